From an optimization exercise on the open Yosys and OpenROAD flow, aimed at small area, a short achievable clock period and few clock cycles per item; shortcuts taken in it are not production practice. At most, simulation tests tie the RTL to the original design; equivalence was not proved. The runs stand in the order in which they began. Some may have run side by side, so a run need not build on the results above it, and the first need not be the original design. Not every run is shown, and edits may drop behaviour that the tests do not exercise. Only the layout flow was run in runs 8, 21 and 22; the RTL was not checked for function there. In runs 11 to 23 the design's own scripts or RTL, not TritonCTS, make the clock network. The clock input has no modelled driver; a real chip could not lean on it and would need a root buffer or a full tree.

[run.sh]
#!/bin/bash
# synth_recipe.tcl (not shown) runs the flow's synth.tcl, then flattens the netlist and writes it again
# the make line also repeats each setting of config.mk as NAME=value (left out here)
make -C /OpenROAD-flow-scripts/flow DESIGN_CONFIG=/design/flow/config.mk WORK_HOME=/design/flow/orfs CLKGATE_MAP_FILE= SYNTH_SCRIPT=/design/flow/synth_recipe.tcl finish
[config.mk]
export PLATFORM = sky130hd
export DESIGN_NAME = cordic_sin_cos
export DESIGN_NICKNAME = cordic_sin_cos
export VERILOG_FILES = /design/flow/design.v
export SDC_FILE = /design/flow/constraint.sdc
export NUM_CORES = 4
export LEC_CHECK = 0
export CAP_MARGIN = 20
export CORE_MARGIN = 2
export CORE_UTILIZATION = 30
export SLEW_MARGIN = 20
[constraint.sdc]
create_clock -name core_clock -period 5.5 [get_ports {clk}]
set_input_delay 1.1000 -clock core_clock [delete_from_list [all_inputs] [get_ports {clk}]]
set_output_delay 1.1000 -clock core_clock [all_outputs]
set_load 0.01 [all_outputs]
[design.v]
module cordic_sin_cos(
    input       wire        clk,
    input       wire        rst_n,
    input       wire        clk_vld,
    input       wire        soft_rst,
    input       wire        trig,
    output      reg         vld,
    input       wire  [9:0] a,
    output      reg  signed [12:0]  cosa3_latch,
    output      reg  signed [12:0]  sina3_latch
);
reg                     [3:0]               cnt;
reg                                         vld_pre;
reg                     [8:0]               a2;
reg         signed      [16:0]              tmp1;
reg         signed      [16:0]              tmp2;
reg         signed      [15:0]              ar;
reg                     [13:0]              tt; 
reg         signed      [16:0]              cosa;
reg         signed      [16:0]              sina;
wire        signed      [13:0]              cosa_tmp;
wire        signed      [13:0]              sina_tmp;
wire        signed      [12:0]              cosa2;
wire        signed      [12:0]              sina2;
reg         signed      [12:0]              cosa3;
reg         signed      [12:0]              sina3;
always @ (posedge clk or negedge rst_n)
begin
    if (!rst_n)
        cnt <= 4'd0;
    else if (soft_rst)
        cnt <= 4'd0;
    else if (clk_vld)
        begin
            if (trig)
                cnt <= 4'd1;
            else if ((cnt > 4'd0) & (cnt < 4'd14))
                cnt <= cnt + 4'd1;
            else 
                cnt <= 4'd0;
        end
end
always @ (posedge clk or negedge rst_n)
begin
   if (!rst_n)
        vld_pre <= 1'b0;
    else if (soft_rst)
        vld_pre <= 1'b0;
    else if (clk_vld)
        vld_pre <= (cnt == 4'd14);
end
always @ (posedge clk or negedge rst_n)
begin
    if (!rst_n)
        vld <= 1'b0;
    else if (soft_rst)
        vld <= 1'b0;
    else if (clk_vld)
        vld <= vld_pre;
end
always @ (posedge clk or negedge rst_n)
begin
    if (!rst_n)
    begin
        cosa3_latch <= {1'b0,1'b1,11'd0};
        sina3_latch <= 13'd0;
    end
    else if (soft_rst)
    begin
        cosa3_latch <= {1'b0,1'b1,11'd0};
        sina3_latch <= 13'd0;  
    end
    else if (clk_vld & vld_pre)
    begin
        cosa3_latch <= cosa3;
        sina3_latch <= sina3;
    end
end
always @ (*)
begin
    if (a < 10'd256)
        a2 = a;
    else if ((a >= 10'd256) & (a < 10'd512))
        a2 = 11'd512 - a;
    else if ((a >= 10'd512) & (a < 10'd768))
        a2 = a - 11'd512;
    else
        a2 = 11'd1024 - a;
end
always @ (*)
begin
    case (cnt)
            4'd1 : 
            begin
                tmp1 = sina;
                tmp2 = cosa;
            end
            4'd2 :
            begin
                tmp1 = sina >>> 1;
                tmp2 = cosa >>> 1;
            end
            4'd3 :
            begin
                tmp1 = sina >>> 2;
                tmp2 = cosa >>> 2;
            end
            4'd4 :
            begin
                tmp1 = sina >>> 3;
                tmp2 = cosa >>> 3;
            end
            4'd5 :
            begin
                tmp1 = sina >>> 4;
                tmp2 = cosa >>> 4;
            end
            4'd6 :
            begin
                tmp1 = sina >>> 5;
                tmp2 = cosa >>> 5;
            end
            4'd7 :
            begin
                tmp1 = sina >>> 6;
                tmp2 = cosa >>> 6;
            end
            4'd8 :
            begin
                tmp1 = sina >>> 7;
                tmp2 = cosa >>> 7;
            end
            4'd9 :
            begin
                tmp1 = sina >>> 8;
                tmp2 = cosa >>> 8;
            end
            4'd10 :
            begin
                tmp1 = sina >>> 9;
                tmp2 = cosa >>> 9;
            end
            4'd11 :
            begin
                tmp1 = sina >>> 10;
                tmp2 = cosa >>> 10;
            end
            4'd12 :
            begin
                tmp1 = sina >>> 11;
                tmp2 = cosa >>> 11;
            end
            4'd13 :
            begin
                tmp1 = sina >>> 12;
                tmp2 = cosa >>> 12;
            end
            4'd14 :
            begin
                tmp1 = sina >>> 13;
                tmp2 = cosa >>> 13;
            end
            default :
            begin
                tmp1 = 17'd0;
                tmp2 = 17'd0;
            end
    endcase
end
always @ (posedge clk or negedge rst_n)
begin
    if (!rst_n)
        begin
            cosa <= 17'd19898;
            sina <= 17'd0;
        end
    else if (soft_rst)
        begin
            cosa <= 17'd19898;
            sina <= 17'd0;
        end
    else if (clk_vld)
        begin
            if (cnt == 4'd0)
            begin
                cosa <= 17'd19898;
                sina <= 17'd0;
            end
            else 
            begin
                if (ar >= 0)
                begin
                    cosa <= cosa - tmp1;
                    sina <= sina + tmp2;
                end
                else 
                begin
                    cosa <= cosa + tmp1;
                    sina <= sina - tmp2;
                end
            end
        end
end
always @ (posedge clk or negedge rst_n)
begin
    if (!rst_n)
        ar <= 16'd0;
    else if (soft_rst)
        ar <= 16'd0;
    else if (clk_vld)
        begin
            if (cnt == 4'd0)
                ar <= {1'b0,a2,6'd0};
            else 
            begin
                if (ar >= 0)
                    ar <= ar - signed'({1'b0,tt});
                else 
                    ar <= ar + signed'({1'b0,tt});
            end
        end
end
always @ (*)
begin
    case (cnt)
            4'd0 : tt = 14'd0;
            4'd1 : tt = 14'd8192;
            4'd2 : tt = 14'd4836;
            4'd3 : tt = 14'd2555;
            4'd4 : tt = 14'd1297;
            4'd5 : tt = 14'd651;
            4'd6 : tt = 14'd326;
            4'd7 : tt = 14'd163;
            4'd8 : tt = 14'd81;
            4'd9 : tt = 14'd41;
            4'd10 : tt = 14'd20;
            4'd11 : tt = 14'd10;
            4'd12 : tt = 14'd5;
            4'd13 : tt = 14'd3;
            4'd14 : tt = 14'd1;
            default : tt = 14'd0;
    endcase
end 
assign cosa_tmp = (cosa >>> 3) + signed'(14'd1);
assign sina_tmp = (sina >>> 3) + signed'(14'd1);
assign cosa2 = cosa_tmp >>> 1;
assign sina2 = sina_tmp >>> 1;
always @ (*)
begin
    if (a < 10'd256)
        begin
            cosa3 = cosa2;
            sina3 = sina2;
        end
    else if ((a >= 10'd256) & (a < 10'd512))
        begin
            cosa3 = -cosa2;
            sina3 = sina2;
        end
    else if ((a >= 10'd512) & (a < 10'd768))
        begin
            cosa3 = -cosa2;
            sina3 = -sina2;
        end
    else 
        begin
            cosa3 = cosa2;
            sina3 = -sina2;
        end 
end
endmodule 
==> flow_summary.yaml, run 1 <==
run_status:
  outcome: "no timing/DRC/antenna violations"
cts:
  clk_latency_ps: 360
  numCtsBuffers: 9
  clock-root-buffer: "clkbuf_16"
  path_clk_slew_ps: 70
  cts.sinks: 82
  cts_buffer_depth: 2
  htreeDepth: 3
  cts_tree: "done"
worst_hold_path:
  hold_class: "reg2reg"
  worstHoldStart: "vld"
worst_setup_path:
  cp-start-kind: "flop"
  startpoint: "cnt[1]"
  endpoint_kind: "flop"
  worstReg2RegStart: "cnt[1]"
  crit_type: "reg2reg"
  required_ps: 5740
  cp_max_fo: 21
  critical_path_arrival_ps: 5280
global_routing:
  antenna_found_initial: 0
  grt_pass1_wl_um: 52420
  grt_usage_pct: 19.51
  grt_max_degree: 57
  grt_pass1_vias: 9477
  grt-ovfl-total: 0
logic_synthesis:
  synth.avg_cell_area_um2: 7.779
  synthArstFlopShare_pct: 100.0
  synth.top_cell.area_share_pct: 18.34
  yosysTopAreaCell: "dfrtp_1"
  syn_nets: 1344
  synthCells: 1263
  ys_ff_latch: 82
  synthFlopType: "dfrtp_1"
  ys_warn_count: 1
  ys_seq_area_share_pct: 21.01
  synth_area_leaders: "dfrtp_1 (18%), ha_1 (8.0%), xnor2_1 (6.0%), xor2_1 (5.1%), nand2_1 (5.0%)"
  synth_edf_count: 0
  synthesis.area_um2: 9824
  yosysUniqueCellTypes: 84
sta:
  setup_viol: 0
  fin_crit_sh_pct: 91.62
  slew_violations: 0
  fin_skew_ps: 12.03
  relSlewSlack_pct: 37.71
  min_period_ps: 5039
  fmax_mhz: 198.4
  setup_tns_ps: 0
  worst_pin_slew_ps: 932.1
  hold_viol_final: 0
  rsz0062_at_grt: "no"
detailed_routing:
  firstDrtPassIters: 7
  ant_nets: 0
  dr_total_vias: 9804
  wl_per_cell_um: 19.45
  routed_wl_um: 33340
  drc: 0
  drt_iter0_markers: 760
  via_per_inst: 5.720
finish:
  final_common_cell: "nand2_1"
  area_delta_synth_final_pct: 12.71
  layout.cells.non_filler: 1714
  mostFrequentLayoutCells: "nand2_1 (132), a21oi_1 (84), nor2_1 (83), o21ai_0 (83), dfrtp_1 (69)"
  nFillCells: 3450
  utilization_pct: 34.21
  fin_nets: 1348
  diodes: 0
  regArea_um2: 2068
  multiInputGateArea_um2: 7161
  drive_above_1_share_pct: 9.984
floorplanning:
  ios: 42
  dieArea_um2: 34210
  coreArea_um2: 32370
  die_x_um: 185.0
  fp-row-count: 66
  initial_utilization_pct: 30.35
  fp.dieH_um: 185.0
placement:
  numPortBuffers: 41
  gp_congestion: 0.9566
  dp_cells: 1697
  dp_hpwl_um: 24100
job:
  drv_cap: 0
kinds of logic (layout without fill, tap and decap cells):
kind of cell	count (synthesis)	count (layout)	share of synthesized area (%)
flip-flops	82	82	21.01
adder cells (fa/ha/maj)	66	66	8.635
AND/OR/NAND/NOR	405	405	20.33
XOR/XNOR	125	125	11.30
multiplexers	33	33	3.477
AO/OA/AOI/OAI	412	412	28.58
buffers and inverters	140	149	6.673
routing by layer:
metal	vias up	GRT usage [%]	share of wire, %
met3	81	3.755	7.3
met4	0	8.222	4.1
met1	4667	25.20	44
li1	4644	-	-
met5	-	0	0
met2	412	31.75	45
state kept, by name, indices dropped and copies added (netlist names):
name         cells
ar              16
cnt              4
cosa            17
sina3_latch     13
vld_pre          1
sina            17
cosa3_latch     13
vld              1
area by class of cell:
cell class / count / area share, %
well taps: 442 / 4.994
flip-flops and latches: 82 / 18.68
inverters: 36 / 1.220
clock buffers: 10 / 2.068
repair buffers: 97 / 7.706
multi-input cells: 1041 / 64.67
clock inverters: 6 / 0.6667
Yosys cell counts, types with 6 or more instances:
library cell and number:
o21a_1 8, a211oi_1 11, o21ai_1 6, a21oi_1 85
buf_4 9, a31oi_1 17, buf_2 11, nand2_1 132
dfrtp_1 72, a21o_1 6, or2_2 8, clkbuf_1 72
o21ai_0 84, a222oi_1 9, buf_6 11, ha_1 63
a22o_1 32, or3_1 18, a221oi_1 7, a21boi_0 6
nor2_1 85, and2_1 7, nand3b_1 9, a32o_1 9
nand2b_1 19, mux2_2 8, nor2b_1 20, o31ai_1 13
xnor2_1 67, mux2i_1 24, and3_1 15, nor3_1 18
o211ai_1 10, o22ai_1 18, inv_1 33, a22oi_1 39
dfstp_2 10, nand3_1 41, xor2_1 57
worst paths after layout:
| check | endpoint | slack (ps) | depth (start not counted) |
|---|---|---|---|
| worst max-delay path | cosa[15] | 460 | 21 |
| worst min-delay path | vld | 490 | 1 |
| worst max register to register | cosa[15] | 460 | 21 |
| worst min register to register | vld | 490 | 1 |
| max in group asynchronous | cnt[3] | 3770 | 2 |
| min in group asynchronous | sina[13] | 770 | 1 |
what timing repair did:
| action | CTS | global route |
|---|---|---|
| gates resized for setup | 0 | 8 |
| setup endpoints to repair | 0 | 6 |
| hold endpoints to repair | 0 | 0 |
| setup buffers | 0 | 1 |
| hold buffers | 0 | 0 |
through the flow:
stage	area (um2)	worst slack [ps]	hold WS, ps
6_report	11070	460.9	487.8
3_3_place_gp	10720	393.3	470.0
2_1_floorplan	9824	343.2	455.1
4_1_cts	11030	283.8	494.2
5_1_grt	11070	59.87	509.2
3_5_place_dp	10730	317.6	478.2
worst max-delay path, cell delays in order, from the launching register on:
cell and delay [ps]:
dfrtp_2 480, inv_1 180, ha_2 340, buf_4 230, buf_4 290, a22oi_1 100, nand3_1 110, a21oi_1 80
a21oi_1 350, inv_1 80, ha_1 280, mux2i_1 210, ha_1 270, nor2b_1 120, o21ai_0 190, a21boi_0 200
nor4_2 290, o2111ai_1 240, nand3_1 130, a41oi_1 150, or3_1 330, a32o_1 240
Testbench counts, summed over its fixed seeds: cycles 51,200, items 3,200.
Power of run 1 is not shown: the default activity estimate is doubtful for this run.
==> inputs of run 2 (changes only) <==
==> design.v (replaced) <==
module cordic_sin_cos(
    input       wire        clk,
    input       wire        rst_n,
    input       wire        clk_vld,
    input       wire        soft_rst,
    input       wire        trig,
    output      reg         vld,
    input       wire  [9:0] a,
    output      reg  signed [12:0]  cosa3_latch,
    output      reg  signed [12:0]  sina3_latch
);
reg [9:0] a_r;
always @(posedge clk or negedge rst_n)
begin
    if (!rst_n) begin
        a_r <= 10'd0;
        vld <= 1'b0;
    end else if (soft_rst) begin
        a_r <= 10'd0;
        vld <= 1'b0;
    end else if (clk_vld) begin
        vld <= trig;
        if (trig) a_r <= a;
    end
end
wire [8:0] idx = a_r[8] ? (9'd256 - {1'b0,a_r[7:0]}) : {1'b0,a_r[7:0]};
reg [11:0] c2, s2;
always @(*) begin
    case (idx)
        9'd0: begin c2 = 12'd2048; s2 = 12'd0; end
        9'd1: begin c2 = 12'd2048; s2 = 12'd13; end
        9'd2: begin c2 = 12'd2048; s2 = 12'd25; end
        9'd3: begin c2 = 12'd2048; s2 = 12'd38; end
        9'd4: begin c2 = 12'd2047; s2 = 12'd50; end
        9'd5: begin c2 = 12'd2047; s2 = 12'd63; end
        9'd6: begin c2 = 12'd2047; s2 = 12'd76; end
        9'd7: begin c2 = 12'd2046; s2 = 12'd88; end
        9'd8: begin c2 = 12'd2046; s2 = 12'd101; end
        9'd9: begin c2 = 12'd2045; s2 = 12'd113; end
        9'd10: begin c2 = 12'd2044; s2 = 12'd125; end
        9'd11: begin c2 = 12'd2043; s2 = 12'd139; end
        9'd12: begin c2 = 12'd2043; s2 = 12'd151; end
        9'd13: begin c2 = 12'd2041; s2 = 12'd163; end
        9'd14: begin c2 = 12'd2040; s2 = 12'd176; end
        9'd15: begin c2 = 12'd2039; s2 = 12'd189; end
        9'd16: begin c2 = 12'd2038; s2 = 12'd201; end
        9'd17: begin c2 = 12'd2037; s2 = 12'd213; end
        9'd18: begin c2 = 12'd2035; s2 = 12'd226; end
        9'd19: begin c2 = 12'd2034; s2 = 12'd238; end
        9'd20: begin c2 = 12'd2033; s2 = 12'd251; end
        9'd21: begin c2 = 12'd2031; s2 = 12'd264; end
        9'd22: begin c2 = 12'd2029; s2 = 12'd276; end
        9'd23: begin c2 = 12'd2028; s2 = 12'd288; end
        9'd24: begin c2 = 12'd2026; s2 = 12'd300; end
        9'd25: begin c2 = 12'd2024; s2 = 12'd313; end
        9'd26: begin c2 = 12'd2022; s2 = 12'd325; end
        9'd27: begin c2 = 12'd2020; s2 = 12'd338; end
        9'd28: begin c2 = 12'd2018; s2 = 12'd350; end
        9'd29: begin c2 = 12'd2016; s2 = 12'd363; end
        9'd30: begin c2 = 12'd2014; s2 = 12'd375; end
        9'd31: begin c2 = 12'd2011; s2 = 12'd387; end
        9'd32: begin c2 = 12'd2009; s2 = 12'd400; end
        9'd33: begin c2 = 12'd2006; s2 = 12'd412; end
        9'd34: begin c2 = 12'd2004; s2 = 12'd424; end
        9'd35: begin c2 = 12'd2001; s2 = 12'd437; end
        9'd36: begin c2 = 12'd1998; s2 = 12'd449; end
        9'd37: begin c2 = 12'd1995; s2 = 12'd461; end
        9'd38: begin c2 = 12'd1992; s2 = 12'd473; end
        9'd39: begin c2 = 12'd1990; s2 = 12'd486; end
        9'd40: begin c2 = 12'd1987; s2 = 12'd497; end
        9'd41: begin c2 = 12'd1984; s2 = 12'd510; end
        9'd42: begin c2 = 12'd1980; s2 = 12'd522; end
        9'd43: begin c2 = 12'd1977; s2 = 12'd534; end
        9'd44: begin c2 = 12'd1974; s2 = 12'd546; end
        9'd45: begin c2 = 12'd1970; s2 = 12'd558; end
        9'd46: begin c2 = 12'd1967; s2 = 12'd571; end
        9'd47: begin c2 = 12'd1963; s2 = 12'd582; end
        9'd48: begin c2 = 12'd1960; s2 = 12'd595; end
        9'd49: begin c2 = 12'd1956; s2 = 12'd607; end
        9'd50: begin c2 = 12'd1952; s2 = 12'd619; end
        9'd51: begin c2 = 12'd1949; s2 = 12'd630; end
        9'd52: begin c2 = 12'd1945; s2 = 12'd642; end
        9'd53: begin c2 = 12'd1941; s2 = 12'd654; end
        9'd54: begin c2 = 12'd1936; s2 = 12'd667; end
        9'd55: begin c2 = 12'd1932; s2 = 12'd678; end
        9'd56: begin c2 = 12'd1928; s2 = 12'd690; end
        9'd57: begin c2 = 12'd1924; s2 = 12'd702; end
        9'd58: begin c2 = 12'd1920; s2 = 12'd714; end
        9'd59: begin c2 = 12'd1915; s2 = 12'd725; end
        9'd60: begin c2 = 12'd1910; s2 = 12'd738; end
        9'd61: begin c2 = 12'd1906; s2 = 12'd749; end
        9'd62: begin c2 = 12'd1901; s2 = 12'd760; end
        9'd63: begin c2 = 12'd1897; s2 = 12'd772; end
        9'd64: begin c2 = 12'd1892; s2 = 12'd784; end
        9'd65: begin c2 = 12'd1887; s2 = 12'd795; end
        9'd66: begin c2 = 12'd1882; s2 = 12'd807; end
        9'd67: begin c2 = 12'd1878; s2 = 12'd818; end
        9'd68: begin c2 = 12'd1872; s2 = 12'd830; end
        9'd69: begin c2 = 12'd1867; s2 = 12'd841; end
        9'd70: begin c2 = 12'd1862; s2 = 12'd853; end
        9'd71: begin c2 = 12'd1857; s2 = 12'd864; end
        9'd72: begin c2 = 12'd1852; s2 = 12'd875; end
        9'd73: begin c2 = 12'd1846; s2 = 12'd887; end
        9'd74: begin c2 = 12'd1840; s2 = 12'd899; end
        9'd75: begin c2 = 12'd1835; s2 = 12'd910; end
        9'd76: begin c2 = 12'd1829; s2 = 12'd921; end
        9'd77: begin c2 = 12'd1823; s2 = 12'd932; end
        9'd78: begin c2 = 12'd1818; s2 = 12'd944; end
        9'd79: begin c2 = 12'd1812; s2 = 12'd954; end
        9'd80: begin c2 = 12'd1806; s2 = 12'd966; end
        9'd81: begin c2 = 12'd1800; s2 = 12'd977; end
        9'd82: begin c2 = 12'd1794; s2 = 12'd987; end
        9'd83: begin c2 = 12'd1788; s2 = 12'd999; end
        9'd84: begin c2 = 12'd1782; s2 = 12'd1009; end
        9'd85: begin c2 = 12'd1776; s2 = 12'd1021; end
        9'd86: begin c2 = 12'd1769; s2 = 12'd1031; end
        9'd87: begin c2 = 12'd1763; s2 = 12'd1042; end
        9'd88: begin c2 = 12'd1757; s2 = 12'd1053; end
        9'd89: begin c2 = 12'd1750; s2 = 12'd1064; end
        9'd90: begin c2 = 12'd1743; s2 = 12'd1074; end
        9'd91: begin c2 = 12'd1737; s2 = 12'd1085; end
        9'd92: begin c2 = 12'd1730; s2 = 12'd1096; end
        9'd93: begin c2 = 12'd1723; s2 = 12'd1106; end
        9'd94: begin c2 = 12'd1716; s2 = 12'd1117; end
        9'd95: begin c2 = 12'd1709; s2 = 12'd1128; end
        9'd96: begin c2 = 12'd1703; s2 = 12'd1138; end
        9'd97: begin c2 = 12'd1696; s2 = 12'd1148; end
        9'd98: begin c2 = 12'd1688; s2 = 12'd1159; end
        9'd99: begin c2 = 12'd1681; s2 = 12'd1169; end
        9'd100: begin c2 = 12'd1674; s2 = 12'd1179; end
        9'd101: begin c2 = 12'd1667; s2 = 12'd1190; end
        9'd102: begin c2 = 12'd1660; s2 = 12'd1200; end
        9'd103: begin c2 = 12'd1652; s2 = 12'd1210; end
        9'd104: begin c2 = 12'd1645; s2 = 12'd1220; end
        9'd105: begin c2 = 12'd1637; s2 = 12'd1230; end
        9'd106: begin c2 = 12'd1630; s2 = 12'd1240; end
        9'd107: begin c2 = 12'd1622; s2 = 12'd1250; end
        9'd108: begin c2 = 12'd1615; s2 = 12'd1260; end
        9'd109: begin c2 = 12'd1607; s2 = 12'd1270; end
        9'd110: begin c2 = 12'd1599; s2 = 12'd1280; end
        9'd111: begin c2 = 12'd1591; s2 = 12'd1290; end
        9'd112: begin c2 = 12'd1583; s2 = 12'd1299; end
        9'd113: begin c2 = 12'd1575; s2 = 12'd1309; end
        9'd114: begin c2 = 12'd1567; s2 = 12'd1319; end
        9'd115: begin c2 = 12'd1559; s2 = 12'd1328; end
        9'd116: begin c2 = 12'd1551; s2 = 12'd1338; end
        9'd117: begin c2 = 12'd1543; s2 = 12'd1347; end
        9'd118: begin c2 = 12'd1534; s2 = 12'd1357; end
        9'd119: begin c2 = 12'd1526; s2 = 12'd1366; end
        9'd120: begin c2 = 12'd1518; s2 = 12'd1375; end
        9'd121: begin c2 = 12'd1509; s2 = 12'd1385; end
        9'd122: begin c2 = 12'd1500; s2 = 12'd1394; end
        9'd123: begin c2 = 12'd1492; s2 = 12'd1403; end
        9'd124: begin c2 = 12'd1483; s2 = 12'd1412; end
        9'd125: begin c2 = 12'd1475; s2 = 12'd1421; end
        9'd126: begin c2 = 12'd1465; s2 = 12'd1431; end
        9'd127: begin c2 = 12'd1457; s2 = 12'd1439; end
        9'd128: begin c2 = 12'd1448; s2 = 12'd1448; end
        9'd129: begin c2 = 12'd1439; s2 = 12'd1457; end
        9'd130: begin c2 = 12'd1430; s2 = 12'd1466; end
        9'd131: begin c2 = 12'd1421; s2 = 12'd1475; end
        9'd132: begin c2 = 12'd1412; s2 = 12'd1483; end
        9'd133: begin c2 = 12'd1403; s2 = 12'd1492; end
        9'd134: begin c2 = 12'd1394; s2 = 12'd1501; end
        9'd135: begin c2 = 12'd1385; s2 = 12'd1509; end
        9'd136: begin c2 = 12'd1375; s2 = 12'd1518; end
        9'd137: begin c2 = 12'd1366; s2 = 12'd1526; end
        9'd138: begin c2 = 12'd1356; s2 = 12'd1535; end
        9'd139: begin c2 = 12'd1347; s2 = 12'd1543; end
        9'd140: begin c2 = 12'd1338; s2 = 12'd1551; end
        9'd141: begin c2 = 12'd1328; s2 = 12'd1559; end
        9'd142: begin c2 = 12'd1319; s2 = 12'd1567; end
        9'd143: begin c2 = 12'd1309; s2 = 12'd1575; end
        9'd144: begin c2 = 12'd1299; s2 = 12'd1583; end
        9'd145: begin c2 = 12'd1289; s2 = 12'd1591; end
        9'd146: begin c2 = 12'd1280; s2 = 12'd1599; end
        9'd147: begin c2 = 12'd1269; s2 = 12'd1607; end
        9'd148: begin c2 = 12'd1260; s2 = 12'd1615; end
        9'd149: begin c2 = 12'd1250; s2 = 12'd1622; end
        9'd150: begin c2 = 12'd1240; s2 = 12'd1630; end
        9'd151: begin c2 = 12'd1230; s2 = 12'd1638; end
        9'd152: begin c2 = 12'd1220; s2 = 12'd1645; end
        9'd153: begin c2 = 12'd1210; s2 = 12'd1652; end
        9'd154: begin c2 = 12'd1200; s2 = 12'd1660; end
        9'd155: begin c2 = 12'd1189; s2 = 12'd1667; end
        9'd156: begin c2 = 12'd1179; s2 = 12'd1674; end
        9'd157: begin c2 = 12'd1169; s2 = 12'd1682; end
        9'd158: begin c2 = 12'd1158; s2 = 12'd1689; end
        9'd159: begin c2 = 12'd1148; s2 = 12'd1696; end
        9'd160: begin c2 = 12'd1138; s2 = 12'd1703; end
        9'd161: begin c2 = 12'd1127; s2 = 12'd1710; end
        9'd162: begin c2 = 12'd1116; s2 = 12'd1717; end
        9'd163: begin c2 = 12'd1106; s2 = 12'd1723; end
        9'd164: begin c2 = 12'd1096; s2 = 12'd1730; end
        9'd165: begin c2 = 12'd1085; s2 = 12'd1737; end
        9'd166: begin c2 = 12'd1074; s2 = 12'd1743; end
        9'd167: begin c2 = 12'd1063; s2 = 12'd1750; end
        9'd168: begin c2 = 12'd1052; s2 = 12'd1757; end
        9'd169: begin c2 = 12'd1042; s2 = 12'd1763; end
        9'd170: begin c2 = 12'd1031; s2 = 12'd1769; end
        9'd171: begin c2 = 12'd1020; s2 = 12'd1776; end
        9'd172: begin c2 = 12'd1009; s2 = 12'd1782; end
        9'd173: begin c2 = 12'd999; s2 = 12'd1788; end
        9'd174: begin c2 = 12'd987; s2 = 12'd1794; end
        9'd175: begin c2 = 12'd977; s2 = 12'd1800; end
        9'd176: begin c2 = 12'd965; s2 = 12'd1806; end
        9'd177: begin c2 = 12'd954; s2 = 12'd1812; end
        9'd178: begin c2 = 12'd943; s2 = 12'd1818; end
        9'd179: begin c2 = 12'd932; s2 = 12'd1824; end
        9'd180: begin c2 = 12'd921; s2 = 12'd1829; end
        9'd181: begin c2 = 12'd910; s2 = 12'd1835; end
        9'd182: begin c2 = 12'd898; s2 = 12'd1841; end
        9'd183: begin c2 = 12'd887; s2 = 12'd1846; end
        9'd184: begin c2 = 12'd875; s2 = 12'd1852; end
        9'd185: begin c2 = 12'd864; s2 = 12'd1857; end
        9'd186: begin c2 = 12'd853; s2 = 12'd1862; end
        9'd187: begin c2 = 12'd841; s2 = 12'd1867; end
        9'd188: begin c2 = 12'd830; s2 = 12'd1872; end
        9'd189: begin c2 = 12'd818; s2 = 12'd1878; end
        9'd190: begin c2 = 12'd807; s2 = 12'd1882; end
        9'd191: begin c2 = 12'd795; s2 = 12'd1887; end
        9'd192: begin c2 = 12'd783; s2 = 12'd1892; end
        9'd193: begin c2 = 12'd772; s2 = 12'd1897; end
        9'd194: begin c2 = 12'd760; s2 = 12'd1901; end
        9'd195: begin c2 = 12'd749; s2 = 12'd1906; end
        9'd196: begin c2 = 12'd737; s2 = 12'd1911; end
        9'd197: begin c2 = 12'd725; s2 = 12'd1915; end
        9'd198: begin c2 = 12'd714; s2 = 12'd1920; end
        9'd199: begin c2 = 12'd701; s2 = 12'd1924; end
        9'd200: begin c2 = 12'd690; s2 = 12'd1928; end
        9'd201: begin c2 = 12'd678; s2 = 12'd1932; end
        9'd202: begin c2 = 12'd666; s2 = 12'd1937; end
        9'd203: begin c2 = 12'd654; s2 = 12'd1941; end
        9'd204: begin c2 = 12'd642; s2 = 12'd1945; end
        9'd205: begin c2 = 12'd630; s2 = 12'd1949; end
        9'd206: begin c2 = 12'd618; s2 = 12'd1952; end
        9'd207: begin c2 = 12'd606; s2 = 12'd1956; end
        9'd208: begin c2 = 12'd594; s2 = 12'd1960; end
        9'd209: begin c2 = 12'd582; s2 = 12'd1963; end
        9'd210: begin c2 = 12'd570; s2 = 12'd1967; end
        9'd211: begin c2 = 12'd558; s2 = 12'd1970; end
        9'd212: begin c2 = 12'd546; s2 = 12'd1974; end
        9'd213: begin c2 = 12'd534; s2 = 12'd1977; end
        9'd214: begin c2 = 12'd522; s2 = 12'd1980; end
        9'd215: begin c2 = 12'd510; s2 = 12'd1984; end
        9'd216: begin c2 = 12'd497; s2 = 12'd1987; end
        9'd217: begin c2 = 12'd485; s2 = 12'd1990; end
        9'd218: begin c2 = 12'd473; s2 = 12'd1992; end
        9'd219: begin c2 = 12'd461; s2 = 12'd1995; end
        9'd220: begin c2 = 12'd449; s2 = 12'd1998; end
        9'd221: begin c2 = 12'd436; s2 = 12'd2001; end
        9'd222: begin c2 = 12'd424; s2 = 12'd2004; end
        9'd223: begin c2 = 12'd412; s2 = 12'd2006; end
        9'd224: begin c2 = 12'd399; s2 = 12'd2009; end
        9'd225: begin c2 = 12'd387; s2 = 12'd2011; end
        9'd226: begin c2 = 12'd375; s2 = 12'd2014; end
        9'd227: begin c2 = 12'd363; s2 = 12'd2016; end
        9'd228: begin c2 = 12'd350; s2 = 12'd2018; end
        9'd229: begin c2 = 12'd338; s2 = 12'd2020; end
        9'd230: begin c2 = 12'd325; s2 = 12'd2022; end
        9'd231: begin c2 = 12'd313; s2 = 12'd2024; end
        9'd232: begin c2 = 12'd300; s2 = 12'd2026; end
        9'd233: begin c2 = 12'd288; s2 = 12'd2028; end
        9'd234: begin c2 = 12'd276; s2 = 12'd2029; end
        9'd235: begin c2 = 12'd263; s2 = 12'd2031; end
        9'd236: begin c2 = 12'd251; s2 = 12'd2033; end
        9'd237: begin c2 = 12'd238; s2 = 12'd2034; end
        9'd238: begin c2 = 12'd225; s2 = 12'd2036; end
        9'd239: begin c2 = 12'd213; s2 = 12'd2037; end
        9'd240: begin c2 = 12'd201; s2 = 12'd2038; end
        9'd241: begin c2 = 12'd188; s2 = 12'd2039; end
        9'd242: begin c2 = 12'd175; s2 = 12'd2040; end
        9'd243: begin c2 = 12'd163; s2 = 12'd2041; end
        9'd244: begin c2 = 12'd151; s2 = 12'd2043; end
        9'd245: begin c2 = 12'd138; s2 = 12'd2043; end
        9'd246: begin c2 = 12'd125; s2 = 12'd2044; end
        9'd247: begin c2 = 12'd113; s2 = 12'd2045; end
        9'd248: begin c2 = 12'd100; s2 = 12'd2046; end
        9'd249: begin c2 = 12'd88; s2 = 12'd2046; end
        9'd250: begin c2 = 12'd76; s2 = 12'd2047; end
        9'd251: begin c2 = 12'd63; s2 = 12'd2047; end
        9'd252: begin c2 = 12'd50; s2 = 12'd2047; end
        9'd253: begin c2 = 12'd38; s2 = 12'd2048; end
        9'd254: begin c2 = 12'd25; s2 = 12'd2048; end
        9'd255: begin c2 = 12'd13; s2 = 12'd2048; end
        9'd256: begin c2 = 12'd0; s2 = 12'd2048; end
        default: begin c2 = 12'd0; s2 = 12'd0; end
    endcase
    cosa3_latch = (a_r[9] ^ a_r[8]) ? -{1'b0,c2} : {1'b0,c2};
    sina3_latch = a_r[9] ? -{1'b0,s2} : {1'b0,s2};
end
endmodule
==> flow_summary.yaml, run 2 <==
logic_synthesis:
  ys_warn_count: 1
run_status:
  stop_stage: "synthesis (1_2_yosys)"
  outcome: "stopped before the end"
  tool.error: "ERROR: TCL interpreter returned an error: Source files actually used in the design:"
Testbench counts for the RTL of run 2, summed over its fixed seeds: cycles 3,200, items 3,200.
==> inputs of run 3 (changes only) <==
--- a/config.mk
+++ b/config.mk
@@ -5,7 +5,9 @@
 export SDC_FILE = /design/flow/constraint.sdc
 export NUM_CORES = 4
 export LEC_CHECK = 0
+export ABC_AREA = 1
 export CAP_MARGIN = 20
 export CORE_MARGIN = 2
 export CORE_UTILIZATION = 30
 export SLEW_MARGIN = 20
+export SYNTH_MEMORY_MAX_BITS = 65536
==> flow_summary.yaml, run 3 <==
detailed_routing:
  ant_nets: 0
  via_per_inst: 5.958
  routed_wl_um: 35400
  dr_total_vias: 9044
  drt_iter0_markers: 1540
  drc: 0
  firstDrtPassIters: 6
  wl_per_cell_um: 23.32
logic_synthesis:
  synth.avg_cell_area_um2: 4.947
  yosysUniqueCellTypes: 39
  synth_area_leaders: "nand2_1 (34%), nand3_1 (16%), inv_1 (4.9%), dfrtp_1 (4.6%), nor2_1 (4.0%)"
  ys_warn_count: 1
  synthCells: 1219
  ys_seq_area_share_pct: 4.564
  ys_ff_latch: 11
  synthesis.area_um2: 6031
  synth_most_common_cell: "nand2_1"
  syn_nets: 1253
  synth_edf_count: 0
  synthArstFlopShare_pct: 100.0
  synthFlopType: "dfrtp_1"
  yosysTopAreaCell: "nand2_1"
  synthTopCellsByCount: "nand2_1 (543), nand3_1 (188), inv_1 (79)"
  synth.top_cell.area_share_pct: 33.80
finish:
  diodes: 0
  top_register: "a_r"
  final_common_cell: "nand2_1"
  nFillCells: 2270
  mostFrequentLayoutCells: "nand2_1 (535), nand3_1 (183), inv_1 (77)"
  largest_register_ffs: 10
  drive_above_1_share_pct: 11.33
  area_delta_synth_final_pct: 15.64
  post-route-cell-area_um2: 6974
  fin_nets: 1288
  reg.largest.list: "a_r: 10 flops, vld: 1 flops"
  layout.cells.non_filler: 1518
worst_setup_path:
  cp.depth: 20
  slowest_delay_ps: 550
  critical_path_arrival_ps: 4200
  crit_type: "reg2out"
  required_ps: 4400
  endpoint_kind: "primary output"
  crit_chain: "buf_4, nand2_1, o21ai_4, ha_2, nand3_2, nand2_2, inv_2, nor2_1, nand2_1, o21ai_0, nand2_1, nand4_1, nand2_1, nand2_1, nand2_1, nor2_2, nand2_1, nand2_1, xor2_1, clkdlybuf4s50_1"
  slowest_stage: "dfrtp_1"
  critical_path.top_delay_family: "simple AND/OR/NAND/NOR gates"
  cp-start-kind: "flop"
  r2r_cells: 2
  cp_num_buf_inv: 3
  cp_common_cell: "nand2_1"
  cp_max_fo: 10
cts:
  cts.sinks: 11
  clk_latency_ps: 240
  post_cts_buffers: 0
  numCtsBuffers: 3
  htreeDepth: 1
  path_clk_slew_ps: 40
  clock-root-buffer: "clkbuf_16"
  ctsHoldBuffers: 0
  cts_tree: "done"
  cts_buffer_depth: 2
  cts_resized: 0
global_routing:
  grt_max_degree: 30
  grt_usage_pct: 32.07
  grt_pass1_wl_um: 52540
  grt_pass1_vias: 8461
  grt-ovfl-total: 0
  antenna_found_initial: 0
sta:
  relSlewSlack_pct: 52.11
  whs_ps: 544.4
  slew_violations: 0
  setup_viol: 0
  hold_viol_final: 0
  fin_crit_sh_pct: 96.32
  fmax_mhz: 188.8
  min_period_ps: 5298
  fin_ws_ps: 202.2
  fin_skew_ps: 0
  worst_pin_slew_ps: 717.6
floorplanning:
  fp-row-count: 51
  dieArea_um2: 21250
  ios: 42
  initial_utilization_pct: 30.78
  fp.dieH_um: 145.8
  coreArea_um2: 19590
  die_x_um: 145.8
placement:
  dp_hpwl_um: 26770
  dp_cells: 1514
  placed_area_um2: 6770
  numPortBuffers: 41
  gp_congestion: 1.050
  place_worst_setup_slack_ps: 323.7
run_status:
  outcome: "no timing/DRC/antenna violations"
job:
  drv_cap: 0
worst_hold_path:
  min_path_cells: 2
  hold_class: "reg2reg"
## run 3: final timing paths
check,startpoint,endpoint,slack [ps]
setup / recovery,a_r[8],sina3_latch[8],200
hold / removal,vld,vld,540
setup reg to reg,a_r[9],a_r[9],4440
hold reg to reg,vld,vld,540
max in group asynchronous,rst_n,a_r[0],3970
min in group asynchronous,rst_n,a_r[9],1190
## run 3: layout make-up
class,count,area [um2],share of cell area [%]
multi-input combinational,1050,5091,73.00
timing repair buffer,96,847.1,12.15
inverter,92,350.3,5.023
tap,265,331.6,4.754
sequential,11,275.3,3.947
clock buffer,4,78.83,1.130
## run 3: worst reg2reg max path, stage by stage (launching register included)
cell and delay (ps):
dfrtp_1 600, inv_1 180, o21ai_0 180
## run 3: metrics by stage
stage / TNS [ps] / utilization (%)
2_1_floorplan: 0 / -
3_3_place_gp: 0 / 34.56
3_5_place_dp: 0 / 34.56
4_1_cts: 0 / 34.96
5_1_grt: -4.982 / 35.60
6_report: 0 / 35.60
## run 3: logic make-up (layout without fill, tap and decap cells)
group	after synthesis	after routing	synth area share (%)
buffers and inverters	158	192	12.95
AO/OA/AOI/OAI	141	141	12.80
adder cells (fa/ha/maj)	19	19	3.942
flip-flops	11	11	4.564
XOR/XNOR	13	13	1.888
AND/OR/NAND/NOR	877	877	63.86
## run 3: routing by layer
metal | vias up | track usage (%) | wire length (um)
li1 | 4035 | - | -
met1 | 4047 | 41.81 | 13920
met2 | 785 | 48.25 | 14590
met3 | 177 | 7.806 | 4635
met4 | 0 | 17.99 | 2255
met5 | - | 0 | 0
Power of run 3 is not shown: the default activity estimate is doubtful for this run.
==> inputs of run 4 (changes only) <==
==> design.v (replaced) <==
module cordic_sin_cos(
    input       wire        clk,
    input       wire        rst_n,
    input       wire        clk_vld,
    input       wire        soft_rst,
    input       wire        trig,
    output      reg         vld,
    input       wire  [9:0] a,
    output      reg  signed [12:0]  cosa3_latch,
    output      reg  signed [12:0]  sina3_latch
);
wire [7:0] u = a[7:0];
wire [8:0] a2 = a[8] ? (9'd256 - {1'b0,u}) : {1'b0,u};
reg  [7:0] lo;
reg        hi, negc, negs;
always @(posedge clk or negedge rst_n)
begin
    if (!rst_n) begin
        lo <= 8'd0; hi <= 1'b0; negc <= 1'b0; negs <= 1'b0;
        vld <= 1'b0;
    end else if (soft_rst) begin
        lo <= 8'd0; hi <= 1'b0; negc <= 1'b0; negs <= 1'b0;
        vld <= 1'b0;
    end else if (clk_vld) begin
        vld <= trig;
        if (trig) begin
            lo <= a2[7:0];
            hi <= a2[8];
            negc <= a[9] ^ a[8];
            negs <= a[9];
        end
    end
end
reg [11:0] c2, s2;
always @(*) begin
    case (lo)
        8'd0: begin c2 = 12'd2048; s2 = 12'd0; end
        8'd1: begin c2 = 12'd2048; s2 = 12'd13; end
        8'd2: begin c2 = 12'd2048; s2 = 12'd25; end
        8'd3: begin c2 = 12'd2048; s2 = 12'd38; end
        8'd4: begin c2 = 12'd2047; s2 = 12'd50; end
        8'd5: begin c2 = 12'd2047; s2 = 12'd63; end
        8'd6: begin c2 = 12'd2047; s2 = 12'd76; end
        8'd7: begin c2 = 12'd2046; s2 = 12'd88; end
        8'd8: begin c2 = 12'd2046; s2 = 12'd101; end
        8'd9: begin c2 = 12'd2045; s2 = 12'd113; end
        8'd10: begin c2 = 12'd2044; s2 = 12'd125; end
        8'd11: begin c2 = 12'd2043; s2 = 12'd139; end
        8'd12: begin c2 = 12'd2043; s2 = 12'd151; end
        8'd13: begin c2 = 12'd2041; s2 = 12'd163; end
        8'd14: begin c2 = 12'd2040; s2 = 12'd176; end
        8'd15: begin c2 = 12'd2039; s2 = 12'd189; end
        8'd16: begin c2 = 12'd2038; s2 = 12'd201; end
        8'd17: begin c2 = 12'd2037; s2 = 12'd213; end
        8'd18: begin c2 = 12'd2035; s2 = 12'd226; end
        8'd19: begin c2 = 12'd2034; s2 = 12'd238; end
        8'd20: begin c2 = 12'd2033; s2 = 12'd251; end
        8'd21: begin c2 = 12'd2031; s2 = 12'd264; end
        8'd22: begin c2 = 12'd2029; s2 = 12'd276; end
        8'd23: begin c2 = 12'd2028; s2 = 12'd288; end
        8'd24: begin c2 = 12'd2026; s2 = 12'd300; end
        8'd25: begin c2 = 12'd2024; s2 = 12'd313; end
        8'd26: begin c2 = 12'd2022; s2 = 12'd325; end
        8'd27: begin c2 = 12'd2020; s2 = 12'd338; end
        8'd28: begin c2 = 12'd2018; s2 = 12'd350; end
        8'd29: begin c2 = 12'd2016; s2 = 12'd363; end
        8'd30: begin c2 = 12'd2014; s2 = 12'd375; end
        8'd31: begin c2 = 12'd2011; s2 = 12'd387; end
        8'd32: begin c2 = 12'd2009; s2 = 12'd400; end
        8'd33: begin c2 = 12'd2006; s2 = 12'd412; end
        8'd34: begin c2 = 12'd2004; s2 = 12'd424; end
        8'd35: begin c2 = 12'd2001; s2 = 12'd437; end
        8'd36: begin c2 = 12'd1998; s2 = 12'd449; end
        8'd37: begin c2 = 12'd1995; s2 = 12'd461; end
        8'd38: begin c2 = 12'd1992; s2 = 12'd473; end
        8'd39: begin c2 = 12'd1990; s2 = 12'd486; end
        8'd40: begin c2 = 12'd1987; s2 = 12'd497; end
        8'd41: begin c2 = 12'd1984; s2 = 12'd510; end
        8'd42: begin c2 = 12'd1980; s2 = 12'd522; end
        8'd43: begin c2 = 12'd1977; s2 = 12'd534; end
        8'd44: begin c2 = 12'd1974; s2 = 12'd546; end
        8'd45: begin c2 = 12'd1970; s2 = 12'd558; end
        8'd46: begin c2 = 12'd1967; s2 = 12'd571; end
        8'd47: begin c2 = 12'd1963; s2 = 12'd582; end
        8'd48: begin c2 = 12'd1960; s2 = 12'd595; end
        8'd49: begin c2 = 12'd1956; s2 = 12'd607; end
        8'd50: begin c2 = 12'd1952; s2 = 12'd619; end
        8'd51: begin c2 = 12'd1949; s2 = 12'd630; end
        8'd52: begin c2 = 12'd1945; s2 = 12'd642; end
        8'd53: begin c2 = 12'd1941; s2 = 12'd654; end
        8'd54: begin c2 = 12'd1936; s2 = 12'd667; end
        8'd55: begin c2 = 12'd1932; s2 = 12'd678; end
        8'd56: begin c2 = 12'd1928; s2 = 12'd690; end
        8'd57: begin c2 = 12'd1924; s2 = 12'd702; end
        8'd58: begin c2 = 12'd1920; s2 = 12'd714; end
        8'd59: begin c2 = 12'd1915; s2 = 12'd725; end
        8'd60: begin c2 = 12'd1910; s2 = 12'd738; end
        8'd61: begin c2 = 12'd1906; s2 = 12'd749; end
        8'd62: begin c2 = 12'd1901; s2 = 12'd760; end
        8'd63: begin c2 = 12'd1897; s2 = 12'd772; end
        8'd64: begin c2 = 12'd1892; s2 = 12'd784; end
        8'd65: begin c2 = 12'd1887; s2 = 12'd795; end
        8'd66: begin c2 = 12'd1882; s2 = 12'd807; end
        8'd67: begin c2 = 12'd1878; s2 = 12'd818; end
        8'd68: begin c2 = 12'd1872; s2 = 12'd830; end
        8'd69: begin c2 = 12'd1867; s2 = 12'd841; end
        8'd70: begin c2 = 12'd1862; s2 = 12'd853; end
        8'd71: begin c2 = 12'd1857; s2 = 12'd864; end
        8'd72: begin c2 = 12'd1852; s2 = 12'd875; end
        8'd73: begin c2 = 12'd1846; s2 = 12'd887; end
        8'd74: begin c2 = 12'd1840; s2 = 12'd899; end
        8'd75: begin c2 = 12'd1835; s2 = 12'd910; end
        8'd76: begin c2 = 12'd1829; s2 = 12'd921; end
        8'd77: begin c2 = 12'd1823; s2 = 12'd932; end
        8'd78: begin c2 = 12'd1818; s2 = 12'd944; end
        8'd79: begin c2 = 12'd1812; s2 = 12'd954; end
        8'd80: begin c2 = 12'd1806; s2 = 12'd966; end
        8'd81: begin c2 = 12'd1800; s2 = 12'd977; end
        8'd82: begin c2 = 12'd1794; s2 = 12'd987; end
        8'd83: begin c2 = 12'd1788; s2 = 12'd999; end
        8'd84: begin c2 = 12'd1782; s2 = 12'd1009; end
        8'd85: begin c2 = 12'd1776; s2 = 12'd1021; end
        8'd86: begin c2 = 12'd1769; s2 = 12'd1031; end
        8'd87: begin c2 = 12'd1763; s2 = 12'd1042; end
        8'd88: begin c2 = 12'd1757; s2 = 12'd1053; end
        8'd89: begin c2 = 12'd1750; s2 = 12'd1064; end
        8'd90: begin c2 = 12'd1743; s2 = 12'd1074; end
        8'd91: begin c2 = 12'd1737; s2 = 12'd1085; end
        8'd92: begin c2 = 12'd1730; s2 = 12'd1096; end
        8'd93: begin c2 = 12'd1723; s2 = 12'd1106; end
        8'd94: begin c2 = 12'd1716; s2 = 12'd1117; end
        8'd95: begin c2 = 12'd1709; s2 = 12'd1128; end
        8'd96: begin c2 = 12'd1703; s2 = 12'd1138; end
        8'd97: begin c2 = 12'd1696; s2 = 12'd1148; end
        8'd98: begin c2 = 12'd1688; s2 = 12'd1159; end
        8'd99: begin c2 = 12'd1681; s2 = 12'd1169; end
        8'd100: begin c2 = 12'd1674; s2 = 12'd1179; end
        8'd101: begin c2 = 12'd1667; s2 = 12'd1190; end
        8'd102: begin c2 = 12'd1660; s2 = 12'd1200; end
        8'd103: begin c2 = 12'd1652; s2 = 12'd1210; end
        8'd104: begin c2 = 12'd1645; s2 = 12'd1220; end
        8'd105: begin c2 = 12'd1637; s2 = 12'd1230; end
        8'd106: begin c2 = 12'd1630; s2 = 12'd1240; end
        8'd107: begin c2 = 12'd1622; s2 = 12'd1250; end
        8'd108: begin c2 = 12'd1615; s2 = 12'd1260; end
        8'd109: begin c2 = 12'd1607; s2 = 12'd1270; end
        8'd110: begin c2 = 12'd1599; s2 = 12'd1280; end
        8'd111: begin c2 = 12'd1591; s2 = 12'd1290; end
        8'd112: begin c2 = 12'd1583; s2 = 12'd1299; end
        8'd113: begin c2 = 12'd1575; s2 = 12'd1309; end
        8'd114: begin c2 = 12'd1567; s2 = 12'd1319; end
        8'd115: begin c2 = 12'd1559; s2 = 12'd1328; end
        8'd116: begin c2 = 12'd1551; s2 = 12'd1338; end
        8'd117: begin c2 = 12'd1543; s2 = 12'd1347; end
        8'd118: begin c2 = 12'd1534; s2 = 12'd1357; end
        8'd119: begin c2 = 12'd1526; s2 = 12'd1366; end
        8'd120: begin c2 = 12'd1518; s2 = 12'd1375; end
        8'd121: begin c2 = 12'd1509; s2 = 12'd1385; end
        8'd122: begin c2 = 12'd1500; s2 = 12'd1394; end
        8'd123: begin c2 = 12'd1492; s2 = 12'd1403; end
        8'd124: begin c2 = 12'd1483; s2 = 12'd1412; end
        8'd125: begin c2 = 12'd1475; s2 = 12'd1421; end
        8'd126: begin c2 = 12'd1465; s2 = 12'd1431; end
        8'd127: begin c2 = 12'd1457; s2 = 12'd1439; end
        8'd128: begin c2 = 12'd1448; s2 = 12'd1448; end
        8'd129: begin c2 = 12'd1439; s2 = 12'd1457; end
        8'd130: begin c2 = 12'd1430; s2 = 12'd1466; end
        8'd131: begin c2 = 12'd1421; s2 = 12'd1475; end
        8'd132: begin c2 = 12'd1412; s2 = 12'd1483; end
        8'd133: begin c2 = 12'd1403; s2 = 12'd1492; end
        8'd134: begin c2 = 12'd1394; s2 = 12'd1501; end
        8'd135: begin c2 = 12'd1385; s2 = 12'd1509; end
        8'd136: begin c2 = 12'd1375; s2 = 12'd1518; end
        8'd137: begin c2 = 12'd1366; s2 = 12'd1526; end
        8'd138: begin c2 = 12'd1356; s2 = 12'd1535; end
        8'd139: begin c2 = 12'd1347; s2 = 12'd1543; end
        8'd140: begin c2 = 12'd1338; s2 = 12'd1551; end
        8'd141: begin c2 = 12'd1328; s2 = 12'd1559; end
        8'd142: begin c2 = 12'd1319; s2 = 12'd1567; end
        8'd143: begin c2 = 12'd1309; s2 = 12'd1575; end
        8'd144: begin c2 = 12'd1299; s2 = 12'd1583; end
        8'd145: begin c2 = 12'd1289; s2 = 12'd1591; end
        8'd146: begin c2 = 12'd1280; s2 = 12'd1599; end
        8'd147: begin c2 = 12'd1269; s2 = 12'd1607; end
        8'd148: begin c2 = 12'd1260; s2 = 12'd1615; end
        8'd149: begin c2 = 12'd1250; s2 = 12'd1622; end
        8'd150: begin c2 = 12'd1240; s2 = 12'd1630; end
        8'd151: begin c2 = 12'd1230; s2 = 12'd1638; end
        8'd152: begin c2 = 12'd1220; s2 = 12'd1645; end
        8'd153: begin c2 = 12'd1210; s2 = 12'd1652; end
        8'd154: begin c2 = 12'd1200; s2 = 12'd1660; end
        8'd155: begin c2 = 12'd1189; s2 = 12'd1667; end
        8'd156: begin c2 = 12'd1179; s2 = 12'd1674; end
        8'd157: begin c2 = 12'd1169; s2 = 12'd1682; end
        8'd158: begin c2 = 12'd1158; s2 = 12'd1689; end
        8'd159: begin c2 = 12'd1148; s2 = 12'd1696; end
        8'd160: begin c2 = 12'd1138; s2 = 12'd1703; end
        8'd161: begin c2 = 12'd1127; s2 = 12'd1710; end
        8'd162: begin c2 = 12'd1116; s2 = 12'd1717; end
        8'd163: begin c2 = 12'd1106; s2 = 12'd1723; end
        8'd164: begin c2 = 12'd1096; s2 = 12'd1730; end
        8'd165: begin c2 = 12'd1085; s2 = 12'd1737; end
        8'd166: begin c2 = 12'd1074; s2 = 12'd1743; end
        8'd167: begin c2 = 12'd1063; s2 = 12'd1750; end
        8'd168: begin c2 = 12'd1052; s2 = 12'd1757; end
        8'd169: begin c2 = 12'd1042; s2 = 12'd1763; end
        8'd170: begin c2 = 12'd1031; s2 = 12'd1769; end
        8'd171: begin c2 = 12'd1020; s2 = 12'd1776; end
        8'd172: begin c2 = 12'd1009; s2 = 12'd1782; end
        8'd173: begin c2 = 12'd999; s2 = 12'd1788; end
        8'd174: begin c2 = 12'd987; s2 = 12'd1794; end
        8'd175: begin c2 = 12'd977; s2 = 12'd1800; end
        8'd176: begin c2 = 12'd965; s2 = 12'd1806; end
        8'd177: begin c2 = 12'd954; s2 = 12'd1812; end
        8'd178: begin c2 = 12'd943; s2 = 12'd1818; end
        8'd179: begin c2 = 12'd932; s2 = 12'd1824; end
        8'd180: begin c2 = 12'd921; s2 = 12'd1829; end
        8'd181: begin c2 = 12'd910; s2 = 12'd1835; end
        8'd182: begin c2 = 12'd898; s2 = 12'd1841; end
        8'd183: begin c2 = 12'd887; s2 = 12'd1846; end
        8'd184: begin c2 = 12'd875; s2 = 12'd1852; end
        8'd185: begin c2 = 12'd864; s2 = 12'd1857; end
        8'd186: begin c2 = 12'd853; s2 = 12'd1862; end
        8'd187: begin c2 = 12'd841; s2 = 12'd1867; end
        8'd188: begin c2 = 12'd830; s2 = 12'd1872; end
        8'd189: begin c2 = 12'd818; s2 = 12'd1878; end
        8'd190: begin c2 = 12'd807; s2 = 12'd1882; end
        8'd191: begin c2 = 12'd795; s2 = 12'd1887; end
        8'd192: begin c2 = 12'd783; s2 = 12'd1892; end
        8'd193: begin c2 = 12'd772; s2 = 12'd1897; end
        8'd194: begin c2 = 12'd760; s2 = 12'd1901; end
        8'd195: begin c2 = 12'd749; s2 = 12'd1906; end
        8'd196: begin c2 = 12'd737; s2 = 12'd1911; end
        8'd197: begin c2 = 12'd725; s2 = 12'd1915; end
        8'd198: begin c2 = 12'd714; s2 = 12'd1920; end
        8'd199: begin c2 = 12'd701; s2 = 12'd1924; end
        8'd200: begin c2 = 12'd690; s2 = 12'd1928; end
        8'd201: begin c2 = 12'd678; s2 = 12'd1932; end
        8'd202: begin c2 = 12'd666; s2 = 12'd1937; end
        8'd203: begin c2 = 12'd654; s2 = 12'd1941; end
        8'd204: begin c2 = 12'd642; s2 = 12'd1945; end
        8'd205: begin c2 = 12'd630; s2 = 12'd1949; end
        8'd206: begin c2 = 12'd618; s2 = 12'd1952; end
        8'd207: begin c2 = 12'd606; s2 = 12'd1956; end
        8'd208: begin c2 = 12'd594; s2 = 12'd1960; end
        8'd209: begin c2 = 12'd582; s2 = 12'd1963; end
        8'd210: begin c2 = 12'd570; s2 = 12'd1967; end
        8'd211: begin c2 = 12'd558; s2 = 12'd1970; end
        8'd212: begin c2 = 12'd546; s2 = 12'd1974; end
        8'd213: begin c2 = 12'd534; s2 = 12'd1977; end
        8'd214: begin c2 = 12'd522; s2 = 12'd1980; end
        8'd215: begin c2 = 12'd510; s2 = 12'd1984; end
        8'd216: begin c2 = 12'd497; s2 = 12'd1987; end
        8'd217: begin c2 = 12'd485; s2 = 12'd1990; end
        8'd218: begin c2 = 12'd473; s2 = 12'd1992; end
        8'd219: begin c2 = 12'd461; s2 = 12'd1995; end
        8'd220: begin c2 = 12'd449; s2 = 12'd1998; end
        8'd221: begin c2 = 12'd436; s2 = 12'd2001; end
        8'd222: begin c2 = 12'd424; s2 = 12'd2004; end
        8'd223: begin c2 = 12'd412; s2 = 12'd2006; end
        8'd224: begin c2 = 12'd399; s2 = 12'd2009; end
        8'd225: begin c2 = 12'd387; s2 = 12'd2011; end
        8'd226: begin c2 = 12'd375; s2 = 12'd2014; end
        8'd227: begin c2 = 12'd363; s2 = 12'd2016; end
        8'd228: begin c2 = 12'd350; s2 = 12'd2018; end
        8'd229: begin c2 = 12'd338; s2 = 12'd2020; end
        8'd230: begin c2 = 12'd325; s2 = 12'd2022; end
        8'd231: begin c2 = 12'd313; s2 = 12'd2024; end
        8'd232: begin c2 = 12'd300; s2 = 12'd2026; end
        8'd233: begin c2 = 12'd288; s2 = 12'd2028; end
        8'd234: begin c2 = 12'd276; s2 = 12'd2029; end
        8'd235: begin c2 = 12'd263; s2 = 12'd2031; end
        8'd236: begin c2 = 12'd251; s2 = 12'd2033; end
        8'd237: begin c2 = 12'd238; s2 = 12'd2034; end
        8'd238: begin c2 = 12'd225; s2 = 12'd2036; end
        8'd239: begin c2 = 12'd213; s2 = 12'd2037; end
        8'd240: begin c2 = 12'd201; s2 = 12'd2038; end
        8'd241: begin c2 = 12'd188; s2 = 12'd2039; end
        8'd242: begin c2 = 12'd175; s2 = 12'd2040; end
        8'd243: begin c2 = 12'd163; s2 = 12'd2041; end
        8'd244: begin c2 = 12'd151; s2 = 12'd2043; end
        8'd245: begin c2 = 12'd138; s2 = 12'd2043; end
        8'd246: begin c2 = 12'd125; s2 = 12'd2044; end
        8'd247: begin c2 = 12'd113; s2 = 12'd2045; end
        8'd248: begin c2 = 12'd100; s2 = 12'd2046; end
        8'd249: begin c2 = 12'd88; s2 = 12'd2046; end
        8'd250: begin c2 = 12'd76; s2 = 12'd2047; end
        8'd251: begin c2 = 12'd63; s2 = 12'd2047; end
        8'd252: begin c2 = 12'd50; s2 = 12'd2047; end
        8'd253: begin c2 = 12'd38; s2 = 12'd2048; end
        8'd254: begin c2 = 12'd25; s2 = 12'd2048; end
        8'd255: begin c2 = 12'd13; s2 = 12'd2048; end
        default: begin c2 = 12'd0; s2 = 12'd0; end
    endcase
    if (hi) begin c2 = 12'd0; s2 = 12'd2048; end
end
always @(*) begin
    cosa3_latch = negc ? -{1'b0,c2} : {1'b0,c2};
    sina3_latch = negs ? -{1'b0,s2} : {1'b0,s2};
end
endmodule
--- a/config.mk
+++ b/config.mk
@@ -8,6 +8,6 @@
 export ABC_AREA = 1
 export CAP_MARGIN = 20
 export CORE_MARGIN = 2
-export CORE_UTILIZATION = 30
+export CORE_UTILIZATION = 50
 export SLEW_MARGIN = 20
 export SYNTH_MEMORY_MAX_BITS = 65536
==> flow_summary.yaml, run 4 <==
run_status:
  outcome: "no timing/DRC/antenna violations"
logic_synthesis:
  yosysUniqueCellTypes: 33
  synth.avg_cell_area_um2: 4.852
  synthArstFlopShare_pct: 100.0
  synth_edf_count: 0
  synth_area_leaders: "nand2_1 (31%), nand3_1 (16%), nor2_1 (6.4%), o21ai_0 (5.9%), ha_1 (5.8%)"
  synthCells: 1120
  synthTopCellsByCount: "nand2_1 (443), nand3_1 (178), nor2_1 (93)"
  synth_most_common_cell: "nand2_1"
  synthesis.area_um2: 5434
  ys_warn_count: 1
  synth.top_cell.area_share_pct: 30.60
  ys_ff_latch: 12
  synthFlopType: "dfrtp_1"
  ys_seq_area_share_pct: 5.526
  syn_nets: 1160
  yosysTopAreaCell: "nand2_1"
detailed_routing:
  drt_iter0_markers: 1583
  wl_per_cell_um: 22.18
  ant_nets: 0
  via_per_inst: 6.676
  routed_wl_um: 28240
  dr_total_vias: 8499
  drc: 0
  firstDrtPassIters: 9
floorplanning:
  dieArea_um2: 11720
  die_x_um: 108.3
  initial_utilization_pct: 50.80
  fp-row-count: 38
  ios: 42
  fp.dieH_um: 108.3
  coreArea_um2: 10700
finish:
  final_common_cell: "nand2_1"
  nFillCells: 1154
  area_delta_synth_final_pct: 10.87
  diodes: 0
  layout.cells.non_filler: 1273
  largest_register_ffs: 8
  top_register: "lo"
  utilization_pct: 56.32
  mostFrequentLayoutCells: "nand2_1 (442), nand3_1 (178), nor2_1 (93)"
  drive_above_1_share_pct: 4.237
  fin_nets: 1174
cts:
  cts_buffer_depth: 2
  path_clk_slew_ps: 50
  clock-root-buffer: "clkbuf_8"
  ctsHoldBuffers: 0
  cts_tree: "done"
  cts.sinks: 12
  numCtsBuffers: 3
  htreeDepth: 1
  clk_latency_ps: 250
worst_hold_path:
  min_path_cells: 2
  hold_class: "reg2reg"
  hold_end: "vld"
  worstHoldStart: "vld"
worst_setup_path:
  cp-start-kind: "flop"
  slowest_stage: "dfrtp_1"
  critical_path_arrival_ps: 4030
  crit_chain: "inv_1, ha_1, inv_1, nand2_1, nand2_1, nand2_1, nand2_1, nor2_1, nor2_1, nand2_1, nand2_1, nand2_1, nand3_1, ha_1, inv_1, nor2_1, nand3_1, nand2_1, nand3_1, nand2_1, clkdlybuf4s50_1"
  slowest_delay_ps: 570
  endpoint_kind: "primary output"
  cp_max_fo: 11
  crit_type: "reg2out"
  r2r_cells: 3
  cp_num_buf_inv: 4
  r2r_slack_ps: 3960
  required_ps: 4400
  cp_common_cell: "nand2_1"
  reg2reg_to: "lo[5]"
  worstReg2RegStart: "lo[5]"
  critical_path.top_delay_family: "simple AND/OR/NAND/NOR gates"
  cp.depth: 21
sta:
  setup_viol: 0
  hold_viol_final: 0
  setup_tns_ps: 0
  fin_crit_sh_pct: 93.34
  min_period_ps: 5134
  slew_violations: 0
  relSlewSlack_pct: 35.81
  worst_pin_slew_ps: 961.7
  fin_skew_ps: 0
  fmax_mhz: 194.8
  rsz0062_at_grt: "no"
placement:
  dp_hpwl_um: 20660
  gp_congestion: 1.138
  dp_cells: 1269
  numPortBuffers: 41
global_routing:
  grt_pass1_wl_um: 42860
  grt_max_degree: 43
  grt_pass1_vias: 7558
  grt-ovfl-total: 0
  antenna_found_initial: 0
  grt_usage_pct: 47.92
job:
  drv_cap: 0
run 4: per-stage QoR:
stage / hold WS, ps / setup WS (ps) / cell area (um2)
floorplan: 514.9 / 1656 / 5434
global placement: 471.7 / 693.7 / 5967
detailed placement: 481.1 / 663.1 / 5967
CTS: 500.1 / 382.4 / 6022
global route: 518.9 / 118.9 / 6025
finish: 493.2 / 366.5 / 6025
run 4: layout make-up:
type / count / area (um2) / share of cell area (%)
multi-input combinational: 964 / 4523 / 75.08
inverter: 82 / 307.8 / 5.109
sequential: 12 / 302.8 / 5.026
timing repair buffer: 71 / 660.6 / 10.97
clock buffer: 4 / 55.05 / 0.9138
tap: 140 / 175.2 / 2.908
run 4: cells by family (layout without fill, tap and decap cells):
logic type,Yosys count,in the layout,synth area share (%)
buffers and inverters,144,157,11.28
and+or+nand+nor,753,753,57.93
xor gates and xnor gates,9,9,1.451
adders and majority gates,25,25,5.756
DFF,12,12,5.526
AOI/OAI and AO/OA,177,177,18.05
run 4: how the worst max path moves through the flow:
stage | start | to | slack (ps)
detailed placement | lo[0] | sina3_latch[6] | 660
global placement | lo[0] | cosa3_latch[8] | 690
finish | lo[0] | sina3_latch[6] | 370
floorplan | lo[1] | sina3_latch[8] | 1660
global route | lo[0] | sina3_latch[8] | 120
CTS | lo[0] | sina3_latch[6] | 380
run 4: what timing repair did:
item                       in CTS  in global routing
setup endpoints to repair       0                  1
setup buffers                   0                  0
resized for setup               0                  1
run 4: metal layers:
metal,part of all wire [%],vias up,global-route usage [%]
li1,-,3730,-
met1,36,3719,60.63
met2,39,869,66.62
met3,19,177,23.63
met4,6.0,4,23.44
met5,0.33,-,4.464
run 4: tightest hold or removal path: stages, from the launching register on:
cell and delay [ps]:
dfrtp_1 340, nand2_1 60, nand2_1 60
Testbench counts for the RTL of run 4, summed over its fixed seeds: cycles 3,200, items 3,200.
Power of run 4 is not shown: the default activity estimate is doubtful for this run.
==> inputs of run 5 (changes only) <==
--- a/config.mk
+++ b/config.mk
@@ -9,5 +9,6 @@
 export CAP_MARGIN = 20
 export CORE_MARGIN = 2
 export CORE_UTILIZATION = 50
+export SETUP_SLACK_MARGIN = 2.0
 export SLEW_MARGIN = 20
 export SYNTH_MEMORY_MAX_BITS = 65536
==> flow_summary.yaml, run 5 <==
run_status:
  outcome: "no timing/DRC/antenna violations"
cts:
  numCtsBuffers: 3
  clk_latency_ps: 240
  cts_tree: "done"
  cts_buffer_depth: 2
  htreeDepth: 1
  clock-root-buffer: "clkbuf_8"
  cts.sinks: 12
  path_clk_slew_ps: 50
floorplanning:
  dieArea_um2: 11720
  fp-row-count: 38
  initial_utilization_pct: 50.80
  fp.dieH_um: 108.3
  ios: 42
  die_x_um: 108.3
  coreArea_um2: 10700
logic_synthesis:
  yosysUniqueCellTypes: 33
  synth.top_cell.area_share_pct: 30.60
  synth_edf_count: 0
  synthCells: 1120
  syn_nets: 1160
  synthArstFlopShare_pct: 100.0
  ys_warn_count: 1
  synthesis.area_um2: 5434
  synth.avg_cell_area_um2: 4.852
  synthFlopType: "dfrtp_1"
  synth_area_leaders: "nand2_1 (31%), nand3_1 (16%), nor2_1 (6.4%), o21ai_0 (5.9%), ha_1 (5.8%)"
  yosysTopAreaCell: "nand2_1"
  synthTopCellsByCount: "nand2_1 (443), nand3_1 (178), nor2_1 (93)"
  ys_ff_latch: 12
  ys_seq_area_share_pct: 5.526
  synth_most_common_cell: "nand2_1"
global_routing:
  grt_pass1_vias: 8650
  grt_pass1_wl_um: 49210
  grt-ovfl-total: 0
  antenna_found_initial: 1
  grt_max_degree: 35
  grt_usage_pct: 55.72
worst_setup_path:
  critical_path_arrival_ps: 2980
  r2r_slack_ps: 3820
  endpoint_kind: "primary output"
  required_ps: 4400
  cp-start-kind: "flop"
  crit_type: "reg2out"
  cp_max_fo: 9
finish:
  fin_nets: 1247
  mostFrequentLayoutCells: "nand2_1 (351), nand3_1 (154), buf_4 (77)"
  final_common_cell: "nand2_1"
  diodes: 0
  utilization_pct: 72.60
  drive_above_1_share_pct: 29.52
  largest_register_ffs: 8
  area_delta_synth_final_pct: 42.92
  top_register: "lo"
  post-route-cell-area_um2: 7766
sta:
  worst_pin_slew_ps: 890.4
  setup_tns_ps: 0
  rsz0062_at_grt: "yes"
  whs_ps: 489.5
  fin_crit_sh_pct: 74.15
  slew_violations: 0
  fmax_mhz: 245.2
  fin_skew_ps: 0
  setup_viol: 0
  min_period_ps: 4078
  relSlewSlack_pct: 40.57
  hold_viol_final: 0
job:
  drv_cap: 0
placement:
  numPortBuffers: 41
  gp_congestion: 1.169
  dp_hpwl_um: 21300
  placed_area_um2: 5988
detailed_routing:
  ant_nets: 0
  dr_total_vias: 9639
  via_per_inst: 7.161
  wl_per_cell_um: 24.81
  drt_iter0_markers: 2281
  routed_wl_um: 33390
  drc: 0
  firstDrtPassIters: 15
worst_hold_path:
  hold_class: "reg2reg"
## run 5: cell counts after synthesis
Identical to the previous run, type by type.
## run 5: metal layers
| layer | global-route usage [%] | routed length [um] | vias up |
|---|---|---|---|
| li1 | - | - | 3896 |
| met5 | 0.4464 | 0 | - |
| met2 | 75.70 | 12360 | 1121 |
| met4 | 36.72 | 3734 | 0 |
| met1 | 64.70 | 10890 | 4176 |
| met3 | 34.00 | 6406 | 446 |
## run 5: area by class of cell
type / count / area, um2
sequential: 12 / 311.5
inverter: 82 / 365.4
clock buffer: 4 / 55.05
multi-input combinational: 964 / 5550
fill: 893 / 2932
timing repair buffer: 144 / 1309
tap: 140 / 175.2
## run 5: through the flow
| stage | worst slack (ps) | cells |
|---|---|---|
| floorplan | 1989 | 1120 |
| CTS | 1620 | 1330 |
| finish | 1422 | 1346 |
| detailed placement | 780.1 | 1266 |
| global placement | 775.4 | 1266 |
| global route | 1371 | 1346 |
## run 5: logic make-up after synthesis
kind of cell	after synthesis	share of synthesized area (%)
xor gates and xnor gates	9	1.451
DFF	12	5.526
buffers and inverters	144	11.28
AOI/OAI and AO/OA	177	18.05
and+or+nand+nor	753	57.93
adders and majority gates	25	5.756
## run 5: final timing paths
check | startpoint | endpoint | cells after the start
min reg2reg | vld | vld | 2
min | vld | vld | 2
max reg2reg | hi | hi | 2
max | lo[2] | sina3_latch[10] | 19
min in group asynchronous | rst_n | vld | 1
max in group asynchronous | rst_n | lo[4] | 1
## run 5: repair_timing
action                                  4_1_cts  5_1_grt
cloned                                        2        0
endpoints found under the setup margin       26       26
hold buffers                                  0        0
resized for setup                           370       56
buffers inserted                             58       16
pin swaps                                    68       36
hold endpoints to repair                      0        0
## run 5: critical path, stage by stage, from the launching register on
cell and delay [ps]:
dfrtp_2 450, buf_12 170, buf_12 160, buf_4 150
nand2_4 120, nand2_2 90, nand2_1 80, nand4_1 360
nand2_1 160, nand2_1 60, nand2_1 70, nand3_2 100
ha_2 190, inv_2 80, nor2_4 50, nand3b_1 110
nand2_1 70, nand2_1 90, nand2_1 50, buf_2 130
Power of run 5 is not shown: the default activity estimate is doubtful for this run.
==> inputs of run 6 (changes only) <==
--- a/config.mk
+++ b/config.mk
@@ -8,7 +8,6 @@
 export ABC_AREA = 1
 export CAP_MARGIN = 20
 export CORE_MARGIN = 2
-export CORE_UTILIZATION = 50
-export SETUP_SLACK_MARGIN = 2.0
+export CORE_UTILIZATION = 40
 export SLEW_MARGIN = 20
 export SYNTH_MEMORY_MAX_BITS = 65536
==> flow_summary.yaml, run 6 <==
run_status:
  outcome: "no timing/DRC/antenna violations"
sta:
  rsz0062_at_grt: "yes"
  worst_pin_slew_ps: 875.8
  setup_viol: 0
  slew_violations: 0
  min_period_ps: 5310
  fin_crit_sh_pct: 96.55
  relSlewSlack_pct: 41.39
  hold_viol_final: 0
  fin_skew_ps: 0
  fmax_mhz: 188.3
  fin_ws_ps: 189.6
  setup_tns_ps: 0
worst_setup_path:
  cp_max_fo: 11
  cp-start-kind: "flop"
  crit_type: "reg2out"
  critical_path_arrival_ps: 4210
  required_ps: 4400
  endpoint_kind: "primary output"
detailed_routing:
  ant_nets: 0
  dr_total_vias: 8509
  via_per_inst: 6.451
  drc: 0
  drt_iter0_markers: 1431
  wl_per_cell_um: 23.33
  routed_wl_um: 30770
  firstDrtPassIters: 10
cts:
  numCtsBuffers: 3
  cts_tree: "done"
  path_clk_slew_ps: 40
  ctsHoldBuffers: 0
  clk_latency_ps: 240
  cts.sinks: 12
  cts_resized: 0
  clock-root-buffer: "clkbuf_16"
  post_cts_buffers: 0
  htreeDepth: 1
  cts_buffer_depth: 2
logic_synthesis:
  ys_ff_latch: 12
  synth.top_cell.area_share_pct: 30.60
  synthCells: 1120
  synth.avg_cell_area_um2: 4.852
  synth_most_common_cell: "nand2_1"
  synthTopCellsByCount: "nand2_1 (443), nand3_1 (178), nor2_1 (93)"
  synthArstFlopShare_pct: 100.0
  syn_nets: 1160
  synth.mux.area_fraction_pct: 0
  synth_edf_count: 0
  yosysTopAreaCell: "nand2_1"
  ys_seq_area_share_pct: 5.526
  synth_compound_area_share_pct: 18.05
  synth_area_leaders: "nand2_1 (31%), nand3_1 (16%), nor2_1 (6.4%), o21ai_0 (5.9%), ha_1 (5.8%)"
  yosys.area_share.simple_pct: 57.93
  synthFlopType: "dfrtp_1"
  ys_warn_count: 1
  yosysUniqueCellTypes: 33
  synth_xor_area_share_pct: 1.451
  yosys.area_share.adder_pct: 5.756
  synthesis.area_um2: 5434
  synth_top_family_by_area: "simple AND/OR/NAND/NOR gates"
global_routing:
  grt_pass1_vias: 7809
  grt_max_degree: 62
  antenna_found_initial: 0
  grt_pass1_wl_um: 46350
  grt_usage_pct: 41.67
  grt-ovfl-total: 0
job:
  drv_cap: 0
finish:
  utilization_pct: 46.50
  drive_above_1_share_pct: 4.904
  area_delta_synth_final_pct: 13.33
  top_register: "lo"
  final_common_cell: "nand2_1"
  mostFrequentLayoutCells: "nand2_1 (443), nand3_1 (178), nor2_1 (93)"
  fin_nets: 1183
  largest_register_ffs: 8
placement:
  gp_congestion: 1.150
  place_worst_setup_slack_ps: 606.2
  numPortBuffers: 41
  dp_hpwl_um: 22830
floorplanning:
  initial_utilization_pct: 41.03
  dieArea_um2: 14530
  fp.dieH_um: 120.6
  fp-row-count: 42
  coreArea_um2: 13240
  die_x_um: 120.6
  ios: 42
worst_hold_path:
  hold_class: "reg2reg"
run 6: cell counts after synthesis:
Identical to the previous run, type by type.
run 6: metal layers:
layer / track usage (%) / vias to the layer above / wire (um) / part of all wire (%)
met5: 0 / - / 0 / 0
met4: 22.89 / 0 / 2221 / 7.2
met3: 14.29 / 183 / 4786 / 16
met2: 58.69 / 835 / 12010 / 39
met1: 55.19 / 3733 / 11750 / 38
li1: - / 3758 / - / -
run 6: path summary, 6_finish.rpt:
kind / slack, ps / endpoint / cells after the start / startpoint
min: 510 / vld / 2 / vld
min reg2reg: 510 / vld / 2 / vld
max reg2reg: 4060 / hi / 2 / hi
max in group asynchronous: 3870 / lo[4] / 1 / rst_n
max: 190 / cosa3_latch[8] / 17 / lo[0]
min in group asynchronous: 1230 / vld / 1 / rst_n
run 6: cell families after synthesis:
logic type | count (synthesis)
xor gates and xnor gates | 9
DFF | 12
adders and majority gates | 25
AOI/OAI and AO/OA | 177
and+or+nand+nor | 753
buffers and inverters | 144
run 6: area by class of cell:
| class | count | area, um2 |
|---|---|---|
| Fill cell | 1541 | 7084 |
| Multi-Input combinational cell | 964 | 4521 |
| Timing Repair Buffer | 80 | 715.7 |
| Inverter | 82 | 307.8 |
| Sequential cell | 12 | 302.8 |
| Tap cell | 176 | 220.2 |
| Clock buffer | 4 | 88.84 |
| Antenna cell | 1 | 2.502 |
run 6: critical path, stage by stage (launching register included):
cell	delay, ps
dfrtp_1	580
inv_1	120
ha_1	440
inv_1	260
nand2_1	360
nand3_1	200
o211ai_1	90
o21ai_0	260
nand3_1	140
nand2_1	80
nand3_1	130
ha_1	270
nand3_1	190
nor2_2	100
nor2_1	90
nand2_1	50
nand2_1	60
clkdlybuf4s50_1	530
run 6: per-stage QoR:
stage	instances	hold WS (ps)	cell area, um2
4_1_cts	1318	526.3	6156
5_1_grt	1318	552.2	6156
3_3_place_gp	1314	472.7	6067
6_report	1319	510.1	6158
2_1_floorplan	1120	514.9	5434
3_5_place_dp	1314	506.4	6067
Power of run 6 is not shown: the default activity estimate is doubtful for this run.
==> inputs of run 7 (changes only) <==
==> flow/run.sh (new file) <==
#!/bin/bash
# The standard layout, except for synthesis: the same synthesis script,
# but ABC maps the logic with flow/abc.script, and half/full adders are not
# extracted into adder cells (ADDER_MAP_FILE empty).
set -euo pipefail
W=$(pwd)
rm -rf "$W/scripts_own"
cp -r "$FLOW_HOME/scripts" "$W/scripts_own"
cp "$W/flow/abc.script" "$W/scripts_own/abc_area.script"
sed "s#CLKGATE_MAP_FILE= #CLKGATE_MAP_FILE= SCRIPTS_DIR=$W/scripts_own ADDER_MAP_FILE= #" standard.sh > synth_own.sh
grep -q "SCRIPTS_DIR=$W/scripts_own" synth_own.sh
bash synth_own.sh synth > "$W/synth.log" 2>&1
bash standard.sh > "$W/layout.log" 2>&1
==> flow/abc.script (new file) <==
strash
dch
map -B 0.9
topo
stime -c
buffer -c
upsize -c
dnsize -c
==> standard.sh (new file) <==
#!/bin/bash
# synth_recipe.tcl (not shown) runs the flow's synth.tcl, then flattens the netlist and writes it again
# the make line also repeats each setting of config.mk as NAME=value (left out here)
make -C /OpenROAD-flow-scripts/flow DESIGN_CONFIG=/design/flow/config.mk WORK_HOME=/design/flow/orfs CLKGATE_MAP_FILE= SYNTH_SCRIPT=/design/flow/synth_recipe.tcl "${@:-finish}"
removed: run.sh
==> flow_summary.yaml, run 7 <==
worst_setup_path:
  cp_max_fo: 18
  required_ps: 4400
  crit_type: "reg2out"
  r2r_slack_ps: 3970
  endpoint_kind: "primary output"
  critical_path_arrival_ps: 4060
  cp-start-kind: "flop"
finish:
  area_delta_synth_final_pct: 11.90
  mostFrequentLayoutCells: "nand2_1 (402), nand3_1 (179), nor2_1 (90)"
  final_common_cell: "nand2_1"
  fin_nets: 1062
  diodes: 0
  top_register: "lo"
  drive_above_1_share_pct: 7.361
  largest_register_ffs: 8
global_routing:
  grt-ovfl-total: 0
  grt_pass1_wl_um: 40070
  antenna_found_initial: 0
  grt_usage_pct: 39.43
  grt_max_degree: 66
  grt_pass1_vias: 6861
sta:
  setup_viol: 0
  rsz0062_at_grt: "no"
  slew_violations: 0
  setup_tns_ps: 0
  hold_viol_final: 0
  fmax_mhz: 193.8
  worst_pin_slew_ps: 842.5
  fin_skew_ps: 0
  fin_crit_sh_pct: 93.83
  relSlewSlack_pct: 43.83
  min_period_ps: 5160
floorplanning:
  dieArea_um2: 13400
  fp.dieH_um: 115.7
  coreArea_um2: 12110
  ios: 42
  initial_utilization_pct: 41.24
  fp-row-count: 40
  die_x_um: 115.7
detailed_routing:
  dr_total_vias: 7556
  drc: 0
  routed_wl_um: 26190
  drt_iter0_markers: 1302
  firstDrtPassIters: 7
  ant_nets: 0
  wl_per_cell_um: 21.57
  via_per_inst: 6.224
logic_synthesis:
  ys_seq_area_share_pct: 6.012
  synth_edf_count: 0
  synthArstFlopShare_pct: 100.0
  synthFlopType: "dfrtp_1"
  yosysUniqueCellTypes: 40
  synth_most_common_cell: "nand2_1"
  syn_nets: 1050
  synth.top_cell.area_share_pct: 30.21
  synth_area_leaders: "nand2_1 (30%), nand3_1 (18%), nor2_1 (6.8%), dfrtp_1 (6.0%), inv_1 (5.8%)"
  synth.avg_cell_area_um2: 4.826
  ys_warn_count: 1
  synthCells: 1035
  synthesis.area_um2: 4995
  ys_ff_latch: 12
  yosysTopAreaCell: "nand2_1"
  synthTopCellsByCount: "nand2_1 (402), nand3_1 (179), nor2_1 (90)"
job:
  drv_cap: 0
cts:
  post_cts_buffers: 0
  cts_resized: 0
  numCtsBuffers: 3
  cts.sinks: 12
  cts_tree: "done"
  path_clk_slew_ps: 40
  clock-root-buffer: "clkbuf_16"
  htreeDepth: 1
  clk_latency_ps: 240
  cts_buffer_depth: 2
  ctsHoldBuffers: 0
run_status:
  outcome: "no timing/DRC/antenna violations"
placement:
  dp_hpwl_um: 19770
  gp_congestion: 1.098
  numPortBuffers: 41
worst_hold_path:
  hold_class: "reg2reg"
-- run 7: cell count changes after synthesis, sizes merged, moves of 6 or more --
cell	change
ha	-25
nand2	-25
o21ai	-22
a21oi	-8
nand3	+8
inv	+7
nand4	-6
-- run 7: final cells by class --
type                       count  area, um2
fill                        1410       6523
multi-input combinational    874       4024
inverter                      90      340.3
sequential                    12      302.8
timing repair buffer          66      623.1
tap                          168      210.2
clock buffer                   4      88.84
-- run 7: final timing paths --
path,startpoint,endpoint,depth (start not counted)
setup / recovery,lo[1],sina3_latch[8],17
hold / removal,vld,vld,2
setup reg to reg,lo[4],lo[4],3
hold reg to reg,vld,vld,2
max in group asynchronous,rst_n,lo[3],1
min in group asynchronous,rst_n,lo[0],1
-- run 7: logic make-up after synthesis --
kind of cell              count (synthesis)  share of synthesized area [%]
xor gates and xnor gates                  9                          1.578
DFF                                      12                          6.012
AOI/OAI and AO/OA                       142                          15.96
buffers and inverters                   149                          13.43
and+or+nand+nor                         723                          63.03
-- run 7: metal layers --
layer	global-route usage [%]	wire, um	share of wire [%]
met5	0	0	0
met3	9.414	3827	15
met1	54.42	10070	38
met2	57.08	10660	41
met4	20.00	1635	6.2
-- run 7: per-stage QoR --
step           hold WS [ps]  instances  cell area [um2]  utilization (%)  setup slack, ps
2_1_floorplan         514.9       1035             4995                -             2430
3_3_place_gp          472.0       1210             5500            45.41            824.8
6_report              488.6       1214             5589            46.15            339.5
3_5_place_dp          472.3       1210             5500            45.41            771.4
4_1_cts               486.3       1214             5589            46.15            489.5
5_1_grt               511.4       1214             5589            46.15            111.6
-- run 7: critical path, cell delays in order, from the launching register on --
cell	delay (ps)
dfrtp_1	890
inv_4	250
nand2_1	420
nand2_1	280
nand2_1	290
nand2_1	80
nand3_1	100
nand3_1	80
nand2_1	120
nand2_1	70
nand2_1	140
nand2_1	100
nor2_1	200
nand2_1	100
nand2_1	60
nand2_1	50
nand2_1	60
clkdlybuf4s50_1	530
Power of run 7 is not shown: the default activity estimate is doubtful for this run.
==> inputs of run 8 (changes only) <==
==> design.v (replaced) <==
module cordic_sin_cos(
    input       wire        clk,
    input       wire        rst_n,
    input       wire        clk_vld,
    input       wire        soft_rst,
    input       wire        trig,
    output      reg         vld,
    input       wire  [9:0] a,
    output      reg  signed [12:0]  cosa3_latch,
    output      reg  signed [12:0]  sina3_latch
);
wire [8:0] a2 = a[8] ? (9'd256 - {1'b0, a[7:0]}) : {1'b0, a[7:0]};
reg  [7:0] lo;
reg        hi, negc, negs;
always @(posedge clk or negedge rst_n)
begin
    if (!rst_n) begin
        lo <= 8'd0; hi <= 1'b0; negc <= 1'b0; negs <= 1'b0;
        vld <= 1'b0;
    end else if (soft_rst) begin
        lo <= 8'd0; hi <= 1'b0; negc <= 1'b0; negs <= 1'b0;
        vld <= 1'b0;
    end else if (clk_vld) begin
        vld <= trig;
        if (trig) begin
            lo   <= a2[7:0];
            hi   <= a2[8];
            negc <= a[9] ^ a[8];
            negs <= a[9];
        end
    end
end
wire [11:0] c2, s2;
reg  [15:0] crom, srom;
always @(*) begin
    case (lo)
        8'd0: begin crom = 16'h800; srom = 16'h0; end
        8'd1: begin crom = 16'h800; srom = 16'hf00d; end
        8'd2: begin crom = 16'h800; srom = 16'hf019; end
        8'd3: begin crom = 16'h800; srom = 16'hf026; end
        8'd4: begin crom = 16'hf7ff; srom = 16'hf032; end
        8'd5: begin crom = 16'hf7ff; srom = 16'hf03f; end
        8'd6: begin crom = 16'hf7ff; srom = 16'hf04c; end
        8'd7: begin crom = 16'hf7fe; srom = 16'hf058; end
        8'd8: begin crom = 16'hf7fe; srom = 16'hf065; end
        8'd9: begin crom = 16'hf7fd; srom = 16'hf071; end
        8'd10: begin crom = 16'hf7fc; srom = 16'hf07d; end
        8'd11: begin crom = 16'hf7fb; srom = 16'hf08b; end
        8'd12: begin crom = 16'hf7fb; srom = 16'hf097; end
        8'd13: begin crom = 16'hf7f9; srom = 16'hf0a3; end
        8'd14: begin crom = 16'hf7f8; srom = 16'hf0b0; end
        8'd15: begin crom = 16'hf7f7; srom = 16'hf0bd; end
        8'd16: begin crom = 16'hf7f6; srom = 16'hf0c9; end
        8'd17: begin crom = 16'hf7f5; srom = 16'hf0d5; end
        8'd18: begin crom = 16'hf7f3; srom = 16'hf0e2; end
        8'd19: begin crom = 16'hf7f2; srom = 16'hf0ee; end
        8'd20: begin crom = 16'hf7f1; srom = 16'hf0fb; end
        8'd21: begin crom = 16'hf7ef; srom = 16'hf108; end
        8'd22: begin crom = 16'hf7ed; srom = 16'hf114; end
        8'd23: begin crom = 16'hf7ec; srom = 16'hf120; end
        8'd24: begin crom = 16'hf7ea; srom = 16'hf12c; end
        8'd25: begin crom = 16'hf7e8; srom = 16'hf139; end
        8'd26: begin crom = 16'hf7e6; srom = 16'hf145; end
        8'd27: begin crom = 16'hf7e4; srom = 16'hf152; end
        8'd28: begin crom = 16'hf7e2; srom = 16'hf15e; end
        8'd29: begin crom = 16'hf7e0; srom = 16'hf16b; end
        8'd30: begin crom = 16'hf7de; srom = 16'hf177; end
        8'd31: begin crom = 16'hf7db; srom = 16'hf183; end
        8'd32: begin crom = 16'hf7d9; srom = 16'hf190; end
        8'd33: begin crom = 16'hf7d6; srom = 16'hf19c; end
        8'd34: begin crom = 16'hf7d4; srom = 16'hf1a8; end
        8'd35: begin crom = 16'hf7d1; srom = 16'hf1b5; end
        8'd36: begin crom = 16'hf7ce; srom = 16'hf1c1; end
        8'd37: begin crom = 16'hf7cb; srom = 16'hf1cd; end
        8'd38: begin crom = 16'hf7c8; srom = 16'hf1d9; end
        8'd39: begin crom = 16'hf7c6; srom = 16'hf1e6; end
        8'd40: begin crom = 16'hf7c3; srom = 16'hf1f1; end
        8'd41: begin crom = 16'hf7c0; srom = 16'hf1fe; end
        8'd42: begin crom = 16'hf7bc; srom = 16'hf20a; end
        8'd43: begin crom = 16'hf7b9; srom = 16'hf216; end
        8'd44: begin crom = 16'hf7b6; srom = 16'hf222; end
        8'd45: begin crom = 16'hf7b2; srom = 16'hf22e; end
        8'd46: begin crom = 16'hf7af; srom = 16'hf23b; end
        8'd47: begin crom = 16'hf7ab; srom = 16'hf246; end
        8'd48: begin crom = 16'hf7a8; srom = 16'hf253; end
        8'd49: begin crom = 16'hf7a4; srom = 16'hf25f; end
        8'd50: begin crom = 16'hf7a0; srom = 16'hf26b; end
        8'd51: begin crom = 16'hf79d; srom = 16'hf276; end
        8'd52: begin crom = 16'hf799; srom = 16'hf282; end
        8'd53: begin crom = 16'hf795; srom = 16'hf28e; end
        8'd54: begin crom = 16'hf790; srom = 16'hf29b; end
        8'd55: begin crom = 16'hf78c; srom = 16'hf2a6; end
        8'd56: begin crom = 16'hf788; srom = 16'hf2b2; end
        8'd57: begin crom = 16'hf784; srom = 16'hf2be; end
        8'd58: begin crom = 16'hf780; srom = 16'hf2ca; end
        8'd59: begin crom = 16'hf77b; srom = 16'hf2d5; end
        8'd60: begin crom = 16'hf776; srom = 16'hf2e2; end
        8'd61: begin crom = 16'hf772; srom = 16'hf2ed; end
        8'd62: begin crom = 16'hf76d; srom = 16'hf2f8; end
        8'd63: begin crom = 16'hf769; srom = 16'hf304; end
        8'd64: begin crom = 16'hf764; srom = 16'hf310; end
        8'd65: begin crom = 16'hf75f; srom = 16'hf31b; end
        8'd66: begin crom = 16'hf75a; srom = 16'hf327; end
        8'd67: begin crom = 16'hf756; srom = 16'hf332; end
        8'd68: begin crom = 16'hf750; srom = 16'hf33e; end
        8'd69: begin crom = 16'hf74b; srom = 16'hf349; end
        8'd70: begin crom = 16'hf746; srom = 16'hf355; end
        8'd71: begin crom = 16'hf741; srom = 16'hf360; end
        8'd72: begin crom = 16'hf73c; srom = 16'hf36b; end
        8'd73: begin crom = 16'hf736; srom = 16'hf377; end
        8'd74: begin crom = 16'hf730; srom = 16'hf383; end
        8'd75: begin crom = 16'hf72b; srom = 16'hf38e; end
        8'd76: begin crom = 16'hf725; srom = 16'hf399; end
        8'd77: begin crom = 16'hf71f; srom = 16'hf3a4; end
        8'd78: begin crom = 16'hf71a; srom = 16'hf3b0; end
        8'd79: begin crom = 16'hf714; srom = 16'hf3ba; end
        8'd80: begin crom = 16'hf70e; srom = 16'hf3c6; end
        8'd81: begin crom = 16'hf708; srom = 16'hf3d1; end
        8'd82: begin crom = 16'hf702; srom = 16'hf3db; end
        8'd83: begin crom = 16'hf6fc; srom = 16'hf3e7; end
        8'd84: begin crom = 16'hf6f6; srom = 16'hf3f1; end
        8'd85: begin crom = 16'hf6f0; srom = 16'hf3fd; end
        8'd86: begin crom = 16'hf6e9; srom = 16'hf407; end
        8'd87: begin crom = 16'hf6e3; srom = 16'hf412; end
        8'd88: begin crom = 16'hf6dd; srom = 16'hf41d; end
        8'd89: begin crom = 16'hf6d6; srom = 16'hf428; end
        8'd90: begin crom = 16'hf6cf; srom = 16'hf432; end
        8'd91: begin crom = 16'hf6c9; srom = 16'hf43d; end
        8'd92: begin crom = 16'hf6c2; srom = 16'hf448; end
        8'd93: begin crom = 16'hf6bb; srom = 16'hf452; end
        8'd94: begin crom = 16'hf6b4; srom = 16'hf45d; end
        8'd95: begin crom = 16'hf6ad; srom = 16'hf468; end
        8'd96: begin crom = 16'hf6a7; srom = 16'hf472; end
        8'd97: begin crom = 16'hf6a0; srom = 16'hf47c; end
        8'd98: begin crom = 16'hf698; srom = 16'hf487; end
        8'd99: begin crom = 16'hf691; srom = 16'hf491; end
        8'd100: begin crom = 16'hf68a; srom = 16'hf49b; end
        8'd101: begin crom = 16'hf683; srom = 16'hf4a6; end
        8'd102: begin crom = 16'hf67c; srom = 16'hf4b0; end
        8'd103: begin crom = 16'hf674; srom = 16'hf4ba; end
        8'd104: begin crom = 16'hf66d; srom = 16'hf4c4; end
        8'd105: begin crom = 16'hf665; srom = 16'hf4ce; end
        8'd106: begin crom = 16'hf65e; srom = 16'hf4d8; end
        8'd107: begin crom = 16'hf656; srom = 16'hf4e2; end
        8'd108: begin crom = 16'hf64f; srom = 16'hf4ec; end
        8'd109: begin crom = 16'hf647; srom = 16'hf4f6; end
        8'd110: begin crom = 16'hf63f; srom = 16'he500; end
        8'd111: begin crom = 16'hf637; srom = 16'hf50a; end
        8'd112: begin crom = 16'hf62f; srom = 16'hf513; end
        8'd113: begin crom = 16'hf627; srom = 16'hf51d; end
        8'd114: begin crom = 16'hf61f; srom = 16'hf527; end
        8'd115: begin crom = 16'hf617; srom = 16'hf530; end
        8'd116: begin crom = 16'hf60f; srom = 16'hf53a; end
        8'd117: begin crom = 16'hf607; srom = 16'hf543; end
        8'd118: begin crom = 16'hf5fe; srom = 16'hf54d; end
        8'd119: begin crom = 16'hf5f6; srom = 16'hf556; end
        8'd120: begin crom = 16'hf5ee; srom = 16'hf55f; end
        8'd121: begin crom = 16'hf5e5; srom = 16'hf569; end
        8'd122: begin crom = 16'hf5dc; srom = 16'hf572; end
        8'd123: begin crom = 16'hf5d4; srom = 16'hf57b; end
        8'd124: begin crom = 16'hf5cb; srom = 16'hf584; end
        8'd125: begin crom = 16'hf5c3; srom = 16'hf58d; end
        8'd126: begin crom = 16'hf5b9; srom = 16'hf597; end
        8'd127: begin crom = 16'hf5b1; srom = 16'hf59f; end
        8'd128: begin crom = 16'hf5a8; srom = 16'hf5a8; end
        8'd129: begin crom = 16'hf59f; srom = 16'hf5b1; end
        8'd130: begin crom = 16'hf596; srom = 16'hf5ba; end
        8'd131: begin crom = 16'hf58d; srom = 16'hf5c3; end
        8'd132: begin crom = 16'hf584; srom = 16'hf5cb; end
        8'd133: begin crom = 16'hf57b; srom = 16'hf5d4; end
        8'd134: begin crom = 16'hf572; srom = 16'hf5dd; end
        8'd135: begin crom = 16'hf569; srom = 16'hf5e5; end
        8'd136: begin crom = 16'hf55f; srom = 16'hf5ee; end
        8'd137: begin crom = 16'hf556; srom = 16'hf5f6; end
        8'd138: begin crom = 16'hf54c; srom = 16'hf5ff; end
        8'd139: begin crom = 16'hf543; srom = 16'hf607; end
        8'd140: begin crom = 16'hf53a; srom = 16'hf60f; end
        8'd141: begin crom = 16'hf530; srom = 16'hf617; end
        8'd142: begin crom = 16'hf527; srom = 16'hf61f; end
        8'd143: begin crom = 16'hf51d; srom = 16'hf627; end
        8'd144: begin crom = 16'hf513; srom = 16'hf62f; end
        8'd145: begin crom = 16'hf509; srom = 16'hf637; end
        8'd146: begin crom = 16'he500; srom = 16'hf63f; end
        8'd147: begin crom = 16'hf4f5; srom = 16'hf647; end
        8'd148: begin crom = 16'hf4ec; srom = 16'hf64f; end
        8'd149: begin crom = 16'hf4e2; srom = 16'hf656; end
        8'd150: begin crom = 16'hf4d8; srom = 16'hf65e; end
        8'd151: begin crom = 16'hf4ce; srom = 16'hf666; end
        8'd152: begin crom = 16'hf4c4; srom = 16'hf66d; end
        8'd153: begin crom = 16'hf4ba; srom = 16'hf674; end
        8'd154: begin crom = 16'hf4b0; srom = 16'hf67c; end
        8'd155: begin crom = 16'hf4a5; srom = 16'hf683; end
        8'd156: begin crom = 16'hf49b; srom = 16'hf68a; end
        8'd157: begin crom = 16'hf491; srom = 16'hf692; end
        8'd158: begin crom = 16'hf486; srom = 16'hf699; end
        8'd159: begin crom = 16'hf47c; srom = 16'hf6a0; end
        8'd160: begin crom = 16'hf472; srom = 16'hf6a7; end
        8'd161: begin crom = 16'hf467; srom = 16'hf6ae; end
        8'd162: begin crom = 16'hf45c; srom = 16'hf6b5; end
        8'd163: begin crom = 16'hf452; srom = 16'hf6bb; end
        8'd164: begin crom = 16'hf448; srom = 16'hf6c2; end
        8'd165: begin crom = 16'hf43d; srom = 16'hf6c9; end
        8'd166: begin crom = 16'hf432; srom = 16'hf6cf; end
        8'd167: begin crom = 16'hf427; srom = 16'hf6d6; end
        8'd168: begin crom = 16'hf41c; srom = 16'hf6dd; end
        8'd169: begin crom = 16'hf412; srom = 16'hf6e3; end
        8'd170: begin crom = 16'hf407; srom = 16'hf6e9; end
        8'd171: begin crom = 16'hf3fc; srom = 16'hf6f0; end
        8'd172: begin crom = 16'hf3f1; srom = 16'hf6f6; end
        8'd173: begin crom = 16'hf3e7; srom = 16'hf6fc; end
        8'd174: begin crom = 16'hf3db; srom = 16'hf702; end
        8'd175: begin crom = 16'hf3d1; srom = 16'hf708; end
        8'd176: begin crom = 16'hf3c5; srom = 16'hf70e; end
        8'd177: begin crom = 16'hf3ba; srom = 16'hf714; end
        8'd178: begin crom = 16'hf3af; srom = 16'hf71a; end
        8'd179: begin crom = 16'hf3a4; srom = 16'hf720; end
        8'd180: begin crom = 16'hf399; srom = 16'hf725; end
        8'd181: begin crom = 16'hf38e; srom = 16'hf72b; end
        8'd182: begin crom = 16'hf382; srom = 16'hf731; end
        8'd183: begin crom = 16'hf377; srom = 16'hf736; end
        8'd184: begin crom = 16'hf36b; srom = 16'hf73c; end
        8'd185: begin crom = 16'hf360; srom = 16'hf741; end
        8'd186: begin crom = 16'hf355; srom = 16'hf746; end
        8'd187: begin crom = 16'hf349; srom = 16'hf74b; end
        8'd188: begin crom = 16'hf33e; srom = 16'hf750; end
        8'd189: begin crom = 16'hf332; srom = 16'hf756; end
        8'd190: begin crom = 16'hf327; srom = 16'hf75a; end
        8'd191: begin crom = 16'hf31b; srom = 16'hf75f; end
        8'd192: begin crom = 16'hf30f; srom = 16'hf764; end
        8'd193: begin crom = 16'hf304; srom = 16'hf769; end
        8'd194: begin crom = 16'hf2f8; srom = 16'hf76d; end
        8'd195: begin crom = 16'hf2ed; srom = 16'hf772; end
        8'd196: begin crom = 16'hf2e1; srom = 16'hf777; end
        8'd197: begin crom = 16'hf2d5; srom = 16'hf77b; end
        8'd198: begin crom = 16'hf2ca; srom = 16'hf780; end
        8'd199: begin crom = 16'hf2bd; srom = 16'hf784; end
        8'd200: begin crom = 16'hf2b2; srom = 16'hf788; end
        8'd201: begin crom = 16'hf2a6; srom = 16'hf78c; end
        8'd202: begin crom = 16'hf29a; srom = 16'hf791; end
        8'd203: begin crom = 16'hf28e; srom = 16'hf795; end
        8'd204: begin crom = 16'hf282; srom = 16'hf799; end
        8'd205: begin crom = 16'hf276; srom = 16'hf79d; end
        8'd206: begin crom = 16'hf26a; srom = 16'hf7a0; end
        8'd207: begin crom = 16'hf25e; srom = 16'hf7a4; end
        8'd208: begin crom = 16'hf252; srom = 16'hf7a8; end
        8'd209: begin crom = 16'hf246; srom = 16'hf7ab; end
        8'd210: begin crom = 16'hf23a; srom = 16'hf7af; end
        8'd211: begin crom = 16'hf22e; srom = 16'hf7b2; end
        8'd212: begin crom = 16'hf222; srom = 16'hf7b6; end
        8'd213: begin crom = 16'hf216; srom = 16'hf7b9; end
        8'd214: begin crom = 16'hf20a; srom = 16'hf7bc; end
        8'd215: begin crom = 16'hf1fe; srom = 16'hf7c0; end
        8'd216: begin crom = 16'hf1f1; srom = 16'hf7c3; end
        8'd217: begin crom = 16'hf1e5; srom = 16'hf7c6; end
        8'd218: begin crom = 16'hf1d9; srom = 16'hf7c8; end
        8'd219: begin crom = 16'hf1cd; srom = 16'hf7cb; end
        8'd220: begin crom = 16'hf1c1; srom = 16'hf7ce; end
        8'd221: begin crom = 16'hf1b4; srom = 16'hf7d1; end
        8'd222: begin crom = 16'hf1a8; srom = 16'hf7d4; end
        8'd223: begin crom = 16'hf19c; srom = 16'hf7d6; end
        8'd224: begin crom = 16'hf18f; srom = 16'hf7d9; end
        8'd225: begin crom = 16'hf183; srom = 16'hf7db; end
        8'd226: begin crom = 16'hf177; srom = 16'hf7de; end
        8'd227: begin crom = 16'hf16b; srom = 16'hf7e0; end
        8'd228: begin crom = 16'hf15e; srom = 16'hf7e2; end
        8'd229: begin crom = 16'hf152; srom = 16'hf7e4; end
        8'd230: begin crom = 16'hf145; srom = 16'hf7e6; end
        8'd231: begin crom = 16'hf139; srom = 16'hf7e8; end
        8'd232: begin crom = 16'hf12c; srom = 16'hf7ea; end
        8'd233: begin crom = 16'hf120; srom = 16'hf7ec; end
        8'd234: begin crom = 16'hf114; srom = 16'hf7ed; end
        8'd235: begin crom = 16'hf107; srom = 16'hf7ef; end
        8'd236: begin crom = 16'hf0fb; srom = 16'hf7f1; end
        8'd237: begin crom = 16'hf0ee; srom = 16'hf7f2; end
        8'd238: begin crom = 16'hf0e1; srom = 16'hf7f4; end
        8'd239: begin crom = 16'hf0d5; srom = 16'hf7f5; end
        8'd240: begin crom = 16'hf0c9; srom = 16'hf7f6; end
        8'd241: begin crom = 16'hf0bc; srom = 16'hf7f7; end
        8'd242: begin crom = 16'hf0af; srom = 16'hf7f8; end
        8'd243: begin crom = 16'hf0a3; srom = 16'hf7f9; end
        8'd244: begin crom = 16'hf097; srom = 16'hf7fb; end
        8'd245: begin crom = 16'hf08a; srom = 16'hf7fb; end
        8'd246: begin crom = 16'hf07d; srom = 16'hf7fc; end
        8'd247: begin crom = 16'hf071; srom = 16'hf7fd; end
        8'd248: begin crom = 16'hf064; srom = 16'hf7fe; end
        8'd249: begin crom = 16'hf058; srom = 16'hf7fe; end
        8'd250: begin crom = 16'hf04c; srom = 16'hf7ff; end
        8'd251: begin crom = 16'hf03f; srom = 16'hf7ff; end
        8'd252: begin crom = 16'hf032; srom = 16'hf7ff; end
        8'd253: begin crom = 16'hf026; srom = 16'h800; end
        8'd254: begin crom = 16'hf019; srom = 16'h800; end
        8'd255: begin crom = 16'hf00d; srom = 16'h800; end
        default: begin crom = 16'h0; srom = 16'h0; end
    endcase
end
assign c2 = crom[11:0];
assign s2 = srom[11:0];
wire [12:1] cnz_t, snz_t;
assign cnz_t[1] = |c2[0:0];
assign snz_t[1] = |s2[0:0];
assign cnz_t[2] = |c2[1:0];
assign snz_t[2] = |s2[1:0];
assign cnz_t[3] = |c2[2:0];
assign snz_t[3] = |s2[2:0];
assign cnz_t[4] = |c2[3:0];
assign snz_t[4] = |s2[3:0];
assign cnz_t[5] = |c2[4:0];
assign snz_t[5] = |s2[4:0];
assign cnz_t[6] = |c2[5:0];
assign snz_t[6] = |s2[5:0];
assign cnz_t[7] = |c2[6:0];
assign snz_t[7] = |s2[6:0];
assign cnz_t[8] = crom[12];
assign snz_t[8] = srom[12];
assign cnz_t[9] = crom[13];
assign snz_t[9] = srom[13];
assign cnz_t[10] = crom[14];
assign snz_t[10] = srom[14];
assign cnz_t[11] = crom[15];
assign snz_t[11] = srom[15];
assign cnz_t[12] = ~hi;
assign snz_t[12] = hi | (|lo);
wire [11:0] cm = {c2[11] & ~hi, c2[10:0]};
wire [11:0] sm = {s2[11] | hi, s2[10:0]};
wire [12:0] cx = {1'b0, cm};
wire [12:0] sx = {1'b0, sm};
always @(*) begin
    cosa3_latch = cx ^ ({13{negc}} & {cnz_t, 1'b0});
    sina3_latch = sx ^ ({13{negs}} & {snz_t, 1'b0});
end
endmodule
==> flow/run.sh (replaced) <==
#!/bin/bash
# The standard layout (standard.sh), with these changes:
# - synthesis: the same script, but ABC maps the logic with flow/abc.script,
#   and half/full adders are not extracted into adder cells;
# - the port buffers are sky130_fd_sc_hd__buf_2 cells.
set -euo pipefail
W=$(pwd)
rm -rf "$W/scripts_own"
cp -r "$FLOW_HOME/scripts" "$W/scripts_own"
cp "$W/flow/abc.script" "$W/scripts_own/abc_area.script"
PB="BUFFER_PORTS_ARGS='-buffer_cell sky130_fd_sc_hd__buf_2'"
sed "s#CLKGATE_MAP_FILE= #CLKGATE_MAP_FILE= SCRIPTS_DIR=$W/scripts_own ADDER_MAP_FILE= #" standard.sh > synth_own.sh
sed "s#CLKGATE_MAP_FILE= #CLKGATE_MAP_FILE= $PB #" standard.sh > layout_own.sh
grep -q "SCRIPTS_DIR=$W/scripts_own" synth_own.sh
grep -q "BUFFER_PORTS_ARGS" layout_own.sh
bash synth_own.sh synth > "$W/synth.log" 2>&1
bash layout_own.sh > "$W/layout.log" 2>&1
--- a/config.mk
+++ b/config.mk
@@ -8,6 +8,7 @@
 export ABC_AREA = 1
 export CAP_MARGIN = 20
 export CORE_MARGIN = 2
-export CORE_UTILIZATION = 40
+export CORE_UTILIZATION = 30
+export SETUP_SLACK_MARGIN = 1.0
 export SLEW_MARGIN = 20
 export SYNTH_MEMORY_MAX_BITS = 65536
==> flow_summary.yaml, run 8 <==
run_status:
  outcome: "no timing/DRC/antenna violations"
logic_synthesis:
  synth_edf_count: 0
  synth.top_cell.area_share_pct: 31.13
  synthArstFlopShare_pct: 100.0
  synthCells: 1047
  synthesis.area_um2: 5101
  synth_most_common_cell: "nand2_1"
  synth.avg_cell_area_um2: 4.872
  yosysUniqueCellTypes: 42
  ys_warn_count: 1
  syn_nets: 1062
  ys_ff_latch: 12
  synthTopCellsByCount: "nand2_1 (423), nand3_1 (176), nor2_1 (83)"
  synth_area_leaders: "nand2_1 (31%), nand3_1 (17%), nor2_1 (6.1%), dfrtp_1 (5.9%), a21oi_1 (5.5%)"
  synthFlopType: "dfrtp_1"
  ys_seq_area_share_pct: 5.887
  yosysTopAreaCell: "nand2_1"
worst_hold_path:
  hold_class: "reg2reg"
  worstHoldStart: "vld"
floorplanning:
  ios: 42
  coreArea_um2: 16580
  die_x_um: 134.4
  fp-row-count: 47
  dieArea_um2: 18060
  fp.dieH_um: 134.4
  initial_utilization_pct: 30.76
global_routing:
  grt_pass1_vias: 7007
  grt_usage_pct: 30.13
  grt_pass1_wl_um: 41980
  grt_max_degree: 45
  grt-ovfl-total: 0
  antenna_found_initial: 1
detailed_routing:
  firstDrtPassIters: 8
  dr_total_vias: 7649
  ant_nets: 0
  via_per_inst: 6.013
  drt_iter0_markers: 1507
  drc: 0
  wl_per_cell_um: 21.92
  routed_wl_um: 27890
finish:
  regArea_um2: 304.0
  utilization_pct: 32.75
  largest_register_ffs: 8
  top_register: "lo"
  nFillCells: 1949
  diodes: 0
  multiInputGateArea_um2: 4096
  area_delta_synth_final_pct: 6.475
  fin_nets: 1068
  drive_above_1_share_pct: 11.79
  mostFrequentLayoutCells: "nand2_1 (423), nand3_1 (176), nor2_1 (83)"
  final_common_cell: "nand2_1"
cts:
  clk_latency_ps: 240
  path_clk_slew_ps: 40
  numCtsBuffers: 3
  post_cts_buffers: 0
  cts_tree: "done"
  clock-root-buffer: "clkbuf_16"
  cts_buffer_depth: 2
  cts.sinks: 12
  ctsHoldBuffers: 0
  htreeDepth: 1
worst_setup_path:
  critical_path_arrival_ps: 3230
  startpoint: "lo[3]"
  crit_type: "reg2out"
  cp_max_fo: 30
  endpoint_kind: "primary output"
  worstReg2RegStart: "lo[7]"
  cp-start-kind: "flop"
  required_ps: 4400
  r2r_slack_ps: 3860
sta:
  setup_viol: 0
  slew_violations: 0
  fin_skew_ps: 0
  min_period_ps: 4329
  setup_tns_ps: 0
  fin_ws_ps: 1171
  worst_pin_slew_ps: 831.0
  fmax_mhz: 231.0
  rsz0062_at_grt: "no"
  relSlewSlack_pct: 44.54
  hold_viol_final: 0
  fin_crit_sh_pct: 78.72
job:
  drv_cap: 0
placement:
  gp_congestion: 1.131
  place_worst_setup_slack_ps: 1415
  numPortBuffers: 41
  dp_hpwl_um: 20820
==> run 8: cell types whose count changed after synthesis, moves of 7 or more <==
cell      change
nand2_1      +21
o211ai_1     -13
nand4_1       -7
o21ai_0      +11
nor2_1        -7
nand2_2       +9
buf_6         +7
==> run 8: metrics by stage <==
stage	std cells	hold WS (ps)	area, um2
floorplan	1047	535.8	5101
global placement	1268	536.9	5341
detailed placement	1268	542.0	5341
CTS	1272	547.3	5430
global route	1272	555.8	5431
finish	1272	543.1	5431
==> run 8: layout make-up <==
class | instances | share of cell area (%)
multi-input combinational | 894 | 75.42
timing repair buffer | 61 | 6.542
inverter | 81 | 5.736
sequential | 12 | 5.598
tap | 220 | 5.068
clock buffer | 4 | 1.636
==> run 8: kinds of logic after synthesis <==
| family | after synthesis | synth area share (%) |
|---|---|---|
| AO/OA/AOI/OAI | 146 | 15.92 |
| XOR/XNOR | 12 | 2.060 |
| buffers and inverters | 141 | 13.81 |
| flip-flops | 12 | 5.887 |
| AND/OR/NAND/NOR | 736 | 62.33 |
==> run 8: repair_timing <==
action	4_1_cts	5_1_grt
resized for setup	0	1
endpoints found under the setup margin	0	7
hold endpoints to repair	0	0
==> run 8: routing by layer <==
layer	track usage [%]	share of wire (%)	vias to the layer above
met5	0	0	-
met4	16.20	7.0	0
met3	6.954	14	157
met2	44.05	40	721
met1	40.83	39	3351
li1	-	-	3420
==> run 8: worst max-delay path, cell delays in order (launching register included) <==
cell     delay (ps)
dfrtp_2         390
buf_4           280
nor2_2          540
nand2_1         380
nand2_1         160
o21ai_0         110
a31oi_1         250
nand3_1         100
nand2_1         160
nand2_1         100
nor2_2          170
nand2_1          60
nand3_1          70
nand2_1          60
buf_2           130
==> run 8: worst paths after layout <==
path	end	cells past startpoint
max in group asynchronous	lo[2]	1
hold reg to reg	vld	2
setup / recovery	cosa3_latch[5]	14
hold / removal	vld	2
min in group asynchronous	negc	1
setup reg to reg	lo[7]	3
Power of run 8 is not shown: the default activity estimate is doubtful for this run.
==> inputs of run 9 (changes only) <==
==> design.v (replaced) <==
module cordic_sin_cos(
    input       wire        clk,
    input       wire        rst_n,
    input       wire        clk_vld,
    input       wire        soft_rst,
    input       wire        trig,
    output      reg         vld,
    input       wire  [9:0] a,
    output      reg  signed [12:0]  cosa3_latch,
    output      reg  signed [12:0]  sina3_latch
);
wire [8:0] a2 = a[8] ? (9'd256 - {1'b0, a[7:0]}) : {1'b0, a[7:0]};
reg  [7:0] lo;
reg        hi, negc, negs;
always @(posedge clk or negedge rst_n)
begin
    if (!rst_n) begin
        lo <= 8'd0; hi <= 1'b0; negc <= 1'b0; negs <= 1'b0;
        vld <= 1'b0;
    end else if (soft_rst) begin
        lo <= 8'd0; hi <= 1'b0; negc <= 1'b0; negs <= 1'b0;
        vld <= 1'b0;
    end else if (clk_vld) begin
        vld <= trig;
        if (trig) begin
            lo   <= a2[7:0];
            hi   <= a2[8];
            negc <= a[9] ^ a[8];
            negs <= a[9];
        end
    end
end
wire [11:0] c2, s2;
reg  [17:0] crom, srom;
always @(*) begin
    case (lo)
        8'd0: begin crom = 18'h800; srom = 18'h0; end
        8'd1: begin crom = 18'h800; srom = 18'h3f00d; end
        8'd2: begin crom = 18'h800; srom = 18'h3f019; end
        8'd3: begin crom = 18'h800; srom = 18'h3f026; end
        8'd4: begin crom = 18'h3f7ff; srom = 18'h3f032; end
        8'd5: begin crom = 18'h3f7ff; srom = 18'h3f03f; end
        8'd6: begin crom = 18'h3f7ff; srom = 18'h3f04c; end
        8'd7: begin crom = 18'h3f7fe; srom = 18'h3f058; end
        8'd8: begin crom = 18'h3f7fe; srom = 18'h3f065; end
        8'd9: begin crom = 18'h3f7fd; srom = 18'h3f071; end
        8'd10: begin crom = 18'h3f7fc; srom = 18'h3f07d; end
        8'd11: begin crom = 18'h3f7fb; srom = 18'h3f08b; end
        8'd12: begin crom = 18'h3f7fb; srom = 18'h3f097; end
        8'd13: begin crom = 18'h3f7f9; srom = 18'h3f0a3; end
        8'd14: begin crom = 18'h3f7f8; srom = 18'h3f0b0; end
        8'd15: begin crom = 18'h3f7f7; srom = 18'h3f0bd; end
        8'd16: begin crom = 18'h3f7f6; srom = 18'h3f0c9; end
        8'd17: begin crom = 18'h3f7f5; srom = 18'h3f0d5; end
        8'd18: begin crom = 18'h3f7f3; srom = 18'h3f0e2; end
        8'd19: begin crom = 18'h3f7f2; srom = 18'h3f0ee; end
        8'd20: begin crom = 18'h3f7f1; srom = 18'h3f0fb; end
        8'd21: begin crom = 18'h3f7ef; srom = 18'h3f108; end
        8'd22: begin crom = 18'h3f7ed; srom = 18'h3f114; end
        8'd23: begin crom = 18'h3f7ec; srom = 18'h3f120; end
        8'd24: begin crom = 18'h3f7ea; srom = 18'h3f12c; end
        8'd25: begin crom = 18'h3f7e8; srom = 18'h3f139; end
        8'd26: begin crom = 18'h3f7e6; srom = 18'h3f145; end
        8'd27: begin crom = 18'h3f7e4; srom = 18'h3f152; end
        8'd28: begin crom = 18'h3f7e2; srom = 18'h3f15e; end
        8'd29: begin crom = 18'h3f7e0; srom = 18'h3f16b; end
        8'd30: begin crom = 18'h3f7de; srom = 18'h3f177; end
        8'd31: begin crom = 18'h3f7db; srom = 18'h3f183; end
        8'd32: begin crom = 18'h3f7d9; srom = 18'h3f190; end
        8'd33: begin crom = 18'h3f7d6; srom = 18'h3f19c; end
        8'd34: begin crom = 18'h3f7d4; srom = 18'h3f1a8; end
        8'd35: begin crom = 18'h3f7d1; srom = 18'h3f1b5; end
        8'd36: begin crom = 18'h3f7ce; srom = 18'h3f1c1; end
        8'd37: begin crom = 18'h3f7cb; srom = 18'h3f1cd; end
        8'd38: begin crom = 18'h3f7c8; srom = 18'h3f1d9; end
        8'd39: begin crom = 18'h3f7c6; srom = 18'h3f1e6; end
        8'd40: begin crom = 18'h3f7c3; srom = 18'h3f1f1; end
        8'd41: begin crom = 18'h3e7c0; srom = 18'h3f1fe; end
        8'd42: begin crom = 18'h3f7bc; srom = 18'h3f20a; end
        8'd43: begin crom = 18'h3f7b9; srom = 18'h3f216; end
        8'd44: begin crom = 18'h3f7b6; srom = 18'h3f222; end
        8'd45: begin crom = 18'h3f7b2; srom = 18'h3f22e; end
        8'd46: begin crom = 18'h3f7af; srom = 18'h3f23b; end
        8'd47: begin crom = 18'h3f7ab; srom = 18'h3f246; end
        8'd48: begin crom = 18'h3f7a8; srom = 18'h3f253; end
        8'd49: begin crom = 18'h3f7a4; srom = 18'h3f25f; end
        8'd50: begin crom = 18'h3f7a0; srom = 18'h3f26b; end
        8'd51: begin crom = 18'h3f79d; srom = 18'h3f276; end
        8'd52: begin crom = 18'h3f799; srom = 18'h3f282; end
        8'd53: begin crom = 18'h3f795; srom = 18'h3f28e; end
        8'd54: begin crom = 18'h3f790; srom = 18'h3f29b; end
        8'd55: begin crom = 18'h3f78c; srom = 18'h3f2a6; end
        8'd56: begin crom = 18'h3f788; srom = 18'h3f2b2; end
        8'd57: begin crom = 18'h3f784; srom = 18'h3f2be; end
        8'd58: begin crom = 18'h3c780; srom = 18'h3f2ca; end
        8'd59: begin crom = 18'h3f77b; srom = 18'h3f2d5; end
        8'd60: begin crom = 18'h3f776; srom = 18'h3f2e2; end
        8'd61: begin crom = 18'h3f772; srom = 18'h3f2ed; end
        8'd62: begin crom = 18'h3f76d; srom = 18'h3f2f8; end
        8'd63: begin crom = 18'h3f769; srom = 18'h3f304; end
        8'd64: begin crom = 18'h3f764; srom = 18'h3f310; end
        8'd65: begin crom = 18'h3f75f; srom = 18'h3f31b; end
        8'd66: begin crom = 18'h3f75a; srom = 18'h3f327; end
        8'd67: begin crom = 18'h3f756; srom = 18'h3f332; end
        8'd68: begin crom = 18'h3f750; srom = 18'h3f33e; end
        8'd69: begin crom = 18'h3f74b; srom = 18'h3f349; end
        8'd70: begin crom = 18'h3f746; srom = 18'h3f355; end
        8'd71: begin crom = 18'h3f741; srom = 18'h3f360; end
        8'd72: begin crom = 18'h3f73c; srom = 18'h3f36b; end
        8'd73: begin crom = 18'h3f736; srom = 18'h3f377; end
        8'd74: begin crom = 18'h3f730; srom = 18'h3f383; end
        8'd75: begin crom = 18'h3f72b; srom = 18'h3f38e; end
        8'd76: begin crom = 18'h3f725; srom = 18'h3f399; end
        8'd77: begin crom = 18'h3f71f; srom = 18'h3f3a4; end
        8'd78: begin crom = 18'h3f71a; srom = 18'h3f3b0; end
        8'd79: begin crom = 18'h3f714; srom = 18'h3f3ba; end
        8'd80: begin crom = 18'h3f70e; srom = 18'h3f3c6; end
        8'd81: begin crom = 18'h3f708; srom = 18'h3f3d1; end
        8'd82: begin crom = 18'h3f702; srom = 18'h3f3db; end
        8'd83: begin crom = 18'h3f6fc; srom = 18'h3f3e7; end
        8'd84: begin crom = 18'h3f6f6; srom = 18'h3f3f1; end
        8'd85: begin crom = 18'h3f6f0; srom = 18'h3f3fd; end
        8'd86: begin crom = 18'h3f6e9; srom = 18'h3f407; end
        8'd87: begin crom = 18'h3f6e3; srom = 18'h3f412; end
        8'd88: begin crom = 18'h3f6dd; srom = 18'h3f41d; end
        8'd89: begin crom = 18'h3f6d6; srom = 18'h3f428; end
        8'd90: begin crom = 18'h3f6cf; srom = 18'h3f432; end
        8'd91: begin crom = 18'h3f6c9; srom = 18'h3f43d; end
        8'd92: begin crom = 18'h3f6c2; srom = 18'h3f448; end
        8'd93: begin crom = 18'h3f6bb; srom = 18'h3f452; end
        8'd94: begin crom = 18'h3f6b4; srom = 18'h3f45d; end
        8'd95: begin crom = 18'h3f6ad; srom = 18'h3f468; end
        8'd96: begin crom = 18'h3f6a7; srom = 18'h3f472; end
        8'd97: begin crom = 18'h3f6a0; srom = 18'h3f47c; end
        8'd98: begin crom = 18'h3f698; srom = 18'h3f487; end
        8'd99: begin crom = 18'h3f691; srom = 18'h3f491; end
        8'd100: begin crom = 18'h3f68a; srom = 18'h3f49b; end
        8'd101: begin crom = 18'h3f683; srom = 18'h3f4a6; end
        8'd102: begin crom = 18'h3f67c; srom = 18'h3f4b0; end
        8'd103: begin crom = 18'h3f674; srom = 18'h3f4ba; end
        8'd104: begin crom = 18'h3f66d; srom = 18'h3f4c4; end
        8'd105: begin crom = 18'h3f665; srom = 18'h3f4ce; end
        8'd106: begin crom = 18'h3f65e; srom = 18'h3f4d8; end
        8'd107: begin crom = 18'h3f656; srom = 18'h3f4e2; end
        8'd108: begin crom = 18'h3f64f; srom = 18'h3f4ec; end
        8'd109: begin crom = 18'h3f647; srom = 18'h3f4f6; end
        8'd110: begin crom = 18'h3f63f; srom = 18'h38500; end
        8'd111: begin crom = 18'h3f637; srom = 18'h3f50a; end
        8'd112: begin crom = 18'h3f62f; srom = 18'h3f513; end
        8'd113: begin crom = 18'h3f627; srom = 18'h3f51d; end
        8'd114: begin crom = 18'h3f61f; srom = 18'h3f527; end
        8'd115: begin crom = 18'h3f617; srom = 18'h3f530; end
        8'd116: begin crom = 18'h3f60f; srom = 18'h3f53a; end
        8'd117: begin crom = 18'h3f607; srom = 18'h3f543; end
        8'd118: begin crom = 18'h3f5fe; srom = 18'h3f54d; end
        8'd119: begin crom = 18'h3f5f6; srom = 18'h3f556; end
        8'd120: begin crom = 18'h3f5ee; srom = 18'h3f55f; end
        8'd121: begin crom = 18'h3f5e5; srom = 18'h3f569; end
        8'd122: begin crom = 18'h3f5dc; srom = 18'h3f572; end
        8'd123: begin crom = 18'h3f5d4; srom = 18'h3f57b; end
        8'd124: begin crom = 18'h3f5cb; srom = 18'h3f584; end
        8'd125: begin crom = 18'h3f5c3; srom = 18'h3f58d; end
        8'd126: begin crom = 18'h3f5b9; srom = 18'h3f597; end
        8'd127: begin crom = 18'h3f5b1; srom = 18'h3f59f; end
        8'd128: begin crom = 18'h3f5a8; srom = 18'h3f5a8; end
        8'd129: begin crom = 18'h3f59f; srom = 18'h3f5b1; end
        8'd130: begin crom = 18'h3f596; srom = 18'h3f5ba; end
        8'd131: begin crom = 18'h3f58d; srom = 18'h3f5c3; end
        8'd132: begin crom = 18'h3f584; srom = 18'h3f5cb; end
        8'd133: begin crom = 18'h3f57b; srom = 18'h3f5d4; end
        8'd134: begin crom = 18'h3f572; srom = 18'h3f5dd; end
        8'd135: begin crom = 18'h3f569; srom = 18'h3f5e5; end
        8'd136: begin crom = 18'h3f55f; srom = 18'h3f5ee; end
        8'd137: begin crom = 18'h3f556; srom = 18'h3f5f6; end
        8'd138: begin crom = 18'h3f54c; srom = 18'h3f5ff; end
        8'd139: begin crom = 18'h3f543; srom = 18'h3f607; end
        8'd140: begin crom = 18'h3f53a; srom = 18'h3f60f; end
        8'd141: begin crom = 18'h3f530; srom = 18'h3f617; end
        8'd142: begin crom = 18'h3f527; srom = 18'h3f61f; end
        8'd143: begin crom = 18'h3f51d; srom = 18'h3f627; end
        8'd144: begin crom = 18'h3f513; srom = 18'h3f62f; end
        8'd145: begin crom = 18'h3f509; srom = 18'h3f637; end
        8'd146: begin crom = 18'h38500; srom = 18'h3f63f; end
        8'd147: begin crom = 18'h3f4f5; srom = 18'h3f647; end
        8'd148: begin crom = 18'h3f4ec; srom = 18'h3f64f; end
        8'd149: begin crom = 18'h3f4e2; srom = 18'h3f656; end
        8'd150: begin crom = 18'h3f4d8; srom = 18'h3f65e; end
        8'd151: begin crom = 18'h3f4ce; srom = 18'h3f666; end
        8'd152: begin crom = 18'h3f4c4; srom = 18'h3f66d; end
        8'd153: begin crom = 18'h3f4ba; srom = 18'h3f674; end
        8'd154: begin crom = 18'h3f4b0; srom = 18'h3f67c; end
        8'd155: begin crom = 18'h3f4a5; srom = 18'h3f683; end
        8'd156: begin crom = 18'h3f49b; srom = 18'h3f68a; end
        8'd157: begin crom = 18'h3f491; srom = 18'h3f692; end
        8'd158: begin crom = 18'h3f486; srom = 18'h3f699; end
        8'd159: begin crom = 18'h3f47c; srom = 18'h3f6a0; end
        8'd160: begin crom = 18'h3f472; srom = 18'h3f6a7; end
        8'd161: begin crom = 18'h3f467; srom = 18'h3f6ae; end
        8'd162: begin crom = 18'h3f45c; srom = 18'h3f6b5; end
        8'd163: begin crom = 18'h3f452; srom = 18'h3f6bb; end
        8'd164: begin crom = 18'h3f448; srom = 18'h3f6c2; end
        8'd165: begin crom = 18'h3f43d; srom = 18'h3f6c9; end
        8'd166: begin crom = 18'h3f432; srom = 18'h3f6cf; end
        8'd167: begin crom = 18'h3f427; srom = 18'h3f6d6; end
        8'd168: begin crom = 18'h3f41c; srom = 18'h3f6dd; end
        8'd169: begin crom = 18'h3f412; srom = 18'h3f6e3; end
        8'd170: begin crom = 18'h3f407; srom = 18'h3f6e9; end
        8'd171: begin crom = 18'h3f3fc; srom = 18'h3f6f0; end
        8'd172: begin crom = 18'h3f3f1; srom = 18'h3f6f6; end
        8'd173: begin crom = 18'h3f3e7; srom = 18'h3f6fc; end
        8'd174: begin crom = 18'h3f3db; srom = 18'h3f702; end
        8'd175: begin crom = 18'h3f3d1; srom = 18'h3f708; end
        8'd176: begin crom = 18'h3f3c5; srom = 18'h3f70e; end
        8'd177: begin crom = 18'h3f3ba; srom = 18'h3f714; end
        8'd178: begin crom = 18'h3f3af; srom = 18'h3f71a; end
        8'd179: begin crom = 18'h3f3a4; srom = 18'h3f720; end
        8'd180: begin crom = 18'h3f399; srom = 18'h3f725; end
        8'd181: begin crom = 18'h3f38e; srom = 18'h3f72b; end
        8'd182: begin crom = 18'h3f382; srom = 18'h3f731; end
        8'd183: begin crom = 18'h3f377; srom = 18'h3f736; end
        8'd184: begin crom = 18'h3f36b; srom = 18'h3f73c; end
        8'd185: begin crom = 18'h3f360; srom = 18'h3f741; end
        8'd186: begin crom = 18'h3f355; srom = 18'h3f746; end
        8'd187: begin crom = 18'h3f349; srom = 18'h3f74b; end
        8'd188: begin crom = 18'h3f33e; srom = 18'h3f750; end
        8'd189: begin crom = 18'h3f332; srom = 18'h3f756; end
        8'd190: begin crom = 18'h3f327; srom = 18'h3f75a; end
        8'd191: begin crom = 18'h3f31b; srom = 18'h3f75f; end
        8'd192: begin crom = 18'h3f30f; srom = 18'h3f764; end
        8'd193: begin crom = 18'h3f304; srom = 18'h3f769; end
        8'd194: begin crom = 18'h3f2f8; srom = 18'h3f76d; end
        8'd195: begin crom = 18'h3f2ed; srom = 18'h3f772; end
        8'd196: begin crom = 18'h3f2e1; srom = 18'h3f777; end
        8'd197: begin crom = 18'h3f2d5; srom = 18'h3f77b; end
        8'd198: begin crom = 18'h3f2ca; srom = 18'h3c780; end
        8'd199: begin crom = 18'h3f2bd; srom = 18'h3f784; end
        8'd200: begin crom = 18'h3f2b2; srom = 18'h3f788; end
        8'd201: begin crom = 18'h3f2a6; srom = 18'h3f78c; end
        8'd202: begin crom = 18'h3f29a; srom = 18'h3f791; end
        8'd203: begin crom = 18'h3f28e; srom = 18'h3f795; end
        8'd204: begin crom = 18'h3f282; srom = 18'h3f799; end
        8'd205: begin crom = 18'h3f276; srom = 18'h3f79d; end
        8'd206: begin crom = 18'h3f26a; srom = 18'h3f7a0; end
        8'd207: begin crom = 18'h3f25e; srom = 18'h3f7a4; end
        8'd208: begin crom = 18'h3f252; srom = 18'h3f7a8; end
        8'd209: begin crom = 18'h3f246; srom = 18'h3f7ab; end
        8'd210: begin crom = 18'h3f23a; srom = 18'h3f7af; end
        8'd211: begin crom = 18'h3f22e; srom = 18'h3f7b2; end
        8'd212: begin crom = 18'h3f222; srom = 18'h3f7b6; end
        8'd213: begin crom = 18'h3f216; srom = 18'h3f7b9; end
        8'd214: begin crom = 18'h3f20a; srom = 18'h3f7bc; end
        8'd215: begin crom = 18'h3f1fe; srom = 18'h3e7c0; end
        8'd216: begin crom = 18'h3f1f1; srom = 18'h3f7c3; end
        8'd217: begin crom = 18'h3f1e5; srom = 18'h3f7c6; end
        8'd218: begin crom = 18'h3f1d9; srom = 18'h3f7c8; end
        8'd219: begin crom = 18'h3f1cd; srom = 18'h3f7cb; end
        8'd220: begin crom = 18'h3f1c1; srom = 18'h3f7ce; end
        8'd221: begin crom = 18'h3f1b4; srom = 18'h3f7d1; end
        8'd222: begin crom = 18'h3f1a8; srom = 18'h3f7d4; end
        8'd223: begin crom = 18'h3f19c; srom = 18'h3f7d6; end
        8'd224: begin crom = 18'h3f18f; srom = 18'h3f7d9; end
        8'd225: begin crom = 18'h3f183; srom = 18'h3f7db; end
        8'd226: begin crom = 18'h3f177; srom = 18'h3f7de; end
        8'd227: begin crom = 18'h3f16b; srom = 18'h3f7e0; end
        8'd228: begin crom = 18'h3f15e; srom = 18'h3f7e2; end
        8'd229: begin crom = 18'h3f152; srom = 18'h3f7e4; end
        8'd230: begin crom = 18'h3f145; srom = 18'h3f7e6; end
        8'd231: begin crom = 18'h3f139; srom = 18'h3f7e8; end
        8'd232: begin crom = 18'h3f12c; srom = 18'h3f7ea; end
        8'd233: begin crom = 18'h3f120; srom = 18'h3f7ec; end
        8'd234: begin crom = 18'h3f114; srom = 18'h3f7ed; end
        8'd235: begin crom = 18'h3f107; srom = 18'h3f7ef; end
        8'd236: begin crom = 18'h3f0fb; srom = 18'h3f7f1; end
        8'd237: begin crom = 18'h3f0ee; srom = 18'h3f7f2; end
        8'd238: begin crom = 18'h3f0e1; srom = 18'h3f7f4; end
        8'd239: begin crom = 18'h3f0d5; srom = 18'h3f7f5; end
        8'd240: begin crom = 18'h3f0c9; srom = 18'h3f7f6; end
        8'd241: begin crom = 18'h3f0bc; srom = 18'h3f7f7; end
        8'd242: begin crom = 18'h3f0af; srom = 18'h3f7f8; end
        8'd243: begin crom = 18'h3f0a3; srom = 18'h3f7f9; end
        8'd244: begin crom = 18'h3f097; srom = 18'h3f7fb; end
        8'd245: begin crom = 18'h3f08a; srom = 18'h3f7fb; end
        8'd246: begin crom = 18'h3f07d; srom = 18'h3f7fc; end
        8'd247: begin crom = 18'h3f071; srom = 18'h3f7fd; end
        8'd248: begin crom = 18'h3f064; srom = 18'h3f7fe; end
        8'd249: begin crom = 18'h3f058; srom = 18'h3f7fe; end
        8'd250: begin crom = 18'h3f04c; srom = 18'h3f7ff; end
        8'd251: begin crom = 18'h3f03f; srom = 18'h3f7ff; end
        8'd252: begin crom = 18'h3f032; srom = 18'h3f7ff; end
        8'd253: begin crom = 18'h3f026; srom = 18'h800; end
        8'd254: begin crom = 18'h3f019; srom = 18'h800; end
        8'd255: begin crom = 18'h3f00d; srom = 18'h800; end
        default: begin crom = 18'h0; srom = 18'h0; end
    endcase
end
assign c2 = crom[11:0];
assign s2 = srom[11:0];
wire [12:1] cnz_t, snz_t;
assign cnz_t[1] = |c2[0:0];
assign snz_t[1] = |s2[0:0];
assign cnz_t[2] = |c2[1:0];
assign snz_t[2] = |s2[1:0];
assign cnz_t[3] = |c2[2:0];
assign snz_t[3] = |s2[2:0];
assign cnz_t[4] = |c2[3:0];
assign snz_t[4] = |s2[3:0];
assign cnz_t[5] = |c2[4:0];
assign snz_t[5] = |s2[4:0];
assign cnz_t[6] = crom[12];
assign snz_t[6] = srom[12];
assign cnz_t[7] = crom[13];
assign snz_t[7] = srom[13];
assign cnz_t[8] = crom[14];
assign snz_t[8] = srom[14];
assign cnz_t[9] = crom[15];
assign snz_t[9] = srom[15];
assign cnz_t[10] = crom[16];
assign snz_t[10] = srom[16];
assign cnz_t[11] = crom[17];
assign snz_t[11] = srom[17];
assign cnz_t[12] = ~hi;
assign snz_t[12] = hi | (|lo);
wire [11:0] cm = {c2[11] & ~hi, c2[10:0]};
wire [11:0] sm = {s2[11] | hi, s2[10:0]};
wire [12:0] cx = {1'b0, cm};
wire [12:0] sx = {1'b0, sm};
always @(*) begin
    cosa3_latch = cx ^ ({13{negc}} & {cnz_t, 1'b0});
    sina3_latch = sx ^ ({13{negs}} & {snz_t, 1'b0});
end
endmodule
--- a/config.mk
+++ b/config.mk
@@ -9,6 +9,6 @@
 export CAP_MARGIN = 20
 export CORE_MARGIN = 2
 export CORE_UTILIZATION = 30
-export SETUP_SLACK_MARGIN = 1.0
+export SETUP_SLACK_MARGIN = 1.5
 export SLEW_MARGIN = 20
 export SYNTH_MEMORY_MAX_BITS = 65536
==> flow_summary.yaml, run 9 <==
run_status:
  outcome: "no timing/DRC/antenna violations"
cts:
  cts_buffer_depth: 2
  path_clk_slew_ps: 40
  cts.sinks: 12
  clock-root-buffer: "clkbuf_16"
  cts_tree: "done"
  clk_latency_ps: 240
  ctsHoldBuffers: 0
  numCtsBuffers: 3
  htreeDepth: 1
worst_hold_path:
  hold_class: "reg2reg"
  min_path_cells: 2
  hold_end: "vld"
  worstHoldStart: "vld"
logic_synthesis:
  synth_top_family_by_area: "simple AND/OR/NAND/NOR gates"
  synthesis.area_um2: 4816
  synth_most_common_cell: "nand2_1"
  synth.top_cell.area_share_pct: 27.36
  synthFlopType: "dfrtp_1"
  synth_edf_count: 0
  yosys.area_share.adder_pct: 0
  synthCells: 969
  synth_area_leaders: "nand2_1 (27%), nand3_1 (18%), dfrtp_1 (6.2%), a21oi_1 (5.8%), nor2_1 (5.8%)"
  synthTopCellsByCount: "nand2_1 (351), nand3_1 (174), nor2_1 (74)"
  yosysTopAreaCell: "nand2_1"
  synthArstFlopShare_pct: 100.0
  synth.mux.area_fraction_pct: 0
  yosysUniqueCellTypes: 45
  ys_seq_area_share_pct: 6.235
  synth_compound_area_share_pct: 17.98
  yosys.area_share.simple_pct: 60.61
  synth.avg_cell_area_um2: 4.970
  ys_warn_count: 1
  ys_ff_latch: 12
  synth_xor_area_share_pct: 2.728
  syn_nets: 984
detailed_routing:
  firstDrtPassIters: 6
  via_per_inst: 6.073
  routed_wl_um: 28010
  top_layer: "met4"
  met3_length_um: 4078
  met2_length_um: 10920
  met1_length_um: 10730
  drt_iter0_markers: 1287
  wl_per_cell_um: 23.30
  drc: 0
  ant_nets: 0
  dr_total_vias: 7300
placement:
  numPortBuffers: 41
  gp_congestion: 1.115
  dp_hpwl_um: 20740
sta:
  setup_viol: 0
  fin_crit_sh_pct: 72.52
  worst_pin_slew_ps: 535.7
  min_period_ps: 3989
  relSlewSlack_pct: 64.16
  fmax_mhz: 250.7
  slew_violations: 0
  setup_tns_ps: 0
  fin_skew_ps: 0
  hold_viol_final: 0
  rsz0062_at_grt: "yes"
global_routing:
  grt-ovfl-total: 0
  grt_max_degree: 54
  antenna_found_initial: 1
  grt_pass1_vias: 6672
  grt_usage_pct: 32.63
  grt_pass1_wl_um: 41390
finish:
  final_common_cell: "nand2_1"
  drive_above_1_share_pct: 15.53
  top_register: "lo"
  fin_nets: 1001
  area_delta_synth_final_pct: 12.55
  mostFrequentLayoutCells: "nand2_1 (343), nand3_1 (173), nor2_1 (68)"
  largest_register_ffs: 8
floorplanning:
  dieArea_um2: 17080
  die_x_um: 130.7
  coreArea_um2: 15770
  initial_utilization_pct: 30.54
  fp-row-count: 46
  fp.dieH_um: 130.7
  ios: 42
worst_setup_path:
  cp-start-kind: "flop"
  crit_type: "reg2out"
  endpoint_kind: "primary output"
  required_ps: 4400
  reg2reg_to: "lo[4]"
  worstReg2RegStart: "lo[4]"
  r2r_slack_ps: 4130
  critical_path_arrival_ps: 2890
  cp_max_fo: 13
  r2r_cells: 4
  startpoint: "lo[6]"
job:
  drv_cap: 0
## run 9: cell types whose count changed in the layout (fill, tap and decap cells not counted), moves of 5 or more
cell	delta
o21ai_0	-8
nor2_4	+7
inv_1	-10
nand2_1	-80
nand2_2	+9
a31oi_1	+5
nor2_1	-15
xnor2_1	+5
## run 9: worst max-delay path by stage
stage	to	slack [ps]	depth (start not counted)
6_report	cosa3_latch[5]	1510	12
5_1_grt	sina3_latch[5]	1430	17
4_1_cts	cosa3_latch[5]	1500	17
3_5_place_dp	cosa3_latch[5]	1160	15
3_3_place_gp	sina3_latch[5]	1040	15
2_1_floorplan	cosa3_latch[3]	2530	14
## run 9: cell type report
cell class | count | area, um2
multi-input combinational | 826 | 3996
inverter | 76 | 325.3
fill | 1913 | 10350
antenna | 1 | 2.502
timing repair buffer | 67 | 440.4
tap | 216 | 270.3
clock buffer | 4 | 78.83
sequential | 12 | 306.5
## run 9: layer usage
metal / up-vias / GRT usage [%]
met3: 179 / 9.650
li1: 3252 / -
met4: 0 / 21.34
met1: 3232 / 42.69
met2: 637 / 46.35
met5: - / 0
## run 9: logic make-up after synthesis
| logic type | Yosys count |
|---|---|
| xor+xnor | 15 |
| compound gates | 152 |
| buf+inv | 131 |
| flops | 12 |
| simple gates | 659 |
## run 9: worst max-delay path, stage by stage (launching register included)
cell and delay [ps]:
dfrtp_2 550, nand2_1 430, clkinv_2 400, a21oi_1 370, nand3_1 120, nand2_1 70, nand2_1 120, nor2_1 160
nand2_1 90, nand2_1 80, nand3_1 70, nand2_1 60, buf_2 120
## run 9: metrics by stage
stage / std cells / area, um2 / utilization [%] / setup slack [ps] / hold WS, ps
floorplan: 969 / 4816 / - / 2533 / 514.9
finish: 1202 / 5420 / 34.37 / 1511 / 480.1
detailed placement: 1190 / 5136 / 32.57 / 1156 / 460.6
global route: 1201 / 5418 / 34.35 / 1435 / 524.0
global placement: 1190 / 5136 / 32.57 / 1038 / 475.3
CTS: 1196 / 5273 / 33.43 / 1504 / 479.8
## run 9: timing repair
item / CTS / global route
setup buffers: 2 / 5
gates resized for setup: 16 / 33
cloned: 0 / 0
pin swaps: 0 / 2
endpoints found under the setup margin: 17 / 12
Testbench counts for the RTL of run 9, summed over its fixed seeds: cycles 3,200, items 3,200.
Power of run 9 is not shown: the default activity estimate is doubtful for this run.
==> inputs of run 10 (changes only) <==
--- a/config.mk
+++ b/config.mk
@@ -8,7 +8,7 @@
 export ABC_AREA = 1
 export CAP_MARGIN = 20
 export CORE_MARGIN = 2
-export CORE_UTILIZATION = 30
+export CORE_UTILIZATION = 40
 export SETUP_SLACK_MARGIN = 1.5
 export SLEW_MARGIN = 20
 export SYNTH_MEMORY_MAX_BITS = 65536
==> flow_summary.yaml, run 10 <==
run_status:
  outcome: "no timing/DRC/antenna violations"
finish:
  diodes: 0
  multiInputGateArea_um2: 4028
  largest_register_ffs: 8
  nFillCells: 1399
  regArea_um2: 310.3
  top_register: "lo"
  mostFrequentLayoutCells: "nand2_1 (341), nand3_1 (173), nor2_1 (65)"
  layout.cells.non_filler: 1137
  fin_nets: 1006
  post-route-cell-area_um2: 5450
  final_common_cell: "nand2_1"
  area_delta_synth_final_pct: 13.17
  utilization_pct: 45.95
  drive_above_1_share_pct: 16.36
floorplanning:
  dieArea_um2: 12930
  die_x_um: 113.7
  initial_utilization_pct: 40.60
  fp-row-count: 40
  coreArea_um2: 11860
  fp.dieH_um: 113.7
  ios: 42
logic_synthesis:
  synth_edf_count: 0
  syn_nets: 984
  yosysUniqueCellTypes: 45
  synth.top_cell.area_share_pct: 27.36
  ys_seq_area_share_pct: 6.235
  synthTopCellsByCount: "nand2_1 (351), nand3_1 (174), nor2_1 (74)"
  synthArstFlopShare_pct: 100.0
  synthFlopType: "dfrtp_1"
  synth_area_leaders: "nand2_1 (27%), nand3_1 (18%), dfrtp_1 (6.2%), a21oi_1 (5.8%), nor2_1 (5.8%)"
  synthesis.area_um2: 4816
  synthCells: 969
  synth.avg_cell_area_um2: 4.970
  ys_warn_count: 1
  ys_ff_latch: 12
  synth_most_common_cell: "nand2_1"
  yosysTopAreaCell: "nand2_1"
worst_hold_path:
  hold_class: "reg2reg"
placement:
  dp_hpwl_um: 20140
  placed_area_um2: 5045
  dp_cells: 1122
  gp_congestion: 1.112
  numPortBuffers: 41
cts:
  cts.sinks: 12
  ctsHoldBuffers: 0
  htreeDepth: 1
  cts_tree: "done"
  clock-root-buffer: "clkbuf_16"
  cts_buffer_depth: 2
  numCtsBuffers: 3
  path_clk_slew_ps: 40
  clk_latency_ps: 240
sta:
  setup_tns_ps: 0
  min_period_ps: 3925
  fin_crit_sh_pct: 71.36
  fin_skew_ps: 0
  setup_viol: 0
  hold_viol_final: 0
  slew_violations: 0
  fmax_mhz: 254.8
  rsz0062_at_grt: "no"
  worst_pin_slew_ps: 570.4
  relSlewSlack_pct: 61.84
global_routing:
  grt-ovfl-total: 0
  antenna_found_initial: 0
  grt_pass1_wl_um: 40630
  grt_max_degree: 48
  grt_pass1_vias: 6719
  grt_usage_pct: 41.73
worst_setup_path:
  cp_common_cell: "nand2_1"
  crit_type: "reg2out"
  required_ps: 4400
  cp_num_buf_inv: 3
  cp_max_fo: 11
  endpoint_kind: "primary output"
  crit_chain: "buf_8, nand2_4, nand2_2, inv_1, nand2_1, nand2_1, nand2_1, nand3_1, nand3_1, nand2_1, nand2_1, nand2_1, nor2_2, nand2_1, nand2_1, nand3_1, nand2_1, buf_2"
  critical_path_arrival_ps: 2830
  slowest_stage: "dfrtp_2"
  critical_path.top_delay_family: "simple AND/OR/NAND/NOR gates"
  slowest_delay_ps: 500
  cp-start-kind: "flop"
detailed_routing:
  via_per_inst: 6.497
  dr_total_vias: 7387
  wl_per_cell_um: 24.34
  firstDrtPassIters: 8
  drt_iter0_markers: 1404
  drc: 0
  ant_nets: 0
  routed_wl_um: 27670
job:
  drv_cap: 0
==> run 10: layer usage <==
layer	track usage, %	share of wire (%)	wire length, um
met3	11.00	15	4039
met5	0	0	0
met4	28.78	9.6	2643
met1	52.80	36	9918
met2	61.84	40	11070
==> run 10: timing repair <==
action	CTS	global route
setup buffers	0	10
resized for setup	16	56
setup endpoints to repair	16	17
pin swaps	0	1
cloned	0	1
==> run 10: cell families after synthesis <==
family	synth area share, %
AOI/OAI and AO/OA	17.98
buffers and inverters	12.44
xor gates and xnor gates	2.728
DFF	6.235
and+or+nand+nor	60.61
==> run 10: cell type report <==
| cell class | count | area share (%) |
|---|---|---|
| multi-input cells | 826 | 73.90 |
| repair buffers | 72 | 9.435 |
| inverters | 76 | 6.152 |
| flip-flops and latches | 12 | 5.693 |
| well taps | 147 | 3.375 |
| clock buffers | 4 | 1.446 |
==> run 10: worst reg2reg max path: stages, from the launching register on <==
cell	delay, ps
dfrtp_1	660
inv_1	190
o22ai_1	190
==> run 10: path summary, 6_finish.rpt <==
kind,slack [ps],startpoint,to,depth (start not counted)
min in group asynchronous,730,rst_n,lo[1],1
hold / removal,480,vld,vld,2
hold reg to reg,480,vld,vld,2
max in group asynchronous,4530,rst_n,lo[4],1
setup / recovery,1570,lo[0],sina3_latch[4],18
setup reg to reg,4390,negc,negc,2
==> run 10: stage by stage <==
stage               worst slack, ps  hold WS, ps
floorplan                      2533        514.9
global route                   1501        520.2
detailed placement             1235        465.0
CTS                            1470        481.6
global placement               1117        465.3
finish                         1575        481.7
Power of run 10 is not shown: the default activity estimate is doubtful for this run.
==> inputs of run 11 (changes only) <==
==> flow/run.sh (replaced) <==
#!/bin/bash
# The standard layout (standard.sh), with a copy of the ORFS scripts that
# differs in three ways:
# - synthesis: ABC maps the logic with flow/abc.script (ORFS's area script
#   without the delay-driven re-buffering settings changed), and half/full
#   adders are not extracted into adder cells (ADDER_MAP_FILE empty);
# - the port buffers are sky130_fd_sc_hd__buf_2 cells;
# - clock distribution: instead of an H-tree (two levels of clkbuf_16 for
#   12 registers), flow/clock_buffer.tcl inserts one clkbuf_8 at the
#   centroid of the registers, driving all their clock pins.
# Each tool's output goes to a log of its own (make.log here, and ORFS's
# per-step logs under orfs/logs/).
set -euo pipefail
W=$(pwd)
S="$W/scripts_own"
rm -rf "$S"
cp -r "$FLOW_HOME/scripts" "$S"
cp "$W/flow/abc.script" "$S/abc_area.script"
cp "$W/flow/clock_buffer.tcl" "$S/clock_buffer.tcl"
sed -i 's%^log_cmd clock_tree_synthesis {\*}$cts_args%source $::env(SCRIPTS_DIR)/clock_buffer.tcl%' "$S/cts.tcl"
grep -q "clock_buffer.tcl" "$S/cts.tcl"
EXTRA="SCRIPTS_DIR=$S ADDER_MAP_FILE= BUFFER_PORTS_ARGS='-buffer_cell sky130_fd_sc_hd__buf_2' CLOCK_BUFFER_CELL=sky130_fd_sc_hd__clkbuf_8 CLOCK_PORT=clk"
sed "s#CLKGATE_MAP_FILE= #CLKGATE_MAP_FILE= $EXTRA #" standard.sh > standard_own.sh
grep -q "SCRIPTS_DIR=$S" standard_own.sh
bash standard_own.sh > "$W/make.log" 2>&1
==> flow/clock_buffer.tcl (new file) <==
# Clock distribution for a design with few registers: one clock buffer,
# placed at the centroid of the registers, drives every clock pin.
set block [ord::get_db_block]
set sx 0
set sy 0
set n 0
foreach inst [$block getInsts] {
  if { [[$inst getMaster] isSequential] } {
    set loc [$inst getLocation]
    set sx [expr { $sx + [lindex $loc 0] }]
    set sy [expr { $sy + [lindex $loc 1] }]
    incr n
  }
}
set dbu [$block getDbUnitsPerMicron]
set cx [expr { $sx / $n / double($dbu) }]
set cy [expr { $sy / $n / double($dbu) }]
puts "clock buffer at ($cx, $cy), driving $n registers"
log_cmd insert_buffer -buffer_cell $::env(CLOCK_BUFFER_CELL) -net $::env(CLOCK_PORT) \
  -location [list $cx $cy] -buffer_name clkbuf_root -net_name clknet_root
set_propagated_clock [all_clocks]
--- a/config.mk
+++ b/config.mk
@@ -8,7 +8,7 @@
 export ABC_AREA = 1
 export CAP_MARGIN = 20
 export CORE_MARGIN = 2
-export CORE_UTILIZATION = 40
+export CORE_UTILIZATION = 30
 export SETUP_SLACK_MARGIN = 1.5
 export SLEW_MARGIN = 20
 export SYNTH_MEMORY_MAX_BITS = 65536
==> flow_summary.yaml, run 11 <==
worst_setup_path:
  cp_common_cell: "nand2_1"
  slowest_delay_ps: 510
  critical_path.top_delay_family: "simple AND/OR/NAND/NOR gates"
  endpoint: "cosa3_latch[5]"
  cp_num_buf_inv: 3
  endpoint_kind: "primary output"
  slowest_stage: "nor2_1"
  cp.depth: 16
  crit_type: "reg2out"
  reg2reg_to: "lo[4]"
  worstReg2RegStart: "lo[4]"
  critical_path_arrival_ps: 2820
  r2r_cells: 4
  startpoint: "lo[4]"
  cp_max_fo: 29
  crit_chain: "buf_4, nor2_1, inv_1, nand3_1, nand3_1, nand2_1, nand2_1, nand3_1, nand2_1, nand3_2, nor2_2, nand2_1, nand2_1, nand3_1, nand2_1, buf_2"
  required_ps: 4400
  r2r_slack_ps: 4150
  cp-start-kind: "flop"
logic_synthesis:
  synth.top_cell.area_share_pct: 27.36
  synthCells: 969
  synth_most_common_cell: "nand2_1"
  ys_warn_count: 1
  ys_ff_latch: 12
  synth_area_leaders: "nand2_1 (27%), nand3_1 (18%), dfrtp_1 (6.2%), a21oi_1 (5.8%), nor2_1 (5.8%)"
  synthesis.area_um2: 4816
  synthTopCellsByCount: "nand2_1 (351), nand3_1 (174), nor2_1 (74)"
  synthFlopType: "dfrtp_1"
  syn_nets: 984
  yosysUniqueCellTypes: 45
  ys_seq_area_share_pct: 6.235
  yosysTopAreaCell: "nand2_1"
  synthArstFlopShare_pct: 100.0
  synth_edf_count: 0
  synth.avg_cell_area_um2: 4.970
detailed_routing:
  drt_iter0_markers: 1233
  via_per_inst: 6.098
  routed_wl_um: 27870
  drc: 0
  firstDrtPassIters: 8
  ant_nets: 0
  wl_per_cell_um: 23.27
  dr_total_vias: 7306
sta:
  worst_pin_slew_ps: 586.3
  slew_violations: 0
  whs_ps: 488.6
  min_period_ps: 3916
  fin_skew_ps: 0
  relSlewSlack_pct: 60.77
  setup_viol: 0
  fmax_mhz: 255.4
  setup_tns_ps: 0
  rsz0062_at_grt: "yes"
  hold_viol_final: 0
  fin_crit_sh_pct: 71.20
run_status:
  outcome: "no timing/DRC/antenna violations"
global_routing:
  grt_max_degree: 54
  grt_usage_pct: 32.37
  grt_pass1_vias: 6639
  grt_pass1_wl_um: 41280
  antenna_found_initial: 1
  grt-ovfl-total: 0
finish:
  drive_above_1_share_pct: 14.68
  top_register: "lo"
  post-route-cell-area_um2: 5301
  multiInputGateArea_um2: 3969
  nFillCells: 1930
  largest_register_ffs: 8
  mostFrequentLayoutCells: "nand2_1 (344), nand3_1 (174), nor2_1 (70)"
  area_delta_synth_final_pct: 10.08
  regArea_um2: 305.3
  final_common_cell: "nand2_1"
  fin_nets: 998
  layout.cells.non_filler: 1198
floorplanning:
  initial_utilization_pct: 30.54
  ios: 42
  die_x_um: 130.7
  fp-row-count: 46
  dieArea_um2: 17080
  fp.dieH_um: 130.7
  coreArea_um2: 15770
placement:
  numPortBuffers: 41
  gp_congestion: 1.115
  dp_cells: 1190
  placed_area_um2: 5136
  dp_hpwl_um: 20740
cts:
  path_clk_slew_ps: 80
  clk_latency_ps: 140
worst_hold_path:
  hold_class: "reg2reg"
job:
  drv_cap: 0
## run 11: cell count changes in the layout (fill, tap and decap cells not counted), sizes merged
cell	change
buf	-5
clkbuf	-4
clkinvlp	+1
diode	+1
inv	-1
## run 11: what timing repair did
action / 4_1_cts / 5_1_grt
resized for setup: 12 / 22
endpoints found under the setup margin: 13 / 14
buffers inserted: 2 / 4
pin swaps: 0 / 1
hold buffers: 0 / 0
## run 11: cell families after synthesis
| logic type | Yosys count | synth area share (%) |
|---|---|---|
| compound gates | 152 | 17.98 |
| xor+xnor | 15 | 2.728 |
| buf+inv | 131 | 12.44 |
| flops | 12 | 6.235 |
| simple gates | 659 | 60.61 |
## run 11: area by class of cell, clock buffers not listed
type	count	share of cell area, %
antenna	1	0.04720
inverter	76	5.948
timing repair buffer	66	8.025
sequential	12	5.759
tap	216	5.098
multi-input combinational	826	74.86
## run 11: worst register-to-register path, cell delays in order, from the launching register on
cell,delay [ps]
dfrtp_2,440
buf_4,230
inv_2,120
buf_12,260
o22ai_1,180
## run 11: worst min path at each step
stage               startpoint   to  slack (ps)  cells after the start
floorplan                  vld  vld         510                      2
global placement           vld  vld         480                      2
detailed placement         vld  vld         460                      2
CTS                        vld  vld         490                      2
global route               vld  vld         530                      2
finish                     vld  vld         490                      2
## run 11: stage by stage
| stage | utilization (%) | setup slack [ps] |
|---|---|---|
| final | 33.62 | 1584 |
| after global routing | 33.60 | 1475 |
| after CTS | 32.94 | 1541 |
| after detailed placement | 32.57 | 1156 |
| after global placement | 32.57 | 1038 |
| after floorplan | - | 2533 |
## run 11: layer usage
metal  track usage (%)  up-vias  wire length [um]
met4             19.84        0              2383
met2             46.29      670             10760
met3             9.039      186              4028
li1                  -     3243                 -
met1             42.96     3207             10710
met5                 0        -                 0
Power of run 11 is not shown: the default activity estimate is doubtful for this run.
==> inputs of run 12 (changes only) <==
==> flow/run.sh (replaced) <==
#!/bin/bash
# The standard layout (standard.sh) run with a copy of the ORFS scripts
# and three changes:
# - synthesis does not extract half/full adders into adder cells
#   (ADDER_MAP_FILE empty); ABC maps all the logic;
# - the port buffers are sky130_fd_sc_hd__buf_2 cells;
# - clock distribution: instead of an H-tree (two levels of clkbuf_16 for
#   12 registers), flow/clock_buffer.tcl inserts one clkbuf_8 at the
#   centroid of the registers, driving all their clock pins.
# make's output goes to make.log here; ORFS writes each step's log under
# orfs/logs/.
set -euo pipefail
W=$(pwd)
S="$W/scripts_own"
rm -rf "$S"
cp -r "$FLOW_HOME/scripts" "$S"
cp "$W/flow/clock_buffer.tcl" "$S/clock_buffer.tcl"
sed -i 's%^log_cmd clock_tree_synthesis {\*}$cts_args%source $::env(SCRIPTS_DIR)/clock_buffer.tcl%' "$S/cts.tcl"
grep -q "clock_buffer.tcl" "$S/cts.tcl"
EXTRA="SCRIPTS_DIR=$S ADDER_MAP_FILE= BUFFER_PORTS_ARGS='-buffer_cell sky130_fd_sc_hd__buf_2' CLOCK_BUFFER_CELL=sky130_fd_sc_hd__clkbuf_8 CLOCK_PORT=clk"
sed "s#CLKGATE_MAP_FILE= #CLKGATE_MAP_FILE= $EXTRA #" standard.sh > standard_own.sh
grep -q "SCRIPTS_DIR=$S" standard_own.sh
bash standard_own.sh > "$W/make.log" 2>&1
removed: flow/abc.script
==> flow_summary.yaml, run 12 <==
run_status:
  outcome: "no timing/DRC/antenna violations"
sta:
  worst_pin_slew_ps: 586.3
  min_period_ps: 3916
  fmax_mhz: 255.4
  setup_viol: 0
  relSlewSlack_pct: 60.77
  fin_crit_sh_pct: 71.20
  setup_tns_ps: 0
  slew_violations: 0
  fin_skew_ps: 0
  whs_ps: 488.6
  hold_viol_final: 0
  rsz0062_at_grt: "yes"
worst_hold_path:
  hold_end: "vld"
  worstHoldStart: "vld"
  min_path_cells: 2
  hold_class: "reg2reg"
logic_synthesis:
  synthTopCellsByCount: "nand2_1 (351), nand3_1 (174), nor2_1 (74)"
  synthFlopType: "dfrtp_1"
  synth.top_cell.area_share_pct: 27.36
  ys_ff_latch: 12
  synth.avg_cell_area_um2: 4.970
  syn_nets: 984
  synth_edf_count: 0
  synth_most_common_cell: "nand2_1"
  synth_area_leaders: "nand2_1 (27%), nand3_1 (18%), dfrtp_1 (6.2%), a21oi_1 (5.8%), nor2_1 (5.8%)"
  yosysTopAreaCell: "nand2_1"
  synthCells: 969
  ys_seq_area_share_pct: 6.235
  yosysUniqueCellTypes: 45
  synthesis.area_um2: 4816
  synthArstFlopShare_pct: 100.0
  ys_warn_count: 1
floorplanning:
  ios: 42
  fp.dieH_um: 130.7
  initial_utilization_pct: 30.54
  coreArea_um2: 15770
  die_x_um: 130.7
  dieArea_um2: 17080
  fp-row-count: 46
placement:
  dp_hpwl_um: 20740
  gp_congestion: 1.115
  numPortBuffers: 41
cts:
  ctsHoldBuffers: 0
  path_clk_slew_ps: 80
  clk_latency_ps: 140
detailed_routing:
  via_per_inst: 6.098
  dr_total_vias: 7306
  ant_nets: 0
  wl_per_cell_um: 23.27
  drt_iter0_markers: 1233
  drc: 0
  routed_wl_um: 27870
  firstDrtPassIters: 8
worst_setup_path:
  crit_type: "reg2out"
  endpoint_kind: "primary output"
  cp_max_fo: 29
  crit_chain: "buf_4, nor2_1, inv_1, nand3_1, nand3_1, nand2_1, nand2_1, nand3_1, nand2_1, nand3_2, nor2_2, nand2_1, nand2_1, nand3_1, nand2_1, buf_2"
  cp_common_cell: "nand2_1"
  reg2reg_to: "lo[4]"
  slowest_delay_ps: 510
  worstReg2RegStart: "lo[4]"
  cp-start-kind: "flop"
  r2r_slack_ps: 4150
  critical_path_arrival_ps: 2820
  slowest_stage: "nor2_1"
  required_ps: 4400
  r2r_cells: 4
finish:
  largest_register_ffs: 8
  fin_nets: 998
  drive_above_1_share_pct: 14.68
  top_register: "lo"
  mostFrequentLayoutCells: "nand2_1 (344), nand3_1 (174), nor2_1 (70)"
  final_common_cell: "nand2_1"
  area_delta_synth_final_pct: 10.08
global_routing:
  grt_max_degree: 54
  grt-ovfl-total: 0
  grt_pass1_vias: 6639
  antenna_found_initial: 1
  grt_usage_pct: 32.37
  grt_pass1_wl_um: 41280
job:
  drv_cap: 0
## run 12: layer usage
layer,routed length [um],vias up,GRT usage (%)
li1,-,3243,-
met1,10710,3207,42.96
met2,10760,670,46.29
met3,4028,186,9.039
met4,2383,0,19.84
met5,0,-,0
## run 12: timing repair
item / in CTS / in global routing
gates resized for setup: 12 / 22
pin swaps: 0 / 1
setup endpoints to repair: 13 / 14
setup buffers: 2 / 4
gates cloned: 0 / 0
endpoints found under the hold margin: 0 / 0
## run 12: worst max path at each step
stage / slack [ps] / startpoint / end
2_1_floorplan: 2530 / lo[0] / cosa3_latch[3]
3_3_place_gp: 1040 / lo[3] / sina3_latch[5]
3_5_place_dp: 1160 / lo[3] / cosa3_latch[5]
4_1_cts: 1540 / lo[5] / sina3_latch[7]
5_1_grt: 1480 / lo[3] / sina3_latch[5]
6_report: 1580 / lo[4] / cosa3_latch[5]
## run 12: kinds of logic (layout without fill, tap and decap cells)
| group | Yosys count | in the layout | synth area share [%] |
|---|---|---|---|
| compound gates | 152 | 152 | 17.98 |
| xor+xnor | 15 | 15 | 2.728 |
| buf+inv | 131 | 143 | 12.44 |
| flops | 12 | 12 | 6.235 |
| other cells | 0 | 1 | 0 |
| simple gates | 659 | 659 | 60.61 |
## run 12: layout make-up, clock buffers not listed
type	instances	area, um2
diodes	1	2.502
fillers	1930	10470
inverters	76	315.3
multi-input cells	826	3969
flip-flops and latches	12	305.3
well taps	216	270.3
repair buffers	66	425.4
## run 12: through the flow
| step | setup WS [ps] | cell area [um2] | cells | util [%] |
|---|---|---|---|---|
| after floorplan | 2533 | 4816 | 969 | - |
| after global placement | 1038 | 5136 | 1190 | 32.57 |
| after detailed placement | 1156 | 5136 | 1190 | 32.57 |
| after CTS | 1541 | 5195 | 1193 | 32.94 |
| after global routing | 1475 | 5299 | 1197 | 33.60 |
| final | 1584 | 5301 | 1198 | 33.62 |
## run 12: critical path: cells and delay by family (launching register included)
kind                   cells  cell delay [ps]
buffers and inverters      3              640
DFF                        1              440
and+or+nand+nor           13             1600
Power of run 12 is not shown: the default activity estimate is doubtful for this run.
==> inputs of run 13 (changes only) <==
--- a/config.mk
+++ b/config.mk
@@ -10,5 +10,5 @@
 export CORE_MARGIN = 2
 export CORE_UTILIZATION = 30
 export SETUP_SLACK_MARGIN = 1.5
-export SLEW_MARGIN = 20
+export SLEW_MARGIN = 70
 export SYNTH_MEMORY_MAX_BITS = 65536
==> flow_summary.yaml, run 13 <==
sta:
  relSlewSlack_pct: 69.95
  fmax_mhz: 256.5
  setup_tns_ps: 0
  hold_viol_final: 0
  min_period_ps: 3899
  fin_skew_ps: 0
  fin_ws_ps: 1601
  slew_violations: 0
  setup_viol: 0
  rsz0062_at_grt: "yes"
  fin_crit_sh_pct: 70.90
  worst_pin_slew_ps: 450.3
logic_synthesis:
  synth_most_common_cell: "nand2_1"
  yosysTopAreaCell: "nand2_1"
  ys_seq_area_share_pct: 6.235
  synth_edf_count: 0
  synthArstFlopShare_pct: 100.0
  synthesis.area_um2: 4816
  synthFlopType: "dfrtp_1"
  synth_area_leaders: "nand2_1 (27%), nand3_1 (18%), dfrtp_1 (6.2%), a21oi_1 (5.8%), nor2_1 (5.8%)"
  ys_ff_latch: 12
  synth.top_cell.area_share_pct: 27.36
  synthTopCellsByCount: "nand2_1 (351), nand3_1 (174), nor2_1 (74)"
  syn_nets: 984
  synthCells: 969
  yosysUniqueCellTypes: 45
  ys_warn_count: 1
  synth.avg_cell_area_um2: 4.970
finish:
  drive_above_1_share_pct: 15.32
  post-route-cell-area_um2: 5308
  final_common_cell: "nand2_1"
  area_delta_synth_final_pct: 10.21
  top_register: "lo"
  mostFrequentLayoutCells: "nand2_1 (341), nand3_1 (174), nor2_1 (67)"
  largest_register_ffs: 8
  fin_nets: 996
floorplanning:
  initial_utilization_pct: 30.54
  ios: 42
  fp-row-count: 46
  fp.dieH_um: 130.7
  coreArea_um2: 15770
  dieArea_um2: 17080
  die_x_um: 130.7
global_routing:
  antenna_found_initial: 1
  grt_pass1_wl_um: 41430
  grt-ovfl-total: 0
  grt_usage_pct: 32.40
  grt_pass1_vias: 6707
  grt_max_degree: 54
placement:
  gp_congestion: 1.115
  place_worst_setup_slack_ps: 1600
  numPortBuffers: 41
  dp_hpwl_um: 20740
  placed_area_um2: 5176
detailed_routing:
  firstDrtPassIters: 9
  dr_total_vias: 7323
  wl_per_cell_um: 23.25
  routed_wl_um: 27810
  drc: 0
  ant_nets: 0
  via_per_inst: 6.123
  drt_iter0_markers: 1247
job:
  drv_cap: 0
worst_setup_path:
  endpoint_kind: "primary output"
  required_ps: 4400
  cp_common_cell: "nand2_1"
  critical_path.top_delay_family: "simple AND/OR/NAND/NOR gates"
  crit_type: "reg2out"
  cp-start-kind: "flop"
  crit_chain: "inv_6, nand2_1, inv_1, a21oi_2, nand2_1, a21boi_1, nor2_1, nand2_1, nand2_2, nor2_1, nand3_1, nand2_1, nand2_1, nand2_1, buf_2"
  critical_path_arrival_ps: 2800
  slowest_stage: "dfrtp_4"
  slowest_delay_ps: 560
  cp_max_fo: 15
  cp_num_buf_inv: 3
cts:
  ctsHoldBuffers: 0
  clk_latency_ps: 140
  path_clk_slew_ps: 80
worst_hold_path:
  hold_class: "reg2reg"
run_status:
  outcome: "no timing/DRC/antenna violations"
## run 13: logic make-up (layout without fill, tap and decap cells)
family,after synthesis,after routing,synth area share [%]
buf+inv,131,141,12.44
xor+xnor,15,15,2.728
compound gates,152,152,17.98
flops,12,12,6.235
other cells,0,1,0
simple gates,659,659,60.61
## run 13: area by class of cell, clock buffers not listed
| type | instances | area [um2] |
|---|---|---|
| fill | 1898 | 10460 |
| multi-input combinational | 826 | 3989 |
| timing repair buffer | 64 | 405.4 |
| inverter | 76 | 316.6 |
| sequential | 12 | 310.3 |
| tap | 216 | 270.3 |
| antenna | 1 | 2.502 |
## run 13: through the flow
stage | hold WS, ps | util (%) | instances
floorplan | 514.9 | - | 969
global placement | 475.3 | 32.57 | 1190
detailed placement | 462.4 | 32.82 | 1190
CTS | 490.1 | 32.93 | 1191
global route | 509.5 | 33.64 | 1195
finish | 486.9 | 33.66 | 1196
## run 13: what timing repair did
| action | 4_1_cts | 5_1_grt |
|---|---|---|
| pin swaps | 0 | 1 |
| gates resized for setup | 1 | 27 |
| setup buffers | 0 | 4 |
| endpoints found under the setup margin | 4 | 10 |
## run 13: worst reg2reg max path, stage by stage (launching register included)
cell     delay (ps)
dfrtp_2         440
buf_4           230
inv_2           120
buf_12          260
o22ai_1         180
## run 13: final timing paths
| path | from | end | slack, ps | depth (start not counted) |
|---|---|---|---|---|
| worst max-delay path | lo[2] | sina3_latch[5] | 1600 | 15 |
| worst min-delay path | vld | vld | 490 | 2 |
| max in group asynchronous | rst_n | lo[2] | 4440 | 1 |
| worst min register to register | vld | vld | 490 | 2 |
| min in group asynchronous | rst_n | hi | 820 | 1 |
| worst max register to register | lo[4] | lo[4] | 4150 | 4 |
## run 13: layer usage
metal  routed length [um]  track usage [%]  up-vias  share of wire (%)
met5                    0                0        -                  0
met4                 2327            21.21        0                8.4
met3                 4063            9.406      168                 15
met2                10800            45.22      646                 39
met1                10620            43.14     3265                 38
li1                     -                -     3244                  -
Power of run 13 is not shown: the default activity estimate is doubtful for this run.
==> inputs of run 14 (changes only) <==
--- a/flow/run.sh
+++ b/flow/run.sh
@@ -1,9 +1,11 @@
 #!/bin/bash
 # The standard layout (standard.sh) run with a copy of the ORFS scripts
-# and three changes:
+# and these changes:
 # - synthesis does not extract half/full adders into adder cells
 #   (ADDER_MAP_FILE empty); ABC maps all the logic;
 # - the port buffers are sky130_fd_sc_hd__buf_2 cells;
+# - wire parasitics are estimated 25% higher (flow/setRC_own.tcl) while
+#   the layout is repaired;
 # - clock distribution: instead of an H-tree (two levels of clkbuf_16 for
 #   12 registers), flow/clock_buffer.tcl inserts one clkbuf_8 at the
 #   centroid of the registers, driving all their clock pins.
@@ -17,6 +19,9 @@
 cp "$W/flow/clock_buffer.tcl" "$S/clock_buffer.tcl"
 sed -i 's%^log_cmd clock_tree_synthesis {\*}$cts_args%source $::env(SCRIPTS_DIR)/clock_buffer.tcl%' "$S/cts.tcl"
 grep -q "clock_buffer.tcl" "$S/cts.tcl"
+cp "$W/flow/setRC_own.tcl" "$S/setRC_own.tcl"
+sed -i 's%$::env(PLATFORM_DIR)/setRC.tcl%$::env(SCRIPTS_DIR)/setRC_own.tcl%' "$S/load.tcl" "$S/detail_place.tcl"
+grep -q "setRC_own.tcl" "$S/load.tcl"
 EXTRA="SCRIPTS_DIR=$S ADDER_MAP_FILE= BUFFER_PORTS_ARGS='-buffer_cell sky130_fd_sc_hd__buf_2' CLOCK_BUFFER_CELL=sky130_fd_sc_hd__clkbuf_8 CLOCK_PORT=clk"
 sed "s#CLKGATE_MAP_FILE= #CLKGATE_MAP_FILE= $EXTRA #" standard.sh > standard_own.sh
 grep -q "SCRIPTS_DIR=$S" standard_own.sh
==> flow/setRC_own.tcl (new file) <==
# sky130hd setRC.tcl with wire capacitance and resistance raised by 25%,
# so that repair sees the delays the routed layout shows.
# correlateRC.py gcd,ibex,aes,jpeg,chameleon,riscv32i,chameleon_hier
# cap units pf/um
set_layer_rc -layer li1 -capacitance 1.873750e-04 -resistance 8.970000e-02
set_layer_rc -layer met1 -capacitance 2.154688e-04 -resistance 1.116125e-03
set_layer_rc -layer met2 -capacitance 1.702913e-04 -resistance 1.116125e-03
set_layer_rc -layer met3 -capacitance 2.687025e-04 -resistance 1.958750e-04
set_layer_rc -layer met4 -capacitance 1.851600e-04 -resistance 1.958750e-04
set_layer_rc -layer met5 -capacitance 1.926087e-04 -resistance 2.226250e-05
# end correlate

set_layer_rc -via mcon -resistance 9.249146E-3
set_layer_rc -via via -resistance 4.5E-3
set_layer_rc -via via2 -resistance 3.368786E-3
set_layer_rc -via via3 -resistance 0.376635E-3
set_layer_rc -via via4 -resistance 0.00580E-3

set_wire_rc -signal -layer met1
set_wire_rc -clock -layer met3
--- a/config.mk
+++ b/config.mk
@@ -9,6 +9,6 @@
 export CAP_MARGIN = 20
 export CORE_MARGIN = 2
 export CORE_UTILIZATION = 30
-export SETUP_SLACK_MARGIN = 1.5
-export SLEW_MARGIN = 70
+export SETUP_SLACK_MARGIN = 1.3
+export SLEW_MARGIN = 20
 export SYNTH_MEMORY_MAX_BITS = 65536
==> flow_summary.yaml, run 14 <==
worst_setup_path:
  cp-start-kind: "flop"
  critical_path_arrival_ps: 2890
  crit_type: "reg2out"
  cp_max_fo: 24
  endpoint_kind: "primary output"
  required_ps: 4400
logic_synthesis:
  synth.avg_cell_area_um2: 4.970
  synthArstFlopShare_pct: 100.0
  yosysTopAreaCell: "nand2_1"
  synthCells: 969
  synthesis.area_um2: 4816
  synth_edf_count: 0
  synth.top_cell.area_share_pct: 27.36
  ys_seq_area_share_pct: 6.235
  synth_most_common_cell: "nand2_1"
  yosysUniqueCellTypes: 45
  synthFlopType: "dfrtp_1"
  syn_nets: 984
  synthTopCellsByCount: "nand2_1 (351), nand3_1 (174), nor2_1 (74)"
  ys_ff_latch: 12
  ys_warn_count: 1
  synth_area_leaders: "nand2_1 (27%), nand3_1 (18%), dfrtp_1 (6.2%), a21oi_1 (5.8%), nor2_1 (5.8%)"
placement:
  numPortBuffers: 41
  dp_hpwl_um: 22450
  gp_congestion: 1.079
finish:
  drive_above_1_share_pct: 17.51
  diodes: 0
  final_common_cell: "nand2_1"
  fin_nets: 1022
  top_register: "lo"
  mostFrequentLayoutCells: "nand2_1 (341), nand3_1 (173), nor2_1 (68)"
  area_delta_synth_final_pct: 15.28
  nFillCells: 1923
  largest_register_ffs: 8
cts:
  ctsHoldBuffers: 0
  clk_latency_ps: 150
  path_clk_slew_ps: 90
floorplanning:
  initial_utilization_pct: 30.54
  fp.dieH_um: 130.7
  fp-row-count: 46
  ios: 42
  dieArea_um2: 17080
  coreArea_um2: 15770
  die_x_um: 130.7
global_routing:
  antenna_found_initial: 0
  grt_max_degree: 48
  grt_usage_pct: 34.66
  grt_pass1_vias: 6819
  grt-ovfl-total: 0
  grt_pass1_wl_um: 43770
sta:
  rsz0062_at_grt: "no"
  hold_viol_final: 0
  min_period_ps: 3986
  relSlewSlack_pct: 60.68
  slew_violations: 0
  setup_viol: 0
  fin_skew_ps: 0
  fmax_mhz: 250.9
  worst_pin_slew_ps: 587.6
  fin_crit_sh_pct: 72.47
  setup_tns_ps: 0
detailed_routing:
  drc: 0
  wl_per_cell_um: 24.82
  firstDrtPassIters: 7
  drt_iter0_markers: 1412
  dr_total_vias: 7502
  routed_wl_um: 30310
  ant_nets: 0
  via_per_inst: 6.144
worst_hold_path:
  hold_class: "reg2reg"
job:
  drv_cap: 0
run_status:
  outcome: "no timing/DRC/antenna violations"
-- run 14: cell counts after synthesis --
Identical to the previous run, type by type.
-- run 14: kinds of logic after synthesis --
kind of cell    share of synthesized area [%]
simple gates                            60.61
xor+xnor                                2.728
buf+inv                                 12.44
flops                                   6.235
compound gates                          17.98
-- run 14: timing repair --
action | in CTS | in global routing
buffers inserted | 0 | 6
cloned | 0 | 1
endpoints found under the hold margin | 0 | 0
gates resized for setup | 6 | 48
endpoints found under the setup margin | 6 | 14
pin swaps | 0 | 1
-- run 14: area by class of cell, clock buffers not listed --
type	count	area (um2)	share of cell area, %
inverters	76	314.1	5.657
multi-input cells	826	4016	72.35
flip-flops and latches	12	311.5	5.612
well taps	216	270.3	4.868
repair buffers	90	625.6	11.27
-- run 14: worst paths after layout --
| check | start | end | slack, ps | cells past startpoint |
|---|---|---|---|---|
| max reg2reg | lo[5] | lo[5] | 4100 | 3 |
| min reg2reg | vld | vld | 490 | 2 |
| max in group asynchronous | rst_n | lo[4] | 4430 | 1 |
| min in group asynchronous | rst_n | hi | 820 | 1 |
| max | lo[3] | sina3_latch[5] | 1510 | 18 |
| min | vld | vld | 490 | 2 |
-- run 14: worst max-delay path, stage by stage (launching register included) --
cell and delay (ps):
dfrtp_2 510, buf_12 220, nand2_4 180, clkinvlp_4 220, buf_4 200, buf_4 160, nand3_1 90, nand2_1 50
nor2_1 190, nor2_1 60, nor2_1 150, nand2_1 90, nand2_2 110, nor2_1 80, nand3_1 110, nand2_1 50
nand2_1 70, nand2_1 40, buf_2 130
-- run 14: layer usage --
layer / vias up / part of all wire (%) / global-route usage [%]
met5: - / 0 / 0
met1: 3376 / 38 / 46.60
met3: 161 / 14 / 8.265
met4: 0 / 7.3 / 20.34
li1: 3291 / - / -
met2: 674 / 40 / 50.34
-- run 14: per-stage QoR --
| stage | utilization, % | cells | setup WS (ps) | instance area, um2 | hold slack, ps |
|---|---|---|---|---|---|
| after floorplan | - | 969 | 2533 | 4816 | 514.9 |
| after CTS | 33.84 | 1214 | 1292 | 5336 | 509.3 |
| after global placement | 33.66 | 1213 | 1284 | 5309 | 468.5 |
| final | 35.20 | 1221 | 1514 | 5552 | 489.0 |
| after detailed placement | 33.66 | 1213 | 1384 | 5309 | 477.9 |
| after global routing | 35.20 | 1221 | 1296 | 5552 | 545.7 |
Power of run 14 is not shown: the default activity estimate is doubtful for this run.
==> inputs of run 15 (changes only) <==
==> flow/run.sh (replaced) <==
#!/bin/bash
# The standard layout (standard.sh) run with a copy of the ORFS scripts
# and these changes:
# - synthesis does not extract half/full adders into adder cells
#   (ADDER_MAP_FILE empty); ABC maps all the logic;
# - the port buffers are sky130_fd_sc_hd__buf_2 cells;
# - clock distribution: instead of an H-tree (two levels of clkbuf_16 for
#   12 registers), flow/clock_buffer.tcl inserts one clkbuf_8 at the
#   centroid of the registers, driving all their clock pins.
# make's output goes to make.log here; ORFS writes each step's log under
# orfs/logs/.
set -euo pipefail
W=$(pwd)
S="$W/scripts_own"
rm -rf "$S"
cp -r "$FLOW_HOME/scripts" "$S"
cp "$W/flow/clock_buffer.tcl" "$S/clock_buffer.tcl"
sed -i 's%^log_cmd clock_tree_synthesis {\*}$cts_args%source $::env(SCRIPTS_DIR)/clock_buffer.tcl%' "$S/cts.tcl"
grep -q "clock_buffer.tcl" "$S/cts.tcl"
EXTRA="SCRIPTS_DIR=$S ADDER_MAP_FILE= BUFFER_PORTS_ARGS='-buffer_cell sky130_fd_sc_hd__buf_2' CLOCK_BUFFER_CELL=sky130_fd_sc_hd__clkbuf_8 CLOCK_PORT=clk"
sed "s#CLKGATE_MAP_FILE= #CLKGATE_MAP_FILE= $EXTRA #" standard.sh > standard_own.sh
grep -q "SCRIPTS_DIR=$S" standard_own.sh
bash standard_own.sh > "$W/make.log" 2>&1
--- a/config.mk
+++ b/config.mk
@@ -9,6 +9,6 @@
 export CAP_MARGIN = 20
 export CORE_MARGIN = 2
 export CORE_UTILIZATION = 30
-export SETUP_SLACK_MARGIN = 1.3
+export SETUP_SLACK_MARGIN = 1.7
 export SLEW_MARGIN = 20
 export SYNTH_MEMORY_MAX_BITS = 65536
removed: flow/setRC_own.tcl
==> flow_summary.yaml, run 15 <==
run_status:
  outcome: "no timing/DRC/antenna violations"
finish:
  drive_above_1_share_pct: 17.74
  largest_register_ffs: 8
  top_register: "lo"
  mostFrequentLayoutCells: "nand2_1 (334), nand3_1 (172), nor2_1 (64)"
  layout.cells.non_filler: 1209
  fin_nets: 1009
  area_delta_synth_final_pct: 16.37
  final_common_cell: "nand2_1"
logic_synthesis:
  synthFlopType: "dfrtp_1"
  synth.avg_cell_area_um2: 4.970
  yosysTopAreaCell: "nand2_1"
  ys_seq_area_share_pct: 6.235
  syn_nets: 984
  yosysUniqueCellTypes: 45
  synthesis.area_um2: 4816
  synthTopCellsByCount: "nand2_1 (351), nand3_1 (174), nor2_1 (74)"
  ys_ff_latch: 12
  synth_most_common_cell: "nand2_1"
  synthCells: 969
  synth_edf_count: 0
  synth_area_leaders: "nand2_1 (27%), nand3_1 (18%), dfrtp_1 (6.2%), a21oi_1 (5.8%), nor2_1 (5.8%)"
  ys_warn_count: 1
  synthArstFlopShare_pct: 100.0
  synth.top_cell.area_share_pct: 27.36
worst_setup_path:
  crit_chain: "nand2_4, nand2_2, nand2_1, o21ai_0, nand2_1, nand3_1, nand2_1, nand2_1, nand2_2, nor2_1, nand3_1, nand2_1, nand2_1, nand2_1, buf_2"
  cp_max_fo: 10
  cp.depth: 15
  cp_common_cell: "nand2_1"
  endpoint_kind: "primary output"
  slowest_stage: "dfrtp_2"
  r2r_cells: 4
  critical_path_arrival_ps: 2680
  cp-start-kind: "flop"
  crit_type: "reg2out"
  cp_num_buf_inv: 1
  worstReg2RegStart: "lo[4]"
  required_ps: 4400
  slowest_delay_ps: 570
  startpoint: "lo[0]"
  critical_path.top_delay_family: "simple AND/OR/NAND/NOR gates"
detailed_routing:
  wl_per_cell_um: 23.25
  firstDrtPassIters: 6
  routed_wl_um: 28110
  drc: 0
  drt_iter0_markers: 1343
  dr_total_vias: 7324
  ant_nets: 0
  via_per_inst: 6.058
sta:
  hold_viol_final: 0
  fmax_mhz: 264.8
  rsz0062_at_grt: "yes"
  worst_pin_slew_ps: 543.3
  relSlewSlack_pct: 63.64
  setup_tns_ps: 0
  min_period_ps: 3776
  fin_skew_ps: 0
  slew_violations: 0
  fin_crit_sh_pct: 68.65
  setup_viol: 0
worst_hold_path:
  worstHoldStart: "vld"
  min_path_cells: 2
  hold_class: "reg2reg"
global_routing:
  grt_pass1_vias: 6648
  antenna_found_initial: 1
  grt_usage_pct: 32.48
  grt_pass1_wl_um: 41450
  grt_max_degree: 54
  grt-ovfl-total: 0
floorplanning:
  coreArea_um2: 15770
  ios: 42
  initial_utilization_pct: 30.54
  fp-row-count: 46
  fp.dieH_um: 130.7
  die_x_um: 130.7
  dieArea_um2: 17080
placement:
  numPortBuffers: 41
  gp_congestion: 1.115
  dp_hpwl_um: 20740
  dp_cells: 1190
job:
  drv_cap: 0
cts:
  path_clk_slew_ps: 80
  clk_latency_ps: 140
  ctsHoldBuffers: 0
## run 15: cell counts after synthesis
No cell type changed its count.
## run 15: routing by layer
layer / part of all wire [%] / GRT usage [%] / up-vias / routed length, um
met4: 7.9 / 20.03 / 0 / 2217
met1: 38 / 43.46 / 3230 / 10560
met5: 0 / 0 / - / 0
met3: 15 / 8.184 / 154 / 4182
met2: 40 / 46.63 / 668 / 11140
li1: - / - / 3272 / -
## run 15: per-stage QoR
step	hold slack (ps)	utilization [%]	cell area [um2]	setup WS, ps
2_1_floorplan	514.9	-	4816	2533
3_3_place_gp	475.3	32.57	5136	1038
3_5_place_dp	460.6	32.57	5136	1156
4_1_cts	488.6	33.40	5268	1670
5_1_grt	533.1	35.52	5602	1617
6_report	488.7	35.54	5604	1724
## run 15: repair_timing
| action | 4_1_cts | 5_1_grt |
|---|---|---|
| gates cloned | 0 | 1 |
| resized for setup | 25 | 61 |
| setup buffers | 6 | 10 |
| setup endpoints to repair | 19 | 15 |
| pin swaps | 1 | 1 |
## run 15: final cells by class, clock buffers not listed
class / instances / area, um2
diodes: 1 / 2.502
fillers: 1889 / 10170
inverters: 76 / 347.8
multi-input cells: 826 / 4118
flip-flops and latches: 12 / 306.5
well taps: 216 / 270.3
repair buffers: 76 / 540.5
repair inverters: 1 / 5.005
## run 15: worst register-to-register path: stages (launching register included)
cell,delay (ps)
dfrtp_2,450
buf_6,190
inv_2,110
buf_12,270
o22ai_1,170
## run 15: kinds of logic after synthesis
group                  synth area share [%]
flip-flops                            6.235
buffers and inverters                 12.44
AO/OA/AOI/OAI                         17.98
AND/OR/NAND/NOR                       60.61
XOR/XNOR                              2.728
## run 15: final timing paths
| check | end | slack, ps |
|---|---|---|
| max in group asynchronous | lo[0] | 4440 |
| worst max-delay path | sina3_latch[5] | 1720 |
| worst min register to register | vld | 490 |
| min in group asynchronous | negc | 820 |
| worst max register to register | lo[4] | 4180 |
| worst min-delay path | vld | 490 |
Power of run 15 is not shown: the default activity estimate is doubtful for this run.
==> inputs of run 16 (changes only) <==
--- a/config.mk
+++ b/config.mk
@@ -9,6 +9,6 @@
 export CAP_MARGIN = 20
 export CORE_MARGIN = 2
 export CORE_UTILIZATION = 30
-export SETUP_SLACK_MARGIN = 1.7
+export SETUP_SLACK_MARGIN = 1.3
 export SLEW_MARGIN = 20
 export SYNTH_MEMORY_MAX_BITS = 65536
==> flow_summary.yaml, run 16 <==
placement:
  gp_congestion: 1.115
  placed_area_um2: 5136
  numPortBuffers: 41
  dp_hpwl_um: 20740
sta:
  rsz0062_at_grt: "no"
  fin_crit_sh_pct: 74.91
  worst_pin_slew_ps: 678.1
  fin_skew_ps: 0
  setup_viol: 0
  slew_violations: 0
  fmax_mhz: 242.7
  setup_tns_ps: 0
  min_period_ps: 4120
  relSlewSlack_pct: 54.63
  hold_viol_final: 0
worst_hold_path:
  hold_end: "vld"
  min_path_cells: 2
  hold_class: "reg2reg"
  worstHoldStart: "vld"
worst_setup_path:
  worstReg2RegStart: "lo[4]"
  crit_type: "reg2out"
  r2r_cells: 4
  critical_path_arrival_ps: 3020
  cp_num_buf_inv: 2
  endpoint_kind: "primary output"
  cp-start-kind: "flop"
  r2r_slack_ps: 4170
  cp_common_cell: "nand2_1"
  required_ps: 4400
  reg2reg_to: "lo[4]"
  cp_max_fo: 13
  slowest_delay_ps: 560
  crit_chain: "nand2_4, nand2_2, inv_2, nor2_2, nand2_1, nand2_1, o22ai_1, o211ai_1, nand2_1, nor2_1, nand3_1, nand2_1, buf_2"
  slowest_stage: "dfrtp_2"
  critical_path.top_delay_family: "simple AND/OR/NAND/NOR gates"
finish:
  post-route-cell-area_um2: 5209
  mostFrequentLayoutCells: "nand2_1 (349), nand3_1 (174), nor2_1 (72)"
  top_register: "lo"
  largest_register_ffs: 8
  final_common_cell: "nand2_1"
  drive_above_1_share_pct: 13.50
  fin_nets: 995
  utilization_pct: 33.03
  area_delta_synth_final_pct: 8.158
detailed_routing:
  drt_iter0_markers: 1234
  routed_wl_um: 27800
  firstDrtPassIters: 6
  top_layer: "met4"
  drc: 0
  met3_length_um: 3956
  ant_nets: 0
  met1_length_um: 10710
  wl_per_cell_um: 23.26
  dr_total_vias: 7289
  via_per_inst: 6.100
  met2_length_um: 10670
logic_synthesis:
  synthCells: 969
  yosysTopAreaCell: "nand2_1"
  synth_edf_count: 0
  syn_nets: 984
  synth.top_cell.area_share_pct: 27.36
  yosysUniqueCellTypes: 45
  synthFlopType: "dfrtp_1"
  synthesis.area_um2: 4816
  ys_ff_latch: 12
  synth_most_common_cell: "nand2_1"
  synthTopCellsByCount: "nand2_1 (351), nand3_1 (174), nor2_1 (74)"
  synthArstFlopShare_pct: 100.0
  synth_area_leaders: "nand2_1 (27%), nand3_1 (18%), dfrtp_1 (6.2%), a21oi_1 (5.8%), nor2_1 (5.8%)"
  ys_seq_area_share_pct: 6.235
  synth.avg_cell_area_um2: 4.970
  ys_warn_count: 1
global_routing:
  grt-ovfl-total: 0
  grt_max_degree: 54
  grt_pass1_vias: 6642
  grt_usage_pct: 32.22
  grt_pass1_wl_um: 41170
  antenna_found_initial: 1
cts:
  clk_latency_ps: 140
  path_clk_slew_ps: 80
floorplanning:
  initial_utilization_pct: 30.54
  die_x_um: 130.7
  fp-row-count: 46
  coreArea_um2: 15770
  dieArea_um2: 17080
  fp.dieH_um: 130.7
  ios: 42
job:
  drv_cap: 0
run_status:
  outcome: "no timing/DRC/antenna violations"
[run 16: worst register-to-register path, cell delays in order (launching register included)]
cell and delay [ps]:
dfrtp_2 430, buf_4 230, inv_2 120, buf_12 260, o22ai_1 170
[run 16: routing by layer]
metal	GRT usage [%]	vias to the layer above
li1	-	3225
met4	19.90	0
met5	0	-
met3	9.080	178
met2	46.17	631
met1	42.57	3255
[run 16: how the worst max path moves through the flow]
stage	start	endpoint	slack, ps	depth (start not counted)
global route	lo[2]	sina3_latch[5]	1320	14
finish	lo[2]	sina3_latch[5]	1380	13
CTS	lo[3]	cosa3_latch[5]	1340	15
global placement	lo[3]	sina3_latch[5]	1040	15
detailed placement	lo[3]	cosa3_latch[5]	1160	15
floorplan	lo[0]	cosa3_latch[3]	2530	14
[run 16: timing repair]
action / 4_1_cts / 5_1_grt
buffers inserted: 0 / 3
gates cloned: 0 / 0
hold buffers: 0 / 0
gates resized for setup: 1 / 13
setup endpoints to repair: 8 / 11
[run 16: area by class of cell, clock buffers not listed]
cell class,instances,area [um2]
fillers,1923,10560
well taps,216,270.3
repair buffers,63,382.9
diodes,1,2.502
inverters,76,304.0
flip-flops and latches,12,304.0
multi-input cells,826,3931
[run 16: per-stage QoR]
| stage | std cells | hold slack (ps) | worst slack (ps) |
|---|---|---|---|
| 2_1_floorplan | 969 | 514.9 | 2533 |
| 3_3_place_gp | 1190 | 475.3 | 1038 |
| 3_5_place_dp | 1190 | 460.6 | 1156 |
| 4_1_cts | 1191 | 488.6 | 1343 |
| 5_1_grt | 1194 | 533.2 | 1319 |
| 6_report | 1195 | 488.8 | 1380 |
[run 16: cell families (layout without fill, tap and decap cells)]
kind of cell | after synthesis | after routing | share of synthesized area (%)
xor gates and xnor gates | 15 | 15 | 2.728
AOI/OAI and AO/OA | 152 | 152 | 17.98
and+or+nand+nor | 659 | 659 | 60.61
other | 0 | 1 | 0
buffers and inverters | 131 | 140 | 12.44
DFF | 12 | 12 | 6.235
Power of run 16 is not shown: the default activity estimate is doubtful for this run.
==> inputs of run 17 (changes only) <==
--- a/config.mk
+++ b/config.mk
@@ -8,7 +8,7 @@
 export ABC_AREA = 1
 export CAP_MARGIN = 20
 export CORE_MARGIN = 2
-export CORE_UTILIZATION = 30
-export SETUP_SLACK_MARGIN = 1.3
+export CORE_UTILIZATION = 40
+export SETUP_SLACK_MARGIN = 1.5
 export SLEW_MARGIN = 20
 export SYNTH_MEMORY_MAX_BITS = 65536
==> flow_summary.yaml, run 17 <==
worst_hold_path:
  min_path_cells: 2
  worstHoldStart: "vld"
  hold_class: "reg2reg"
  hold_end: "vld"
worst_setup_path:
  crit_type: "reg2out"
  worstReg2RegStart: "lo[4]"
  required_ps: 4400
  endpoint_kind: "primary output"
  reg2reg_to: "lo[4]"
  r2r_cells: 2
  critical_path_arrival_ps: 2820
  cp_max_fo: 27
  r2r_slack_ps: 4280
  cp-start-kind: "flop"
finish:
  largest_register_ffs: 8
  top_register: "lo"
  post-route-cell-area_um2: 5271
  diodes: 0
  fin_nets: 999
  drive_above_1_share_pct: 15.17
  final_common_cell: "nand2_1"
  regArea_um2: 310.3
  nFillCells: 1415
  mostFrequentLayoutCells: "nand2_1 (345), nand3_1 (172), nor2_1 (67)"
  multiInputGateArea_um2: 3988
  area_delta_synth_final_pct: 9.457
sta:
  worst_pin_slew_ps: 571.9
  hold_viol_final: 0
  fin_ws_ps: 1581
  fin_skew_ps: 0
  relSlewSlack_pct: 61.73
  fmax_mhz: 255.2
  rsz0062_at_grt: "no"
  fin_crit_sh_pct: 71.25
  slew_violations: 0
  setup_tns_ps: 0
  min_period_ps: 3919
  setup_viol: 0
  whs_ps: 483.7
job:
  drv_cap: 0
logic_synthesis:
  synth_area_leaders: "nand2_1 (27%), nand3_1 (18%), dfrtp_1 (6.2%), a21oi_1 (5.8%), nor2_1 (5.8%)"
  yosysTopAreaCell: "nand2_1"
  synthCells: 969
  ys_seq_area_share_pct: 6.235
  synthFlopType: "dfrtp_1"
  synthesis.area_um2: 4816
  synth_most_common_cell: "nand2_1"
  syn_nets: 984
  yosysUniqueCellTypes: 45
  synthTopCellsByCount: "nand2_1 (351), nand3_1 (174), nor2_1 (74)"
  ys_ff_latch: 12
  synthArstFlopShare_pct: 100.0
  synth_edf_count: 0
  synth.avg_cell_area_um2: 4.970
  ys_warn_count: 1
  synth.top_cell.area_share_pct: 27.36
global_routing:
  grt-ovfl-total: 0
  grt_pass1_wl_um: 40580
  grt_usage_pct: 41.39
  antenna_found_initial: 1
  grt_pass1_vias: 6709
  grt_max_degree: 48
detailed_routing:
  firstDrtPassIters: 7
  routed_wl_um: 27740
  via_per_inst: 6.552
  drt_iter0_markers: 1339
  wl_per_cell_um: 24.57
  ant_nets: 0
  drc: 0
  dr_total_vias: 7397
floorplanning:
  initial_utilization_pct: 40.60
  fp.dieH_um: 113.7
  die_x_um: 113.7
  dieArea_um2: 12930
  fp-row-count: 40
  coreArea_um2: 11860
  ios: 42
cts:
  clk_latency_ps: 140
  path_clk_slew_ps: 80
placement:
  dp_hpwl_um: 20140
  placed_area_um2: 5045
  gp_congestion: 1.112
  numPortBuffers: 41
  place_worst_setup_slack_ps: 1235
run_status:
  outcome: "no timing/DRC/antenna violations"
-- run 17: cell counts after synthesis --
Identical to the previous run, type by type.
-- run 17: metal layers --
metal	vias to the layer above	global-route usage, %	wire length (um)
met5	-	0	0
met4	0	26.75	2676
met3	208	11.58	4153
met2	718	61.84	11060
met1	3222	52.28	9851
li1	3249	-	-
-- run 17: cells by family after synthesis --
| group | after synthesis | share of synthesized area (%) |
|---|---|---|
| AND/OR/NAND/NOR | 659 | 60.61 |
| AO/OA/AOI/OAI | 152 | 17.98 |
| flip-flops | 12 | 6.235 |
| XOR/XNOR | 15 | 2.728 |
| buffers and inverters | 131 | 12.44 |
-- run 17: area by class of cell, clock buffers not listed --
| cell class | count | area share [%] |
|---|---|---|
| Timing Repair Buffer | 67 | 8.664 |
| Tap cell | 147 | 3.489 |
| Multi-Input combinational cell | 826 | 75.65 |
| Inverter | 76 | 6.053 |
| Sequential cell | 12 | 5.887 |
-- run 17: what timing repair did --
item | 4_1_cts | 5_1_grt
gates resized for setup | 10 | 42
endpoints found under the hold margin | 0 | 0
gates cloned | 0 | 1
hold buffers | 0 | 0
buffers inserted | 0 | 5
endpoints found under the setup margin | 13 | 13
-- run 17: worst max-delay path by stage --
stage / start / endpoint / cells after the start
floorplan: lo[0] / cosa3_latch[3] / 14
global placement: lo[4] / cosa3_latch[5] / 15
detailed placement: lo[4] / cosa3_latch[5] / 15
CTS: lo[5] / sina3_latch[4] / 13
global route: lo[4] / cosa3_latch[4] / 15
finish: lo[4] / cosa3_latch[5] / 15
-- run 17: worst max-delay path, stage by stage, from the launching register on --
cell and delay (ps):
dfrtp_4 640, buf_4 310, nor2_1 170, buf_6 230, inv_1 110, o31ai_1 350, inv_1 110, nand2_1 80
nand2_1 40, nand3_1 150, nor2_1 70, nand2_1 90, nand2_1 70, nand3_1 90, nand2_1 40, buf_2 130
-- run 17: per-stage QoR --
step / utilization, % / instances
global placement: 42.53 / 1122
CTS: 42.88 / 1123
global route: 44.44 / 1129
finish: 44.44 / 1129
detailed placement: 42.53 / 1122
floorplan: - / 969
Power of run 17 is not shown: the default activity estimate is doubtful for this run.
==> inputs of run 18 (changes only) <==
--- a/config.mk
+++ b/config.mk
@@ -8,7 +8,7 @@
 export ABC_AREA = 1
 export CAP_MARGIN = 20
 export CORE_MARGIN = 2
-export CORE_UTILIZATION = 40
+export CORE_UTILIZATION = 20
 export SETUP_SLACK_MARGIN = 1.5
 export SLEW_MARGIN = 20
 export SYNTH_MEMORY_MAX_BITS = 65536
==> flow_summary.yaml, run 18 <==
run_status:
  outcome: "no timing/DRC/antenna violations"
worst_setup_path:
  cp_num_buf_inv: 3
  endpoint_kind: "primary output"
  worstReg2RegStart: "lo[4]"
  crit_type: "reg2out"
  cp-start-kind: "flop"
  required_ps: 4400
  cp.depth: 11
  cp_common_cell: "nand2_1"
  critical_path.top_delay_family: "simple AND/OR/NAND/NOR gates"
  r2r_slack_ps: 4010
  cp_max_fo: 44
  reg2reg_to: "lo[4]"
  crit_chain: "buf_4, nand2_1, clkinvlp_4, a31oi_1, nand3_1, nand2_1, nand3_1, nand2_1, nand2_1, nand2_1, buf_2"
  critical_path_arrival_ps: 2900
  slowest_delay_ps: 490
  startpoint: "lo[5]"
  slowest_stage: "a31oi_1"
  r2r_cells: 3
logic_synthesis:
  synth_area_leaders: "nand2_1 (27%), nand3_1 (18%), dfrtp_1 (6.2%), a21oi_1 (5.8%), nor2_1 (5.8%)"
  syn_nets: 984
  ys_ff_latch: 12
  yosysUniqueCellTypes: 45
  synthCells: 969
  synth_edf_count: 0
  synthTopCellsByCount: "nand2_1 (351), nand3_1 (174), nor2_1 (74)"
  synth.top_cell.area_share_pct: 27.36
  ys_seq_area_share_pct: 6.235
  synthFlopType: "dfrtp_1"
  yosysTopAreaCell: "nand2_1"
  synth_most_common_cell: "nand2_1"
  ys_warn_count: 1
  synthArstFlopShare_pct: 100.0
  synthesis.area_um2: 4816
  synth.avg_cell_area_um2: 4.970
detailed_routing:
  drc: 0
  ant_nets: 0
  firstDrtPassIters: 6
  routed_wl_um: 29970
  wl_per_cell_um: 22.91
  via_per_inst: 5.559
  drt_iter0_markers: 1018
  dr_total_vias: 7271
cts:
  clk_latency_ps: 140
  path_clk_slew_ps: 80
global_routing:
  grt_max_degree: 45
  grt_pass1_vias: 6921
  grt_pass1_wl_um: 44220
  grt_usage_pct: 22.59
  grt-ovfl-total: 0
  antenna_found_initial: 0
placement:
  dp_cells: 1298
  numPortBuffers: 41
  dp_hpwl_um: 22960
  gp_congestion: 1.061
sta:
  relSlewSlack_pct: 55.84
  rsz0062_at_grt: "yes"
  setup_viol: 0
  slew_violations: 0
  fin_crit_sh_pct: 72.74
  worst_pin_slew_ps: 661.8
  fmax_mhz: 250.0
  fin_skew_ps: 0
  setup_tns_ps: 0
  hold_viol_final: 0
  min_period_ps: 4001
finish:
  fin_nets: 1006
  layout.cells.non_filler: 1308
  largest_register_ffs: 8
  area_delta_synth_final_pct: 14.63
  final_common_cell: "nand2_1"
  drive_above_1_share_pct: 16.18
  top_register: "lo"
  nFillCells: 2882
  diodes: 0
  mostFrequentLayoutCells: "nand2_1 (340), nand3_1 (171), nor2_1 (68)"
floorplanning:
  ios: 42
  fp-row-count: 56
  die_x_um: 159.2
  dieArea_um2: 25340
  coreArea_um2: 23540
  fp.dieH_um: 159.2
  initial_utilization_pct: 20.46
worst_hold_path:
  min_path_cells: 2
  hold_end: "vld"
  worstHoldStart: "vld"
  hold_class: "reg2reg"
job:
  drv_cap: 0
run 18: cell counts after synthesis:
Identical to the previous run, type by type.
run 18: cells by family after synthesis:
group | after synthesis | share of synthesized area (%)
AOI/OAI and AO/OA | 152 | 17.98
xor gates and xnor gates | 15 | 2.728
buffers and inverters | 131 | 12.44
DFF | 12 | 6.235
and+or+nand+nor | 659 | 60.61
run 18: per-layer routing:
layer  wire (um)  part of all wire (%)  global-route usage [%]
met5           0                     0                       0
met4        1933                   6.5                   11.61
met3        3585                    12                   5.132
met2       12350                    41                   34.49
met1       12100                    40                   29.72
run 18: worst register-to-register path, delay by kind of cell, from the launching register on:
kind	cells	cell delay [ps]
flip-flops	1	680
buffers and inverters	2	530
AO/OA/AOI/OAI	1	160
run 18: final cells by class, clock buffers not listed:
cell class	instances	area (um2)	area share, %
flip-flops and latches	12	310.3	5.621
well taps	319	399.1	7.230
inverters	76	306.5	5.553
repair buffers	74	461.7	8.364
multi-input cells	826	4029	72.98
run 18: worst max-delay path by stage:
stage,slack [ps],endpoint
after floorplan,2530,cosa3_latch[3]
after global placement,690,cosa3_latch[5]
after detailed placement,1310,cosa3_latch[5]
after CTS,1480,cosa3_latch[5]
after global routing,1420,sina3_latch[5]
final,1500,sina3_latch[5]
run 18: repair_timing:
| action | in CTS | in global routing |
|---|---|---|
| resized for setup | 8 | 39 |
| cloned | 0 | 0 |
| hold endpoints to repair | 0 | 0 |
| hold buffers | 0 | 0 |
| endpoints found under the setup margin | 10 | 13 |
| setup buffers | 0 | 9 |
| pin swaps | 0 | 3 |
run 18: per-stage QoR:
stage | cell area, um2 | hold slack, ps | worst slack (ps) | util [%]
2_1_floorplan | 4816 | 514.9 | 2533 | -
3_3_place_gp | 5290 | 463.5 | 688.7 | 22.47
3_5_place_dp | 5293 | 466.0 | 1307 | 22.48
4_1_cts | 5329 | 488.1 | 1485 | 22.63
5_1_grt | 5520 | 502.3 | 1419 | 23.45
6_report | 5520 | 489.2 | 1499 | 23.45
Power of run 18 is not shown: the default activity estimate is doubtful for this run.
==> inputs of run 19 (changes only) <==
--- a/flow/run.sh
+++ b/flow/run.sh
@@ -4,6 +4,8 @@
 # - synthesis does not extract half/full adders into adder cells
 #   (ADDER_MAP_FILE empty); ABC maps all the logic;
 # - the port buffers are sky130_fd_sc_hd__buf_2 cells;
+# - timing repair only removes buffers, sizes cells up and swaps pins
+#   (SETUP_MOVE_SEQUENCE), so it does not grow the design with buffers;
 # - clock distribution: instead of an H-tree (two levels of clkbuf_16 for
 #   12 registers), flow/clock_buffer.tcl inserts one clkbuf_8 at the
 #   centroid of the registers, driving all their clock pins.
@@ -17,7 +19,7 @@
 cp "$W/flow/clock_buffer.tcl" "$S/clock_buffer.tcl"
 sed -i 's%^log_cmd clock_tree_synthesis {\*}$cts_args%source $::env(SCRIPTS_DIR)/clock_buffer.tcl%' "$S/cts.tcl"
 grep -q "clock_buffer.tcl" "$S/cts.tcl"
-EXTRA="SCRIPTS_DIR=$S ADDER_MAP_FILE= BUFFER_PORTS_ARGS='-buffer_cell sky130_fd_sc_hd__buf_2' CLOCK_BUFFER_CELL=sky130_fd_sc_hd__clkbuf_8 CLOCK_PORT=clk"
+EXTRA="SCRIPTS_DIR=$S ADDER_MAP_FILE= BUFFER_PORTS_ARGS='-buffer_cell sky130_fd_sc_hd__buf_2' CLOCK_BUFFER_CELL=sky130_fd_sc_hd__clkbuf_8 CLOCK_PORT=clk SETUP_MOVE_SEQUENCE=unbuffer,sizeup,swap"
 sed "s#CLKGATE_MAP_FILE= #CLKGATE_MAP_FILE= $EXTRA #" standard.sh > standard_own.sh
 grep -q "SCRIPTS_DIR=$S" standard_own.sh
 bash standard_own.sh > "$W/make.log" 2>&1
--- a/config.mk
+++ b/config.mk
@@ -8,7 +8,7 @@
 export ABC_AREA = 1
 export CAP_MARGIN = 20
 export CORE_MARGIN = 2
-export CORE_UTILIZATION = 20
-export SETUP_SLACK_MARGIN = 1.5
+export CORE_UTILIZATION = 30
+export SETUP_SLACK_MARGIN = 2.0
 export SLEW_MARGIN = 20
 export SYNTH_MEMORY_MAX_BITS = 65536
==> flow_summary.yaml, run 19 <==
finish:
  fin_nets: 992
  layout.cells.non_filler: 1192
  utilization_pct: 36.31
  top_register: "lo"
  drive_above_1_share_pct: 19.59
  largest_register_ffs: 8
  mostFrequentLayoutCells: "nand2_1 (320), nand3_1 (164), inv_1 (59)"
  area_delta_synth_final_pct: 18.91
  post-route-cell-area_um2: 5727
  final_common_cell: "nand2_1"
sta:
  rsz0062_at_grt: "yes"
  hold_viol_final: 0
  fin_crit_sh_pct: 69.64
  setup_tns_ps: 0
  setup_viol: 0
  fin_skew_ps: 0
  slew_violations: 0
  relSlewSlack_pct: 64.40
  min_period_ps: 3830
  worst_pin_slew_ps: 532.0
  fmax_mhz: 261.1
worst_hold_path:
  hold_end: "vld"
  hold_class: "reg2reg"
  worstHoldStart: "vld"
  min_path_cells: 2
detailed_routing:
  wl_per_cell_um: 23.39
  drt_iter0_markers: 1254
  drc: 0
  routed_wl_um: 27880
  ant_nets: 0
  dr_total_vias: 7289
  firstDrtPassIters: 9
  via_per_inst: 6.115
logic_synthesis:
  synth_area_leaders: "nand2_1 (27%), nand3_1 (18%), dfrtp_1 (6.2%), a21oi_1 (5.8%), nor2_1 (5.8%)"
  yosysUniqueCellTypes: 45
  synthArstFlopShare_pct: 100.0
  synth_edf_count: 0
  synthCells: 969
  ys_warn_count: 1
  synthFlopType: "dfrtp_1"
  synth_most_common_cell: "nand2_1"
  synth.avg_cell_area_um2: 4.970
  yosysTopAreaCell: "nand2_1"
  synthesis.area_um2: 4816
  ys_ff_latch: 12
  syn_nets: 984
  synth.top_cell.area_share_pct: 27.36
  synthTopCellsByCount: "nand2_1 (351), nand3_1 (174), nor2_1 (74)"
  ys_seq_area_share_pct: 6.235
floorplanning:
  coreArea_um2: 15770
  initial_utilization_pct: 30.54
  ios: 42
  dieArea_um2: 17080
  fp-row-count: 46
  die_x_um: 130.7
  fp.dieH_um: 130.7
cts:
  ctsHoldBuffers: 0
  clk_latency_ps: 140
  path_clk_slew_ps: 80
worst_setup_path:
  r2r_cells: 4
  cp-start-kind: "flop"
  reg2reg_to: "lo[4]"
  crit_type: "reg2out"
  r2r_slack_ps: 4160
  worstReg2RegStart: "lo[4]"
  cp_max_fo: 13
  endpoint_kind: "primary output"
  critical_path_arrival_ps: 2730
  required_ps: 4400
placement:
  placed_area_um2: 5136
  gp_congestion: 1.115
  dp_cells: 1190
  numPortBuffers: 41
  dp_hpwl_um: 20740
global_routing:
  grt_usage_pct: 32.53
  grt_pass1_vias: 6738
  grt-ovfl-total: 0
  grt_max_degree: 54
  grt_pass1_wl_um: 41560
  antenna_found_initial: 1
job:
  drv_cap: 0
run_status:
  outcome: "no timing/DRC/antenna violations"
## run 19: cell counts after synthesis
Identical to the previous run, type by type.
## run 19: cell type report, clock buffers not listed
type,instances,area (um2)
Sequential cell,12,312.8
Tap cell,216,270.3
Multi-Input combinational cell,826,4335
Antenna cell,1,2.502
Inverter,76,362.8
Fill cell,1875,10040
Timing Repair Buffer,60,429.2
## run 19: worst max-delay path: stages, from the launching register on
cell	delay (ps)
dfrtp_4	600
nand2_1	430
clkinv_2	400
a21oi_2	310
nand3_1	100
nand2_1	70
nand2_1	120
nor2_2	150
nand2_1	80
nand2_1	80
nand3_1	70
nand2_1	60
buf_2	120
## run 19: how the worst max path moves through the flow
stage                     startpoint        endpoint  cells past startpoint
after floorplan                lo[0]  cosa3_latch[3]                     14
after detailed placement       lo[3]  cosa3_latch[5]                     15
final                          lo[6]  cosa3_latch[5]                     12
after global placement         lo[3]  sina3_latch[5]                     15
after global routing           lo[3]  cosa3_latch[5]                     17
after CTS                      lo[4]  sina3_latch[5]                     15
## run 19: metal layers
layer	global-route usage (%)	routed length, um	up-vias	share of wire [%]
met5	0	0	-	0
met4	20.78	2305	0	8.3
met3	8.998	3956	178	14
met2	46.26	10990	643	39
met1	43.11	10620	3235	38
li1	-	-	3233	-
## run 19: kinds of logic (layout without fill, tap and decap cells)
| logic type | after synthesis | in the layout | synth area share (%) |
|---|---|---|---|
| buffers and inverters | 131 | 137 | 12.44 |
| AO/OA/AOI/OAI | 152 | 152 | 17.98 |
| XOR/XNOR | 15 | 15 | 2.728 |
| AND/OR/NAND/NOR | 659 | 659 | 60.61 |
| other | 0 | 1 | 0 |
| flip-flops | 12 | 12 | 6.235 |
## run 19: stage by stage
step                      hold slack [ps]  setup WS, ps
after floorplan                     514.9          2533
after global placement              475.3          1038
after detailed placement            460.6          1156
after CTS                           488.6          1787
after global routing                533.2          1627
final                               488.8          1670
## run 19: repair_timing
item | in CTS | in global routing
resized for setup | 82 | 79
setup buffers | 0 | 0
pin swaps | 7 | 17
endpoints found under the setup margin | 25 | 18
Power of run 19 is not shown: the default activity estimate is doubtful for this run.
==> inputs of run 20 (changes only) <==
--- a/config.mk
+++ b/config.mk
@@ -9,6 +9,6 @@
 export CAP_MARGIN = 20
 export CORE_MARGIN = 2
 export CORE_UTILIZATION = 30
-export SETUP_SLACK_MARGIN = 2.0
+export SETUP_SLACK_MARGIN = 1.7
 export SLEW_MARGIN = 20
 export SYNTH_MEMORY_MAX_BITS = 65536
==> flow_summary.yaml, run 20 <==
cts:
  clk_latency_ps: 140
  path_clk_slew_ps: 80
  post_cts_buffers: 0
floorplanning:
  fp-row-count: 46
  die_x_um: 130.7
  initial_utilization_pct: 30.54
  coreArea_um2: 15770
  ios: 42
  fp.dieH_um: 130.7
  dieArea_um2: 17080
logic_synthesis:
  synthFlopType: "dfrtp_1"
  ys_warn_count: 1
  synth_area_leaders: "nand2_1 (27%), nand3_1 (18%), dfrtp_1 (6.2%), a21oi_1 (5.8%), nor2_1 (5.8%)"
  synth.avg_cell_area_um2: 4.970
  synthTopCellsByCount: "nand2_1 (351), nand3_1 (174), nor2_1 (74)"
  synthCells: 969
  syn_nets: 984
  synth.top_cell.area_share_pct: 27.36
  yosysTopAreaCell: "nand2_1"
  synth.mux.area_fraction_pct: 0
  yosysUniqueCellTypes: 45
  yosys.area_share.simple_pct: 60.61
  synth_top_family_by_area: "simple AND/OR/NAND/NOR gates"
  synthArstFlopShare_pct: 100.0
  ys_ff_latch: 12
  synth_edf_count: 0
  synth_most_common_cell: "nand2_1"
  yosys.area_share.adder_pct: 0
  synthesis.area_um2: 4816
  ys_seq_area_share_pct: 6.235
  synth_xor_area_share_pct: 2.728
  synth_compound_area_share_pct: 17.98
placement:
  dp_hpwl_um: 20740
  gp_congestion: 1.115
  numPortBuffers: 41
worst_hold_path:
  hold_class: "reg2reg"
global_routing:
  grt_max_degree: 54
  grt_pass1_vias: 6638
  antenna_found_initial: 1
  grt_usage_pct: 32.35
  grt-ovfl-total: 0
  grt_pass1_wl_um: 41320
detailed_routing:
  drt_iter0_markers: 1225
  via_per_inst: 6.098
  dr_total_vias: 7269
  routed_wl_um: 28030
  wl_per_cell_um: 23.52
  drc: 0
  ant_nets: 0
  firstDrtPassIters: 7
sta:
  fin_skew_ps: 0
  setup_tns_ps: 0
  relSlewSlack_pct: 64.19
  fmax_mhz: 259.6
  slew_violations: 0
  hold_viol_final: 0
  fin_crit_sh_pct: 70.03
  min_period_ps: 3852
  setup_viol: 0
  worst_pin_slew_ps: 535.1
  rsz0062_at_grt: "yes"
finish:
  drive_above_1_share_pct: 17.85
  multiInputGateArea_um2: 4232
  final_common_cell: "nand2_1"
  nFillCells: 1899
  regArea_um2: 309.0
  top_register: "lo"
  largest_register_ffs: 8
  area_delta_synth_final_pct: 15.90
  mostFrequentLayoutCells: "nand2_1 (327), nand3_1 (169), nor2_1 (62)"
  fin_nets: 992
job:
  drv_cap: 0
worst_setup_path:
  cp_max_fo: 15
  endpoint_kind: "primary output"
  required_ps: 4400
  cp-start-kind: "flop"
  critical_path_arrival_ps: 2750
  crit_type: "reg2out"
run_status:
  outcome: "no timing/DRC/antenna violations"
-- run 20: cell counts after synthesis --
No cell type changed its count.
-- run 20: worst paths after layout --
check | cells past startpoint | endpoint | startpoint | slack [ps]
min in group asynchronous | 1 | hi | rst_n | 820
worst max register to register | 4 | lo[4] | lo[4] | 4150
worst max-delay path | 15 | sina3_latch[4] | lo[2] | 1650
worst min-delay path | 2 | vld | vld | 490
worst min register to register | 2 | vld | vld | 490
max in group asynchronous | 1 | lo[2] | rst_n | 4430
-- run 20: final cells by class, clock buffers not listed --
| type | count | area share, % |
|---|---|---|
| Sequential cell | 12 | 5.537 |
| Inverter | 76 | 6.142 |
| Antenna cell | 1 | 0.04483 |
| Timing Repair Buffer | 60 | 7.375 |
| Tap cell | 216 | 4.842 |
| Multi-Input combinational cell | 826 | 75.81 |
-- run 20: what timing repair did --
action,CTS,global route
endpoints found under the setup margin,19,14
gates resized for setup,33,85
pin swaps,3,15
hold buffers,0,0
cloned,0,0
-- run 20: cell families after synthesis --
| group | Yosys count |
|---|---|
| XOR/XNOR | 15 |
| buffers and inverters | 131 |
| AO/OA/AOI/OAI | 152 |
| AND/OR/NAND/NOR | 659 |
| flip-flops | 12 |
-- run 20: routing by layer --
metal / vias to the layer above / GRT usage (%) / part of all wire (%)
li1: 3232 / - / -
met1: 3224 / 43.06 / 38
met2: 636 / 46.63 / 40
met3: 177 / 8.713 / 14
met4: 0 / 19.27 / 7.8
met5: - / 0 / 0
-- run 20: worst max-delay path, cell delays in order (launching register included) --
cell and delay, ps:
dfrtp_4 620, clkinv_8 220, nand2_8 130, clkinvlp_4 250
a21oi_4 360, nand2_1 110, a21boi_1 150, nor2_1 60
nand2_1 100, nand2_4 100, nor2_4 130, nand2_2 60
nand2_1 50, nand3_1 70, nand2_1 60, buf_2 120
-- run 20: metrics by stage --
| stage | area (um2) | std cells | hold WS, ps | setup WS [ps] | utilization, % |
|---|---|---|---|---|---|
| floorplan | 4816 | 969 | 514.9 | 2533 | - |
| global placement | 5136 | 1190 | 475.3 | 1038 | 32.57 |
| detailed placement | 5136 | 1190 | 460.6 | 1156 | 32.57 |
| CTS | 5246 | 1191 | 488.6 | 1684 | 33.27 |
| global route | 5579 | 1191 | 533.2 | 1585 | 35.38 |
| finish | 5582 | 1192 | 488.7 | 1648 | 35.39 |
Power of run 20 is not shown: the default activity estimate is doubtful for this run.
==> inputs of run 21 (changes only) <==
==> design.v (replaced) <==
module cordic_sin_cos(
    input       wire        clk,
    input       wire        rst_n,
    input       wire        clk_vld,
    input       wire        soft_rst,
    input       wire        trig,
    output      reg         vld,
    input       wire  [9:0] a,
    output      reg  signed [12:0]  cosa3_latch,
    output      reg  signed [12:0]  sina3_latch
);
wire [8:0] a2 = a[8] ? (9'd256 - {1'b0, a[7:0]}) : {1'b0, a[7:0]};
reg  [7:0] lo;
reg        hi, negc, negs;
always @(posedge clk or negedge rst_n)
begin
    if (!rst_n) begin
        lo <= 8'd0; hi <= 1'b0; negc <= 1'b0; negs <= 1'b0;
        vld <= 1'b0;
    end else if (soft_rst) begin
        lo <= 8'd0; hi <= 1'b0; negc <= 1'b0; negs <= 1'b0;
        vld <= 1'b0;
    end else if (clk_vld) begin
        vld <= trig;
        if (trig) begin
            lo   <= a2[7:0];
            hi   <= a2[8];
            negc <= a[9] ^ a[8];
            negs <= a[9];
        end
    end
end
wire [11:0] c2, s2;
reg  [18:0] crom, srom;
always @(*) begin
    case (lo)
        8'd0: begin crom = 19'h800; srom = 19'h0; end
        8'd1: begin crom = 19'h800; srom = 19'h7f00d; end
        8'd2: begin crom = 19'h800; srom = 19'h7f019; end
        8'd3: begin crom = 19'h800; srom = 19'h7f026; end
        8'd4: begin crom = 19'h7f7ff; srom = 19'h7f032; end
        8'd5: begin crom = 19'h7f7ff; srom = 19'h7f03f; end
        8'd6: begin crom = 19'h7f7ff; srom = 19'h7f04c; end
        8'd7: begin crom = 19'h7f7fe; srom = 19'h7f058; end
        8'd8: begin crom = 19'h7f7fe; srom = 19'h7f065; end
        8'd9: begin crom = 19'h7f7fd; srom = 19'h7f071; end
        8'd10: begin crom = 19'h7f7fc; srom = 19'h7f07d; end
        8'd11: begin crom = 19'h7f7fb; srom = 19'h7f08b; end
        8'd12: begin crom = 19'h7f7fb; srom = 19'h7f097; end
        8'd13: begin crom = 19'h7f7f9; srom = 19'h7f0a3; end
        8'd14: begin crom = 19'h7f7f8; srom = 19'h7f0b0; end
        8'd15: begin crom = 19'h7f7f7; srom = 19'h7f0bd; end
        8'd16: begin crom = 19'h7f7f6; srom = 19'h7f0c9; end
        8'd17: begin crom = 19'h7f7f5; srom = 19'h7f0d5; end
        8'd18: begin crom = 19'h7f7f3; srom = 19'h7f0e2; end
        8'd19: begin crom = 19'h7f7f2; srom = 19'h7f0ee; end
        8'd20: begin crom = 19'h7f7f1; srom = 19'h7f0fb; end
        8'd21: begin crom = 19'h7f7ef; srom = 19'h7f108; end
        8'd22: begin crom = 19'h7f7ed; srom = 19'h7f114; end
        8'd23: begin crom = 19'h7f7ec; srom = 19'h7e120; end
        8'd24: begin crom = 19'h7f7ea; srom = 19'h7f12c; end
        8'd25: begin crom = 19'h7f7e8; srom = 19'h7f139; end
        8'd26: begin crom = 19'h7f7e6; srom = 19'h7f145; end
        8'd27: begin crom = 19'h7f7e4; srom = 19'h7f152; end
        8'd28: begin crom = 19'h7f7e2; srom = 19'h7f15e; end
        8'd29: begin crom = 19'h7e7e0; srom = 19'h7f16b; end
        8'd30: begin crom = 19'h7f7de; srom = 19'h7f177; end
        8'd31: begin crom = 19'h7f7db; srom = 19'h7f183; end
        8'd32: begin crom = 19'h7f7d9; srom = 19'h7f190; end
        8'd33: begin crom = 19'h7f7d6; srom = 19'h7f19c; end
        8'd34: begin crom = 19'h7f7d4; srom = 19'h7f1a8; end
        8'd35: begin crom = 19'h7f7d1; srom = 19'h7f1b5; end
        8'd36: begin crom = 19'h7f7ce; srom = 19'h7f1c1; end
        8'd37: begin crom = 19'h7f7cb; srom = 19'h7f1cd; end
        8'd38: begin crom = 19'h7f7c8; srom = 19'h7f1d9; end
        8'd39: begin crom = 19'h7f7c6; srom = 19'h7f1e6; end
        8'd40: begin crom = 19'h7f7c3; srom = 19'h7f1f1; end
        8'd41: begin crom = 19'h7c7c0; srom = 19'h7f1fe; end
        8'd42: begin crom = 19'h7f7bc; srom = 19'h7f20a; end
        8'd43: begin crom = 19'h7f7b9; srom = 19'h7f216; end
        8'd44: begin crom = 19'h7f7b6; srom = 19'h7f222; end
        8'd45: begin crom = 19'h7f7b2; srom = 19'h7f22e; end
        8'd46: begin crom = 19'h7f7af; srom = 19'h7f23b; end
        8'd47: begin crom = 19'h7f7ab; srom = 19'h7f246; end
        8'd48: begin crom = 19'h7f7a8; srom = 19'h7f253; end
        8'd49: begin crom = 19'h7f7a4; srom = 19'h7f25f; end
        8'd50: begin crom = 19'h7e7a0; srom = 19'h7f26b; end
        8'd51: begin crom = 19'h7f79d; srom = 19'h7f276; end
        8'd52: begin crom = 19'h7f799; srom = 19'h7f282; end
        8'd53: begin crom = 19'h7f795; srom = 19'h7f28e; end
        8'd54: begin crom = 19'h7f790; srom = 19'h7f29b; end
        8'd55: begin crom = 19'h7f78c; srom = 19'h7f2a6; end
        8'd56: begin crom = 19'h7f788; srom = 19'h7f2b2; end
        8'd57: begin crom = 19'h7f784; srom = 19'h7f2be; end
        8'd58: begin crom = 19'h78780; srom = 19'h7f2ca; end
        8'd59: begin crom = 19'h7f77b; srom = 19'h7f2d5; end
        8'd60: begin crom = 19'h7f776; srom = 19'h7f2e2; end
        8'd61: begin crom = 19'h7f772; srom = 19'h7f2ed; end
        8'd62: begin crom = 19'h7f76d; srom = 19'h7f2f8; end
        8'd63: begin crom = 19'h7f769; srom = 19'h7f304; end
        8'd64: begin crom = 19'h7f764; srom = 19'h7f310; end
        8'd65: begin crom = 19'h7f75f; srom = 19'h7f31b; end
        8'd66: begin crom = 19'h7f75a; srom = 19'h7f327; end
        8'd67: begin crom = 19'h7f756; srom = 19'h7f332; end
        8'd68: begin crom = 19'h7f750; srom = 19'h7f33e; end
        8'd69: begin crom = 19'h7f74b; srom = 19'h7f349; end
        8'd70: begin crom = 19'h7f746; srom = 19'h7f355; end
        8'd71: begin crom = 19'h7f741; srom = 19'h7e360; end
        8'd72: begin crom = 19'h7f73c; srom = 19'h7f36b; end
        8'd73: begin crom = 19'h7f736; srom = 19'h7f377; end
        8'd74: begin crom = 19'h7f730; srom = 19'h7f383; end
        8'd75: begin crom = 19'h7f72b; srom = 19'h7f38e; end
        8'd76: begin crom = 19'h7f725; srom = 19'h7f399; end
        8'd77: begin crom = 19'h7f71f; srom = 19'h7f3a4; end
        8'd78: begin crom = 19'h7f71a; srom = 19'h7f3b0; end
        8'd79: begin crom = 19'h7f714; srom = 19'h7f3ba; end
        8'd80: begin crom = 19'h7f70e; srom = 19'h7f3c6; end
        8'd81: begin crom = 19'h7f708; srom = 19'h7f3d1; end
        8'd82: begin crom = 19'h7f702; srom = 19'h7f3db; end
        8'd83: begin crom = 19'h7f6fc; srom = 19'h7f3e7; end
        8'd84: begin crom = 19'h7f6f6; srom = 19'h7f3f1; end
        8'd85: begin crom = 19'h7f6f0; srom = 19'h7f3fd; end
        8'd86: begin crom = 19'h7f6e9; srom = 19'h7f407; end
        8'd87: begin crom = 19'h7f6e3; srom = 19'h7f412; end
        8'd88: begin crom = 19'h7f6dd; srom = 19'h7f41d; end
        8'd89: begin crom = 19'h7f6d6; srom = 19'h7f428; end
        8'd90: begin crom = 19'h7f6cf; srom = 19'h7f432; end
        8'd91: begin crom = 19'h7f6c9; srom = 19'h7f43d; end
        8'd92: begin crom = 19'h7f6c2; srom = 19'h7f448; end
        8'd93: begin crom = 19'h7f6bb; srom = 19'h7f452; end
        8'd94: begin crom = 19'h7f6b4; srom = 19'h7f45d; end
        8'd95: begin crom = 19'h7f6ad; srom = 19'h7f468; end
        8'd96: begin crom = 19'h7f6a7; srom = 19'h7f472; end
        8'd97: begin crom = 19'h7e6a0; srom = 19'h7f47c; end
        8'd98: begin crom = 19'h7f698; srom = 19'h7f487; end
        8'd99: begin crom = 19'h7f691; srom = 19'h7f491; end
        8'd100: begin crom = 19'h7f68a; srom = 19'h7f49b; end
        8'd101: begin crom = 19'h7f683; srom = 19'h7f4a6; end
        8'd102: begin crom = 19'h7f67c; srom = 19'h7f4b0; end
        8'd103: begin crom = 19'h7f674; srom = 19'h7f4ba; end
        8'd104: begin crom = 19'h7f66d; srom = 19'h7f4c4; end
        8'd105: begin crom = 19'h7f665; srom = 19'h7f4ce; end
        8'd106: begin crom = 19'h7f65e; srom = 19'h7f4d8; end
        8'd107: begin crom = 19'h7f656; srom = 19'h7f4e2; end
        8'd108: begin crom = 19'h7f64f; srom = 19'h7f4ec; end
        8'd109: begin crom = 19'h7f647; srom = 19'h7f4f6; end
        8'd110: begin crom = 19'h7f63f; srom = 19'h70500; end
        8'd111: begin crom = 19'h7f637; srom = 19'h7f50a; end
        8'd112: begin crom = 19'h7f62f; srom = 19'h7f513; end
        8'd113: begin crom = 19'h7f627; srom = 19'h7f51d; end
        8'd114: begin crom = 19'h7f61f; srom = 19'h7f527; end
        8'd115: begin crom = 19'h7f617; srom = 19'h7f530; end
        8'd116: begin crom = 19'h7f60f; srom = 19'h7f53a; end
        8'd117: begin crom = 19'h7f607; srom = 19'h7f543; end
        8'd118: begin crom = 19'h7f5fe; srom = 19'h7f54d; end
        8'd119: begin crom = 19'h7f5f6; srom = 19'h7f556; end
        8'd120: begin crom = 19'h7f5ee; srom = 19'h7f55f; end
        8'd121: begin crom = 19'h7f5e5; srom = 19'h7f569; end
        8'd122: begin crom = 19'h7f5dc; srom = 19'h7f572; end
        8'd123: begin crom = 19'h7f5d4; srom = 19'h7f57b; end
        8'd124: begin crom = 19'h7f5cb; srom = 19'h7f584; end
        8'd125: begin crom = 19'h7f5c3; srom = 19'h7f58d; end
        8'd126: begin crom = 19'h7f5b9; srom = 19'h7f597; end
        8'd127: begin crom = 19'h7f5b1; srom = 19'h7f59f; end
        8'd128: begin crom = 19'h7f5a8; srom = 19'h7f5a8; end
        8'd129: begin crom = 19'h7f59f; srom = 19'h7f5b1; end
        8'd130: begin crom = 19'h7f596; srom = 19'h7f5ba; end
        8'd131: begin crom = 19'h7f58d; srom = 19'h7f5c3; end
        8'd132: begin crom = 19'h7f584; srom = 19'h7f5cb; end
        8'd133: begin crom = 19'h7f57b; srom = 19'h7f5d4; end
        8'd134: begin crom = 19'h7f572; srom = 19'h7f5dd; end
        8'd135: begin crom = 19'h7f569; srom = 19'h7f5e5; end
        8'd136: begin crom = 19'h7f55f; srom = 19'h7f5ee; end
        8'd137: begin crom = 19'h7f556; srom = 19'h7f5f6; end
        8'd138: begin crom = 19'h7f54c; srom = 19'h7f5ff; end
        8'd139: begin crom = 19'h7f543; srom = 19'h7f607; end
        8'd140: begin crom = 19'h7f53a; srom = 19'h7f60f; end
        8'd141: begin crom = 19'h7f530; srom = 19'h7f617; end
        8'd142: begin crom = 19'h7f527; srom = 19'h7f61f; end
        8'd143: begin crom = 19'h7f51d; srom = 19'h7f627; end
        8'd144: begin crom = 19'h7f513; srom = 19'h7f62f; end
        8'd145: begin crom = 19'h7f509; srom = 19'h7f637; end
        8'd146: begin crom = 19'h70500; srom = 19'h7f63f; end
        8'd147: begin crom = 19'h7f4f5; srom = 19'h7f647; end
        8'd148: begin crom = 19'h7f4ec; srom = 19'h7f64f; end
        8'd149: begin crom = 19'h7f4e2; srom = 19'h7f656; end
        8'd150: begin crom = 19'h7f4d8; srom = 19'h7f65e; end
        8'd151: begin crom = 19'h7f4ce; srom = 19'h7f666; end
        8'd152: begin crom = 19'h7f4c4; srom = 19'h7f66d; end
        8'd153: begin crom = 19'h7f4ba; srom = 19'h7f674; end
        8'd154: begin crom = 19'h7f4b0; srom = 19'h7f67c; end
        8'd155: begin crom = 19'h7f4a5; srom = 19'h7f683; end
        8'd156: begin crom = 19'h7f49b; srom = 19'h7f68a; end
        8'd157: begin crom = 19'h7f491; srom = 19'h7f692; end
        8'd158: begin crom = 19'h7f486; srom = 19'h7f699; end
        8'd159: begin crom = 19'h7f47c; srom = 19'h7e6a0; end
        8'd160: begin crom = 19'h7f472; srom = 19'h7f6a7; end
        8'd161: begin crom = 19'h7f467; srom = 19'h7f6ae; end
        8'd162: begin crom = 19'h7f45c; srom = 19'h7f6b5; end
        8'd163: begin crom = 19'h7f452; srom = 19'h7f6bb; end
        8'd164: begin crom = 19'h7f448; srom = 19'h7f6c2; end
        8'd165: begin crom = 19'h7f43d; srom = 19'h7f6c9; end
        8'd166: begin crom = 19'h7f432; srom = 19'h7f6cf; end
        8'd167: begin crom = 19'h7f427; srom = 19'h7f6d6; end
        8'd168: begin crom = 19'h7f41c; srom = 19'h7f6dd; end
        8'd169: begin crom = 19'h7f412; srom = 19'h7f6e3; end
        8'd170: begin crom = 19'h7f407; srom = 19'h7f6e9; end
        8'd171: begin crom = 19'h7f3fc; srom = 19'h7f6f0; end
        8'd172: begin crom = 19'h7f3f1; srom = 19'h7f6f6; end
        8'd173: begin crom = 19'h7f3e7; srom = 19'h7f6fc; end
        8'd174: begin crom = 19'h7f3db; srom = 19'h7f702; end
        8'd175: begin crom = 19'h7f3d1; srom = 19'h7f708; end
        8'd176: begin crom = 19'h7f3c5; srom = 19'h7f70e; end
        8'd177: begin crom = 19'h7f3ba; srom = 19'h7f714; end
        8'd178: begin crom = 19'h7f3af; srom = 19'h7f71a; end
        8'd179: begin crom = 19'h7f3a4; srom = 19'h7e720; end
        8'd180: begin crom = 19'h7f399; srom = 19'h7f725; end
        8'd181: begin crom = 19'h7f38e; srom = 19'h7f72b; end
        8'd182: begin crom = 19'h7f382; srom = 19'h7f731; end
        8'd183: begin crom = 19'h7f377; srom = 19'h7f736; end
        8'd184: begin crom = 19'h7f36b; srom = 19'h7f73c; end
        8'd185: begin crom = 19'h7e360; srom = 19'h7f741; end
        8'd186: begin crom = 19'h7f355; srom = 19'h7f746; end
        8'd187: begin crom = 19'h7f349; srom = 19'h7f74b; end
        8'd188: begin crom = 19'h7f33e; srom = 19'h7f750; end
        8'd189: begin crom = 19'h7f332; srom = 19'h7f756; end
        8'd190: begin crom = 19'h7f327; srom = 19'h7f75a; end
        8'd191: begin crom = 19'h7f31b; srom = 19'h7f75f; end
        8'd192: begin crom = 19'h7f30f; srom = 19'h7f764; end
        8'd193: begin crom = 19'h7f304; srom = 19'h7f769; end
        8'd194: begin crom = 19'h7f2f8; srom = 19'h7f76d; end
        8'd195: begin crom = 19'h7f2ed; srom = 19'h7f772; end
        8'd196: begin crom = 19'h7f2e1; srom = 19'h7f777; end
        8'd197: begin crom = 19'h7f2d5; srom = 19'h7f77b; end
        8'd198: begin crom = 19'h7f2ca; srom = 19'h78780; end
        8'd199: begin crom = 19'h7f2bd; srom = 19'h7f784; end
        8'd200: begin crom = 19'h7f2b2; srom = 19'h7f788; end
        8'd201: begin crom = 19'h7f2a6; srom = 19'h7f78c; end
        8'd202: begin crom = 19'h7f29a; srom = 19'h7f791; end
        8'd203: begin crom = 19'h7f28e; srom = 19'h7f795; end
        8'd204: begin crom = 19'h7f282; srom = 19'h7f799; end
        8'd205: begin crom = 19'h7f276; srom = 19'h7f79d; end
        8'd206: begin crom = 19'h7f26a; srom = 19'h7e7a0; end
        8'd207: begin crom = 19'h7f25e; srom = 19'h7f7a4; end
        8'd208: begin crom = 19'h7f252; srom = 19'h7f7a8; end
        8'd209: begin crom = 19'h7f246; srom = 19'h7f7ab; end
        8'd210: begin crom = 19'h7f23a; srom = 19'h7f7af; end
        8'd211: begin crom = 19'h7f22e; srom = 19'h7f7b2; end
        8'd212: begin crom = 19'h7f222; srom = 19'h7f7b6; end
        8'd213: begin crom = 19'h7f216; srom = 19'h7f7b9; end
        8'd214: begin crom = 19'h7f20a; srom = 19'h7f7bc; end
        8'd215: begin crom = 19'h7f1fe; srom = 19'h7c7c0; end
        8'd216: begin crom = 19'h7f1f1; srom = 19'h7f7c3; end
        8'd217: begin crom = 19'h7f1e5; srom = 19'h7f7c6; end
        8'd218: begin crom = 19'h7f1d9; srom = 19'h7f7c8; end
        8'd219: begin crom = 19'h7f1cd; srom = 19'h7f7cb; end
        8'd220: begin crom = 19'h7f1c1; srom = 19'h7f7ce; end
        8'd221: begin crom = 19'h7f1b4; srom = 19'h7f7d1; end
        8'd222: begin crom = 19'h7f1a8; srom = 19'h7f7d4; end
        8'd223: begin crom = 19'h7f19c; srom = 19'h7f7d6; end
        8'd224: begin crom = 19'h7f18f; srom = 19'h7f7d9; end
        8'd225: begin crom = 19'h7f183; srom = 19'h7f7db; end
        8'd226: begin crom = 19'h7f177; srom = 19'h7f7de; end
        8'd227: begin crom = 19'h7f16b; srom = 19'h7e7e0; end
        8'd228: begin crom = 19'h7f15e; srom = 19'h7f7e2; end
        8'd229: begin crom = 19'h7f152; srom = 19'h7f7e4; end
        8'd230: begin crom = 19'h7f145; srom = 19'h7f7e6; end
        8'd231: begin crom = 19'h7f139; srom = 19'h7f7e8; end
        8'd232: begin crom = 19'h7f12c; srom = 19'h7f7ea; end
        8'd233: begin crom = 19'h7e120; srom = 19'h7f7ec; end
        8'd234: begin crom = 19'h7f114; srom = 19'h7f7ed; end
        8'd235: begin crom = 19'h7f107; srom = 19'h7f7ef; end
        8'd236: begin crom = 19'h7f0fb; srom = 19'h7f7f1; end
        8'd237: begin crom = 19'h7f0ee; srom = 19'h7f7f2; end
        8'd238: begin crom = 19'h7f0e1; srom = 19'h7f7f4; end
        8'd239: begin crom = 19'h7f0d5; srom = 19'h7f7f5; end
        8'd240: begin crom = 19'h7f0c9; srom = 19'h7f7f6; end
        8'd241: begin crom = 19'h7f0bc; srom = 19'h7f7f7; end
        8'd242: begin crom = 19'h7f0af; srom = 19'h7f7f8; end
        8'd243: begin crom = 19'h7f0a3; srom = 19'h7f7f9; end
        8'd244: begin crom = 19'h7f097; srom = 19'h7f7fb; end
        8'd245: begin crom = 19'h7f08a; srom = 19'h7f7fb; end
        8'd246: begin crom = 19'h7f07d; srom = 19'h7f7fc; end
        8'd247: begin crom = 19'h7f071; srom = 19'h7f7fd; end
        8'd248: begin crom = 19'h7f064; srom = 19'h7f7fe; end
        8'd249: begin crom = 19'h7f058; srom = 19'h7f7fe; end
        8'd250: begin crom = 19'h7f04c; srom = 19'h7f7ff; end
        8'd251: begin crom = 19'h7f03f; srom = 19'h7f7ff; end
        8'd252: begin crom = 19'h7f032; srom = 19'h7f7ff; end
        8'd253: begin crom = 19'h7f026; srom = 19'h800; end
        8'd254: begin crom = 19'h7f019; srom = 19'h800; end
        8'd255: begin crom = 19'h7f00d; srom = 19'h800; end
        default: begin crom = 19'h0; srom = 19'h0; end
    endcase
end
assign c2 = crom[11:0];
assign s2 = srom[11:0];
wire [12:1] cnz_t, snz_t;
assign cnz_t[1] = |c2[0:0];
assign snz_t[1] = |s2[0:0];
assign cnz_t[2] = |c2[1:0];
assign snz_t[2] = |s2[1:0];
assign cnz_t[3] = |c2[2:0];
assign snz_t[3] = |s2[2:0];
assign cnz_t[4] = |c2[3:0];
assign snz_t[4] = |s2[3:0];
assign cnz_t[5] = crom[12];
assign snz_t[5] = srom[12];
assign cnz_t[6] = crom[13];
assign snz_t[6] = srom[13];
assign cnz_t[7] = crom[14];
assign snz_t[7] = srom[14];
assign cnz_t[8] = crom[15];
assign snz_t[8] = srom[15];
assign cnz_t[9] = crom[16];
assign snz_t[9] = srom[16];
assign cnz_t[10] = crom[17];
assign snz_t[10] = srom[17];
assign cnz_t[11] = crom[18];
assign snz_t[11] = srom[18];
assign cnz_t[12] = ~hi;
assign snz_t[12] = hi | (|lo);
wire [11:0] cm = {c2[11] & ~hi, c2[10:0]};
wire [11:0] sm = {s2[11] | hi, s2[10:0]};
wire [12:0] cx = {1'b0, cm};
wire [12:0] sx = {1'b0, sm};
always @(*) begin
    cosa3_latch = cx ^ ({13{negc}} & {cnz_t, 1'b0});
    sina3_latch = sx ^ ({13{negs}} & {snz_t, 1'b0});
end
endmodule
==> flow/run.sh (replaced) <==
#!/bin/bash
# The standard layout (standard.sh) run with a copy of the ORFS scripts
# and these changes:
# - synthesis does not extract half/full adders into adder cells
#   (ADDER_MAP_FILE empty); ABC maps all the logic;
# - the port buffers are sky130_fd_sc_hd__buf_2 cells;
# - clock distribution: instead of an H-tree (two levels of clkbuf_16 for
#   12 registers), flow/clock_buffer.tcl inserts one clkbuf_8 at the
#   centroid of the registers, driving all their clock pins.
# make's output goes to make.log here; ORFS writes each step's log under
# orfs/logs/.
set -euo pipefail
W=$(pwd)
S="$W/scripts_own"
rm -rf "$S"
cp -r "$FLOW_HOME/scripts" "$S"
cp "$W/flow/clock_buffer.tcl" "$S/clock_buffer.tcl"
sed -i 's%^log_cmd clock_tree_synthesis {\*}$cts_args%source $::env(SCRIPTS_DIR)/clock_buffer.tcl%' "$S/cts.tcl"
grep -q "clock_buffer.tcl" "$S/cts.tcl"
EXTRA="SCRIPTS_DIR=$S ADDER_MAP_FILE= BUFFER_PORTS_ARGS='-buffer_cell sky130_fd_sc_hd__buf_2' CLOCK_BUFFER_CELL=sky130_fd_sc_hd__clkbuf_8 CLOCK_PORT=clk"
sed "s#CLKGATE_MAP_FILE= #CLKGATE_MAP_FILE= $EXTRA #" standard.sh > standard_own.sh
grep -q "SCRIPTS_DIR=$S" standard_own.sh
bash standard_own.sh > "$W/make.log" 2>&1
--- a/config.mk
+++ b/config.mk
@@ -9,6 +9,6 @@
 export CAP_MARGIN = 20
 export CORE_MARGIN = 2
 export CORE_UTILIZATION = 30
-export SETUP_SLACK_MARGIN = 1.7
+export SETUP_SLACK_MARGIN = 1.5
 export SLEW_MARGIN = 20
 export SYNTH_MEMORY_MAX_BITS = 65536
==> flow_summary.yaml, run 21 <==
finish:
  final_common_cell: "nand2_1"
  post-route-cell-area_um2: 5485
  mostFrequentLayoutCells: "nand2_1 (351), nand3_1 (145), nor2_1 (83)"
  largest_register_ffs: 8
  drive_above_1_share_pct: 13.40
  diodes: 0
  area_delta_synth_final_pct: 12.01
  fin_nets: 1032
  top_register: "lo"
global_routing:
  grt_pass1_vias: 7392
  grt_pass1_wl_um: 47810
  antenna_found_initial: 2
  grt-ovfl-total: 0
  grt_usage_pct: 35.95
  grt_max_degree: 56
worst_hold_path:
  worstHoldStart: "vld"
  hold_class: "reg2reg"
  hold_end: "vld"
  min_path_cells: 2
detailed_routing:
  ant_nets: 0
  via_per_inst: 6.327
  wl_per_cell_um: 26.28
  dr_total_vias: 7788
  drc: 0
  firstDrtPassIters: 7
  routed_wl_um: 32350
  drt_iter0_markers: 1505
logic_synthesis:
  synth.top_cell.area_share_pct: 27.44
  synthFlopType: "dfrtp_1"
  syn_nets: 1008
  synth.avg_cell_area_um2: 4.932
  synthCells: 993
  ys_warn_count: 1
  synthesis.area_um2: 4897
  synth_most_common_cell: "nand2_1"
  yosysTopAreaCell: "nand2_1"
  synthTopCellsByCount: "nand2_1 (358), nand3_1 (149), nor2_1 (86)"
  ys_ff_latch: 12
  synthArstFlopShare_pct: 100.0
  synth_area_leaders: "nand2_1 (27%), nand3_1 (15%), nor2_1 (6.6%), o21ai_0 (6.3%), dfrtp_1 (6.1%)"
  synth_edf_count: 0
  yosysUniqueCellTypes: 44
  ys_seq_area_share_pct: 6.132
worst_setup_path:
  worstReg2RegStart: "lo[4]"
  crit_type: "reg2out"
  reg2reg_to: "lo[4]"
  slowest_stage: "inv_2"
  cp-start-kind: "flop"
  r2r_cells: 3
  startpoint: "lo[5]"
  critical_path_arrival_ps: 2830
  cp_num_buf_inv: 3
  critical_path.top_delay_family: "simple AND/OR/NAND/NOR gates"
  slowest_delay_ps: 420
  endpoint_kind: "primary output"
  required_ps: 4400
  cp_common_cell: "nand2_1"
  crit_chain: "buf_4, nand2_1, inv_2, nand2_1, o21ai_1, nor2_1, nand3_1, nand3_1, nand3_1, nand2_1, nand2_1, xor2_1, buf_2"
  r2r_slack_ps: 4070
  cp_max_fo: 23
sta:
  rsz0062_at_grt: "no"
  slew_violations: 0
  fin_skew_ps: 0
  whs_ps: 549.3
  relSlewSlack_pct: 48.43
  setup_viol: 0
  min_period_ps: 3932
  worst_pin_slew_ps: 772.8
  setup_tns_ps: 0
  hold_viol_final: 0
  fmax_mhz: 254.3
  fin_ws_ps: 1568
  fin_crit_sh_pct: 71.48
cts:
  clk_latency_ps: 150
  path_clk_slew_ps: 90
  ctsHoldBuffers: 0
placement:
  gp_congestion: 1.132
  place_worst_setup_slack_ps: 1402
  dp_hpwl_um: 23990
  numPortBuffers: 41
  placed_area_um2: 5306
floorplanning:
  dieArea_um2: 17360
  fp.dieH_um: 131.8
  initial_utilization_pct: 30.72
  coreArea_um2: 15940
  die_x_um: 131.8
  ios: 42
  fp-row-count: 46
run_status:
  outcome: "no timing/DRC/antenna violations"
job:
  drv_cap: 0
run 21: kinds of logic after synthesis:
group	synth area share [%]
buffers and inverters	12.54
AND/OR/NAND/NOR	57.61
XOR/XNOR	2.504
flip-flops	6.132
AO/OA/AOI/OAI	21.21
run 21: final cells by class, clock buffers not listed:
| class | count | area (um2) |
|---|---|---|
| fill | 1920 | 10460 |
| multi-input combinational | 843 | 4044 |
| timing repair buffer | 71 | 501.7 |
| inverter | 88 | 344.1 |
| sequential | 12 | 311.5 |
| tap | 216 | 270.3 |
run 21: how the worst max path moves through the flow:
stage,slack [ps],end,depth (start not counted)
5_1_grt,1500,sina3_latch[4],16
2_1_floorplan,2570,cosa3_latch[2],15
6_report,1570,cosa3_latch[2],13
3_5_place_dp,1400,cosa3_latch[2],14
3_3_place_gp,1280,sina3_latch[4],13
4_1_cts,1510,cosa3_latch[2],12
run 21: what timing repair did:
action	in CTS	in global routing
buffers inserted	0	4
setup endpoints to repair	11	13
hold endpoints to repair	0	0
resized for setup	7	27
cloned	0	1
run 21: tightest hold or removal path, cell delays in order, from the launching register on:
cell and delay [ps]:
dfrtp_1 390, nand2_1 60, o21ai_0 60
run 21: routing by layer:
metal / vias to the layer above / global-route usage, % / wire (um)
met5: - / 0 / 0
met4: 0 / 27.11 / 3199
met3: 212 / 7.689 / 4508
met2: 718 / 53.29 / 13120
met1: 3503 / 45.63 / 11520
li1: 3355 / - / -
run 21: metrics by stage:
| step | util, % | instances |
|---|---|---|
| after global routing | 34.41 | 1231 |
| after CTS | 33.49 | 1226 |
| after floorplan | - | 993 |
| final | 34.41 | 1231 |
| after global placement | 33.28 | 1225 |
| after detailed placement | 33.28 | 1225 |
Power of run 21 is not shown: the default activity estimate is doubtful for this run.
==> inputs of run 22 (changes only) <==
==> design.v (replaced) <==
module cordic_sin_cos(
    input       wire        clk,
    input       wire        rst_n,
    input       wire        clk_vld,
    input       wire        soft_rst,
    input       wire        trig,
    output      reg         vld,
    input       wire  [9:0] a,
    output      reg  signed [12:0]  cosa3_latch,
    output      reg  signed [12:0]  sina3_latch
);
wire [8:0] a2 = a[8] ? (9'd256 - {1'b0, a[7:0]}) : {1'b0, a[7:0]};
reg  [7:0] lo;
reg        hi, negc, negs;
always @(posedge clk or negedge rst_n)
begin
    if (!rst_n) begin
        lo <= 8'd0; hi <= 1'b0; negc <= 1'b0; negs <= 1'b0;
        vld <= 1'b0;
    end else if (soft_rst) begin
        lo <= 8'd0; hi <= 1'b0; negc <= 1'b0; negs <= 1'b0;
        vld <= 1'b0;
    end else if (clk_vld) begin
        vld <= trig;
        if (trig) begin
            lo   <= a2[7:0];
            hi   <= a2[8];
            negc <= a[9] ^ a[8];
            negs <= a[9];
        end
    end
end
wire [11:0] c2, s2;
reg  [16:0] crom, srom;
always @(*) begin
    case (lo)
        8'd0: begin crom = 17'h800; srom = 17'h0; end
        8'd1: begin crom = 17'h800; srom = 17'h1f00d; end
        8'd2: begin crom = 17'h800; srom = 17'h1f019; end
        8'd3: begin crom = 17'h800; srom = 17'h1f026; end
        8'd4: begin crom = 17'h1f7ff; srom = 17'h1f032; end
        8'd5: begin crom = 17'h1f7ff; srom = 17'h1f03f; end
        8'd6: begin crom = 17'h1f7ff; srom = 17'h1f04c; end
        8'd7: begin crom = 17'h1f7fe; srom = 17'h1f058; end
        8'd8: begin crom = 17'h1f7fe; srom = 17'h1f065; end
        8'd9: begin crom = 17'h1f7fd; srom = 17'h1f071; end
        8'd10: begin crom = 17'h1f7fc; srom = 17'h1f07d; end
        8'd11: begin crom = 17'h1f7fb; srom = 17'h1f08b; end
        8'd12: begin crom = 17'h1f7fb; srom = 17'h1f097; end
        8'd13: begin crom = 17'h1f7f9; srom = 17'h1f0a3; end
        8'd14: begin crom = 17'h1f7f8; srom = 17'h1f0b0; end
        8'd15: begin crom = 17'h1f7f7; srom = 17'h1f0bd; end
        8'd16: begin crom = 17'h1f7f6; srom = 17'h1f0c9; end
        8'd17: begin crom = 17'h1f7f5; srom = 17'h1f0d5; end
        8'd18: begin crom = 17'h1f7f3; srom = 17'h1f0e2; end
        8'd19: begin crom = 17'h1f7f2; srom = 17'h1f0ee; end
        8'd20: begin crom = 17'h1f7f1; srom = 17'h1f0fb; end
        8'd21: begin crom = 17'h1f7ef; srom = 17'h1f108; end
        8'd22: begin crom = 17'h1f7ed; srom = 17'h1f114; end
        8'd23: begin crom = 17'h1f7ec; srom = 17'h1f120; end
        8'd24: begin crom = 17'h1f7ea; srom = 17'h1f12c; end
        8'd25: begin crom = 17'h1f7e8; srom = 17'h1f139; end
        8'd26: begin crom = 17'h1f7e6; srom = 17'h1f145; end
        8'd27: begin crom = 17'h1f7e4; srom = 17'h1f152; end
        8'd28: begin crom = 17'h1f7e2; srom = 17'h1f15e; end
        8'd29: begin crom = 17'h1f7e0; srom = 17'h1f16b; end
        8'd30: begin crom = 17'h1f7de; srom = 17'h1f177; end
        8'd31: begin crom = 17'h1f7db; srom = 17'h1f183; end
        8'd32: begin crom = 17'h1f7d9; srom = 17'h1f190; end
        8'd33: begin crom = 17'h1f7d6; srom = 17'h1f19c; end
        8'd34: begin crom = 17'h1f7d4; srom = 17'h1f1a8; end
        8'd35: begin crom = 17'h1f7d1; srom = 17'h1f1b5; end
        8'd36: begin crom = 17'h1f7ce; srom = 17'h1f1c1; end
        8'd37: begin crom = 17'h1f7cb; srom = 17'h1f1cd; end
        8'd38: begin crom = 17'h1f7c8; srom = 17'h1f1d9; end
        8'd39: begin crom = 17'h1f7c6; srom = 17'h1f1e6; end
        8'd40: begin crom = 17'h1f7c3; srom = 17'h1f1f1; end
        8'd41: begin crom = 17'h1f7c0; srom = 17'h1f1fe; end
        8'd42: begin crom = 17'h1f7bc; srom = 17'h1f20a; end
        8'd43: begin crom = 17'h1f7b9; srom = 17'h1f216; end
        8'd44: begin crom = 17'h1f7b6; srom = 17'h1f222; end
        8'd45: begin crom = 17'h1f7b2; srom = 17'h1f22e; end
        8'd46: begin crom = 17'h1f7af; srom = 17'h1f23b; end
        8'd47: begin crom = 17'h1f7ab; srom = 17'h1f246; end
        8'd48: begin crom = 17'h1f7a8; srom = 17'h1f253; end
        8'd49: begin crom = 17'h1f7a4; srom = 17'h1f25f; end
        8'd50: begin crom = 17'h1f7a0; srom = 17'h1f26b; end
        8'd51: begin crom = 17'h1f79d; srom = 17'h1f276; end
        8'd52: begin crom = 17'h1f799; srom = 17'h1f282; end
        8'd53: begin crom = 17'h1f795; srom = 17'h1f28e; end
        8'd54: begin crom = 17'h1f790; srom = 17'h1f29b; end
        8'd55: begin crom = 17'h1f78c; srom = 17'h1f2a6; end
        8'd56: begin crom = 17'h1f788; srom = 17'h1f2b2; end
        8'd57: begin crom = 17'h1f784; srom = 17'h1f2be; end
        8'd58: begin crom = 17'h1e780; srom = 17'h1f2ca; end
        8'd59: begin crom = 17'h1f77b; srom = 17'h1f2d5; end
        8'd60: begin crom = 17'h1f776; srom = 17'h1f2e2; end
        8'd61: begin crom = 17'h1f772; srom = 17'h1f2ed; end
        8'd62: begin crom = 17'h1f76d; srom = 17'h1f2f8; end
        8'd63: begin crom = 17'h1f769; srom = 17'h1f304; end
        8'd64: begin crom = 17'h1f764; srom = 17'h1f310; end
        8'd65: begin crom = 17'h1f75f; srom = 17'h1f31b; end
        8'd66: begin crom = 17'h1f75a; srom = 17'h1f327; end
        8'd67: begin crom = 17'h1f756; srom = 17'h1f332; end
        8'd68: begin crom = 17'h1f750; srom = 17'h1f33e; end
        8'd69: begin crom = 17'h1f74b; srom = 17'h1f349; end
        8'd70: begin crom = 17'h1f746; srom = 17'h1f355; end
        8'd71: begin crom = 17'h1f741; srom = 17'h1f360; end
        8'd72: begin crom = 17'h1f73c; srom = 17'h1f36b; end
        8'd73: begin crom = 17'h1f736; srom = 17'h1f377; end
        8'd74: begin crom = 17'h1f730; srom = 17'h1f383; end
        8'd75: begin crom = 17'h1f72b; srom = 17'h1f38e; end
        8'd76: begin crom = 17'h1f725; srom = 17'h1f399; end
        8'd77: begin crom = 17'h1f71f; srom = 17'h1f3a4; end
        8'd78: begin crom = 17'h1f71a; srom = 17'h1f3b0; end
        8'd79: begin crom = 17'h1f714; srom = 17'h1f3ba; end
        8'd80: begin crom = 17'h1f70e; srom = 17'h1f3c6; end
        8'd81: begin crom = 17'h1f708; srom = 17'h1f3d1; end
        8'd82: begin crom = 17'h1f702; srom = 17'h1f3db; end
        8'd83: begin crom = 17'h1f6fc; srom = 17'h1f3e7; end
        8'd84: begin crom = 17'h1f6f6; srom = 17'h1f3f1; end
        8'd85: begin crom = 17'h1f6f0; srom = 17'h1f3fd; end
        8'd86: begin crom = 17'h1f6e9; srom = 17'h1f407; end
        8'd87: begin crom = 17'h1f6e3; srom = 17'h1f412; end
        8'd88: begin crom = 17'h1f6dd; srom = 17'h1f41d; end
        8'd89: begin crom = 17'h1f6d6; srom = 17'h1f428; end
        8'd90: begin crom = 17'h1f6cf; srom = 17'h1f432; end
        8'd91: begin crom = 17'h1f6c9; srom = 17'h1f43d; end
        8'd92: begin crom = 17'h1f6c2; srom = 17'h1f448; end
        8'd93: begin crom = 17'h1f6bb; srom = 17'h1f452; end
        8'd94: begin crom = 17'h1f6b4; srom = 17'h1f45d; end
        8'd95: begin crom = 17'h1f6ad; srom = 17'h1f468; end
        8'd96: begin crom = 17'h1f6a7; srom = 17'h1f472; end
        8'd97: begin crom = 17'h1f6a0; srom = 17'h1f47c; end
        8'd98: begin crom = 17'h1f698; srom = 17'h1f487; end
        8'd99: begin crom = 17'h1f691; srom = 17'h1f491; end
        8'd100: begin crom = 17'h1f68a; srom = 17'h1f49b; end
        8'd101: begin crom = 17'h1f683; srom = 17'h1f4a6; end
        8'd102: begin crom = 17'h1f67c; srom = 17'h1f4b0; end
        8'd103: begin crom = 17'h1f674; srom = 17'h1f4ba; end
        8'd104: begin crom = 17'h1f66d; srom = 17'h1f4c4; end
        8'd105: begin crom = 17'h1f665; srom = 17'h1f4ce; end
        8'd106: begin crom = 17'h1f65e; srom = 17'h1f4d8; end
        8'd107: begin crom = 17'h1f656; srom = 17'h1f4e2; end
        8'd108: begin crom = 17'h1f64f; srom = 17'h1f4ec; end
        8'd109: begin crom = 17'h1f647; srom = 17'h1f4f6; end
        8'd110: begin crom = 17'h1f63f; srom = 17'h1c500; end
        8'd111: begin crom = 17'h1f637; srom = 17'h1f50a; end
        8'd112: begin crom = 17'h1f62f; srom = 17'h1f513; end
        8'd113: begin crom = 17'h1f627; srom = 17'h1f51d; end
        8'd114: begin crom = 17'h1f61f; srom = 17'h1f527; end
        8'd115: begin crom = 17'h1f617; srom = 17'h1f530; end
        8'd116: begin crom = 17'h1f60f; srom = 17'h1f53a; end
        8'd117: begin crom = 17'h1f607; srom = 17'h1f543; end
        8'd118: begin crom = 17'h1f5fe; srom = 17'h1f54d; end
        8'd119: begin crom = 17'h1f5f6; srom = 17'h1f556; end
        8'd120: begin crom = 17'h1f5ee; srom = 17'h1f55f; end
        8'd121: begin crom = 17'h1f5e5; srom = 17'h1f569; end
        8'd122: begin crom = 17'h1f5dc; srom = 17'h1f572; end
        8'd123: begin crom = 17'h1f5d4; srom = 17'h1f57b; end
        8'd124: begin crom = 17'h1f5cb; srom = 17'h1f584; end
        8'd125: begin crom = 17'h1f5c3; srom = 17'h1f58d; end
        8'd126: begin crom = 17'h1f5b9; srom = 17'h1f597; end
        8'd127: begin crom = 17'h1f5b1; srom = 17'h1f59f; end
        8'd128: begin crom = 17'h1f5a8; srom = 17'h1f5a8; end
        8'd129: begin crom = 17'h1f59f; srom = 17'h1f5b1; end
        8'd130: begin crom = 17'h1f596; srom = 17'h1f5ba; end
        8'd131: begin crom = 17'h1f58d; srom = 17'h1f5c3; end
        8'd132: begin crom = 17'h1f584; srom = 17'h1f5cb; end
        8'd133: begin crom = 17'h1f57b; srom = 17'h1f5d4; end
        8'd134: begin crom = 17'h1f572; srom = 17'h1f5dd; end
        8'd135: begin crom = 17'h1f569; srom = 17'h1f5e5; end
        8'd136: begin crom = 17'h1f55f; srom = 17'h1f5ee; end
        8'd137: begin crom = 17'h1f556; srom = 17'h1f5f6; end
        8'd138: begin crom = 17'h1f54c; srom = 17'h1f5ff; end
        8'd139: begin crom = 17'h1f543; srom = 17'h1f607; end
        8'd140: begin crom = 17'h1f53a; srom = 17'h1f60f; end
        8'd141: begin crom = 17'h1f530; srom = 17'h1f617; end
        8'd142: begin crom = 17'h1f527; srom = 17'h1f61f; end
        8'd143: begin crom = 17'h1f51d; srom = 17'h1f627; end
        8'd144: begin crom = 17'h1f513; srom = 17'h1f62f; end
        8'd145: begin crom = 17'h1f509; srom = 17'h1f637; end
        8'd146: begin crom = 17'h1c500; srom = 17'h1f63f; end
        8'd147: begin crom = 17'h1f4f5; srom = 17'h1f647; end
        8'd148: begin crom = 17'h1f4ec; srom = 17'h1f64f; end
        8'd149: begin crom = 17'h1f4e2; srom = 17'h1f656; end
        8'd150: begin crom = 17'h1f4d8; srom = 17'h1f65e; end
        8'd151: begin crom = 17'h1f4ce; srom = 17'h1f666; end
        8'd152: begin crom = 17'h1f4c4; srom = 17'h1f66d; end
        8'd153: begin crom = 17'h1f4ba; srom = 17'h1f674; end
        8'd154: begin crom = 17'h1f4b0; srom = 17'h1f67c; end
        8'd155: begin crom = 17'h1f4a5; srom = 17'h1f683; end
        8'd156: begin crom = 17'h1f49b; srom = 17'h1f68a; end
        8'd157: begin crom = 17'h1f491; srom = 17'h1f692; end
        8'd158: begin crom = 17'h1f486; srom = 17'h1f699; end
        8'd159: begin crom = 17'h1f47c; srom = 17'h1f6a0; end
        8'd160: begin crom = 17'h1f472; srom = 17'h1f6a7; end
        8'd161: begin crom = 17'h1f467; srom = 17'h1f6ae; end
        8'd162: begin crom = 17'h1f45c; srom = 17'h1f6b5; end
        8'd163: begin crom = 17'h1f452; srom = 17'h1f6bb; end
        8'd164: begin crom = 17'h1f448; srom = 17'h1f6c2; end
        8'd165: begin crom = 17'h1f43d; srom = 17'h1f6c9; end
        8'd166: begin crom = 17'h1f432; srom = 17'h1f6cf; end
        8'd167: begin crom = 17'h1f427; srom = 17'h1f6d6; end
        8'd168: begin crom = 17'h1f41c; srom = 17'h1f6dd; end
        8'd169: begin crom = 17'h1f412; srom = 17'h1f6e3; end
        8'd170: begin crom = 17'h1f407; srom = 17'h1f6e9; end
        8'd171: begin crom = 17'h1f3fc; srom = 17'h1f6f0; end
        8'd172: begin crom = 17'h1f3f1; srom = 17'h1f6f6; end
        8'd173: begin crom = 17'h1f3e7; srom = 17'h1f6fc; end
        8'd174: begin crom = 17'h1f3db; srom = 17'h1f702; end
        8'd175: begin crom = 17'h1f3d1; srom = 17'h1f708; end
        8'd176: begin crom = 17'h1f3c5; srom = 17'h1f70e; end
        8'd177: begin crom = 17'h1f3ba; srom = 17'h1f714; end
        8'd178: begin crom = 17'h1f3af; srom = 17'h1f71a; end
        8'd179: begin crom = 17'h1f3a4; srom = 17'h1f720; end
        8'd180: begin crom = 17'h1f399; srom = 17'h1f725; end
        8'd181: begin crom = 17'h1f38e; srom = 17'h1f72b; end
        8'd182: begin crom = 17'h1f382; srom = 17'h1f731; end
        8'd183: begin crom = 17'h1f377; srom = 17'h1f736; end
        8'd184: begin crom = 17'h1f36b; srom = 17'h1f73c; end
        8'd185: begin crom = 17'h1f360; srom = 17'h1f741; end
        8'd186: begin crom = 17'h1f355; srom = 17'h1f746; end
        8'd187: begin crom = 17'h1f349; srom = 17'h1f74b; end
        8'd188: begin crom = 17'h1f33e; srom = 17'h1f750; end
        8'd189: begin crom = 17'h1f332; srom = 17'h1f756; end
        8'd190: begin crom = 17'h1f327; srom = 17'h1f75a; end
        8'd191: begin crom = 17'h1f31b; srom = 17'h1f75f; end
        8'd192: begin crom = 17'h1f30f; srom = 17'h1f764; end
        8'd193: begin crom = 17'h1f304; srom = 17'h1f769; end
        8'd194: begin crom = 17'h1f2f8; srom = 17'h1f76d; end
        8'd195: begin crom = 17'h1f2ed; srom = 17'h1f772; end
        8'd196: begin crom = 17'h1f2e1; srom = 17'h1f777; end
        8'd197: begin crom = 17'h1f2d5; srom = 17'h1f77b; end
        8'd198: begin crom = 17'h1f2ca; srom = 17'h1e780; end
        8'd199: begin crom = 17'h1f2bd; srom = 17'h1f784; end
        8'd200: begin crom = 17'h1f2b2; srom = 17'h1f788; end
        8'd201: begin crom = 17'h1f2a6; srom = 17'h1f78c; end
        8'd202: begin crom = 17'h1f29a; srom = 17'h1f791; end
        8'd203: begin crom = 17'h1f28e; srom = 17'h1f795; end
        8'd204: begin crom = 17'h1f282; srom = 17'h1f799; end
        8'd205: begin crom = 17'h1f276; srom = 17'h1f79d; end
        8'd206: begin crom = 17'h1f26a; srom = 17'h1f7a0; end
        8'd207: begin crom = 17'h1f25e; srom = 17'h1f7a4; end
        8'd208: begin crom = 17'h1f252; srom = 17'h1f7a8; end
        8'd209: begin crom = 17'h1f246; srom = 17'h1f7ab; end
        8'd210: begin crom = 17'h1f23a; srom = 17'h1f7af; end
        8'd211: begin crom = 17'h1f22e; srom = 17'h1f7b2; end
        8'd212: begin crom = 17'h1f222; srom = 17'h1f7b6; end
        8'd213: begin crom = 17'h1f216; srom = 17'h1f7b9; end
        8'd214: begin crom = 17'h1f20a; srom = 17'h1f7bc; end
        8'd215: begin crom = 17'h1f1fe; srom = 17'h1f7c0; end
        8'd216: begin crom = 17'h1f1f1; srom = 17'h1f7c3; end
        8'd217: begin crom = 17'h1f1e5; srom = 17'h1f7c6; end
        8'd218: begin crom = 17'h1f1d9; srom = 17'h1f7c8; end
        8'd219: begin crom = 17'h1f1cd; srom = 17'h1f7cb; end
        8'd220: begin crom = 17'h1f1c1; srom = 17'h1f7ce; end
        8'd221: begin crom = 17'h1f1b4; srom = 17'h1f7d1; end
        8'd222: begin crom = 17'h1f1a8; srom = 17'h1f7d4; end
        8'd223: begin crom = 17'h1f19c; srom = 17'h1f7d6; end
        8'd224: begin crom = 17'h1f18f; srom = 17'h1f7d9; end
        8'd225: begin crom = 17'h1f183; srom = 17'h1f7db; end
        8'd226: begin crom = 17'h1f177; srom = 17'h1f7de; end
        8'd227: begin crom = 17'h1f16b; srom = 17'h1f7e0; end
        8'd228: begin crom = 17'h1f15e; srom = 17'h1f7e2; end
        8'd229: begin crom = 17'h1f152; srom = 17'h1f7e4; end
        8'd230: begin crom = 17'h1f145; srom = 17'h1f7e6; end
        8'd231: begin crom = 17'h1f139; srom = 17'h1f7e8; end
        8'd232: begin crom = 17'h1f12c; srom = 17'h1f7ea; end
        8'd233: begin crom = 17'h1f120; srom = 17'h1f7ec; end
        8'd234: begin crom = 17'h1f114; srom = 17'h1f7ed; end
        8'd235: begin crom = 17'h1f107; srom = 17'h1f7ef; end
        8'd236: begin crom = 17'h1f0fb; srom = 17'h1f7f1; end
        8'd237: begin crom = 17'h1f0ee; srom = 17'h1f7f2; end
        8'd238: begin crom = 17'h1f0e1; srom = 17'h1f7f4; end
        8'd239: begin crom = 17'h1f0d5; srom = 17'h1f7f5; end
        8'd240: begin crom = 17'h1f0c9; srom = 17'h1f7f6; end
        8'd241: begin crom = 17'h1f0bc; srom = 17'h1f7f7; end
        8'd242: begin crom = 17'h1f0af; srom = 17'h1f7f8; end
        8'd243: begin crom = 17'h1f0a3; srom = 17'h1f7f9; end
        8'd244: begin crom = 17'h1f097; srom = 17'h1f7fb; end
        8'd245: begin crom = 17'h1f08a; srom = 17'h1f7fb; end
        8'd246: begin crom = 17'h1f07d; srom = 17'h1f7fc; end
        8'd247: begin crom = 17'h1f071; srom = 17'h1f7fd; end
        8'd248: begin crom = 17'h1f064; srom = 17'h1f7fe; end
        8'd249: begin crom = 17'h1f058; srom = 17'h1f7fe; end
        8'd250: begin crom = 17'h1f04c; srom = 17'h1f7ff; end
        8'd251: begin crom = 17'h1f03f; srom = 17'h1f7ff; end
        8'd252: begin crom = 17'h1f032; srom = 17'h1f7ff; end
        8'd253: begin crom = 17'h1f026; srom = 17'h800; end
        8'd254: begin crom = 17'h1f019; srom = 17'h800; end
        8'd255: begin crom = 17'h1f00d; srom = 17'h800; end
        default: begin crom = 17'h0; srom = 17'h0; end
    endcase
end
assign c2 = crom[11:0];
assign s2 = srom[11:0];
wire [12:1] cnz_t, snz_t;
assign cnz_t[1] = |c2[0:0];
assign snz_t[1] = |s2[0:0];
assign cnz_t[2] = |c2[1:0];
assign snz_t[2] = |s2[1:0];
assign cnz_t[3] = |c2[2:0];
assign snz_t[3] = |s2[2:0];
assign cnz_t[4] = |c2[3:0];
assign snz_t[4] = |s2[3:0];
assign cnz_t[5] = |c2[4:0];
assign snz_t[5] = |s2[4:0];
assign cnz_t[6] = |c2[5:0];
assign snz_t[6] = |s2[5:0];
assign cnz_t[7] = crom[12];
assign snz_t[7] = srom[12];
assign cnz_t[8] = crom[13];
assign snz_t[8] = srom[13];
assign cnz_t[9] = crom[14];
assign snz_t[9] = srom[14];
assign cnz_t[10] = crom[15];
assign snz_t[10] = srom[15];
assign cnz_t[11] = crom[16];
assign snz_t[11] = srom[16];
assign cnz_t[12] = ~hi;
assign snz_t[12] = hi | (|lo);
wire [11:0] cm = {c2[11] & ~hi, c2[10:0]};
wire [11:0] sm = {s2[11] | hi, s2[10:0]};
wire [12:0] cx = {1'b0, cm};
wire [12:0] sx = {1'b0, sm};
always @(*) begin
    cosa3_latch = cx ^ ({13{negc}} & {cnz_t, 1'b0});
    sina3_latch = sx ^ ({13{negs}} & {snz_t, 1'b0});
end
endmodule
==> flow_summary.yaml, run 22 <==
cts:
  path_clk_slew_ps: 80
  clk_latency_ps: 140
  ctsHoldBuffers: 0
worst_setup_path:
  critical_path_arrival_ps: 2830
  endpoint_kind: "primary output"
  cp_max_fo: 19
  required_ps: 4400
  crit_type: "reg2out"
  cp-start-kind: "flop"
floorplanning:
  coreArea_um2: 15260
  fp-row-count: 45
  fp.dieH_um: 129.0
  ios: 42
  die_x_um: 129.0
  initial_utilization_pct: 30.73
  dieArea_um2: 16640
sta:
  fmax_mhz: 254.5
  whs_ps: 491.4
  setup_tns_ps: 0
  hold_viol_final: 0
  worst_pin_slew_ps: 776.6
  rsz0062_at_grt: "no"
  setup_viol: 0
  fin_skew_ps: 0
  min_period_ps: 3929
  slew_violations: 0
  fin_crit_sh_pct: 71.43
  relSlewSlack_pct: 47.75
finish:
  diodes: 0
  fin_nets: 1004
  mostFrequentLayoutCells: "nand2_1 (334), nand3_1 (148), nor2_1 (83)"
  layout.cells.non_filler: 1198
  largest_register_ffs: 8
  drive_above_1_share_pct: 14.99
  utilization_pct: 34.75
  top_register: "lo"
  area_delta_synth_final_pct: 13.10
  final_common_cell: "nand2_1"
global_routing:
  grt_pass1_vias: 6555
  grt_usage_pct: 33.20
  grt_pass1_wl_um: 41320
  antenna_found_initial: 0
  grt-ovfl-total: 0
  grt_max_degree: 36
logic_synthesis:
  synthesis.area_um2: 4688
  synth_edf_count: 0
  syn_nets: 978
  synth.top_cell.area_share_pct: 27.30
  ys_warn_count: 1
  yosysUniqueCellTypes: 38
  synthArstFlopShare_pct: 100.0
  synthFlopType: "dfrtp_1"
  synth_most_common_cell: "nand2_1"
  synthTopCellsByCount: "nand2_1 (341), nand3_1 (152), nor2_1 (90)"
  synth_area_leaders: "nand2_1 (27%), nand3_1 (16%), nor2_1 (7.2%), dfrtp_1 (6.4%), o21ai_0 (6.2%)"
  synthCells: 963
  ys_seq_area_share_pct: 6.405
  synth.avg_cell_area_um2: 4.868
  yosysTopAreaCell: "nand2_1"
  ys_ff_latch: 12
detailed_routing:
  routed_wl_um: 28430
  firstDrtPassIters: 8
  drt_iter0_markers: 1345
  via_per_inst: 6.232
  wl_per_cell_um: 23.73
  drc: 0
  ant_nets: 0
  dr_total_vias: 7466
placement:
  dp_hpwl_um: 21590
  dp_cells: 1183
  numPortBuffers: 41
  gp_congestion: 1.106
job:
  drv_cap: 0
worst_hold_path:
  hold_class: "reg2reg"
run_status:
  outcome: "no timing/DRC/antenna violations"
==> run 22: cell count changes after synthesis, moves of 4 or more <==
| cell | change |
|---|---|
| o2111ai_1 | -5 |
| nor3_1 | +7 |
| nand2_2 | +5 |
| o21ai_0 | -4 |
| nor2_1 | +4 |
| inv_1 | -9 |
| nand3_2 | -4 |
| a21oi_1 | -9 |
| nand2_1 | -17 |
| nor2_2 | -5 |
| o31ai_1 | -4 |
| nand4_1 | +10 |
| o21ai_1 | +4 |
| xnor2_1 | -4 |
==> run 22: per-stage QoR <==
| step | worst slack, ps | area, um2 |
|---|---|---|
| after floorplan | 2554 | 4688 |
| after CTS | 1479 | 5077 |
| after detailed placement | 1135 | 5035 |
| final | 1571 | 5303 |
| after global placement | 1014 | 5035 |
| after global routing | 1501 | 5303 |
==> run 22: cell type report, clock buffers not listed <==
cell class	count	area [um2]
fill	1803	9956
multi-input combinational	818	3892
timing repair buffer	75	483.0
inverter	81	336.6
sequential	12	312.8
tap	211	264.0
==> run 22: logic make-up after synthesis <==
| logic type | after synthesis | synth area share (%) |
|---|---|---|
| and+or+nand+nor | 648 | 59.89 |
| AOI/OAI and AO/OA | 157 | 18.63 |
| buffers and inverters | 133 | 12.49 |
| xor gates and xnor gates | 13 | 2.589 |
| DFF | 12 | 6.405 |
==> run 22: worst paths after layout <==
| path | depth (start not counted) | start | end | slack, ps |
|---|---|---|---|---|
| max | 14 | lo[2] | sina3_latch[3] | 1570 |
| min | 2 | vld | vld | 490 |
| max reg2reg | 3 | lo[6] | lo[6] | 4190 |
| min reg2reg | 2 | vld | vld | 490 |
| max in group asynchronous | 1 | rst_n | lo[0] | 4450 |
| min in group asynchronous | 1 | rst_n | vld | 820 |
==> run 22: repair_timing <==
item,4_1_cts,5_1_grt
pin swaps,0,1
hold endpoints to repair,0,0
resized for setup,11,36
setup buffers,0,14
setup endpoints to repair,15,15
==> run 22: per-layer routing <==
layer	track usage, %	up-vias	part of all wire [%]
met2	51.14	684	41
met4	19.63	0	8.8
met1	42.43	3324	37
met3	7.638	204	14
met5	0	-	0
li1	-	3254	-
==> run 22: critical path, stage by stage (launching register included) <==
cell     delay (ps)
dfrtp_1         430
buf_8           190
nand2_2         210
nand2_4         170
nor2_1          410
nor2_1          110
nor2_1          140
nor2_1           60
nor2_1          280
nand2_1         150
nand3_2         120
nand2_4          80
nand2_2         100
xnor2_2         100
buf_2           140
Power of run 22 is not shown: the default activity estimate is doubtful for this run.
==> inputs of run 23 (changes only) <==
==> design.v (replaced) <==
module cordic_sin_cos(
    input       wire        clk,
    input       wire        rst_n,
    input       wire        clk_vld,
    input       wire        soft_rst,
    input       wire        trig,
    output      reg         vld,
    input       wire  [9:0] a,
    output      reg  signed [12:0]  cosa3_latch,
    output      reg  signed [12:0]  sina3_latch
);
wire [8:0] a2 = a[8] ? (9'd256 - {1'b0, a[7:0]}) : {1'b0, a[7:0]};
reg  [7:0] lo;
reg        hi, negc, negs;
always @(posedge clk or negedge rst_n)
begin
    if (!rst_n) begin
        lo <= 8'd0; hi <= 1'b0; negc <= 1'b0; negs <= 1'b0;
        vld <= 1'b0;
    end else if (soft_rst) begin
        lo <= 8'd0; hi <= 1'b0; negc <= 1'b0; negs <= 1'b0;
        vld <= 1'b0;
    end else if (clk_vld) begin
        vld <= trig;
        if (trig) begin
            lo   <= a2[7:0];
            hi   <= a2[8];
            negc <= a[9] ^ a[8];
            negs <= a[9];
        end
    end
end
wire [11:0] c2, s2;
reg  [17:0] crom, srom;
always @(*) begin
    case (lo)
        8'd0: crom[11:0] = 12'h800;
        8'd1: crom[11:0] = 12'h800;
        8'd2: crom[11:0] = 12'h800;
        8'd3: crom[11:0] = 12'h800;
        8'd4: crom[11:0] = 12'h7ff;
        8'd5: crom[11:0] = 12'h7ff;
        8'd6: crom[11:0] = 12'h7ff;
        8'd7: crom[11:0] = 12'h7fe;
        8'd8: crom[11:0] = 12'h7fe;
        8'd9: crom[11:0] = 12'h7fd;
        8'd10: crom[11:0] = 12'h7fc;
        8'd11: crom[11:0] = 12'h7fb;
        8'd12: crom[11:0] = 12'h7fb;
        8'd13: crom[11:0] = 12'h7f9;
        8'd14: crom[11:0] = 12'h7f8;
        8'd15: crom[11:0] = 12'h7f7;
        8'd16: crom[11:0] = 12'h7f6;
        8'd17: crom[11:0] = 12'h7f5;
        8'd18: crom[11:0] = 12'h7f3;
        8'd19: crom[11:0] = 12'h7f2;
        8'd20: crom[11:0] = 12'h7f1;
        8'd21: crom[11:0] = 12'h7ef;
        8'd22: crom[11:0] = 12'h7ed;
        8'd23: crom[11:0] = 12'h7ec;
        8'd24: crom[11:0] = 12'h7ea;
        8'd25: crom[11:0] = 12'h7e8;
        8'd26: crom[11:0] = 12'h7e6;
        8'd27: crom[11:0] = 12'h7e4;
        8'd28: crom[11:0] = 12'h7e2;
        8'd29: crom[11:0] = 12'h7e0;
        8'd30: crom[11:0] = 12'h7de;
        8'd31: crom[11:0] = 12'h7db;
        8'd32: crom[11:0] = 12'h7d9;
        8'd33: crom[11:0] = 12'h7d6;
        8'd34: crom[11:0] = 12'h7d4;
        8'd35: crom[11:0] = 12'h7d1;
        8'd36: crom[11:0] = 12'h7ce;
        8'd37: crom[11:0] = 12'h7cb;
        8'd38: crom[11:0] = 12'h7c8;
        8'd39: crom[11:0] = 12'h7c6;
        8'd40: crom[11:0] = 12'h7c3;
        8'd41: crom[11:0] = 12'h7c0;
        8'd42: crom[11:0] = 12'h7bc;
        8'd43: crom[11:0] = 12'h7b9;
        8'd44: crom[11:0] = 12'h7b6;
        8'd45: crom[11:0] = 12'h7b2;
        8'd46: crom[11:0] = 12'h7af;
        8'd47: crom[11:0] = 12'h7ab;
        8'd48: crom[11:0] = 12'h7a8;
        8'd49: crom[11:0] = 12'h7a4;
        8'd50: crom[11:0] = 12'h7a0;
        8'd51: crom[11:0] = 12'h79d;
        8'd52: crom[11:0] = 12'h799;
        8'd53: crom[11:0] = 12'h795;
        8'd54: crom[11:0] = 12'h790;
        8'd55: crom[11:0] = 12'h78c;
        8'd56: crom[11:0] = 12'h788;
        8'd57: crom[11:0] = 12'h784;
        8'd58: crom[11:0] = 12'h780;
        8'd59: crom[11:0] = 12'h77b;
        8'd60: crom[11:0] = 12'h776;
        8'd61: crom[11:0] = 12'h772;
        8'd62: crom[11:0] = 12'h76d;
        8'd63: crom[11:0] = 12'h769;
        8'd64: crom[11:0] = 12'h764;
        8'd65: crom[11:0] = 12'h75f;
        8'd66: crom[11:0] = 12'h75a;
        8'd67: crom[11:0] = 12'h756;
        8'd68: crom[11:0] = 12'h750;
        8'd69: crom[11:0] = 12'h74b;
        8'd70: crom[11:0] = 12'h746;
        8'd71: crom[11:0] = 12'h741;
        8'd72: crom[11:0] = 12'h73c;
        8'd73: crom[11:0] = 12'h736;
        8'd74: crom[11:0] = 12'h730;
        8'd75: crom[11:0] = 12'h72b;
        8'd76: crom[11:0] = 12'h725;
        8'd77: crom[11:0] = 12'h71f;
        8'd78: crom[11:0] = 12'h71a;
        8'd79: crom[11:0] = 12'h714;
        8'd80: crom[11:0] = 12'h70e;
        8'd81: crom[11:0] = 12'h708;
        8'd82: crom[11:0] = 12'h702;
        8'd83: crom[11:0] = 12'h6fc;
        8'd84: crom[11:0] = 12'h6f6;
        8'd85: crom[11:0] = 12'h6f0;
        8'd86: crom[11:0] = 12'h6e9;
        8'd87: crom[11:0] = 12'h6e3;
        8'd88: crom[11:0] = 12'h6dd;
        8'd89: crom[11:0] = 12'h6d6;
        8'd90: crom[11:0] = 12'h6cf;
        8'd91: crom[11:0] = 12'h6c9;
        8'd92: crom[11:0] = 12'h6c2;
        8'd93: crom[11:0] = 12'h6bb;
        8'd94: crom[11:0] = 12'h6b4;
        8'd95: crom[11:0] = 12'h6ad;
        8'd96: crom[11:0] = 12'h6a7;
        8'd97: crom[11:0] = 12'h6a0;
        8'd98: crom[11:0] = 12'h698;
        8'd99: crom[11:0] = 12'h691;
        8'd100: crom[11:0] = 12'h68a;
        8'd101: crom[11:0] = 12'h683;
        8'd102: crom[11:0] = 12'h67c;
        8'd103: crom[11:0] = 12'h674;
        8'd104: crom[11:0] = 12'h66d;
        8'd105: crom[11:0] = 12'h665;
        8'd106: crom[11:0] = 12'h65e;
        8'd107: crom[11:0] = 12'h656;
        8'd108: crom[11:0] = 12'h64f;
        8'd109: crom[11:0] = 12'h647;
        8'd110: crom[11:0] = 12'h63f;
        8'd111: crom[11:0] = 12'h637;
        8'd112: crom[11:0] = 12'h62f;
        8'd113: crom[11:0] = 12'h627;
        8'd114: crom[11:0] = 12'h61f;
        8'd115: crom[11:0] = 12'h617;
        8'd116: crom[11:0] = 12'h60f;
        8'd117: crom[11:0] = 12'h607;
        8'd118: crom[11:0] = 12'h5fe;
        8'd119: crom[11:0] = 12'h5f6;
        8'd120: crom[11:0] = 12'h5ee;
        8'd121: crom[11:0] = 12'h5e5;
        8'd122: crom[11:0] = 12'h5dc;
        8'd123: crom[11:0] = 12'h5d4;
        8'd124: crom[11:0] = 12'h5cb;
        8'd125: crom[11:0] = 12'h5c3;
        8'd126: crom[11:0] = 12'h5b9;
        8'd127: crom[11:0] = 12'h5b1;
        8'd128: crom[11:0] = 12'h5a8;
        8'd129: crom[11:0] = 12'h59f;
        8'd130: crom[11:0] = 12'h596;
        8'd131: crom[11:0] = 12'h58d;
        8'd132: crom[11:0] = 12'h584;
        8'd133: crom[11:0] = 12'h57b;
        8'd134: crom[11:0] = 12'h572;
        8'd135: crom[11:0] = 12'h569;
        8'd136: crom[11:0] = 12'h55f;
        8'd137: crom[11:0] = 12'h556;
        8'd138: crom[11:0] = 12'h54c;
        8'd139: crom[11:0] = 12'h543;
        8'd140: crom[11:0] = 12'h53a;
        8'd141: crom[11:0] = 12'h530;
        8'd142: crom[11:0] = 12'h527;
        8'd143: crom[11:0] = 12'h51d;
        8'd144: crom[11:0] = 12'h513;
        8'd145: crom[11:0] = 12'h509;
        8'd146: crom[11:0] = 12'h500;
        8'd147: crom[11:0] = 12'h4f5;
        8'd148: crom[11:0] = 12'h4ec;
        8'd149: crom[11:0] = 12'h4e2;
        8'd150: crom[11:0] = 12'h4d8;
        8'd151: crom[11:0] = 12'h4ce;
        8'd152: crom[11:0] = 12'h4c4;
        8'd153: crom[11:0] = 12'h4ba;
        8'd154: crom[11:0] = 12'h4b0;
        8'd155: crom[11:0] = 12'h4a5;
        8'd156: crom[11:0] = 12'h49b;
        8'd157: crom[11:0] = 12'h491;
        8'd158: crom[11:0] = 12'h486;
        8'd159: crom[11:0] = 12'h47c;
        8'd160: crom[11:0] = 12'h472;
        8'd161: crom[11:0] = 12'h467;
        8'd162: crom[11:0] = 12'h45c;
        8'd163: crom[11:0] = 12'h452;
        8'd164: crom[11:0] = 12'h448;
        8'd165: crom[11:0] = 12'h43d;
        8'd166: crom[11:0] = 12'h432;
        8'd167: crom[11:0] = 12'h427;
        8'd168: crom[11:0] = 12'h41c;
        8'd169: crom[11:0] = 12'h412;
        8'd170: crom[11:0] = 12'h407;
        8'd171: crom[11:0] = 12'h3fc;
        8'd172: crom[11:0] = 12'h3f1;
        8'd173: crom[11:0] = 12'h3e7;
        8'd174: crom[11:0] = 12'h3db;
        8'd175: crom[11:0] = 12'h3d1;
        8'd176: crom[11:0] = 12'h3c5;
        8'd177: crom[11:0] = 12'h3ba;
        8'd178: crom[11:0] = 12'h3af;
        8'd179: crom[11:0] = 12'h3a4;
        8'd180: crom[11:0] = 12'h399;
        8'd181: crom[11:0] = 12'h38e;
        8'd182: crom[11:0] = 12'h382;
        8'd183: crom[11:0] = 12'h377;
        8'd184: crom[11:0] = 12'h36b;
        8'd185: crom[11:0] = 12'h360;
        8'd186: crom[11:0] = 12'h355;
        8'd187: crom[11:0] = 12'h349;
        8'd188: crom[11:0] = 12'h33e;
        8'd189: crom[11:0] = 12'h332;
        8'd190: crom[11:0] = 12'h327;
        8'd191: crom[11:0] = 12'h31b;
        8'd192: crom[11:0] = 12'h30f;
        8'd193: crom[11:0] = 12'h304;
        8'd194: crom[11:0] = 12'h2f8;
        8'd195: crom[11:0] = 12'h2ed;
        8'd196: crom[11:0] = 12'h2e1;
        8'd197: crom[11:0] = 12'h2d5;
        8'd198: crom[11:0] = 12'h2ca;
        8'd199: crom[11:0] = 12'h2bd;
        8'd200: crom[11:0] = 12'h2b2;
        8'd201: crom[11:0] = 12'h2a6;
        8'd202: crom[11:0] = 12'h29a;
        8'd203: crom[11:0] = 12'h28e;
        8'd204: crom[11:0] = 12'h282;
        8'd205: crom[11:0] = 12'h276;
        8'd206: crom[11:0] = 12'h26a;
        8'd207: crom[11:0] = 12'h25e;
        8'd208: crom[11:0] = 12'h252;
        8'd209: crom[11:0] = 12'h246;
        8'd210: crom[11:0] = 12'h23a;
        8'd211: crom[11:0] = 12'h22e;
        8'd212: crom[11:0] = 12'h222;
        8'd213: crom[11:0] = 12'h216;
        8'd214: crom[11:0] = 12'h20a;
        8'd215: crom[11:0] = 12'h1fe;
        8'd216: crom[11:0] = 12'h1f1;
        8'd217: crom[11:0] = 12'h1e5;
        8'd218: crom[11:0] = 12'h1d9;
        8'd219: crom[11:0] = 12'h1cd;
        8'd220: crom[11:0] = 12'h1c1;
        8'd221: crom[11:0] = 12'h1b4;
        8'd222: crom[11:0] = 12'h1a8;
        8'd223: crom[11:0] = 12'h19c;
        8'd224: crom[11:0] = 12'h18f;
        8'd225: crom[11:0] = 12'h183;
        8'd226: crom[11:0] = 12'h177;
        8'd227: crom[11:0] = 12'h16b;
        8'd228: crom[11:0] = 12'h15e;
        8'd229: crom[11:0] = 12'h152;
        8'd230: crom[11:0] = 12'h145;
        8'd231: crom[11:0] = 12'h139;
        8'd232: crom[11:0] = 12'h12c;
        8'd233: crom[11:0] = 12'h120;
        8'd234: crom[11:0] = 12'h114;
        8'd235: crom[11:0] = 12'h107;
        8'd236: crom[11:0] = 12'hfb;
        8'd237: crom[11:0] = 12'hee;
        8'd238: crom[11:0] = 12'he1;
        8'd239: crom[11:0] = 12'hd5;
        8'd240: crom[11:0] = 12'hc9;
        8'd241: crom[11:0] = 12'hbc;
        8'd242: crom[11:0] = 12'haf;
        8'd243: crom[11:0] = 12'ha3;
        8'd244: crom[11:0] = 12'h97;
        8'd245: crom[11:0] = 12'h8a;
        8'd246: crom[11:0] = 12'h7d;
        8'd247: crom[11:0] = 12'h71;
        8'd248: crom[11:0] = 12'h64;
        8'd249: crom[11:0] = 12'h58;
        8'd250: crom[11:0] = 12'h4c;
        8'd251: crom[11:0] = 12'h3f;
        8'd252: crom[11:0] = 12'h32;
        8'd253: crom[11:0] = 12'h26;
        8'd254: crom[11:0] = 12'h19;
        8'd255: crom[11:0] = 12'hd;
        default: crom[11:0] = 12'h0;
    endcase
end
always @(*) begin
    case (lo)
        8'd0: crom[17:12] = 6'h0;
        8'd1: crom[17:12] = 6'h0;
        8'd2: crom[17:12] = 6'h0;
        8'd3: crom[17:12] = 6'h0;
        8'd4: crom[17:12] = 6'h3f;
        8'd5: crom[17:12] = 6'h3f;
        8'd6: crom[17:12] = 6'h3f;
        8'd7: crom[17:12] = 6'h3f;
        8'd8: crom[17:12] = 6'h3f;
        8'd9: crom[17:12] = 6'h3f;
        8'd10: crom[17:12] = 6'h3f;
        8'd11: crom[17:12] = 6'h3f;
        8'd12: crom[17:12] = 6'h3f;
        8'd13: crom[17:12] = 6'h3f;
        8'd14: crom[17:12] = 6'h3f;
        8'd15: crom[17:12] = 6'h3f;
        8'd16: crom[17:12] = 6'h3f;
        8'd17: crom[17:12] = 6'h3f;
        8'd18: crom[17:12] = 6'h3f;
        8'd19: crom[17:12] = 6'h3f;
        8'd20: crom[17:12] = 6'h3f;
        8'd21: crom[17:12] = 6'h3f;
        8'd22: crom[17:12] = 6'h3f;
        8'd23: crom[17:12] = 6'h3f;
        8'd24: crom[17:12] = 6'h3f;
        8'd25: crom[17:12] = 6'h3f;
        8'd26: crom[17:12] = 6'h3f;
        8'd27: crom[17:12] = 6'h3f;
        8'd28: crom[17:12] = 6'h3f;
        8'd29: crom[17:12] = 6'h3f;
        8'd30: crom[17:12] = 6'h3f;
        8'd31: crom[17:12] = 6'h3f;
        8'd32: crom[17:12] = 6'h3f;
        8'd33: crom[17:12] = 6'h3f;
        8'd34: crom[17:12] = 6'h3f;
        8'd35: crom[17:12] = 6'h3f;
        8'd36: crom[17:12] = 6'h3f;
        8'd37: crom[17:12] = 6'h3f;
        8'd38: crom[17:12] = 6'h3f;
        8'd39: crom[17:12] = 6'h3f;
        8'd40: crom[17:12] = 6'h3f;
        8'd41: crom[17:12] = 6'h3e;
        8'd42: crom[17:12] = 6'h3f;
        8'd43: crom[17:12] = 6'h3f;
        8'd44: crom[17:12] = 6'h3f;
        8'd45: crom[17:12] = 6'h3f;
        8'd46: crom[17:12] = 6'h3f;
        8'd47: crom[17:12] = 6'h3f;
        8'd48: crom[17:12] = 6'h3f;
        8'd49: crom[17:12] = 6'h3f;
        8'd50: crom[17:12] = 6'h3f;
        8'd51: crom[17:12] = 6'h3f;
        8'd52: crom[17:12] = 6'h3f;
        8'd53: crom[17:12] = 6'h3f;
        8'd54: crom[17:12] = 6'h3f;
        8'd55: crom[17:12] = 6'h3f;
        8'd56: crom[17:12] = 6'h3f;
        8'd57: crom[17:12] = 6'h3f;
        8'd58: crom[17:12] = 6'h3c;
        8'd59: crom[17:12] = 6'h3f;
        8'd60: crom[17:12] = 6'h3f;
        8'd61: crom[17:12] = 6'h3f;
        8'd62: crom[17:12] = 6'h3f;
        8'd63: crom[17:12] = 6'h3f;
        8'd64: crom[17:12] = 6'h3f;
        8'd65: crom[17:12] = 6'h3f;
        8'd66: crom[17:12] = 6'h3f;
        8'd67: crom[17:12] = 6'h3f;
        8'd68: crom[17:12] = 6'h3f;
        8'd69: crom[17:12] = 6'h3f;
        8'd70: crom[17:12] = 6'h3f;
        8'd71: crom[17:12] = 6'h3f;
        8'd72: crom[17:12] = 6'h3f;
        8'd73: crom[17:12] = 6'h3f;
        8'd74: crom[17:12] = 6'h3f;
        8'd75: crom[17:12] = 6'h3f;
        8'd76: crom[17:12] = 6'h3f;
        8'd77: crom[17:12] = 6'h3f;
        8'd78: crom[17:12] = 6'h3f;
        8'd79: crom[17:12] = 6'h3f;
        8'd80: crom[17:12] = 6'h3f;
        8'd81: crom[17:12] = 6'h3f;
        8'd82: crom[17:12] = 6'h3f;
        8'd83: crom[17:12] = 6'h3f;
        8'd84: crom[17:12] = 6'h3f;
        8'd85: crom[17:12] = 6'h3f;
        8'd86: crom[17:12] = 6'h3f;
        8'd87: crom[17:12] = 6'h3f;
        8'd88: crom[17:12] = 6'h3f;
        8'd89: crom[17:12] = 6'h3f;
        8'd90: crom[17:12] = 6'h3f;
        8'd91: crom[17:12] = 6'h3f;
        8'd92: crom[17:12] = 6'h3f;
        8'd93: crom[17:12] = 6'h3f;
        8'd94: crom[17:12] = 6'h3f;
        8'd95: crom[17:12] = 6'h3f;
        8'd96: crom[17:12] = 6'h3f;
        8'd97: crom[17:12] = 6'h3f;
        8'd98: crom[17:12] = 6'h3f;
        8'd99: crom[17:12] = 6'h3f;
        8'd100: crom[17:12] = 6'h3f;
        8'd101: crom[17:12] = 6'h3f;
        8'd102: crom[17:12] = 6'h3f;
        8'd103: crom[17:12] = 6'h3f;
        8'd104: crom[17:12] = 6'h3f;
        8'd105: crom[17:12] = 6'h3f;
        8'd106: crom[17:12] = 6'h3f;
        8'd107: crom[17:12] = 6'h3f;
        8'd108: crom[17:12] = 6'h3f;
        8'd109: crom[17:12] = 6'h3f;
        8'd110: crom[17:12] = 6'h3f;
        8'd111: crom[17:12] = 6'h3f;
        8'd112: crom[17:12] = 6'h3f;
        8'd113: crom[17:12] = 6'h3f;
        8'd114: crom[17:12] = 6'h3f;
        8'd115: crom[17:12] = 6'h3f;
        8'd116: crom[17:12] = 6'h3f;
        8'd117: crom[17:12] = 6'h3f;
        8'd118: crom[17:12] = 6'h3f;
        8'd119: crom[17:12] = 6'h3f;
        8'd120: crom[17:12] = 6'h3f;
        8'd121: crom[17:12] = 6'h3f;
        8'd122: crom[17:12] = 6'h3f;
        8'd123: crom[17:12] = 6'h3f;
        8'd124: crom[17:12] = 6'h3f;
        8'd125: crom[17:12] = 6'h3f;
        8'd126: crom[17:12] = 6'h3f;
        8'd127: crom[17:12] = 6'h3f;
        8'd128: crom[17:12] = 6'h3f;
        8'd129: crom[17:12] = 6'h3f;
        8'd130: crom[17:12] = 6'h3f;
        8'd131: crom[17:12] = 6'h3f;
        8'd132: crom[17:12] = 6'h3f;
        8'd133: crom[17:12] = 6'h3f;
        8'd134: crom[17:12] = 6'h3f;
        8'd135: crom[17:12] = 6'h3f;
        8'd136: crom[17:12] = 6'h3f;
        8'd137: crom[17:12] = 6'h3f;
        8'd138: crom[17:12] = 6'h3f;
        8'd139: crom[17:12] = 6'h3f;
        8'd140: crom[17:12] = 6'h3f;
        8'd141: crom[17:12] = 6'h3f;
        8'd142: crom[17:12] = 6'h3f;
        8'd143: crom[17:12] = 6'h3f;
        8'd144: crom[17:12] = 6'h3f;
        8'd145: crom[17:12] = 6'h3f;
        8'd146: crom[17:12] = 6'h38;
        8'd147: crom[17:12] = 6'h3f;
        8'd148: crom[17:12] = 6'h3f;
        8'd149: crom[17:12] = 6'h3f;
        8'd150: crom[17:12] = 6'h3f;
        8'd151: crom[17:12] = 6'h3f;
        8'd152: crom[17:12] = 6'h3f;
        8'd153: crom[17:12] = 6'h3f;
        8'd154: crom[17:12] = 6'h3f;
        8'd155: crom[17:12] = 6'h3f;
        8'd156: crom[17:12] = 6'h3f;
        8'd157: crom[17:12] = 6'h3f;
        8'd158: crom[17:12] = 6'h3f;
        8'd159: crom[17:12] = 6'h3f;
        8'd160: crom[17:12] = 6'h3f;
        8'd161: crom[17:12] = 6'h3f;
        8'd162: crom[17:12] = 6'h3f;
        8'd163: crom[17:12] = 6'h3f;
        8'd164: crom[17:12] = 6'h3f;
        8'd165: crom[17:12] = 6'h3f;
        8'd166: crom[17:12] = 6'h3f;
        8'd167: crom[17:12] = 6'h3f;
        8'd168: crom[17:12] = 6'h3f;
        8'd169: crom[17:12] = 6'h3f;
        8'd170: crom[17:12] = 6'h3f;
        8'd171: crom[17:12] = 6'h3f;
        8'd172: crom[17:12] = 6'h3f;
        8'd173: crom[17:12] = 6'h3f;
        8'd174: crom[17:12] = 6'h3f;
        8'd175: crom[17:12] = 6'h3f;
        8'd176: crom[17:12] = 6'h3f;
        8'd177: crom[17:12] = 6'h3f;
        8'd178: crom[17:12] = 6'h3f;
        8'd179: crom[17:12] = 6'h3f;
        8'd180: crom[17:12] = 6'h3f;
        8'd181: crom[17:12] = 6'h3f;
        8'd182: crom[17:12] = 6'h3f;
        8'd183: crom[17:12] = 6'h3f;
        8'd184: crom[17:12] = 6'h3f;
        8'd185: crom[17:12] = 6'h3f;
        8'd186: crom[17:12] = 6'h3f;
        8'd187: crom[17:12] = 6'h3f;
        8'd188: crom[17:12] = 6'h3f;
        8'd189: crom[17:12] = 6'h3f;
        8'd190: crom[17:12] = 6'h3f;
        8'd191: crom[17:12] = 6'h3f;
        8'd192: crom[17:12] = 6'h3f;
        8'd193: crom[17:12] = 6'h3f;
        8'd194: crom[17:12] = 6'h3f;
        8'd195: crom[17:12] = 6'h3f;
        8'd196: crom[17:12] = 6'h3f;
        8'd197: crom[17:12] = 6'h3f;
        8'd198: crom[17:12] = 6'h3f;
        8'd199: crom[17:12] = 6'h3f;
        8'd200: crom[17:12] = 6'h3f;
        8'd201: crom[17:12] = 6'h3f;
        8'd202: crom[17:12] = 6'h3f;
        8'd203: crom[17:12] = 6'h3f;
        8'd204: crom[17:12] = 6'h3f;
        8'd205: crom[17:12] = 6'h3f;
        8'd206: crom[17:12] = 6'h3f;
        8'd207: crom[17:12] = 6'h3f;
        8'd208: crom[17:12] = 6'h3f;
        8'd209: crom[17:12] = 6'h3f;
        8'd210: crom[17:12] = 6'h3f;
        8'd211: crom[17:12] = 6'h3f;
        8'd212: crom[17:12] = 6'h3f;
        8'd213: crom[17:12] = 6'h3f;
        8'd214: crom[17:12] = 6'h3f;
        8'd215: crom[17:12] = 6'h3f;
        8'd216: crom[17:12] = 6'h3f;
        8'd217: crom[17:12] = 6'h3f;
        8'd218: crom[17:12] = 6'h3f;
        8'd219: crom[17:12] = 6'h3f;
        8'd220: crom[17:12] = 6'h3f;
        8'd221: crom[17:12] = 6'h3f;
        8'd222: crom[17:12] = 6'h3f;
        8'd223: crom[17:12] = 6'h3f;
        8'd224: crom[17:12] = 6'h3f;
        8'd225: crom[17:12] = 6'h3f;
        8'd226: crom[17:12] = 6'h3f;
        8'd227: crom[17:12] = 6'h3f;
        8'd228: crom[17:12] = 6'h3f;
        8'd229: crom[17:12] = 6'h3f;
        8'd230: crom[17:12] = 6'h3f;
        8'd231: crom[17:12] = 6'h3f;
        8'd232: crom[17:12] = 6'h3f;
        8'd233: crom[17:12] = 6'h3f;
        8'd234: crom[17:12] = 6'h3f;
        8'd235: crom[17:12] = 6'h3f;
        8'd236: crom[17:12] = 6'h3f;
        8'd237: crom[17:12] = 6'h3f;
        8'd238: crom[17:12] = 6'h3f;
        8'd239: crom[17:12] = 6'h3f;
        8'd240: crom[17:12] = 6'h3f;
        8'd241: crom[17:12] = 6'h3f;
        8'd242: crom[17:12] = 6'h3f;
        8'd243: crom[17:12] = 6'h3f;
        8'd244: crom[17:12] = 6'h3f;
        8'd245: crom[17:12] = 6'h3f;
        8'd246: crom[17:12] = 6'h3f;
        8'd247: crom[17:12] = 6'h3f;
        8'd248: crom[17:12] = 6'h3f;
        8'd249: crom[17:12] = 6'h3f;
        8'd250: crom[17:12] = 6'h3f;
        8'd251: crom[17:12] = 6'h3f;
        8'd252: crom[17:12] = 6'h3f;
        8'd253: crom[17:12] = 6'h3f;
        8'd254: crom[17:12] = 6'h3f;
        8'd255: crom[17:12] = 6'h3f;
        default: crom[17:12] = 6'h0;
    endcase
end
always @(*) begin
    case (lo)
        8'd0: srom[11:0] = 12'h0;
        8'd1: srom[11:0] = 12'hd;
        8'd2: srom[11:0] = 12'h19;
        8'd3: srom[11:0] = 12'h26;
        8'd4: srom[11:0] = 12'h32;
        8'd5: srom[11:0] = 12'h3f;
        8'd6: srom[11:0] = 12'h4c;
        8'd7: srom[11:0] = 12'h58;
        8'd8: srom[11:0] = 12'h65;
        8'd9: srom[11:0] = 12'h71;
        8'd10: srom[11:0] = 12'h7d;
        8'd11: srom[11:0] = 12'h8b;
        8'd12: srom[11:0] = 12'h97;
        8'd13: srom[11:0] = 12'ha3;
        8'd14: srom[11:0] = 12'hb0;
        8'd15: srom[11:0] = 12'hbd;
        8'd16: srom[11:0] = 12'hc9;
        8'd17: srom[11:0] = 12'hd5;
        8'd18: srom[11:0] = 12'he2;
        8'd19: srom[11:0] = 12'hee;
        8'd20: srom[11:0] = 12'hfb;
        8'd21: srom[11:0] = 12'h108;
        8'd22: srom[11:0] = 12'h114;
        8'd23: srom[11:0] = 12'h120;
        8'd24: srom[11:0] = 12'h12c;
        8'd25: srom[11:0] = 12'h139;
        8'd26: srom[11:0] = 12'h145;
        8'd27: srom[11:0] = 12'h152;
        8'd28: srom[11:0] = 12'h15e;
        8'd29: srom[11:0] = 12'h16b;
        8'd30: srom[11:0] = 12'h177;
        8'd31: srom[11:0] = 12'h183;
        8'd32: srom[11:0] = 12'h190;
        8'd33: srom[11:0] = 12'h19c;
        8'd34: srom[11:0] = 12'h1a8;
        8'd35: srom[11:0] = 12'h1b5;
        8'd36: srom[11:0] = 12'h1c1;
        8'd37: srom[11:0] = 12'h1cd;
        8'd38: srom[11:0] = 12'h1d9;
        8'd39: srom[11:0] = 12'h1e6;
        8'd40: srom[11:0] = 12'h1f1;
        8'd41: srom[11:0] = 12'h1fe;
        8'd42: srom[11:0] = 12'h20a;
        8'd43: srom[11:0] = 12'h216;
        8'd44: srom[11:0] = 12'h222;
        8'd45: srom[11:0] = 12'h22e;
        8'd46: srom[11:0] = 12'h23b;
        8'd47: srom[11:0] = 12'h246;
        8'd48: srom[11:0] = 12'h253;
        8'd49: srom[11:0] = 12'h25f;
        8'd50: srom[11:0] = 12'h26b;
        8'd51: srom[11:0] = 12'h276;
        8'd52: srom[11:0] = 12'h282;
        8'd53: srom[11:0] = 12'h28e;
        8'd54: srom[11:0] = 12'h29b;
        8'd55: srom[11:0] = 12'h2a6;
        8'd56: srom[11:0] = 12'h2b2;
        8'd57: srom[11:0] = 12'h2be;
        8'd58: srom[11:0] = 12'h2ca;
        8'd59: srom[11:0] = 12'h2d5;
        8'd60: srom[11:0] = 12'h2e2;
        8'd61: srom[11:0] = 12'h2ed;
        8'd62: srom[11:0] = 12'h2f8;
        8'd63: srom[11:0] = 12'h304;
        8'd64: srom[11:0] = 12'h310;
        8'd65: srom[11:0] = 12'h31b;
        8'd66: srom[11:0] = 12'h327;
        8'd67: srom[11:0] = 12'h332;
        8'd68: srom[11:0] = 12'h33e;
        8'd69: srom[11:0] = 12'h349;
        8'd70: srom[11:0] = 12'h355;
        8'd71: srom[11:0] = 12'h360;
        8'd72: srom[11:0] = 12'h36b;
        8'd73: srom[11:0] = 12'h377;
        8'd74: srom[11:0] = 12'h383;
        8'd75: srom[11:0] = 12'h38e;
        8'd76: srom[11:0] = 12'h399;
        8'd77: srom[11:0] = 12'h3a4;
        8'd78: srom[11:0] = 12'h3b0;
        8'd79: srom[11:0] = 12'h3ba;
        8'd80: srom[11:0] = 12'h3c6;
        8'd81: srom[11:0] = 12'h3d1;
        8'd82: srom[11:0] = 12'h3db;
        8'd83: srom[11:0] = 12'h3e7;
        8'd84: srom[11:0] = 12'h3f1;
        8'd85: srom[11:0] = 12'h3fd;
        8'd86: srom[11:0] = 12'h407;
        8'd87: srom[11:0] = 12'h412;
        8'd88: srom[11:0] = 12'h41d;
        8'd89: srom[11:0] = 12'h428;
        8'd90: srom[11:0] = 12'h432;
        8'd91: srom[11:0] = 12'h43d;
        8'd92: srom[11:0] = 12'h448;
        8'd93: srom[11:0] = 12'h452;
        8'd94: srom[11:0] = 12'h45d;
        8'd95: srom[11:0] = 12'h468;
        8'd96: srom[11:0] = 12'h472;
        8'd97: srom[11:0] = 12'h47c;
        8'd98: srom[11:0] = 12'h487;
        8'd99: srom[11:0] = 12'h491;
        8'd100: srom[11:0] = 12'h49b;
        8'd101: srom[11:0] = 12'h4a6;
        8'd102: srom[11:0] = 12'h4b0;
        8'd103: srom[11:0] = 12'h4ba;
        8'd104: srom[11:0] = 12'h4c4;
        8'd105: srom[11:0] = 12'h4ce;
        8'd106: srom[11:0] = 12'h4d8;
        8'd107: srom[11:0] = 12'h4e2;
        8'd108: srom[11:0] = 12'h4ec;
        8'd109: srom[11:0] = 12'h4f6;
        8'd110: srom[11:0] = 12'h500;
        8'd111: srom[11:0] = 12'h50a;
        8'd112: srom[11:0] = 12'h513;
        8'd113: srom[11:0] = 12'h51d;
        8'd114: srom[11:0] = 12'h527;
        8'd115: srom[11:0] = 12'h530;
        8'd116: srom[11:0] = 12'h53a;
        8'd117: srom[11:0] = 12'h543;
        8'd118: srom[11:0] = 12'h54d;
        8'd119: srom[11:0] = 12'h556;
        8'd120: srom[11:0] = 12'h55f;
        8'd121: srom[11:0] = 12'h569;
        8'd122: srom[11:0] = 12'h572;
        8'd123: srom[11:0] = 12'h57b;
        8'd124: srom[11:0] = 12'h584;
        8'd125: srom[11:0] = 12'h58d;
        8'd126: srom[11:0] = 12'h597;
        8'd127: srom[11:0] = 12'h59f;
        8'd128: srom[11:0] = 12'h5a8;
        8'd129: srom[11:0] = 12'h5b1;
        8'd130: srom[11:0] = 12'h5ba;
        8'd131: srom[11:0] = 12'h5c3;
        8'd132: srom[11:0] = 12'h5cb;
        8'd133: srom[11:0] = 12'h5d4;
        8'd134: srom[11:0] = 12'h5dd;
        8'd135: srom[11:0] = 12'h5e5;
        8'd136: srom[11:0] = 12'h5ee;
        8'd137: srom[11:0] = 12'h5f6;
        8'd138: srom[11:0] = 12'h5ff;
        8'd139: srom[11:0] = 12'h607;
        8'd140: srom[11:0] = 12'h60f;
        8'd141: srom[11:0] = 12'h617;
        8'd142: srom[11:0] = 12'h61f;
        8'd143: srom[11:0] = 12'h627;
        8'd144: srom[11:0] = 12'h62f;
        8'd145: srom[11:0] = 12'h637;
        8'd146: srom[11:0] = 12'h63f;
        8'd147: srom[11:0] = 12'h647;
        8'd148: srom[11:0] = 12'h64f;
        8'd149: srom[11:0] = 12'h656;
        8'd150: srom[11:0] = 12'h65e;
        8'd151: srom[11:0] = 12'h666;
        8'd152: srom[11:0] = 12'h66d;
        8'd153: srom[11:0] = 12'h674;
        8'd154: srom[11:0] = 12'h67c;
        8'd155: srom[11:0] = 12'h683;
        8'd156: srom[11:0] = 12'h68a;
        8'd157: srom[11:0] = 12'h692;
        8'd158: srom[11:0] = 12'h699;
        8'd159: srom[11:0] = 12'h6a0;
        8'd160: srom[11:0] = 12'h6a7;
        8'd161: srom[11:0] = 12'h6ae;
        8'd162: srom[11:0] = 12'h6b5;
        8'd163: srom[11:0] = 12'h6bb;
        8'd164: srom[11:0] = 12'h6c2;
        8'd165: srom[11:0] = 12'h6c9;
        8'd166: srom[11:0] = 12'h6cf;
        8'd167: srom[11:0] = 12'h6d6;
        8'd168: srom[11:0] = 12'h6dd;
        8'd169: srom[11:0] = 12'h6e3;
        8'd170: srom[11:0] = 12'h6e9;
        8'd171: srom[11:0] = 12'h6f0;
        8'd172: srom[11:0] = 12'h6f6;
        8'd173: srom[11:0] = 12'h6fc;
        8'd174: srom[11:0] = 12'h702;
        8'd175: srom[11:0] = 12'h708;
        8'd176: srom[11:0] = 12'h70e;
        8'd177: srom[11:0] = 12'h714;
        8'd178: srom[11:0] = 12'h71a;
        8'd179: srom[11:0] = 12'h720;
        8'd180: srom[11:0] = 12'h725;
        8'd181: srom[11:0] = 12'h72b;
        8'd182: srom[11:0] = 12'h731;
        8'd183: srom[11:0] = 12'h736;
        8'd184: srom[11:0] = 12'h73c;
        8'd185: srom[11:0] = 12'h741;
        8'd186: srom[11:0] = 12'h746;
        8'd187: srom[11:0] = 12'h74b;
        8'd188: srom[11:0] = 12'h750;
        8'd189: srom[11:0] = 12'h756;
        8'd190: srom[11:0] = 12'h75a;
        8'd191: srom[11:0] = 12'h75f;
        8'd192: srom[11:0] = 12'h764;
        8'd193: srom[11:0] = 12'h769;
        8'd194: srom[11:0] = 12'h76d;
        8'd195: srom[11:0] = 12'h772;
        8'd196: srom[11:0] = 12'h777;
        8'd197: srom[11:0] = 12'h77b;
        8'd198: srom[11:0] = 12'h780;
        8'd199: srom[11:0] = 12'h784;
        8'd200: srom[11:0] = 12'h788;
        8'd201: srom[11:0] = 12'h78c;
        8'd202: srom[11:0] = 12'h791;
        8'd203: srom[11:0] = 12'h795;
        8'd204: srom[11:0] = 12'h799;
        8'd205: srom[11:0] = 12'h79d;
        8'd206: srom[11:0] = 12'h7a0;
        8'd207: srom[11:0] = 12'h7a4;
        8'd208: srom[11:0] = 12'h7a8;
        8'd209: srom[11:0] = 12'h7ab;
        8'd210: srom[11:0] = 12'h7af;
        8'd211: srom[11:0] = 12'h7b2;
        8'd212: srom[11:0] = 12'h7b6;
        8'd213: srom[11:0] = 12'h7b9;
        8'd214: srom[11:0] = 12'h7bc;
        8'd215: srom[11:0] = 12'h7c0;
        8'd216: srom[11:0] = 12'h7c3;
        8'd217: srom[11:0] = 12'h7c6;
        8'd218: srom[11:0] = 12'h7c8;
        8'd219: srom[11:0] = 12'h7cb;
        8'd220: srom[11:0] = 12'h7ce;
        8'd221: srom[11:0] = 12'h7d1;
        8'd222: srom[11:0] = 12'h7d4;
        8'd223: srom[11:0] = 12'h7d6;
        8'd224: srom[11:0] = 12'h7d9;
        8'd225: srom[11:0] = 12'h7db;
        8'd226: srom[11:0] = 12'h7de;
        8'd227: srom[11:0] = 12'h7e0;
        8'd228: srom[11:0] = 12'h7e2;
        8'd229: srom[11:0] = 12'h7e4;
        8'd230: srom[11:0] = 12'h7e6;
        8'd231: srom[11:0] = 12'h7e8;
        8'd232: srom[11:0] = 12'h7ea;
        8'd233: srom[11:0] = 12'h7ec;
        8'd234: srom[11:0] = 12'h7ed;
        8'd235: srom[11:0] = 12'h7ef;
        8'd236: srom[11:0] = 12'h7f1;
        8'd237: srom[11:0] = 12'h7f2;
        8'd238: srom[11:0] = 12'h7f4;
        8'd239: srom[11:0] = 12'h7f5;
        8'd240: srom[11:0] = 12'h7f6;
        8'd241: srom[11:0] = 12'h7f7;
        8'd242: srom[11:0] = 12'h7f8;
        8'd243: srom[11:0] = 12'h7f9;
        8'd244: srom[11:0] = 12'h7fb;
        8'd245: srom[11:0] = 12'h7fb;
        8'd246: srom[11:0] = 12'h7fc;
        8'd247: srom[11:0] = 12'h7fd;
        8'd248: srom[11:0] = 12'h7fe;
        8'd249: srom[11:0] = 12'h7fe;
        8'd250: srom[11:0] = 12'h7ff;
        8'd251: srom[11:0] = 12'h7ff;
        8'd252: srom[11:0] = 12'h7ff;
        8'd253: srom[11:0] = 12'h800;
        8'd254: srom[11:0] = 12'h800;
        8'd255: srom[11:0] = 12'h800;
        default: srom[11:0] = 12'h0;
    endcase
end
always @(*) begin
    case (lo)
        8'd0: srom[17:12] = 6'h0;
        8'd1: srom[17:12] = 6'h3f;
        8'd2: srom[17:12] = 6'h3f;
        8'd3: srom[17:12] = 6'h3f;
        8'd4: srom[17:12] = 6'h3f;
        8'd5: srom[17:12] = 6'h3f;
        8'd6: srom[17:12] = 6'h3f;
        8'd7: srom[17:12] = 6'h3f;
        8'd8: srom[17:12] = 6'h3f;
        8'd9: srom[17:12] = 6'h3f;
        8'd10: srom[17:12] = 6'h3f;
        8'd11: srom[17:12] = 6'h3f;
        8'd12: srom[17:12] = 6'h3f;
        8'd13: srom[17:12] = 6'h3f;
        8'd14: srom[17:12] = 6'h3f;
        8'd15: srom[17:12] = 6'h3f;
        8'd16: srom[17:12] = 6'h3f;
        8'd17: srom[17:12] = 6'h3f;
        8'd18: srom[17:12] = 6'h3f;
        8'd19: srom[17:12] = 6'h3f;
        8'd20: srom[17:12] = 6'h3f;
        8'd21: srom[17:12] = 6'h3f;
        8'd22: srom[17:12] = 6'h3f;
        8'd23: srom[17:12] = 6'h3f;
        8'd24: srom[17:12] = 6'h3f;
        8'd25: srom[17:12] = 6'h3f;
        8'd26: srom[17:12] = 6'h3f;
        8'd27: srom[17:12] = 6'h3f;
        8'd28: srom[17:12] = 6'h3f;
        8'd29: srom[17:12] = 6'h3f;
        8'd30: srom[17:12] = 6'h3f;
        8'd31: srom[17:12] = 6'h3f;
        8'd32: srom[17:12] = 6'h3f;
        8'd33: srom[17:12] = 6'h3f;
        8'd34: srom[17:12] = 6'h3f;
        8'd35: srom[17:12] = 6'h3f;
        8'd36: srom[17:12] = 6'h3f;
        8'd37: srom[17:12] = 6'h3f;
        8'd38: srom[17:12] = 6'h3f;
        8'd39: srom[17:12] = 6'h3f;
        8'd40: srom[17:12] = 6'h3f;
        8'd41: srom[17:12] = 6'h3f;
        8'd42: srom[17:12] = 6'h3f;
        8'd43: srom[17:12] = 6'h3f;
        8'd44: srom[17:12] = 6'h3f;
        8'd45: srom[17:12] = 6'h3f;
        8'd46: srom[17:12] = 6'h3f;
        8'd47: srom[17:12] = 6'h3f;
        8'd48: srom[17:12] = 6'h3f;
        8'd49: srom[17:12] = 6'h3f;
        8'd50: srom[17:12] = 6'h3f;
        8'd51: srom[17:12] = 6'h3f;
        8'd52: srom[17:12] = 6'h3f;
        8'd53: srom[17:12] = 6'h3f;
        8'd54: srom[17:12] = 6'h3f;
        8'd55: srom[17:12] = 6'h3f;
        8'd56: srom[17:12] = 6'h3f;
        8'd57: srom[17:12] = 6'h3f;
        8'd58: srom[17:12] = 6'h3f;
        8'd59: srom[17:12] = 6'h3f;
        8'd60: srom[17:12] = 6'h3f;
        8'd61: srom[17:12] = 6'h3f;
        8'd62: srom[17:12] = 6'h3f;
        8'd63: srom[17:12] = 6'h3f;
        8'd64: srom[17:12] = 6'h3f;
        8'd65: srom[17:12] = 6'h3f;
        8'd66: srom[17:12] = 6'h3f;
        8'd67: srom[17:12] = 6'h3f;
        8'd68: srom[17:12] = 6'h3f;
        8'd69: srom[17:12] = 6'h3f;
        8'd70: srom[17:12] = 6'h3f;
        8'd71: srom[17:12] = 6'h3f;
        8'd72: srom[17:12] = 6'h3f;
        8'd73: srom[17:12] = 6'h3f;
        8'd74: srom[17:12] = 6'h3f;
        8'd75: srom[17:12] = 6'h3f;
        8'd76: srom[17:12] = 6'h3f;
        8'd77: srom[17:12] = 6'h3f;
        8'd78: srom[17:12] = 6'h3f;
        8'd79: srom[17:12] = 6'h3f;
        8'd80: srom[17:12] = 6'h3f;
        8'd81: srom[17:12] = 6'h3f;
        8'd82: srom[17:12] = 6'h3f;
        8'd83: srom[17:12] = 6'h3f;
        8'd84: srom[17:12] = 6'h3f;
        8'd85: srom[17:12] = 6'h3f;
        8'd86: srom[17:12] = 6'h3f;
        8'd87: srom[17:12] = 6'h3f;
        8'd88: srom[17:12] = 6'h3f;
        8'd89: srom[17:12] = 6'h3f;
        8'd90: srom[17:12] = 6'h3f;
        8'd91: srom[17:12] = 6'h3f;
        8'd92: srom[17:12] = 6'h3f;
        8'd93: srom[17:12] = 6'h3f;
        8'd94: srom[17:12] = 6'h3f;
        8'd95: srom[17:12] = 6'h3f;
        8'd96: srom[17:12] = 6'h3f;
        8'd97: srom[17:12] = 6'h3f;
        8'd98: srom[17:12] = 6'h3f;
        8'd99: srom[17:12] = 6'h3f;
        8'd100: srom[17:12] = 6'h3f;
        8'd101: srom[17:12] = 6'h3f;
        8'd102: srom[17:12] = 6'h3f;
        8'd103: srom[17:12] = 6'h3f;
        8'd104: srom[17:12] = 6'h3f;
        8'd105: srom[17:12] = 6'h3f;
        8'd106: srom[17:12] = 6'h3f;
        8'd107: srom[17:12] = 6'h3f;
        8'd108: srom[17:12] = 6'h3f;
        8'd109: srom[17:12] = 6'h3f;
        8'd110: srom[17:12] = 6'h38;
        8'd111: srom[17:12] = 6'h3f;
        8'd112: srom[17:12] = 6'h3f;
        8'd113: srom[17:12] = 6'h3f;
        8'd114: srom[17:12] = 6'h3f;
        8'd115: srom[17:12] = 6'h3f;
        8'd116: srom[17:12] = 6'h3f;
        8'd117: srom[17:12] = 6'h3f;
        8'd118: srom[17:12] = 6'h3f;
        8'd119: srom[17:12] = 6'h3f;
        8'd120: srom[17:12] = 6'h3f;
        8'd121: srom[17:12] = 6'h3f;
        8'd122: srom[17:12] = 6'h3f;
        8'd123: srom[17:12] = 6'h3f;
        8'd124: srom[17:12] = 6'h3f;
        8'd125: srom[17:12] = 6'h3f;
        8'd126: srom[17:12] = 6'h3f;
        8'd127: srom[17:12] = 6'h3f;
        8'd128: srom[17:12] = 6'h3f;
        8'd129: srom[17:12] = 6'h3f;
        8'd130: srom[17:12] = 6'h3f;
        8'd131: srom[17:12] = 6'h3f;
        8'd132: srom[17:12] = 6'h3f;
        8'd133: srom[17:12] = 6'h3f;
        8'd134: srom[17:12] = 6'h3f;
        8'd135: srom[17:12] = 6'h3f;
        8'd136: srom[17:12] = 6'h3f;
        8'd137: srom[17:12] = 6'h3f;
        8'd138: srom[17:12] = 6'h3f;
        8'd139: srom[17:12] = 6'h3f;
        8'd140: srom[17:12] = 6'h3f;
        8'd141: srom[17:12] = 6'h3f;
        8'd142: srom[17:12] = 6'h3f;
        8'd143: srom[17:12] = 6'h3f;
        8'd144: srom[17:12] = 6'h3f;
        8'd145: srom[17:12] = 6'h3f;
        8'd146: srom[17:12] = 6'h3f;
        8'd147: srom[17:12] = 6'h3f;
        8'd148: srom[17:12] = 6'h3f;
        8'd149: srom[17:12] = 6'h3f;
        8'd150: srom[17:12] = 6'h3f;
        8'd151: srom[17:12] = 6'h3f;
        8'd152: srom[17:12] = 6'h3f;
        8'd153: srom[17:12] = 6'h3f;
        8'd154: srom[17:12] = 6'h3f;
        8'd155: srom[17:12] = 6'h3f;
        8'd156: srom[17:12] = 6'h3f;
        8'd157: srom[17:12] = 6'h3f;
        8'd158: srom[17:12] = 6'h3f;
        8'd159: srom[17:12] = 6'h3f;
        8'd160: srom[17:12] = 6'h3f;
        8'd161: srom[17:12] = 6'h3f;
        8'd162: srom[17:12] = 6'h3f;
        8'd163: srom[17:12] = 6'h3f;
        8'd164: srom[17:12] = 6'h3f;
        8'd165: srom[17:12] = 6'h3f;
        8'd166: srom[17:12] = 6'h3f;
        8'd167: srom[17:12] = 6'h3f;
        8'd168: srom[17:12] = 6'h3f;
        8'd169: srom[17:12] = 6'h3f;
        8'd170: srom[17:12] = 6'h3f;
        8'd171: srom[17:12] = 6'h3f;
        8'd172: srom[17:12] = 6'h3f;
        8'd173: srom[17:12] = 6'h3f;
        8'd174: srom[17:12] = 6'h3f;
        8'd175: srom[17:12] = 6'h3f;
        8'd176: srom[17:12] = 6'h3f;
        8'd177: srom[17:12] = 6'h3f;
        8'd178: srom[17:12] = 6'h3f;
        8'd179: srom[17:12] = 6'h3f;
        8'd180: srom[17:12] = 6'h3f;
        8'd181: srom[17:12] = 6'h3f;
        8'd182: srom[17:12] = 6'h3f;
        8'd183: srom[17:12] = 6'h3f;
        8'd184: srom[17:12] = 6'h3f;
        8'd185: srom[17:12] = 6'h3f;
        8'd186: srom[17:12] = 6'h3f;
        8'd187: srom[17:12] = 6'h3f;
        8'd188: srom[17:12] = 6'h3f;
        8'd189: srom[17:12] = 6'h3f;
        8'd190: srom[17:12] = 6'h3f;
        8'd191: srom[17:12] = 6'h3f;
        8'd192: srom[17:12] = 6'h3f;
        8'd193: srom[17:12] = 6'h3f;
        8'd194: srom[17:12] = 6'h3f;
        8'd195: srom[17:12] = 6'h3f;
        8'd196: srom[17:12] = 6'h3f;
        8'd197: srom[17:12] = 6'h3f;
        8'd198: srom[17:12] = 6'h3c;
        8'd199: srom[17:12] = 6'h3f;
        8'd200: srom[17:12] = 6'h3f;
        8'd201: srom[17:12] = 6'h3f;
        8'd202: srom[17:12] = 6'h3f;
        8'd203: srom[17:12] = 6'h3f;
        8'd204: srom[17:12] = 6'h3f;
        8'd205: srom[17:12] = 6'h3f;
        8'd206: srom[17:12] = 6'h3f;
        8'd207: srom[17:12] = 6'h3f;
        8'd208: srom[17:12] = 6'h3f;
        8'd209: srom[17:12] = 6'h3f;
        8'd210: srom[17:12] = 6'h3f;
        8'd211: srom[17:12] = 6'h3f;
        8'd212: srom[17:12] = 6'h3f;
        8'd213: srom[17:12] = 6'h3f;
        8'd214: srom[17:12] = 6'h3f;
        8'd215: srom[17:12] = 6'h3e;
        8'd216: srom[17:12] = 6'h3f;
        8'd217: srom[17:12] = 6'h3f;
        8'd218: srom[17:12] = 6'h3f;
        8'd219: srom[17:12] = 6'h3f;
        8'd220: srom[17:12] = 6'h3f;
        8'd221: srom[17:12] = 6'h3f;
        8'd222: srom[17:12] = 6'h3f;
        8'd223: srom[17:12] = 6'h3f;
        8'd224: srom[17:12] = 6'h3f;
        8'd225: srom[17:12] = 6'h3f;
        8'd226: srom[17:12] = 6'h3f;
        8'd227: srom[17:12] = 6'h3f;
        8'd228: srom[17:12] = 6'h3f;
        8'd229: srom[17:12] = 6'h3f;
        8'd230: srom[17:12] = 6'h3f;
        8'd231: srom[17:12] = 6'h3f;
        8'd232: srom[17:12] = 6'h3f;
        8'd233: srom[17:12] = 6'h3f;
        8'd234: srom[17:12] = 6'h3f;
        8'd235: srom[17:12] = 6'h3f;
        8'd236: srom[17:12] = 6'h3f;
        8'd237: srom[17:12] = 6'h3f;
        8'd238: srom[17:12] = 6'h3f;
        8'd239: srom[17:12] = 6'h3f;
        8'd240: srom[17:12] = 6'h3f;
        8'd241: srom[17:12] = 6'h3f;
        8'd242: srom[17:12] = 6'h3f;
        8'd243: srom[17:12] = 6'h3f;
        8'd244: srom[17:12] = 6'h3f;
        8'd245: srom[17:12] = 6'h3f;
        8'd246: srom[17:12] = 6'h3f;
        8'd247: srom[17:12] = 6'h3f;
        8'd248: srom[17:12] = 6'h3f;
        8'd249: srom[17:12] = 6'h3f;
        8'd250: srom[17:12] = 6'h3f;
        8'd251: srom[17:12] = 6'h3f;
        8'd252: srom[17:12] = 6'h3f;
        8'd253: srom[17:12] = 6'h0;
        8'd254: srom[17:12] = 6'h0;
        8'd255: srom[17:12] = 6'h0;
        default: srom[17:12] = 6'h0;
    endcase
end
assign c2 = crom[11:0];
assign s2 = srom[11:0];
wire [12:1] cnz_t, snz_t;
assign cnz_t[1] = |c2[0:0];
assign snz_t[1] = |s2[0:0];
assign cnz_t[2] = |c2[1:0];
assign snz_t[2] = |s2[1:0];
assign cnz_t[3] = |c2[2:0];
assign snz_t[3] = |s2[2:0];
assign cnz_t[4] = |c2[3:0];
assign snz_t[4] = |s2[3:0];
assign cnz_t[5] = |c2[4:0];
assign snz_t[5] = |s2[4:0];
assign cnz_t[6] = crom[12];
assign snz_t[6] = srom[12];
assign cnz_t[7] = crom[13];
assign snz_t[7] = srom[13];
assign cnz_t[8] = crom[14];
assign snz_t[8] = srom[14];
assign cnz_t[9] = crom[15];
assign snz_t[9] = srom[15];
assign cnz_t[10] = crom[16];
assign snz_t[10] = srom[16];
assign cnz_t[11] = crom[17];
assign snz_t[11] = srom[17];
assign cnz_t[12] = ~hi;
assign snz_t[12] = hi | (|lo);
wire [11:0] cm = {c2[11] & ~hi, c2[10:0]};
wire [11:0] sm = {s2[11] | hi, s2[10:0]};
wire [12:0] cx = {1'b0, cm};
wire [12:0] sx = {1'b0, sm};
always @(*) begin
    cosa3_latch = cx ^ ({13{negc}} & {cnz_t, 1'b0});
    sina3_latch = sx ^ ({13{negs}} & {snz_t, 1'b0});
end
endmodule
--- a/config.mk
+++ b/config.mk
@@ -11,4 +11,3 @@
 export CORE_UTILIZATION = 30
 export SETUP_SLACK_MARGIN = 1.5
 export SLEW_MARGIN = 20
-export SYNTH_MEMORY_MAX_BITS = 65536
==> flow_summary.yaml, run 23 <==
worst_setup_path:
  slowest_delay_ps: 490
  slowest_stage: "dfrtp_2"
  worstReg2RegStart: "lo[3]"
  cp_max_fo: 16
  r2r_slack_ps: 4000
  r2r_cells: 2
  crit_type: "reg2out"
  reg2reg_to: "lo[3]"
  cp_common_cell: "nand2_1"
  critical_path_arrival_ps: 2810
  crit_chain: "buf_4, nand2_2, inv_4, nand2_1, o21ai_0, a21oi_1, o31ai_1, nand3_1, nand4_1, nand2_1, buf_2"
  required_ps: 4400
  endpoint_kind: "primary output"
  cp-start-kind: "flop"
logic_synthesis:
  ys_seq_area_share_pct: 6.312
  synthTopCellsByCount: "nand2_1 (363), nand3_1 (155), nor2_1 (110)"
  synth.avg_cell_area_um2: 4.786
  synth_most_common_cell: "nand2_1"
  syn_nets: 1009
  synth.top_cell.area_share_pct: 28.64
  ys_ff_latch: 12
  ys_warn_count: 1
  synth_edf_count: 0
  yosysUniqueCellTypes: 40
  synthesis.area_um2: 4757
  synth_area_leaders: "nand2_1 (29%), nand3_1 (16%), nor2_1 (8.7%), dfrtp_1 (6.3%), o21ai_0 (6.3%)"
  synthArstFlopShare_pct: 100.0
  yosysTopAreaCell: "nand2_1"
  synthCells: 994
  synthFlopType: "dfrtp_1"
worst_hold_path:
  min_path_cells: 2
  worstHoldStart: "vld"
  hold_end: "vld"
  hold_class: "reg2reg"
finish:
  largest_register_ffs: 8
  final_common_cell: "nand2_1"
  top_register: "lo"
  mostFrequentLayoutCells: "nand2_1 (356), nand3_1 (154), nor2_1 (102)"
  post-route-cell-area_um2: 5365
  fin_nets: 1037
  nFillCells: 1874
  drive_above_1_share_pct: 13.33
  area_delta_synth_final_pct: 12.78
run_status:
  outcome: "no timing/DRC/antenna violations"
placement:
  placed_area_um2: 5139
  dp_hpwl_um: 21880
  numPortBuffers: 41
  gp_congestion: 1.136
detailed_routing:
  firstDrtPassIters: 7
  wl_per_cell_um: 23.50
  via_per_inst: 6.141
  drc: 0
  drt_iter0_markers: 1193
  ant_nets: 0
  routed_wl_um: 29070
  dr_total_vias: 7596
sta:
  rsz0062_at_grt: "yes"
  fmax_mhz: 255.6
  hold_viol_final: 0
  relSlewSlack_pct: 54.28
  whs_ps: 545.0
  setup_tns_ps: 0
  fin_skew_ps: 0
  worst_pin_slew_ps: 683.2
  min_period_ps: 3913
  slew_violations: 0
  setup_viol: 0
  fin_crit_sh_pct: 71.15
floorplanning:
  fp.dieH_um: 129.9
  dieArea_um2: 16880
  die_x_um: 129.9
  coreArea_um2: 15710
  ios: 42
  fp-row-count: 46
  initial_utilization_pct: 30.28
global_routing:
  grt_pass1_vias: 6774
  grt_pass1_wl_um: 42520
  antenna_found_initial: 2
  grt-ovfl-total: 0
  grt_usage_pct: 33.92
  grt_max_degree: 48
cts:
  path_clk_slew_ps: 100
  ctsHoldBuffers: 0
  clk_latency_ps: 150
job:
  drv_cap: 0
-- run 23: cell count changes after synthesis, moves of 4 or more --
cell | previous run | this run
nand2_1 | 341 | 363
nor2_1 | 90 | 110
o211ai_1 | 16 | 7
nand4_1 | 19 | 11
buf_4 | 6 | 11
o22ai_1 | 8 | 13
a21oi_1 | 49 | 53
nor2_2 | 7 | 3
-- run 23: metal layers --
metal	global-route usage (%)	vias up	share of wire, %
met5	0	-	0
met3	8.815	210	13
met2	48.91	690	40
met4	24.79	0	9.9
li1	-	3358	-
met1	43.48	3338	37
-- run 23: layout make-up, clock buffers not listed --
class                   instances  area, um2  share of cell area [%]
multi-input cells             850       3940                   73.44
flip-flops and latches         12      310.3                   5.784
repair inverters                1      5.005                 0.09328
inverters                      79      310.3                   5.784
diodes                          1      2.502                 0.04664
repair buffers                 77      513.0                   9.562
well taps                     216      270.3                   5.037
-- run 23: how the worst max path moves through the flow --
stage | to | slack [ps] | start
4_1_cts | sina3_latch[5] | 1470 | lo[1]
5_1_grt | cosa3_latch[3] | 1440 | lo[3]
3_5_place_dp | sina3_latch[5] | 1360 | lo[2]
6_report | sina3_latch[5] | 1590 | lo[3]
2_1_floorplan | sina3_latch[2] | 2560 | lo[1]
3_3_place_gp | sina3_latch[5] | 1220 | lo[2]
-- run 23: timing repair --
| item | CTS | global route |
|---|---|---|
| gates cloned | 1 | 0 |
| endpoints found under the setup margin | 15 | 17 |
| setup buffers | 0 | 11 |
| resized for setup | 9 | 32 |
| pin swaps | 0 | 3 |
-- run 23: logic make-up after synthesis --
| kind of cell | Yosys count | share of synthesized area, % |
|---|---|---|
| DFF | 12 | 6.313 |
| xor gates and xnor gates | 14 | 2.578 |
| AOI/OAI and AO/OA | 162 | 18.88 |
| and+or+nand+nor | 674 | 59.97 |
| buffers and inverters | 132 | 12.26 |
-- run 23: through the flow --
stage	worst slack, ps	utilization (%)	cells
6_report	1587	34.15	1237
5_1_grt	1439	34.15	1237
4_1_cts	1468	32.97	1225
3_5_place_dp	1362	32.70	1223
3_3_place_gp	1223	32.70	1223
2_1_floorplan	2564	-	994
-- run 23: critical path, delay by kind of cell (launching register included) --
kind	cells	cell delay, ps
AOI/OAI and AO/OA	3	730
buffers and inverters	3	630
DFF	1	490
and+or+nand+nor	5	770
Testbench counts for the RTL of run 23, summed over its fixed seeds: cycles 3,200, items 3,200.
Power of run 23 is not shown: the default activity estimate is doubtful for this run.

## afterwards: timing with drivers on the ports
How much do the figures lean on ideal ports? The routed layouts below were timed once more, with nothing changed but the port constraints. Step 1: set_driving_cell puts a clkbuf_16 on clk and a buf_2 on each other input, an assumption about the parent block. Step 2 moves the port delays by t, midway between the first and last clock arrival at a register: inputs arrive t later, outputs are due t later. That takes back most of the time a late clock gives input paths. Three values: no drivers, after step 1, after step 2; two values: the first two.
run	t, ns	setup slack, ns	clock arrival spread, ns	worst slew at a driven data input, ns
run 1	0.399	0.461 / 0.461 / 0.461	0.012 / 0.012	0.03
run 3	0.263	0.202 / 0.177 / 0.440	0.002 / 0.002	0.03
run 4	0.273	0.366 / 0.343 / 0.616	0.002 / 0.002	0.04
run 5	0.267	1.422 / 1.398 / 1.665	0.002 / 0.002	0.03
run 6	0.260	0.190 / 0.165 / 0.425	0.002 / 0.003	0.04
run 7	0.265	0.340 / 0.313 / 0.578	0.002 / 0.003	0.03
run 8	0.263	1.171 / 1.143 / 1.405	0.001 / 0.001	0.03
run 9	0.266	1.511 / 1.485 / 1.751	0.001 / 0.001	0.03
run 10	0.266	1.575 / 1.547 / 1.813	0.004 / 0.005	0.03
run 11	0.161	1.584 / 1.562 / 1.723	0.000 / 0.000	0.03
run 12	0.161	1.584 / 1.562 / 1.723	0.000 / 0.000	0.03
run 13	0.161	1.601 / 1.579 / 1.740	0.000 / 0.000	0.03
run 14	0.169	1.514 / 1.491 / 1.659	0.001 / 0.001	0.03
run 15	0.162	1.724 / 1.702 / 1.863	0.001 / 0.001	0.03
run 16	0.162	1.380 / 1.358 / 1.520	0.000 / 0.000	0.03
run 17	0.162	1.581 / 1.558 / 1.719	0.001 / 0.001	0.03
run 18	0.167	1.499 / 1.476 / 1.643	0.001 / 0.001	0.04
run 19	0.162	1.670 / 1.648 / 1.809	0.001 / 0.001	0.03
run 20	0.162	1.648 / 1.626 / 1.787	0.000 / 0.001	0.03
run 21	0.175	1.568 / 1.541 / 1.716	0.001 / 0.002	0.03
run 22	0.158	1.571 / 1.549 / 1.707	0.001 / 0.002	0.03
run 23	0.178	1.587 / 1.563 / 1.741	0.002 / 0.002	0.03
After both steps every run listed still meets setup and hold.
